From an optimization exercise on the open Yosys and OpenROAD flow, aimed at small area, a short achievable clock period and few clock cycles; shortcuts taken in it are not production practice.
Where RTL was checked, it was by simulation tests only, not by an equivalence proof against the original.
Order is by start time. A run may have started before the one above it ended, and the first run may already hold edits.
The series may have gaps, and a smaller design here may also do less where the tests do not look.
For runs 2, 3, 6, 7, 12, 13, 15 and 18, only the layout was checked, not whether the RTL still works.
Power is estimated from default activity; no workload was simulated.

==> config.mk <==
export PLATFORM = sky130hd
export DESIGN_NAME = axi_slave_ram
export DESIGN_NICKNAME = axi_slave_ram
export VERILOG_FILES = /design/flow/design.v
export SDC_FILE = /design/flow/constraint.sdc
export NUM_CORES = 8
export LEC_CHECK = 0
export CAP_MARGIN = 20
export CORE_MARGIN = 2
export CORE_UTILIZATION = 50
export PLACE_DENSITY = 0.6
export SLEW_MARGIN = 20
==> constraint.sdc <==
create_clock -name core_clock -period 5.0 [get_ports {clk}]
set_input_delay 1.0000 -clock core_clock [delete_from_list [all_inputs] [get_ports {clk}]]
set_output_delay 1.0000 -clock core_clock [all_outputs]
set_load 0.01 [all_outputs]
==> design.v <==
`timescale 1ns / 1ps
module axi_slave_ram #
(
	parameter C_AXI_ADDR_WIDTH = 9,
	parameter C_AXI_DATA_WIDTH = 32,  
    parameter STRB_WIDTH = (C_AXI_DATA_WIDTH/8),
    parameter ID_WIDTH = 1,
    parameter PIPELINE_OUTPUT = 0
)
(
    input  wire                   clk,
    input  wire                   rst,
    input  wire [ID_WIDTH-1:0]    s_axi_awid,
    input  wire [C_AXI_ADDR_WIDTH-1:0]  s_axi_awaddr,
    input  wire [7:0]             s_axi_awlen,
    input  wire [2:0]             s_axi_awsize,
    input  wire [1:0]             s_axi_awburst,
    input  wire                   s_axi_awlock,
    input  wire [3:0]             s_axi_awcache,
    input  wire [2:0]             s_axi_awprot,
    input  wire                   s_axi_awvalid,
    output wire                   s_axi_awready,
    input  wire [C_AXI_DATA_WIDTH-1:0]  s_axi_wdata,
    input  wire [STRB_WIDTH-1:0]  s_axi_wstrb,
    input  wire                   s_axi_wlast,
    input  wire                   s_axi_wvalid,
    output wire                   s_axi_wready,
    output wire [ID_WIDTH-1:0]    s_axi_bid,
    output wire [1:0]             s_axi_bresp,
    output wire                   s_axi_bvalid,
    input  wire                   s_axi_bready,
    input  wire [ID_WIDTH-1:0]    s_axi_arid,
    input  wire [C_AXI_ADDR_WIDTH-1:0]  s_axi_araddr,
    input  wire [7:0]             s_axi_arlen,
    input  wire [2:0]             s_axi_arsize,
    input  wire [1:0]             s_axi_arburst,
    input  wire                   s_axi_arlock,
    input  wire [3:0]             s_axi_arcache,
    input  wire [2:0]             s_axi_arprot,
    input  wire                   s_axi_arvalid,
    output wire                   s_axi_arready,
    output wire [ID_WIDTH-1:0]    s_axi_rid,
    output wire [C_AXI_DATA_WIDTH-1:0]  s_axi_rdata,
    output wire [1:0]             s_axi_rresp,
    output wire                   s_axi_rlast,
    output wire                   s_axi_rvalid,
    input  wire                   s_axi_rready
);
parameter VALID_ADDR_WIDTH = C_AXI_ADDR_WIDTH - $clog2(STRB_WIDTH);
parameter WORD_WIDTH = STRB_WIDTH;
parameter WORD_SIZE = C_AXI_DATA_WIDTH/WORD_WIDTH;
localparam [0:0]
    READ_STATE_IDLE = 1'd0,
    READ_STATE_BURST = 1'd1;
reg [0:0] read_state_reg, read_state_next;
localparam [1:0]
    WRITE_STATE_IDLE = 2'd0,
    WRITE_STATE_BURST = 2'd1,
    WRITE_STATE_RESP = 2'd2;
reg [1:0] write_state_reg, write_state_next;
reg mem_wr_en;
reg mem_rd_en;
reg [ID_WIDTH-1:0] read_id_reg, read_id_next;
reg [C_AXI_ADDR_WIDTH-1:0] read_addr_reg, read_addr_next;
reg [7:0] read_count_reg, read_count_next;
reg [2:0] read_size_reg, read_size_next;
reg [1:0] read_burst_reg, read_burst_next;
reg [ID_WIDTH-1:0] write_id_reg, write_id_next;
reg [C_AXI_ADDR_WIDTH-1:0] write_addr_reg, write_addr_next;
reg [7:0] write_count_reg, write_count_next;
reg [2:0] write_size_reg, write_size_next;
reg [1:0] write_burst_reg, write_burst_next;
reg s_axi_awready_reg, s_axi_awready_next;
reg s_axi_wready_reg, s_axi_wready_next;
reg [ID_WIDTH-1:0] s_axi_bid_reg, s_axi_bid_next;
reg s_axi_bvalid_reg, s_axi_bvalid_next;
reg s_axi_arready_reg, s_axi_arready_next;
reg [ID_WIDTH-1:0] s_axi_rid_reg, s_axi_rid_next;
reg [C_AXI_DATA_WIDTH-1:0] s_axi_rdata_reg, s_axi_rdata_next;
reg s_axi_rlast_reg, s_axi_rlast_next;
reg s_axi_rvalid_reg, s_axi_rvalid_next;
reg [ID_WIDTH-1:0] s_axi_rid_pipe_reg;
reg [C_AXI_DATA_WIDTH-1:0] s_axi_rdata_pipe_reg;
reg s_axi_rlast_pipe_reg;
reg s_axi_rvalid_pipe_reg;
reg [C_AXI_DATA_WIDTH-1:0] mem[(2**VALID_ADDR_WIDTH)-1:0];
wire [VALID_ADDR_WIDTH-1:0] s_axi_awaddr_valid = s_axi_awaddr >> (C_AXI_ADDR_WIDTH - VALID_ADDR_WIDTH);
wire [VALID_ADDR_WIDTH-1:0] s_axi_araddr_valid = s_axi_araddr >> (C_AXI_ADDR_WIDTH - VALID_ADDR_WIDTH);
wire [VALID_ADDR_WIDTH-1:0] read_addr_valid = read_addr_reg >> (C_AXI_ADDR_WIDTH - VALID_ADDR_WIDTH);
wire [VALID_ADDR_WIDTH-1:0] write_addr_valid = write_addr_reg >> (C_AXI_ADDR_WIDTH - VALID_ADDR_WIDTH);
assign s_axi_awready = s_axi_awready_reg;
assign s_axi_wready = s_axi_wready_reg;
assign s_axi_bid = s_axi_bid_reg;
assign s_axi_bresp = 2'b00;
assign s_axi_bvalid = s_axi_bvalid_reg;
assign s_axi_arready = s_axi_arready_reg;
assign s_axi_rid = PIPELINE_OUTPUT ? s_axi_rid_pipe_reg : s_axi_rid_reg;
assign s_axi_rdata = PIPELINE_OUTPUT ? s_axi_rdata_pipe_reg : s_axi_rdata_reg;
assign s_axi_rresp = 2'b00;
assign s_axi_rlast = PIPELINE_OUTPUT ? s_axi_rlast_pipe_reg : s_axi_rlast_reg;
assign s_axi_rvalid = PIPELINE_OUTPUT ? s_axi_rvalid_pipe_reg : s_axi_rvalid_reg;
integer i;
wire either_AW_or_W_channel_had_accepted_transaction 
		= (s_axi_wvalid && s_axi_wready) || (s_axi_awvalid && s_axi_awready);
always @* begin
    write_state_next = WRITE_STATE_IDLE;
    mem_wr_en = 1'b0;
    write_id_next = write_id_reg;
    write_addr_next = write_addr_reg;
    write_count_next = write_count_reg;
    write_size_next = write_size_reg;
    write_burst_next = write_burst_reg;
    s_axi_awready_next = 1'b0;
    s_axi_wready_next = 1'b0;
    s_axi_bid_next = s_axi_bid_reg;
    s_axi_bvalid_next = s_axi_bvalid_reg && !s_axi_bready;
    case (write_state_reg)
        WRITE_STATE_IDLE: begin
            s_axi_awready_next = 1'b1;
            if (s_axi_awready && s_axi_awvalid) begin
                write_id_next = s_axi_awid;
                write_addr_next = s_axi_awaddr;
                write_count_next = s_axi_awlen;
                write_size_next = s_axi_awsize < $clog2(STRB_WIDTH) ? s_axi_awsize : $clog2(STRB_WIDTH);
                write_burst_next = s_axi_awburst;
                s_axi_awready_next = 1'b0;
                s_axi_wready_next = 1'b1;
                write_state_next = WRITE_STATE_BURST;
            end else begin
                write_state_next = WRITE_STATE_IDLE;
            end
        end
        WRITE_STATE_BURST: begin
            s_axi_wready_next = 1'b1;
            if (s_axi_wready && s_axi_wvalid) begin
                mem_wr_en = 1'b1;
                if (write_burst_reg != 2'b00) begin
                    write_addr_next = write_addr_reg + (1 << write_size_reg);
                end
                write_count_next = write_count_reg - 1;
                if (write_count_reg > 0) begin
                    write_state_next = WRITE_STATE_BURST;
                end else begin
                    s_axi_wready_next = 1'b0;
                    if ((s_axi_bready || !s_axi_bvalid) && either_AW_or_W_channel_had_accepted_transaction) begin
                        s_axi_bid_next = write_id_reg;
                        s_axi_bvalid_next = 1'b1;
                        s_axi_awready_next = 1'b1;
                        write_state_next = WRITE_STATE_IDLE;
                    end else begin
                        write_state_next = WRITE_STATE_RESP;
                    end
                end
            end else begin
                write_state_next = WRITE_STATE_BURST;
            end
        end
        WRITE_STATE_RESP: begin
            if (s_axi_bready || !s_axi_bvalid) begin
                s_axi_bid_next = write_id_reg;
                s_axi_bvalid_next = 1'b1;
                s_axi_awready_next = 1'b1;
                write_state_next = WRITE_STATE_IDLE;
            end else begin
                write_state_next = WRITE_STATE_RESP;
            end
        end
    endcase
end
always @(posedge clk) begin
    if (rst) begin
        write_state_reg <= WRITE_STATE_IDLE;
        s_axi_awready_reg <= 1'b0;
        s_axi_wready_reg <= 1'b0;
        s_axi_bvalid_reg <= 1'b0;
    end else begin
        write_state_reg <= write_state_next;
        s_axi_awready_reg <= s_axi_awready_next;
        s_axi_wready_reg <= s_axi_wready_next;
        s_axi_bvalid_reg <= s_axi_bvalid_next;
    end
    write_id_reg <= write_id_next;
    write_addr_reg <= write_addr_next;
    write_count_reg <= write_count_next;
    write_size_reg <= write_size_next;
    write_burst_reg <= write_burst_next;
    s_axi_bid_reg <= s_axi_bid_next;
    for (i = 0; i < WORD_WIDTH; i = i + 1) begin
        if (mem_wr_en & s_axi_wstrb[i]) begin
            mem[write_addr_valid][WORD_SIZE*i +: WORD_SIZE] <= s_axi_wdata[WORD_SIZE*i +: WORD_SIZE];
        end
    end
end
always @* begin
    read_state_next = READ_STATE_IDLE;
    mem_rd_en = 1'b0;
    s_axi_rid_next = s_axi_rid_reg;
    s_axi_rlast_next = s_axi_rlast_reg;
    s_axi_rvalid_next = s_axi_rvalid_reg && !(s_axi_rready || (PIPELINE_OUTPUT && !s_axi_rvalid_pipe_reg));
    read_id_next = read_id_reg;
    read_addr_next = read_addr_reg;
    read_count_next = read_count_reg;
    read_size_next = read_size_reg;
    read_burst_next = read_burst_reg;
    s_axi_arready_next = 1'b0;
    case (read_state_reg)
        READ_STATE_IDLE: begin
            s_axi_arready_next = 1'b1;
            if (s_axi_arready && s_axi_arvalid) begin
                read_id_next = s_axi_arid;
                read_addr_next = s_axi_araddr;
                read_count_next = s_axi_arlen;
                read_size_next = s_axi_arsize < $clog2(STRB_WIDTH) ? s_axi_arsize : $clog2(STRB_WIDTH);
                read_burst_next = s_axi_arburst;
                s_axi_arready_next = 1'b0;
                read_state_next = READ_STATE_BURST;
            end else begin
                read_state_next = READ_STATE_IDLE;
            end
        end
        READ_STATE_BURST: begin
            if (s_axi_rready || (PIPELINE_OUTPUT && !s_axi_rvalid_pipe_reg) || !s_axi_rvalid_reg) begin
                mem_rd_en = 1'b1;
                s_axi_rvalid_next = 1'b1;
                s_axi_rid_next = read_id_reg;
                s_axi_rlast_next = read_count_reg == 0;
                if (read_burst_reg != 2'b00) begin
                    read_addr_next = read_addr_reg + (1 << read_size_reg);
                end
                read_count_next = read_count_reg - 1;
                if (read_count_reg > 0) begin
                    read_state_next = READ_STATE_BURST;
                end else begin
                    s_axi_arready_next = 1'b1;
                    read_state_next = READ_STATE_IDLE;
                end
            end else begin
                read_state_next = READ_STATE_BURST;
            end
        end
    endcase
end
always @(posedge clk) begin
    if (rst) begin
        read_state_reg <= READ_STATE_IDLE;
        s_axi_arready_reg <= 1'b0;
        s_axi_rvalid_reg <= 1'b0;
        s_axi_rvalid_pipe_reg <= 1'b0;
    end else begin
        read_state_reg <= read_state_next;
        s_axi_arready_reg <= s_axi_arready_next;
        s_axi_rvalid_reg <= s_axi_rvalid_next;
        if (!s_axi_rvalid_pipe_reg || s_axi_rready) begin
            s_axi_rvalid_pipe_reg <= s_axi_rvalid_reg;
        end
    end
    read_id_reg <= read_id_next;
    read_addr_reg <= read_addr_next;
    read_count_reg <= read_count_next;
    read_size_reg <= read_size_next;
    read_burst_reg <= read_burst_next;
    s_axi_rid_reg <= s_axi_rid_next;
    s_axi_rlast_reg <= s_axi_rlast_next;
    if (mem_rd_en) begin
        s_axi_rdata_reg <= mem[read_addr_valid];
    end
    if (!s_axi_rvalid_pipe_reg || s_axi_rready) begin
        s_axi_rid_pipe_reg <= s_axi_rid_reg;
        s_axi_rdata_pipe_reg <= s_axi_rdata_reg;
        s_axi_rlast_pipe_reg <= s_axi_rlast_reg;
    end
end
endmodule
==> run.sh <==
#!/bin/bash
# synth_recipe.tcl (not shown) runs the flow's synth.tcl, then flattens the netlist and writes it again
# the make line also repeats each setting of config.mk as NAME=value (left out here)
make -C /OpenROAD-flow-scripts/flow DESIGN_CONFIG=/design/flow/config.mk WORK_HOME=/design/flow/orfs CLKGATE_MAP_FILE= SYNTH_SCRIPT=/design/flow/synth_recipe.tcl finish
==> results of run 1 <==
==> critical path: cells and delay by family (launching register included) <==
kind / cells / cell delay, ns
flip-flops: 1 / 0.84
AND/OR/NAND/NOR: 4 / 3.08
==> Yosys cell counts, drive strengths merged (6+ instances only) <==
master	instances	area, um2
nor2b	15	93.8
ha	24	300
xnor2	11	96.3
nor3	26	130
mux2i	801	8020
nand4	66	413
a22o	55	482
a221o	8	80.1
a31oi	31	194
xor2	7	61.3
a22oi	466	3500
clkbuf	272	1020
dfxtp	8	160
a221oi	59	517
or3	8	50.1
edfxtp	4177	125000
inv	25	93.8
o21ai	56	280
buf	218	1180
mux4	672	15100
nor3b	7	52.6
a21o	7	52.6
and3b	6	52.6
nand2b	8	50.1
a21oi	26	130
nor2	573	2150
a311oi	24	210
a211oi	16	120
or4	25	188
nand2	185	694
nand3	200	1000
mux2	34	383
==> where the power goes <==
group          internal (uW)  leakage (uW)  total [uW]  switching [uW]
logic                   1940        0.0154        5290            3350
registers              38700        0.0376       38800             133
clock network          17700       0.00661       31100           13400
==> metrics by stage <==
step	setup WS (ns)	hold slack [ns]	util	total power [uW]	instance area, um2
5_1_grt	0.751	0.439	0.573	77100	186000
3_3_place_gp	0.469	0.418	0.530	44800	172000
2_1_floorplan	2.13	0.400	-	42400	163000
4_1_cts	0.859	0.434	0.572	75500	185000
3_5_place_dp	0.832	0.406	0.531	44800	172000
6_report	0.662	0.432	0.573	75200	186000
==> how the worst max path moves through the flow <==
stage / startpoint / end / slack [ns] / cells after the start
3_3_place_gp: read_addr_reg[2] / s_axi_rdata_reg[22] / 0.47 / 6
4_1_cts: write_addr_reg[8] / mem[32][1] / 0.86 / 5
6_report: write_addr_reg[5] / mem[13][17] / 0.66 / 4
3_5_place_dp: s_axi_wvalid / mem[53][29] / 0.83 / 7
2_1_floorplan: read_addr_reg[4] / s_axi_rdata_reg[17] / 2.13 / 9
5_1_grt: read_addr_reg[2] / s_axi_rdata_reg[17] / 0.75 / 9
==> cells by family (layout without fill, tap and decap cells) <==
| family | Yosys count | in the layout | share of synthesized area |
|---|---|---|---|
| AO/OA/AOI/OAI | 768 | 768 | 0.0352 |
| XOR/XNOR | 18 | 18 | 0.000969 |
| adder cells (fa/ha/maj) | 26 | 26 | 0.00209 |
| buffers and inverters | 515 | 1470 | 0.0141 |
| flip-flops | 4185 | 4185 | 0.772 |
| multiplexers | 1507 | 1507 | 0.145 |
| other | 1 | 95 | 0.0000231 |
| AND/OR/NAND/NOR | 1135 | 1135 | 0.0307 |
==> final cells by class <==
type / count / area [um2] / area share
sequential: 4185 / 126000 / 0.676
clock buffer: 526 / 11200 / 0.0605
inverter: 25 / 93.8 / 0.000505
antenna: 89 / 223 / 0.00120
clock inverter: 265 / 2320 / 0.0125
multi-input combinational: 3460 / 35000 / 0.188
tap: 4325 / 5410 / 0.0291
timing repair buffer: 654 / 5880 / 0.0317
==> layer usage <==
metal  share of wire  vias to the layer above
li1                -                    35000
met4           0.047                       42
met2            0.46                     4533
met1            0.39                    45000
met3            0.11                      924
met5          0.0011                        -
==> flow_summary.ini, run 1 <==
[routing]
drcViolationCount = 0
firstDrtPassIters = 29
wl_um = 478000
wire_per_inst_um = 35.3
drtIter0Drc = 12200
num_vias = 85500
antenna_left = 0
vias_per_cell = 6.32

[worst_hold_path]
whs_path_depth = 0
min_to = s_axi_rid_reg
min-delay-start = read_id_reg
hold_path_class = flip-flop to flip-flop

[setup_path]
max_stage_delay_ns = 1.07
cp_slowest_cell = nand2_1
r2r_setup_slack_ns = 0.66
cp-start-kind = flip-flop
rr_worst_depth = 4
r2r-start = write_addr_reg[5]
crit_type = flip-flop to flip-flop
cp_cell_sequence = nand2b_1 -> nor3_1 -> nand2_1 -> nor2_1
cp.arrival_ns = 4.92
cp.required_ns = 5.59
cp_max_fo = 8
r2r_end = mem[13][17]
end_kind = flip-flop

[grt]
antenna_found_initial = 97
use_met1 = 0.396
grt_pass1_wl_um = 656000
first_global_vias = 83000
grt_remaining_overflow = 0
met2_usage = 0.430
gr-max-usage-layer = met2
grt_max_degree = 129
grt_usage = 0.287
grt_use_met3 = 0.0775

[sta]
clock_skew_ns = 0.0523
tightestPinTransition_ns = 1.34
fin_crit_ns = 4.34
rsz0062_at_grt = no
maxSlewViolCount = 0
maxSlewHeadroom = 0.106
setup_viol = 0
period_share = 0.868
tns_ns = 0
hold_viol = 0
clock.fmax_ghz = 0.231

[power]
vdd_ir_drop_max_uv = 299
powerDensity_nw_per_um2 = 405
power.leakage_uw = 0.0597

[clock_network]
numCtsBuffers = 427
clk_pin_slew_ns = 0.06
clock-sinks = 4185
hold_buffers = 0
htreeDepth = 5
ctsResizeCount = 0
cts_tree = yes
clk_latency_ns = 1.01
clockRootBuffer = clkbuf_16
cts_buffer_depth = 4
postCtsSetupBuffers = 0

[finish]
instances_no_fill = 13500
mostFrequentLayoutCells = edfxtp_1, mux2i_1, mux4_2
drive_above_1_share = 0.210
fill_cells = 23700
largest_reg_flops = 4096
mostFrequentLayoutCell = edfxtp_1
area_delta_synth_final_pct = 14.2
finalNetCount = 8885

[yosys]
async_flop_share = 0
syn_avg_cell_area_um2 = 19.9
seq_area_frac_synth = 0.772
yosys_warnings = 1
mappedNetlistArea_um2 = 163000
synth_edf_count = 4177
ys_ff_latch = 4185
ys_types = 57
syn_inst = 8155
ys.flop_type = edfxtp_1

[place]
placed_cells = 12600
gp_congestion = 0.883
io_buffers = 128
dp_hpwl_um = 306000

[die]
fp.dieH_um = 574
pin_count = 150
core_um2 = 324000
fp-row-count = 209
die-area_um2 = 330000
start_util = 0.502
chipWidth_um = 574

[outcome]
status = no timing/DRC/antenna violations

[job]
cap_violations = 0
Testbench counts, summed over its fixed seeds: cycles 14,140.
==> inputs of run 2 (changes only) <==
==> design.v (replaced) <==
`timescale 1ns / 1ps
module axi_slave_ram #
(
    parameter C_AXI_ADDR_WIDTH = 9,
    parameter C_AXI_DATA_WIDTH = 32,
    parameter STRB_WIDTH = (C_AXI_DATA_WIDTH/8),
    parameter ID_WIDTH = 1,
    parameter PIPELINE_OUTPUT = 0
)
(
    input  wire                   clk,
    input  wire                   rst,
    input  wire [ID_WIDTH-1:0]    s_axi_awid,
    input  wire [C_AXI_ADDR_WIDTH-1:0]  s_axi_awaddr,
    input  wire [7:0]             s_axi_awlen,
    input  wire [2:0]             s_axi_awsize,
    input  wire [1:0]             s_axi_awburst,
    input  wire                   s_axi_awlock,
    input  wire [3:0]             s_axi_awcache,
    input  wire [2:0]             s_axi_awprot,
    input  wire                   s_axi_awvalid,
    output wire                   s_axi_awready,
    input  wire [C_AXI_DATA_WIDTH-1:0]  s_axi_wdata,
    input  wire [STRB_WIDTH-1:0]  s_axi_wstrb,
    input  wire                   s_axi_wlast,
    input  wire                   s_axi_wvalid,
    output wire                   s_axi_wready,
    output wire [ID_WIDTH-1:0]    s_axi_bid,
    output wire [1:0]             s_axi_bresp,
    output wire                   s_axi_bvalid,
    input  wire                   s_axi_bready,
    input  wire [ID_WIDTH-1:0]    s_axi_arid,
    input  wire [C_AXI_ADDR_WIDTH-1:0]  s_axi_araddr,
    input  wire [7:0]             s_axi_arlen,
    input  wire [2:0]             s_axi_arsize,
    input  wire [1:0]             s_axi_arburst,
    input  wire                   s_axi_arlock,
    input  wire [3:0]             s_axi_arcache,
    input  wire [2:0]             s_axi_arprot,
    input  wire                   s_axi_arvalid,
    output wire                   s_axi_arready,
    output wire [ID_WIDTH-1:0]    s_axi_rid,
    output wire [C_AXI_DATA_WIDTH-1:0]  s_axi_rdata,
    output wire [1:0]             s_axi_rresp,
    output wire                   s_axi_rlast,
    output wire                   s_axi_rvalid,
    input  wire                   s_axi_rready
);
localparam NWORDS = 128;
reg [31:0] mem [0:NWORDS-1];
reg                wc_v;           
reg [8:0]          wc_addr;
reg [1:0]          wc_size;
reg                wc_fixed;
reg [7:0]          wc_cnt;
reg [ID_WIDTH-1:0] wc_id;
reg                awq_v;          
reg [8:0]          awq_addr;
reg [1:0]          awq_size;
reg                awq_fixed;
reg [7:0]          awq_len;
reg [ID_WIDTH-1:0] awq_id;
reg                wq_v;           
reg [6:0]          wq_word;
reg [31:0]         wq_data;
reg [3:0]          wq_strb;
reg                bvalid_r;       
reg [ID_WIDTH-1:0] bid_r;
reg                bq1_v;
reg [ID_WIDTH-1:0] bq1_id;
reg                awready_r;
reg                wready_r;
assign s_axi_awready = awready_r;
assign s_axi_wready  = wready_r;
assign s_axi_bvalid  = bvalid_r;
assign s_axi_bid     = bid_r;
assign s_axi_bresp   = 2'b00;
wire aw_hs = s_axi_awvalid & awready_r;
wire w_hs  = s_axi_wvalid & wready_r;
wire b_hs  = bvalid_r & s_axi_bready;
wire w_last = (wc_cnt == 8'd0);
wire b_push = w_hs & w_last;
wire [1:0] awsize_c = (s_axi_awsize > 3'd2) ? 2'd2 : s_axi_awsize[1:0];
wire [8:0] wc_inc = (wc_size == 2'd0) ? 9'd1 : (wc_size == 2'd1) ? 9'd2 : 9'd4;
reg                wc_v_n;
reg [8:0]          wc_addr_n;
reg [1:0]          wc_size_n;
reg                wc_fixed_n;
reg [7:0]          wc_cnt_n;
reg [ID_WIDTH-1:0] wc_id_n;
reg                awq_v_n;
reg                bvalid_n, bq1_v_n;
reg [ID_WIDTH-1:0] bid_n, bq1_id_n;
wire wc_free = !wc_v | b_push;    
always @* begin
    wc_v_n = wc_v; wc_addr_n = wc_addr; wc_size_n = wc_size; wc_fixed_n = wc_fixed;
    wc_cnt_n = wc_cnt; wc_id_n = wc_id;
    awq_v_n = awq_v;
    if (w_hs && !w_last) begin
        if (!wc_fixed) wc_addr_n = wc_addr + wc_inc;
        wc_cnt_n = wc_cnt - 8'd1;
    end
    if (wc_free) begin
        if (awq_v) begin
            wc_v_n = 1'b1; wc_addr_n = awq_addr; wc_size_n = awq_size; wc_fixed_n = awq_fixed;
            wc_cnt_n = awq_len; wc_id_n = awq_id;
            awq_v_n = aw_hs;
        end else if (aw_hs) begin
            wc_v_n = 1'b1; wc_addr_n = s_axi_awaddr; wc_size_n = awsize_c;
            wc_fixed_n = (s_axi_awburst == 2'b00);
            wc_cnt_n = s_axi_awlen; wc_id_n = s_axi_awid;
        end else begin
            wc_v_n = 1'b0;
        end
    end else if (aw_hs) begin
        awq_v_n = 1'b1;
    end
    bvalid_n = bvalid_r; bid_n = bid_r; bq1_v_n = bq1_v; bq1_id_n = bq1_id;
    if (b_hs) begin
        bvalid_n = bq1_v; bid_n = bq1_id; bq1_v_n = 1'b0;
    end
    if (b_push) begin
        if (!bvalid_n) begin
            bvalid_n = 1'b1; bid_n = wc_id;
        end else begin
            bq1_v_n = 1'b1; bq1_id_n = wc_id;
        end
    end
end
always @(posedge clk) begin
    if (rst) begin
        wc_v <= 1'b0;
        awq_v <= 1'b0;
        wq_v <= 1'b0;
        bvalid_r <= 1'b0;
        bq1_v <= 1'b0;
        awready_r <= 1'b0;
        wready_r <= 1'b0;
    end else begin
        wc_v <= wc_v_n;
        awq_v <= awq_v_n;
        wq_v <= w_hs;
        bvalid_r <= bvalid_n;
        bq1_v <= bq1_v_n;
        awready_r <= !awq_v_n;
        wready_r <= wc_v_n && !(wc_cnt_n == 8'd0 && bvalid_n && bq1_v_n);
    end
    wc_addr <= wc_addr_n; wc_size <= wc_size_n; wc_fixed <= wc_fixed_n;
    wc_cnt <= wc_cnt_n; wc_id <= wc_id_n;
    bid_r <= bid_n; bq1_id <= bq1_id_n;
    if (aw_hs) begin
        awq_addr <= s_axi_awaddr; awq_size <= awsize_c; awq_fixed <= (s_axi_awburst == 2'b00);
        awq_len <= s_axi_awlen; awq_id <= s_axi_awid;
    end
    if (w_hs) begin
        wq_word <= wc_addr[8:2];
        wq_data <= s_axi_wdata;
        wq_strb <= s_axi_wstrb;
    end
end
genvar gi, gb;
generate
    for (gi = 0; gi < NWORDS; gi = gi + 1) begin : g_word
        wire wsel = wq_v && (wq_word == gi);
        for (gb = 0; gb < 4; gb = gb + 1) begin : g_byte
            always @(posedge clk) begin
                if (wsel && wq_strb[gb])
                    mem[gi][8*gb +: 8] <= wq_data[8*gb +: 8];
            end
        end
    end
endgenerate
reg                rc_v;
reg [8:0]          rc_addr;
reg [1:0]          rc_size;
reg                rc_fixed;
reg [7:0]          rc_cnt;
reg [ID_WIDTH-1:0] rc_id;
reg                arq_v;
reg [8:0]          arq_addr;
reg [1:0]          arq_size;
reg                arq_fixed;
reg [7:0]          arq_len;
reg [ID_WIDTH-1:0] arq_id;
reg                arready_r;
reg                rvalid_r;
reg [31:0]         rdata_r;
reg                rlast_r;
reg [ID_WIDTH-1:0] rid_r;
assign s_axi_arready = arready_r;
assign s_axi_rvalid  = rvalid_r;
assign s_axi_rdata   = rdata_r;
assign s_axi_rlast   = rlast_r;
assign s_axi_rid     = rid_r;
assign s_axi_rresp   = 2'b00;
wire ar_hs  = s_axi_arvalid & arready_r;
wire fetch  = rc_v & (!rvalid_r | s_axi_rready);
wire r_last = (rc_cnt == 8'd0);
wire rc_free = !rc_v | (fetch & r_last);
wire [1:0] arsize_c = (s_axi_arsize > 3'd2) ? 2'd2 : s_axi_arsize[1:0];
wire [8:0] rc_inc = (rc_size == 2'd0) ? 9'd1 : (rc_size == 2'd1) ? 9'd2 : 9'd4;
wire [6:0] rword = rc_addr[8:2];
wire [NWORDS-1:0] rsel;
genvar gs;
generate
    for (gs = 0; gs < NWORDS; gs = gs + 1) begin : g_rsel
        assign rsel[gs] = (rword == gs);
    end
endgenerate
wire [31:0] rd_mux;
genvar gj, gg;
generate
    for (gj = 0; gj < 32; gj = gj + 1) begin : g_rbit
        wire [43:0] l1;    
        wire [10:0] l2;    
        wire [2:0]  l3;    
        for (gg = 0; gg < 42; gg = gg + 1) begin : g_l1
            rm_aoi222 u (.a0(mem[3*gg][gj]), .s0(rsel[3*gg]),
                         .a1(mem[3*gg+1][gj]), .s1(rsel[3*gg+1]),
                         .a2(mem[3*gg+2][gj]), .s2(rsel[3*gg+2]), .y(l1[gg]));
        end
        rm_aoi22 u42 (.a0(mem[126][gj]), .s0(rsel[126]), .a1(mem[127][gj]), .s1(rsel[127]), .y(l1[42]));
        assign l1[43] = 1'b1;
        for (gg = 0; gg < 11; gg = gg + 1) begin : g_l2
            rm_nand4 u (.a(l1[4*gg]), .b(l1[4*gg+1]), .c(l1[4*gg+2]), .d(l1[4*gg+3]), .y(l2[gg]));
        end
        rm_nor4 u30 (.a(l2[0]), .b(l2[1]), .c(l2[2]), .d(l2[3]), .y(l3[0]));
        rm_nor4 u31 (.a(l2[4]), .b(l2[5]), .c(l2[6]), .d(l2[7]), .y(l3[1]));
        rm_nor3 u32 (.a(l2[8]), .b(l2[9]), .c(l2[10]), .y(l3[2]));
        rm_nand3 u4 (.a(l3[0]), .b(l3[1]), .c(l3[2]), .y(rd_mux[gj]));
    end
endgenerate
reg arq_v_n;
always @(posedge clk) begin
    if (rst) begin
        rc_v <= 1'b0;
        arq_v <= 1'b0;
        rvalid_r <= 1'b0;
        arready_r <= 1'b0;
    end else begin
        if (rc_free)
            rc_v <= arq_v | ar_hs;
        if (rc_free)
            arq_v <= arq_v & ar_hs;
        else if (ar_hs)
            arq_v <= 1'b1;
        arready_r <= !(rc_free ? (arq_v & ar_hs) : (arq_v | ar_hs));
        if (fetch)
            rvalid_r <= 1'b1;
        else if (s_axi_rready)
            rvalid_r <= 1'b0;
    end
    if (rc_free) begin
        if (arq_v) begin
            rc_addr <= arq_addr; rc_size <= arq_size; rc_fixed <= arq_fixed;
            rc_cnt <= arq_len; rc_id <= arq_id;
        end else begin
            rc_addr <= s_axi_araddr; rc_size <= arsize_c; rc_fixed <= (s_axi_arburst == 2'b00);
            rc_cnt <= s_axi_arlen; rc_id <= s_axi_arid;
        end
    end else if (fetch) begin
        if (!rc_fixed) rc_addr <= rc_addr + rc_inc;
        rc_cnt <= rc_cnt - 8'd1;
    end
    if (ar_hs) begin
        arq_addr <= s_axi_araddr; arq_size <= arsize_c; arq_fixed <= (s_axi_arburst == 2'b00);
        arq_len <= s_axi_arlen; arq_id <= s_axi_arid;
    end
    if (fetch) begin
        rdata_r <= rd_mux;
        rlast_r <= r_last;
        rid_r <= rc_id;
    end
end
endmodule
module rm_aoi222 (input wire a0, input wire s0, input wire a1, input wire s1,
                  input wire a2, input wire s2, output wire y);
    assign y = ~((a0 & s0) | (a1 & s1) | (a2 & s2));
endmodule
module rm_aoi22 (input wire a0, input wire s0, input wire a1, input wire s1, output wire y);
    assign y = ~((a0 & s0) | (a1 & s1));
endmodule
module rm_nand4 (input wire a, input wire b, input wire c, input wire d, output wire y);
    assign y = ~(a & b & c & d);
endmodule
module rm_nor4 (input wire a, input wire b, input wire c, input wire d, output wire y);
    assign y = ~(a | b | c | d);
endmodule
module rm_nor3 (input wire a, input wire b, input wire c, output wire y);
    assign y = ~(a | b | c);
endmodule
module rm_nand3 (input wire a, input wire b, input wire c, output wire y);
    assign y = ~(a & b & c);
endmodule
--- a/config.mk
+++ b/config.mk
@@ -10,3 +10,4 @@
 export CORE_UTILIZATION = 50
 export PLACE_DENSITY = 0.6
 export SLEW_MARGIN = 20
+export SYNTH_HIERARCHICAL = 1
==> run 2 against run 1 <==
Routed wire length shrank 6.7%. Global-route usage shrank 0.37 points. Setup slack lost 0.052 ns. Synthesized cell count shrank 10%. Area after synthesis shrank 6.5%. Critical path type unchanged. Via count grew 0.62%.
==> flow_summary.ini, run 2 <==
[clock_network]
cts_buffer_depth = 4
cts_tree = yes
clockRootBuffer = clkbuf_16
htreeDepth = 5
clk_latency_ns = 0.97
ctsResizeCount = 0
clk_pin_slew_ns = 0.06
numCtsBuffers = 422
postCtsSetupBuffers = 0
hold_buffers = 0
clock-sinks = 4270

[sta]
clock_skew_ns = 0.0598
hold_viol = 0
maxSlewViolCount = 0
rsz0062_at_grt = no
maxSlewHeadroom = 0.190
setup_viol = 0
setup_ws_ns = 0.610
tightestPinTransition_ns = 1.21
fin_crit_ns = 4.39
clock.fmax_ghz = 0.228
period_share = 0.878
tns_ns = 0

[yosys]
seq_area_frac_synth = 0.842
yosys.area.top_type = edfxtp_1
synth_edf_count = 4241
syn_inst = 7332
ys_ff_latch = 4270
ys.flop_type = edfxtp_1
syn_avg_cell_area_um2 = 20.7
ys_types = 57
yosys_warnings = 9
synthTopCellsByArea = edfxtp_1, a222oi_1, and3_1
yosys-top-cells-count = edfxtp_1, a222oi_1, and3_1, nand4_1, nor2_1
synth_most_common_cell = edfxtp_1
mappedNetlistArea_um2 = 152000
synth_top_area_frac = 0.838
async_flop_share = 0

[setup_path]
cp-start-kind = flip-flop
crit_type = flip-flop to flip-flop
cp.required_ns = 5.64
end_kind = flip-flop
r2r_setup_slack_ns = 0.61
max_stage_delay_ns = 0.64
cp_max_fo = 32
crit_buf_inv = 2
cp.arrival_ns = 5.03
cp_slowest_cell = edfxtp_1
cp_cell_sequence = nor2b_1 -> nand3_1 -> buf_4 -> nor2_2 -> buf_4 -> a222oi_1 -> nand4_1 -> nor4_2 -> nand3_1
cp_top_family = simple AND/OR/NAND/NOR gates

[die]
chipWidth_um = 555
die-area_um2 = 308000
start_util = 0.502
fp.dieH_um = 555
core_um2 = 303000
fp-row-count = 202
pin_count = 150

[place]
dp_hpwl_um = 275000
gp_congestion = 0.879
io_buffers = 128
post-place-ws_ns = 0.815
placed_cell_area_um2 = 161000

[routing]
drcViolationCount = 0
wl_um = 446000
drtIter0Drc = 17800
wire_per_inst_um = 35.8
firstDrtPassIters = 14
num_vias = 86000
antenna_left = 0
vias_per_cell = 6.91

[finish]
largest_reg_flops = 4096
multi_input_area_um2 = 24000
mostFrequentLayoutCells = edfxtp_1, a222oi_1, and3_1
area_delta_synth_final_pct = 14.8
fill_cells = 22100
mostFrequentLayoutCell = edfxtp_1
drive_above_1_share = 0.143
regMostFlops = mem
finalNetCount = 8167
seq_area_um2 = 128000
fin_area_um2 = 175000

[job]
cap_violations = 0

[grt]
first_global_vias = 82700
antenna_found_initial = 40
grt_usage = 0.283
grt_max_degree = 129
grt_pass1_wl_um = 618000
grt_remaining_overflow = 0

[power]
powerDensity_nw_per_um2 = 419
vdd_ir_drop_max_uv = 330
power.leakage_uw = 0.0556

[outcome]
status = no timing/DRC/antenna violations

[worst_hold_path]
hold_path_class = flip-flop to flip-flop
## run 2: changes by cell type after synthesis, moves of 375 or more
cell / previous run / this run
a222oi_1: 0 / 1344
mux4_2: 672 / 0
nor2_1: 573 / 198
and3_1: 5 / 467
a22oi_1: 466 / 0
mux2i_1: 801 / 16
## run 2: cells by family after synthesis
kind of cell	after synthesis	synth area share
other	2	0.0000494
AND/OR/NAND/NOR	1332	0.0540
adder cells (fa/ha/maj)	12	0.00107
AO/OA/AOI/OAI	1472	0.0952
buffers and inverters	198	0.00501
multiplexers	24	0.00165
XOR/XNOR	22	0.00127
flip-flops	4270	0.842
## run 2: Yosys stat by module, one instance, submodules excluded
| module | flip-flops and latches | cells inside | cell area, um2 | times used |
|---|---|---|---|---|
| axi_slave_ram | 4270 | 5476 | 135000 | 1 |
| rm_nor3 | 0 | 1 | 10.0 | 32 |
| rm_aoi222 | 0 | 1 | 10.0 | 1344 |
| rm_nor4 | 0 | 1 | 12.5 | 64 |
| rm_nand4 | 0 | 1 | 6.26 | 352 |
| rm_nand3 | 0 | 1 | 5.00 | 32 |
| rm_aoi22 | 0 | 1 | 12.5 | 32 |
## run 2: per-layer routing
layer	routed length, um	track usage	vias up
met2	206000	0.433	5695
met5	80	0	-
met1	166000	0.397	44400
met4	17900	0.115	12
met3	55100	0.0619	704
li1	-	-	35200
## run 2: through the flow
step	cells	utilization	total power, uW	hold WS, ns
after global placement	11600	0.532	42900	0.413
after CTS	12400	0.576	73300	0.431
after floorplan	7366	-	41200	0.400
final	12400	0.577	73100	0.426
after detailed placement	11600	0.532	43000	0.429
after global routing	12400	0.576	74800	0.436
## run 2: cell type report
cell class                 count  share of cell area
multi-input combinational   2898               0.137
clock buffer                 522              0.0634
clock inverter               250              0.0134
antenna                       63            0.000903
tap                         3978              0.0285
sequential                  4270               0.733
timing repair buffer         438              0.0231
inverter                      20            0.000430
## run 2: worst register-to-register path: cells and delay by family (launching register included)
kind,cells,cell delay (ns)
AO/OA/AOI/OAI,1,0.50
buffers and inverters,2,0.60
flip-flops,1,0.64
AND/OR/NAND/NOR,6,2.33
## run 2: worst paths after layout
| check | startpoint | to | depth (start not counted) |
|---|---|---|---|
| worst max-delay path | rc_addr[5] | rdata_r[30] | 9 |
| worst min-delay path | rc_id | rid_r | 0 |
| worst max register to register | rc_addr[5] | rdata_r[30] | 9 |
| worst min register to register | rc_id | rid_r | 0 |
## run 2: power breakdown
group / switching [uW] / internal (uW)
combinational: 2080 / 789
sequential: 162 / 39200
clock: 13200 / 17600
==> inputs of run 3 (changes only) <==
--- a/design.v
+++ b/design.v
@@ -47,6 +47,7 @@
     input  wire                   s_axi_rready
 );
 localparam NWORDS = 128;
+integer h;
 reg [31:0] mem [0:NWORDS-1];
 reg                wc_v;           
 reg [8:0]          wc_addr;
@@ -60,8 +61,8 @@
 reg                awq_fixed;
 reg [7:0]          awq_len;
 reg [ID_WIDTH-1:0] awq_id;
-reg                wq_v;           
-reg [6:0]          wq_word;
+reg [7:0]          wq_hi;
+reg [15:0]         wq_lo;
 reg [31:0]         wq_data;
 reg [3:0]          wq_strb;
 reg                bvalid_r;       
@@ -131,7 +132,6 @@
     if (rst) begin
         wc_v <= 1'b0;
         awq_v <= 1'b0;
-        wq_v <= 1'b0;
         bvalid_r <= 1'b0;
         bq1_v <= 1'b0;
         awready_r <= 1'b0;
@@ -139,7 +139,6 @@
     end else begin
         wc_v <= wc_v_n;
         awq_v <= awq_v_n;
-        wq_v <= w_hs;
         bvalid_r <= bvalid_n;
         bq1_v <= bq1_v_n;
         awready_r <= !awq_v_n;
@@ -152,124 +151,169 @@
         awq_addr <= s_axi_awaddr; awq_size <= awsize_c; awq_fixed <= (s_axi_awburst == 2'b00);
         awq_len <= s_axi_awlen; awq_id <= s_axi_awid;
     end
-    if (w_hs) begin
-        wq_word <= wc_addr[8:2];
-        wq_data <= s_axi_wdata;
-        wq_strb <= s_axi_wstrb;
-    end
+    for (h = 0; h < 8; h = h + 1)
+        wq_hi[h] <= !rst && w_hs && (wc_addr[8:6] == h);
+    for (h = 0; h < 16; h = h + 1)
+        wq_lo[h] <= (wc_addr[5:2] == h);
+    wq_data <= s_axi_wdata;
+    wq_strb <= s_axi_wstrb;
 end
 genvar gi, gb;
 generate
     for (gi = 0; gi < NWORDS; gi = gi + 1) begin : g_word
-        wire wsel = wq_v && (wq_word == gi);
         for (gb = 0; gb < 4; gb = gb + 1) begin : g_byte
+            wire wen;
+            rm_and3 u_en (.a(wq_hi[gi / 16]), .b(wq_lo[gi % 16]), .c(wq_strb[gb]), .y(wen));
             always @(posedge clk) begin
-                if (wsel && wq_strb[gb])
+                if (wen)
                     mem[gi][8*gb +: 8] <= wq_data[8*gb +: 8];
             end
         end
     end
 endgenerate
 reg                rc_v;
-reg [8:0]          rc_addr;
+reg [1:0]          rc_off;
 reg [1:0]          rc_size;
 reg                rc_fixed;
 reg [7:0]          rc_cnt;
 reg [ID_WIDTH-1:0] rc_id;
+reg [31:0]         rs_lo;
+reg [3:0]          rs_hi;
 reg                arq_v;
 reg [8:0]          arq_addr;
 reg [1:0]          arq_size;
 reg                arq_fixed;
 reg [7:0]          arq_len;
 reg [ID_WIDTH-1:0] arq_id;
+reg                s2_v;
+reg                s2_last;
+reg [ID_WIDTH-1:0] s2_id;
+reg [31:0]         p_n [0:3];
 reg                arready_r;
 reg                rvalid_r;
-reg [31:0]         rdata_r;
-reg                rlast_r;
-reg [ID_WIDTH-1:0] rid_r;
+wire [31:0]        rdata_r;
+wire               rlast_r;
+wire [ID_WIDTH-1:0] rid_r;
 assign s_axi_arready = arready_r;
 assign s_axi_rvalid  = rvalid_r;
 assign s_axi_rdata   = rdata_r;
 assign s_axi_rlast   = rlast_r;
 assign s_axi_rid     = rid_r;
 assign s_axi_rresp   = 2'b00;
-wire ar_hs  = s_axi_arvalid & arready_r;
-wire fetch  = rc_v & (!rvalid_r | s_axi_rready);
-wire r_last = (rc_cnt == 8'd0);
-wire rc_free = !rc_v | (fetch & r_last);
+wire ar_hs    = s_axi_arvalid & arready_r;
+wire out_free = !rvalid_r | s_axi_rready;
+wire s2_adv   = s2_v & out_free;
+wire fetch    = rc_v & (!s2_v | out_free);
+wire r_last   = (rc_cnt == 8'd0);
+wire rc_free  = !rc_v | (fetch & r_last);
 wire [1:0] arsize_c = (s_axi_arsize > 3'd2) ? 2'd2 : s_axi_arsize[1:0];
-wire [8:0] rc_inc = (rc_size == 2'd0) ? 9'd1 : (rc_size == 2'd1) ? 9'd2 : 9'd4;
-wire [6:0] rword = rc_addr[8:2];
-wire [NWORDS-1:0] rsel;
-genvar gs;
+wire rc_carry = !rc_fixed && ((rc_size == 2'd2) || (rc_size == 2'd1 && rc_off[1]) ||
+                              (rc_size == 2'd0 && rc_off == 2'd3));
+wire [1:0] rc_off_inc = (rc_size == 2'd0) ? rc_off + 2'd1 : (rc_size == 2'd1) ? rc_off + 2'd2 : rc_off;
+wire [8:0] new_addr = arq_v ? arq_addr : s_axi_araddr;
+wire [31:0] p_mux [0:3];
+genvar gj, gg, gk;
 generate
-    for (gs = 0; gs < NWORDS; gs = gs + 1) begin : g_rsel
-        assign rsel[gs] = (rword == gs);
+    for (gk = 0; gk < 4; gk = gk + 1) begin : g_grp
+        for (gj = 0; gj < 32; gj = gj + 1) begin : g_rbit
+            wire [11:0] l1;    
+            wire [2:0]  l2;    
+            for (gg = 0; gg < 10; gg = gg + 1) begin : g_l1
+                rm_aoi222 u (.a0(mem[32*gk+3*gg][gj]), .s0(rs_lo[3*gg]),
+                             .a1(mem[32*gk+3*gg+1][gj]), .s1(rs_lo[3*gg+1]),
+                             .a2(mem[32*gk+3*gg+2][gj]), .s2(rs_lo[3*gg+2]), .y(l1[gg]));
+            end
+            rm_aoi22 u10 (.a0(mem[32*gk+30][gj]), .s0(rs_lo[30]),
+                          .a1(mem[32*gk+31][gj]), .s1(rs_lo[31]), .y(l1[10]));
+            assign l1[11] = 1'b1;
+            rm_nand4 u20 (.a(l1[0]), .b(l1[1]), .c(l1[2]),  .d(l1[3]),  .y(l2[0]));
+            rm_nand4 u21 (.a(l1[4]), .b(l1[5]), .c(l1[6]),  .d(l1[7]),  .y(l2[1]));
+            rm_nand3 u22 (.a(l1[8]), .b(l1[9]), .c(l1[10]), .y(l2[2]));
+            rm_oai31 u3 (.a(l2[0]), .b(l2[1]), .c(l2[2]), .s(rs_hi[gk]), .y(p_mux[gk][gj]));
+        end
     end
 endgenerate
-wire [31:0] rd_mux;
-genvar gj, gg;
+wire [31:0] rdata_d = ~(p_n[0] & p_n[1] & p_n[2] & p_n[3]);
+reg  [31:0] rdata_q;
+reg         rlast_q;
+reg  [ID_WIDTH-1:0] rid_q;
+wire [31:0] rdata_nd;
+wire        rlast_nd;
+wire [ID_WIDTH-1:0] rid_nd;
+genvar go;
 generate
-    for (gj = 0; gj < 32; gj = gj + 1) begin : g_rbit
-        wire [43:0] l1;    
-        wire [10:0] l2;    
-        wire [2:0]  l3;    
-        for (gg = 0; gg < 42; gg = gg + 1) begin : g_l1
-            rm_aoi222 u (.a0(mem[3*gg][gj]), .s0(rsel[3*gg]),
-                         .a1(mem[3*gg+1][gj]), .s1(rsel[3*gg+1]),
-                         .a2(mem[3*gg+2][gj]), .s2(rsel[3*gg+2]), .y(l1[gg]));
-        end
-        rm_aoi22 u42 (.a0(mem[126][gj]), .s0(rsel[126]), .a1(mem[127][gj]), .s1(rsel[127]), .y(l1[42]));
-        assign l1[43] = 1'b1;
-        for (gg = 0; gg < 11; gg = gg + 1) begin : g_l2
-            rm_nand4 u (.a(l1[4*gg]), .b(l1[4*gg+1]), .c(l1[4*gg+2]), .d(l1[4*gg+3]), .y(l2[gg]));
-        end
-        rm_nor4 u30 (.a(l2[0]), .b(l2[1]), .c(l2[2]), .d(l2[3]), .y(l3[0]));
-        rm_nor4 u31 (.a(l2[4]), .b(l2[5]), .c(l2[6]), .d(l2[7]), .y(l3[1]));
-        rm_nor3 u32 (.a(l2[8]), .b(l2[9]), .c(l2[10]), .y(l3[2]));
-        rm_nand3 u4 (.a(l3[0]), .b(l3[1]), .c(l3[2]), .y(rd_mux[gj]));
+    for (go = 0; go < 32; go = go + 1) begin : g_rdata
+        rm_mux2 u (.s(s2_adv), .a0(rdata_q[go]), .a1(rdata_d[go]), .y(rdata_nd[go]));
+    end
+    for (go = 0; go < ID_WIDTH; go = go + 1) begin : g_rid
+        rm_mux2 u (.s(s2_adv), .a0(rid_q[go]), .a1(s2_id[go]), .y(rid_nd[go]));
     end
 endgenerate
-reg arq_v_n;
+rm_mux2 u_rlast (.s(s2_adv), .a0(rlast_q), .a1(s2_last), .y(rlast_nd));
+always @(posedge clk) begin
+    rdata_q <= rdata_nd;
+    rlast_q <= rlast_nd;
+    rid_q <= rid_nd;
+end
+assign rdata_r = rdata_q;
+assign rlast_r = rlast_q;
+assign rid_r = rid_q;
+integer k;
 always @(posedge clk) begin
     if (rst) begin
         rc_v <= 1'b0;
         arq_v <= 1'b0;
+        s2_v <= 1'b0;
         rvalid_r <= 1'b0;
         arready_r <= 1'b0;
     end else begin
         if (rc_free)
             rc_v <= arq_v | ar_hs;
         if (rc_free)
-            arq_v <= arq_v & ar_hs;
+            arq_v <= 1'b0;
         else if (ar_hs)
             arq_v <= 1'b1;
-        arready_r <= !(rc_free ? (arq_v & ar_hs) : (arq_v | ar_hs));
+        arready_r <= !(rc_free ? 1'b0 : (arq_v | ar_hs));
         if (fetch)
+            s2_v <= 1'b1;
+        else if (s2_adv)
+            s2_v <= 1'b0;
+        if (s2_adv)
             rvalid_r <= 1'b1;
         else if (s_axi_rready)
             rvalid_r <= 1'b0;
     end
     if (rc_free) begin
+        rc_off <= new_addr[1:0];
         if (arq_v) begin
-            rc_addr <= arq_addr; rc_size <= arq_size; rc_fixed <= arq_fixed;
-            rc_cnt <= arq_len; rc_id <= arq_id;
+            rc_size <= arq_size; rc_fixed <= arq_fixed; rc_cnt <= arq_len; rc_id <= arq_id;
         end else begin
-            rc_addr <= s_axi_araddr; rc_size <= arsize_c; rc_fixed <= (s_axi_arburst == 2'b00);
+            rc_size <= arsize_c; rc_fixed <= (s_axi_arburst == 2'b00);
             rc_cnt <= s_axi_arlen; rc_id <= s_axi_arid;
         end
+        for (h = 0; h < 32; h = h + 1)
+            rs_lo[h] <= (new_addr[6:2] == h);
+        for (h = 0; h < 4; h = h + 1)
+            rs_hi[h] <= (new_addr[8:7] == h);
     end else if (fetch) begin
-        if (!rc_fixed) rc_addr <= rc_addr + rc_inc;
         rc_cnt <= rc_cnt - 8'd1;
+        if (!rc_fixed)
+            rc_off <= rc_off_inc;
+        if (rc_carry) begin
+            rs_lo <= {rs_lo[30:0], rs_lo[31]};
+            if (rs_lo[31])
+                rs_hi <= {rs_hi[2:0], rs_hi[3]};
+        end
     end
     if (ar_hs) begin
         arq_addr <= s_axi_araddr; arq_size <= arsize_c; arq_fixed <= (s_axi_arburst == 2'b00);
         arq_len <= s_axi_arlen; arq_id <= s_axi_arid;
     end
     if (fetch) begin
-        rdata_r <= rd_mux;
-        rlast_r <= r_last;
-        rid_r <= rc_id;
+        for (k = 0; k < 4; k = k + 1)
+            p_n[k] <= p_mux[k];
+        s2_last <= r_last;
+        s2_id <= rc_id;
     end
 end
 endmodule
@@ -283,12 +327,15 @@
 module rm_nand4 (input wire a, input wire b, input wire c, input wire d, output wire y);
     assign y = ~(a & b & c & d);
 endmodule
-module rm_nor4 (input wire a, input wire b, input wire c, input wire d, output wire y);
-    assign y = ~(a | b | c | d);
-endmodule
-module rm_nor3 (input wire a, input wire b, input wire c, output wire y);
-    assign y = ~(a | b | c);
-endmodule
 module rm_nand3 (input wire a, input wire b, input wire c, output wire y);
     assign y = ~(a & b & c);
 endmodule
+module rm_and3 (input wire a, input wire b, input wire c, output wire y);
+    assign y = a & b & c;
+endmodule
+module rm_oai31 (input wire a, input wire b, input wire c, input wire s, output wire y);
+    assign y = ~((a | b | c) & s);
+endmodule
+module rm_mux2 (input wire s, input wire a0, input wire a1, output wire y);
+    assign y = s ? a1 : a0;
+endmodule
--- a/config.mk
+++ b/config.mk
@@ -7,7 +7,10 @@
 export LEC_CHECK = 0
 export CAP_MARGIN = 20
 export CORE_MARGIN = 2
-export CORE_UTILIZATION = 50
-export PLACE_DENSITY = 0.6
+export CORE_UTILIZATION = 60
+export CTS_CLUSTER_DIAMETER = 150
+export CTS_CLUSTER_SIZE = 30
+export PLACE_DENSITY = 0.7
+export SETUP_SLACK_MARGIN = 2.6
 export SLEW_MARGIN = 20
 export SYNTH_HIERARCHICAL = 1
==> run 3 against run 2 <==
Now fails the layout checks on antenna violations. Sequential power grew 6.6%. Largest cell class unchanged. Hold slack gained 0.031 ns. Via count grew 1.8%. Highest routed layer unchanged.
==> flow_summary.ini, run 3 <==
[outcome]
status = failed layout checks
so_faults = antenna violations

[routing]
firstDrtPassIters = 15
drcViolationCount = 0
wire_per_inst_um = 37.5
vias_per_cell = 7.54
num_vias = 87500
wl_um = 435000
drtIter0Drc = 19100
antenna_left = 1

[setup_path]
max_stage_delay_ns = 0.66
worstSetupStartpoint = rs_lo[13]
crit_type = flip-flop to flip-flop
rr_worst_depth = 4
cp.arrival_ns = 3.19
cp.required_ns = 5.68
cp_max_fo = 97
end_kind = flip-flop
cp_cell_sequence = buf_12 -> a222oi_1 -> nand4_1 -> o31ai_2
cp_slowest_cell = a222oi_1
r2r_setup_slack_ns = 2.49
r2r_end = p_n[0][8]
r2r-start = rs_lo[13]
cp-start-kind = flip-flop
cp-endpoint = p_n[0][8]

[die]
chipWidth_um = 516
fp-row-count = 187
die-area_um2 = 266000
fp.dieH_um = 516
start_util = 0.604
pin_count = 150
core_um2 = 260000

[sta]
tightestPinTransition_ns = 1.24
clock.fmax_ghz = 0.398
maxSlewHeadroom = 0.167
hold_viol = 0
fin_crit_ns = 2.51
setup_viol = 0
maxSlewViolCount = 0
period_share = 0.503
clock_skew_ns = 0.0403
rsz0062_at_grt = yes
tns_ns = 0

[finish]
seq_area_um2 = 133000
mostFrequentLayoutCell = edfxtp_1
multi_input_area_um2 = 24900
fill_cells = 16700
regMostFlops = mem
largest_reg_flops = 4096
mostFrequentLayoutCells = edfxtp_1, a222oi_1, and3_1
instances_no_fill = 11600
area_delta_synth_final_pct = 8.96
drive_above_1_share = 0.115
finalNetCount = 8026

[clock_network]
numCtsBuffers = 166
cts_buffer_depth = 3
clock-sinks = 4446
htreeDepth = 4
hold_buffers = 0
clk_latency_ns = 0.87
cts_tree = yes
clk_pin_slew_ns = 0.12
clockRootBuffer = clkbuf_16

[place]
placed_cells = 11100
gp_congestion = 0.834
dp_hpwl_um = 232000
io_buffers = 128

[yosys]
seq_area_frac_synth = 0.842
syn_inst = 7386
ys_types = 64
async_flop_share = 0
yosys_warnings = 11
yosys-top-cells-count = edfxtp_1, a222oi_1, and3_1, nand4_1, nand3_1
synthTopCellsByArea = edfxtp_1, a222oi_1, and3_1
syn_avg_cell_area_um2 = 21.3
synth_top_area_frac = 0.826
ys_ff_latch = 4446
synth_edf_count = 4323
yosys.area.top_type = edfxtp_1
ys.flop_type = edfxtp_1
synth_most_common_cell = edfxtp_1
mappedNetlistArea_um2 = 157000

[grt]
first_global_vias = 82300
grt_max_degree = 130
grt_usage = 0.318
grt_remaining_overflow = 0
grt_pass1_wl_um = 598000
antenna_found_initial = 31

[power]
powerDensity_nw_per_um2 = 387
vdd_ir_drop_max_uv = 405
power.leakage_uw = 0.0528

[worst_hold_path]
hold_path_class = flip-flop to flip-flop

[job]
cap_violations = 0
==> run 3: changes by cell type after synthesis, sizes merged, moves of 35 or more <==
cell	previous run	this run
nor2	198	60
a222oi	1344	1280
mux2	8	43
nand4	357	288
o31ai	4	166
nand3	49	136
nor4	66	4
clkbuf	170	15
edfxtp	4241	4323
and3	467	514
and2	50	4
a22oi	32	130
dfxtp	29	123
==> run 3: layer usage <==
metal,GRT usage,up-vias,share of wire,routed length (um)
li1,-,35100,-,-
met1,0.443,45000,0.35,152000
met2,0.500,6642,0.48,207000
met3,0.0654,731,0.14,59500
met4,0.121,12,0.039,16800
met5,0,-,0.00018,77
==> run 3: worst max-delay path: cells and delay by family, from the launching register on <==
family,cells,cell delay [ns]
AOI/OAI and AO/OA,2,1.01
DFF,1,0.51
buffers and inverters,1,0.25
and+or+nand+nor,1,0.22
==> run 3: kinds of logic after synthesis <==
logic type / Yosys count / share of synthesized area
and+or+nand+nor: 1145 / 0.0425
AOI/OAI and AO/OA: 1669 / 0.108
DFF: 4446 / 0.842
buffers and inverters: 48 / 0.00139
muxes: 57 / 0.00479
adders and majority gates: 7 / 0.000605
other: 1 / 0.0000239
xor gates and xnor gates: 13 / 0.000725
==> run 3: layout make-up <==
class                           instances  share of cell area
Antenna cell                           73             0.00107
Clock buffer                          276              0.0273
Clock inverter                         11            0.000775
Inverter                               15            0.000409
Multi-Input combinational cell       2897               0.146
Sequential cell                      4446               0.775
Tap cell                             3496              0.0256
Timing Repair Buffer                  387              0.0245
==> run 3: what timing repair did <==
| action | CTS | global route |
|---|---|---|
| endpoints found under the setup margin | 550 | 186 |
| cloned | 10 | 8 |
| pin swaps | 22 | 56 |
| buffers inserted | 68 | 21 |
| gates resized for setup | 267 | 57 |
==> run 3: stage by stage <==
step	setup slack (ns)	util	instance area (um2)	power, uW	hold WS [ns]
floorplan	0.371	-	157000	45800	0.400
global placement	1.58	0.633	164000	49100	0.403
detailed placement	1.52	0.633	164000	49200	0.433
CTS	2.41	0.656	170000	65900	0.460
global route	2.48	0.658	171000	67600	0.466
finish	2.49	0.658	171000	66200	0.457
==> run 3: per-module statistics from Yosys (local to each module, per instance) <==
module | times used | cell area, um2
rm_mux2 | 34 | 15.0
axi_slave_ram | 1 | 135000
rm_and3 | 512 | 6.26
rm_aoi22 | 128 | 12.5
rm_nand4 | 256 | 6.26
rm_nand3 | 128 | 5.00
rm_oai31 | 128 | 12.5
rm_aoi222 | 1280 | 10.0
==> run 3: power breakdown <==
| part | internal [uW] | switching, uW | leakage [uW] |
|---|---|---|---|
| clock | 6540 | 10500 | 0.00229 |
| sequential | 41200 | 800 | 0.0400 |
| combinational | 2140 | 5020 | 0.0105 |
==> run 3: worst min path at each step <==
stage,depth (start not counted),endpoint,from,slack (ns)
final,0,s2_id,rc_id,0.46
after global routing,0,s2_id,rc_id,0.47
after CTS,0,s2_id,rc_id,0.46
after detailed placement,0,s2_id,rc_id,0.43
after global placement,0,s2_id,rc_id,0.40
after floorplan,0,s2_id,rc_id,0.40
==> inputs of run 4 (changes only) <==
--- a/design.v
+++ b/design.v
@@ -54,6 +54,7 @@
 reg [1:0]          wc_size;
 reg                wc_fixed;
 reg [7:0]          wc_cnt;
+reg                wc_last;        
 reg [ID_WIDTH-1:0] wc_id;
 reg                awq_v;          
 reg [8:0]          awq_addr;
@@ -79,7 +80,7 @@
 wire aw_hs = s_axi_awvalid & awready_r;
 wire w_hs  = s_axi_wvalid & wready_r;
 wire b_hs  = bvalid_r & s_axi_bready;
-wire w_last = (wc_cnt == 8'd0);
+wire w_last = wc_last;
 wire b_push = w_hs & w_last;
 wire [1:0] awsize_c = (s_axi_awsize > 3'd2) ? 2'd2 : s_axi_awsize[1:0];
 wire [8:0] wc_inc = (wc_size == 2'd0) ? 9'd1 : (wc_size == 2'd1) ? 9'd2 : 9'd4;
@@ -146,6 +147,7 @@
     end
     wc_addr <= wc_addr_n; wc_size <= wc_size_n; wc_fixed <= wc_fixed_n;
     wc_cnt <= wc_cnt_n; wc_id <= wc_id_n;
+    wc_last <= (wc_cnt_n == 8'd0);
     bid_r <= bid_n; bq1_id <= bq1_id_n;
     if (aw_hs) begin
         awq_addr <= s_axi_awaddr; awq_size <= awsize_c; awq_fixed <= (s_axi_awburst == 2'b00);
@@ -176,6 +178,7 @@
 reg [1:0]          rc_size;
 reg                rc_fixed;
 reg [7:0]          rc_cnt;
+reg                rc_last;        
 reg [ID_WIDTH-1:0] rc_id;
 reg [31:0]         rs_lo;
 reg [3:0]          rs_hi;
@@ -204,7 +207,7 @@
 wire out_free = !rvalid_r | s_axi_rready;
 wire s2_adv   = s2_v & out_free;
 wire fetch    = rc_v & (!s2_v | out_free);
-wire r_last   = (rc_cnt == 8'd0);
+wire r_last   = rc_last;
 wire rc_free  = !rc_v | (fetch & r_last);
 wire [1:0] arsize_c = (s_axi_arsize > 3'd2) ? 2'd2 : s_axi_arsize[1:0];
 wire rc_carry = !rc_fixed && ((rc_size == 2'd2) || (rc_size == 2'd1 && rc_off[1]) ||
@@ -291,12 +294,14 @@
             rc_size <= arsize_c; rc_fixed <= (s_axi_arburst == 2'b00);
             rc_cnt <= s_axi_arlen; rc_id <= s_axi_arid;
         end
+        rc_last <= arq_v ? (arq_len == 8'd0) : (s_axi_arlen == 8'd0);
         for (h = 0; h < 32; h = h + 1)
             rs_lo[h] <= (new_addr[6:2] == h);
         for (h = 0; h < 4; h = h + 1)
             rs_hi[h] <= (new_addr[8:7] == h);
     end else if (fetch) begin
         rc_cnt <= rc_cnt - 8'd1;
+        rc_last <= (rc_cnt == 8'd1);
         if (!rc_fixed)
             rc_off <= rc_off_inc;
         if (rc_carry) begin
@@ -330,12 +335,12 @@
 module rm_nand3 (input wire a, input wire b, input wire c, output wire y);
     assign y = ~(a & b & c);
 endmodule
-module rm_and3 (input wire a, input wire b, input wire c, output wire y);
-    assign y = a & b & c;
-endmodule
 module rm_oai31 (input wire a, input wire b, input wire c, input wire s, output wire y);
     assign y = ~((a | b | c) & s);
 endmodule
 module rm_mux2 (input wire s, input wire a0, input wire a1, output wire y);
     assign y = s ? a1 : a0;
 endmodule
+module rm_and3 (input wire a, input wire b, input wire c, output wire y);
+    assign y = a & b & c;
+endmodule
--- a/config.mk
+++ b/config.mk
@@ -8,8 +8,8 @@
 export CAP_MARGIN = 20
 export CORE_MARGIN = 2
 export CORE_UTILIZATION = 60
-export CTS_CLUSTER_DIAMETER = 150
-export CTS_CLUSTER_SIZE = 30
+export CTS_CLUSTER_DIAMETER = 120
+export CTS_CLUSTER_SIZE = 25
 export PLACE_DENSITY = 0.7
 export SETUP_SLACK_MARGIN = 2.6
 export SLEW_MARGIN = 20
==> run 4 against run 3 <==
The run now finishes clean. Global-route usage shrank 0.47 points. Area after synthesis is essentially flat. Sequential cell count increased by 2. Clock skew down 0.0048 ns. Hold slack lost 0.024 ns. Clock power is 6% higher. Combinational power grew 3%. First-iteration DRC count rose by 8.8%. Critical path type unchanged. Largest cell class unchanged.
==> flow_summary.ini, run 4 <==
[finish]
multi_input_area_um2 = 24800
fill_cells = 16700
seq_area_um2 = 133000
fin_area_um2 = 172000
finalNetCount = 8023
largest_reg_flops = 4096
drive_above_1_share = 0.113
mostFrequentLayoutCell = edfxtp_1
area_delta_synth_final_pct = 9.36
regMostFlops = mem
mostFrequentLayoutCells = edfxtp_1, a222oi_1, and3_1

[routing]
wire_per_inst_um = 37.7
wl_um = 439000
firstDrtPassIters = 14
antenna_left = 0
vias_per_cell = 7.53
num_vias = 87700
drcViolationCount = 0
drtIter0Drc = 20800

[yosys]
syn_inst = 7366
yosys_warnings = 11
yosys.area.top_type = edfxtp_1
synth_top_area_frac = 0.827
mappedNetlistArea_um2 = 157000
ys_types = 67
ys.flop_type = edfxtp_1
syn_avg_cell_area_um2 = 21.3
ys_ff_latch = 4448
yosys-top-cells-count = edfxtp_1, a222oi_1, and3_1, nand4_1, nand3_1
synth_edf_count = 4324
seq_area_frac_synth = 0.843
async_flop_share = 0
synth_most_common_cell = edfxtp_1
synthTopCellsByArea = edfxtp_1, a222oi_1, and3_1

[clock_network]
htreeDepth = 4
clk_latency_ns = 0.90
cts_tree = yes
numCtsBuffers = 195
cts_buffer_depth = 3
clock-sinks = 4448
clk_pin_slew_ns = 0.11
clockRootBuffer = clkbuf_16
hold_buffers = 0

[sta]
clock.fmax_ghz = 0.399
setup_viol = 0
period_share = 0.502
maxSlewHeadroom = 0.155
tightestPinTransition_ns = 1.27
fin_crit_ns = 2.51
rsz0062_at_grt = yes
clock_skew_ns = 0.0355
setup_ws_ns = 2.49
hold_viol = 0
tns_ns = 0
maxSlewViolCount = 0

[setup_path]
cp_max_fo = 16
max_stage_delay_ns = 0.53
end_kind = flip-flop
crit_type = flip-flop to flip-flop
r2r-start = rs_lo[18]
cp_cell_sequence = buf_8 -> buf_4 -> buf_12 -> a222oi_1 -> nand4_1 -> o31ai_2
cp-start-kind = flip-flop
cp_slowest_cell = a222oi_1
cp.arrival_ns = 3.19
worstSetupStartpoint = rs_lo[18]
cp.required_ns = 5.68
r2r_setup_slack_ns = 2.49

[place]
dp_hpwl_um = 232000
post-place-ws_ns = 1.46
gp_congestion = 0.812
placed_cell_area_um2 = 164000
io_buffers = 128

[grt]
grt_remaining_overflow = 0
first_global_vias = 82500
grt_max_degree = 130
antenna_found_initial = 42
grt_usage = 0.313
grt_pass1_wl_um = 591000

[die]
fp.dieH_um = 516
pin_count = 150
fp-row-count = 187
core_um2 = 260000
die-area_um2 = 266000
chipWidth_um = 516
start_util = 0.604

[power]
total_power_uw = 67700
vdd_ir_drop_max_uv = 451
power.leakage_uw = 0.0531
powerDensity_nw_per_um2 = 394

[outcome]
status = no timing/DRC/antenna violations

[worst_hold_path]
hold_path_class = flip-flop to flip-flop
min-delay-start = rc_id

[job]
cap_violations = 0
[run 4: changes by cell type in the layout (fill, tap and decap cells not counted), moves of 8 or more]
cell       delta
buf_16        -8
o31ai_2      -27
diode_2      +53
buf_2        -25
o21ai_0      +15
o31ai_1      -18
a22o_1       +17
nor2_1        -9
o31ai_4      +11
buf_4        -14
buf_6        +32
xor2_1        +8
clkbuf_16    +30
[run 4: logic make-up after synthesis]
kind of cell / after synthesis / share of synthesized area
adder cells (fa/ha/maj): 8 / 0.000685
AO/OA/AOI/OAI: 1653 / 0.107
multiplexers: 61 / 0.00505
AND/OR/NAND/NOR: 1125 / 0.0421
XOR/XNOR: 21 / 0.00117
flip-flops: 4448 / 0.843
buffers and inverters: 49 / 0.00138
other: 1 / 0.0000239
[run 4: metal layers]
layer	part of all wire	wire [um]	track usage	vias to the layer above
met5	0.00023	100	0	-
met4	0.027	11800	0.0985	10
met3	0.16	70700	0.0688	645
met2	0.47	204000	0.478	7208
met1	0.35	152000	0.457	44700
li1	-	-	-	35100
[run 4: layout make-up]
cell class | count | area share
Clock inverter | 5 | 0.000226
Clock buffer | 311 | 0.0317
Multi-Input combinational cell | 2873 | 0.144
Antenna cell | 126 | 0.00184
Timing Repair Buffer | 373 | 0.0238
Inverter | 18 | 0.000393
Tap cell | 3496 | 0.0255
Sequential cell | 4448 | 0.772
[run 4: per-module statistics from Yosys, one instance, submodules excluded, a selection]
module         cells  copies in the design
rm_oai31           1                   128
rm_aoi22           1                   128
rm_and3            1                   512
rm_nand3           1                   128
axi_slave_ram   4900                     1
rm_nand4           1                   256
rm_aoi222          1                  1280
[run 4: worst max-delay path, delay by kind of cell, from the launching register on]
family                 cells  cell delay [ns]
AO/OA/AOI/OAI              2             0.92
buffers and inverters      3             0.59
AND/OR/NAND/NOR            1             0.29
flip-flops                 1             0.46
[run 4: worst paths after layout]
check,to,cells after the start
min reg2reg,s2_id,0
max reg2reg,p_n[3][5],6
max,p_n[3][5],6
min,s2_id,0
[run 4: report_power, final]
part,internal [uW],leakage [uW],switching [uW]
clock network,7520,0.00263,10700
logic,2190,0.0104,5160
registers,41200,0.0400,933
total,50900,0.0531,16800
[run 4: timing repair]
action | 4_1_cts | 5_1_grt
endpoints found under the setup margin | 938 | 550
pin swaps | 34 | 87
buffers inserted | 57 | 22
gates resized for setup | 279 | 74
gates cloned | 3 | 13
[run 4: stage by stage]
step	hold slack, ns	std cells	utilization
after floorplan	0.400	7369	-
after global placement	0.411	11100	0.632
after detailed placement	0.412	11100	0.632
after CTS	0.436	11500	0.657
after global routing	0.449	11500	0.659
final	0.433	11700	0.661
Testbench counts for the RTL of run 4, summed over its fixed seeds: cycles 11,739.
==> inputs of run 5 (changes only) <==
--- a/design.v
+++ b/design.v
@@ -48,7 +48,19 @@
 );
 localparam NWORDS = 128;
 integer h;
-reg [31:0] mem [0:NWORDS-1];
+reg [31:0] ra [0:NWORDS/2-1];
+reg [31:0] rb [0:NWORDS/2-1];
+reg        ph;
+wire [31:0] mem [0:NWORDS-1];
+genvar gp;
+generate
+    for (gp = 0; gp < NWORDS/2; gp = gp + 1) begin : g_phys
+        assign mem[2*gp]   = ra[gp];
+        assign mem[2*gp+1] = rb[gp];
+    end
+endgenerate
+always @(posedge clk)
+    ph <= !ph;
 reg                wc_v;           
 reg [8:0]          wc_addr;
 reg [1:0]          wc_size;
@@ -62,10 +74,17 @@
 reg                awq_fixed;
 reg [7:0]          awq_len;
 reg [ID_WIDTH-1:0] awq_id;
+reg                wq_v;
 reg [7:0]          wq_hi;
-reg [15:0]         wq_lo;
+reg [7:0]          wq_lo;
+reg                wq_w0;
 reg [31:0]         wq_data;
 reg [3:0]          wq_strb;
+reg                wq2_v;
+reg [7:0]          wq2_hi;
+reg [7:0]          wq2_lo;
+reg [31:0]         wq2_data;
+reg [3:0]          wq2_strb;
 reg                bvalid_r;       
 reg [ID_WIDTH-1:0] bid_r;
 reg                bq1_v;
@@ -143,7 +162,8 @@
         bvalid_r <= bvalid_n;
         bq1_v <= bq1_v_n;
         awready_r <= !awq_v_n;
-        wready_r <= wc_v_n && !(wc_cnt_n == 8'd0 && bvalid_n && bq1_v_n);
+        wready_r <= wc_v_n && !(wc_cnt_n == 8'd0 && bvalid_n && bq1_v_n) &&
+                    !(w_hs && (wc_addr_n[2] == wc_addr[2]));
     end
     wc_addr <= wc_addr_n; wc_size <= wc_size_n; wc_fixed <= wc_fixed_n;
     wc_cnt <= wc_cnt_n; wc_id <= wc_id_n;
@@ -155,22 +175,40 @@
     end
     for (h = 0; h < 8; h = h + 1)
         wq_hi[h] <= !rst && w_hs && (wc_addr[8:6] == h);
-    for (h = 0; h < 16; h = h + 1)
-        wq_lo[h] <= (wc_addr[5:2] == h);
+    for (h = 0; h < 8; h = h + 1)
+        wq_lo[h] <= (wc_addr[5:3] == h);
+    wq_v <= !rst && w_hs;
+    wq_w0 <= wc_addr[2];
     wq_data <= s_axi_wdata;
     wq_strb <= s_axi_wstrb;
+    wq2_v <= wq_v && wq_defer;
+    wq2_hi <= wq_hi & {8{wq_defer}};
+    wq2_lo <= wq_lo;
+    wq2_data <= wq_data;
+    wq2_strb <= wq_strb;
 end
-genvar gi, gb;
+wire       wq_defer = wq_w0 == ph;
+wire [7:0] ws_hi    = wq2_hi | (wq_hi & {8{!wq_defer}});
+wire [7:0] ws_lo    = wq2_v ? wq2_lo : wq_lo;
+wire [3:0] ws_strb  = wq2_v ? wq2_strb : wq_strb;
+wire [31:0] ws_data = wq2_v ? wq2_data : wq_data;
+genvar gi, gb, gt;
 generate
-    for (gi = 0; gi < NWORDS; gi = gi + 1) begin : g_word
+    for (gi = 0; gi < NWORDS/2; gi = gi + 1) begin : g_pair
+        wire [31:0] na;
         for (gb = 0; gb < 4; gb = gb + 1) begin : g_byte
-            wire wen;
-            rm_and3 u_en (.a(wq_hi[gi / 16]), .b(wq_lo[gi % 16]), .c(wq_strb[gb]), .y(wen));
-            always @(posedge clk) begin
-                if (wen)
-                    mem[gi][8*gb +: 8] <= wq_data[8*gb +: 8];
+            wire wen, wen_n;
+            rm_and3  u_en  (.a(ws_hi[gi / 8]), .b(ws_lo[gi % 8]), .c(ws_strb[gb]), .y(wen));
+            rm_nand3 u_enn (.a(ws_hi[gi / 8]), .b(ws_lo[gi % 8]), .c(ws_strb[gb]), .y(wen_n));
+            for (gt = 0; gt < 8; gt = gt + 1) begin : g_bit
+                rm_ao22 u_m (.a0(wen), .a1(ws_data[8*gb+gt]), .b0(wen_n), .b1(rb[gi][8*gb+gt]),
+                             .y(na[8*gb+gt]));
             end
         end
+        always @(posedge clk) begin
+            ra[gi] <= na;
+            rb[gi] <= ra[gi];
+        end
     end
 endgenerate
 reg                rc_v;
@@ -180,6 +218,7 @@
 reg [7:0]          rc_cnt;
 reg                rc_last;        
 reg [ID_WIDTH-1:0] rc_id;
+reg                rc_w0;          
 reg [31:0]         rs_lo;
 reg [3:0]          rs_hi;
 reg                arq_v;
@@ -295,8 +334,9 @@
             rc_cnt <= s_axi_arlen; rc_id <= s_axi_arid;
         end
         rc_last <= arq_v ? (arq_len == 8'd0) : (s_axi_arlen == 8'd0);
+        rc_w0 <= new_addr[2];
         for (h = 0; h < 32; h = h + 1)
-            rs_lo[h] <= (new_addr[6:2] == h);
+            rs_lo[h] <= ({new_addr[6:3], new_addr[2] ^ !ph} == h);
         for (h = 0; h < 4; h = h + 1)
             rs_hi[h] <= (new_addr[8:7] == h);
     end else if (fetch) begin
@@ -305,9 +345,22 @@
         if (!rc_fixed)
             rc_off <= rc_off_inc;
         if (rc_carry) begin
-            rs_lo <= {rs_lo[30:0], rs_lo[31]};
-            if (rs_lo[31])
-                rs_hi <= {rs_hi[2:0], rs_hi[3]};
+            rc_w0 <= !rc_w0;
+            if (rc_w0) begin
+                rs_lo <= {rs_lo[29:0], rs_lo[31:30]};
+                if (rs_lo[31] | rs_lo[30])
+                    rs_hi <= {rs_hi[2:0], rs_hi[3]};
+            end
+        end else begin
+            for (h = 0; h < 16; h = h + 1) begin
+                rs_lo[2*h]   <= rs_lo[2*h+1];
+                rs_lo[2*h+1] <= rs_lo[2*h];
+            end
+        end
+    end else begin
+        for (h = 0; h < 16; h = h + 1) begin
+            rs_lo[2*h]   <= rs_lo[2*h+1];
+            rs_lo[2*h+1] <= rs_lo[2*h];
         end
     end
     if (ar_hs) begin
@@ -344,3 +397,6 @@
 module rm_and3 (input wire a, input wire b, input wire c, output wire y);
     assign y = a & b & c;
 endmodule
+module rm_ao22 (input wire a0, input wire a1, input wire b0, input wire b1, output wire y);
+    assign y = (a0 & a1) | (b0 & b1);
+endmodule
==> run 5 against run 4 <==
Combinational power decreased by 42%. Setup slack got worse by 0.055 ns. Critical path depth decreased by 1. Power decreased by 11%. Synthesized cell count increased by 29%. Routed wire length increased by 8.3%. Highest routed layer unchanged. Still clean. Clock power about the same. Cell count increased by 14%. Fmax decreased by 2.2%. Largest power group unchanged.
==> flow_summary.ini, run 5 <==
[yosys]
yosys.area.top_type = dfxtp_1
ys_types = 74
ys_ff_latch = 4497
synth_most_common_cell = dfxtp_1
syn_avg_cell_area_um2 = 14.2
yosys_warnings = 13
syn_inst = 9538
synth_top_area_frac = 0.630
mappedNetlistArea_um2 = 136000
async_flop_share = 0
yosys-top-cells-count = dfxtp_1, a22o_1, a222oi_1, nand3_1, nand4_1
ys.flop_type = dfxtp_1
synthTopCellsByArea = dfxtp_1, a22o_1, a222oi_1
seq_area_frac_synth = 0.681
synth_edf_count = 229

[routing]
wl_um = 476000
drcViolationCount = 0
vias_per_cell = 7.65
drtIter0Drc = 19500
num_vias = 101000
firstDrtPassIters = 14
antenna_left = 0
wire_per_inst_um = 36.0

[sta]
maxSlewViolCount = 0
fin_crit_ns = 2.56
rsz0062_at_grt = yes
hold_viol = 0
maxSlewHeadroom = 0.233
tns_ns = 0
tightestPinTransition_ns = 1.15
setup_viol = 0
clock.fmax_ghz = 0.390
period_share = 0.513
clock_skew_ns = 0.0302

[finish]
mostFrequentLayoutCell = dfxtp_1
area_delta_synth_final_pct = 11.8
fin_area_um2 = 152000
drive_above_1_share = 0.115
mostFrequentLayoutCells = dfxtp_1, a22o_1, a222oi_1
finalNetCount = 10300
fill_cells = 16000

[setup_path]
cp-endpoint = p_n[2][26]
max_stage_delay_ns = 0.76
cp_max_fo = 32
r2r_end = p_n[2][26]
rr_worst_depth = 5
r2r-start = rs_lo[9]
cp_slowest_cell = a222oi_1
cp-start-kind = flip-flop
cp.required_ns = 5.72
cp.arrival_ns = 3.29
r2r_setup_slack_ns = 2.44
worstSetupStartpoint = rs_lo[9]
crit_type = flip-flop to flip-flop
end_kind = flip-flop
cp_cell_sequence = buf_4 -> buf_6 -> a222oi_1 -> nand4_1 -> o31ai_2

[grt]
grt_usage = 0.369
grt_remaining_overflow = 0
antenna_found_initial = 27
grt_max_degree = 131
first_global_vias = 98400
grt_pass1_wl_um = 645000

[die]
fp-row-count = 174
chipWidth_um = 479
start_util = 0.604
die-area_um2 = 230000
core_um2 = 225000
pin_count = 150
fp.dieH_um = 479

[outcome]
status = no timing/DRC/antenna violations

[clock_network]
cts_tree = yes
clk_latency_ns = 0.91
cts_buffer_depth = 3
numCtsBuffers = 197
clockRootBuffer = clkbuf_16
clk_pin_slew_ns = 0.10
clock-sinks = 4497
htreeDepth = 4

[place]
placed_cell_area_um2 = 142000
io_buffers = 128
dp_hpwl_um = 245000
gp_congestion = 0.851

[power]
vdd_ir_drop_max_uv = 301
powerDensity_nw_per_um2 = 397
power.leakage_uw = 0.0550

[job]
cap_violations = 0

[worst_hold_path]
min-delay-start = ra[17][28]
hold_path_class = flip-flop to flip-flop
## run 5: per-module statistics from Yosys, one instance, submodules excluded
module	cell area, um2	cells inside	flops+latches
axi_slave_ram	96100	5024	4497
rm_and3	6.26	1	0
rm_ao22	8.76	1	0
rm_aoi22	12.5	1	0
rm_aoi222	10.0	1	0
rm_mux2	15.0	1	0
rm_nand3	5.00	1	0
rm_nand4	6.26	1	0
rm_oai31	12.5	1	0
## run 5: what timing repair did
action                     in CTS  in global routing
gates cloned                   15                 41
buffers inserted               51                 58
setup endpoints to repair    2213               1756
resized for setup             434                223
hold buffers                    0                  0
pin swaps                      28                 41
## run 5: cells by family after synthesis
family                     synth area share
xor gates and xnor gates            0.00174
DFF                                   0.681
buffers and inverters               0.00200
and+or+nand+nor                      0.0465
AOI/OAI and AO/OA                     0.256
other                             0.0000276
adders and majority gates          0.000867
muxes                                0.0119
## run 5: routing by layer
layer / up-vias / track usage / share of wire
met5: - / 0 / 0.00058
met4: 14 / 0.172 / 0.058
met1: 50700 / 0.502 / 0.37
met2: 7417 / 0.560 / 0.43
met3: 1266 / 0.0828 / 0.14
li1: 41900 / - / -
## run 5: worst min-delay path by stage
stage | to | slack (ns) | cells past startpoint
after CTS | rb[17][28] | 0.34 | 0
after detailed placement | rb[60][15] | 0.33 | 0
after global placement | wq2_data[11] | 0.33 | 0
after global routing | rb[17][28] | 0.33 | 0
final | rb[17][28] | 0.33 | 0
after floorplan | wq2_data[0] | 0.33 | 0
## run 5: cell type report
type	count	area [um2]	area share
flip-flops and latches	4497	92400	0.609
well taps	2992	3740	0.0247
clock inverters	11	115	0.000759
diodes	25	62.6	0.000413
multi-input cells	5013	44800	0.296
inverters	17	78.8	0.000520
clock buffers	252	5240	0.0346
repair buffers	430	5160	0.0340
## run 5: critical path: cells and delay by family, from the launching register on
family | cells | cell delay (ns)
simple gates | 1 | 0.22
buf+inv | 2 | 0.56
compound gates | 2 | 1.07
flops | 1 | 0.49
## run 5: power breakdown
group | internal (uW) | switching (uW) | leakage, uW | total, uW
clock network | 7410 | 11000 | 0.00260 | 18400
registers | 36900 | 632 | 0.0363 | 37600
logic | 1080 | 3170 | 0.0161 | 4250
## run 5: stage by stage
step	total power (uW)	std cells	setup slack, ns	utilization	hold WS, ns
detailed placement	41500	12800	1.33	0.633	0.334
finish	60200	13200	2.44	0.675	0.328
global route	61500	13200	2.46	0.675	0.332
CTS	59500	13100	2.54	0.665	0.335
global placement	41400	12800	1.41	0.633	0.332
floorplan	39600	9541	0.283	-	0.327
Testbench counts for the RTL of run 5, summed over its fixed seeds: cycles 12,407.
==> inputs of run 6 (changes only) <==
--- a/design.v
+++ b/design.v
@@ -74,17 +74,15 @@
 reg                awq_fixed;
 reg [7:0]          awq_len;
 reg [ID_WIDTH-1:0] awq_id;
-reg                wq_v;
-reg [7:0]          wq_hi;
-reg [7:0]          wq_lo;
-reg                wq_w0;
-reg [31:0]         wq_data;
-reg [3:0]          wq_strb;
-reg                wq2_v;
-reg [7:0]          wq2_hi;
-reg [7:0]          wq2_lo;
-reg [31:0]         wq2_data;
-reg [3:0]          wq2_strb;
+reg [7:0]          wp_hi;
+reg [7:0]          wp_lo;
+reg [31:0]         wp_data;
+reg [3:0]          wp_strb;
+reg                wd_v;
+reg [7:0]          wd_hi;
+reg [7:0]          wd_lo;
+reg [31:0]         wd_data;
+reg [3:0]          wd_strb;
 reg                bvalid_r;       
 reg [ID_WIDTH-1:0] bid_r;
 reg                bq1_v;
@@ -101,6 +99,16 @@
 wire b_hs  = bvalid_r & s_axi_bready;
 wire w_last = wc_last;
 wire b_push = w_hs & w_last;
+wire w_direct = w_hs & !rst & (wc_addr[2] == ph);
+wire w_defer  = w_hs & !rst & (wc_addr[2] != ph);
+wire [7:0] w_hi, w_lo;
+genvar gd;
+generate
+    for (gd = 0; gd < 8; gd = gd + 1) begin : g_wdec
+        assign w_hi[gd] = (wc_addr[8:6] == gd);
+        assign w_lo[gd] = (wc_addr[5:3] == gd);
+    end
+endgenerate
 wire [1:0] awsize_c = (s_axi_awsize > 3'd2) ? 2'd2 : s_axi_awsize[1:0];
 wire [8:0] wc_inc = (wc_size == 2'd0) ? 9'd1 : (wc_size == 2'd1) ? 9'd2 : 9'd4;
 reg                wc_v_n;
@@ -173,25 +181,27 @@
         awq_addr <= s_axi_awaddr; awq_size <= awsize_c; awq_fixed <= (s_axi_awburst == 2'b00);
         awq_len <= s_axi_awlen; awq_id <= s_axi_awid;
     end
-    for (h = 0; h < 8; h = h + 1)
-        wq_hi[h] <= !rst && w_hs && (wc_addr[8:6] == h);
-    for (h = 0; h < 8; h = h + 1)
-        wq_lo[h] <= (wc_addr[5:3] == h);
-    wq_v <= !rst && w_hs;
-    wq_w0 <= wc_addr[2];
-    wq_data <= s_axi_wdata;
-    wq_strb <= s_axi_wstrb;
-    wq2_v <= wq_v && wq_defer;
-    wq2_hi <= wq_hi & {8{wq_defer}};
-    wq2_lo <= wq_lo;
-    wq2_data <= wq_data;
-    wq2_strb <= wq_strb;
+    wd_v <= w_defer;
+    wd_hi <= w_hi;
+    wd_lo <= w_lo;
+    wd_data <= s_axi_wdata;
+    wd_strb <= s_axi_wstrb;
+    if (w_direct) begin
+        wp_hi <= w_hi;
+        wp_lo <= w_lo;
+        wp_data <= s_axi_wdata;
+        wp_strb <= s_axi_wstrb;
+    end else begin
+        wp_hi <= wd_hi & {8{wd_v}};
+        wp_lo <= wd_lo;
+        wp_data <= wd_data;
+        wp_strb <= wd_strb;
+    end
 end
-wire       wq_defer = wq_w0 == ph;
-wire [7:0] ws_hi    = wq2_hi | (wq_hi & {8{!wq_defer}});
-wire [7:0] ws_lo    = wq2_v ? wq2_lo : wq_lo;
-wire [3:0] ws_strb  = wq2_v ? wq2_strb : wq_strb;
-wire [31:0] ws_data = wq2_v ? wq2_data : wq_data;
+wire [7:0]  ws_hi   = wp_hi;
+wire [7:0]  ws_lo   = wp_lo;
+wire [3:0]  ws_strb = wp_strb;
+wire [31:0] ws_data = wp_data;
 genvar gi, gb, gt;
 generate
     for (gi = 0; gi < NWORDS/2; gi = gi + 1) begin : g_pair
@@ -253,6 +263,13 @@
                               (rc_size == 2'd0 && rc_off == 2'd3));
 wire [1:0] rc_off_inc = (rc_size == 2'd0) ? rc_off + 2'd1 : (rc_size == 2'd1) ? rc_off + 2'd2 : rc_off;
 wire [8:0] new_addr = arq_v ? arq_addr : s_axi_araddr;
+wire [NWORDS-1:0] rsel;
+genvar gs;
+generate
+    for (gs = 0; gs < NWORDS; gs = gs + 1) begin : g_rsel
+        rm_and2 u (.a(rs_lo[gs % 32]), .b(rs_hi[gs / 32]), .y(rsel[gs]));
+    end
+endgenerate
 wire [31:0] p_mux [0:3];
 genvar gj, gg, gk;
 generate
@@ -261,17 +278,17 @@
             wire [11:0] l1;    
             wire [2:0]  l2;    
             for (gg = 0; gg < 10; gg = gg + 1) begin : g_l1
-                rm_aoi222 u (.a0(mem[32*gk+3*gg][gj]), .s0(rs_lo[3*gg]),
-                             .a1(mem[32*gk+3*gg+1][gj]), .s1(rs_lo[3*gg+1]),
-                             .a2(mem[32*gk+3*gg+2][gj]), .s2(rs_lo[3*gg+2]), .y(l1[gg]));
+                rm_aoi222 u (.a0(mem[32*gk+3*gg][gj]), .s0(rsel[32*gk+3*gg]),
+                             .a1(mem[32*gk+3*gg+1][gj]), .s1(rsel[32*gk+3*gg+1]),
+                             .a2(mem[32*gk+3*gg+2][gj]), .s2(rsel[32*gk+3*gg+2]), .y(l1[gg]));
             end
-            rm_aoi22 u10 (.a0(mem[32*gk+30][gj]), .s0(rs_lo[30]),
-                          .a1(mem[32*gk+31][gj]), .s1(rs_lo[31]), .y(l1[10]));
+            rm_aoi22 u10 (.a0(mem[32*gk+30][gj]), .s0(rsel[32*gk+30]),
+                          .a1(mem[32*gk+31][gj]), .s1(rsel[32*gk+31]), .y(l1[10]));
             assign l1[11] = 1'b1;
             rm_nand4 u20 (.a(l1[0]), .b(l1[1]), .c(l1[2]),  .d(l1[3]),  .y(l2[0]));
             rm_nand4 u21 (.a(l1[4]), .b(l1[5]), .c(l1[6]),  .d(l1[7]),  .y(l2[1]));
             rm_nand3 u22 (.a(l1[8]), .b(l1[9]), .c(l1[10]), .y(l2[2]));
-            rm_oai31 u3 (.a(l2[0]), .b(l2[1]), .c(l2[2]), .s(rs_hi[gk]), .y(p_mux[gk][gj]));
+            rm_nor3 u3 (.a(l2[0]), .b(l2[1]), .c(l2[2]), .y(p_mux[gk][gj]));
         end
     end
 endgenerate
@@ -388,9 +405,6 @@
 module rm_nand3 (input wire a, input wire b, input wire c, output wire y);
     assign y = ~(a & b & c);
 endmodule
-module rm_oai31 (input wire a, input wire b, input wire c, input wire s, output wire y);
-    assign y = ~((a | b | c) & s);
-endmodule
 module rm_mux2 (input wire s, input wire a0, input wire a1, output wire y);
     assign y = s ? a1 : a0;
 endmodule
@@ -400,3 +414,9 @@
 module rm_ao22 (input wire a0, input wire a1, input wire b0, input wire b1, output wire y);
     assign y = (a0 & a1) | (b0 & b1);
 endmodule
+module rm_and2 (input wire a, input wire b, output wire y);
+    assign y = a & b;
+endmodule
+module rm_nor3 (input wire a, input wire b, input wire c, output wire y);
+    assign y = ~(a | b | c);
+endmodule
==> run 6 against run 5 <==
Critical endpoint is now p_n[3][4]. Clock skew is 0.0078 ns higher. Design area shrank 0.34%. Sequential power up 2%.
==> flow_summary.ini, run 6 <==
[sta]
maxSlewViolCount = 0
maxSlewHeadroom = 0.192
tns_ns = 0
setup_viol = 0
clock_skew_ns = 0.0380
rsz0062_at_grt = yes
period_share = 0.547
fin_crit_ns = 2.74
hold_viol = 0
tightestPinTransition_ns = 1.21
clock.fmax_ghz = 0.366

[power]
powerDensity_nw_per_um2 = 389
power.leakage_uw = 0.0557
vdd_ir_drop_max_uv = 339

[yosys]
ys.flop_type = dfxtp_1
syn_inst = 9752
mappedNetlistArea_um2 = 136000
ys_ff_latch = 4495
yosys_warnings = 13
yosys.area.top_type = dfxtp_1
synthTopCellsByArea = dfxtp_1, a22o_1, a222oi_1
ys_types = 71
syn_avg_cell_area_um2 = 13.9
synth_top_area_frac = 0.628
seq_area_frac_synth = 0.678
yosys-top-cells-count = dfxtp_1, a22o_1, a222oi_1, nand3_1, nand4_1
synth_most_common_cell = dfxtp_1
async_flop_share = 0
synth_edf_count = 229

[clock_network]
clk_latency_ns = 0.89
numCtsBuffers = 197
hold_buffers = 0
clockRootBuffer = clkbuf_16
clk_pin_slew_ns = 0.11
cts_buffer_depth = 3
clock-sinks = 4495
cts_tree = yes
htreeDepth = 4

[place]
gp_congestion = 0.953
io_buffers = 128
dp_hpwl_um = 260000
placed_cells = 13000

[die]
chipWidth_um = 480
fp.dieH_um = 480
core_um2 = 225000
fp-row-count = 174
pin_count = 150
die-area_um2 = 231000
start_util = 0.604

[setup_path]
cp_top_family = simple AND/OR/NAND/NOR gates
cp_max_fo = 32
cp_cell_sequence = buf_12 -> and2_1 -> buf_12 -> a222oi_1 -> nand4_1 -> nor3_4
max_stage_delay_ns = 0.58
end_kind = flip-flop
cp_slowest_cell = a222oi_1
cp.arrival_ns = 3.41
path_common_cell = buf_12
cp.required_ns = 5.67
crit_buf_inv = 2
crit_type = flip-flop to flip-flop
cp-start-kind = flip-flop

[grt]
grt_max_degree = 95
antenna_found_initial = 20
grt_remaining_overflow = 0
grt_pass1_wl_um = 605000
grt_usage = 0.341
first_global_vias = 93800

[job]
cap_violations = 0

[routing]
num_vias = 97600
firstDrtPassIters = 14
vias_per_cell = 7.28
antenna_left = 0
wl_um = 423000
wire_per_inst_um = 31.5
drcViolationCount = 0
drtIter0Drc = 16100

[finish]
instances_no_fill = 13400
mostFrequentLayoutCell = dfxtp_1
mostFrequentLayoutCells = dfxtp_1, a22o_1, a222oi_1
finalNetCount = 10500
drive_above_1_share = 0.103
area_delta_synth_final_pct = 11.1

[outcome]
status = no timing/DRC/antenna violations

[worst_hold_path]
hold_path_class = flip-flop to flip-flop
run 6: cell count changes after synthesis, sizes merged, moves of 3 or more:
cell,delta
nand2b,-3
nor3,+127
nand2,+130
a21o,-7
and2,+119
nor2,-6
mux2,-39
o31ai,-128
clkbuf,+7
nand3,+6
a21oi,-3
buf,+3
run 6: final timing paths:
| path | slack (ns) | startpoint | cells after the start | end |
|---|---|---|---|---|
| max reg2reg | 2.26 | rs_hi[3] | 6 | p_n[3][4] |
| min reg2reg | 0.34 | ra[35][4] | 0 | rb[35][4] |
| max | 2.26 | rs_hi[3] | 6 | p_n[3][4] |
| min | 0.34 | ra[35][4] | 0 | rb[35][4] |
run 6: timing repair:
action                     4_1_cts  5_1_grt
pin swaps                      171      230
gates cloned                    17       31
setup endpoints to repair      387      289
gates resized for setup        467      185
hold endpoints to repair         0        0
buffers inserted                79       54
run 6: logic make-up after synthesis:
family | Yosys count | share of synthesized area
simple gates | 1483 | 0.0649
mux | 97 | 0.00852
flops | 4495 | 0.678
xor+xnor | 25 | 0.00161
fa+ha+maj | 9 | 0.000865
buf+inv | 64 | 0.00209
compound gates | 3578 | 0.244
other cells | 1 | 0.0000276
run 6: layout make-up:
class	instances	area (um2)
clock buffer	260	5380
antenna	21	52.6
timing repair inverter	1	5.00
inverter	18	75.1
clock inverter	2	16.3
timing repair buffer	419	5050
fill	16200	74000
tap	2992	3740
sequential	4495	92500
multi-input combinational	5207	44300
run 6: per-module statistics from Yosys, one instance, submodules excluded:
| module | times used | flops+latches | cell area, um2 | cells inside |
|---|---|---|---|---|
| rm_nand4 | 256 | 0 | 6.26 | 1 |
| axi_slave_ram | 1 | 4495 | 96000 | 5110 |
| rm_mux2 | 34 | 0 | 15.0 | 1 |
| rm_and2 | 128 | 0 | 6.26 | 1 |
| rm_ao22 | 2048 | 0 | 8.76 | 1 |
| rm_aoi22 | 128 | 0 | 12.5 | 1 |
| rm_nor3 | 128 | 0 | 10.0 | 1 |
| rm_nand3 | 384 | 0 | 5.00 | 1 |
| rm_aoi222 | 1280 | 0 | 10.0 | 1 |
| rm_and3 | 256 | 0 | 6.26 | 1 |
run 6: metal layers:
layer,routed length [um],global-route usage,vias up
met5,48,0,-
met4,20500,0.153,8
met3,43400,0.0664,803
met2,185000,0.505,5615
met1,173000,0.486,48900
li1,-,-,42300
run 6: power breakdown:
part	internal, uW	leakage [uW]	switching (uW)
Sequential	36900	0.0363	1370
Clock	7540	0.00262	10800
Combinational	849	0.0168	1370
run 6: through the flow:
step	total power, uW	hold slack (ns)	util	worst slack (ns)	area [um2]
after floorplan	39300	0.330	-	1.43	136000
after global placement	40600	0.332	0.631	1.45	142000
after detailed placement	40700	0.334	0.631	1.44	142000
after CTS	58600	0.337	0.664	2.41	149000
after global routing	60300	0.344	0.671	2.34	151000
final	58800	0.338	0.671	2.26	151000
==> inputs of run 7 (changes only) <==
--- a/config.mk
+++ b/config.mk
@@ -7,10 +7,10 @@
 export LEC_CHECK = 0
 export CAP_MARGIN = 20
 export CORE_MARGIN = 2
-export CORE_UTILIZATION = 60
+export CORE_UTILIZATION = 75
 export CTS_CLUSTER_DIAMETER = 120
 export CTS_CLUSTER_SIZE = 25
-export PLACE_DENSITY = 0.7
+export PLACE_DENSITY = 0.8
 export SETUP_SLACK_MARGIN = 2.6
 export SLEW_MARGIN = 20
 export SYNTH_HIERARCHICAL = 1
==> run 7 against run 6 <==
Still clean. Die area shrank 20%. Setup slack gained 0.0064 ns. Combinational power shrank 8%. Global-route usage grew 7.3 points. Register-to-register slack is essentially flat. Fmax grew 0.23%. Routed wire length grew 0.53%.
==> flow_summary.ini, run 7 <==
[routing]
antenna_left = 0
drtIter0Drc = 21700
num_vias = 102000
wire_per_inst_um = 33.2
vias_per_cell = 7.96
firstDrtPassIters = 17
wl_um = 425000
drcViolationCount = 0

[setup_path]
max_stage_delay_ns = 0.58
r2r_setup_slack_ns = 2.27
worstSetupStartpoint = rs_hi[1]
r2r_end = p_n[1][5]
rr_worst_depth = 5
cp.required_ns = 5.64
cp_slowest_cell = a222oi_1
cp_cell_sequence = buf_12 -> and2_2 -> a222oi_1 -> nand4_1 -> nor3_4
crit_type = flip-flop to flip-flop
cp-endpoint = p_n[1][5]
cp.depth = 5
cp-start-kind = flip-flop
end_kind = flip-flop
cp.arrival_ns = 3.37
crit_buf_inv = 1
cp_top_family = simple AND/OR/NAND/NOR gates
r2r-start = rs_hi[1]
cp_max_fo = 32

[die]
die-area_um2 = 185000
pin_count = 150
fp-row-count = 156
fp.dieH_um = 430
core_um2 = 181000
start_util = 0.753
chipWidth_um = 430

[grt]
grt_remaining_overflow = 0
grt_pass1_wl_um = 595000
grt_max_degree = 109
grt_usage = 0.414
first_global_vias = 96200
antenna_found_initial = 26

[worst_hold_path]
hold_path_class = flip-flop to flip-flop
min-delay-start = ra[38][8]

[yosys]
async_flop_share = 0
synth_most_common_cell = dfxtp_1
synth_edf_count = 229
yosys.area.top_type = dfxtp_1
syn_inst = 9752
yosys_warnings = 13
synth_top_area_frac = 0.628
syn_avg_cell_area_um2 = 13.9
ys_ff_latch = 4495
synthTopCellsByArea = dfxtp_1, a22o_1, a222oi_1
ys.flop_type = dfxtp_1
ys_types = 71
yosys-top-cells-count = dfxtp_1, a22o_1, a222oi_1, nand3_1, nand4_1
mappedNetlistArea_um2 = 136000
seq_area_frac_synth = 0.678

[clock_network]
clk_pin_slew_ns = 0.10
numCtsBuffers = 197
cts_buffer_depth = 3
cts_tree = yes
htreeDepth = 4
clockRootBuffer = clkbuf_16
clock-sinks = 4495
clk_latency_ns = 0.91

[outcome]
status = no timing/DRC/antenna violations

[sta]
maxSlewHeadroom = 0.155
tns_ns = 0
hold_viol = 0
setup_viol = 0
tightestPinTransition_ns = 1.27
clock_skew_ns = 0.0351
period_share = 0.546
maxSlewViolCount = 0
clock.fmax_ghz = 0.366
fin_crit_ns = 2.73
rsz0062_at_grt = yes

[power]
internal_power_uw = 45300
vdd_ir_drop_max_uv = 376
pwr-share-seq = 0.654
total_power_uw = 58700
powerDensity_nw_per_um2 = 390
power.leakage_uw = 0.0558
p_sw_uw = 13500
pwr-share-comb = 0.035
p_clk_frac = 0.311
switching_share = 0.229

[finish]
finalNetCount = 10500
drive_above_1_share = 0.104
mostFrequentLayoutCells = dfxtp_1, a22o_1, a222oi_1
instances_no_fill = 12800
area_delta_synth_final_pct = 10.6
mostFrequentLayoutCell = dfxtp_1

[place]
gp_congestion = 0.977
placed_cells = 12300
dp_hpwl_um = 251000
io_buffers = 128

[job]
cap_violations = 0
[run 7: cell counts after synthesis]
No cell type changed its count.
[run 7: how the worst min path moves through the flow]
stage | depth (start not counted) | to
2_1_floorplan | 0 | rb[0][0]
3_3_place_gp | 0 | rb[13][16]
3_5_place_dp | 0 | rb[35][4]
4_1_cts | 0 | rb[32][17]
5_1_grt | 0 | rb[13][21]
6_report | 0 | rb[38][8]
[run 7: metrics by stage]
stage | area [um2] | utilization | hold WS [ns] | setup slack [ns]
2_1_floorplan | 136000 | - | 0.330 | 1.43
3_3_place_gp | 141000 | 0.782 | 0.333 | 1.47
3_5_place_dp | 141000 | 0.782 | 0.335 | 1.42
4_1_cts | 148000 | 0.818 | 0.338 | 2.47
5_1_grt | 150000 | 0.833 | 0.341 | 2.33
6_report | 150000 | 0.833 | 0.334 | 2.27
[run 7: layout make-up]
type,instances,area [um2]
diodes,17,42.5
clock buffers,257,5370
clock inverters,2,16.3
fillers,9665,30100
inverters,18,75.1
multi-input cells,5212,44400
flip-flops and latches,4495,92500
well taps,2370,2970
repair buffers,426,5070
repair inverters,2,10.0
[run 7: cell families (layout without fill, tap and decap cells)]
| family | after synthesis | in the layout | synth area share |
|---|---|---|---|
| AOI/OAI and AO/OA | 3578 | 3578 | 0.244 |
| xor gates and xnor gates | 25 | 25 | 0.00161 |
| adders and majority gates | 9 | 9 | 0.000865 |
| buffers and inverters | 64 | 705 | 0.00209 |
| DFF | 4495 | 4495 | 0.678 |
| muxes | 97 | 97 | 0.00852 |
| other | 1 | 21 | 0.0000276 |
| and+or+nand+nor | 1483 | 1499 | 0.0649 |
[run 7: metal layers]
layer / track usage / vias to the layer above / share of wire
met2: 0.609 / 8076 / 0.43
met1: 0.582 / 50100 / 0.37
met5: 0.00234 / - / 0.00032
met3: 0.0983 / 1333 / 0.14
met4: 0.190 / 14 / 0.063
li1: - / 42300 / -
[run 7: repair_timing]
action | in CTS | in global routing
hold buffers | 0 | 0
cloned | 3 | 58
pin swaps | 94 | 244
gates resized for setup | 396 | 257
buffers inserted | 69 | 75
setup endpoints to repair | 835 | 456
[run 7: power groups by stage]
stage / Combinational, uW / Sequential [uW] / Clock, uW
after global routing: 2090 / 38500 / 19400
after floorplan: 859 / 38500 / 0
after global placement: 1410 / 39100 / 0
after detailed placement: 1460 / 39200 / 0
final: 2050 / 38400 / 18300
after CTS: 1590 / 38300 / 18100
[run 7: modules after synthesis, one instance, submodules excluded]
module | area [um2] | cells | copies in the design | flip-flops and latches
rm_mux2 | 15.0 | 1 | 34 | 0
rm_aoi222 | 10.0 | 1 | 1280 | 0
axi_slave_ram | 96000 | 5110 | 1 | 4495
rm_aoi22 | 12.5 | 1 | 128 | 0
rm_ao22 | 8.76 | 1 | 2048 | 0
rm_and3 | 6.26 | 1 | 256 | 0
rm_nor3 | 10.0 | 1 | 128 | 0
rm_and2 | 6.26 | 1 | 128 | 0
rm_nand3 | 5.00 | 1 | 384 | 0
rm_nand4 | 6.26 | 1 | 256 | 0
==> inputs of run 8 (changes only) <==
--- a/design.v
+++ b/design.v
@@ -74,8 +74,7 @@
 reg                awq_fixed;
 reg [7:0]          awq_len;
 reg [ID_WIDTH-1:0] awq_id;
-reg [7:0]          wp_hi;
-reg [7:0]          wp_lo;
+reg [63:0]         wp_pair;
 reg [31:0]         wp_data;
 reg [3:0]          wp_strb;
 reg                wd_v;
@@ -186,20 +185,16 @@
     wd_lo <= w_lo;
     wd_data <= s_axi_wdata;
     wd_strb <= s_axi_wstrb;
+    for (h = 0; h < 64; h = h + 1)
+        wp_pair[h] <= w_direct ? (w_hi[h / 8] & w_lo[h % 8]) : (wd_v & wd_hi[h / 8] & wd_lo[h % 8]);
     if (w_direct) begin
-        wp_hi <= w_hi;
-        wp_lo <= w_lo;
         wp_data <= s_axi_wdata;
         wp_strb <= s_axi_wstrb;
     end else begin
-        wp_hi <= wd_hi & {8{wd_v}};
-        wp_lo <= wd_lo;
         wp_data <= wd_data;
         wp_strb <= wd_strb;
     end
 end
-wire [7:0]  ws_hi   = wp_hi;
-wire [7:0]  ws_lo   = wp_lo;
 wire [3:0]  ws_strb = wp_strb;
 wire [31:0] ws_data = wp_data;
 genvar gi, gb, gt;
@@ -208,8 +203,8 @@
         wire [31:0] na;
         for (gb = 0; gb < 4; gb = gb + 1) begin : g_byte
             wire wen, wen_n;
-            rm_and3  u_en  (.a(ws_hi[gi / 8]), .b(ws_lo[gi % 8]), .c(ws_strb[gb]), .y(wen));
-            rm_nand3 u_enn (.a(ws_hi[gi / 8]), .b(ws_lo[gi % 8]), .c(ws_strb[gb]), .y(wen_n));
+            rm_and2  u_en  (.a(wp_pair[gi]), .b(ws_strb[gb]), .y(wen));
+            rm_nand2 u_enn (.a(wp_pair[gi]), .b(ws_strb[gb]), .y(wen_n));
             for (gt = 0; gt < 8; gt = gt + 1) begin : g_bit
                 rm_ao22 u_m (.a0(wen), .a1(ws_data[8*gb+gt]), .b0(wen_n), .b1(rb[gi][8*gb+gt]),
                              .y(na[8*gb+gt]));
@@ -263,13 +258,40 @@
                               (rc_size == 2'd0 && rc_off == 2'd3));
 wire [1:0] rc_off_inc = (rc_size == 2'd0) ? rc_off + 2'd1 : (rc_size == 2'd1) ? rc_off + 2'd2 : rc_off;
 wire [8:0] new_addr = arq_v ? arq_addr : s_axi_araddr;
-wire [NWORDS-1:0] rsel;
+reg [31:0] rs_lo_n;
+reg [3:0]  rs_hi_n;
+integer q;
+always @* begin
+    rs_hi_n = rs_hi;
+    for (q = 0; q < 16; q = q + 1) begin
+        rs_lo_n[2*q]   = rs_lo[2*q+1];
+        rs_lo_n[2*q+1] = rs_lo[2*q];
+    end
+    if (rc_free) begin
+        for (q = 0; q < 32; q = q + 1)
+            rs_lo_n[q] = ({new_addr[6:3], new_addr[2] ^ !ph} == q);
+        for (q = 0; q < 4; q = q + 1)
+            rs_hi_n[q] = (new_addr[8:7] == q);
+    end else if (fetch && rc_carry) begin
+        if (rc_w0) begin
+            rs_lo_n = {rs_lo[29:0], rs_lo[31:30]};
+            if (rs_lo[31] | rs_lo[30])
+                rs_hi_n = {rs_hi[2:0], rs_hi[3]};
+        end else begin
+            rs_lo_n = rs_lo;
+        end
+    end
+end
+reg  [NWORDS-1:0] rsel;
+wire [NWORDS-1:0] rsel_n;
 genvar gs;
 generate
     for (gs = 0; gs < NWORDS; gs = gs + 1) begin : g_rsel
-        rm_and2 u (.a(rs_lo[gs % 32]), .b(rs_hi[gs / 32]), .y(rsel[gs]));
+        rm_and2 u (.a(rs_lo_n[gs % 32]), .b(rs_hi_n[gs / 32]), .y(rsel_n[gs]));
     end
 endgenerate
+always @(posedge clk)
+    rsel <= rsel_n;
 wire [31:0] p_mux [0:3];
 genvar gj, gg, gk;
 generate
@@ -352,34 +374,16 @@
         end
         rc_last <= arq_v ? (arq_len == 8'd0) : (s_axi_arlen == 8'd0);
         rc_w0 <= new_addr[2];
-        for (h = 0; h < 32; h = h + 1)
-            rs_lo[h] <= ({new_addr[6:3], new_addr[2] ^ !ph} == h);
-        for (h = 0; h < 4; h = h + 1)
-            rs_hi[h] <= (new_addr[8:7] == h);
     end else if (fetch) begin
         rc_cnt <= rc_cnt - 8'd1;
         rc_last <= (rc_cnt == 8'd1);
         if (!rc_fixed)
             rc_off <= rc_off_inc;
-        if (rc_carry) begin
+        if (rc_carry)
             rc_w0 <= !rc_w0;
-            if (rc_w0) begin
-                rs_lo <= {rs_lo[29:0], rs_lo[31:30]};
-                if (rs_lo[31] | rs_lo[30])
-                    rs_hi <= {rs_hi[2:0], rs_hi[3]};
-            end
-        end else begin
-            for (h = 0; h < 16; h = h + 1) begin
-                rs_lo[2*h]   <= rs_lo[2*h+1];
-                rs_lo[2*h+1] <= rs_lo[2*h];
-            end
-        end
-    end else begin
-        for (h = 0; h < 16; h = h + 1) begin
-            rs_lo[2*h]   <= rs_lo[2*h+1];
-            rs_lo[2*h+1] <= rs_lo[2*h];
-        end
     end
+    rs_lo <= rs_lo_n;
+    rs_hi <= rs_hi_n;
     if (ar_hs) begin
         arq_addr <= s_axi_araddr; arq_size <= arsize_c; arq_fixed <= (s_axi_arburst == 2'b00);
         arq_len <= s_axi_arlen; arq_id <= s_axi_arid;
@@ -420,3 +424,6 @@
 module rm_nor3 (input wire a, input wire b, input wire c, output wire y);
     assign y = ~(a | b | c);
 endmodule
+module rm_nand2 (input wire a, input wire b, output wire y);
+    assign y = ~(a & b);
+endmodule
--- a/config.mk
+++ b/config.mk
@@ -7,10 +7,10 @@
 export LEC_CHECK = 0
 export CAP_MARGIN = 20
 export CORE_MARGIN = 2
-export CORE_UTILIZATION = 75
-export CTS_CLUSTER_DIAMETER = 120
-export CTS_CLUSTER_SIZE = 25
-export PLACE_DENSITY = 0.8
+export CORE_UTILIZATION = 60
+export CTS_CLUSTER_DIAMETER = 80
+export CTS_CLUSTER_SIZE = 30
+export PLACE_DENSITY = 0.7
 export SETUP_SLACK_MARGIN = 2.6
 export SLEW_MARGIN = 20
 export SYNTH_HIERARCHICAL = 1
==> run 8 against run 7 <==
Fmax increased by 7.6%. Largest power group unchanged. Clock skew increased by 0.0020 ns. Critical path type unchanged. Cell count increased by 6.4%. Non-clock buffer count decreased by 158. Clock power about the same. Combinational power decreased by 22%. Power increased by 0.92%. Design area increased by 0.95%. Synthesized cell count increased by 3.3%. Critical endpoint is now p_n[1][29]. Global-route usage decreased by 7.2 points. Setup slack improved by 0.19 ns. Utilization decreased by 18 points.
==> flow_summary.ini, run 8 <==
[sta]
setup_viol = 0
tns_ns = 0
period_share = 0.507
clock_skew_ns = 0.0370
tightestPinTransition_ns = 1.22
clock.fmax_ghz = 0.394
rsz0062_at_grt = yes
maxSlewHeadroom = 0.187
maxSlewViolCount = 0
fin_crit_ns = 2.54
hold_viol = 0

[yosys]
syn_avg_cell_area_um2 = 13.9
synth_top_area_frac = 0.642
async_flop_share = 0
yosys-top-cells-count = dfxtp_1, a22o_1, a222oi_1, nand2_1, and2_1
ys.flop_type = dfxtp_1
synth_edf_count = 193
syn_inst = 10100
seq_area_frac_synth = 0.683
ys_types = 80
yosys.area.top_type = dfxtp_1
mappedNetlistArea_um2 = 140000
synthTopCellsByArea = dfxtp_1, a22o_1, a222oi_1
synth_most_common_cell = dfxtp_1
yosys_warnings = 13
ys_ff_latch = 4671

[grt]
grt_remaining_overflow = 0
first_global_vias = 93800
grt_usage = 0.342
antenna_found_initial = 19
grt_pass1_wl_um = 618000
grt_max_degree = 77

[power]
powerDensity_nw_per_um2 = 390
vdd_ir_drop_max_uv = 342
power.leakage_uw = 0.0549

[setup_path]
cp_max_fo = 32
crit_buf_inv = 0
rr_worst_depth = 3
cp.required_ns = 5.58
cp-start-kind = flip-flop
end_kind = flip-flop
r2r_setup_slack_ns = 2.46
r2r_end = p_n[1][29]
cp_slowest_cell = nor3_2
cp_top_family = simple AND/OR/NAND/NOR gates
cp_cell_sequence = a222oi_1 -> nand4_1 -> nor3_2
r2r-start = rsel[32]
crit_type = flip-flop to flip-flop
max_stage_delay_ns = 0.66
cp.arrival_ns = 3.12
cp.depth = 3

[finish]
mostFrequentLayoutCell = dfxtp_1
postLayoutCoreUtil = 0.654
area_delta_synth_final_pct = 8.73
mostFrequentLayoutCells = dfxtp_1, a22o_1, a222oi_1
finalNetCount = 10600
drive_above_1_share = 0.0876
fill_cells = 17100

[outcome]
status = no timing/DRC/antenna violations

[clock_network]
clk_latency_ns = 0.88
cts_buffer_depth = 3
cts_tree = yes
clock-sinks = 4671
clockRootBuffer = clkbuf_16
numCtsBuffers = 178
clk_pin_slew_ns = 0.11
htreeDepth = 4
hold_buffers = 0

[routing]
num_vias = 97700
wire_per_inst_um = 31.1
firstDrtPassIters = 13
wl_um = 424000
vias_per_cell = 7.18
drtIter0Drc = 16600
drcViolationCount = 0
antenna_left = 0

[worst_hold_path]
min_to = rb[41][4]
min-delay-start = ra[41][4]
whs_path_depth = 0
hold_path_class = flip-flop to flip-flop

[die]
start_util = 0.602
chipWidth_um = 487
core_um2 = 232000
fp-row-count = 177
fp.dieH_um = 487
die-area_um2 = 237000
pin_count = 150

[place]
dp_hpwl_um = 278000
io_buffers = 128
gp_congestion = 0.939

[job]
cap_violations = 0
[run 8: cell types whose count changed after synthesis, sizes merged, moves of 36 or more]
| cell | change |
|---|---|
| nand2 | +277 |
| and3 | -260 |
| and2 | +257 |
| nand3 | -256 |
| dfxtp | +212 |
| o22ai | +55 |
| edfxtp | -36 |
[run 8: stage by stage]
stage	worst slack, ns	area (um2)	instances	hold slack, ns	total power [uW]
global placement	1.10	146000	13300	0.333	41500
CTS	2.56	151000	13600	0.336	59300
detailed placement	0.970	146000	13300	0.335	41600
global route	2.53	152000	13600	0.344	60900
floorplan	1.35	140000	10100	0.330	40600
finish	2.46	152000	13600	0.336	59300
[run 8: worst reg2reg max path, stage by stage, from the launching register on]
cell and delay, ns:
dfxtp_2 0.60, a222oi_1 0.66, nand4_1 0.33, nor3_2 0.66
[run 8: area by class of cell]
class / count / area, um2 / area share
Clock inverter: 25 / 229 / 0.00151
Inverter: 30 / 151 / 0.000997
Antenna cell: 17 / 42.5 / 0.000280
Sequential cell: 4671 / 95700 / 0.630
Tap cell: 3043 / 3810 / 0.0251
Clock buffer: 233 / 4960 / 0.0326
Timing Repair Buffer: 268 / 2430 / 0.0160
Timing Repair inverter: 1 / 5.00 / 0.0000330
Multi-Input combinational cell: 5326 / 44500 / 0.293
[run 8: repair_timing]
action                     CTS  global route
cloned                       7             2
setup endpoints to repair  363           189
buffers inserted            26            11
gates resized for setup    293            34
pin swaps                   11            16
[run 8: cells by family (layout without fill, tap and decap cells)]
logic type | after synthesis | count (layout) | synth area share
AOI/OAI and AO/OA | 3672 | 3678 | 0.241
xor gates and xnor gates | 20 | 20 | 0.00125
adders and majority gates | 9 | 9 | 0.000842
buffers and inverters | 88 | 557 | 0.00285
DFF | 4671 | 4671 | 0.683
muxes | 104 | 104 | 0.00877
other | 1 | 21 | 0.0000268
and+or+nand+nor | 1510 | 1511 | 0.0617
[run 8: per-layer routing]
layer	vias up	wire length, um	GRT usage
met5	-	65	0
met4	10	17000	0.129
met3	617	47700	0.0766
met2	5434	178000	0.490
met1	49200	182000	0.504
li1	42500	-	-
[run 8: report_power, final]
| part | switching, uW | internal [uW] |
|---|---|---|
| Clock | 11200 | 7150 |
| Sequential | 1140 | 38200 |
| Combinational | 948 | 648 |
[run 8: per-module statistics from Yosys (local to each module, per instance)]
| module | cell area (um2) | flip-flops and latches | cells | copies in the design |
|---|---|---|---|---|
| axi_slave_ram | 99900 | 4671 | 5433 | 1 |
| rm_and2 | 6.26 | 0 | 1 | 384 |
| rm_ao22 | 8.76 | 0 | 1 | 2048 |
| rm_aoi22 | 12.5 | 0 | 1 | 128 |
| rm_aoi222 | 10.0 | 0 | 1 | 1280 |
| rm_mux2 | 15.0 | 0 | 1 | 34 |
| rm_nand2 | 3.75 | 0 | 1 | 256 |
| rm_nand3 | 5.00 | 0 | 1 | 128 |
| rm_nand4 | 6.26 | 0 | 1 | 256 |
| rm_nor3 | 10.0 | 0 | 1 | 128 |
[run 8: how the worst max path moves through the flow]
stage / start / end / slack (ns)
final: rsel[32] / p_n[1][29] / 2.46
after global routing: s_axi_araddr[2] / rsel[46] / 2.53
after CTS: rdata_q[29] / s_axi_rdata[29] / 2.56
after detailed placement: s_axi_rready / rsel[73] / 0.97
after global placement: s_axi_rready / rsel[9] / 1.10
after floorplan: s_axi_rready / p_n[0][0] / 1.35
Testbench counts for the RTL of run 8, summed over its fixed seeds: cycles 12,407.
==> inputs of run 9 (changes only) <==
==> flow/run.sh (new file) <==
#!/bin/bash
export BUFFER_PORTS_ARGS="-buffer_cell sky130_fd_sc_hd__buf_2"
export RECOVER_POWER=100
export MAX_REPAIR_ANTENNAS_ITER_DRT=5
bash standard.sh > standard.log 2>&1
==> standard.sh (new file) <==
#!/bin/bash
# synth_recipe.tcl (not shown) runs the flow's synth.tcl, then flattens the netlist and writes it again
# the make line also repeats each setting of config.mk as NAME=value (left out here)
make -C /OpenROAD-flow-scripts/flow DESIGN_CONFIG=/design/flow/config.mk WORK_HOME=/design/flow/orfs CLKGATE_MAP_FILE= SYNTH_SCRIPT=/design/flow/synth_recipe.tcl "${@:-finish}"
removed: run.sh
==> run 9 against run 8 <==
Now fails the layout checks on max-capacitance violations, max-slew violations. Routed wire length shrank 1.0%. Sequential share of layout area is 0.68 points higher. Utilization shrank 0.74 points. Sequential power about the same. Area after synthesis unchanged. Sequential cell count unchanged. Register-to-register slack got worse by 0.99 ns. Critical endpoint is now p_n[2][14].
==> flow_summary.ini, run 9 <==
[sta]
tns_ns = 0
tightestPinTransition_ns = 2.43
fin_crit_ns = 3.52
maxSlewHeadroom = -0.622
rsz0062_at_grt = yes
hold_viol = 0
setup_ws_ns = 1.48
clock_skew_ns = 0.0344
setup_viol = 0
maxSlewViolCount = 300
clock.fmax_ghz = 0.284
whs_ns = 0.222
period_share = 0.704

[routing]
wire_per_inst_um = 30.8
num_vias = 97600
vias_per_cell = 7.17
drcViolationCount = 0
antenna_left = 0
wl_um = 420000
drtIter0Drc = 16200
firstDrtPassIters = 14

[place]
placed_cells = 13300
io_buffers = 128
gp_congestion = 0.956
post-place-ws_ns = 1.32
dp_hpwl_um = 275000

[clock_network]
numCtsBuffers = 178
clock-sinks = 4671
hold_buffers = 0
clockRootBuffer = clkbuf_16
cts_tree = yes
clk_pin_slew_ns = 0.11
cts_buffer_depth = 3
clk_latency_ns = 0.89
htreeDepth = 4

[yosys]
seq_area_frac_synth = 0.683
syn_avg_cell_area_um2 = 13.9
synth_edf_count = 193
synth_top_area_frac = 0.642
ys_ff_latch = 4671
ys_types = 80
yosys-top-cells-count = dfxtp_1, a22o_1, a222oi_1, nand2_1, and2_1
mappedNetlistArea_um2 = 140000
yosys_warnings = 13
synth_most_common_cell = dfxtp_1
ys.flop_type = dfxtp_1
syn_inst = 10100
synthTopCellsByArea = dfxtp_1, a22o_1, a222oi_1
yosys.area.top_type = dfxtp_1
async_flop_share = 0

[die]
die-area_um2 = 237000
fp-row-count = 177
fp.dieH_um = 487
pin_count = 150
chipWidth_um = 487
core_um2 = 232000
start_util = 0.602

[grt]
antenna_found_initial = 38
use_met1 = 0.501
first_global_vias = 94400
grt_usage = 0.340
grt_pass1_wl_um = 617000
gr-max-usage-layer = met1
grt_use_met3 = 0.0670
grt_remaining_overflow = 0
met2_usage = 0.489
grt_max_degree = 76

[finish]
instances_no_fill = 13600
finalNetCount = 10600
area_delta_synth_final_pct = 7.50
postLayoutCoreUtil = 0.647
mostFrequentLayoutCells = dfxtp_1, a22o_1, a222oi_1
mostFrequentLayoutCell = dfxtp_1
drive_above_1_share = 0.0659

[setup_path]
cp_slowest_cell = nor3_1
crit_type = flip-flop to flip-flop
cp-start-kind = flip-flop
cp.arrival_ns = 4.00
cp_max_fo = 32
cp_top_family = simple AND/OR/NAND/NOR gates
r2r_setup_slack_ns = 1.48
cp.depth = 3
rr_worst_depth = 3
end_kind = flip-flop
crit_buf_inv = 0
max_stage_delay_ns = 1.22
cp.required_ns = 5.48
cp_cell_sequence = a222oi_1 -> nand4_1 -> nor3_1

[power]
p_sw_uw = 13200
pwr-share-seq = 0.666
pwr-share-comb = 0.024
powerDensity_nw_per_um2 = 394
p_clk_frac = 0.310
internal_power_uw = 46000
switching_share = 0.222
vdd_ir_drop_max_uv = 383
power.leakage_uw = 0.0543

[outcome]
so_faults = max-capacitance violations, max-slew violations
status = failed layout checks

[worst_hold_path]
whs_path_depth = 1
hold_path_class = input pin to flip-flop

[job]
cap_violations = 12
## run 9: logic make-up after synthesis
family | share of synthesized area
buffers and inverters | 0.00285
other | 0.0000268
xor gates and xnor gates | 0.00125
muxes | 0.00877
AOI/OAI and AO/OA | 0.241
adders and majority gates | 0.000842
DFF | 0.683
and+or+nand+nor | 0.0617
## run 9: per-module statistics from Yosys, one instance, submodules excluded
module | cells | copies in the design | cell area (um2)
rm_nor3 | 1 | 128 | 10.0
rm_nand2 | 1 | 256 | 3.75
rm_nand3 | 1 | 128 | 5.00
rm_aoi222 | 1 | 1280 | 10.0
rm_mux2 | 1 | 34 | 15.0
rm_nand4 | 1 | 256 | 6.26
axi_slave_ram | 5433 | 1 | 99900
rm_and2 | 1 | 384 | 6.26
rm_aoi22 | 1 | 128 | 12.5
rm_ao22 | 1 | 2048 | 8.76
## run 9: layout make-up
| cell class | instances | area [um2] |
|---|---|---|
| antenna | 28 | 70.1 |
| clock buffer | 241 | 4920 |
| clock inverter | 24 | 320 |
| fill | 17400 | 81900 |
| inverter | 30 | 126 |
| multi-input combinational | 5324 | 43300 |
| sequential | 4671 | 95700 |
| tap | 3043 | 3810 |
| timing repair buffer | 256 | 1910 |
## run 9: worst paths after layout
kind	from	endpoint
worst max register to register	rsel[76]	p_n[2][14]
worst max-delay path	rsel[76]	p_n[2][14]
worst min register to register	ra[22][20]	rb[22][20]
worst min-delay path	s_axi_wdata[30]	wd_data[30]
## run 9: what timing repair did
| item | 4_1_cts | 5_1_grt |
|---|---|---|
| pin swaps | 9 | 12 |
| gates resized for setup | 146 | 48 |
| cloned | 4 | 3 |
| endpoints found under the setup margin | 421 | 218 |
| buffers inserted | 18 | 13 |
## run 9: stage by stage
step / instance area [um2] / power (uW)
2_1_floorplan: 140000 / 40600
3_3_place_gp: 145000 / 41400
3_5_place_dp: 145000 / 41500
4_1_cts: 151000 / 59200
5_1_grt: 150000 / 60800
6_report: 150000 / 59200
## run 9: power by group through the flow
stage               Clock, uW  Combinational [uW]  Sequential, uW
finish                  18400                1440           39400
global route            19800                1530           39500
CTS                     18500                1360           39400
detailed placement          0                1270           40300
global placement            0                1230           40200
floorplan                   0                 825           39700
## run 9: metal layers
layer	up-vias	routed length, um
met2	5227	176000
met1	49200	181000
met3	628	44100
met5	-	120
li1	42500	-
met4	18	19100
==> inputs of run 10 (changes only) <==
==> flow/run.sh (replaced) <==
#!/bin/bash
export BUFFER_PORTS_ARGS="-buffer_cell sky130_fd_sc_hd__buf_2"
export MAX_REPAIR_ANTENNAS_ITER_DRT=5
bash standard.sh > standard.log 2>&1
--- a/config.mk
+++ b/config.mk
@@ -11,6 +11,6 @@
 export CTS_CLUSTER_DIAMETER = 80
 export CTS_CLUSTER_SIZE = 30
 export PLACE_DENSITY = 0.7
-export SETUP_SLACK_MARGIN = 2.6
+export SETUP_SLACK_MARGIN = 2.4
 export SLEW_MARGIN = 20
 export SYNTH_HIERARCHICAL = 1
==> run 10 against run 9 <==
The run now finishes clean. Fmax grew 31%. Area after synthesis is the same. Sequential power is essentially flat. Cell count shrank 0.25%. Hold slack gained 0.016 ns. Critical path type unchanged.
==> flow_summary.ini, run 10 <==
[yosys]
seq_area_frac_synth = 0.683
ys_ff_latch = 4671
synth_edf_count = 193
yosys.area.top_type = dfxtp_1
mappedNetlistArea_um2 = 140000
synthTopCellsByArea = dfxtp_1, a22o_1, a222oi_1
yosys_warnings = 13
synth_most_common_cell = dfxtp_1
ys.flop_type = dfxtp_1
ys_types = 80
syn_avg_cell_area_um2 = 13.9
synth_top_area_frac = 0.642
async_flop_share = 0
yosys-top-cells-count = dfxtp_1, a22o_1, a222oi_1, nand2_1, and2_1
syn_inst = 10100

[power]
vdd_ir_drop_max_uv = 369
power.leakage_uw = 0.0547
powerDensity_nw_per_um2 = 394

[outcome]
status = no timing/DRC/antenna violations

[routing]
drcViolationCount = 0
drtIter0Drc = 17100
wl_um = 448000
vias_per_cell = 7.32
wire_per_inst_um = 33.0
num_vias = 99400
firstDrtPassIters = 12
antenna_left = 0

[grt]
antenna_found_initial = 32
grt_usage = 0.364
first_global_vias = 96800
grt_max_degree = 80
grt_remaining_overflow = 0
grt_pass1_wl_um = 651000

[finish]
mostFrequentLayoutCell = dfxtp_1
drive_above_1_share = 0.0917
multi_input_area_um2 = 44300
area_delta_synth_final_pct = 8.03
seq_area_um2 = 95700
mostFrequentLayoutCells = dfxtp_1, a22o_1, a222oi_1
finalNetCount = 10600
instances_no_fill = 13600
fill_cells = 17200

[sta]
tns_ns = 0
rsz0062_at_grt = no
fin_crit_ns = 2.69
maxSlewHeadroom = 0.163
hold_viol = 0
setup_ws_ns = 2.31
period_share = 0.538
clock.fmax_ghz = 0.371
clock_skew_ns = 0.0427
setup_viol = 0
tightestPinTransition_ns = 1.26
maxSlewViolCount = 0

[setup_path]
cp-start-kind = flip-flop
cp_max_fo = 32
cp_slowest_cell = nor3_4
worstSetupStartpoint = rsel[118]
end_kind = flip-flop
cp.arrival_ns = 3.28
cp_cell_sequence = a222oi_1 -> nand4_1 -> nor3_4
cp.required_ns = 5.59
crit_buf_inv = 0
r2r-start = rsel[118]
max_stage_delay_ns = 0.74
cp_top_family = simple AND/OR/NAND/NOR gates
crit_type = flip-flop to flip-flop

[clock_network]
clock-sinks = 4671
clk_pin_slew_ns = 0.11
htreeDepth = 4
numCtsBuffers = 178
clk_latency_ns = 0.89
hold_buffers = 0
clockRootBuffer = clkbuf_16
cts_tree = yes
cts_buffer_depth = 3

[die]
pin_count = 150
chipWidth_um = 487
start_util = 0.602
die-area_um2 = 237000
fp-row-count = 177
fp.dieH_um = 487
core_um2 = 232000

[place]
post-place-ws_ns = 1.32
placed_cells = 13300
gp_congestion = 0.949
dp_hpwl_um = 291000
io_buffers = 128

[worst_hold_path]
hold_path_class = input pin to flip-flop
min-delay-start = s_axi_wdata[0]

[job]
cap_violations = 0
==> run 10: cell counts after synthesis <==
No cell type changed its count.
==> run 10: area by class of cell <==
cell class / instances / share of cell area
well taps: 3043 / 0.0252
clock inverters: 22 / 0.00201
repair buffers: 256 / 0.0111
clock buffers: 227 / 0.0327
flip-flops and latches: 4671 / 0.634
inverters: 30 / 0.000837
multi-input cells: 5323 / 0.294
diodes: 11 / 0.000182
==> run 10: final timing paths <==
check	end	cells after the start	slack (ns)
worst max-delay path	p_n[3][2]	3	2.31
worst min-delay path	wd_data[0]	1	0.24
worst max register to register	p_n[3][2]	3	2.31
worst min register to register	rb[51][1]	0	0.34
==> run 10: power by group <==
part,internal (uW),total [uW],switching [uW],leakage (uW)
sequential,38200,39300,1030,0.0376
combinational,566,1710,1140,0.0146
clock,7280,18500,11200,0.00255
total,46100,59400,13400,0.0547
==> run 10: cell families (layout without fill, tap and decap cells) <==
logic type / count (synthesis) / count (layout) / synth area share
DFF: 4671 / 4671 / 0.683
and+or+nand+nor: 1510 / 1510 / 0.0617
xor gates and xnor gates: 20 / 20 / 0.00125
buffers and inverters: 88 / 535 / 0.00285
AOI/OAI and AO/OA: 3672 / 3676 / 0.241
other: 1 / 15 / 0.0000268
adders and majority gates: 9 / 9 / 0.000842
muxes: 104 / 104 / 0.00877
==> run 10: timing repair <==
| item | in CTS | in global routing |
|---|---|---|
| setup endpoints to repair | 173 | 277 |
| gates resized for setup | 52 | 32 |
| cloned | 1 | 3 |
| setup buffers | 1 | 2 |
| pin swaps | 4 | 12 |
==> run 10: routing by layer <==
layer,share of wire,global-route usage,vias up
met3,0.11,0.0822,894
met4,0.055,0.174,30
li1,-,-,42400
met2,0.42,0.537,5884
met1,0.41,0.508,50200
met5,0.00047,0,-
==> run 10: stage by stage <==
stage	area [um2]	utilization	hold WS (ns)	power, uW
2_1_floorplan	140000	-	0.330	40600
3_3_place_gp	145000	0.625	0.333	41600
3_5_place_dp	145000	0.625	0.334	41600
4_1_cts	151000	0.649	0.201	59400
5_1_grt	151000	0.650	0.209	61000
6_report	151000	0.650	0.238	59400
==> run 10: Yosys stat by module, one instance, submodules excluded, a selection <==
module         area, um2  flops+latches
axi_slave_ram      99900           4671
rm_nor3             10.0              0
rm_nand3            5.00              0
rm_mux2             15.0              0
rm_nand2            3.75              0
rm_aoi222           10.0              0
rm_nand4            6.26              0
rm_aoi22            12.5              0
rm_and2             6.26              0
==> inputs of run 11 (changes only) <==
--- a/config.mk
+++ b/config.mk
@@ -11,6 +11,6 @@
 export CTS_CLUSTER_DIAMETER = 80
 export CTS_CLUSTER_SIZE = 30
 export PLACE_DENSITY = 0.7
-export SETUP_SLACK_MARGIN = 2.4
+export SETUP_SLACK_MARGIN = 2.8
 export SLEW_MARGIN = 20
 export SYNTH_HIERARCHICAL = 1
==> run 11 against run 10 <==
Area after synthesis unchanged. Synthesized cell count unchanged. Fmax up 6.1%. Highest routed layer unchanged. Setup slack better by 0.15 ns.
==> flow_summary.ini, run 11 <==
[grt]
grt_usage = 0.353
first_global_vias = 96500
grt_remaining_overflow = 0
grt_pass1_wl_um = 637000
antenna_found_initial = 30
grt_max_degree = 65

[place]
dp_hpwl_um = 282000
io_buffers = 128
placed_cell_area_um2 = 145000
gp_congestion = 0.932

[setup_path]
crit_buf_inv = 1
cp.arrival_ns = 1.54
cp.required_ns = 4.00
crit_type = flip-flop to output pin
cp_cell_sequence = buf_6
cp_slowest_cell = dfxtp_4
r2r_end = rsel[105]
r2r_setup_slack_ns = 2.57
rr_worst_depth = 9
end_kind = output pin
cp_max_fo = 2
cp_top_family = flip-flops
r2r-start = rc_off[1]
max_stage_delay_ns = 0.49
cp-start-kind = flip-flop

[routing]
wl_um = 442000
firstDrtPassIters = 11
drcViolationCount = 0
vias_per_cell = 7.25
wire_per_inst_um = 32.1
drtIter0Drc = 16700
antenna_left = 0
num_vias = 99600

[power]
powerDensity_nw_per_um2 = 388
vdd_ir_drop_max_uv = 304
power.leakage_uw = 0.0559

[sta]
clock_skew_ns = 0.0402
whs_ns = 0.212
tns_ns = 0
setup_viol = 0
tightestPinTransition_ns = 1.23
fin_crit_ns = 2.54
rsz0062_at_grt = yes
period_share = 0.507
hold_viol = 0
clock.fmax_ghz = 0.394
maxSlewViolCount = 0
maxSlewHeadroom = 0.177

[yosys]
mappedNetlistArea_um2 = 140000
ys.flop_type = dfxtp_1
ys_ff_latch = 4671
seq_area_frac_synth = 0.683
synthTopCellsByArea = dfxtp_1, a22o_1, a222oi_1
ys_types = 80
synth_most_common_cell = dfxtp_1
synth_edf_count = 193
syn_avg_cell_area_um2 = 13.9
yosys_warnings = 13
synth_top_area_frac = 0.642
yosys.area.top_type = dfxtp_1
syn_inst = 10100
yosys-top-cells-count = dfxtp_1, a22o_1, a222oi_1, nand2_1, and2_1
async_flop_share = 0

[finish]
area_delta_synth_final_pct = 10.2
fin_area_um2 = 154000
finalNetCount = 10700
mostFrequentLayoutCell = dfxtp_1
mostFrequentLayoutCells = dfxtp_1, a22o_1, a222oi_1
drive_above_1_share = 0.114

[outcome]
status = no timing/DRC/antenna violations

[clock_network]
clockRootBuffer = clkbuf_16
htreeDepth = 4
cts_buffer_depth = 3
cts_tree = yes
clk_pin_slew_ns = 0.11
clk_latency_ns = 0.90
numCtsBuffers = 179
clock-sinks = 4671
hold_buffers = 0

[die]
pin_count = 150
chipWidth_um = 487
core_um2 = 232000
fp.dieH_um = 487
die-area_um2 = 237000
fp-row-count = 177
start_util = 0.602

[job]
cap_violations = 0

[worst_hold_path]
whs_path_depth = 1
min-delay-start = s_axi_wdata[31]
min_to = wd_data[31]
hold_path_class = input pin to flip-flop
-- run 11: cell counts after synthesis --
Identical to the previous run, type by type.
-- run 11: cell type report --
class | count | area (um2)
sequential | 4671 | 95800
tap | 3043 | 3810
multi-input combinational | 5337 | 45100
inverter | 30 | 151
timing repair inverter | 3 | 23.8
fill | 16800 | 78200
clock inverter | 27 | 270
clock buffer | 242 | 5000
timing repair buffer | 378 | 3720
antenna | 16 | 40.0
-- run 11: what timing repair did --
item | in CTS | in global routing
gates resized for setup | 285 | 116
endpoints found under the setup margin | 1153 | 430
pin swaps | 62 | 88
setup buffers | 64 | 54
cloned | 24 | 7
-- run 11: power by group --
| group | switching (uW) | internal, uW |
|---|---|---|
| Sequential | 1050 | 38200 |
| Combinational | 1220 | 738 |
| Clock | 11200 | 7210 |
| Total | 13500 | 46200 |
-- run 11: per-stage QoR --
step | std cells | utilization | setup slack (ns) | power, uW
after global placement | 13300 | 0.625 | 1.32 | 41500
final | 13700 | 0.663 | 2.46 | 59700
after floorplan | 10100 | - | 1.35 | 40600
after global routing | 13700 | 0.663 | 2.44 | 61200
after CTS | 13700 | 0.657 | 2.45 | 59500
after detailed placement | 13300 | 0.625 | 1.30 | 41600
-- run 11: cell families after synthesis --
kind of cell,share of synthesized area
AOI/OAI and AO/OA,0.241
adders and majority gates,0.000842
other,0.0000268
xor gates and xnor gates,0.00125
DFF,0.683
muxes,0.00877
and+or+nand+nor,0.0617
buffers and inverters,0.00285
-- run 11: worst max-delay path by stage --
stage,from,to,slack (ns),cells past startpoint
after floorplan,s_axi_rready,p_n[0][0],1.35,3
after global placement,s_axi_rready,rsel[7],1.32,6
after detailed placement,s_axi_rready,rsel[4],1.30,6
after CTS,arready_r,s_axi_arready,2.45,1
after global routing,arready_r,s_axi_arready,2.44,1
final,arready_r,s_axi_arready,2.46,1
-- run 11: per-layer routing --
| metal | global-route usage | vias up | wire [um] |
|---|---|---|---|
| li1 | - | 42800 | - |
| met1 | 0.511 | 50200 | 185000 |
| met2 | 0.514 | 5848 | 187000 |
| met3 | 0.0795 | 746 | 50900 |
| met4 | 0.134 | 24 | 18300 |
| met5 | 0 | - | 151 |
-- run 11: Yosys stat by module, one instance, submodules excluded --
module | area (um2) | times used | cells
axi_slave_ram | 99900 | 1 | 5433
rm_ao22 | 8.76 | 2048 | 1
rm_mux2 | 15.0 | 34 | 1
rm_aoi222 | 10.0 | 1280 | 1
rm_nand3 | 5.00 | 128 | 1
rm_aoi22 | 12.5 | 128 | 1
rm_and2 | 6.26 | 384 | 1
rm_nor3 | 10.0 | 128 | 1
rm_nand4 | 6.26 | 256 | 1
rm_nand2 | 3.75 | 256 | 1
==> inputs of run 12 (changes only) <==
--- a/design.v
+++ b/design.v
@@ -228,6 +228,8 @@
 reg [3:0]          rs_hi;
 reg                arq_v;
 reg [8:0]          arq_addr;
+reg [31:0]         arq_lo;         
+reg [3:0]          arq_hi;         
 reg [1:0]          arq_size;
 reg                arq_fixed;
 reg [7:0]          arq_len;
@@ -236,6 +238,10 @@
 reg                s2_last;
 reg [ID_WIDTH-1:0] s2_id;
 reg [31:0]         p_n [0:3];
+reg                sk_v;
+reg [31:0]         sk_data;
+reg                sk_last;
+reg [ID_WIDTH-1:0] sk_id;
 reg                arready_r;
 reg                rvalid_r;
 wire [31:0]        rdata_r;
@@ -249,8 +255,8 @@
 assign s_axi_rresp   = 2'b00;
 wire ar_hs    = s_axi_arvalid & arready_r;
 wire out_free = !rvalid_r | s_axi_rready;
-wire s2_adv   = s2_v & out_free;
-wire fetch    = rc_v & (!s2_v | out_free);
+wire out_load = out_free & (sk_v | s2_v);
+wire fetch    = rc_v & !sk_v & (!s2_v | out_free);
 wire r_last   = rc_last;
 wire rc_free  = !rc_v | (fetch & r_last);
 wire [1:0] arsize_c = (s_axi_arsize > 3'd2) ? 2'd2 : s_axi_arsize[1:0];
@@ -267,11 +273,17 @@
         rs_lo_n[2*q]   = rs_lo[2*q+1];
         rs_lo_n[2*q+1] = rs_lo[2*q];
     end
-    if (rc_free) begin
+    if (rc_free && arq_v) begin
+        for (q = 0; q < 16; q = q + 1) begin
+            rs_lo_n[2*q]   = arq_lo[2*q+1];
+            rs_lo_n[2*q+1] = arq_lo[2*q];
+        end
+        rs_hi_n = arq_hi;
+    end else if (rc_free) begin
         for (q = 0; q < 32; q = q + 1)
-            rs_lo_n[q] = ({new_addr[6:3], new_addr[2] ^ !ph} == q);
+            rs_lo_n[q] = ({s_axi_araddr[6:3], s_axi_araddr[2] ^ !ph} == q);
         for (q = 0; q < 4; q = q + 1)
-            rs_hi_n[q] = (new_addr[8:7] == q);
+            rs_hi_n[q] = (s_axi_araddr[8:7] == q);
     end else if (fetch && rc_carry) begin
         if (rc_w0) begin
             rs_lo_n = {rs_lo[29:0], rs_lo[31:30]};
@@ -315,6 +327,9 @@
     end
 endgenerate
 wire [31:0] rdata_d = ~(p_n[0] & p_n[1] & p_n[2] & p_n[3]);
+wire [31:0] rdata_s = sk_v ? sk_data : rdata_d;
+wire        rlast_s = sk_v ? sk_last : s2_last;
+wire [ID_WIDTH-1:0] rid_s = sk_v ? sk_id : s2_id;
 reg  [31:0] rdata_q;
 reg         rlast_q;
 reg  [ID_WIDTH-1:0] rid_q;
@@ -324,13 +339,13 @@
 genvar go;
 generate
     for (go = 0; go < 32; go = go + 1) begin : g_rdata
-        rm_mux2 u (.s(s2_adv), .a0(rdata_q[go]), .a1(rdata_d[go]), .y(rdata_nd[go]));
+        rm_mux2 u (.s(out_load), .a0(rdata_q[go]), .a1(rdata_s[go]), .y(rdata_nd[go]));
     end
     for (go = 0; go < ID_WIDTH; go = go + 1) begin : g_rid
-        rm_mux2 u (.s(s2_adv), .a0(rid_q[go]), .a1(s2_id[go]), .y(rid_nd[go]));
+        rm_mux2 u (.s(out_load), .a0(rid_q[go]), .a1(rid_s[go]), .y(rid_nd[go]));
     end
 endgenerate
-rm_mux2 u_rlast (.s(s2_adv), .a0(rlast_q), .a1(s2_last), .y(rlast_nd));
+rm_mux2 u_rlast (.s(out_load), .a0(rlast_q), .a1(rlast_s), .y(rlast_nd));
 always @(posedge clk) begin
     rdata_q <= rdata_nd;
     rlast_q <= rlast_nd;
@@ -345,6 +360,7 @@
         rc_v <= 1'b0;
         arq_v <= 1'b0;
         s2_v <= 1'b0;
+        sk_v <= 1'b0;
         rvalid_r <= 1'b0;
         arready_r <= 1'b0;
     end else begin
@@ -355,11 +371,12 @@
         else if (ar_hs)
             arq_v <= 1'b1;
         arready_r <= !(rc_free ? 1'b0 : (arq_v | ar_hs));
-        if (fetch)
-            s2_v <= 1'b1;
-        else if (s2_adv)
-            s2_v <= 1'b0;
-        if (s2_adv)
+        s2_v <= fetch;
+        if (out_free)
+            sk_v <= sk_v & s2_v;
+        else
+            sk_v <= sk_v | s2_v;
+        if (out_load)
             rvalid_r <= 1'b1;
         else if (s_axi_rready)
             rvalid_r <= 1'b0;
@@ -388,11 +405,25 @@
         arq_addr <= s_axi_araddr; arq_size <= arsize_c; arq_fixed <= (s_axi_arburst == 2'b00);
         arq_len <= s_axi_arlen; arq_id <= s_axi_arid;
     end
-    if (fetch) begin
+    for (k = 0; k < 4; k = k + 1)
+        p_n[k] <= p_mux[k];
+    s2_last <= r_last;
+    s2_id <= rc_id;
+    if (s2_v && !(out_free && !sk_v)) begin
+        sk_data <= rdata_d;
+        sk_last <= s2_last;
+        sk_id <= s2_id;
+    end
+    if (ar_hs) begin
+        for (k = 0; k < 32; k = k + 1)
+            arq_lo[k] <= ({s_axi_araddr[6:3], s_axi_araddr[2] ^ !ph} == k);
         for (k = 0; k < 4; k = k + 1)
-            p_n[k] <= p_mux[k];
-        s2_last <= r_last;
-        s2_id <= rc_id;
+            arq_hi[k] <= (s_axi_araddr[8:7] == k);
+    end else begin
+        for (k = 0; k < 16; k = k + 1) begin
+            arq_lo[2*k]   <= arq_lo[2*k+1];
+            arq_lo[2*k+1] <= arq_lo[2*k];
+        end
     end
 end
 endmodule
--- a/config.mk
+++ b/config.mk
@@ -11,6 +11,6 @@
 export CTS_CLUSTER_DIAMETER = 80
 export CTS_CLUSTER_SIZE = 30
 export PLACE_DENSITY = 0.7
-export SETUP_SLACK_MARGIN = 2.8
+export SETUP_SLACK_MARGIN = 2.6
 export SLEW_MARGIN = 20
 export SYNTH_HIERARCHICAL = 1
==> run 12 against run 11 <==
Critical endpoint is now rsel[59]. Design area hardly changed. Critical path depth increased by 10. Fmax decreased by 2.6%. Die area is 1.2% higher. Area after synthesis increased by 1.2%. Sequential cell count up 65.
==> flow_summary.ini, run 12 <==
[worst_hold_path]
min_to = wd_strb[1]
hold_path_class = input pin to flip-flop
whs_path_depth = 1
min-delay-start = s_axi_wstrb[1]

[routing]
wire_per_inst_um = 33.2
num_vias = 101000
vias_per_cell = 7.25
drtIter0Drc = 18200
firstDrtPassIters = 14
wl_um = 464000
drcViolationCount = 0
antenna_left = 0

[setup_path]
cp.depth = 11
r2r-start = rsel[84]
max_stage_delay_ns = 0.41
cp_top_family = simple AND/OR/NAND/NOR gates
cp_slowest_cell = or3b_4
cp-start-kind = input pin
rr_worst_depth = 3
cp_max_fo = 13
path_common_cell = mux2i_4
cp.required_ns = 5.82
r2r_setup_slack_ns = 2.41
cp_cell_sequence = buf_2 -> and3b_2 -> or3b_4 -> a2111oi_4 -> o211ai_1 -> buf_4 -> mux2i_4 -> buf_6 -> mux2i_4 -> buf_12 -> and2_1
crit_buf_inv = 4
cp.arrival_ns = 3.43
end_kind = flip-flop
crit_type = input pin to flip-flop
r2r_end = p_n[2][10]

[sta]
tightestPinTransition_ns = 1.19
clock_skew_ns = 0.0464
tns_ns = 0
period_share = 0.521
hold_viol = 0
fin_crit_ns = 2.61
rsz0062_at_grt = yes
clock.fmax_ghz = 0.384
maxSlewHeadroom = 0.207
setup_viol = 0
maxSlewViolCount = 0
setup_ws_ns = 2.39

[die]
chipWidth_um = 489
start_util = 0.602
fp.dieH_um = 489
pin_count = 150
fp-row-count = 178
die-area_um2 = 239000
core_um2 = 235000

[place]
placed_cells = 13700
post-place-ws_ns = 1.12
dp_hpwl_um = 300000
gp_congestion = 0.951
io_buffers = 128

[yosys]
yosys-top-cells-count = dfxtp_1, a22o_1, a222oi_1, nand2_1, and2_1
ys.flop_type = dfxtp_1
mappedNetlistArea_um2 = 141000
synth_top_area_frac = 0.657
seq_area_frac_synth = 0.678
synth_edf_count = 95
yosys_warnings = 13
async_flop_share = 0
ys_ff_latch = 4736
synth_most_common_cell = dfxtp_1
ys_types = 70
yosys.area.top_type = dfxtp_1
synthTopCellsByArea = dfxtp_1, a22o_1, a222oi_1
syn_avg_cell_area_um2 = 13.7
syn_inst = 10300

[power]
power.leakage_uw = 0.0564
total_power_uw = 59900
powerDensity_nw_per_um2 = 389
vdd_ir_drop_max_uv = 393

[clock_network]
clock-sinks = 4736
clk_pin_slew_ns = 0.11
htreeDepth = 4
hold_buffers = 0
numCtsBuffers = 180
clockRootBuffer = clkbuf_16
cts_buffer_depth = 3
cts_tree = yes
clk_latency_ns = 0.90

[finish]
instances_no_fill = 14000
area_delta_synth_final_pct = 8.93
mostFrequentLayoutCells = dfxtp_1, a22o_1, a222oi_1
finalNetCount = 10900
drive_above_1_share = 0.112
postLayoutCoreUtil = 0.656
mostFrequentLayoutCell = dfxtp_1

[grt]
grt_pass1_wl_um = 667000
grt_remaining_overflow = 0
grt_usage = 0.373
grt_max_degree = 134
antenna_found_initial = 47
first_global_vias = 98000

[job]
cap_violations = 0

[outcome]
status = no timing/DRC/antenna violations
-- run 12: cell count changes in the layout (fill, tap and decap cells not counted), moves of 23 or more --
cell | previous run | this run
nand2_1 | 444 | 406
dfxtp_1 | 4331 | 4477
o22ai_1 | 57 | 4
a32oi_1 | 0 | 32
edfxtp_1 | 193 | 95
o21ai_0 | 38 | 132
buf_12 | 40 | 17
nand3_1 | 129 | 197
dfxtp_2 | 71 | 104
mux2_2 | 11 | 80
o21ai_2 | 4 | 36
-- run 12: worst max-delay path by stage --
stage | start | end | slack (ns)
3_5_place_dp | s_axi_rready | rsel[76] | 1.12
2_1_floorplan | s_axi_rready | rsel[0] | 2.13
6_report | s_axi_rready | rsel[59] | 2.39
3_3_place_gp | s_axi_rready | rsel[117] | 1.09
4_1_cts | rvalid_r | rsel[110] | 2.36
5_1_grt | rvalid_r | rsel[60] | 2.39
-- run 12: worst register-to-register path, stage by stage, from the launching register on --
cell	delay, ns
dfxtp_2	0.62
a222oi_1	0.68
nand4_1	0.66
nor3_4	0.54
-- run 12: power breakdown --
part | internal [uW] | switching [uW] | total, uW
sequential | 38700 | 987 | 39600
combinational | 720 | 1340 | 2060
clock | 6910 | 11300 | 18200
-- run 12: layer usage --
| metal | up-vias | wire length [um] | track usage |
|---|---|---|---|
| li1 | 43300 | - | - |
| met1 | 50900 | 189000 | 0.519 |
| met2 | 6150 | 196000 | 0.545 |
| met3 | 1044 | 52100 | 0.0863 |
| met4 | 34 | 26900 | 0.189 |
| met5 | - | 221 | 0 |
-- run 12: per-module statistics from Yosys (local to each module, per instance), excerpt --
module,cells,flops+latches,times used
axi_slave_ram,5685,4736,1
rm_ao22,1,0,2048
rm_aoi22,1,0,128
rm_aoi222,1,0,1280
rm_mux2,1,0,34
rm_nand3,1,0,128
rm_nand4,1,0,256
rm_nor3,1,0,128
-- run 12: layout make-up --
| type | count | area, um2 |
|---|---|---|
| clock inverter | 23 | 216 |
| sequential | 4736 | 96100 |
| multi-input combinational | 5484 | 45800 |
| inverter | 15 | 67.6 |
| clock buffer | 216 | 4790 |
| fill | 17600 | 80800 |
| antenna | 22 | 55.1 |
| tap | 3150 | 3940 |
| timing repair buffer | 341 | 2930 |
-- run 12: cells by family after synthesis --
logic type,count (synthesis),synth area share
compound gates,3725,0.240
mux,175,0.0143
xor+xnor,22,0.00136
fa+ha+maj,9,0.000832
simple gates,1545,0.0626
flops,4736,0.678
buf+inv,114,0.00328
other cells,1,0.0000265
-- run 12: metrics by stage --
stage                     area [um2]  hold slack (ns)
after floorplan               141000            0.323
after global placement        147000            0.333
after detailed placement      147000            0.335
after CTS                     153000            0.185
after global routing          154000            0.188
final                         154000            0.219
-- run 12: what timing repair did --
item                       CTS  global route
gates cloned                 6             7
hold endpoints to repair     0             0
setup buffers               42            18
pin swaps                   14            24
setup endpoints to repair  497           213
gates resized for setup    191            97
==> inputs of run 13 (changes only) <==
--- a/config.mk
+++ b/config.mk
@@ -11,6 +11,6 @@
 export CTS_CLUSTER_DIAMETER = 80
 export CTS_CLUSTER_SIZE = 30
 export PLACE_DENSITY = 0.7
-export SETUP_SLACK_MARGIN = 2.6
+export SETUP_SLACK_MARGIN = 2.7
 export SLEW_MARGIN = 20
 export SYNTH_HIERARCHICAL = 1
==> run 13 against run 12 <==
Still clean. Register-to-register slack worse by 0.14 ns. Non-clock buffer count is 65 higher. Clock skew is 0.0090 ns higher. Via count is 0.15% higher. Power is 0.51% higher. Die area stayed put. Global-route usage is 0.36 points lower. Critical endpoint is now rsel[30].
==> flow_summary.ini, run 13 <==
[clock_network]
cts_buffer_depth = 3
cts_tree = yes
clk_pin_slew_ns = 0.11
htreeDepth = 4
clockRootBuffer = clkbuf_16
clk_latency_ns = 0.91
clock-sinks = 4736
numCtsBuffers = 180

[grt]
grt_pass1_wl_um = 662000
grt_remaining_overflow = 0
first_global_vias = 98100
antenna_found_initial = 30
grt_usage = 0.370
grt_max_degree = 165

[sta]
hold_viol = 0
fin_crit_ns = 2.73
tns_ns = 0
period_share = 0.545
rsz0062_at_grt = yes
clock.fmax_ghz = 0.367
setup_ws_ns = 2.27
maxSlewViolCount = 0
clock_skew_ns = 0.0554
setup_viol = 0
tightestPinTransition_ns = 1.20
maxSlewHeadroom = 0.196

[die]
core_um2 = 235000
die-area_um2 = 239000
fp-row-count = 178
fp.dieH_um = 489
start_util = 0.602
pin_count = 150
chipWidth_um = 489

[setup_path]
cp_slowest_cell = or3b_4
max_stage_delay_ns = 0.39
cp-start-kind = flip-flop
crit_buf_inv = 5
end_kind = flip-flop
cp.required_ns = 5.80
r2r_end = rsel[30]
r2r-start = rvalid_r
cp_top_family = buffers and inverters
cp_cell_sequence = and3b_2 -> or3b_4 -> a2111oi_4 -> buf_6 -> o211ai_1 -> buf_4 -> mux2i_4 -> mux2i_4 -> buf_6 -> buf_12 -> buf_16 -> and2_4
cp_max_fo = 8
crit_type = flip-flop to flip-flop
r2r_setup_slack_ns = 2.27
rr_worst_depth = 12
cp.arrival_ns = 3.53

[power]
powerDensity_nw_per_um2 = 390
power.leakage_uw = 0.0568
vdd_ir_drop_max_uv = 356

[yosys]
yosys_warnings = 13
synth_edf_count = 95
yosys.area.top_type = dfxtp_1
ys_ff_latch = 4736
syn_avg_cell_area_um2 = 13.7
synth_most_common_cell = dfxtp_1
mappedNetlistArea_um2 = 141000
seq_area_frac_synth = 0.678
ys_types = 70
synth_compound_area_frac = 0.240
yosys-top-cells-count = dfxtp_1, a22o_1, a222oi_1, nand2_1, and2_1
synthSimpleGateAreaFrac = 0.0626
synth-xor-area-share = 0.00136
synth_top_area_frac = 0.657
synthTopCellsByArea = dfxtp_1, a22o_1, a222oi_1
async_flop_share = 0
syn_inst = 10300
synth_top_family_by_area = compound AO/OA/AOI/OAI gates
yosys.area_share.adder = 0.000832
synth.mux.area_fraction = 0.0143
ys.flop_type = dfxtp_1

[finish]
instances_no_fill = 14100
fin_area_um2 = 155000
finalNetCount = 10900
mostFrequentLayoutCells = dfxtp_1, a22o_1, a222oi_1
mostFrequentLayoutCell = dfxtp_1
drive_above_1_share = 0.118
area_delta_synth_final_pct = 9.37

[routing]
wl_um = 462000
vias_per_cell = 7.23
drcViolationCount = 0
antenna_left = 0
wire_per_inst_um = 32.9
firstDrtPassIters = 14
drtIter0Drc = 18000
num_vias = 102000

[place]
gp_congestion = 0.943
dp_hpwl_um = 298000
io_buffers = 128
placed_cell_area_um2 = 147000
post-place-ws_ns = 1.08
placed_cells = 13700

[worst_hold_path]
whs_path_depth = 1
min-delay-start = s_axi_wdata[24]
min_to = wd_data[24]
hold_path_class = input pin to flip-flop

[job]
cap_violations = 0

[outcome]
status = no timing/DRC/antenna violations
run 13: changes by cell type in the layout (fill, tap and decap cells not counted), moves of 5 or more:
| cell | previous run | this run |
|---|---|---|
| buf_4 | 162 | 220 |
| and2_1 | 358 | 335 |
| and2_4 | 37 | 60 |
| buf_6 | 55 | 69 |
| dfxtp_1 | 4477 | 4490 |
| dfxtp_4 | 60 | 49 |
| buf_2 | 95 | 88 |
| nor3_2 | 105 | 112 |
| nor3_4 | 24 | 17 |
| o21ai_0 | 132 | 139 |
| clkbuf_8 | 2 | 8 |
| bufinv_16 | 0 | 5 |
run 13: worst max path at each step:
stage,from,endpoint,slack (ns),depth (start not counted)
finish,rvalid_r,rsel[30],2.27,12
global route,rvalid_r,rsel[52],2.20,12
CTS,s2_v,rsel[30],2.36,12
detailed placement,s_axi_rready,rsel[108],1.08,8
global placement,s_axi_rready,rsel[9],1.13,8
floorplan,s_axi_rready,rsel[0],2.13,7
run 13: logic make-up after synthesis:
group           count (synthesis)
other cells                     1
compound gates               3725
buf+inv                       114
mux                           175
simple gates                 1545
flops                        4736
fa+ha+maj                       9
xor+xnor                       22
run 13: repair_timing:
action / 4_1_cts / 5_1_grt
pin swaps: 23 / 22
hold buffers: 0 / 0
cloned: 10 / 6
resized for setup: 214 / 78
buffers inserted: 81 / 30
hold endpoints to repair: 0 / 0
setup endpoints to repair: 494 / 560
run 13: report_power, final:
part,switching [uW],total [uW],internal [uW]
combinational,1380,2130,758
sequential,970,39600,38700
clock,11300,18400,7160
run 13: metrics by stage:
step	hold slack (ns)	power [uW]	util
after floorplan	0.323	41000	-
after global placement	0.327	42100	0.627
after detailed placement	0.334	42200	0.627
after CTS	0.137	60100	0.656
after global routing	0.185	61700	0.658
final	0.195	60200	0.658
run 13: area by class of cell:
class / instances / area [um2]
Antenna cell: 22 / 55.1
Inverter: 15 / 71.3
Clock inverter: 22 / 333
Timing Repair inverter: 1 / 5.00
Clock buffer: 217 / 4790
Sequential cell: 4736 / 96100
Tap cell: 3150 / 3940
Fill cell: 17200 / 80200
Multi-Input combinational cell: 5484 / 45800
Timing Repair Buffer: 406 / 3490
run 13: Yosys stat by module (local to each module, per instance):
module         flops+latches  cells inside
rm_aoi222                  0             1
rm_ao22                    0             1
axi_slave_ram           4736          5685
rm_nor3                    0             1
rm_nand4                   0             1
rm_nand2                   0             1
rm_aoi22                   0             1
rm_nand3                   0             1
rm_and2                    0             1
rm_mux2                    0             1
run 13: metal layers:
layer,share of wire,GRT usage,vias up,wire length (um)
met5,0.00016,0,-,74
li1,-,-,43400,-
met2,0.43,0.545,6173,197000
met3,0.11,0.0744,1025,51700
met1,0.40,0.511,50900,186000
met4,0.060,0.203,10,27900
==> inputs of run 14 (changes only) <==
==> design.v: back to that of run 8 <==
--- a/config.mk
+++ b/config.mk
@@ -11,6 +11,6 @@
 export CTS_CLUSTER_DIAMETER = 80
 export CTS_CLUSTER_SIZE = 30
 export PLACE_DENSITY = 0.7
-export SETUP_SLACK_MARGIN = 2.7
+export SETUP_SLACK_MARGIN = 2.6
 export SLEW_MARGIN = 20
 export SYNTH_HIERARCHICAL = 1
==> run 14 against run 13 <==
Area after synthesis down 1.2%. Still clean on timing, DRC and antenna. Count of clock-buffer cells in the layout up 24. Critical path depth is 9 lower. Critical endpoint is now p_n[1][28]. Power is 1.5% lower. Sequential power about the same. Sequential cell count down 65. Clock power about the same. Cell count decreased by 3.1%. Utilization fell by 0.52 points.
==> flow_summary.ini, run 14 <==
[sta]
setup_viol = 0
fin_crit_ns = 2.48
maxSlewViolCount = 0
clock_skew_ns = 0.0324
period_share = 0.496
tns_ns = 0
tightestPinTransition_ns = 1.21
rsz0062_at_grt = yes
maxSlewHeadroom = 0.194
clock.fmax_ghz = 0.403
hold_viol = 0
whs_ns = 0.225

[routing]
drtIter0Drc = 16100
wl_um = 419000
drcViolationCount = 0
vias_per_cell = 7.16
num_vias = 97500
firstDrtPassIters = 13
antenna_left = 0
wire_per_inst_um = 30.8

[worst_hold_path]
hold_path_class = input pin to flip-flop
min-delay-start = s_axi_wdata[30]
min_to = wd_data[30]
whs_path_depth = 1

[die]
fp.dieH_um = 487
die-area_um2 = 237000
core_um2 = 232000
pin_count = 150
chipWidth_um = 487
start_util = 0.602
fp-row-count = 177

[setup_path]
cp-start-kind = flip-flop
crit_type = flip-flop to flip-flop
cp_max_fo = 32
cp.required_ns = 5.61
r2r_setup_slack_ns = 2.52
r2r_end = p_n[1][28]
end_kind = flip-flop
cp.arrival_ns = 3.09
rr_worst_depth = 3
r2r-start = rsel[32]

[clock_network]
clk_latency_ns = 0.89
cts_tree = yes
clk_pin_slew_ns = 0.12
htreeDepth = 4
numCtsBuffers = 178
clock-sinks = 4671
clockRootBuffer = clkbuf_16
cts_buffer_depth = 3

[grt]
grt_max_degree = 76
first_global_vias = 94400
grt_usage = 0.340
grt_pass1_wl_um = 617000
antenna_found_initial = 31
grt_remaining_overflow = 0

[yosys]
ys_ff_latch = 4671
syn_inst = 10100
mappedNetlistArea_um2 = 140000
synth-xor-area-share = 0.00125
synthTopCellsByArea = dfxtp_1, a22o_1, a222oi_1
synth.mux.area_fraction = 0.00877
synthSimpleGateAreaFrac = 0.0617
yosys-top-cells-count = dfxtp_1, a22o_1, a222oi_1, nand2_1, and2_1
ys_types = 80
synth_top_family_by_area = compound AO/OA/AOI/OAI gates
seq_area_frac_synth = 0.683
syn_avg_cell_area_um2 = 13.9
async_flop_share = 0
yosys.area_share.adder = 0.000842
ys.flop_type = dfxtp_1
synth_most_common_cell = dfxtp_1
yosys_warnings = 13
yosys.area.top_type = dfxtp_1
synth_edf_count = 193
synth_top_area_frac = 0.642
synth_compound_area_frac = 0.241

[power]
power.leakage_uw = 0.0549
total_power_uw = 59300
vdd_ir_drop_max_uv = 384
powerDensity_nw_per_um2 = 391

[place]
gp_congestion = 0.956
dp_hpwl_um = 275000
io_buffers = 128

[job]
cap_violations = 0

[finish]
mostFrequentLayoutCell = dfxtp_1
mostFrequentLayoutCells = dfxtp_1, a22o_1, a222oi_1
fill_cells = 17100
drive_above_1_share = 0.0954
finalNetCount = 10600
area_delta_synth_final_pct = 8.53

[outcome]
status = no timing/DRC/antenna violations
[run 14: cell types whose count changed after synthesis, sizes merged, moves of 59 or more]
cell / change
mux2: -70
o22ai: +86
dfxtp: -163
o21ai: -121
nand3: -59
edfxtp: +98
[run 14: area by class of cell]
| cell class | instances | area, um2 | share of cell area |
|---|---|---|---|
| flip-flops and latches | 4671 | 95700 | 0.632 |
| multi-input cells | 5324 | 44500 | 0.294 |
| clock buffers | 241 | 4920 | 0.0325 |
| well taps | 3043 | 3810 | 0.0251 |
| repair buffers | 256 | 2070 | 0.0137 |
| clock inverters | 24 | 320 | 0.00211 |
| inverters | 30 | 133 | 0.000875 |
| diodes | 27 | 67.6 | 0.000446 |
[run 14: per-stage QoR]
stage	utilization	instance area, um2	setup WS (ns)	cells
after floorplan	-	140000	1.35	10100
after global placement	0.624	145000	1.36	13300
after detailed placement	0.624	145000	1.32	13300
after CTS	0.650	151000	2.57	13600
after global routing	0.653	152000	2.48	13600
final	0.653	152000	2.52	13600
[run 14: worst max-delay path: stages (launching register included)]
cell	delay [ns]
dfxtp_2	0.60
a222oi_1	0.62
nand4_1	0.34
nor3_2	0.62
[run 14: metal layers]
layer  track usage  wire, um  vias up
met4         0.137     17500       10
li1              -         -    42500
met5             0        57        -
met3        0.0670     43400      593
met1         0.501    181000    49300
met2         0.489    177000     5170
[run 14: worst max path at each step]
stage,from,to,slack (ns)
5_1_grt,arq_v,rsel[40],2.48
4_1_cts,rdata_q[25],s_axi_rdata[25],2.57
6_report,rsel[32],p_n[1][28],2.52
3_3_place_gp,s_axi_rready,rsel[118],1.36
3_5_place_dp,s_axi_rready,rsel[119],1.32
2_1_floorplan,s_axi_rready,p_n[0][0],1.35
[run 14: per-module statistics from Yosys (local to each module, per instance)]
module         flip-flops and latches  copies in the design  cells  cell area, um2
axi_slave_ram                    4671                     1   5433           99900
rm_mux2                             0                    34      1            15.0
rm_aoi22                            0                   128      1            12.5
rm_aoi222                           0                  1280      1            10.0
rm_nor3                             0                   128      1            10.0
rm_ao22                             0                  2048      1            8.76
rm_and2                             0                   384      1            6.26
rm_nand4                            0                   256      1            6.26
rm_nand3                            0                   128      1            5.00
rm_nand2                            0                   256      1            3.75
[run 14: power breakdown]
| part | internal (uW) | switching (uW) |
|---|---|---|
| registers | 38200 | 1190 |
| logic | 616 | 898 |
| clock network | 7240 | 11100 |
| total | 46100 | 13200 |
[run 14: logic make-up (layout without fill, tap and decap cells)]
family                     count (synthesis)  count (layout)
muxes                                    104             104
DFF                                     4671            4671
xor gates and xnor gates                  20              20
other                                      1              31
buffers and inverters                     88             551
and+or+nand+nor                         1510            1511
adders and majority gates                  9               9
AOI/OAI and AO/OA                       3672            3676
[run 14: timing repair]
| action | in CTS | in global routing |
|---|---|---|
| pin swaps | 9 | 12 |
| buffers inserted | 18 | 13 |
| gates resized for setup | 146 | 48 |
| hold buffers | 0 | 0 |
| setup endpoints to repair | 421 | 218 |
| cloned | 4 | 3 |
Testbench counts for the RTL of run 14, summed over its fixed seeds: cycles 12,407.
==> inputs of run 15 (changes only) <==
--- a/design.v
+++ b/design.v
@@ -228,6 +228,8 @@
 reg [3:0]          rs_hi;
 reg                arq_v;
 reg [8:0]          arq_addr;
+reg [31:0]         arq_lo;         
+reg [3:0]          arq_hi;         
 reg [1:0]          arq_size;
 reg                arq_fixed;
 reg [7:0]          arq_len;
@@ -236,6 +238,10 @@
 reg                s2_last;
 reg [ID_WIDTH-1:0] s2_id;
 reg [31:0]         p_n [0:3];
+reg                sk_v;
+reg [31:0]         sk_data;
+reg                sk_last;
+reg [ID_WIDTH-1:0] sk_id;
 reg                arready_r;
 reg                rvalid_r;
 wire [31:0]        rdata_r;
@@ -249,8 +255,8 @@
 assign s_axi_rresp   = 2'b00;
 wire ar_hs    = s_axi_arvalid & arready_r;
 wire out_free = !rvalid_r | s_axi_rready;
-wire s2_adv   = s2_v & out_free;
-wire fetch    = rc_v & (!s2_v | out_free);
+wire out_load = out_free & (sk_v | s2_v);
+wire fetch    = rc_v & !sk_v & (!s2_v | out_free);
 wire r_last   = rc_last;
 wire rc_free  = !rc_v | (fetch & r_last);
 wire [1:0] arsize_c = (s_axi_arsize > 3'd2) ? 2'd2 : s_axi_arsize[1:0];
@@ -258,30 +264,58 @@
                               (rc_size == 2'd0 && rc_off == 2'd3));
 wire [1:0] rc_off_inc = (rc_size == 2'd0) ? rc_off + 2'd1 : (rc_size == 2'd1) ? rc_off + 2'd2 : rc_off;
 wire [8:0] new_addr = arq_v ? arq_addr : s_axi_araddr;
-reg [31:0] rs_lo_n;
-reg [3:0]  rs_hi_n;
+reg [31:0] nb_lo, f_lo, h_lo;    
+reg [3:0]  nb_hi, f_hi, h_hi;
 integer q;
 always @* begin
-    rs_hi_n = rs_hi;
-    for (q = 0; q < 16; q = q + 1) begin
-        rs_lo_n[2*q]   = rs_lo[2*q+1];
-        rs_lo_n[2*q+1] = rs_lo[2*q];
-    end
-    if (rc_free) begin
+    if (arq_v) begin
+        for (q = 0; q < 16; q = q + 1) begin
+            nb_lo[2*q]   = arq_lo[2*q+1];
+            nb_lo[2*q+1] = arq_lo[2*q];
+        end
+        nb_hi = arq_hi;
+    end else begin
         for (q = 0; q < 32; q = q + 1)
-            rs_lo_n[q] = ({new_addr[6:3], new_addr[2] ^ !ph} == q);
+            nb_lo[q] = ({s_axi_araddr[6:3], s_axi_araddr[2] ^ !ph} == q);
         for (q = 0; q < 4; q = q + 1)
-            rs_hi_n[q] = (new_addr[8:7] == q);
-    end else if (fetch && rc_carry) begin
+            nb_hi[q] = (s_axi_araddr[8:7] == q);
+    end
+    for (q = 0; q < 16; q = q + 1) begin
+        h_lo[2*q]   = rs_lo[2*q+1];
+        h_lo[2*q+1] = rs_lo[2*q];
+    end
+    h_hi = rs_hi;
+    if (!rc_v) begin
+        h_lo = nb_lo;
+        h_hi = nb_hi;
+    end
+    f_lo = h_lo;
+    f_hi = rs_hi;
+    if (rc_carry) begin
         if (rc_w0) begin
-            rs_lo_n = {rs_lo[29:0], rs_lo[31:30]};
+            f_lo = {rs_lo[29:0], rs_lo[31:30]};
             if (rs_lo[31] | rs_lo[30])
-                rs_hi_n = {rs_hi[2:0], rs_hi[3]};
+                f_hi = {rs_hi[2:0], rs_hi[3]};
         end else begin
-            rs_lo_n = rs_lo;
+            f_lo = rs_lo;
         end
     end
+    if (r_last) begin
+        f_lo = nb_lo;
+        f_hi = nb_hi;
+    end
 end
+wire [31:0] rs_lo_n;
+wire [3:0]  rs_hi_n;
+genvar gf;
+generate
+    for (gf = 0; gf < 32; gf = gf + 1) begin : g_rslo
+        rm_mux2 u (.s(fetch), .a0(h_lo[gf]), .a1(f_lo[gf]), .y(rs_lo_n[gf]));
+    end
+    for (gf = 0; gf < 4; gf = gf + 1) begin : g_rshi
+        rm_mux2 u (.s(fetch), .a0(h_hi[gf]), .a1(f_hi[gf]), .y(rs_hi_n[gf]));
+    end
+endgenerate
 reg  [NWORDS-1:0] rsel;
 wire [NWORDS-1:0] rsel_n;
 genvar gs;
@@ -315,6 +349,9 @@
     end
 endgenerate
 wire [31:0] rdata_d = ~(p_n[0] & p_n[1] & p_n[2] & p_n[3]);
+wire [31:0] rdata_s = sk_v ? sk_data : rdata_d;
+wire        rlast_s = sk_v ? sk_last : s2_last;
+wire [ID_WIDTH-1:0] rid_s = sk_v ? sk_id : s2_id;
 reg  [31:0] rdata_q;
 reg         rlast_q;
 reg  [ID_WIDTH-1:0] rid_q;
@@ -324,13 +361,13 @@
 genvar go;
 generate
     for (go = 0; go < 32; go = go + 1) begin : g_rdata
-        rm_mux2 u (.s(s2_adv), .a0(rdata_q[go]), .a1(rdata_d[go]), .y(rdata_nd[go]));
+        rm_mux2 u (.s(out_load), .a0(rdata_q[go]), .a1(rdata_s[go]), .y(rdata_nd[go]));
     end
     for (go = 0; go < ID_WIDTH; go = go + 1) begin : g_rid
-        rm_mux2 u (.s(s2_adv), .a0(rid_q[go]), .a1(s2_id[go]), .y(rid_nd[go]));
+        rm_mux2 u (.s(out_load), .a0(rid_q[go]), .a1(rid_s[go]), .y(rid_nd[go]));
     end
 endgenerate
-rm_mux2 u_rlast (.s(s2_adv), .a0(rlast_q), .a1(s2_last), .y(rlast_nd));
+rm_mux2 u_rlast (.s(out_load), .a0(rlast_q), .a1(rlast_s), .y(rlast_nd));
 always @(posedge clk) begin
     rdata_q <= rdata_nd;
     rlast_q <= rlast_nd;
@@ -345,6 +382,7 @@
         rc_v <= 1'b0;
         arq_v <= 1'b0;
         s2_v <= 1'b0;
+        sk_v <= 1'b0;
         rvalid_r <= 1'b0;
         arready_r <= 1'b0;
     end else begin
@@ -355,11 +393,12 @@
         else if (ar_hs)
             arq_v <= 1'b1;
         arready_r <= !(rc_free ? 1'b0 : (arq_v | ar_hs));
-        if (fetch)
-            s2_v <= 1'b1;
-        else if (s2_adv)
-            s2_v <= 1'b0;
-        if (s2_adv)
+        s2_v <= fetch;
+        if (out_free)
+            sk_v <= sk_v & s2_v;
+        else
+            sk_v <= sk_v | s2_v;
+        if (out_load)
             rvalid_r <= 1'b1;
         else if (s_axi_rready)
             rvalid_r <= 1'b0;
@@ -388,11 +427,25 @@
         arq_addr <= s_axi_araddr; arq_size <= arsize_c; arq_fixed <= (s_axi_arburst == 2'b00);
         arq_len <= s_axi_arlen; arq_id <= s_axi_arid;
     end
-    if (fetch) begin
+    for (k = 0; k < 4; k = k + 1)
+        p_n[k] <= p_mux[k];
+    s2_last <= r_last;
+    s2_id <= rc_id;
+    if (s2_v && !(out_free && !sk_v)) begin
+        sk_data <= rdata_d;
+        sk_last <= s2_last;
+        sk_id <= s2_id;
+    end
+    if (ar_hs) begin
+        for (k = 0; k < 32; k = k + 1)
+            arq_lo[k] <= ({s_axi_araddr[6:3], s_axi_araddr[2] ^ !ph} == k);
         for (k = 0; k < 4; k = k + 1)
-            p_n[k] <= p_mux[k];
-        s2_last <= r_last;
-        s2_id <= rc_id;
+            arq_hi[k] <= (s_axi_araddr[8:7] == k);
+    end else begin
+        for (k = 0; k < 16; k = k + 1) begin
+            arq_lo[2*k]   <= arq_lo[2*k+1];
+            arq_lo[2*k+1] <= arq_lo[2*k];
+        end
     end
 end
 endmodule
==> run 15 against run 14 <==
Still clean on timing, DRC and antenna. Routed wire length increased by 6.3%. Fmax decreased by 2.1%. First-iteration DRC count increased by 2.7%. Die area increased by 2.1%. Power increased by 2.9%. Non-clock buffer count increased by 32. Count of clock-buffer cells in the layout decreased by 16. Sequential share of layout area decreased by 1.0 points. Setup slack got worse by 0.054 ns. Global-route usage increased by 1.1 points. Area after synthesis increased by 2.1%. Largest cell class unchanged.
==> flow_summary.ini, run 15 <==
[yosys]
mappedNetlistArea_um2 = 143000
syn_inst = 10500
syn_avg_cell_area_um2 = 13.6
yosys.area.top_type = dfxtp_1
synth_most_common_cell = dfxtp_1
seq_area_frac_synth = 0.672
synth_edf_count = 95
ys_types = 75
synthTopCellsByArea = dfxtp_1, a22o_1, a222oi_1
yosys-top-cells-count = dfxtp_1, a22o_1, a222oi_1, and2_1, nand2_1
async_flop_share = 0
synth_top_area_frac = 0.652
ys.flop_type = dfxtp_1
yosys_warnings = 13
ys_ff_latch = 4736

[worst_hold_path]
hold_path_class = input pin to flip-flop

[sta]
rsz0062_at_grt = yes
maxSlewViolCount = 0
hold_viol = 0
setup_ws_ns = 2.47
tightestPinTransition_ns = 1.27
clock.fmax_ghz = 0.394
maxSlewHeadroom = 0.153
setup_viol = 0
period_share = 0.507
whs_ns = 0.203
tns_ns = 0
fin_crit_ns = 2.53
clock_skew_ns = 0.0347

[place]
placed_cell_area_um2 = 148000
io_buffers = 128
dp_hpwl_um = 289000
post-place-ws_ns = 1.41
gp_congestion = 0.932

[setup_path]
cp_slowest_cell = edfxtp_1
cp.required_ns = 5.79
r2r_end = rsel[36]
end_kind = flip-flop
crit_type = flip-flop to flip-flop
cp-endpoint = rsel[36]
crit_buf_inv = 2
max_stage_delay_ns = 0.47
cp.arrival_ns = 3.33
cp-start-kind = flip-flop
cp_max_fo = 17
cp.depth = 9
rr_worst_depth = 9
cp_cell_sequence = ha_1 -> inv_1 -> a221oi_4 -> buf_12 -> o211a_4 -> mux2i_1 -> o21ai_1 -> mux2_4 -> and2_1
r2r_setup_slack_ns = 2.47
cp_top_family = compound AO/OA/AOI/OAI gates
r2r-start = rc_off[1]
worstSetupStartpoint = rc_off[1]

[clock_network]
clk_latency_ns = 0.90
hold_buffers = 0
htreeDepth = 4
clockRootBuffer = clkbuf_16
cts_buffer_depth = 3
cts_tree = yes
numCtsBuffers = 181
clock-sinks = 4736
clk_pin_slew_ns = 0.12

[routing]
vias_per_cell = 7.16
antenna_left = 0
drcViolationCount = 0
wl_um = 445000
drtIter0Drc = 16500
num_vias = 101000
firstDrtPassIters = 13
wire_per_inst_um = 31.5

[die]
fp-row-count = 178
core_um2 = 236000
chipWidth_um = 492
start_util = 0.605
fp.dieH_um = 492
pin_count = 150
die-area_um2 = 242000

[finish]
area_delta_synth_final_pct = 8.45
mostFrequentLayoutCells = dfxtp_1, a22o_1, a222oi_1
fin_area_um2 = 155000
fill_cells = 17200
drive_above_1_share = 0.102
mostFrequentLayoutCell = dfxtp_1
finalNetCount = 11000

[grt]
antenna_found_initial = 40
grt_pass1_wl_um = 646000
grt_max_degree = 165
first_global_vias = 98200
grt_usage = 0.350
grt_remaining_overflow = 0

[power]
vdd_ir_drop_max_uv = 502
powerDensity_nw_per_um2 = 394
power.leakage_uw = 0.0567

[outcome]
status = no timing/DRC/antenna violations

[job]
cap_violations = 0
[run 15: where the power goes]
group	switching [uW]	internal [uW]	leakage, uW
Clock	11300	7340	0.00257
Sequential	1200	38700	0.0384
Combinational	1600	838	0.0157
[run 15: metrics by stage]
step            util  cells  power [uW]
2_1_floorplan      -  10500       41400
3_3_place_gp   0.627  13800       42700
3_5_place_dp   0.627  13800       42700
4_1_cts        0.653  14100       60800
5_1_grt        0.656  14100       62600
6_report       0.656  14100       61000
[run 15: per-module statistics from Yosys, one instance, submodules excluded, a selection]
module         cell area [um2]  times used  cells
rm_aoi22                  12.5         128      1
axi_slave_ram           102000           1   5818
rm_nor3                   10.0         128      1
rm_nand2                  3.75         256      1
rm_aoi222                 10.0        1280      1
rm_ao22                   8.76        2048      1
rm_and2                   6.26         384      1
[run 15: per-layer routing]
metal,vias up,global-route usage,share of wire
met5,-,0,0.00062
met4,24,0.150,0.046
met3,800,0.0807,0.11
met2,5853,0.519,0.43
met1,50500,0.491,0.41
li1,43900,-,-
[run 15: cells by family after synthesis]
| kind of cell | synth area share |
|---|---|
| fa+ha+maj | 0.000755 |
| simple gates | 0.0630 |
| xor+xnor | 0.00104 |
| compound gates | 0.241 |
| buf+inv | 0.00479 |
| mux | 0.0180 |
| flops | 0.672 |
| other cells | 0.0000263 |
[run 15: area by class of cell]
| type | count | area (um2) | share of cell area |
|---|---|---|---|
| diodes | 27 | 67.6 | 0.000437 |
| clock buffers | 225 | 4960 | 0.0321 |
| clock inverters | 28 | 338 | 0.00218 |
| inverters | 48 | 190 | 0.00123 |
| multi-input cells | 5609 | 46700 | 0.302 |
| flip-flops and latches | 4736 | 96100 | 0.621 |
| well taps | 3150 | 3940 | 0.0255 |
| repair buffers | 288 | 2380 | 0.0154 |
| repair inverters | 1 | 7.51 | 0.0000485 |
[run 15: worst min path at each step]
stage / endpoint / cells past startpoint / slack [ns] / from
after floorplan: s2_id / 0 / 0.32 / rc_id
after global placement: rb[23][25] / 0 / 0.33 / ra[23][25]
after detailed placement: rb[41][8] / 0 / 0.34 / ra[41][8]
after CTS: wd_data[29] / 1 / 0.16 / s_axi_wdata[29]
after global routing: wd_data[12] / 1 / 0.18 / s_axi_wdata[12]
final: wd_data[12] / 1 / 0.20 / s_axi_wdata[12]
[run 15: worst reg2reg max path, cell delays in order, from the launching register on]
cell and delay, ns:
edfxtp_1 0.47, ha_1 0.18, inv_1 0.06, a221oi_4 0.36, buf_12 0.17, o211a_4 0.20
mux2i_1 0.20, o21ai_1 0.16, mux2_4 0.43, and2_1 0.19
[run 15: repair_timing]
action,4_1_cts,5_1_grt
setup endpoints to repair,331,322
resized for setup,121,40
hold endpoints to repair,0,0
pin swaps,5,15
gates cloned,7,7
buffers inserted,33,11
==> inputs of run 16 (changes only) <==
==> design.v: back to that of run 8 <==
--- a/config.mk
+++ b/config.mk
@@ -7,10 +7,10 @@
 export LEC_CHECK = 0
 export CAP_MARGIN = 20
 export CORE_MARGIN = 2
-export CORE_UTILIZATION = 60
+export CORE_UTILIZATION = 55
 export CTS_CLUSTER_DIAMETER = 80
 export CTS_CLUSTER_SIZE = 30
-export PLACE_DENSITY = 0.7
+export PLACE_DENSITY = 0.65
 export SETUP_SLACK_MARGIN = 2.6
 export SLEW_MARGIN = 20
 export SYNTH_HIERARCHICAL = 1
==> run 16 against run 15 <==
Still clean on timing, DRC and antenna. Clock power is essentially flat. Power is 2.4% lower. Sequential power fell by 1%. Register-to-register slack gained 0.03 ns. Non-clock buffer count up 15. Utilization decreased by 5.2 points. Via count shrank 4.4%. Fmax is 1.2% higher. Die area grew 6.8%. Largest cell class unchanged.
==> flow_summary.ini, run 16 <==
[yosys]
yosys.area.top_type = dfxtp_1
syn_inst = 10100
synth_top_area_frac = 0.642
async_flop_share = 0
synth_most_common_cell = dfxtp_1
ys_ff_latch = 4671
seq_area_frac_synth = 0.683
ys_types = 80
yosys_warnings = 13
mappedNetlistArea_um2 = 140000
synth_edf_count = 193
yosys-top-cells-count = dfxtp_1, a22o_1, a222oi_1, nand2_1, and2_1
syn_avg_cell_area_um2 = 13.9
synthTopCellsByArea = dfxtp_1, a22o_1, a222oi_1
ys.flop_type = dfxtp_1

[power]
powerDensity_nw_per_um2 = 389
pwr-share-comb = 0.027
total_power_uw = 59500
pwr-share-seq = 0.663
vdd_ir_drop_max_uv = 337
p_sw_uw = 13400
switching_share = 0.226
internal_power_uw = 46100
power.leakage_uw = 0.0553
p_clk_frac = 0.310

[routing]
num_vias = 96600
drcViolationCount = 0
antenna_left = 0
firstDrtPassIters = 11
drtIter0Drc = 15000
vias_per_cell = 6.90
wl_um = 418000
wire_per_inst_um = 29.9

[grt]
use_met1 = 0.461
grt_pass1_wl_um = 612000
met2_usage = 0.451
first_global_vias = 93100
antenna_found_initial = 26
grt_use_met3 = 0.0527
grt_usage = 0.309
grt_remaining_overflow = 0
gr-max-usage-layer = met1
grt_max_degree = 130

[sta]
rsz0062_at_grt = yes
maxSlewHeadroom = 0.189
period_share = 0.501
tightestPinTransition_ns = 1.22
setup_viol = 0
fin_crit_ns = 2.51
maxSlewViolCount = 0
hold_viol = 0
tns_ns = 0
clock.fmax_ghz = 0.399
clock_skew_ns = 0.0365

[finish]
mostFrequentLayoutCells = dfxtp_1, a22o_1, a222oi_1
fill_cells = 19700
drive_above_1_share = 0.104
finalNetCount = 10600
mostFrequentLayoutCell = dfxtp_1
area_delta_synth_final_pct = 9.43

[clock_network]
cts_tree = yes
clk_pin_slew_ns = 0.11
clk_latency_ns = 0.91
htreeDepth = 4
cts_buffer_depth = 3
numCtsBuffers = 180
hold_buffers = 0
clockRootBuffer = clkbuf_16
clock-sinks = 4671

[setup_path]
cp-endpoint = rsel[33]
rr_worst_depth = 6
cp.arrival_ns = 3.34
cp.required_ns = 5.84
r2r_end = rsel[33]
r2r_setup_slack_ns = 2.49
crit_type = flip-flop to flip-flop
cp_max_fo = 5
r2r-start = ph
cp-start-kind = flip-flop
end_kind = flip-flop
worstSetupStartpoint = ph

[die]
start_util = 0.552
fp.dieH_um = 508
pin_count = 150
chipWidth_um = 508
die-area_um2 = 258000
core_um2 = 253000
fp-row-count = 185

[place]
dp_hpwl_um = 278000
gp_congestion = 0.952
io_buffers = 128

[outcome]
status = no timing/DRC/antenna violations

[job]
cap_violations = 0

[worst_hold_path]
hold_path_class = input pin to flip-flop
[run 16: cell types whose count changed in the layout (fill, tap and decap cells not counted), sizes merged, moves of 33 or more]
cell and change:
a21oi -55, a22oi -33, dfxtp -163, edfxtp +98, mux2 -130, nand2 +52
nand3 -58, nor2 -42, o22ai +61
[run 16: area by class of cell]
cell class | count | area, um2 | area share
flip-flops and latches | 4671 | 95700 | 0.626
multi-input cells | 5334 | 44900 | 0.294
clock buffers | 228 | 4850 | 0.0317
well taps | 3366 | 4210 | 0.0276
repair buffers | 303 | 2560 | 0.0167
clock inverters | 40 | 448 | 0.00293
inverters | 30 | 151 | 0.000990
diodes | 14 | 35.0 | 0.000229
[run 16: per-module statistics from Yosys (local to each module, per instance), excerpt]
module         copies in the design  flops+latches
rm_nand2                        256              0
axi_slave_ram                     1           4671
rm_nand4                        256              0
rm_and2                         384              0
rm_nor3                         128              0
rm_aoi222                      1280              0
rm_nand3                        128              0
rm_ao22                        2048              0
[run 16: kinds of logic (layout without fill, tap and decap cells)]
| kind of cell | after synthesis | in the layout | synth area share |
|---|---|---|---|
| multiplexers | 104 | 104 | 0.00877 |
| flip-flops | 4671 | 4671 | 0.683 |
| AO/OA/AOI/OAI | 3672 | 3685 | 0.241 |
| buffers and inverters | 88 | 601 | 0.00285 |
| XOR/XNOR | 20 | 20 | 0.00125 |
| AND/OR/NAND/NOR | 1510 | 1512 | 0.0617 |
| other | 1 | 18 | 0.0000268 |
| adder cells (fa/ha/maj) | 9 | 9 | 0.000842 |
[run 16: per-stage QoR]
step	std cells	worst slack [ns]	area (um2)	util	hold slack [ns]
after floorplan	10100	1.35	140000	-	0.330
after global placement	13600	1.28	145000	0.574	0.333
after detailed placement	13600	1.19	145000	0.574	0.336
after CTS	13900	2.51	152000	0.600	0.155
after global routing	14000	2.50	153000	0.604	0.176
final	14000	2.49	153000	0.604	0.213
[run 16: power by group through the flow]
| stage | Clock (uW) | Sequential [uW] | Combinational (uW) |
|---|---|---|---|
| floorplan | 0 | 39700 | 825 |
| global placement | 0 | 40200 | 1240 |
| detailed placement | 0 | 40300 | 1280 |
| CTS | 18700 | 39400 | 1420 |
| global route | 20000 | 39500 | 1700 |
| finish | 18500 | 39400 | 1610 |
[run 16: repair_timing]
item,in CTS,in global routing
endpoints found under the setup margin,234,1181
gates resized for setup,182,82
pin swaps,12,31
setup buffers,27,32
cloned,10,9
[run 16: how the worst min path moves through the flow]
stage | to | slack (ns) | cells after the start | startpoint
6_report | wd_strb[1] | 0.21 | 1 | s_axi_wstrb[1]
5_1_grt | wd_data[28] | 0.18 | 1 | s_axi_wdata[28]
4_1_cts | wd_data[25] | 0.15 | 1 | s_axi_wdata[25]
3_5_place_dp | rb[38][29] | 0.34 | 0 | ra[38][29]
3_3_place_gp | rb[4][22] | 0.33 | 0 | ra[4][22]
2_1_floorplan | rb[0][0] | 0.33 | 0 | ra[0][0]
[run 16: routing by layer]
metal,wire length [um],vias up
met4,16500,10
met2,177000,4739
li1,-,42600
met3,38000,563
met5,62,-
met1,187000,48600
[run 16: critical path, cell delays in order, from the launching register on]
cell and delay [ns]:
dfxtp_1 0.70, inv_1 0.22, mux2_2 0.44, nand2b_1 0.33, o22ai_1 0.33, buf_4 0.28, and2_4 0.16
Testbench counts for the RTL of run 16, summed over its fixed seeds: cycles 12,407.
==> inputs of run 17 (changes only) <==
--- a/config.mk
+++ b/config.mk
@@ -7,10 +7,10 @@
 export LEC_CHECK = 0
 export CAP_MARGIN = 20
 export CORE_MARGIN = 2
-export CORE_UTILIZATION = 55
+export CORE_UTILIZATION = 70
 export CTS_CLUSTER_DIAMETER = 80
 export CTS_CLUSTER_SIZE = 30
-export PLACE_DENSITY = 0.65
+export PLACE_DENSITY = 0.78
 export SETUP_SLACK_MARGIN = 2.6
 export SLEW_MARGIN = 20
 export SYNTH_HIERARCHICAL = 1
==> run 17 against run 16 <==
Synthesized cell count unchanged. Area after synthesis unchanged. Non-clock buffer count decreased by 9. First-iteration DRC count increased by 33%. Routed wire length increased by 9.5%. Hold slack improved by 0.0060 ns. Sequential power about the same. Via count increased by 5.2%. Cell count decreased by 5.6%. Sequential share of layout area increased by 0.74 points. Clock power decreased by 6%. Setup slack got worse by 0.026 ns. Largest cell class unchanged. Highest routed layer unchanged.
==> flow_summary.ini, run 17 <==
[outcome]
status = no timing/DRC/antenna violations

[finish]
fill_cells = 12500
mostFrequentLayoutCell = dfxtp_1
seq_area_um2 = 95800
multi_input_area_um2 = 44700
finalNetCount = 10600
drive_above_1_share = 0.100
fin_area_um2 = 151000
instances_no_fill = 13200
mostFrequentLayoutCells = dfxtp_1, a22o_1, a222oi_1
area_delta_synth_final_pct = 8.26

[setup_path]
cp.arrival_ns = 3.11
cp-endpoint = p_n[3][17]
r2r-start = rsel[107]
worstSetupStartpoint = rsel[107]
cp_slowest_cell = nor3_4
r2r_setup_slack_ns = 2.47
rr_worst_depth = 4
end_kind = flip-flop
max_stage_delay_ns = 0.68
crit_type = flip-flop to flip-flop
cp_cell_sequence = buf_4 -> a222oi_1 -> nand4_1 -> nor3_4
cp-start-kind = flip-flop
r2r_end = p_n[3][17]
cp_max_fo = 13
cp.required_ns = 5.58

[place]
gp_congestion = 0.956
io_buffers = 128
placed_cell_area_um2 = 145000
placed_cells = 12900
dp_hpwl_um = 288000

[sta]
period_share = 0.506
tns_ns = 0
clock_skew_ns = 0.0310
maxSlewHeadroom = 0.161
setup_viol = 0
tightestPinTransition_ns = 1.26
rsz0062_at_grt = yes
maxSlewViolCount = 0
hold_viol = 0
fin_crit_ns = 2.53
clock.fmax_ghz = 0.395

[routing]
drcViolationCount = 0
drtIter0Drc = 19900
num_vias = 102000
antenna_left = 0
wire_per_inst_um = 34.6
wl_um = 458000
vias_per_cell = 7.69
firstDrtPassIters = 14

[worst_hold_path]
min-delay-start = s_axi_wdata[15]
whs_path_depth = 1
hold_path_class = input pin to flip-flop

[die]
chipWidth_um = 451
fp-row-count = 163
fp.dieH_um = 451
core_um2 = 198000
die-area_um2 = 203000
pin_count = 150
start_util = 0.706

[clock_network]
cts_buffer_depth = 3
clk_pin_slew_ns = 0.12
htreeDepth = 4
clk_latency_ns = 0.89
cts_tree = yes
clock-sinks = 4671
hold_buffers = 0
numCtsBuffers = 174
clockRootBuffer = clkbuf_16

[yosys]
synth_edf_count = 193
synth_top_area_frac = 0.642
yosys.area.top_type = dfxtp_1
mappedNetlistArea_um2 = 140000
synth_most_common_cell = dfxtp_1
yosys-top-cells-count = dfxtp_1, a22o_1, a222oi_1, nand2_1, and2_1
ys_ff_latch = 4671
syn_avg_cell_area_um2 = 13.9
yosys_warnings = 13
ys.flop_type = dfxtp_1
synthTopCellsByArea = dfxtp_1, a22o_1, a222oi_1
async_flop_share = 0
seq_area_frac_synth = 0.683
syn_inst = 10100
ys_types = 80

[power]
powerDensity_nw_per_um2 = 388
total_power_uw = 58600
vdd_ir_drop_max_uv = 379
power.leakage_uw = 0.0550

[job]
cap_violations = 0

[grt]
grt_pass1_wl_um = 653000
grt_max_degree = 89
first_global_vias = 98200
grt_usage = 0.428
grt_remaining_overflow = 0
antenna_found_initial = 52
## run 17: cell counts after synthesis
No cell type changed its count.
## run 17: report_power, final
part           total [uW]  switching [uW]  internal (uW)
registers           39200            1000          38200
logic                1980            1330            651
clock network       17400           10900           6580
## run 17: repair_timing
action | 4_1_cts | 5_1_grt
pin swaps | 16 | 25
gates resized for setup | 131 | 95
endpoints found under the setup margin | 863 | 861
buffers inserted | 18 | 35
gates cloned | 5 | 5
## run 17: logic make-up after synthesis
group,Yosys count,share of synthesized area
flops,4671,0.683
compound gates,3672,0.241
simple gates,1510,0.0617
mux,104,0.00877
buf+inv,88,0.00285
xor+xnor,20,0.00125
fa+ha+maj,9,0.000842
other cells,1,0.0000268
## run 17: per-stage QoR
stage / hold WS [ns] / worst slack [ns] / utilization
2_1_floorplan: 0.330 / 1.35 / -
3_3_place_gp: 0.332 / 1.63 / 0.731
3_5_place_dp: 0.336 / 1.61 / 0.731
4_1_cts: 0.176 / 2.51 / 0.758
5_1_grt: 0.200 / 2.49 / 0.764
6_report: 0.219 / 2.47 / 0.764
## run 17: how the worst min path moves through the flow
stage             endpoint
3_5_place_dp    rb[38][17]
6_report       wd_data[15]
5_1_grt         wd_strb[3]
3_3_place_gp    rb[49][28]
2_1_floorplan     rb[0][0]
4_1_cts        wd_data[15]
## run 17: area by class of cell
| cell class | instances | share of cell area |
|---|---|---|
| Clock inverter | 7 | 0.000472 |
| Antenna cell | 31 | 0.000513 |
| Sequential cell | 4671 | 0.634 |
| Clock buffer | 210 | 0.0302 |
| Timing Repair Buffer | 294 | 0.0170 |
| Timing Repair inverter | 1 | 0.0000496 |
| Multi-Input combinational cell | 5325 | 0.295 |
| Inverter | 30 | 0.000910 |
| Tap cell | 2640 | 0.0218 |
## run 17: per-layer routing
layer	GRT usage	routed length, um
met5	0	222
met4	0.258	31200
met3	0.121	63700
met2	0.610	191000
met1	0.581	171000
## run 17: worst max-delay path, delay by kind of cell (launching register included)
kind | cells | cell delay (ns)
buffers and inverters | 1 | 0.18
AOI/OAI and AO/OA | 1 | 0.52
DFF | 1 | 0.45
and+or+nand+nor | 2 | 1.05
## run 17: Yosys stat by module, one instance, submodules excluded
| module | flops+latches | copies in the design |
|---|---|---|
| rm_nand3 | 0 | 128 |
| rm_nand4 | 0 | 256 |
| rm_nor3 | 0 | 128 |
| rm_aoi22 | 0 | 128 |
| rm_ao22 | 0 | 2048 |
| rm_and2 | 0 | 384 |
| rm_nand2 | 0 | 256 |
| rm_mux2 | 0 | 34 |
| rm_aoi222 | 0 | 1280 |
| axi_slave_ram | 4671 | 1 |
==> inputs of run 18 (changes only) <==
--- a/design.v
+++ b/design.v
@@ -295,26 +295,38 @@
 wire [31:0] p_mux [0:3];
 genvar gj, gg, gk;
 generate
-    for (gk = 0; gk < 4; gk = gk + 1) begin : g_grp
+    for (gk = 0; gk < 3; gk = gk + 1) begin : g_grp
         for (gj = 0; gj < 32; gj = gj + 1) begin : g_rbit
-            wire [11:0] l1;    
+            wire [10:0] l1;    
             wire [2:0]  l2;    
-            for (gg = 0; gg < 10; gg = gg + 1) begin : g_l1
-                rm_aoi222 u (.a0(mem[32*gk+3*gg][gj]), .s0(rsel[32*gk+3*gg]),
-                             .a1(mem[32*gk+3*gg+1][gj]), .s1(rsel[32*gk+3*gg+1]),
-                             .a2(mem[32*gk+3*gg+2][gj]), .s2(rsel[32*gk+3*gg+2]), .y(l1[gg]));
+            for (gg = 0; gg < 11; gg = gg + 1) begin : g_l1
+                rm_aoi222 u (.a0(mem[33*gk+3*gg][gj]), .s0(rsel[33*gk+3*gg]),
+                             .a1(mem[33*gk+3*gg+1][gj]), .s1(rsel[33*gk+3*gg+1]),
+                             .a2(mem[33*gk+3*gg+2][gj]), .s2(rsel[33*gk+3*gg+2]), .y(l1[gg]));
             end
-            rm_aoi22 u10 (.a0(mem[32*gk+30][gj]), .s0(rsel[32*gk+30]),
-                          .a1(mem[32*gk+31][gj]), .s1(rsel[32*gk+31]), .y(l1[10]));
-            assign l1[11] = 1'b1;
             rm_nand4 u20 (.a(l1[0]), .b(l1[1]), .c(l1[2]),  .d(l1[3]),  .y(l2[0]));
             rm_nand4 u21 (.a(l1[4]), .b(l1[5]), .c(l1[6]),  .d(l1[7]),  .y(l2[1]));
             rm_nand3 u22 (.a(l1[8]), .b(l1[9]), .c(l1[10]), .y(l2[2]));
             rm_nor3 u3 (.a(l2[0]), .b(l2[1]), .c(l2[2]), .y(p_mux[gk][gj]));
         end
     end
+    for (gj = 0; gj < 32; gj = gj + 1) begin : g_rbit3
+        wire [9:0] l1;     
+        wire [2:0] l2;     
+        for (gg = 0; gg < 9; gg = gg + 1) begin : g_l1
+            rm_aoi222 u (.a0(mem[99+3*gg][gj]), .s0(rsel[99+3*gg]),
+                         .a1(mem[99+3*gg+1][gj]), .s1(rsel[99+3*gg+1]),
+                         .a2(mem[99+3*gg+2][gj]), .s2(rsel[99+3*gg+2]), .y(l1[gg]));
+        end
+        rm_aoi22 u9 (.a0(mem[126][gj]), .s0(rsel[126]), .a1(mem[127][gj]), .s1(rsel[127]), .y(l1[9]));
+        rm_nand4 u20 (.a(l1[0]), .b(l1[1]), .c(l1[2]), .d(l1[3]), .y(l2[0]));
+        rm_nand3 u21 (.a(l1[4]), .b(l1[5]), .c(l1[6]), .y(l2[1]));
+        rm_nand3 u22 (.a(l1[7]), .b(l1[8]), .c(l1[9]), .y(l2[2]));
+        rm_nor3 u3 (.a(l2[0]), .b(l2[1]), .c(l2[2]), .y(p_mux[3][gj]));
+    end
 endgenerate
 wire [31:0] rdata_d = ~(p_n[0] & p_n[1] & p_n[2] & p_n[3]);
+wire        s2_hold = !s2_adv;
 reg  [31:0] rdata_q;
 reg         rlast_q;
 reg  [ID_WIDTH-1:0] rid_q;
@@ -324,7 +336,7 @@
 genvar go;
 generate
     for (go = 0; go < 32; go = go + 1) begin : g_rdata
-        rm_mux2 u (.s(s2_adv), .a0(rdata_q[go]), .a1(rdata_d[go]), .y(rdata_nd[go]));
+        rm_ao22 u (.a0(s2_adv), .a1(rdata_d[go]), .b0(s2_hold), .b1(rdata_q[go]), .y(rdata_nd[go]));
     end
     for (go = 0; go < ID_WIDTH; go = go + 1) begin : g_rid
         rm_mux2 u (.s(s2_adv), .a0(rid_q[go]), .a1(s2_id[go]), .y(rid_nd[go]));
--- a/config.mk
+++ b/config.mk
@@ -7,10 +7,10 @@
 export LEC_CHECK = 0
 export CAP_MARGIN = 20
 export CORE_MARGIN = 2
-export CORE_UTILIZATION = 70
+export CORE_UTILIZATION = 65
 export CTS_CLUSTER_DIAMETER = 80
 export CTS_CLUSTER_SIZE = 30
-export PLACE_DENSITY = 0.78
+export PLACE_DENSITY = 0.75
 export SETUP_SLACK_MARGIN = 2.6
 export SLEW_MARGIN = 20
 export SYNTH_HIERARCHICAL = 1
==> run 18 against run 17 <==
Still clean. Non-clock buffer count rose by 12. First-iteration DRC count decreased by 4.6%. Sequential share of layout area up 0.13 points. Combinational power shrank 7%. Via count is 0.24% lower. Global-route usage decreased by 2.7 points. Sequential power hardly changed. Synthesized cell count decreased by 0.29%. Critical path type unchanged. Critical endpoint is now p_n[2][0]. Largest power group unchanged.
==> flow_summary.ini, run 18 <==
[power]
vdd_ir_drop_max_uv = 445
internal_power_uw = 45800
power.leakage_uw = 0.0550
switching_share = 0.225
pwr-share-comb = 0.031
pwr-share-seq = 0.664
p_sw_uw = 13300
p_clk_frac = 0.304
powerDensity_nw_per_um2 = 391

[routing]
drcViolationCount = 0
wire_per_inst_um = 33.9
drtIter0Drc = 19000
num_vias = 101000
firstDrtPassIters = 14
vias_per_cell = 7.57
wl_um = 454000
antenna_left = 0

[yosys]
syn_avg_cell_area_um2 = 13.8
synth_edf_count = 193
synth_compound_area_frac = 0.241
synth.mux.area_fraction = 0.00536
synth_most_common_cell = dfxtp_1
synthTopCellsByArea = dfxtp_1, a22o_1, a222oi_1
synth-xor-area-share = 0.00126
yosys.area_share.adder = 0.000847
yosys.area.top_type = dfxtp_1
seq_area_frac_synth = 0.687
syn_inst = 10000
ys.flop_type = dfxtp_1
ys_ff_latch = 4671
synth_top_area_frac = 0.645
yosys_warnings = 13
synthSimpleGateAreaFrac = 0.0619
async_flop_share = 0
synth_top_family_by_area = compound AO/OA/AOI/OAI gates
yosys-top-cells-count = dfxtp_1, a22o_1, a222oi_1, nand2_1, and2_1
ys_types = 79
mappedNetlistArea_um2 = 139000

[setup_path]
cp-start-kind = flip-flop
cp_max_fo = 9
crit_type = flip-flop to flip-flop
cp.arrival_ns = 3.21
r2r_setup_slack_ns = 2.43
end_kind = flip-flop
cp.required_ns = 5.64

[grt]
first_global_vias = 97900
antenna_found_initial = 49
grt_max_degree = 92
grt_pass1_wl_um = 657000
grt_remaining_overflow = 0
grt_usage = 0.401

[clock_network]
clk_latency_ns = 0.89
clock-sinks = 4671
cts_buffer_depth = 3
hold_buffers = 0
htreeDepth = 4
cts_tree = yes
numCtsBuffers = 175
clk_pin_slew_ns = 0.11
clockRootBuffer = clkbuf_16

[sta]
setup_viol = 0
tightestPinTransition_ns = 1.23
tns_ns = 0
maxSlewViolCount = 0
rsz0062_at_grt = yes
period_share = 0.513
hold_viol = 0
clock_skew_ns = 0.0357
maxSlewHeadroom = 0.180
clock.fmax_ghz = 0.390
setup_ws_ns = 2.43
fin_crit_ns = 2.57

[place]
gp_congestion = 0.974
io_buffers = 128
dp_hpwl_um = 292000
post-place-ws_ns = 1.40

[finish]
mostFrequentLayoutCells = dfxtp_1, a22o_1, a222oi_1
area_delta_synth_final_pct = 8.62
mostFrequentLayoutCell = dfxtp_1
drive_above_1_share = 0.0879
finalNetCount = 10600

[die]
fp.dieH_um = 466
fp-row-count = 169
pin_count = 150
core_um2 = 212000
start_util = 0.654
chipWidth_um = 466
die-area_um2 = 217000

[outcome]
status = no timing/DRC/antenna violations

[worst_hold_path]
hold_path_class = input pin to flip-flop

[job]
cap_violations = 0
-- run 18: cell families after synthesis --
family,Yosys count
AOI/OAI and AO/OA,3671
xor gates and xnor gates,20
adders and majority gates,9
buffers and inverters,88
DFF,4671
muxes,72
other,1
and+or+nand+nor,1514
-- run 18: area by class of cell --
type	count	area, um2
flip-flops and latches	4671	95800
fillers	14600	61400
multi-input cells	5300	43800
clock buffers	227	4770
well taps	2821	3530
repair buffers	306	2610
clock inverters	14	190
inverters	30	155
diodes	19	47.5
repair inverters	2	13.8
-- run 18: worst max-delay path, stage by stage, from the launching register on --
cell	delay, ns
dfxtp_4	0.37
buf_12	0.15
a222oi_1	0.60
nand4_1	0.61
nor3_4	0.59
-- run 18: per-module statistics from Yosys, one instance, submodules excluded --
module	times used	cells inside	flip-flops and latches
axi_slave_ram	1	5436	4671
rm_ao22	2080	1	0
rm_mux2	2	1	0
rm_nand2	256	1	0
rm_nand3	160	1	0
rm_nand4	224	1	0
rm_aoi22	32	1	0
rm_and2	384	1	0
rm_aoi222	1344	1	0
rm_nor3	128	1	0
-- run 18: per-stage QoR --
stage | instances | area (um2) | hold slack (ns) | util | power [uW]
CTS | 13300 | 150000 | 0.174 | 0.708 | 58900
global route | 13400 | 151000 | 0.182 | 0.711 | 60600
global placement | 13100 | 144000 | 0.332 | 0.679 | 41500
finish | 13400 | 151000 | 0.209 | 0.711 | 59100
floorplan | 10000 | 139000 | 0.330 | - | 40500
detailed placement | 13100 | 144000 | 0.335 | 0.679 | 41600
-- run 18: path summary, 6_finish.rpt --
path | start | depth (start not counted) | endpoint
max reg2reg | rsel[75] | 4 | p_n[2][0]
min | s_axi_wstrb[1] | 1 | wd_strb[1]
max | rsel[75] | 4 | p_n[2][0]
min reg2reg | ra[53][1] | 0 | rb[53][1]
-- run 18: per-layer routing --
metal,wire length (um),share of wire,track usage
met5,136,0.00030,0
met3,52500,0.12,0.0897
met2,200000,0.44,0.607
met4,32600,0.072,0.255
met1,169000,0.37,0.522
-- run 18: power groups by stage --
stage / logic (uW) / registers, uW / clock network, uW
2_1_floorplan: 811 / 39700 / 0
3_3_place_gp: 1530 / 40000 / 0
3_5_place_dp: 1570 / 40000 / 0
4_1_cts: 1700 / 39200 / 18000
5_1_grt: 1910 / 39300 / 19300
6_report: 1850 / 39200 / 18000
-- run 18: what timing repair did --
item | in CTS | in global routing
gates resized for setup | 189 | 70
buffers inserted | 33 | 15
endpoints found under the setup margin | 806 | 223
cloned | 11 | 7
pin swaps | 18 | 31
==> inputs of run 19 (changes only) <==
==> design.v: back to that of run 8 <==
==> run 19 against run 18 <==
Still clean on timing, DRC and antenna. Utilization fell by 0.47 points. Register-to-register slack improved by 0.11 ns. Sequential power barely moved. Synthesized cell count rose by 0.29%. Clock skew rose by 0.012 ns. Routed wire length fell by 3.5%. Critical path depth fell by 3. Global-route usage fell by 1.5 points. Setup slack improved by 0.055 ns. First-iteration DRC count fell by 4.3%. Sequential cell count did not move. Count of clock-buffer cells in the layout fell by 5. Critical path type is now flip-flop to output pin. Critical endpoint is now s_axi_arready.
==> flow_summary.ini, run 19 <==
[sta]
maxSlewHeadroom = 0.165
tns_ns = 0
period_share = 0.502
clock_skew_ns = 0.0472
setup_viol = 0
fin_crit_ns = 2.51
clock.fmax_ghz = 0.398
tightestPinTransition_ns = 1.25
maxSlewViolCount = 0
whs_ns = 0.212
rsz0062_at_grt = yes
hold_viol = 0

[finish]
mostFrequentLayoutCells = dfxtp_1, a22o_1, a222oi_1
instances_no_fill = 13400
mostFrequentLayoutCell = dfxtp_1
postLayoutCoreUtil = 0.706
finalNetCount = 10600
fin_area_um2 = 151000
drive_above_1_share = 0.0985
area_delta_synth_final_pct = 8.24

[yosys]
ys_ff_latch = 4671
ys_types = 80
yosys_warnings = 13
syn_avg_cell_area_um2 = 13.9
mappedNetlistArea_um2 = 140000
synth_top_area_frac = 0.642
synth_edf_count = 193
ys.flop_type = dfxtp_1
syn_inst = 10100
synth_most_common_cell = dfxtp_1
synthTopCellsByArea = dfxtp_1, a22o_1, a222oi_1
async_flop_share = 0
seq_area_frac_synth = 0.683
yosys.area.top_type = dfxtp_1
yosys-top-cells-count = dfxtp_1, a22o_1, a222oi_1, nand2_1, and2_1

[setup_path]
cp_top_family = flip-flops
crit_buf_inv = 1
r2r_setup_slack_ns = 2.54
max_stage_delay_ns = 0.48
crit_type = flip-flop to output pin
cp_cell_sequence = buf_6
cp-start-kind = flip-flop
rr_worst_depth = 4
r2r-start = rsel[108]
cp_slowest_cell = dfxtp_4
cp.depth = 1
cp.required_ns = 4.00
cp.arrival_ns = 1.51
end_kind = output pin
r2r_end = p_n[3][19]
cp_max_fo = 2

[routing]
vias_per_cell = 7.45
wl_um = 438000
drtIter0Drc = 18200
wire_per_inst_um = 32.7
drcViolationCount = 0
firstDrtPassIters = 14
num_vias = 99900
antenna_left = 0

[clock_network]
cts_tree = yes
numCtsBuffers = 175
clock-sinks = 4671
hold_buffers = 0
clockRootBuffer = clkbuf_16
cts_buffer_depth = 3
clk_pin_slew_ns = 0.11
htreeDepth = 4
clk_latency_ns = 0.90

[power]
internal_power_uw = 45800
pwr-share-comb = 0.029
p_sw_uw = 13200
vdd_ir_drop_max_uv = 414
switching_share = 0.223
pwr-share-seq = 0.667
p_clk_frac = 0.304
powerDensity_nw_per_um2 = 390
power.leakage_uw = 0.0549

[place]
gp_congestion = 0.933
placed_cell_area_um2 = 145000
dp_hpwl_um = 282000
io_buffers = 128
placed_cells = 13100

[die]
start_util = 0.652
chipWidth_um = 468
die-area_um2 = 219000
pin_count = 150
core_um2 = 214000
fp-row-count = 170
fp.dieH_um = 468

[worst_hold_path]
whs_path_depth = 1
hold_path_class = input pin to flip-flop
min-delay-start = s_axi_wdata[31]
min_to = wd_data[31]

[grt]
grt_remaining_overflow = 0
grt_usage = 0.386
antenna_found_initial = 44
grt_max_degree = 66
first_global_vias = 96900
grt_pass1_wl_um = 638000

[outcome]
status = no timing/DRC/antenna violations

[job]
cap_violations = 0
run 19: power by group through the flow:
stage	Sequential (uW)	Combinational, uW	Clock (uW)
after detailed placement	40100	1460	0
final	39300	1740	17900
after global routing	39400	1810	19200
after CTS	39300	1560	17900
after floorplan	39700	825	0
after global placement	40100	1420	0
run 19: kinds of logic after synthesis:
logic type               count (synthesis)  synth area share
flip-flops                            4671             0.683
AO/OA/AOI/OAI                         3672             0.241
AND/OR/NAND/NOR                       1510            0.0617
multiplexers                           104           0.00877
buffers and inverters                   88           0.00285
XOR/XNOR                                20           0.00125
adder cells (fa/ha/maj)                  9          0.000842
other                                    1         0.0000268
run 19: layer usage:
layer / vias to the layer above / wire (um) / part of all wire / track usage
li1: 42500 / - / - / -
met2: 6447 / 187000 / 0.43 / 0.562
met5: - / 300 / 0.00068 / 0.00483
met4: 36 / 22100 / 0.051 / 0.186
met1: 50100 / 176000 / 0.40 / 0.542
met3: 863 / 53200 / 0.12 / 0.0895
run 19: worst register-to-register path: cells and delay by family, from the launching register on:
| kind | cells | cell delay (ns) |
|---|---|---|
| and+or+nand+nor | 2 | 1.09 |
| AOI/OAI and AO/OA | 1 | 0.50 |
| buffers and inverters | 1 | 0.29 |
| DFF | 1 | 0.32 |
run 19: area by class of cell:
cell class / instances / area [um2]
antenna: 27 / 67.6
clock buffer: 222 / 4800
clock inverter: 12 / 136
fill: 14600 / 63000
inverter: 30 / 130
multi-input combinational: 5324 / 44500
sequential: 4671 / 95800
tap: 2838 / 3550
timing repair buffer: 284 / 2280
run 19: Yosys stat by module, one instance, submodules excluded, excerpt:
module | cell area [um2] | cells | flip-flops and latches | copies in the design
axi_slave_ram | 99900 | 5433 | 4671 | 1
rm_ao22 | 8.76 | 1 | 0 | 2048
rm_aoi22 | 12.5 | 1 | 0 | 128
rm_aoi222 | 10.0 | 1 | 0 | 1280
rm_mux2 | 15.0 | 1 | 0 | 34
rm_nand2 | 3.75 | 1 | 0 | 256
rm_nand3 | 5.00 | 1 | 0 | 128
rm_nand4 | 6.26 | 1 | 0 | 256
rm_nor3 | 10.0 | 1 | 0 | 128
run 19: how the worst max path moves through the flow:
stage	from	to	slack (ns)
2_1_floorplan	s_axi_rready	p_n[0][0]	1.35
6_report	arready_r	s_axi_arready	2.49
3_5_place_dp	s_axi_rready	rsel[114]	1.58
4_1_cts	arready_r	s_axi_arready	2.47
5_1_grt	arready_r	s_axi_arready	2.49
3_3_place_gp	s_axi_rready	rsel[119]	1.55
run 19: repair_timing:
action,in CTS,in global routing
gates resized for setup,148,39
buffers inserted,17,22
endpoints found under the setup margin,707,402
cloned,4,2
pin swaps,12,17
run 19: per-stage QoR:
stage / setup slack [ns] / total power [uW]
after floorplan: 1.35 / 40600
after global placement: 1.55 / 41500
after detailed placement: 1.58 / 41600
after CTS: 2.47 / 58700
after global routing: 2.49 / 60300
final: 2.49 / 58900
Testbench counts for the RTL of run 19, summed over its fixed seeds: cycles 12,407.
==> inputs of run 20 (changes only) <==
--- a/config.mk
+++ b/config.mk
@@ -10,7 +10,7 @@
 export CORE_UTILIZATION = 65
 export CTS_CLUSTER_DIAMETER = 80
 export CTS_CLUSTER_SIZE = 30
-export PLACE_DENSITY = 0.75
+export PLACE_DENSITY = 0.7
 export SETUP_SLACK_MARGIN = 2.6
 export SLEW_MARGIN = 20
 export SYNTH_HIERARCHICAL = 1
==> run 20 against run 19 <==
Still clean on timing, DRC and antenna. Power down 0.11%. Hold slack gained 0.029 ns. Design area down 0.20%. Clock skew fell by 0.0079 ns. Setup slack better by 0.017 ns. First-iteration DRC count decreased by 12%. Non-clock buffer count shrank 20. Sequential cell count did not move. Count of clock-buffer cells in the layout is 1 lower. Combinational power fell by 12%. Highest routed layer unchanged.
==> flow_summary.ini, run 20 <==
[place]
placed_cell_area_um2 = 145000
post-place-ws_ns = 1.39
placed_cells = 13100
gp_congestion = 0.937
io_buffers = 128
dp_hpwl_um = 275000

[yosys]
seq_area_frac_synth = 0.683
synth.mux.area_fraction = 0.00877
synth_most_common_cell = dfxtp_1
syn_avg_cell_area_um2 = 13.9
yosys_warnings = 13
ys.flop_type = dfxtp_1
ys_types = 80
yosys.area_share.adder = 0.000842
mappedNetlistArea_um2 = 140000
synthTopCellsByArea = dfxtp_1, a22o_1, a222oi_1
yosys.area.top_type = dfxtp_1
synth_top_family_by_area = compound AO/OA/AOI/OAI gates
synthSimpleGateAreaFrac = 0.0617
synth_compound_area_frac = 0.241
synth-xor-area-share = 0.00125
async_flop_share = 0
syn_inst = 10100
yosys-top-cells-count = dfxtp_1, a22o_1, a222oi_1, nand2_1, and2_1
synth_edf_count = 193
ys_ff_latch = 4671
synth_top_area_frac = 0.642

[sta]
maxSlewHeadroom = 0.176
setup_ws_ns = 2.51
maxSlewViolCount = 0
setup_viol = 0
rsz0062_at_grt = yes
clock.fmax_ghz = 0.401
tns_ns = 0
period_share = 0.499
fin_crit_ns = 2.49
hold_viol = 0
clock_skew_ns = 0.0393
tightestPinTransition_ns = 1.24

[routing]
num_vias = 97700
wl_met2_um = 175000
vias_per_cell = 7.30
wl_met3_um = 47400
firstDrtPassIters = 14
dr.max_layer_used = met5
drtIter0Drc = 16100
antenna_left = 0
wl_um = 416000
drcViolationCount = 0
wire_per_inst_um = 31.1
met1_length_um = 179000

[clock_network]
cts_tree = yes
clock-sinks = 4671
clk_pin_slew_ns = 0.11
clockRootBuffer = clkbuf_16
numCtsBuffers = 176
htreeDepth = 4
cts_buffer_depth = 3
clk_latency_ns = 0.88

[finish]
fin_area_um2 = 151000
mostFrequentLayoutCells = dfxtp_1, a22o_1, a222oi_1
drive_above_1_share = 0.0955
mostFrequentLayoutCell = dfxtp_1
finalNetCount = 10600
fill_cells = 14800
area_delta_synth_final_pct = 8.02
postLayoutCoreUtil = 0.704
instances_no_fill = 13400

[setup_path]
end_kind = flip-flop
cp-start-kind = flip-flop
cp.required_ns = 5.66
crit_type = flip-flop to flip-flop
r2r_setup_slack_ns = 2.51
r2r_end = p_n[2][19]
rr_worst_depth = 3
cp.arrival_ns = 3.15
cp_max_fo = 32
r2r-start = rsel[87]

[grt]
grt_max_degree = 66
first_global_vias = 93300
antenna_found_initial = 20
grt_remaining_overflow = 0
grt_usage = 0.364
grt_pass1_wl_um = 607000

[outcome]
status = no timing/DRC/antenna violations

[power]
switching_share = 0.223
pwr-share-comb = 0.026
vdd_ir_drop_max_uv = 415
p_sw_uw = 13100
internal_power_uw = 45800
p_clk_frac = 0.304
power.leakage_uw = 0.0547
pwr-share-seq = 0.670
powerDensity_nw_per_um2 = 390

[die]
fp-row-count = 170
core_um2 = 214000
fp.dieH_um = 468
chipWidth_um = 468
pin_count = 150
start_util = 0.652
die-area_um2 = 219000

[worst_hold_path]
hold_path_class = input pin to flip-flop
min_to = wd_data[4]
whs_path_depth = 1
min-delay-start = s_axi_wdata[4]

[job]
cap_violations = 0
[run 20: changes by cell type in the layout (fill, tap and decap cells not counted), moves of 5 or more]
cell / before / now
o22ai_2: 22 / 27
dfxtp_1: 4305 / 4334
clkinv_2: 1 / 7
buf_12: 15 / 9
dfxtp_2: 118 / 97
diode_2: 27 / 13
buf_6: 43 / 23
dfxtp_4: 55 / 47
buf_2: 99 / 108
[run 20: cell type report]
class,instances,area [um2],area share
Antenna cell,13,32.5,0.000216
Clock buffer,221,4780,0.0317
Clock inverter,20,189,0.00125
Inverter,30,138,0.000912
Multi-Input combinational cell,5328,44500,0.295
Sequential cell,4671,95700,0.634
Tap cell,2838,3550,0.0235
Timing Repair Buffer,264,1950,0.0129
Timing Repair inverter,1,8.76,0.0000580
[run 20: power by group through the flow]
stage	Sequential [uW]	Clock [uW]	Combinational, uW
5_1_grt	39500	19300	1610
6_report	39400	17900	1530
4_1_cts	39400	18000	1350
2_1_floorplan	39700	0	825
3_3_place_gp	40200	0	1250
3_5_place_dp	40200	0	1290
[run 20: what timing repair did]
action / 4_1_cts / 5_1_grt
resized for setup: 118 / 44
endpoints found under the setup margin: 436 / 162
pin swaps: 9 / 25
hold buffers: 0 / 0
buffers inserted: 7 / 25
gates cloned: 2 / 8
[run 20: worst max path at each step]
stage	depth (start not counted)	end	slack, ns	startpoint
floorplan	3	p_n[0][0]	1.35	s_axi_rready
global placement	8	rsel[117]	1.44	s_axi_rready
detailed placement	8	rsel[117]	1.39	s_axi_rready
CTS	1	s_axi_arready	2.53	arready_r
global route	1	s_axi_arready	2.55	arready_r
finish	3	p_n[2][19]	2.51	rsel[87]
[run 20: logic make-up (layout without fill, tap and decap cells)]
logic type / after synthesis / count (layout)
other cells: 1 / 17
mux: 104 / 104
compound gates: 3672 / 3681
flops: 4671 / 4671
buf+inv: 88 / 536
simple gates: 1510 / 1510
fa+ha+maj: 9 / 9
xor+xnor: 20 / 20
[run 20: critical path, cell delays in order, from the launching register on]
cell	delay, ns
dfxtp_2	0.60
a222oi_1	0.80
nand4_1	0.43
nor3_2	0.41
[run 20: metal layers]
metal  global-route usage  up-vias
met5                    0        -
met4                0.115        2
met3               0.0823      536
met2                0.529     5475
met1                0.539    49200
li1                     -    42500
[run 20: per-module statistics from Yosys (local to each module, per instance), a selection]
module	copies in the design	cells inside	area [um2]	flip-flops and latches
axi_slave_ram	1	5433	99900	4671
rm_mux2	34	1	15.0	0
rm_nand2	256	1	3.75	0
rm_nor3	128	1	10.0	0
rm_ao22	2048	1	8.76	0
rm_nand3	128	1	5.00	0
rm_nand4	256	1	6.26	0
[run 20: stage by stage]
step / hold slack (ns) / power [uW]
2_1_floorplan: 0.330 / 40600
6_report: 0.241 / 58900
5_1_grt: 0.206 / 60400
3_5_place_dp: 0.334 / 41500
3_3_place_gp: 0.333 / 41400
4_1_cts: 0.189 / 58700
==> inputs of run 21 (changes only) <==
--- a/design.v
+++ b/design.v
@@ -76,7 +76,7 @@
 reg [ID_WIDTH-1:0] awq_id;
 reg [63:0]         wp_pair;
 reg [31:0]         wp_data;
-reg [3:0]          wp_strb;
+reg [3:0]          wp_strb [0:7];   
 reg                wd_v;
 reg [7:0]          wd_hi;
 reg [7:0]          wd_lo;
@@ -86,16 +86,18 @@
 reg [ID_WIDTH-1:0] bid_r;
 reg                bq1_v;
 reg [ID_WIDTH-1:0] bq1_id;
-reg                awready_r;
+reg                awready_r;      
 reg                wready_r;
+reg                wready_ni;      
+reg                bvalid_ni;      
 assign s_axi_awready = awready_r;
 assign s_axi_wready  = wready_r;
 assign s_axi_bvalid  = bvalid_r;
 assign s_axi_bid     = bid_r;
 assign s_axi_bresp   = 2'b00;
-wire aw_hs = s_axi_awvalid & awready_r;
-wire w_hs  = s_axi_wvalid & wready_r;
-wire b_hs  = bvalid_r & s_axi_bready;
+wire aw_hs = s_axi_awvalid & !awq_v;
+wire w_hs  = s_axi_wvalid & !wready_ni;
+wire b_hs  = !bvalid_ni & s_axi_bready;
 wire w_last = wc_last;
 wire b_push = w_hs & w_last;
 wire w_direct = w_hs & !rst & (wc_addr[2] == ph);
@@ -120,6 +122,7 @@
 reg                bvalid_n, bq1_v_n;
 reg [ID_WIDTH-1:0] bid_n, bq1_id_n;
 wire wc_free = !wc_v | b_push;    
+wire wready_n;
 always @* begin
     wc_v_n = wc_v; wc_addr_n = wc_addr; wc_size_n = wc_size; wc_fixed_n = wc_fixed;
     wc_cnt_n = wc_cnt; wc_id_n = wc_id;
@@ -143,7 +146,7 @@
     end else if (aw_hs) begin
         awq_v_n = 1'b1;
     end
-    bvalid_n = bvalid_r; bid_n = bid_r; bq1_v_n = bq1_v; bq1_id_n = bq1_id;
+    bvalid_n = !bvalid_ni; bid_n = bid_r; bq1_v_n = bq1_v; bq1_id_n = bq1_id;
     if (b_hs) begin
         bvalid_n = bq1_v; bid_n = bq1_id; bq1_v_n = 1'b0;
     end
@@ -155,22 +158,27 @@
         end
     end
 end
+assign wready_n = wc_v_n && !(wc_cnt_n == 8'd0 && bvalid_n && bq1_v_n) &&
+                  !(w_hs && (wc_addr_n[2] == wc_addr[2]));
 always @(posedge clk) begin
     if (rst) begin
         wc_v <= 1'b0;
         awq_v <= 1'b0;
         bvalid_r <= 1'b0;
+        bvalid_ni <= 1'b1;
         bq1_v <= 1'b0;
-        awready_r <= 1'b0;
+        awready_r <= 1'b1;
         wready_r <= 1'b0;
+        wready_ni <= 1'b1;
     end else begin
         wc_v <= wc_v_n;
         awq_v <= awq_v_n;
         bvalid_r <= bvalid_n;
+        bvalid_ni <= !bvalid_n;
         bq1_v <= bq1_v_n;
         awready_r <= !awq_v_n;
-        wready_r <= wc_v_n && !(wc_cnt_n == 8'd0 && bvalid_n && bq1_v_n) &&
-                    !(w_hs && (wc_addr_n[2] == wc_addr[2]));
+        wready_r <= wready_n;
+        wready_ni <= !wready_n;
     end
     wc_addr <= wc_addr_n; wc_size <= wc_size_n; wc_fixed <= wc_fixed_n;
     wc_cnt <= wc_cnt_n; wc_id <= wc_id_n;
@@ -189,13 +197,14 @@
         wp_pair[h] <= w_direct ? (w_hi[h / 8] & w_lo[h % 8]) : (wd_v & wd_hi[h / 8] & wd_lo[h % 8]);
     if (w_direct) begin
         wp_data <= s_axi_wdata;
-        wp_strb <= s_axi_wstrb;
+        for (h = 0; h < 8; h = h + 1)
+            wp_strb[h] <= s_axi_wstrb & {4{w_hi[h]}};
     end else begin
         wp_data <= wd_data;
-        wp_strb <= wd_strb;
+        for (h = 0; h < 8; h = h + 1)
+            wp_strb[h] <= wd_strb & {4{wd_v & wd_hi[h]}};
     end
 end
-wire [3:0]  ws_strb = wp_strb;
 wire [31:0] ws_data = wp_data;
 genvar gi, gb, gt;
 generate
@@ -203,8 +212,8 @@
         wire [31:0] na;
         for (gb = 0; gb < 4; gb = gb + 1) begin : g_byte
             wire wen, wen_n;
-            rm_and2  u_en  (.a(wp_pair[gi]), .b(ws_strb[gb]), .y(wen));
-            rm_nand2 u_enn (.a(wp_pair[gi]), .b(ws_strb[gb]), .y(wen_n));
+            rm_and2  u_en  (.a(wp_pair[gi]), .b(wp_strb[gi / 8][gb]), .y(wen));
+            rm_nand2 u_enn (.a(wp_pair[gi]), .b(wp_strb[gi / 8][gb]), .y(wen_n));
             for (gt = 0; gt < 8; gt = gt + 1) begin : g_bit
                 rm_ao22 u_m (.a0(wen), .a1(ws_data[8*gb+gt]), .b0(wen_n), .b1(rb[gi][8*gb+gt]),
                              .y(na[8*gb+gt]));
@@ -236,8 +245,9 @@
 reg                s2_last;
 reg [ID_WIDTH-1:0] s2_id;
 reg [31:0]         p_n [0:3];
-reg                arready_r;
+reg                arready_r;      
 reg                rvalid_r;
+reg                rvalid_ni;      
 wire [31:0]        rdata_r;
 wire               rlast_r;
 wire [ID_WIDTH-1:0] rid_r;
@@ -247,8 +257,8 @@
 assign s_axi_rlast   = rlast_r;
 assign s_axi_rid     = rid_r;
 assign s_axi_rresp   = 2'b00;
-wire ar_hs    = s_axi_arvalid & arready_r;
-wire out_free = !rvalid_r | s_axi_rready;
+wire ar_hs    = s_axi_arvalid & !arq_v;
+wire out_free = rvalid_ni | s_axi_rready;
 wire s2_adv   = s2_v & out_free;
 wire fetch    = rc_v & (!s2_v | out_free);
 wire r_last   = rc_last;
@@ -295,26 +305,38 @@
 wire [31:0] p_mux [0:3];
 genvar gj, gg, gk;
 generate
-    for (gk = 0; gk < 4; gk = gk + 1) begin : g_grp
+    for (gk = 0; gk < 3; gk = gk + 1) begin : g_grp
         for (gj = 0; gj < 32; gj = gj + 1) begin : g_rbit
-            wire [11:0] l1;    
+            wire [10:0] l1;    
             wire [2:0]  l2;    
-            for (gg = 0; gg < 10; gg = gg + 1) begin : g_l1
-                rm_aoi222 u (.a0(mem[32*gk+3*gg][gj]), .s0(rsel[32*gk+3*gg]),
-                             .a1(mem[32*gk+3*gg+1][gj]), .s1(rsel[32*gk+3*gg+1]),
-                             .a2(mem[32*gk+3*gg+2][gj]), .s2(rsel[32*gk+3*gg+2]), .y(l1[gg]));
+            for (gg = 0; gg < 11; gg = gg + 1) begin : g_l1
+                rm_aoi222 u (.a0(mem[33*gk+3*gg][gj]), .s0(rsel[33*gk+3*gg]),
+                             .a1(mem[33*gk+3*gg+1][gj]), .s1(rsel[33*gk+3*gg+1]),
+                             .a2(mem[33*gk+3*gg+2][gj]), .s2(rsel[33*gk+3*gg+2]), .y(l1[gg]));
             end
-            rm_aoi22 u10 (.a0(mem[32*gk+30][gj]), .s0(rsel[32*gk+30]),
-                          .a1(mem[32*gk+31][gj]), .s1(rsel[32*gk+31]), .y(l1[10]));
-            assign l1[11] = 1'b1;
             rm_nand4 u20 (.a(l1[0]), .b(l1[1]), .c(l1[2]),  .d(l1[3]),  .y(l2[0]));
             rm_nand4 u21 (.a(l1[4]), .b(l1[5]), .c(l1[6]),  .d(l1[7]),  .y(l2[1]));
             rm_nand3 u22 (.a(l1[8]), .b(l1[9]), .c(l1[10]), .y(l2[2]));
             rm_nor3 u3 (.a(l2[0]), .b(l2[1]), .c(l2[2]), .y(p_mux[gk][gj]));
         end
     end
+    for (gj = 0; gj < 32; gj = gj + 1) begin : g_rbit3
+        wire [9:0] l1;     
+        wire [2:0] l2;     
+        for (gg = 0; gg < 9; gg = gg + 1) begin : g_l1
+            rm_aoi222 u (.a0(mem[99+3*gg][gj]), .s0(rsel[99+3*gg]),
+                         .a1(mem[99+3*gg+1][gj]), .s1(rsel[99+3*gg+1]),
+                         .a2(mem[99+3*gg+2][gj]), .s2(rsel[99+3*gg+2]), .y(l1[gg]));
+        end
+        rm_aoi22 u9 (.a0(mem[126][gj]), .s0(rsel[126]), .a1(mem[127][gj]), .s1(rsel[127]), .y(l1[9]));
+        rm_nand4 u20 (.a(l1[0]), .b(l1[1]), .c(l1[2]), .d(l1[3]), .y(l2[0]));
+        rm_nand3 u21 (.a(l1[4]), .b(l1[5]), .c(l1[6]), .y(l2[1]));
+        rm_nand3 u22 (.a(l1[7]), .b(l1[8]), .c(l1[9]), .y(l2[2]));
+        rm_nor3 u3 (.a(l2[0]), .b(l2[1]), .c(l2[2]), .y(p_mux[3][gj]));
+    end
 endgenerate
 wire [31:0] rdata_d = ~(p_n[0] & p_n[1] & p_n[2] & p_n[3]);
+wire        s2_hold = !s2_adv;
 reg  [31:0] rdata_q;
 reg         rlast_q;
 reg  [ID_WIDTH-1:0] rid_q;
@@ -324,7 +346,7 @@
 genvar go;
 generate
     for (go = 0; go < 32; go = go + 1) begin : g_rdata
-        rm_mux2 u (.s(s2_adv), .a0(rdata_q[go]), .a1(rdata_d[go]), .y(rdata_nd[go]));
+        rm_ao22 u (.a0(s2_adv), .a1(rdata_d[go]), .b0(s2_hold), .b1(rdata_q[go]), .y(rdata_nd[go]));
     end
     for (go = 0; go < ID_WIDTH; go = go + 1) begin : g_rid
         rm_mux2 u (.s(s2_adv), .a0(rid_q[go]), .a1(s2_id[go]), .y(rid_nd[go]));
@@ -346,7 +368,8 @@
         arq_v <= 1'b0;
         s2_v <= 1'b0;
         rvalid_r <= 1'b0;
-        arready_r <= 1'b0;
+        rvalid_ni <= 1'b1;
+        arready_r <= 1'b1;
     end else begin
         if (rc_free)
             rc_v <= arq_v | ar_hs;
@@ -359,10 +382,13 @@
             s2_v <= 1'b1;
         else if (s2_adv)
             s2_v <= 1'b0;
-        if (s2_adv)
+        if (s2_adv) begin
             rvalid_r <= 1'b1;
-        else if (s_axi_rready)
+            rvalid_ni <= 1'b0;
+        end else if (s_axi_rready) begin
             rvalid_r <= 1'b0;
+            rvalid_ni <= 1'b1;
+        end
     end
     if (rc_free) begin
         rc_off <= new_addr[1:0];
--- a/config.mk
+++ b/config.mk
@@ -7,7 +7,7 @@
 export LEC_CHECK = 0
 export CAP_MARGIN = 20
 export CORE_MARGIN = 2
-export CORE_UTILIZATION = 65
+export CORE_UTILIZATION = 60
 export CTS_CLUSTER_DIAMETER = 80
 export CTS_CLUSTER_SIZE = 30
 export PLACE_DENSITY = 0.7
==> run 21 against run 20 <==
Highest routed layer unchanged. Count of clock-buffer cells in the layout increased by 9. Routed wire length increased by 10%. Still clean. Via count increased by 2.8%. Register-to-register slack improved by 0.03 ns.
==> flow_summary.ini, run 21 <==
[outcome]
status = no timing/DRC/antenna violations

[clock_network]
clockRootBuffer = clkbuf_16
clk_latency_ns = 0.89
cts_tree = yes
htreeDepth = 4
clk_pin_slew_ns = 0.11
cts_buffer_depth = 3
numCtsBuffers = 180
clock-sinks = 4702

[job]
cap_violations = 0

[place]
gp_congestion = 0.982
placed_cells = 13400
io_buffers = 128
placed_cell_area_um2 = 145000
dp_hpwl_um = 307000

[routing]
wire_per_inst_um = 33.6
drtIter0Drc = 17600
firstDrtPassIters = 15
vias_per_cell = 7.35
antenna_left = 0
drcViolationCount = 0
wl_um = 460000
num_vias = 100000

[setup_path]
r2r_setup_slack_ns = 2.54
worstSetupStartpoint = rsel[45]
crit_buf_inv = 1
r2r-start = rsel[45]
r2r_end = p_n[1][22]
cp.required_ns = 5.66
cp-start-kind = flip-flop
cp_slowest_cell = a222oi_1
end_kind = flip-flop
cp_max_fo = 30
max_stage_delay_ns = 0.71
crit_type = flip-flop to flip-flop
cp_cell_sequence = buf_4 -> a222oi_1 -> nand4_1 -> nor3_4
cp.arrival_ns = 3.13
cp_top_family = simple AND/OR/NAND/NOR gates
rr_worst_depth = 4

[worst_hold_path]
whs_path_depth = 1
hold_path_class = input pin to flip-flop
min-delay-start = s_axi_wdata[1]
min_to = wd_data[1]

[sta]
clock.fmax_ghz = 0.406
rsz0062_at_grt = yes
clock_skew_ns = 0.0356
setup_viol = 0
fin_crit_ns = 2.46
maxSlewViolCount = 0
hold_viol = 0
period_share = 0.493
tightestPinTransition_ns = 1.26
tns_ns = 0
whs_ns = 0.220
maxSlewHeadroom = 0.162

[finish]
mostFrequentLayoutCells = dfxtp_1, a22o_1, a222oi_1
finalNetCount = 10700
instances_no_fill = 13700
fin_area_um2 = 152000
mostFrequentLayoutCell = dfxtp_1
area_delta_synth_final_pct = 8.78
drive_above_1_share = 0.0893

[grt]
grt_pass1_wl_um = 660000
met2_usage = 0.566
grt_max_degree = 131
first_global_vias = 97100
grt_remaining_overflow = 0
use_met1 = 0.483
grt_usage = 0.371
gr-max-usage-layer = met2
grt_use_met3 = 0.0904
antenna_found_initial = 45

[yosys]
ys_types = 68
synth_most_common_cell = dfxtp_1
synth_top_area_frac = 0.646
synth.mux.area_fraction = 0.00489
yosys-top-cells-count = dfxtp_1, a22o_1, a222oi_1, nand2_1, and2_1
yosys.area.top_type = dfxtp_1
synth_edf_count = 193
seq_area_frac_synth = 0.687
synthSimpleGateAreaFrac = 0.0612
syn_inst = 10100
mappedNetlistArea_um2 = 140000
ys.flop_type = dfxtp_1
synth_compound_area_frac = 0.241
async_flop_share = 0
ys_ff_latch = 4702
syn_avg_cell_area_um2 = 13.8
yosys.area_share.adder = 0.000841
yosys_warnings = 15
synth_top_family_by_area = compound AO/OA/AOI/OAI gates
synth-xor-area-share = 0.00138
synthTopCellsByArea = dfxtp_1, a22o_1, a222oi_1

[power]
p_sw_uw = 13300
pwr-share-comb = 0.028
internal_power_uw = 45700
pwr-share-seq = 0.656
p_clk_frac = 0.317
power.leakage_uw = 0.0555
vdd_ir_drop_max_uv = 386
powerDensity_nw_per_um2 = 388
switching_share = 0.225
total_power_uw = 59000

[die]
pin_count = 150
die-area_um2 = 237000
core_um2 = 232000
chipWidth_um = 487
fp-row-count = 177
fp.dieH_um = 487
start_util = 0.602
## run 21: cells by family (layout without fill, tap and decap cells)
logic type	count (synthesis)	in the layout
mux	66	66
buf+inv	111	585
compound gates	3710	3714
xor+xnor	22	22
flops	4702	4702
fa+ha+maj	9	9
other cells	1	25
simple gates	1513	1513
## run 21: cell type report
| type | count | area, um2 |
|---|---|---|
| diodes | 21 | 52.6 |
| clock buffers | 230 | 4960 |
| well taps | 3043 | 3810 |
| flip-flops and latches | 4702 | 96400 |
| inverters | 34 | 154 |
| fillers | 16900 | 80000 |
| multi-input cells | 5328 | 44200 |
| clock inverters | 28 | 368 |
| repair buffers | 293 | 2120 |
## run 21: power groups by stage
stage	Combinational, uW	Clock, uW	Sequential, uW
after global placement	1410	0	39500
after CTS	1490	18700	38700
after detailed placement	1430	0	39500
after global routing	1670	20100	38700
after floorplan	614	0	39300
final	1620	18700	38700
## run 21: timing repair
item	4_1_cts	5_1_grt
cloned	1	3
hold buffers	0	0
setup endpoints to repair	311	198
buffers inserted	7	15
pin swaps	23	29
resized for setup	159	75
## run 21: worst max-delay path by stage
| stage | end | slack [ns] | depth (start not counted) |
|---|---|---|---|
| global placement | rsel[12] | 1.44 | 8 |
| CTS | rsel[44] | 2.54 | 7 |
| detailed placement | rsel[44] | 1.37 | 8 |
| finish | p_n[1][22] | 2.54 | 4 |
| global route | rsel[41] | 2.55 | 5 |
| floorplan | rsel[123] | 0.29 | 7 |
## run 21: modules after synthesis (local to each module, per instance)
| module | cells inside | copies in the design |
|---|---|---|
| rm_aoi222 | 1 | 1344 |
| rm_nor3 | 1 | 128 |
| rm_ao22 | 1 | 2080 |
| rm_aoi22 | 1 | 32 |
| rm_mux2 | 1 | 2 |
| rm_nand4 | 1 | 224 |
| axi_slave_ram | 5524 | 1 |
| rm_nand2 | 1 | 256 |
| rm_nand3 | 1 | 160 |
| rm_and2 | 1 | 384 |
## run 21: metal layers
metal / wire length [um] / vias to the layer above
met2: 204000 / 6292
met4: 30900 / 30
li1: - / 42800
met3: 50400 / 1121
met5: 206 / -
met1: 175000 / 50300
## run 21: metrics by stage
step | worst slack [ns] | util
floorplan | 0.291 | -
global placement | 1.44 | 0.626
detailed placement | 1.37 | 0.626
CTS | 2.54 | 0.653
global route | 2.55 | 0.655
finish | 2.54 | 0.655
Testbench counts for the RTL of run 21, summed over its fixed seeds: cycles 12,407.
==> inputs of run 22 (changes only) <==
--- a/config.mk
+++ b/config.mk
@@ -7,10 +7,10 @@
 export LEC_CHECK = 0
 export CAP_MARGIN = 20
 export CORE_MARGIN = 2
-export CORE_UTILIZATION = 60
+export CORE_UTILIZATION = 65
 export CTS_CLUSTER_DIAMETER = 80
 export CTS_CLUSTER_SIZE = 30
-export PLACE_DENSITY = 0.7
+export PLACE_DENSITY = 0.75
 export SETUP_SLACK_MARGIN = 2.6
 export SLEW_MARGIN = 20
 export SYNTH_HIERARCHICAL = 1
==> run 22 against run 21 <==
Hold slack improved by 0.0033 ns. Still clean on timing, DRC and antenna. Cell count decreased by 1.4%. Combinational power hardly changed. Die area fell by 7.6%. Power fell by 1.2%. Setup slack lost 0.087 ns. Utilization increased by 5.4 points.
==> flow_summary.ini, run 22 <==
[outcome]
status = no timing/DRC/antenna violations

[yosys]
mappedNetlistArea_um2 = 140000
syn_inst = 10100
synth_edf_count = 193
seq_area_frac_synth = 0.687
synth_top_area_frac = 0.646
yosys_warnings = 15
ys.flop_type = dfxtp_1
yosys.area.top_type = dfxtp_1
synthTopCellsByArea = dfxtp_1, a22o_1, a222oi_1
ys_types = 68
yosys-top-cells-count = dfxtp_1, a22o_1, a222oi_1, nand2_1, and2_1
syn_avg_cell_area_um2 = 13.8
synth_most_common_cell = dfxtp_1
ys_ff_latch = 4702
async_flop_share = 0

[die]
fp.dieH_um = 468
fp-row-count = 170
die-area_um2 = 219000
pin_count = 150
core_um2 = 214000
chipWidth_um = 468
start_util = 0.653

[place]
dp_hpwl_um = 297000
io_buffers = 128
gp_congestion = 0.988
placed_cells = 13200

[worst_hold_path]
hold_path_class = input pin to flip-flop
whs_path_depth = 1
min_to = wd_data[31]
min-delay-start = s_axi_wdata[31]

[setup_path]
end_kind = flip-flop
cp_cell_sequence = buf_12 -> a222oi_1 -> nand4_1 -> nor3_4
crit_type = flip-flop to flip-flop
r2r_end = p_n[1][18]
cp-start-kind = flip-flop
r2r-start = rsel[44]
cp.arrival_ns = 3.22
cp.required_ns = 5.67
cp_max_fo = 18
max_stage_delay_ns = 0.76
r2r_setup_slack_ns = 2.45
crit_buf_inv = 1
cp_top_family = simple AND/OR/NAND/NOR gates
cp_slowest_cell = a222oi_1
rr_worst_depth = 4

[clock_network]
clk_pin_slew_ns = 0.11
cts_tree = yes
clockRootBuffer = clkbuf_16
clock-sinks = 4702
numCtsBuffers = 176
htreeDepth = 4
cts_buffer_depth = 3
clk_latency_ns = 0.89
hold_buffers = 0

[sta]
maxSlewHeadroom = 0.161
hold_viol = 0
period_share = 0.510
tns_ns = 0
maxSlewViolCount = 0
setup_viol = 0
whs_ns = 0.224
tightestPinTransition_ns = 1.26
rsz0062_at_grt = yes
fin_crit_ns = 2.55
clock.fmax_ghz = 0.392
clock_skew_ns = 0.0319

[routing]
drtIter0Drc = 18600
antenna_left = 0
drcViolationCount = 0
vias_per_cell = 7.47
firstDrtPassIters = 14
num_vias = 101000
wl_um = 449000
wire_per_inst_um = 33.3

[power]
vdd_ir_drop_max_uv = 380
powerDensity_nw_per_um2 = 384
power.leakage_uw = 0.0556

[finish]
mostFrequentLayoutCell = dfxtp_1
instances_no_fill = 13500
drive_above_1_share = 0.0901
fill_cells = 14700
seq_area_um2 = 96400
mostFrequentLayoutCells = dfxtp_1, a22o_1, a222oi_1
area_delta_synth_final_pct = 8.60
finalNetCount = 10700
multi_input_area_um2 = 44300

[grt]
grt_max_degree = 85
first_global_vias = 98500
grt_remaining_overflow = 0
grt_usage = 0.394
grt_pass1_wl_um = 648000
antenna_found_initial = 46

[job]
cap_violations = 0
run 22: layer usage:
| metal | global-route usage | vias up | routed length, um | part of all wire |
|---|---|---|---|---|
| li1 | - | 42800 | - | - |
| met1 | 0.497 | 49900 | 165000 | 0.37 |
| met2 | 0.599 | 6515 | 198000 | 0.44 |
| met3 | 0.0947 | 1412 | 49500 | 0.11 |
| met4 | 0.276 | 40 | 35700 | 0.079 |
| met5 | 0 | - | 259 | 0.00058 |
run 22: modules after synthesis (local to each module, per instance):
module	times used	cells	area, um2	flip-flops and latches
rm_nand4	224	1	6.26	0
axi_slave_ram	1	5524	101000	4702
rm_aoi22	32	1	12.5	0
rm_ao22	2080	1	8.76	0
rm_nand3	160	1	5.00	0
rm_and2	384	1	6.26	0
rm_nor3	128	1	10.0	0
rm_nand2	256	1	3.75	0
rm_mux2	2	1	15.0	0
rm_aoi222	1344	1	10.0	0
run 22: worst max-delay path by stage:
stage	end	cells past startpoint	slack (ns)	start
finish	p_n[1][18]	4	2.45	rsel[44]
global route	rid_q	4	2.51	s2_v
CTS	rlast_q	4	2.57	s2_v
detailed placement	rsel[118]	8	1.29	s_axi_rready
global placement	rsel[51]	8	1.36	s_axi_rready
floorplan	rsel[123]	7	0.29	s_axi_rready
run 22: per-stage QoR:
step                worst slack, ns  total power, uW   util  instance area, um2
floorplan                     0.291            39900      -              140000
global placement               1.36            40900  0.678              145000
detailed placement             1.29            40900  0.678              145000
CTS                            2.57            58100  0.706              151000
global route                   2.51            59600  0.709              152000
finish                         2.45            58300  0.709              152000
run 22: cell families (layout without fill, tap and decap cells):
kind of cell / count (synthesis) / in the layout / share of synthesized area
other: 1 / 29 / 0.0000268
XOR/XNOR: 22 / 22 / 0.00138
flip-flops: 4702 / 4702 / 0.687
multiplexers: 66 / 66 / 0.00489
AND/OR/NAND/NOR: 1513 / 1515 / 0.0612
adder cells (fa/ha/maj): 9 / 9 / 0.000841
AO/OA/AOI/OAI: 3710 / 3714 / 0.241
buffers and inverters: 111 / 595 / 0.00339
run 22: area by class of cell:
class | count | share of cell area
clock buffer | 222 | 0.0315
multi-input combinational | 5330 | 0.292
antenna | 25 | 0.000412
tap | 2838 | 0.0234
timing repair buffer | 327 | 0.0163
inverter | 34 | 0.00108
sequential | 4702 | 0.635
clock inverter | 12 | 0.000873
run 22: what timing repair did:
item                       in CTS  in global routing
gates cloned                    5                  3
buffers inserted               23                 13
resized for setup             168                116
setup endpoints to repair     357                366
pin swaps                      35                 49
run 22: power by group:
| group | internal [uW] | total [uW] | switching (uW) |
|---|---|---|---|
| combinational | 460 | 1630 | 1170 |
| sequential | 37900 | 38700 | 770 |
| clock | 6880 | 17900 | 11100 |
run 22: worst reg2reg max path, delay by kind of cell, from the launching register on:
| kind | cells | cell delay [ns] |
|---|---|---|
| buffers and inverters | 1 | 0.18 |
| and+or+nand+nor | 2 | 0.99 |
| AOI/OAI and AO/OA | 1 | 0.76 |
| DFF | 1 | 0.40 |
==> inputs of run 23 (changes only) <==
--- a/config.mk
+++ b/config.mk
@@ -11,6 +11,6 @@
 export CTS_CLUSTER_DIAMETER = 80
 export CTS_CLUSTER_SIZE = 30
 export PLACE_DENSITY = 0.75
-export SETUP_SLACK_MARGIN = 2.6
+export SETUP_SLACK_MARGIN = 2.7
 export SLEW_MARGIN = 20
 export SYNTH_HIERARCHICAL = 1
==> run 23 against run 22 <==
Still clean on timing, DRC and antenna. Cell count shrank 0.13%. Setup slack gained 0.016 ns. Clock power is essentially flat. Utilization is 0.18 points higher. Hold slack got worse by 0.0088 ns. Critical path type unchanged.
==> flow_summary.ini, run 23 <==
[outcome]
status = no timing/DRC/antenna violations

[clock_network]
clockRootBuffer = clkbuf_16
cts_tree = yes
numCtsBuffers = 176
clk_pin_slew_ns = 0.11
clk_latency_ns = 0.90
hold_buffers = 0
clock-sinks = 4702
cts_buffer_depth = 3
htreeDepth = 4

[power]
power.leakage_uw = 0.0556
total_power_uw = 58400
powerDensity_nw_per_um2 = 383
vdd_ir_drop_max_uv = 413

[finish]
fin_area_um2 = 152000
mostFrequentLayoutCells = dfxtp_1, a22o_1, a222oi_1
finalNetCount = 10700
instances_no_fill = 13500
mostFrequentLayoutCell = dfxtp_1
drive_above_1_share = 0.0919
area_delta_synth_final_pct = 8.88

[yosys]
yosys_warnings = 15
ys.flop_type = dfxtp_1
synthTopCellsByArea = dfxtp_1, a22o_1, a222oi_1
ys_ff_latch = 4702
synth_most_common_cell = dfxtp_1
mappedNetlistArea_um2 = 140000
seq_area_frac_synth = 0.687
synth_edf_count = 193
yosys-top-cells-count = dfxtp_1, a22o_1, a222oi_1, nand2_1, and2_1
ys_types = 68
yosys.area.top_type = dfxtp_1
syn_inst = 10100
synth_top_area_frac = 0.646
syn_avg_cell_area_um2 = 13.8
async_flop_share = 0

[sta]
maxSlewViolCount = 0
rsz0062_at_grt = yes
tns_ns = 0
clock_skew_ns = 0.0513
setup_viol = 0
maxSlewHeadroom = 0.167
fin_crit_ns = 2.54
clock.fmax_ghz = 0.394
tightestPinTransition_ns = 1.25
hold_viol = 0
period_share = 0.507
setup_ws_ns = 2.46

[setup_path]
end_kind = flip-flop
cp.required_ns = 5.61
cp_max_fo = 6
cp.arrival_ns = 3.15
crit_type = flip-flop to flip-flop
cp-start-kind = flip-flop
cp_slowest_cell = nor3_4
cp_cell_sequence = buf_12 -> a222oi_1 -> nand4_1 -> nor3_4
max_stage_delay_ns = 0.69

[place]
dp_hpwl_um = 297000
gp_congestion = 0.994
io_buffers = 128
placed_cells = 13100
placed_cell_area_um2 = 145000
post-place-ws_ns = 1.41

[routing]
drcViolationCount = 0
wire_per_inst_um = 33.9
drtIter0Drc = 18400
vias_per_cell = 7.50
firstDrtPassIters = 15
antenna_left = 0
wl_um = 457000
num_vias = 101000

[die]
pin_count = 150
fp-row-count = 170
chipWidth_um = 468
start_util = 0.653
fp.dieH_um = 468
die-area_um2 = 219000
core_um2 = 214000

[job]
cap_violations = 0

[grt]
grt_usage = 0.401
first_global_vias = 97800
grt_max_degree = 92
antenna_found_initial = 47
grt_remaining_overflow = 0
grt_pass1_wl_um = 655000

[worst_hold_path]
hold_path_class = input pin to flip-flop
==> run 23: cell types whose count changed in the layout (fill, tap and decap cells not counted), moves of 8 or more <==
cell | previous run | this run
o22ai_2 | 22 | 13
and3_4 | 0 | 8
nor3_2 | 70 | 79
buf_6 | 33 | 51
nand2_2 | 0 | 8
dfxtp_4 | 45 | 54
buf_12 | 8 | 21
nand2_1 | 465 | 457
o22ai_4 | 11 | 20
and3_1 | 8 | 0
buf_4 | 170 | 145
buf_2 | 109 | 89
nor3_4 | 66 | 57
==> run 23: repair_timing <==
item                                    4_1_cts  5_1_grt
setup buffers                                47       21
endpoints found under the setup margin      460      316
pin swaps                                    57       41
resized for setup                           256       56
cloned                                        7        2
==> run 23: worst paths after layout <==
path | startpoint | endpoint | slack, ns | cells after the start
setup / recovery | rsel[21] | p_n[0][5] | 2.46 | 4
hold / removal | s_axi_wdata[27] | wd_data[27] | 0.21 | 1
setup reg to reg | rsel[21] | p_n[0][5] | 2.46 | 4
hold reg to reg | ra[44][22] | rb[44][22] | 0.33 | 0
==> run 23: power by group <==
group,internal (uW),switching (uW)
Clock,6890,11000
Combinational,514,1130
Sequential,37900,882
Total,45300,13000
==> run 23: critical path: cells and delay by family (launching register included) <==
family,cells,cell delay [ns]
AO/OA/AOI/OAI,1,0.45
AND/OR/NAND/NOR,2,1.18
buffers and inverters,1,0.17
flip-flops,1,0.43
==> run 23: cells by family after synthesis <==
family | share of synthesized area
buffers and inverters | 0.00339
muxes | 0.00489
other | 0.0000268
AOI/OAI and AO/OA | 0.241
adders and majority gates | 0.000841
DFF | 0.687
xor gates and xnor gates | 0.00138
and+or+nand+nor | 0.0612
==> run 23: Yosys stat by module, one instance, submodules excluded <==
module,flip-flops and latches,copies in the design,cell area [um2],cells inside
rm_mux2,0,2,15.0,1
rm_nor3,0,128,10.0,1
rm_aoi22,0,32,12.5,1
rm_nand2,0,256,3.75,1
axi_slave_ram,4702,1,101000,5524
rm_nand3,0,160,5.00,1
rm_ao22,0,2080,8.76,1
rm_and2,0,384,6.26,1
rm_aoi222,0,1344,10.0,1
rm_nand4,0,224,6.26,1
==> run 23: final cells by class <==
cell class	count	area, um2
Timing Repair Buffer	313	2700
Sequential cell	4702	96400
Clock inverter	11	139
Antenna cell	23	57.6
Timing Repair inverter	1	5.00
Multi-Input combinational cell	5330	44500
Tap cell	2838	3550
Clock buffer	221	4790
Inverter	34	145
Fill cell	14500	61900
==> run 23: metal layers <==
metal	track usage	vias to the layer above	wire [um]
met5	0	-	131
met3	0.0833	1406	48100
met1	0.510	50200	169000
met4	0.281	18	36800
li1	-	42800	-
met2	0.612	6587	203000
==> run 23: metrics by stage <==
stage | utilization | hold slack [ns]
2_1_floorplan | - | 0.330
3_3_place_gp | 0.677 | 0.332
3_5_place_dp | 0.677 | 0.336
4_1_cts | 0.708 | 0.173
5_1_grt | 0.711 | 0.192
6_report | 0.711 | 0.215
==> inputs of run 24 (changes only) <==
--- a/config.mk
+++ b/config.mk
@@ -11,6 +11,6 @@
 export CTS_CLUSTER_DIAMETER = 80
 export CTS_CLUSTER_SIZE = 30
 export PLACE_DENSITY = 0.75
-export SETUP_SLACK_MARGIN = 2.7
+export SETUP_SLACK_MARGIN = 2.9
 export SLEW_MARGIN = 20
 export SYNTH_HIERARCHICAL = 1
==> run 24 against run 23 <==
Die area unchanged. Utilization up 1.5 points. Routed wire length up 3.1%. Clock skew down 0.012 ns. Cell count up 1.4%. Sequential cell count unchanged. Combinational power up about 30%. Sequential power about the same. Fmax up 2.0%. Largest cell class unchanged.
==> flow_summary.ini, run 24 <==
[clock_network]
clock-sinks = 4702
clk_pin_slew_ns = 0.11
hold_buffers = 0
numCtsBuffers = 177
htreeDepth = 4
clockRootBuffer = clkbuf_16
cts_tree = yes
cts_buffer_depth = 3
clk_latency_ns = 0.91

[yosys]
mappedNetlistArea_um2 = 140000
yosys-top-cells-count = dfxtp_1, a22o_1, a222oi_1, nand2_1, and2_1
syn_inst = 10100
ys_ff_latch = 4702
syn_avg_cell_area_um2 = 13.8
synth_top_area_frac = 0.646
async_flop_share = 0
yosys.area.top_type = dfxtp_1
synthTopCellsByArea = dfxtp_1, a22o_1, a222oi_1
synth_edf_count = 193
synth_most_common_cell = dfxtp_1
seq_area_frac_synth = 0.687
ys.flop_type = dfxtp_1
yosys_warnings = 15
ys_types = 68

[setup_path]
cp-start-kind = flip-flop
end_kind = flip-flop
cp_cell_sequence = buf_12 -> a222oi_1 -> nand4_1 -> nor3_4
crit_buf_inv = 1
cp-endpoint = p_n[0][13]
r2r-start = rsel[21]
max_stage_delay_ns = 0.69
cp.arrival_ns = 3.12
crit_type = flip-flop to flip-flop
rr_worst_depth = 4
r2r_end = p_n[0][13]
cp_max_fo = 6
cp_top_family = simple AND/OR/NAND/NOR gates
r2r_setup_slack_ns = 2.51
cp.required_ns = 5.63
cp.depth = 4
cp_slowest_cell = a222oi_1
worstSetupStartpoint = rsel[21]

[routing]
antenna_left = 0
wl_um = 471000
drcViolationCount = 0
num_vias = 103000
vias_per_cell = 7.51
wire_per_inst_um = 34.5
drtIter0Drc = 19400
firstDrtPassIters = 14

[job]
cap_violations = 0

[power]
total_power_uw = 58800
p_sw_uw = 13300
pwr-share-seq = 0.657
powerDensity_nw_per_um2 = 378
switching_share = 0.226
internal_power_uw = 45500
power.leakage_uw = 0.0571
p_clk_frac = 0.307
vdd_ir_drop_max_uv = 448
pwr-share-comb = 0.036

[sta]
setup_viol = 0
maxSlewViolCount = 0
setup_ws_ns = 2.51
tightestPinTransition_ns = 1.27
maxSlewHeadroom = 0.157
tns_ns = 0
clock_skew_ns = 0.0397
period_share = 0.497
fin_crit_ns = 2.49
clock.fmax_ghz = 0.402
hold_viol = 0
rsz0062_at_grt = yes

[place]
dp_hpwl_um = 297000
placed_cells = 13200
post-place-ws_ns = 1.34
io_buffers = 128
gp_congestion = 1.02

[grt]
first_global_vias = 99600
antenna_found_initial = 57
grt_remaining_overflow = 0
grt_max_degree = 72
grt_pass1_wl_um = 670000
grt_usage = 0.413

[finish]
mostFrequentLayoutCell = dfxtp_1
finalNetCount = 10900
instances_no_fill = 13700
postLayoutCoreUtil = 0.726
fill_cells = 14100
mostFrequentLayoutCells = dfxtp_1, a22o_1, a222oi_1
area_delta_synth_final_pct = 11.2
drive_above_1_share = 0.121

[die]
core_um2 = 214000
chipWidth_um = 468
start_util = 0.653
die-area_um2 = 219000
fp-row-count = 170
fp.dieH_um = 468
pin_count = 150

[worst_hold_path]
min-delay-start = s_axi_wdata[27]
hold_path_class = input pin to flip-flop

[outcome]
status = no timing/DRC/antenna violations
[run 24: cell types whose count changed in the layout (fill, tap and decap cells not counted), moves of 25 or more]
cell | previous run | this run
and2_4 | 0 | 68
o21ai_0 | 78 | 24
buf_6 | 51 | 104
and2_1 | 384 | 317
buf_4 | 145 | 201
nor3_4 | 57 | 84
nand2_1 | 457 | 424
nand2_2 | 8 | 41
buf_12 | 21 | 59
o21ai_1 | 6 | 50
nor3_2 | 79 | 54
dfxtp_4 | 54 | 90
[run 24: through the flow]
step / hold slack [ns] / instance area, um2
floorplan: 0.330 / 140000
global placement: 0.332 / 145000
detailed placement: 0.336 / 145000
CTS: 0.176 / 154000
global route: 0.190 / 155000
finish: 0.207 / 156000
[run 24: cell families after synthesis]
logic type | Yosys count | share of synthesized area
buf+inv | 111 | 0.00339
fa+ha+maj | 9 | 0.000841
mux | 66 | 0.00489
xor+xnor | 22 | 0.00138
other cells | 1 | 0.0000268
simple gates | 1513 | 0.0612
flops | 4702 | 0.687
compound gates | 3710 | 0.241
[run 24: power groups by stage]
stage / clock network [uW] / logic [uW] / registers [uW]
after floorplan: 0 / 636 / 39300
after global placement: 0 / 1460 / 39500
after detailed placement: 0 / 1490 / 39500
after CTS: 18000 / 1920 / 38600
after global routing: 19300 / 2170 / 38600
final: 18100 / 2140 / 38600
[run 24: layout make-up]
class	count	area, um2	share of cell area
flip-flops and latches	4702	96500	0.621
multi-input cells	5331	45000	0.289
repair buffers	490	5190	0.0334
clock buffers	220	4800	0.0309
well taps	2838	3550	0.0228
clock inverters	14	176	0.00113
inverters	34	168	0.00108
diodes	29	72.6	0.000467
repair inverters	2	16.3	0.000105
[run 24: timing repair]
item                                   in CTS  in global routing
buffers inserted                          153                 51
endpoints found under the hold margin       0                  0
pin swaps                                 175                167
gates resized for setup                   494                142
gates cloned                               21                  6
setup endpoints to repair                 542                411
[run 24: Yosys stat by module (local to each module, per instance)]
module,flops+latches,cells inside,copies in the design
rm_mux2,0,1,2
rm_nand4,0,1,224
rm_nand2,0,1,256
rm_nor3,0,1,128
axi_slave_ram,4702,5524,1
rm_and2,0,1,384
rm_aoi222,0,1,1344
rm_nand3,0,1,160
rm_aoi22,0,1,32
rm_ao22,0,1,2080
[run 24: layer usage]
layer,global-route usage,routed length [um],up-vias,share of wire
met5,0.00285,391,-,0.00083
met4,0.300,39100,47,0.083
met3,0.112,55500,1524,0.12
met2,0.619,206000,6957,0.44
met1,0.513,170000,50800,0.36
li1,-,-,43200,-
[run 24: worst min path at each step]
stage	to	slack, ns	depth (start not counted)
after floorplan	rb[0][0]	0.33	0
after global placement	rb[19][23]	0.33	0
after detailed placement	rb[51][2]	0.34	0
after CTS	wd_data[27]	0.18	1
after global routing	wd_data[15]	0.19	1
final	wd_data[27]	0.21	1
[run 24: worst register-to-register path, stage by stage, from the launching register on]
cell and delay [ns]:
dfxtp_4 0.39, buf_12 0.16, a222oi_1 0.69, nand4_1 0.43, nor3_4 0.53
==> inputs of run 25 (changes only) <==
--- a/config.mk
+++ b/config.mk
@@ -11,6 +11,6 @@
 export CTS_CLUSTER_DIAMETER = 80
 export CTS_CLUSTER_SIZE = 30
 export PLACE_DENSITY = 0.75
-export SETUP_SLACK_MARGIN = 2.9
+export SETUP_SLACK_MARGIN = 3.0
 export SLEW_MARGIN = 20
 export SYNTH_HIERARCHICAL = 1
==> run 25 against run 24 <==
Global-route usage up 0.41 points. Hold slack lost 0.0075 ns. Highest routed layer unchanged. Critical endpoint is now rsel[107]. Critical path depth is 8 higher. Critical path type unchanged. Sequential cell count stayed put. Area after synthesis is the same. Routed wire length increased by 2.2%. Sequential power about the same. Design area is 0.58% higher. Count of clock-buffer cells in the layout grew 4.
==> flow_summary.ini, run 25 <==
[outcome]
status = no timing/DRC/antenna violations

[power]
internal_power_uw = 45700
switching_share = 0.227
pwr-share-comb = 0.037
vdd_ir_drop_max_uv = 448
power.leakage_uw = 0.0575
pwr-share-seq = 0.655
powerDensity_nw_per_um2 = 378
p_clk_frac = 0.309
p_sw_uw = 13400

[grt]
antenna_found_initial = 48
grt_use_met3 = 0.112
met2_usage = 0.620
grt_remaining_overflow = 0
gr-max-usage-layer = met2
grt_pass1_wl_um = 677000
first_global_vias = 100000
grt_usage = 0.417
grt_max_degree = 80
use_met1 = 0.523

[sta]
whs_ns = 0.199
tns_ns = 0
tightestPinTransition_ns = 1.26
maxSlewHeadroom = 0.161
hold_viol = 0
period_share = 0.518
clock_skew_ns = 0.0480
clock.fmax_ghz = 0.386
maxSlewViolCount = 0
fin_crit_ns = 2.59
rsz0062_at_grt = yes
setup_viol = 0

[clock_network]
clk_latency_ns = 0.93
hold_buffers = 0
htreeDepth = 4
clockRootBuffer = clkbuf_16
numCtsBuffers = 177
clock-sinks = 4702
cts_buffer_depth = 3
clk_pin_slew_ns = 0.11
cts_tree = yes

[die]
chipWidth_um = 468
pin_count = 150
fp.dieH_um = 468
fp-row-count = 170
die-area_um2 = 219000
start_util = 0.653
core_um2 = 214000

[setup_path]
cp-endpoint = rsel[107]
cp_max_fo = 8
end_kind = flip-flop
r2r-start = rc_off[1]
worstSetupStartpoint = rc_off[1]
crit_type = flip-flop to flip-flop
r2r_setup_slack_ns = 2.41
cp.required_ns = 5.81
cp-start-kind = flip-flop
rr_worst_depth = 12
cp.arrival_ns = 3.40
r2r_end = rsel[107]

[finish]
fill_cells = 13800
mostFrequentLayoutCell = dfxtp_1
area_delta_synth_final_pct = 11.9
fin_area_um2 = 156000
instances_no_fill = 13700
mostFrequentLayoutCells = dfxtp_1, a22o_1, a222oi_1
postLayoutCoreUtil = 0.730
finalNetCount = 10900
drive_above_1_share = 0.126

[routing]
wl_um = 482000
antenna_left = 0
wire_per_inst_um = 35.2
num_vias = 104000
drcViolationCount = 0
vias_per_cell = 7.59
drtIter0Drc = 20200
firstDrtPassIters = 17

[yosys]
seq_area_frac_synth = 0.687
mappedNetlistArea_um2 = 140000
synth_top_area_frac = 0.646
syn_avg_cell_area_um2 = 13.8
yosys.area.top_type = dfxtp_1
synthTopCellsByArea = dfxtp_1, a22o_1, a222oi_1
syn_inst = 10100
synth_edf_count = 193
ys_types = 68
ys_ff_latch = 4702
async_flop_share = 0
yosys_warnings = 15
ys.flop_type = dfxtp_1
yosys-top-cells-count = dfxtp_1, a22o_1, a222oi_1, nand2_1, and2_1
synth_most_common_cell = dfxtp_1

[place]
placed_cells = 13100
gp_congestion = 0.985
placed_cell_area_um2 = 145000
io_buffers = 128
dp_hpwl_um = 294000

[worst_hold_path]
hold_path_class = input pin to flip-flop

[job]
cap_violations = 0
==> run 25: cell counts after synthesis <==
No cell type changed its count.
==> run 25: worst min path at each step <==
stage	from	to	slack, ns	depth (start not counted)
6_report	s_axi_wdata[0]	wd_data[0]	0.20	1
5_1_grt	s_axi_wdata[5]	wd_data[5]	0.19	1
4_1_cts	s_axi_wdata[0]	wd_data[0]	0.18	1
3_5_place_dp	ra[36][12]	rb[36][12]	0.33	0
3_3_place_gp	ra[52][26]	rb[52][26]	0.33	0
2_1_floorplan	ra[0][0]	rb[0][0]	0.33	0
==> run 25: per-stage QoR <==
stage               worst slack (ns)  total power [uW]
floorplan                      0.313             39900
global placement                1.34             40900
detailed placement              1.25             40900
CTS                             2.52             58700
global route                    2.38             60400
finish                          2.41             59100
==> run 25: cell type report <==
type                       count  area (um2)  share of cell area
multi-input combinational   5335       45400               0.290
tap                         2838        3550              0.0227
sequential                  4702       96600               0.617
clock inverter                18         233             0.00149
inverter                      34         151            0.000968
antenna                       26        65.1            0.000416
timing repair inverter         1        7.51           0.0000480
timing repair buffer         496        5610              0.0359
clock buffer                 224        4810              0.0307
==> run 25: what timing repair did <==
action | 4_1_cts | 5_1_grt
hold endpoints to repair | 0 | 0
gates resized for setup | 526 | 254
setup buffers | 157 | 92
gates cloned | 25 | 11
setup endpoints to repair | 605 | 497
pin swaps | 234 | 208
==> run 25: kinds of logic after synthesis <==
logic type                 share of synthesized area
other                                      0.0000268
DFF                                            0.687
muxes                                        0.00489
buffers and inverters                        0.00339
AOI/OAI and AO/OA                              0.241
and+or+nand+nor                               0.0612
xor gates and xnor gates                     0.00138
adders and majority gates                   0.000841
==> run 25: worst max-delay path: stages, from the launching register on <==
cell and delay [ns]:
edfxtp_1 0.40, ha_2 0.22, nor3_4 0.05, buf_6 0.13, and4bb_4 0.37, o211a_4 0.23
buf_12 0.12, buf_6 0.10, mux2i_4 0.27, o21ai_4 0.09, buf_6 0.19, buf_16 0.15
and2_1 0.14
==> run 25: power by group through the flow <==
| stage | Sequential [uW] | Combinational [uW] | Clock [uW] |
|---|---|---|---|
| finish | 38700 | 2180 | 18200 |
| global route | 38700 | 2200 | 19400 |
| CTS | 38600 | 1890 | 18200 |
| detailed placement | 39500 | 1390 | 0 |
| global placement | 39500 | 1360 | 0 |
| floorplan | 39300 | 639 | 0 |
==> run 25: routing by layer <==
| layer | vias up | wire length [um] | part of all wire |
|---|---|---|---|
| li1 | 43200 | - | - |
| met1 | 51300 | 172000 | 0.36 |
| met2 | 7583 | 209000 | 0.43 |
| met3 | 1671 | 60700 | 0.13 |
| met4 | 28 | 40500 | 0.084 |
| met5 | - | 295 | 0.00061 |
==> run 25: modules after synthesis (local to each module, per instance), a selection <==
module	area, um2	cells	copies in the design
rm_nand3	5.00	1	160
rm_nand2	3.75	1	256
rm_aoi22	12.5	1	32
rm_ao22	8.76	1	2080
rm_mux2	15.0	1	2
axi_slave_ram	101000	5524	1
rm_aoi222	10.0	1	1344
==> inputs of run 26 (changes only) <==
--- a/config.mk
+++ b/config.mk
@@ -11,6 +11,6 @@
 export CTS_CLUSTER_DIAMETER = 80
 export CTS_CLUSTER_SIZE = 30
 export PLACE_DENSITY = 0.75
-export SETUP_SLACK_MARGIN = 3.0
+export SETUP_SLACK_MARGIN = 2.8
 export SLEW_MARGIN = 20
 export SYNTH_HIERARCHICAL = 1
==> run 26 against run 25 <==
First-iteration DRC count decreased by 6.5%. Die area unchanged. Clock skew increased by 0.0050 ns. Register-to-register slack improved by 0.25 ns. Sequential cell count unchanged. Power decreased by 0.68%. Utilization decreased by 1.4 points.
==> flow_summary.ini, run 26 <==
[grt]
grt_max_degree = 81
antenna_found_initial = 32
grt_usage = 0.400
grt_pass1_wl_um = 656000
grt_remaining_overflow = 0
first_global_vias = 98600

[sta]
tns_ns = 0
period_share = 0.490
setup_viol = 0
fin_crit_ns = 2.45
clock.fmax_ghz = 0.408
maxSlewHeadroom = 0.189
tightestPinTransition_ns = 1.22
clock_skew_ns = 0.0530
rsz0062_at_grt = yes
hold_viol = 0
maxSlewViolCount = 0

[setup_path]
cp.depth = 1
cp.required_ns = 4.00
end_kind = output pin
cp.arrival_ns = 1.45
cp_max_fo = 2
cp_slowest_cell = dfxtp_4
cp_top_family = flip-flops
r2r_setup_slack_ns = 2.66
r2r-start = rsel[57]
r2r_end = p_n[1][6]
cp_cell_sequence = buf_6
crit_buf_inv = 1
rr_worst_depth = 3
max_stage_delay_ns = 0.42
crit_type = flip-flop to output pin
cp-start-kind = flip-flop

[job]
cap_violations = 0

[clock_network]
hold_buffers = 0
htreeDepth = 4
clk_latency_ns = 0.93
clk_pin_slew_ns = 0.11
cts_buffer_depth = 3
clock-sinks = 4702
numCtsBuffers = 177
cts_tree = yes
clockRootBuffer = clkbuf_16

[yosys]
ys_types = 68
yosys-top-cells-count = dfxtp_1, a22o_1, a222oi_1, nand2_1, and2_1
mappedNetlistArea_um2 = 140000
ys.flop_type = dfxtp_1
synth_edf_count = 193
syn_inst = 10100
synth_top_area_frac = 0.646
ys_ff_latch = 4702
async_flop_share = 0
synth_most_common_cell = dfxtp_1
syn_avg_cell_area_um2 = 13.8
seq_area_frac_synth = 0.687
yosys.area.top_type = dfxtp_1
yosys_warnings = 15
synthTopCellsByArea = dfxtp_1, a22o_1, a222oi_1

[power]
powerDensity_nw_per_um2 = 383
power.leakage_uw = 0.0561
vdd_ir_drop_max_uv = 390

[routing]
dr.max_layer_used = met5
drcViolationCount = 0
wl_met2_um = 200000
num_vias = 102000
wl_um = 459000
firstDrtPassIters = 15
wl_met3_um = 55500
antenna_left = 0
wire_per_inst_um = 33.9
drtIter0Drc = 18900
vias_per_cell = 7.50
met1_length_um = 168000

[place]
gp_congestion = 0.972
dp_hpwl_um = 294000
io_buffers = 128

[finish]
drive_above_1_share = 0.103
mostFrequentLayoutCells = dfxtp_1, a22o_1, a222oi_1
area_delta_synth_final_pct = 9.67
finalNetCount = 10700
mostFrequentLayoutCell = dfxtp_1
postLayoutCoreUtil = 0.716

[die]
die-area_um2 = 219000
start_util = 0.653
fp.dieH_um = 468
pin_count = 150
chipWidth_um = 468
fp-row-count = 170
core_um2 = 214000

[outcome]
status = no timing/DRC/antenna violations

[worst_hold_path]
min_to = wd_data[26]
whs_path_depth = 1
hold_path_class = input pin to flip-flop
min-delay-start = s_axi_wdata[26]
run 26: cell counts after synthesis:
Identical to the previous run, type by type.
run 26: worst max path at each step:
stage	slack, ns	start	to
2_1_floorplan	0.31	s_axi_rready	rsel[123]
4_1_cts	2.55	rdata_q[3]	s_axi_rdata[3]
3_5_place_dp	1.57	s_axi_rready	p_n[3][21]
3_3_place_gp	1.57	s_axi_rready	rsel[13]
6_report	2.55	rdata_q[3]	s_axi_rdata[3]
5_1_grt	2.54	rdata_q[3]	s_axi_rdata[3]
run 26: cell families after synthesis:
logic type,Yosys count,synth area share
muxes,66,0.00489
xor gates and xnor gates,22,0.00138
buffers and inverters,111,0.00339
other,1,0.0000268
adders and majority gates,9,0.000841
DFF,4702,0.687
and+or+nand+nor,1513,0.0612
AOI/OAI and AO/OA,3710,0.241
run 26: cell type report:
class	instances	area [um2]
fillers	14400	60800
flip-flops and latches	4702	96500
clock buffers	239	4960
multi-input cells	5331	44500
diodes	19	47.5
well taps	2838	3550
repair buffers	362	3500
inverters	34	161
clock inverters	12	129
run 26: worst reg2reg max path, delay by kind of cell, from the launching register on:
family	cells	cell delay (ns)
AOI/OAI and AO/OA	1	0.85
DFF	1	0.61
and+or+nand+nor	2	0.62
run 26: power by group:
part	leakage, uW	switching, uW	internal [uW]
clock	0.00247	11100	7050
sequential	0.0379	737	37900
combinational	0.0157	1300	575
run 26: metrics by stage:
step                std cells  area, um2  hold WS, ns  worst slack, ns  power (uW)
floorplan               10100     140000        0.330            0.313       39900
global placement        13100     145000        0.332             1.57       40900
detailed placement      13100     145000        0.334             1.57       40900
CTS                     13500     152000        0.167             2.55       58400
global route            13500     153000        0.168             2.54       60000
finish                  13500     153000        0.189             2.55       58700
run 26: timing repair:
action	CTS	global route
cloned	10	11
pin swaps	67	89
buffers inserted	49	45
setup endpoints to repair	431	351
resized for setup	249	178
run 26: modules after synthesis (local to each module, per instance), excerpt:
module / cells / flops+latches / copies in the design
rm_aoi222: 1 / 0 / 1344
rm_nor3: 1 / 0 / 128
rm_nand4: 1 / 0 / 224
rm_nand2: 1 / 0 / 256
rm_aoi22: 1 / 0 / 32
rm_ao22: 1 / 0 / 2080
axi_slave_ram: 5524 / 4702 / 1
rm_and2: 1 / 0 / 384
run 26: metal layers:
layer,global-route usage,up-vias
met5,0.00198,-
met4,0.271,18
met3,0.107,1483
met2,0.599,6921
met1,0.507,50200
li1,-,42900
==> inputs of run 27 (changes only) <==
--- a/config.mk
+++ b/config.mk
@@ -7,10 +7,10 @@
 export LEC_CHECK = 0
 export CAP_MARGIN = 20
 export CORE_MARGIN = 2
-export CORE_UTILIZATION = 65
+export CORE_UTILIZATION = 60
 export CTS_CLUSTER_DIAMETER = 80
 export CTS_CLUSTER_SIZE = 30
-export PLACE_DENSITY = 0.75
+export PLACE_DENSITY = 0.7
 export SETUP_SLACK_MARGIN = 2.8
 export SLEW_MARGIN = 20
 export SYNTH_HIERARCHICAL = 1
==> run 27 against run 26 <==
Still clean on timing, DRC and antenna. Largest cell class unchanged. Highest routed layer unchanged. Clock skew shrank 0.022 ns. Routed wire length grew 2.0%. Count of clock-buffer cells in the layout shrank 17.
==> flow_summary.ini, run 27 <==
[setup_path]
cp.arrival_ns = 3.12
crit_type = flip-flop to flip-flop
cp_top_family = simple AND/OR/NAND/NOR gates
end_kind = flip-flop
cp_slowest_cell = a222oi_1
max_stage_delay_ns = 0.84
cp.required_ns = 5.66
cp_cell_sequence = buf_12 -> a222oi_1 -> nand4_1 -> nor3_4
crit_buf_inv = 1
cp_max_fo = 9
cp-start-kind = flip-flop

[place]
dp_hpwl_um = 301000
placed_cell_area_um2 = 145000
gp_congestion = 0.972
post-place-ws_ns = 1.30
io_buffers = 128

[yosys]
ys_ff_latch = 4702
async_flop_share = 0
seq_area_frac_synth = 0.687
synthTopCellsByArea = dfxtp_1, a22o_1, a222oi_1
synth_most_common_cell = dfxtp_1
ys.flop_type = dfxtp_1
synth_edf_count = 193
ys_types = 68
yosys-top-cells-count = dfxtp_1, a22o_1, a222oi_1, nand2_1, and2_1
mappedNetlistArea_um2 = 140000
yosys.area.top_type = dfxtp_1
yosys_warnings = 15
syn_avg_cell_area_um2 = 13.8
synth_top_area_frac = 0.646
syn_inst = 10100

[clock_network]
clockRootBuffer = clkbuf_16
clock-sinks = 4702
htreeDepth = 4
numCtsBuffers = 178
clk_pin_slew_ns = 0.11
cts_tree = yes
clk_latency_ns = 0.89
cts_buffer_depth = 3

[finish]
mostFrequentLayoutCells = dfxtp_1, a22o_1, a222oi_1
mostFrequentLayoutCell = dfxtp_1
fin_area_um2 = 154000
finalNetCount = 10700
postLayoutCoreUtil = 0.664
drive_above_1_share = 0.108
area_delta_synth_final_pct = 10.3

[die]
fp-row-count = 177
fp.dieH_um = 487
chipWidth_um = 487
start_util = 0.602
core_um2 = 232000
die-area_um2 = 237000
pin_count = 150

[sta]
period_share = 0.493
maxSlewHeadroom = 0.178
setup_viol = 0
tns_ns = 0
rsz0062_at_grt = yes
clock.fmax_ghz = 0.406
fin_crit_ns = 2.47
setup_ws_ns = 2.53
hold_viol = 0
tightestPinTransition_ns = 1.23
clock_skew_ns = 0.0311
maxSlewViolCount = 0

[job]
cap_violations = 0

[routing]
wl_um = 469000
num_vias = 101000
drcViolationCount = 0
drtIter0Drc = 17700
firstDrtPassIters = 17
antenna_left = 0
vias_per_cell = 7.35
wire_per_inst_um = 34.1

[power]
switching_share = 0.226
pwr-share-comb = 0.033
pwr-share-seq = 0.659
total_power_uw = 58700
vdd_ir_drop_max_uv = 324
power.leakage_uw = 0.0564
internal_power_uw = 45500
p_clk_frac = 0.308
powerDensity_nw_per_um2 = 381
p_sw_uw = 13300

[grt]
grt_pass1_wl_um = 665000
first_global_vias = 97900
grt_usage = 0.376
grt_remaining_overflow = 0
antenna_found_initial = 46
grt_max_degree = 83

[worst_hold_path]
hold_path_class = input pin to flip-flop

[outcome]
status = no timing/DRC/antenna violations
==> run 27: worst register-to-register path: cells and delay by family, from the launching register on <==
family,cells,cell delay (ns)
flip-flops,1,0.37
buffers and inverters,1,0.15
AO/OA/AOI/OAI,1,0.86
AND/OR/NAND/NOR,2,0.89
==> run 27: power groups by stage <==
stage                     Sequential, uW  Clock (uW)  Combinational (uW)
after floorplan                    39300           0                 625
after global placement             39500           0                1390
after detailed placement           39500           0                1420
after CTS                          38700       18200                1720
after global routing               38700       19500                1980
final                              38700       18100                1930
==> run 27: kinds of logic after synthesis <==
kind of cell    synth area share
simple gates              0.0612
flops                      0.687
fa+ha+maj               0.000841
compound gates             0.241
other cells            0.0000268
buf+inv                  0.00339
mux                      0.00489
xor+xnor                 0.00138
==> run 27: metrics by stage <==
stage / cells / hold WS [ns]
floorplan: 10100 / 0.330
global placement: 13300 / 0.332
detailed placement: 13300 / 0.335
CTS: 13700 / 0.186
global route: 13700 / 0.186
finish: 13800 / 0.218
==> run 27: cell type report <==
class                           count  area [um2]
Antenna cell                       14        35.0
Multi-Input combinational cell   5331       44800
Timing Repair inverter              1        7.51
Tap cell                         3043        3810
Clock buffer                      222        4800
Fill cell                       16900       77900
Clock inverter                     22         206
Sequential cell                  4702       96500
Timing Repair Buffer              386        3870
Inverter                           34         148
==> run 27: final timing paths <==
kind | slack (ns) | from | cells after the start | end
worst max-delay path | 2.53 | rsel[99] | 4 | p_n[3][21]
worst min register to register | 0.34 | ra[44][29] | 0 | rb[44][29]
worst max register to register | 2.53 | rsel[99] | 4 | p_n[3][21]
worst min-delay path | 0.22 | s_axi_wdata[9] | 1 | wd_data[9]
==> run 27: Yosys stat by module (local to each module, per instance) <==
module / cell area [um2] / cells / copies in the design / flip-flops and latches
rm_nand2: 3.75 / 1 / 256 / 0
rm_aoi222: 10.0 / 1 / 1344 / 0
rm_mux2: 15.0 / 1 / 2 / 0
axi_slave_ram: 101000 / 5524 / 1 / 4702
rm_aoi22: 12.5 / 1 / 32 / 0
rm_nor3: 10.0 / 1 / 128 / 0
rm_ao22: 8.76 / 1 / 2080 / 0
rm_nand3: 5.00 / 1 / 160 / 0
rm_and2: 6.26 / 1 / 384 / 0
rm_nand4: 6.26 / 1 / 224 / 0
==> run 27: routing by layer <==
metal,track usage,part of all wire,vias up
met5,0,0.00053,-
met4,0.238,0.072,38
met3,0.0800,0.11,1289
met2,0.583,0.45,6139
met1,0.481,0.38,50700
li1,-,-,42900
==> run 27: what timing repair did <==
| item | CTS | global route |
|---|---|---|
| pin swaps | 99 | 115 |
| endpoints found under the hold margin | 0 | 0 |
| hold buffers | 0 | 0 |
| gates resized for setup | 358 | 182 |
| setup endpoints to repair | 467 | 411 |
| gates cloned | 17 | 6 |
| buffers inserted | 85 | 58 |
==> inputs of run 28 (changes only) <==
--- a/config.mk
+++ b/config.mk
@@ -7,7 +7,7 @@
 export LEC_CHECK = 0
 export CAP_MARGIN = 20
 export CORE_MARGIN = 2
-export CORE_UTILIZATION = 60
+export CORE_UTILIZATION = 65
 export CTS_CLUSTER_DIAMETER = 80
 export CTS_CLUSTER_SIZE = 30
 export PLACE_DENSITY = 0.7
==> run 28 against run 27 <==
Clock skew is 0.0039 ns higher. Area after synthesis unchanged. Critical endpoint is now p_n[2][2]. Cell count shrank 1.5%.
==> flow_summary.ini, run 28 <==
[setup_path]
worstSetupStartpoint = rsel[75]
rr_worst_depth = 4
end_kind = flip-flop
cp.required_ns = 5.61
cp_max_fo = 6
r2r-start = rsel[75]
cp-endpoint = p_n[2][2]
cp-start-kind = flip-flop
crit_type = flip-flop to flip-flop
r2r_end = p_n[2][2]
r2r_setup_slack_ns = 2.44
cp.arrival_ns = 3.18

[yosys]
seq_area_frac_synth = 0.687
ys_types = 68
yosys.area.top_type = dfxtp_1
ys_ff_latch = 4702
synth_most_common_cell = dfxtp_1
ys.flop_type = dfxtp_1
synth_edf_count = 193
async_flop_share = 0
yosys-top-cells-count = dfxtp_1, a22o_1, a222oi_1, nand2_1, and2_1
yosys_warnings = 15
synth_top_area_frac = 0.646
syn_avg_cell_area_um2 = 13.8
synthTopCellsByArea = dfxtp_1, a22o_1, a222oi_1
mappedNetlistArea_um2 = 140000
syn_inst = 10100

[die]
fp-row-count = 170
pin_count = 150
die-area_um2 = 219000
fp.dieH_um = 468
start_util = 0.653
chipWidth_um = 468
core_um2 = 214000

[clock_network]
clk_latency_ns = 0.88
hold_buffers = 0
clk_pin_slew_ns = 0.12
numCtsBuffers = 176
cts_tree = yes
clock-sinks = 4702
cts_buffer_depth = 3
htreeDepth = 4
clockRootBuffer = clkbuf_16

[routing]
drcViolationCount = 0
wl_um = 462000
num_vias = 101000
vias_per_cell = 7.46
firstDrtPassIters = 14
antenna_left = 0
drtIter0Drc = 17700
wire_per_inst_um = 34.1

[finish]
fill_cells = 14500
finalNetCount = 10700
drive_above_1_share = 0.103
fin_area_um2 = 154000
mostFrequentLayoutCell = dfxtp_1
area_delta_synth_final_pct = 9.91
mostFrequentLayoutCells = dfxtp_1, a22o_1, a222oi_1
postLayoutCoreUtil = 0.718

[sta]
clock.fmax_ghz = 0.390
setup_viol = 0
setup_ws_ns = 2.44
hold_viol = 0
maxSlewHeadroom = 0.168
rsz0062_at_grt = yes
tns_ns = 0
tightestPinTransition_ns = 1.25
period_share = 0.512
clock_skew_ns = 0.0350
fin_crit_ns = 2.56
maxSlewViolCount = 0

[outcome]
status = no timing/DRC/antenna violations

[power]
powerDensity_nw_per_um2 = 381
pwr-share-seq = 0.660
p_clk_frac = 0.307
pwr-share-comb = 0.034
vdd_ir_drop_max_uv = 434
total_power_uw = 58600
internal_power_uw = 45500
power.leakage_uw = 0.0562
p_sw_uw = 13100
switching_share = 0.224

[grt]
first_global_vias = 98200
grt_pass1_wl_um = 660000
antenna_found_initial = 42
grt_max_degree = 131
grt_usage = 0.404
grt_remaining_overflow = 0

[place]
dp_hpwl_um = 301000
io_buffers = 128
gp_congestion = 0.968
post-place-ws_ns = 1.22
placed_cell_area_um2 = 145000

[job]
cap_violations = 0

[worst_hold_path]
hold_path_class = input pin to flip-flop
-- run 28: layer usage --
layer  wire (um)  GRT usage  vias up
met2      206000      0.621     6419
met5         161          0        -
met1      170000      0.506    50400
met4       36600      0.283       24
met3       49000     0.0928     1330
li1            -          -    42900
-- run 28: logic make-up (layout without fill, tap and decap cells) --
| family | Yosys count | after routing | share of synthesized area |
|---|---|---|---|
| flops | 4702 | 4702 | 0.687 |
| compound gates | 3710 | 3715 | 0.241 |
| simple gates | 1513 | 1515 | 0.0612 |
| buf+inv | 111 | 654 | 0.00339 |
| mux | 66 | 66 | 0.00489 |
| xor+xnor | 22 | 22 | 0.00138 |
| fa+ha+maj | 9 | 9 | 0.000841 |
| other cells | 1 | 27 | 0.0000268 |
-- run 28: area by class of cell --
type	count	area (um2)	area share
Timing Repair inverter	1	7.51	0.0000488
Timing Repair Buffer	386	3850	0.0251
Inverter	34	146	0.000953
Antenna cell	23	57.6	0.000375
Clock buffer	222	4790	0.0312
Tap cell	2838	3550	0.0231
Sequential cell	4702	96400	0.628
Clock inverter	11	140	0.000912
Multi-Input combinational cell	5331	44700	0.291
-- run 28: per-module statistics from Yosys, one instance, submodules excluded, excerpt --
| module | cell area [um2] | times used | cells inside |
|---|---|---|---|
| rm_ao22 | 8.76 | 2080 | 1 |
| axi_slave_ram | 101000 | 1 | 5524 |
| rm_aoi22 | 12.5 | 32 | 1 |
| rm_nor3 | 10.0 | 128 | 1 |
| rm_nand2 | 3.75 | 256 | 1 |
| rm_aoi222 | 10.0 | 1344 | 1 |
-- run 28: worst min-delay path by stage --
| stage | from | to | slack, ns | cells after the start |
|---|---|---|---|---|
| after floorplan | ra[0][0] | rb[0][0] | 0.33 | 0 |
| after global placement | ra[40][27] | rb[40][27] | 0.33 | 0 |
| after detailed placement | ra[54][13] | rb[54][13] | 0.33 | 0 |
| after CTS | s_axi_wdata[9] | wd_data[9] | 0.18 | 1 |
| after global routing | s_axi_wdata[9] | wd_data[9] | 0.19 | 1 |
| final | s_axi_wstrb[1] | wd_strb[1] | 0.22 | 1 |
-- run 28: critical path, cell delays in order, from the launching register on --
cell,delay [ns]
dfxtp_4,0.40
buf_12,0.16
a222oi_1,0.56
nand4_1,0.52
nor3_4,0.64
-- run 28: through the flow --
stage,instances,hold slack [ns]
2_1_floorplan,10100,0.330
3_3_place_gp,13200,0.332
3_5_place_dp,13200,0.334
4_1_cts,13500,0.181
5_1_grt,13500,0.192
6_report,13500,0.223
-- run 28: repair_timing --
action | 4_1_cts | 5_1_grt
endpoints found under the setup margin | 418 | 272
pin swaps | 117 | 110
buffers inserted | 82 | 33
resized for setup | 343 | 117
gates cloned | 17 | 4
-- run 28: power groups by stage --
stage               clock (uW)  combinational, uW  sequential, uW
detailed placement           0               1490           39500
floorplan                    0                625           39300
global placement             0               1460           39400
CTS                      18000               1810           38600
global route             19300               2030           38600
finish                   18000               1980           38600
==> inputs of run 29 (changes only) <==
--- a/config.mk
+++ b/config.mk
@@ -8,9 +8,9 @@
 export CAP_MARGIN = 20
 export CORE_MARGIN = 2
 export CORE_UTILIZATION = 65
-export CTS_CLUSTER_DIAMETER = 80
+export CTS_CLUSTER_DIAMETER = 100
 export CTS_CLUSTER_SIZE = 30
-export PLACE_DENSITY = 0.7
+export PLACE_DENSITY = 0.75
 export SETUP_SLACK_MARGIN = 2.8
 export SLEW_MARGIN = 20
 export SYNTH_HIERARCHICAL = 1
==> run 29 against run 28 <==
Combinational power down 5%. First-iteration DRC count increased by 6.7%. Utilization fell by 0.27 points. Critical path type is now flip-flop to output pin. Critical endpoint is now s_axi_rdata[3]. Largest power group unchanged.
==> flow_summary.ini, run 29 <==
[yosys]
ys.flop_type = dfxtp_1
seq_area_frac_synth = 0.687
synth_most_common_cell = dfxtp_1
synthSimpleGateAreaFrac = 0.0612
synth.mux.area_fraction = 0.00489
yosys.area_share.adder = 0.000841
syn_avg_cell_area_um2 = 13.8
ys_types = 68
synth_top_family_by_area = compound AO/OA/AOI/OAI gates
synth_top_area_frac = 0.646
yosys.area.top_type = dfxtp_1
synth_compound_area_frac = 0.241
synth-xor-area-share = 0.00138
yosys_warnings = 15
synth_edf_count = 193
mappedNetlistArea_um2 = 140000
synthTopCellsByArea = dfxtp_1, a22o_1, a222oi_1
syn_inst = 10100
yosys-top-cells-count = dfxtp_1, a22o_1, a222oi_1, nand2_1, and2_1
ys_ff_latch = 4702
async_flop_share = 0

[clock_network]
numCtsBuffers = 174
clk_latency_ns = 0.90
htreeDepth = 4
cts_buffer_depth = 3
clock-sinks = 4702
clockRootBuffer = clkbuf_16
cts_tree = yes
clk_pin_slew_ns = 0.11

[sta]
fin_crit_ns = 2.44
setup_viol = 0
clock.fmax_ghz = 0.409
hold_viol = 0
rsz0062_at_grt = yes
maxSlewViolCount = 0
clock_skew_ns = 0.0481
period_share = 0.489
maxSlewHeadroom = 0.163
tns_ns = 0
tightestPinTransition_ns = 1.26

[setup_path]
cp_top_family = flip-flops
crit_buf_inv = 1
cp_max_fo = 2
cp_slowest_cell = dfxtp_4
r2r-start = rsel[99]
worstSetupStartpoint = rdata_q[3]
max_stage_delay_ns = 0.42
end_kind = output pin
cp.depth = 1
r2r_end = p_n[3][9]
crit_type = flip-flop to output pin
cp.arrival_ns = 1.44
cp_cell_sequence = buf_6
cp.required_ns = 4.00
cp-start-kind = flip-flop
r2r_setup_slack_ns = 2.61
rr_worst_depth = 5
cp-endpoint = s_axi_rdata[3]

[finish]
mostFrequentLayoutCells = dfxtp_1, a22o_1, a222oi_1
finalNetCount = 10700
fill_cells = 14400
mostFrequentLayoutCell = dfxtp_1
drive_above_1_share = 0.104
fin_area_um2 = 153000
area_delta_synth_final_pct = 9.49

[power]
powerDensity_nw_per_um2 = 382
vdd_ir_drop_max_uv = 380
p_sw_uw = 13100
internal_power_uw = 45400
pwr-share-comb = 0.032
switching_share = 0.224
power.leakage_uw = 0.0560
p_clk_frac = 0.306
pwr-share-seq = 0.662

[grt]
grt_remaining_overflow = 0
antenna_found_initial = 30
grt_pass1_wl_um = 657000
grt_usage = 0.400
grt_max_degree = 81
first_global_vias = 98700

[die]
chipWidth_um = 468
fp-row-count = 170
start_util = 0.653
pin_count = 150
die-area_um2 = 219000
fp.dieH_um = 468
core_um2 = 214000

[routing]
firstDrtPassIters = 13
drtIter0Drc = 18900
drcViolationCount = 0
wl_um = 457000
antenna_left = 0
vias_per_cell = 7.49
num_vias = 101000
wire_per_inst_um = 33.8

[place]
io_buffers = 128
dp_hpwl_um = 294000
gp_congestion = 0.972
placed_cell_area_um2 = 145000

[outcome]
status = no timing/DRC/antenna violations

[worst_hold_path]
hold_path_class = input pin to flip-flop
whs_path_depth = 1

[job]
cap_violations = 0
[run 29: power groups by stage]
stage / combinational [uW] / clock [uW] / sequential (uW)
after floorplan: 625 / 0 / 39300
after detailed placement: 1410 / 0 / 39500
after global placement: 1390 / 0 / 39500
after CTS: 1640 / 17900 / 38600
after global routing: 1920 / 19200 / 38700
final: 1880 / 17900 / 38700
[run 29: repair_timing]
item	CTS	global route
endpoints found under the hold margin	0	0
buffers inserted	62	34
setup endpoints to repair	431	341
gates resized for setup	265	179
hold buffers	0	0
pin swaps	59	89
cloned	10	10
[run 29: area by class of cell]
type	instances	area [um2]	share of cell area
Tap cell	2838	3550	0.0232
Clock buffer	232	4830	0.0315
Timing Repair Buffer	363	3470	0.0227
Sequential cell	4702	96500	0.630
Multi-Input combinational cell	5330	44500	0.291
Inverter	34	161	0.00105
Antenna cell	16	40.0	0.000262
Clock inverter	4	42.5	0.000278
[run 29: kinds of logic after synthesis]
kind of cell | Yosys count
AO/OA/AOI/OAI | 3710
XOR/XNOR | 22
adder cells (fa/ha/maj) | 9
buffers and inverters | 111
flip-flops | 4702
multiplexers | 66
other | 1
AND/OR/NAND/NOR | 1513
[run 29: worst min-delay path by stage]
stage                          from     endpoint
finish              s_axi_wdata[14]  wd_data[14]
global route        s_axi_wdata[17]  wd_data[17]
CTS                 s_axi_wdata[30]  wd_data[30]
detailed placement       ra[39][24]   rb[39][24]
global placement         ra[13][31]   rb[13][31]
floorplan                  ra[0][0]     rb[0][0]
[run 29: through the flow]
step	power, uW	utilization	hold slack [ns]	setup slack, ns	cells
floorplan	39900	-	0.330	0.313	10100
global placement	40900	0.677	0.332	1.57	13100
detailed placement	40900	0.677	0.334	1.57	13100
CTS	58200	0.709	0.184	2.54	13500
global route	59800	0.715	0.194	2.53	13500
finish	58400	0.715	0.214	2.56	13500
[run 29: per-layer routing]
layer,routed length (um),part of all wire,up-vias,global-route usage
li1,-,-,42900,-
met1,168000,0.37,50000,0.511
met2,200000,0.44,6903,0.601
met3,54000,0.12,1398,0.102
met4,35200,0.077,22,0.270
met5,193,0.00042,-,0.00198
[run 29: modules after synthesis (local to each module, per instance)]
module	copies in the design	flops+latches	cell area, um2	cells inside
rm_and2	384	0	6.26	1
rm_ao22	2080	0	8.76	1
rm_mux2	2	0	15.0	1
rm_nand4	224	0	6.26	1
rm_nand2	256	0	3.75	1
rm_nand3	160	0	5.00	1
axi_slave_ram	1	4702	101000	5524
rm_nor3	128	0	10.0	1
rm_aoi222	1344	0	10.0	1
rm_aoi22	32	0	12.5	1
==> inputs of run 30 (changes only) <==
--- a/config.mk
+++ b/config.mk
@@ -8,7 +8,7 @@
 export CAP_MARGIN = 20
 export CORE_MARGIN = 2
 export CORE_UTILIZATION = 65
-export CTS_CLUSTER_DIAMETER = 100
+export CTS_CLUSTER_DIAMETER = 120
 export CTS_CLUSTER_SIZE = 30
 export PLACE_DENSITY = 0.75
 export SETUP_SLACK_MARGIN = 2.8
==> run 30 against run 29 <==
Combinational power about the same. Critical path type unchanged. Still clean on timing, DRC and antenna. Fmax down 0.79%. Critical path depth stayed put. Largest cell class unchanged. Global-route usage hardly changed. Clock skew decreased by 0.0077 ns. Design area about the same. Synthesized cell count did not move. Count of clock-buffer cells in the layout fell by 2.
==> flow_summary.ini, run 30 <==
[sta]
rsz0062_at_grt = yes
clock.fmax_ghz = 0.406
tightestPinTransition_ns = 1.22
tns_ns = 0
fin_crit_ns = 2.46
clock_skew_ns = 0.0404
maxSlewViolCount = 0
period_share = 0.492
setup_ws_ns = 2.54
maxSlewHeadroom = 0.184
setup_viol = 0
hold_viol = 0

[die]
die-area_um2 = 219000
start_util = 0.653
core_um2 = 214000
chipWidth_um = 468
fp.dieH_um = 468
pin_count = 150
fp-row-count = 170

[grt]
first_global_vias = 98500
grt_max_degree = 81
grt_pass1_wl_um = 657000
grt_remaining_overflow = 0
grt_usage = 0.401
antenna_found_initial = 35

[finish]
fill_cells = 14400
mostFrequentLayoutCells = dfxtp_1, a22o_1, a222oi_1
seq_area_um2 = 96500
finalNetCount = 10700
area_delta_synth_final_pct = 9.43
drive_above_1_share = 0.101
multi_input_area_um2 = 44500
mostFrequentLayoutCell = dfxtp_1

[power]
pwr-share-seq = 0.662
power.leakage_uw = 0.0560
p_sw_uw = 13100
internal_power_uw = 45300
powerDensity_nw_per_um2 = 382
pwr-share-comb = 0.032
total_power_uw = 58400
switching_share = 0.224
p_clk_frac = 0.306
vdd_ir_drop_max_uv = 381

[routing]
wire_per_inst_um = 33.9
antenna_left = 0
firstDrtPassIters = 15
num_vias = 101000
drcViolationCount = 0
drtIter0Drc = 18900
wl_um = 458000
vias_per_cell = 7.49

[place]
io_buffers = 128
gp_congestion = 0.972
post-place-ws_ns = 1.57
dp_hpwl_um = 294000

[yosys]
yosys.area_share.adder = 0.000841
yosys-top-cells-count = dfxtp_1, a22o_1, a222oi_1, nand2_1, and2_1
ys_ff_latch = 4702
syn_inst = 10100
ys_types = 68
synth_edf_count = 193
yosys_warnings = 15
synth_top_family_by_area = compound AO/OA/AOI/OAI gates
mappedNetlistArea_um2 = 140000
synth_compound_area_frac = 0.241
synthTopCellsByArea = dfxtp_1, a22o_1, a222oi_1
synth-xor-area-share = 0.00138
seq_area_frac_synth = 0.687
synth.mux.area_fraction = 0.00489
synth_most_common_cell = dfxtp_1
async_flop_share = 0
yosys.area.top_type = dfxtp_1
syn_avg_cell_area_um2 = 13.8
synth_top_area_frac = 0.646
synthSimpleGateAreaFrac = 0.0612
ys.flop_type = dfxtp_1

[setup_path]
cp.arrival_ns = 1.46
end_kind = output pin
cp_top_family = flip-flops
cp_cell_sequence = buf_6
cp.required_ns = 4.00
r2r_end = p_n[3][9]
max_stage_delay_ns = 0.43
rr_worst_depth = 5
cp_max_fo = 2
cp-start-kind = flip-flop
r2r-start = rsel[99]
crit_type = flip-flop to output pin
cp_slowest_cell = dfxtp_4
crit_buf_inv = 1
r2r_setup_slack_ns = 2.60

[clock_network]
clk_pin_slew_ns = 0.11
numCtsBuffers = 174
clk_latency_ns = 0.92
cts_buffer_depth = 3
clock-sinks = 4702
htreeDepth = 4
cts_tree = yes
clockRootBuffer = clkbuf_16
hold_buffers = 0

[job]
cap_violations = 0

[worst_hold_path]
hold_path_class = input pin to flip-flop
min-delay-start = s_axi_wdata[14]
whs_path_depth = 1
min_to = wd_data[14]

[outcome]
status = no timing/DRC/antenna violations
## run 30: per-layer routing
layer	vias up	share of wire	track usage
met5	-	0.00049	0.00198
met4	26	0.076	0.260
met3	1391	0.11	0.0963
met2	6752	0.44	0.605
met1	50300	0.37	0.516
li1	42900	-	-
## run 30: how the worst max path moves through the flow
stage	startpoint	endpoint	slack, ns	cells after the start
6_report	rdata_q[3]	s_axi_rdata[3]	2.54	1
5_1_grt	rdata_q[3]	s_axi_rdata[3]	2.52	1
4_1_cts	rdata_q[3]	s_axi_rdata[3]	2.54	1
3_5_place_dp	s_axi_rready	p_n[3][21]	1.57	5
3_3_place_gp	s_axi_rready	rsel[13]	1.57	8
2_1_floorplan	s_axi_rready	rsel[123]	0.31	7
## run 30: cells by family (layout without fill, tap and decap cells)
kind of cell,after synthesis,in the layout
buffers and inverters,111,633
multiplexers,66,66
AND/OR/NAND/NOR,1513,1513
AO/OA/AOI/OAI,3710,3720
other,1,25
XOR/XNOR,22,22
adder cells (fa/ha/maj),9,9
flip-flops,4702,4702
## run 30: stage by stage
step / area (um2) / util / cells / hold slack, ns
floorplan: 140000 / - / 10100 / 0.330
global placement: 145000 / 0.677 / 13100 / 0.332
detailed placement: 145000 / 0.677 / 13100 / 0.334
CTS: 152000 / 0.709 / 13500 / 0.189
global route: 153000 / 0.714 / 13500 / 0.184
finish: 153000 / 0.714 / 13500 / 0.202
## run 30: power by group through the flow
stage          clock, uW  combinational, uW  sequential (uW)
6_report           17900               1890            38700
5_1_grt            19200               1920            38700
4_1_cts            17900               1660            38600
3_5_place_dp           0               1410            39500
3_3_place_gp           0               1390            39500
2_1_floorplan          0                625            39300
## run 30: final cells by class
cell class / count / share of cell area
timing repair buffer: 364 / 0.0221
clock inverter: 4 / 0.000278
antenna: 21 / 0.000343
timing repair inverter: 1 / 0.0000572
clock buffer: 230 / 0.0315
inverter: 34 / 0.00105
multi-input combinational: 5334 / 0.291
sequential: 4702 / 0.630
tap: 2838 / 0.0232
## run 30: repair_timing
item,CTS,global route
cloned,13,9
endpoints found under the setup margin,431,329
pin swaps,58,76
resized for setup,260,144
setup buffers,62,38
## run 30: modules after synthesis, one instance, submodules excluded
module,times used,area [um2],flip-flops and latches,cells inside
rm_and2,384,6.26,0,1
rm_aoi222,1344,10.0,0,1
axi_slave_ram,1,101000,4702,5524
rm_nand3,160,5.00,0,1
rm_nor3,128,10.0,0,1
rm_nand2,256,3.75,0,1
rm_mux2,2,15.0,0,1
rm_ao22,2080,8.76,0,1
rm_aoi22,32,12.5,0,1
rm_nand4,224,6.26,0,1

## static timing again, ports no longer ideal
In the flow no input, the clock included, has a driving cell. The finished layouts below were timed again as built, in two steps. Step 1, drivers: a clkbuf_16 drives clk and a buf_2 each remaining input, both assumed. Step 2 adds t to the input delays and takes it off the output delays; t is the mean of the earliest and latest rising clock arrival at the registers after step 1. Input paths then give back, and output paths get back, about the clock's delay inside the block. Three values: no drivers, after step 1, after step 2; two values: the first two.
| run | shift t [ns] | slack for setup (ns) | worst register clock-pin slew, ns |
|---|---|---|---|
| run 1 | 1.094 | 0.662 / 0.662 / 0.662 | 0.07 / 0.07 |
| run 2 | 1.045 | 0.610 / 0.610 / 0.610 | 0.07 / 0.07 |
| run 3 | 0.956 | 2.486 / 2.486 / 1.753 | 0.12 / 0.12 |
| run 4 | 0.982 | 2.492 / 2.483 / 1.772 | 0.11 / 0.11 |
| run 5 | 0.994 | 2.437 / 2.437 / 1.747 | 0.11 / 0.11 |
| run 6 | 0.974 | 2.265 / 2.265 / 1.746 | 0.11 / 0.11 |
| run 7 | 0.986 | 2.271 / 2.271 / 1.720 | 0.11 / 0.11 |
| run 8 | 0.966 | 2.464 / 2.437 / 1.471 | 0.12 / 0.12 |
| run 9 | 0.975 | 1.479 / 1.479 / 0.634 | 0.12 / 0.12 |
| run 10 | 0.968 | 2.308 / 2.308 / 1.666 | 0.12 / 0.12 |
| run 11 | 0.986 | 2.463 / 2.359 / 1.752 | 0.12 / 0.12 |
| run 12 | 0.976 | 2.394 / 2.344 / 1.487 | 0.12 / 0.12 |
| run 13 | 0.988 | 2.275 / 2.275 / 1.470 | 0.12 / 0.12 |
| run 14 | 0.974 | 2.519 / 2.509 / 1.837 | 0.12 / 0.12 |
| run 15 | 0.987 | 2.465 / 2.465 / 1.918 | 0.12 / 0.12 |
| run 16 | 0.996 | 2.495 / 2.453 / 1.735 | 0.12 / 0.12 |
| run 17 | 0.965 | 2.469 / 2.447 / 1.597 | 0.12 / 0.12 |
| run 18 | 0.978 | 2.434 / 2.434 / 1.527 | 0.12 / 0.12 |
| run 19 | 0.976 | 2.490 / 2.389 / 1.765 | 0.12 / 0.12 |
| run 20 | 0.962 | 2.507 / 2.468 / 1.750 | 0.12 / 0.12 |
| run 21 | 0.970 | 2.535 / 2.528 / 1.892 | 0.12 / 0.12 |
| run 22 | 0.972 | 2.449 / 2.449 / 1.799 | 0.12 / 0.12 |
| run 23 | 0.967 | 2.465 / 2.465 / 1.975 | 0.12 / 0.12 |
| run 24 | 1.002 | 2.515 / 2.464 / 1.895 | 0.12 / 0.12 |
| run 25 | 1.004 | 2.411 / 2.394 / 1.739 | 0.12 / 0.12 |
| run 26 | 1.002 | 2.549 / 2.445 / 1.994 | 0.12 / 0.12 |
| run 27 | 0.985 | 2.535 / 2.510 / 1.983 | 0.12 / 0.12 |
| run 28 | 0.966 | 2.438 / 2.438 / 1.813 | 0.12 / 0.12 |
| run 29 | 0.978 | 2.557 / 2.457 / 1.940 | 0.12 / 0.12 |
| run 30 | 0.984 | 2.538 / 2.452 / 1.970 | 0.12 / 0.12 |
For run 8, which loses most, drivers alone change the setup slack by -0.027 ns; drivers and shift together by -0.993 ns.
